This is an optimization exercise on Yosys and OpenROAD, whose aim is small area and a short achievable clock period, not a production implementation. Where RTL was checked, it was by simulation tests only, not by an equivalence proof against the original. Order is by start time. A run may have started before the one above it ended, and the first run may already hold edits. Some runs may be left out. An edit can pass the tests and still lose a function that they never use. Function not checked in runs 1, 3, 6, 16, 33 to 35, 38 and 41 to 43: the RTL went through the layout flow alone. No driver is modelled on the clock port, so clock power and skew are understated where the tree is cut down; a real chip needs a root buffer or a tree. Power and IR drop assume default switching activity.

**design.v**
```verilog
module deserializer(
    input serial_data,
    input clk,rst,
    input deser_en,
    output reg[9:0] parallel_data,
    output reg data_valid
);
reg [3:0] counter ;
always @(posedge clk,negedge rst) begin
    if (!rst) begin
        parallel_data<=10'b0;
        counter<=4'b0;
        data_valid<=1'b0;
    end
    else if (deser_en) begin
        if(counter!=4'd10)begin
        parallel_data<={serial_data,parallel_data[9:1]};
        counter<=counter+1'b1;
        data_valid<=1'b0;
        end
        else begin
          data_valid<=1'b1;
          counter<=4'b0;
        end
    end
    else
    begin
      data_valid<=1'b0;
    end
end
endmodule
module SERIALIZER(
    input rst,clk,
    input [7:0] data,
    output reg ser_out,
    input data_valid,ss_n
);
reg [7:0] registers;
reg [3:0] counter;  
always @(posedge clk,negedge rst)
begin
  if(!rst)
  begin
    counter<=2'b00;
    registers<=8'b00;
    ser_out<=1'b0;
  end
  else if(data_valid)
  begin
    registers<=data;
    ser_out<=1'b0;
    counter<=4'b0000;
  end
  else if(!ss_n)
  begin
    if (counter!=4'd8) begin
      {registers,ser_out}<={1'b0,registers};
    counter<=counter+1;
    end
    else begin
      counter<=4'd0;
    end
  end
else
counter<=4'b0000;
end
endmodule
module Single_Port_Asyn_RAM #(parameter MEM_DEPTH =256,parameter ADDR_SIZE=8)( 
    input [9:0]din,
    input clk,rst,rx_valid,
    output reg [7:0] dout,
    output reg tx_valid
);
reg [ADDR_SIZE-1:0] MEMORY [0:MEM_DEPTH-1];
reg [ADDR_SIZE-1:0] write_address,read_address;
always @(posedge clk,negedge rst) begin
    if (!rst) begin
        dout<=8'b0;
        tx_valid<=1'b0;
        write_address<='b0;
        read_address<='b0;
    end
    else if(rx_valid)
    begin
      tx_valid<=1'b0;
      case (din[9:8])
        2'b00:begin
          write_address<=din[7:0];
        end 
        2'b01:begin
          MEMORY[write_address]<=din[7:0];
        end
        2'b10:begin
          read_address<=din[7:0];
        end
        2'b11:begin
          dout<=MEMORY[read_address];
          tx_valid<=1'b1;
        end
        default: begin
          dout<=8'b0;
          tx_valid<=1'b0;
          write_address<='b0;
          read_address<='b0;
        end
      endcase
    end
    else
    begin
      tx_valid<=1'b0;
    end
end
endmodule
module SPI_Slave(
    input MOSI,
    input clk,rst,ss_n,
    input tx_valid,
    output wire MISO,
    input [7:0]tx_data,
    output wire [9:0]rx_data,
    output wire rx_valid
);
wire deserializer_en;
localparam IDLE_State     =2'b00;
localparam CHECK_CMD_State=2'b01;
localparam READ_State     =2'b10;
localparam WRITE_State    =3'b11;
reg[1:0] state_next;
reg[1:0] state_reg;
always @(posedge clk,negedge rst) begin
    if (!rst) begin
        state_reg<=3'b00;
    end
    else begin
      state_reg<=state_next;
    end
end
always @(*) begin
    case (state_reg)
        IDLE_State:begin
          if (ss_n) begin
            state_next<=IDLE_State;
          end
          else begin
            state_next<=CHECK_CMD_State;
          end
        end 
        CHECK_CMD_State:begin
          if (ss_n) begin
            state_next<=IDLE_State;
          end
          else begin
            if (MOSI) begin
                state_next<=READ_State;
            end
            else begin
              state_next<=WRITE_State;
            end
          end
        end
        READ_State:begin
          if (ss_n) begin
            state_next<=IDLE_State;
          end
          else begin
            state_next<=READ_State;
          end
        end
        WRITE_State:begin
          if (ss_n) begin
            state_next<=IDLE_State;
          end
          else begin
            state_next<=WRITE_State;
          end
        end
        default: state_next<=IDLE_State;
    endcase
end
assign deserializer_en=(state_reg!=IDLE_State&&state_reg!=CHECK_CMD_State)?1'b1:1'b0;
deserializer  Deserializer_SPI(
    .serial_data(MOSI),
    .clk(clk),
    .rst(rst),
    .deser_en(deserializer_en),
    .parallel_data(rx_data),
    .data_valid(rx_valid)
);
SERIALIZER SERIALIZER_SPI(
   .rst(rst),
   .clk(clk),
   .data(tx_data),
   .ser_out(MISO),
   .data_valid(tx_valid),
   .ss_n(ss_n)
);
endmodule
module SPI_TOP(
    input clk,
	input rst,
	input ss_n,
	input MOSI, 
	output MISO
);
	wire [9:0] SLAVE_RAM;
	wire [7:0] RAM_SLAVE;
	wire tx_valid, rx_valid;
	SPI_Slave SPI_SLAVE 
	(
		.MOSI(MOSI),
		.MISO(MISO),
		.ss_n(ss_n),
		.clk(clk),
		.rst(rst),
		.rx_data(SLAVE_RAM),
		.rx_valid(rx_valid),
		.tx_data(RAM_SLAVE),
		.tx_valid(tx_valid)
	);
	Single_Port_Asyn_RAM RAM
	(
		.clk(clk),
		.rst(rst),
		.din(SLAVE_RAM),
		.rx_valid(rx_valid),
		.dout(RAM_SLAVE),
		.tx_valid(tx_valid)
	);
endmodule
```
**run.sh**
```bash
#!/bin/bash
# synth_recipe.tcl (not shown) runs the flow's synth.tcl, then flattens the netlist and writes it again
# the make line also repeats each setting of config.mk as NAME=value (left out here)
make -C /OpenROAD-flow-scripts/flow DESIGN_CONFIG=/design/flow/config.mk WORK_HOME=/design/flow/orfs CLKGATE_MAP_FILE= SYNTH_SCRIPT=/design/flow/synth_recipe.tcl finish
```
**config.mk**
```make
export PLATFORM = sky130hd
export DESIGN_NAME = SPI_TOP
export DESIGN_NICKNAME = SPI_TOP
export VERILOG_FILES = /design/flow/design.v
export SDC_FILE = /design/flow/constraint.sdc
export NUM_CORES = 8
export LEC_CHECK = 0
export CAP_MARGIN = 30
export CORE_MARGIN = 2
export CORE_UTILIZATION = 35
export SLEW_MARGIN = 40
```
**constraint.sdc**
```tcl
create_clock -name core_clock -period 6.0 [get_ports {clk}]
set_input_delay 1.2000 -clock core_clock [delete_from_list [all_inputs] [get_ports {clk}]]
set_output_delay 1.2000 -clock core_clock [all_outputs]
set_load 0.01 [all_outputs]
```
==> results of run 1 <==
[cell usage in the layout (no fill, tap or decap), drive strengths merged, types with 9 or more instances in the layout]
cell type,synthesis,final
clkbuf,159,302
o22ai,169,169
a32oi,160,160
nand4b,12,12
nand2,109,109
nand3,402,402
or4,34,34
and3,25,25
o2111ai,9,9
a221oi,46,46
or3,12,12
nor4bb,11,11
nor2b,12,12
mux2i,9,9
clkinv,1,106
a222oi,65,65
inv,8,15
dfrtp,55,55
o21ai,49,49
nor3,28,28
or4b,9,9
and4b,9,9
bufinv,0,10
mux2,26,26
a32o,14,14
nor2,383,383
nor4b,10,10
diode,0,95
nand4bb,10,10
buf,233,647
a22oi,428,428
nor4,69,69
a2111oi,9,9
a21oi,47,47
edfxtp,2048,2048
nand4,145,145
a22o,59,59
o211ai,16,16
[metrics by stage]
step | area [sq um] | cells
floorplan | 80570 | 4970
global placement | 88240 | 8197
detailed placement | 89200 | 8241
CTS | 96310 | 8667
global route | 96760 | 8707
finish | 96940 | 8781
[cell families after synthesis]
logic type	after synthesis	synth area share, %
muxes	35	0.4752
DFF	2103	78.03
and+or+nand+nor	1309	8.460
buffers and inverters	401	2.356
xor gates and xnor gates	6	0.06522
adders and majority gates	2	0.03105
AOI/OAI and AO/OA	1114	10.58
[routing by layer]
metal / GRT usage (%) / routed length [microns] / vias up
met5: 2.837 / 709 / -
met4: 39.78 / 62360 / 54
met3: 28.13 / 101800 / 2572
met2: 60.36 / 212000 / 8702
met1: 52.89 / 180200 / 34060
li1: - / - / 21700
[layout make-up]
type	count	share of cell area, %
Sequential cell	2103	64.90
Clock buffer	296	6.285
Timing Repair Buffer	656	6.154
Clock inverter	130	1.047
Tap cell	3026	3.906
Antenna cell	95	0.2452
Multi-Input combinational cell	2466	17.43
Inverter	9	0.03485
[worst max path at each step]
stage / start / to / slack (ns) / depth (start not counted)
after floorplan: SPI_SLAVE.Deserializer_SPI.parallel_data[1] / RAM.MEMORY[0][1] / 1.98 / 0
after global placement: RAM.read_address[2] / RAM.dout[2] / 0.56 / 10
after detailed placement: RAM.read_address[2] / RAM.dout[2] / 1.04 / 10
after CTS: RAM.read_address[2] / RAM.dout[2] / 1.05 / 10
after global routing: RAM.read_address[2] / RAM.dout[2] / 0.76 / 10
final: RAM.read_address[2] / RAM.dout[2] / 0.66 / 10
[power by group]
group	total (mW)	switching (mW)	internal (mW)
clock network	13.9	6.33	7.57
logic	10.6	8.69	1.91
registers	19.0	0.618	18.4
==> impl_summary.txt, run 1 <==
----------------------------------------------------
[Outcome]
  Outcome ... complete, no violations

[STA]
  Final period utilization ... 89.07%
  Peak Freq ... 187.1 MHz
  Worst slew slack as a fraction of its limit ... 28.03%
  Min Hold Slack ... 0.4932 ns
  Unrepaired setup endpoints after global routing ... no
  Post-route setup TNS ... 0 ns
  Final hold viol count ... 0
  Actual slew at the worst max-slew pin ... 1.076 ns
  Clock skew after layout ... 0.06879 ns
  Final setup violating endpoints ... 0
  Final critical delay including setup and external delays ... 5.344 ns
  Slew Limit Fails ... 0
  Crit path setup slack, layout ... 0.6556 ns

[Place]
  Dpl ws ... 1.039 ns
  Routability cong. ... 1.134
  Count of port buffers added during placement ... 4
  Sum of net half-perimeters after detailed placement ... 380,100 microns

[Synthesis]
  Avg Cell Area, Syn ... 16.21 sq um
  Portion of synthesized cell area occupied by the leading cell type ... 76.33%
  Cell type with the highest aggregate area in the netlist ... sky130_fd_sc_hd__edfxtp_1
  Post-synthesis sequential area ratio ... 78.03%
  Net count after synthesis ... 4,976
  Largest cells by area after synthesis ... sky130_fd_sc_hd__edfxtp_1, sky130_fd_sc_hd__a22oi_1, sky130_fd_sc_hd__nand3_1, sky130_fd_sc_hd__nor2_1, sky130_fd_sc_hd__a32oi_1
  Total of flip-flops plus latches after synthesis ... 2,103
  Instance count of the mapped netlist ... 4,970
  Number of enable flip-flop cells after synthesis ... 2,048
  Netlist Area Pre-Place ... 80,570 sq um
  Most instantiated cells after synthesis ... sky130_fd_sc_hd__edfxtp_1, sky130_fd_sc_hd__a22oi_1, sky130_fd_sc_hd__nand3_1
  Cell variety after synth ... 85
  Ys async rst share ... 2.615%
  Most frequent cell after synthesis ... sky130_fd_sc_hd__edfxtp_1
  Synth warnings ... 5
  Post-synth top flop ... sky130_fd_sc_hd__edfxtp_1

[Worst setup path]
  Endpoint of the worst-slack reg-to-reg timing path ... RAM.dout[2]
  Number of cells on the worst reg-to-reg path ... 10
  Kind of end point of the critical path ... flip-flop
  Worst endpoint required time ... 6.81 ns
  Delay-heaviest family, CP ... simple AND/OR/NAND/NOR gates
  Worst reg2reg startpoint ... RAM.read_address[2]
  Dominant cell type by count on the critical path ... sky130_fd_sc_hd__buf_4
  Cell chain of the critical path ... buf_4 > and4bb_4 > buf_4 > a222oi_1 > o22ai_1 > or3_1 > or4_2 > nor4_1 > and3_1 > o21ai_1
  Startpoint-to-endpoint class of the critical path ... flip-flop to flip-flop
  Cell with the largest stage delay on the worst path ... sky130_fd_sc_hd__or4_2
  Worst-case register-to-register setup slack ... 0.66 ns
  Largest stage delay on the critical path ... 1.09 ns
  Biggest fanout along the worst timing path ... 29
  Data arrival at the endpoint of the critical path ... 6.16 ns
  CP Buf/Inv Count ... 2
  Nature of the critical path startpoint ... flip-flop

[Floorplanning]
  Die outline height ... 483.8 microns
  Num rows ... 176
  Starting utilization of the core area ... 35.11%
  Die Outline Area ... 234,100 sq um
  I/O pin total ... 5
  Area inside the core boundary ... 229,500 sq um
  Floorplan die width ... 483.8 microns

[Cells and area]
  Layout overhead on the synthesized area ... 20.31%
  Fraction of layout instances using a drive strength above 1 ... 21.54%
  Reg area ... 62,920 sq um
  Total area of multi-input combinational cells ... 16,890 sq um
  Net count reported at finish ... 5,470
  Register name with the most flops ... RAM.MEMORY
  Final cell utilization of the core ... 42.25%
  Number of filler instances in the final layout ... 20.58k
  Largest registers ... RAM.MEMORY x2048, SPI_SLAVE.Deserializer_SPI.parallel_data x10
  Largest register FFs ... 2,048

[CTS]
  Number of buffers added for setup after CTS ... 0
  Clock tree from TritonCTS ... yes
  CTS resizes ... 0
  Bufs on Longest Clock Path ... 3
  Cell at the root of the clock tree ... sky130_fd_sc_hd__clkbuf_16
  H-Tree Level Count ... 4
  Clock sink count ... 2,103
  Clock buffer count from CTS ... 228
  Post-CTS clock slew at the launch and capture registers of the worst setup and hold paths ... 0.06 ns
  Post-cts hold buffer count ... 0
  Clock network latency to the later pin of the worst-skew pair ... 0.96 ns

[GRT]
  Wire length of the first global-routing pass ... 684,200 microns
  Antenna violations before repair ... 107
  Overall global routing resource usage ... 46.41%
  Largest net degree at the start of global routing ... 143
  Vias in the first global route ... 57.00k
  Remaining global-route overflow ... 0

[Drt]
  Final WL ... 557,100 microns
  Count of nets left with antenna violations after detail routing ... 0
  Via count of the routed design ... 67.09k
  Detailed router's first-iteration violation count ... 16.93k
  Routed vias/inst ... 7.641
  Initial DRT Pass Iterations ... 9
  Remaining DRCs ... 0
  Mean routed wirelength per cell ... 63.44 microns

[Power]
  Peak ir drop on the vdd network ... 0.7245 mV
  Lkg Pwr ... 29.97 nW
  Power density over cell area ... 448.5 nW/um^2
  Overall power after layout ... 43.48 mW

[Flow run]
  Count of maximum capacitance violations ... 0

[Worst hold path]
  Class of the worst hold path ... primary input to asynchronous set/reset pin

----------------------------------------------------
==> inputs of run 2 (changes only) <==
==> design.v (replaced) <==
module deserializer(
    input serial_data,
    input clk,rst,
    input deser_en,
    output reg[9:0] parallel_data,
    output reg data_valid
);
reg [3:0] counter;
wire full = (counter == 4'd10);
always @(posedge clk,negedge rst) begin
    if (!rst) begin
        counter<=4'b0;
        data_valid<=1'b0;
    end
    else begin
        data_valid <= deser_en & full;
        if (deser_en)
            counter <= full ? 4'd0 : counter + 1'b1;
    end
end
always @(posedge clk) begin
    if (deser_en & !full)
        parallel_data<={serial_data,parallel_data[9:1]};
end
endmodule
module SERIALIZER(
    input rst,clk,
    input [7:0] data,
    output reg ser_out,
    input data_valid,ss_n
);
reg [7:0] registers;
reg [3:0] counter;
always @(posedge clk,negedge rst)
begin
  if(!rst)
  begin
    counter<=4'b0000;
    registers<=8'b00;
    ser_out<=1'b0;
  end
  else if(data_valid)
  begin
    registers<=data;
    ser_out<=1'b0;
    counter<=4'b0000;
  end
  else if(!ss_n)
  begin
    if (counter!=4'd8) begin
      {registers,ser_out}<={1'b0,registers};
      counter<=counter+1'b1;
    end
    else begin
      counter<=4'd0;
    end
  end
  else
    counter<=4'b0000;
end
endmodule
module Single_Port_Asyn_RAM #(parameter MEM_DEPTH =256,parameter ADDR_SIZE=8)( 
    input [9:0]din,
    input clk,rst,rx_valid,
    output [7:0] dout,
    output reg tx_valid
);
localparam NG = MEM_DEPTH/8;
reg [ADDR_SIZE-1:0] write_address,read_address;
always @(posedge clk,negedge rst) begin
    if (!rst) begin
        tx_valid<=1'b0;
        write_address<='b0;
        read_address<='b0;
    end
    else begin
        tx_valid <= rx_valid & (din[9:8] == 2'b11);
        if (rx_valid & (din[9:8] == 2'b00))
            write_address <= din[7:0];
        if (rx_valid & (din[9:8] == 2'b10))
            read_address <= din[7:0];
    end
end
reg [ADDR_SIZE-1:0] wa_p;
reg [7:0] wd_p;
reg [2:0] phase;
reg [7:0] rbuf;
always @(posedge clk) begin
    phase <= phase + 1'b1;
    if (rx_valid & (din[9:8] == 2'b01)) begin
        wa_p <= write_address;
        wd_p <= din[7:0];
    end
end
wire wslot = (wa_p[2:0] == phase);
wire [8*NG-1:0] heads;
genvar g;
generate
for (g = 0; g < NG; g = g + 1) begin : grp
    reg [63:0] ring;
    wire [7:0] head = (wslot && wa_p[7:3] == g) ? wd_p : ring[63:56];
    assign heads[8*g +: 8] = head;
    always @(posedge clk)
        ring <= {ring[55:0], head};
end
endgenerate
always @(posedge clk) begin
    if (read_address[2:0] == phase)
        rbuf <= heads[8*read_address[7:3] +: 8];
end
assign dout = rbuf;
endmodule
module SPI_Slave(
    input MOSI,
    input clk,rst,ss_n,
    input tx_valid,
    output wire MISO,
    input [7:0]tx_data,
    output wire [9:0]rx_data,
    output wire rx_valid
);
reg start_q, shift_q;
always @(posedge clk,negedge rst) begin
    if (!rst) begin
        start_q <= 1'b0;
        shift_q <= 1'b0;
    end
    else begin
        start_q <= !ss_n & !start_q & !shift_q;
        shift_q <= !ss_n & (start_q | shift_q);
    end
end
deserializer  Deserializer_SPI(
    .serial_data(MOSI),
    .clk(clk),
    .rst(rst),
    .deser_en(shift_q),
    .parallel_data(rx_data),
    .data_valid(rx_valid)
);
SERIALIZER SERIALIZER_SPI(
   .rst(rst),
   .clk(clk),
   .data(tx_data),
   .ser_out(MISO),
   .data_valid(tx_valid),
   .ss_n(ss_n)
);
endmodule
module SPI_TOP(
    input clk,
	input rst,
	input ss_n,
	input MOSI, 
	output MISO
);
	wire [9:0] SLAVE_RAM;
	wire [7:0] RAM_SLAVE;
	wire tx_valid, rx_valid;
	SPI_Slave SPI_SLAVE 
	(
		.MOSI(MOSI),
		.MISO(MISO),
		.ss_n(ss_n),
		.clk(clk),
		.rst(rst),
		.rx_data(SLAVE_RAM),
		.rx_valid(rx_valid),
		.tx_data(RAM_SLAVE),
		.tx_valid(tx_valid)
	);
	Single_Port_Asyn_RAM RAM
	(
		.clk(clk),
		.rst(rst),
		.din(SLAVE_RAM),
		.rx_valid(rx_valid),
		.dout(RAM_SLAVE),
		.tx_valid(tx_valid)
	);
endmodule
==> run 2 against run 1 <==
  * Setup slack improved by 1.6 ns
  * Critical path depth decreased by 2
  * Global-route usage fell by 32 points
  * Count of clock-buffer cells in the layout fell by 34
  * Sequential share of layout area rose by 7.3 points
  * Area after synthesis decreased by 37%
  * Sequential power fell by 24%
  * Non-clock buffer count down 622
==> impl_summary.txt, run 2 <==
----------------------------------------------------
[Synthesis]
  Portion of synthesized cell area occupied by the leading cell type ... 80.87% (+4.5 points)
  Post-synth top flop ... sky130_fd_sc_hd__dfxtp_1
  Avg Cell Area, Syn ... 15.36 sq um (-5.3%)
  Most instantiated cells after synthesis ... sky130_fd_sc_hd__dfxtp_1, sky130_fd_sc_hd__nand2_1, sky130_fd_sc_hd__mux2_2
  Total of flip-flops plus latches after synthesis ... 2,122 (+0.90%)
  Netlist Area Pre-Place ... 50,770 sq um (-37%)
  Instance count of the mapped netlist ... 3,306 (-33%)
  Net count after synthesis ... 3,313 (-33%)
  Ys async rst share ... 1.744% (-0.87 points)
  Cell type with the highest aggregate area in the netlist ... sky130_fd_sc_hd__dfxtp_1
  Synth warnings ... 4 (-1)
  Cell variety after synth ... 78 (-8.2%)
  Number of enable flip-flop cells after synthesis ... 34 (-98%)

[Flow run]
  Count of maximum capacitance violations ... 0 (unchanged)

[Worst setup path]
  Cell chain of the critical path ... xnor2_2 > and4_2 > buf_4 > nand3_1 > o22ai_1 > o311ai_0 > o21ai_0 > a22oi_1
  Largest stage delay on the critical path ... 0.69 ns (-0.40 ns)
  Delay-heaviest family, CP ... simple AND/OR/NAND/NOR gates
  Nature of the critical path startpoint ... flip-flop
  Cell with the largest stage delay on the worst path ... sky130_fd_sc_hd__and4_2
  Worst endpoint required time ... 6.52 ns (-0.29 ns)
  Number of cells on the worst reg-to-reg path ... 8 (-2)
  Startpoint-to-endpoint class of the critical path ... flip-flop to flip-flop
  Worst-case register-to-register setup slack ... 2.22 ns (+1.56 ns)

[Power]
  Power density over cell area ... 468.1 nW/um^2 (+4.4%)
  Peak ir drop on the vdd network ... 0.2426 mV (-67%)
  Overall power after layout ... 27.89 mW (-36%)

[CTS]
  Number of buffers added for setup after CTS ... 0 (unchanged)
  H-Tree Level Count ... 4 (unchanged)
  Clock network latency to the later pin of the worst-skew pair ... 0.80 ns (-0.16 ns)
  Bufs on Longest Clock Path ... 3 (unchanged)
  Post-cts hold buffer count ... 0 (unchanged)
  Clock sink count ... 2,122 (+0.90%)

[Floorplanning]
  Area inside the core boundary ... 143,800 sq um (-37%)
  I/O pin total ... 5 (unchanged)
  Floorplan die width ... 384.9 microns (-20%)
  Die outline height ... 384.9 microns (-20%)
  Die Outline Area ... 148,100 sq um (-37%)
  Starting utilization of the core area ... 35.30% (+0.19 points)

[Cells and area]
  Register name with the most flops ... RAM.grp.ring
  Largest registers ... RAM.grp.ring x2048, SPI_SLAVE.Deserializer_SPI.parallel_data x10
  Largest register FFs ... 2,048 (unchanged)
  Net count reported at finish ... 3,419 (-37%)
  Fraction of layout instances using a drive strength above 1 ... 16.73% (-4.8 points)
  Final design area excluding fillers ... 59,590 sq um (-39%)
  Number of filler instances in the final layout ... 12.78k (-38%)
  Commonest non-fill, non-tap cells in the layout ... sky130_fd_sc_hd__dfxtp_1, sky130_fd_sc_hd__nand2_1, sky130_fd_sc_hd__mux2_2
  Layout overhead on the synthesized area ... 17.36%

[Drt]
  Via count of the routed design ... 24.49k (-64%)
  Detailed router's first-iteration violation count ... 2,374 (-86%)
  Initial DRT Pass Iterations ... 8 (-1)
  Routed vias/inst ... 4.474 (-41%)
  Remaining DRCs ... 0 (unchanged)
  Final WL ... 106,500 microns (-81%)
  Mean routed wirelength per cell ... 19.46 microns (-69%)
  Count of nets left with antenna violations after detail routing ... 0 (unchanged)

[Place]
  Count of port buffers added during placement ... 4 (unchanged)
  Routability cong. ... 0.9482 (-16%)
  Post-placement cell area ... 52,990 sq um (-41%)

[GRT]
  Vias in the first global route ... 23.54k (-59%)
  Wire length of the first global-routing pass ... 156,200 microns (-77%)
  Antenna violations before repair ... 4 (-96%)
  Remaining global-route overflow ... 0 (unchanged)

[STA]
  Peak Freq ... 264.5 MHz (+41%)
  Clock skew after layout ... 0.05605 ns (-0.01274 ns)
  Unrepaired setup endpoints after global routing ... no
  Post-route setup TNS ... 0 ns (unchanged)
  Final period utilization ... 63.01% (-26 points)
  Final setup violating endpoints ... 0 (unchanged)
  Actual slew at the worst max-slew pin ... 0.9272 ns (-0.1486 ns)

[Worst hold path]
  Class of the worst hold path ... flip-flop to flip-flop

[Outcome]
  Outcome ... complete, no violations

----------------------------------------------------
## run 2: changes by cell type after synthesis, sizes merged, moves of 206 or more
cell    delta
dfxtp   +2051
nand3    -383
edfxtp  -2014
nor2     -289
a22oi    -426
buf      -206
## run 2: final cells by class
cell class | count | area (sq um) | share of cell area (%)
clock buffer | 262 | 5509 | 9.245
antenna | 1 | 2.502 | 0.004199
sequential | 2122 | 43010 | 72.18
multi-input combinational | 1042 | 7261 | 12.18
clock inverter | 83 | 1049 | 1.760
tap | 1903 | 2381 | 3.996
timing repair buffer | 34 | 277.8 | 0.4661
inverter | 26 | 97.59 | 0.1638
## run 2: report_power, final
part | leakage, nW | switching (mW) | internal [mW]
clock network | 3.21 | 5.13 | 7.09
logic | 2.95 | 0.850 | 0.416
registers | 17.4 | 0.141 | 14.3
## run 2: per-layer routing
metal  routed length [microns]  share of wire, %  global-route usage, %
met5                         0                 0                      0
met4                      4596               4.3                  6.590
met3                      7133               6.7                  3.257
met2                     42590                40                  19.78
met1                     52170                49                  21.20
## run 2: worst max path at each step
stage,slack (ns),cells after the start,startpoint,endpoint
after floorplan,3.44,9,RAM.wa_p[2],RAM.rbuf[3]
after global placement,2.08,7,RAM.wa_p[4],RAM.rbuf[1]
after detailed placement,1.88,7,RAM.wa_p[4],RAM.rbuf[1]
after CTS,1.85,7,RAM.wa_p[4],RAM.rbuf[1]
after global routing,2.15,8,RAM.wa_p[2],RAM.rbuf[6]
final,2.22,8,RAM.wa_p[1],RAM.rbuf[6]
## run 2: kinds of logic after synthesis
| kind of cell | count (synthesis) | synth area share, % |
|---|---|---|
| adder cells (fa/ha/maj) | 3 | 0.07393 |
| flip-flops | 2122 | 84.70 |
| AND/OR/NAND/NOR | 459 | 4.147 |
| buffers and inverters | 142 | 1.119 |
| XOR/XNOR | 15 | 0.3031 |
| AO/OA/AOI/OAI | 366 | 5.246 |
| multiplexers | 199 | 4.411 |
## run 2: through the flow
| stage | std cells | hold WS [ns] | setup WS, ns | utilization (%) |
|---|---|---|---|---|
| after floorplan | 3306 | 0.3096 | 3.439 | - |
| after CTS | 5471 | 0.2892 | 1.847 | 41.40 |
| after global placement | 5125 | 0.3096 | 2.085 | 36.81 |
| after detailed placement | 5126 | 0.3121 | 1.883 | 36.84 |
| after global routing | 5472 | 0.3077 | 2.152 | 41.43 |
| final | 5473 | 0.2890 | 2.219 | 41.43 |
==> inputs of run 3 (changes only) <==
--- a/design.v
+++ b/design.v
@@ -95,3 +95,3 @@
 wire wslot = (wa_p[2:0] == phase);
-wire [8*NG-1:0] heads;
+wire [8*NG-1:0] tails;
 genvar g;
@@ -100,11 +100,11 @@
     reg [63:0] ring;
-    wire [7:0] head = (wslot && wa_p[7:3] == g) ? wd_p : ring[63:56];
-    assign heads[8*g +: 8] = head;
+    assign tails[8*g +: 8] = ring[63:56];
     always @(posedge clk)
-        ring <= {ring[55:0], head};
+        ring <= {ring[55:0], (wslot && wa_p[7:3] == g) ? wd_p : ring[63:56]};
 end
 endgenerate
+wire fwd = (wa_p == read_address);
 always @(posedge clk) begin
     if (read_address[2:0] == phase)
-        rbuf <= heads[8*read_address[7:3] +: 8];
+        rbuf <= fwd ? wd_p : tails[8*read_address[7:3] +: 8];
 end
--- a/config.mk
+++ b/config.mk
@@ -10,2 +10,5 @@
 export CORE_UTILIZATION = 35
+export CTS_CLUSTER_DIAMETER = 80
+export CTS_CLUSTER_SIZE = 24
+export SETUP_SLACK_MARGIN = 3.4
 export SLEW_MARGIN = 40
==> run 3 against run 2 <==
  * First-iteration DRC count decreased by 52%
  * Sequential share of layout area grew 7.0 points
  * Worst hold slack better by 0.023 ns
  * Non-clock buffer count decreased by 6
  * Flip-flop and latch count did not move
  * Cell count decreased by 14%
  * Area after synthesis shrank 2.9%
  * Via count down 23%
  * Die area shrank 2.8%
  * Largest power group unchanged
  * Highest routed layer unchanged
==> impl_summary.txt, run 3 <==
----------------------------------------------------
[Power]
  Combinational gate power ... 0.683 mW (-46%)
  Share of total power in sequential cells ... 64.9% (+13 points)
  Overall power after layout ... 22.12 mW (-21%)
  Switching power of the nets ... 4.525 mW (-26%)
  Share of total power consumed by net switching ... 20.45% (-1.5 points)
  Clock share of power ... 32.0% (-12 points)
  Power consumed by sequential cells ... 14.4 mW (about the same)
  Peak ir drop on the vdd network ... 0.3754 mV (+55%)
  Comb pwr share ... 3.1% (-1.4 points)

[Worst setup path]
  Startpoint-to-endpoint class of the critical path ... flip-flop to flip-flop
  Number of cells on the worst reg-to-reg path ... 5 (-3)
  Critical Path Start ... RAM.wa_p[1]
  Cell with the largest stage delay on the worst path ... sky130_fd_sc_hd__nor2_2
  Nature of the critical path startpoint ... flip-flop
  Worst endpoint required time ... 6.56 ns (+0.04 ns)
  Worst-case register-to-register setup slack ... 3.32 ns (+1.10 ns)
  Largest stage delay on the critical path ... 0.83 ns (+0.14 ns)
  Delay-heaviest family, CP ... simple AND/OR/NAND/NOR gates
  Cell chain of the critical path ... xnor2_1 > nand4_1 > nand2b_1 > nor2_2 > mux2_2

[Cells and area]
  Commonest non-fill, non-tap cells in the layout ... sky130_fd_sc_hd__dfxtp_1, sky130_fd_sc_hd__mux2_2, sky130_fd_sc_hd__clkbuf_16
  Register name with the most flops ... RAM.grp.ring
  Net count reported at finish ... 2,832 (-17%)
  Fraction of layout instances using a drive strength above 1 ... 18.21% (+1.5 points)
  Final cell utilization of the core ... 38.90% (-2.5 points)
  Layout overhead on the synthesized area ... 10.17%
  Layout Cells excl Fill ... 4,722 (-14%)
  Largest register FFs ... 2,048 (unchanged)
  Largest registers ... RAM.grp.ring x2048, SPI_SLAVE.Deserializer_SPI.parallel_data x10

[CTS]
  Clock network latency to the later pin of the worst-skew pair ... 0.69 ns (-0.11 ns)
  Bufs on Longest Clock Path ... 3 (unchanged)
  Post-cts hold buffer count ... 0 (unchanged)

[STA]
  Crit path setup slack, layout ... 3.317 ns (+1.098 ns)
  Final period utilization ... 44.71% (-18 points)
  Min Hold Slack ... 0.3116 ns (+0.02253 ns)
  Post-route setup TNS ... 0 ns (unchanged)
  Final setup violating endpoints ... 0 (unchanged)
  Actual slew at the worst max-slew pin ... 0.8694 ns (-0.05778 ns)
  Clock skew after layout ... 0.03778 ns (-0.01827 ns)

[Synthesis]
  Ys async rst share ... 1.744% (unchanged)
  Instance count of the mapped netlist ... 2,756 (-17%)
  Post-synth top flop ... sky130_fd_sc_hd__dfxtp_1
  Portion of synthesized cell area occupied by the leading cell type ... 83.24% (+2.4 points)
  Synth warnings ... 4 (unchanged)
  Avg Cell Area, Syn ... 17.90 sq um (+17%)
  Most instantiated cells after synthesis ... sky130_fd_sc_hd__dfxtp_1, sky130_fd_sc_hd__mux2_2, sky130_fd_sc_hd__mux4_2
  Total of flip-flops plus latches after synthesis ... 2,122 (unchanged)
  Net count after synthesis ... 2,763 (-17%)
  Cell type with the highest aggregate area in the netlist ... sky130_fd_sc_hd__dfxtp_1
  Netlist Area Pre-Place ... 49,320 sq um (-2.9%)

[Place]
  Count of port buffers added during placement ... 4 (unchanged)
  Routability cong. ... 0.7589 (-20%)
  Post-Place Cells ... 4,594 (-10%)
  Dpl ws ... 2.949 ns (+1.066 ns)

[Floorplanning]
  Die outline height ... 379.4 microns (-1.4%)
  I/O pin total ... 5 (unchanged)
  Area inside the core boundary ... 139,700 sq um (-2.9%)
  Starting utilization of the core area ... 35.31% (about the same)
  Die Outline Area ... 143,900 sq um (-2.8%)
  Floorplan die width ... 379.4 microns (-1.4%)

[GRT]
  Vias in the first global route ... 18.09k (-23%)
  Remaining global-route overflow ... 0 (unchanged)
  Wire length of the first global-routing pass ... 115,400 microns (-26%)
  Antenna violations before repair ... 4 (unchanged)

[Drt]
  Final WL ... 77,120 microns (-28%)
  Count of nets left with antenna violations after detail routing ... 0 (unchanged)
  Mean routed wirelength per cell ... 16.33 microns (-16%)
  Remaining DRCs ... 0 (unchanged)
  Via count of the routed design ... 18.75k (-23%)
  Detailed router's first-iteration violation count ... 1,147 (-52%)

[Worst hold path]
  Class of the worst hold path ... flip-flop to flip-flop

[Outcome]
  Outcome ... complete, no violations

----------------------------------------------------
==> run 3: changes by cell type in the layout (fill, tap and decap cells not counted), moves of 14 or more <==
cell / previous run / this run
sky130_fd_sc_hd__nor2_1: 77 / 15
sky130_fd_sc_hd__mux4_2: 0 / 59
sky130_fd_sc_hd__clkinv_2: 35 / 1
sky130_fd_sc_hd__o211ai_1: 17 / 1
sky130_fd_sc_hd__clkbuf_16: 193 / 100
sky130_fd_sc_hd__nand2_1: 230 / 29
sky130_fd_sc_hd__o221ai_1: 57 / 5
sky130_fd_sc_hd__mux2_2: 197 / 284
sky130_fd_sc_hd__o21ai_0: 71 / 7
sky130_fd_sc_hd__nor3_1: 27 / 5
sky130_fd_sc_hd__clkbuf_8: 42 / 1
sky130_fd_sc_hd__a31oi_1: 51 / 3
sky130_fd_sc_hd__clkbuf_1: 27 / 13
==> run 3: final cells by class <==
class / instances / area [sq um] / area share [%]
antenna: 2 / 5.005 / 0.009210
clock buffer: 114 / 2565 / 4.720
clock inverter: 6 / 92.59 / 0.1704
inverter: 14 / 52.55 / 0.09671
multi-input combinational: 560 / 5986 / 11.02
sequential: 2122 / 43020 / 79.16
tap: 1876 / 2347 / 4.319
timing repair buffer: 28 / 277.8 / 0.5112
==> run 3: routing by layer <==
layer,vias up,part of all wire [%],global-route usage (%)
met5,-,0,0
met4,0,2.9,3.616
met3,125,3.5,1.953
met2,256,40,15.40
met1,9230,53,16.46
li1,9135,-,-
==> run 3: logic make-up after synthesis <==
logic type	after synthesis	share of synthesized area, %
buf+inv	74	0.7864
xor+xnor	18	0.3196
flops	2122	87.19
simple gates	136	1.565
compound gates	57	0.8219
mux	346	9.239
fa+ha+maj	3	0.07611
==> run 3: worst max-delay path by stage <==
stage / slack, ns / end / cells past startpoint
2_1_floorplan: 3.97 / SPI_SLAVE.SERIALIZER_SPI.registers[0] / 4
3_3_place_gp: 2.92 / RAM.rbuf[1] / 5
3_5_place_dp: 2.95 / RAM.rbuf[5] / 6
4_1_cts: 3.31 / MISO / 1
5_1_grt: 3.26 / RAM.grp[24].ring[0] / 5
6_report: 3.32 / RAM.grp[27].ring[0] / 5
==> run 3: repair_timing <==
action,CTS,global route
pin swaps,0,1
hold endpoints to repair,0,0
buffers inserted,3,3
resized for setup,8,7
endpoints found under the setup margin,23,110
==> inputs of run 4 (changes only) <==
--- a/design.v
+++ b/design.v
@@ -67,4 +67,12 @@
 );
-localparam NG = MEM_DEPTH/8;
-reg [ADDR_SIZE-1:0] write_address,read_address;
+localparam NG = 24;
+wire hi = din[7] & din[6];
+wire k3 = din[5] & din[4];
+wire [4:0] c_grp  = !hi ? din[7:3] : (!k3 ? {1'b0, din[3:0]} : {2'b10, din[2:0]});
+wire [3:0] c_slot = !hi ? {1'b0, din[2:0]} : (!k3 ? {2'b10, din[5:4]} : {3'b100, din[3]});
+wire cmd_wa = rx_valid & (din[9:8] == 2'b00);
+wire cmd_wr = rx_valid & (din[9:8] == 2'b01);
+wire cmd_ra = rx_valid & (din[9:8] == 2'b10);
+reg [8:0] read_address;
+reg wa_set;    
 always @(posedge clk,negedge rst) begin
@@ -72,4 +80,4 @@
         tx_valid<=1'b0;
-        write_address<='b0;
-        read_address<='b0;
+        read_address<=9'b0;
+        wa_set<=1'b0;
     end
@@ -77,20 +85,35 @@
         tx_valid <= rx_valid & (din[9:8] == 2'b11);
-        if (rx_valid & (din[9:8] == 2'b00))
-            write_address <= din[7:0];
-        if (rx_valid & (din[9:8] == 2'b10))
-            read_address <= din[7:0];
-    end
-end
-reg [ADDR_SIZE-1:0] wa_p;
+        if (cmd_ra)
+            read_address <= {c_grp, c_slot};
+        if (cmd_wa)
+            wa_set <= 1'b1;
+    end
+end
+reg [8:0] write_address;
 reg [7:0] wd_p;
-reg [2:0] phase;
-reg [7:0] rbuf;
-always @(posedge clk) begin
-    phase <= phase + 1'b1;
-    if (rx_valid & (din[9:8] == 2'b01)) begin
-        wa_p <= write_address;
+reg pend;
+wire [8:0] write_address_n = cmd_wa ? {c_grp, c_slot} : (cmd_wr & !wa_set) ? 9'b0 : write_address;
+wire pend_n = cmd_wa ? 1'b0 : cmd_wr ? 1'b1 : pend;
+always @(posedge clk) begin
+    write_address <= write_address_n;
+    pend <= pend_n;
+    if (cmd_wr)
         wd_p <= din[7:0];
-    end
-end
-wire wslot = (wa_p[2:0] == phase);
+end
+reg [3:0] p11, p10;
+wire [3:0] p11_n = (p11 == 4'd10) ? 4'd0 : p11 + 1'b1;
+wire [3:0] p10_n = (p10 == 4'd9)  ? 4'd0 : p10 + 1'b1;
+always @(posedge clk) begin
+    p11 <= p11_n;
+    p10 <= p10_n;
+end
+wire [8:0] read_address_n = cmd_ra ? {c_grp, c_slot} : read_address;
+reg w11, w10, r_hit, fwd;
+always @(posedge clk) begin
+    w11 <= pend_n & (write_address_n[3:0] == p11_n);
+    w10 <= pend_n & (write_address_n[3:0] == p10_n);
+    r_hit <= read_address_n[3:0] == (read_address_n[8] ? p10_n : p11_n);
+    fwd <= pend_n & (write_address_n == read_address_n);
+end
+wire [4:0] w_grp = write_address[8:4];
 wire [8*NG-1:0] tails;
@@ -99,12 +122,15 @@
 for (g = 0; g < NG; g = g + 1) begin : grp
-    reg [63:0] ring;
-    assign tails[8*g +: 8] = ring[63:56];
+    localparam L = (g < 16) ? 11 : 10;
+    reg [8*L-1:0] ring;
+    wire we = ((g < 16) ? w11 : w10) && (w_grp == g);
+    assign tails[8*g +: 8] = ring[8*L-1 -: 8];
     always @(posedge clk)
-        ring <= {ring[55:0], (wslot && wa_p[7:3] == g) ? wd_p : ring[63:56]};
+        ring <= {ring[8*L-9:0], we ? wd_p : ring[8*L-1 -: 8]};
 end
 endgenerate
-wire fwd = (wa_p == read_address);
-always @(posedge clk) begin
-    if (read_address[2:0] == phase)
-        rbuf <= fwd ? wd_p : tails[8*read_address[7:3] +: 8];
+wire [4:0] r_grp = read_address[8:4];
+reg [7:0] rbuf;
+always @(posedge clk) begin
+    if (r_hit)
+        rbuf <= fwd ? wd_p : tails[8*r_grp +: 8];
 end
--- a/config.mk
+++ b/config.mk
@@ -12,3 +12,3 @@
 export CTS_CLUSTER_SIZE = 24
-export SETUP_SLACK_MARGIN = 3.4
+export SETUP_SLACK_MARGIN = 3.6
 export SLEW_MARGIN = 40
==> run 4 against run 3 <==
  * Cell count is 3.1% lower
  * Critical path type unchanged
  * Non-clock buffer count up 3
  * Die area fell by 1.7%
  * Global-route usage down 0.63 points
  * Sequential power hardly changed
  * Area after synthesis fell by 1.7%
  * Clock power rose by 0.6%
  * First-iteration DRC count decreased by 3.7%
==> impl_summary.txt, run 4 <==
----------------------------------------------------
[Outcome]
  Outcome ... complete, no violations

[Synthesis]
  Post-synth top flop ... sky130_fd_sc_hd__dfxtp_1
  Portion of synthesized cell area occupied by the leading cell type ... 85.46% (+2.2 points)
  Synth warnings ... 4 (unchanged)
  Net count after synthesis ... 2,681 (-3.0%)
  Ys async rst share ... 1.457% (-0.29 points)
  Post-synthesis sequential area ratio ... 88.67%
  Total of flip-flops plus latches after synthesis ... 2,127 (+0.24%)
  Netlist Area Pre-Place ... 48,490 sq um (-1.7%)
  Instance count of the mapped netlist ... 2,675 (-2.9%)
  Avg Cell Area, Syn ... 18.13 sq um (+1.3%)
  Most instantiated cells after synthesis ... sky130_fd_sc_hd__dfxtp_1, sky130_fd_sc_hd__mux2_2, sky130_fd_sc_hd__nand2_1
  Cell type with the highest aggregate area in the netlist ... sky130_fd_sc_hd__dfxtp_1

[GRT]
  Global routing usage on met1 ... 15.73% (-0.73 points)
  Met3 Resource Use GR ... 1.844% (-0.11 points)
  Largest net degree at the start of global routing ... 32
  Met2 track utilization from global routing ... 14.52% (-0.88 points)
  Antenna violations before repair ... 8 (+4)
  Wire length of the first global-routing pass ... 107,900 microns (-6.5%)
  Highest-utilization routing layer at the global route stage ... met1
  Vias in the first global route ... 17.23k (-4.7%)
  Remaining global-route overflow ... 0 (unchanged)

[Drt]
  Mean routed wirelength per cell ... 15.80 microns (-3.2%)
  Remaining DRCs ... 0 (unchanged)
  Count of nets left with antenna violations after detail routing ... 0 (unchanged)
  Detailed router's first-iteration violation count ... 1,105 (-3.7%)
  Via count of the routed design ... 17.97k (-4.1%)
  Final WL ... 72,330 microns (-6.2%)
  Initial DRT Pass Iterations ... 5

[Cells and area]
  Commonest non-fill, non-tap cells in the layout ... sky130_fd_sc_hd__dfxtp_1, sky130_fd_sc_hd__mux2_2, sky130_fd_sc_hd__clkbuf_16
  Fraction of layout instances using a drive strength above 1 ... 15.14% (-3.1 points)
  Largest register FFs ... 2,048 (unchanged)
  Final cell utilization of the core ... 38.98% (+0.087 points)
  Largest registers ... RAM.grp.ring x2048, SPI_SLAVE.Deserializer_SPI.parallel_data x10
  Net count reported at finish ... 2,766 (-2.3%)
  Register name with the most flops ... RAM.grp.ring
  Layout overhead on the synthesized area ... 10.54%

[Floorplanning]
  Floorplan die width ... 376.2 microns (-0.84%)
  Area inside the core boundary ... 137,500 sq um (-1.6%)
  I/O pin total ... 5 (unchanged)
  Num rows ... 136
  Die Outline Area ... 141,500 sq um (-1.7%)
  Die outline height ... 376.2 microns (-0.84%)
  Starting utilization of the core area ... 35.27% (-0.038 points)

[STA]
  Final period utilization ... 41.12% (-3.6 points)
  Clock skew after layout ... 0.02844 ns (-0.009336 ns)
  Post-route setup TNS ... 0 ns (unchanged)
  Min Hold Slack ... 0.3139 ns (+0.002302 ns)
  Actual slew at the worst max-slew pin ... 0.8436 ns (-0.02579 ns)
  Final setup violating endpoints ... 0 (unchanged)

[Worst setup path]
  Worst endpoint required time ... 6.46 ns (-0.10 ns)
  Largest stage delay on the critical path ... 0.51 ns (-0.32 ns)
  Number of cells on the worst reg-to-reg path ... 7 (+2)
  Startpoint-to-endpoint class of the critical path ... flip-flop to flip-flop
  Capturing element of the worst setup path ... RAM.rbuf[7]
  CP Depth ... 7 (+2)
  Nature of the critical path startpoint ... flip-flop
  Cell with the largest stage delay on the worst path ... sky130_fd_sc_hd__mux4_2
  Worst-case register-to-register setup slack ... 3.53 ns (+0.22 ns)
  Critical Path Start ... RAM.read_address[4]
  Delay-heaviest family, CP ... multiplexers
  Cell chain of the critical path ... buf_12 > buf_16 > mux4_2 > mux4_2 > inv_2 > o22ai_1 > mux2_2

[CTS]
  Post-cts hold buffer count ... 0 (unchanged)
  Bufs on Longest Clock Path ... 3 (unchanged)
  Clock network latency to the later pin of the worst-skew pair ... 0.70 ns (about the same)

[Worst hold path]
  End point of the most critical hold path ... RAM.grp[14].ring[23]
  Min-delay src ... RAM.grp[14].ring[15]
  Class of the worst hold path ... flip-flop to flip-flop

[Place]
  Routability cong. ... 0.7788 (+2.6%)
  Count of port buffers added during placement ... 4 (unchanged)

[Power]
  Peak ir drop on the vdd network ... 0.2384 mV (-36%)

----------------------------------------------------
-- run 4: changes by cell type in the layout (fill, tap and decap cells not counted), sizes merged, moves of 11 or more --
| cell | previous run | this run |
|---|---|---|
| inv | 17 | 37 |
| xnor2 | 5 | 18 |
| mux2i | 3 | 23 |
| nand3 | 16 | 5 |
| mux2 | 284 | 202 |
| dfxtp | 2051 | 2070 |
-- run 4: routing by layer --
metal,vias up,routed length (microns)
met1,8827,38830
met4,0,1484
met3,101,2740
met5,-,0
met2,259,29270
li1,8786,-
-- run 4: stage by stage --
step | area, sq um | power [mW] | setup WS [ns] | std cells
3_3_place_gp | 50590 | 15.12 | 3.046 | 4440
6_report | 53600 | 22.07 | 3.533 | 4577
2_1_floorplan | 48490 | 15.03 | 3.745 | 2675
5_1_grt | 53590 | 22.87 | 3.476 | 4574
4_1_cts | 53590 | 22.30 | 3.522 | 4574
3_5_place_dp | 50650 | 15.14 | 3.129 | 4442
-- run 4: kinds of logic after synthesis --
| logic type | share of synthesized area (%) |
|---|---|
| compound gates | 0.9057 |
| mux | 7.978 |
| simple gates | 1.143 |
| xor+xnor | 0.3793 |
| buf+inv | 0.8721 |
| fa+ha+maj | 0.05160 |
| flops | 88.67 |
-- run 4: final cells by class --
type	count	area (sq um)	area share [%]
diodes	3	7.507	0.01401
clock buffers	111	2544	4.746
clock inverters	11	187.7	0.3501
inverters	33	123.9	0.2311
multi-input cells	467	5111	9.536
flip-flops and latches	2127	43010	80.23
well taps	1794	2245	4.188
repair buffers	31	376.6	0.7026
-- run 4: worst reg2reg max path, stage by stage (launching register included) --
cell	delay, ns
sky130_fd_sc_hd__dfrtp_4	0.46
sky130_fd_sc_hd__buf_12	0.15
sky130_fd_sc_hd__buf_16	0.16
sky130_fd_sc_hd__mux4_2	0.52
sky130_fd_sc_hd__mux4_2	0.50
sky130_fd_sc_hd__inv_2	0.09
sky130_fd_sc_hd__o22ai_1	0.08
sky130_fd_sc_hd__mux2_2	0.27
-- run 4: where the power goes --
group          switching, mW  internal, mW  leakage [nW]  total (mW)
registers              0.117          14.2          17.3        14.3
logic                  0.299         0.302          2.33       0.601
clock network           4.06          3.07          1.33        7.13
-- run 4: what timing repair did --
| action | CTS | global route |
|---|---|---|
| setup endpoints to repair | 10 | 11 |
| buffers inserted | 7 | 0 |
| pin swaps | 0 | 0 |
| cloned | 3 | 0 |
| gates resized for setup | 42 | 12 |
==> inputs of run 5 (changes only) <==
--- a/config.mk
+++ b/config.mk
@@ -9,6 +9,6 @@
 export CORE_MARGIN = 2
-export CORE_UTILIZATION = 35
+export CORE_UTILIZATION = 50
 export CTS_CLUSTER_DIAMETER = 80
 export CTS_CLUSTER_SIZE = 24
-export SETUP_SLACK_MARGIN = 3.6
+export SETUP_SLACK_MARGIN = 4.0
 export SLEW_MARGIN = 40
==> run 5 against run 4 <==
  * Cell count is 11% lower
  * Flip-flop and latch count unchanged
  * Wire length up 4.9%
  * Via count grew 2.0%
  * Die area decreased by 30%
  * Total power rose by 0.20%
  * Area after synthesis is the same
  * Critical path type unchanged
  * Largest cell class unchanged
==> impl_summary.txt, run 5 <==
----------------------------------------------------
[Synthesis]
  Avg Cell Area, Syn ... 18.13 sq um (unchanged)
  Area fraction in compound gates after synthesis ... 0.9057% (unchanged)
  Portion of synthesized cell area occupied by the leading cell type ... 85.46% (unchanged)
  Instance count of the mapped netlist ... 2,675 (unchanged)
  Ys async rst share ... 1.457% (unchanged)
  Area share of xor/xnor cells in the synthesized design ... 0.3793% (unchanged)
  Most instantiated cells after synthesis ... sky130_fd_sc_hd__dfxtp_1, sky130_fd_sc_hd__mux2_2, sky130_fd_sc_hd__nand2_1
  Post-synth top flop ... sky130_fd_sc_hd__dfxtp_1
  Synth warnings ... 4 (unchanged)
  Post-synthesis sequential area ratio ... 88.67% (unchanged)
  Netlist Area Pre-Place ... 48,490 sq um (unchanged)
  Synthesized-area fraction occupied by adder cells ... 0.05161% (unchanged)
  Cell type with the highest aggregate area in the netlist ... sky130_fd_sc_hd__dfxtp_1

[GRT]
  Remaining global-route overflow ... 0 (unchanged)
  Largest net degree at the start of global routing ... 32 (unchanged)
  Wire length of the first global-routing pass ... 113,200 microns (+4.9%)
  Met2 track utilization from global routing ... 21.89% (+7.4 points)

[Power]
  Power in the clock group ... 7.08 mW (-0.7%)
  Internal portion of total power ... 17.69 mW (+0.55%)
  Top power group ... registers
  Share of total power consumed by net switching ... 19.99% (-0.28 points)
  Combinational gate power ... 0.658 mW (+9.5%)
  Share of total power in sequential cells ... 65.0% (about the same)

[STA]
  Post-route setup TNS ... 0 ns (unchanged)
  Final period utilization ... 41.51% (+0.39 points)
  Clock skew after layout ... 0.03521 ns (+0.006765 ns)
  Actual slew at the worst max-slew pin ... 0.7366 ns (-0.1070 ns)
  Final setup violating endpoints ... 0 (unchanged)

[Cells and area]
  Fraction of layout instances using a drive strength above 1 ... 17.34% (+2.2 points)
  Layout overhead on the synthesized area ... 10.10%
  Buffering overhead ... 1.261% (+0.56 points)
  Layout clock buffers ... 110 (-0.90%)
  Sequential cell area share ... 80.57% (+0.33 points)
  Largest registers ... RAM.grp.ring x2048, SPI_SLAVE.Deserializer_SPI.parallel_data x10
  Total inserted antenna cells ... 1 (-2)
  Fraction of area in multi-input gates ... 9.958% (+0.42 points)
  Total number of sequential cells ... 2,127 (unchanged)
  Register name with the most flops ... RAM.grp.ring
  Signal buffers ... 58 (+87%)
  Area-dominant cell class after layout ... flip-flops and latches
  Largest register FFs ... 2,048 (unchanged)
  Commonest non-fill, non-tap cells in the layout ... sky130_fd_sc_hd__dfxtp_1, sky130_fd_sc_hd__mux2_2, sky130_fd_sc_hd__clkbuf_16
  Total area of multi-input combinational cells ... 5316 sq um (+4.0%)

[Drt]
  Count of nets left with antenna violations after detail routing ... 0 (unchanged)
  Initial DRT Pass Iterations ... 5 (unchanged)
  Top layer used by detailed routing ... met4
  Via count of the routed design ... 18.33k (+2.0%)
  Detailed router's first-iteration violation count ... 1,124 (+1.7%)
  Remaining DRCs ... 0 (unchanged)
  Met1 WL ... 40,030 microns (+3.1%)
  Length of routed met3 wiring ... 3039 microns (+11%)
  Final WL ... 75,840 microns (+4.9%)

[Worst hold path]
  Min-delay src ... RAM.grp[11].ring[5]
  Class of the worst hold path ... flip-flop to flip-flop

[Place]
  Count of port buffers added during placement ... 4 (unchanged)
  Dpl ws ... 3.095 ns (-0.03457 ns)

[Floorplanning]
  Num rows ... 114 (-16%)
  Tap cells ... 1,276 (-29%)
  I/O pin total ... 5 (unchanged)
  Area inside the core boundary ... 96,420 sq um (-30%)
  Die outline height ... 315.4 microns (-16%)
  Starting utilization of the core area ... 50.29% (+15 points)

[CTS]
  Bufs on Longest Clock Path ... 3 (unchanged)
  Clock network latency to the later pin of the worst-skew pair ... 0.70 ns (about the same)
  Post-cts hold buffer count ... 0 (unchanged)

[Worst setup path]
  Nature of the critical path startpoint ... flip-flop
  Worst-case register-to-register setup slack ... 3.51 ns (-0.02 ns)
  Cell chain of the critical path ... buf_12 > buf_16 > mux4_2 > mux4_2 > inv_2 > o22ai_1 > mux2_2
  Largest stage delay on the critical path ... 0.51 ns (about the same)
  Startpoint-to-endpoint class of the critical path ... flip-flop to flip-flop

[Outcome]
  Outcome ... complete, no violations

----------------------------------------------------
run 5: cell types whose count changed in the layout (fill, tap and decap cells not counted), moves of 3 or more:
cell / before / now
sky130_fd_sc_hd__buf_12: 3 / 9
sky130_fd_sc_hd__buf_4: 17 / 37
sky130_fd_sc_hd__clkinv_8: 4 / 1
sky130_fd_sc_hd__dfxtp_1: 2070 / 2067
sky130_fd_sc_hd__dfxtp_2: 0 / 3
sky130_fd_sc_hd__mux4_1: 5 / 2
sky130_fd_sc_hd__mux4_2: 46 / 49
sky130_fd_sc_hd__nand2_1: 35 / 25
sky130_fd_sc_hd__nand2_2: 1 / 9
sky130_fd_sc_hd__nand2b_1: 9 / 5
sky130_fd_sc_hd__nor2_4: 1 / 4
sky130_fd_sc_hd__nor2b_1: 7 / 4
sky130_fd_sc_hd__nor2b_4: 0 / 4
run 5: per-stage QoR:
stage	instances	hold WS (ns)	util (%)	instance area [sq um]	total power, mW
after floorplan	2675	0.3096	-	48420	15.05
after CTS	4060	0.3217	55.04	53070	22.28
final	4080	0.3087	55.37	53390	22.12
after detailed placement	3918	0.3121	51.73	49880	15.15
after global routing	4079	0.3204	55.36	53380	22.87
after global placement	3917	0.3096	51.67	49830	15.11
run 5: how the worst max path moves through the flow:
| stage | to | start | slack, ns | depth (start not counted) |
|---|---|---|---|---|
| after floorplan | RAM.rbuf[5] | RAM.read_address[4] | 3.84 | 7 |
| after global placement | RAM.rbuf[7] | RAM.read_address[4] | 3.04 | 5 |
| after detailed placement | RAM.rbuf[3] | RAM.read_address[4] | 3.09 | 6 |
| after CTS | MISO | SPI_SLAVE.SERIALIZER_SPI.ser_out | 3.52 | 1 |
| after global routing | RAM.rbuf[1] | RAM.read_address[4] | 3.47 | 7 |
| final | RAM.rbuf[3] | RAM.read_address[4] | 3.51 | 7 |
run 5: cells by family (layout without fill, tap and decap cells):
| family | count (synthesis) | after routing |
|---|---|---|
| buffers and inverters | 81 | 208 |
| AO/OA/AOI/OAI | 57 | 57 |
| XOR/XNOR | 21 | 21 |
| flip-flops | 2127 | 2127 |
| multiplexers | 281 | 281 |
| AND/OR/NAND/NOR | 106 | 107 |
| adder cells (fa/ha/maj) | 2 | 2 |
| other | 0 | 1 |
run 5: repair_timing:
item / 4_1_cts / 5_1_grt
setup endpoints to repair: 171 / 137
buffers inserted: 21 / 18
pin swaps: 7 / 10
resized for setup: 63 / 33
gates cloned: 4 / 1
==> inputs of run 6 (changes only) <==
--- a/design.v
+++ b/design.v
@@ -5,3 +5,5 @@
     output reg[9:0] parallel_data,
-    output reg data_valid
+    output reg data_valid,
+    output wire issue,       
+    output wire complete     
 );
@@ -9,2 +11,4 @@
 wire full = (counter == 4'd10);
+assign issue = deser_en & full;
+assign complete = deser_en & (counter == 4'd9);
 always @(posedge clk,negedge rst) begin
@@ -15,3 +19,3 @@
     else begin
-        data_valid <= deser_en & full;
+        data_valid <= issue;
         if (deser_en)
@@ -64,2 +68,4 @@
     input clk,rst,rx_valid,
+    input rx_complete,
+    input MOSI,
     output [7:0] dout,
@@ -68,9 +74,15 @@
 localparam NG = 24;
-wire hi = din[7] & din[6];
-wire k3 = din[5] & din[4];
-wire [4:0] c_grp  = !hi ? din[7:3] : (!k3 ? {1'b0, din[3:0]} : {2'b10, din[2:0]});
-wire [3:0] c_slot = !hi ? {1'b0, din[2:0]} : (!k3 ? {2'b10, din[5:4]} : {3'b100, din[3]});
+function [8:0] conv;
+    input [7:0] a;
+    reg hi, k3;
+    begin
+        hi = a[7] & a[6];
+        k3 = a[5] & a[4];
+        conv[8:4] = !hi ? a[7:3] : (!k3 ? {1'b0, a[3:0]} : {2'b10, a[2:0]});
+        conv[3:0] = !hi ? {1'b0, a[2:0]} : (!k3 ? {2'b10, a[5:4]} : {3'b100, a[3]});
+    end
+endfunction
 wire cmd_wa = rx_valid & (din[9:8] == 2'b00);
 wire cmd_wr = rx_valid & (din[9:8] == 2'b01);
-wire cmd_ra = rx_valid & (din[9:8] == 2'b10);
+wire ld_ra = rx_complete & MOSI & !din[9];
 reg [8:0] read_address;
@@ -85,4 +97,4 @@
         tx_valid <= rx_valid & (din[9:8] == 2'b11);
-        if (cmd_ra)
-            read_address <= {c_grp, c_slot};
+        if (ld_ra)
+            read_address <= conv(din[8:1]);
         if (cmd_wa)
@@ -94,6 +106,7 @@
 reg pend;
-wire [8:0] write_address_n = cmd_wa ? {c_grp, c_slot} : (cmd_wr & !wa_set) ? 9'b0 : write_address;
+wire wa_zero = cmd_wr & !wa_set;
 wire pend_n = cmd_wa ? 1'b0 : cmd_wr ? 1'b1 : pend;
 always @(posedge clk) begin
-    write_address <= write_address_n;
+    if (cmd_wa | wa_zero)
+        write_address <= cmd_wa ? conv(din[7:0]) : 9'b0;
     pend <= pend_n;
@@ -109,11 +122,14 @@
 end
-wire [8:0] read_address_n = cmd_ra ? {c_grp, c_slot} : read_address;
-reg w11, w10, r_hit, fwd;
-always @(posedge clk) begin
-    w11 <= pend_n & (write_address_n[3:0] == p11_n);
-    w10 <= pend_n & (write_address_n[3:0] == p10_n);
-    r_hit <= read_address_n[3:0] == (read_address_n[8] ? p10_n : p11_n);
-    fwd <= pend_n & (write_address_n == read_address_n);
-end
-wire [4:0] w_grp = write_address[8:4];
+wire [3:0] w_slot_n = wa_zero ? 4'd0 : write_address[3:0];
+wire [1:0] w_hi_n = wa_zero ? 2'd0 : write_address[8:7];
+reg [2:0] wsel;
+reg r_hit, fwd;
+always @(posedge clk) begin
+    wsel[0] <= pend_n & (w_hi_n == 2'd0) & (w_slot_n == p11_n);
+    wsel[1] <= pend_n & (w_hi_n == 2'd1) & (w_slot_n == p11_n);
+    wsel[2] <= pend_n & (w_hi_n == 2'd2) & (w_slot_n == p10_n);
+    r_hit <= read_address[3:0] == (read_address[8] ? p10 : p11);
+    fwd <= pend & !wa_zero & (write_address == read_address);
+end
+wire [2:0] w_lo = write_address[6:4];
 wire [8*NG-1:0] tails;
@@ -124,3 +140,3 @@
     reg [8*L-1:0] ring;
-    wire we = ((g < 16) ? w11 : w10) && (w_grp == g);
+    wire we = wsel[g / 8] && (w_lo == g % 8);
     assign tails[8*g +: 8] = ring[8*L-1 -: 8];
@@ -131,6 +147,9 @@
 wire [4:0] r_grp = read_address[8:4];
-reg [7:0] rbuf;
-always @(posedge clk) begin
-    if (r_hit)
-        rbuf <= fwd ? wd_p : tails[8*r_grp +: 8];
+reg [7:0] tsel, rbuf;
+always @(posedge clk) begin
+    tsel <= tails[8*r_grp +: 8];
+    if (fwd)
+        rbuf <= wd_p;
+    else if (r_hit)
+        rbuf <= tsel;
 end
@@ -145,3 +164,5 @@
     output wire [9:0]rx_data,
-    output wire rx_valid
+    output wire rx_valid,
+    output wire rx_issue,
+    output wire rx_complete
 );
@@ -164,3 +185,5 @@
     .parallel_data(rx_data),
-    .data_valid(rx_valid)
+    .data_valid(rx_valid),
+    .issue(rx_issue),
+    .complete(rx_complete)
 );
@@ -184,3 +207,3 @@
 	wire [7:0] RAM_SLAVE;
-	wire tx_valid, rx_valid;
+	wire tx_valid, rx_valid, rx_issue, rx_complete;
 	SPI_Slave SPI_SLAVE 
@@ -194,2 +217,4 @@
 		.rx_valid(rx_valid),
+		.rx_issue(rx_issue),
+		.rx_complete(rx_complete),
 		.tx_data(RAM_SLAVE),
@@ -203,2 +228,4 @@
 		.rx_valid(rx_valid),
+		.rx_complete(rx_complete),
+		.MOSI(MOSI),
 		.dout(RAM_SLAVE),
--- a/config.mk
+++ b/config.mk
@@ -12,3 +12,3 @@
 export CTS_CLUSTER_SIZE = 24
-export SETUP_SLACK_MARGIN = 4.0
+export SETUP_SLACK_MARGIN = 3.6
 export SLEW_MARGIN = 40
==> run 6 against run 5 <==
  * Flip-flop and latch count increased by 9
  * Area after synthesis increased by 1.3%
  * Worst hold slack improved by 0.0050 ns
  * Non-clock buffer count decreased by 29
  * Highest routed layer unchanged
==> impl_summary.txt, run 6 <==
----------------------------------------------------
[CTS]
  Clock network latency to the later pin of the worst-skew pair ... 0.69 ns (about the same)
  Post-cts hold buffer count ... 0 (unchanged)
  Bufs on Longest Clock Path ... 3 (unchanged)
  Clock sink count ... 2,136
  Cell at the root of the clock tree ... sky130_fd_sc_hd__clkbuf_16
  Clock buffer count from CTS ... 99

[Synthesis]
  Area fraction in compound gates after synthesis ... 1.593% (+0.69 points)
  Area share of xor/xnor cells in the synthesized design ... 0.4204% (+0.041 points)
  Synthesized-area fraction occupied by adder cells ... 0.05096% (-0.00064 points)
  Cell type with the highest aggregate area in the netlist ... sky130_fd_sc_hd__dfxtp_1
  Portion of synthesized cell area occupied by the leading cell type ... 84.39% (-1.1 points)
  Number of enable flip-flop cells after synthesis ... 35
  Most instantiated cells after synthesis ... sky130_fd_sc_hd__dfxtp_1, sky130_fd_sc_hd__mux2_2, sky130_fd_sc_hd__mux2_1
  Post-synthesis sequential area ratio ... 88.11% (-0.56 points)
  Netlist Area Pre-Place ... 49,100 sq um (+1.3%)
  Instance count of the mapped netlist ... 2,820 (+5.4%)
  Post-synth top flop ... sky130_fd_sc_hd__dfxtp_1
  Ys async rst share ... 1.451% (-0.0061 points)
  Synth warnings ... 4 (unchanged)
  Avg Cell Area, Syn ... 17.41 sq um (-3.9%)
  Largest family of logic cells by synthesized area ... multiplexers
  Net count after synthesis ... 2,826

[Power]
  Peak ir drop on the vdd network ... 0.2623 mV
  Power density over cell area ... 423.5 nW/um^2

[Worst hold path]
  Class of the worst hold path ... flip-flop to flip-flop

[Place]
  Count of port buffers added during placement ... 4 (unchanged)
  Routability cong. ... 0.8111
  Post-Place Cells ... 4,057 (+3.5%)

[GRT]
  Wire length of the first global-routing pass ... 113,500 microns (+0.32%)
  Largest net degree at the start of global routing ... 33 (+3.1%)
  Vias in the first global route ... 18.93k
  Remaining global-route overflow ... 0 (unchanged)

[STA]
  Final setup violating endpoints ... 0 (unchanged)
  Worst slew slack as a fraction of its limit ... 47.40%
  Actual slew at the worst max-slew pin ... 0.7874 ns (+0.05075 ns)
  Final period utilization ... 39.65% (-1.9 points)
  Peak Freq ... 420.3 MHz
  Clock skew after layout ... 0.03176 ns (-0.003454 ns)
  Post-route setup TNS ... 0 ns (unchanged)

[Drt]
  Count of nets left with antenna violations after detail routing ... 0 (unchanged)
  Mean routed wirelength per cell ... 17.60 microns
  Final WL ... 73,560 microns (-3.0%)
  Remaining DRCs ... 0 (unchanged)
  Initial DRT Pass Iterations ... 7 (+2)
  Via count of the routed design ... 18.87k (+3.0%)
  Detailed router's first-iteration violation count ... 1,388 (+23%)

[Cells and area]
  Total area of multi-input combinational cells ... 5465 sq um (+2.8%)
  Layout Cells excl Fill ... 4,179 (+2.4%)
  Largest register FFs ... 2,048 (unchanged)
  Total inserted antenna cells ... 0 (-1)
  Fraction of layout instances using a drive strength above 1 ... 10.30% (-7.0 points)
  Largest registers ... RAM.grp.ring x2048, SPI_SLAVE.Deserializer_SPI.parallel_data x10
  Reg area ... 43,280 sq um
  Commonest non-fill, non-tap cells in the layout ... sky130_fd_sc_hd__dfxtp_1, sky130_fd_sc_hd__mux2_2, sky130_fd_sc_hd__clkbuf_16
  Layout overhead on the synthesized area ... 8.613%
  Register name with the most flops ... RAM.grp.ring

[Floorplanning]
  Starting utilization of the core area ... 50.63% (+0.34 points)
  Area inside the core boundary ... 96,990 sq um (+0.59%)
  Die outline height ... 317.4 microns (+0.62%)
  I/O pin total ... 5 (unchanged)
  Num rows ... 114 (unchanged)

[Worst setup path]
  Kind of end point of the critical path ... output pin
  Largest stage delay on the critical path ... 0.38 ns (-0.13 ns)
  Startpoint-to-endpoint class of the critical path ... flip-flop to output pin
  Data arrival at the endpoint of the critical path ... 1.18 ns
  CP Buf/Inv Count ... 1
  Cell chain of the critical path ... clkbuf_2
  Nature of the critical path startpoint ... flip-flop
  Biggest fanout along the worst timing path ... 2

[Flow run]
  Count of maximum capacitance violations ... 0

[Outcome]
  Outcome ... complete, no violations

----------------------------------------------------
run 6: metrics by stage:
stage / area (sq um) / utilization (%) / power [mW] / hold slack [ns] / worst slack [ns]
floorplan: 49100 / - / 15.47 / 0.3096 / 3.970
global placement: 50480 / 52.05 / 15.79 / 0.3095 / 2.655
detailed placement: 50600 / 52.17 / 15.83 / 0.3121 / 3.236
CTS: 53320 / 54.97 / 22.82 / 0.3131 / 3.446
global route: 53330 / 54.99 / 23.41 / 0.3243 / 3.554
finish: 53330 / 54.99 / 22.59 / 0.3137 / 3.621
run 6: final timing paths:
path | end | depth (start not counted) | start | slack (ns)
worst min register to register | RAM.grp[4].ring[77] | 0 | RAM.grp[4].ring[69] | 0.31
worst min-delay path | RAM.grp[4].ring[77] | 0 | RAM.grp[4].ring[69] | 0.31
max in group asynchronous | RAM.read_address[5] | 2 | rst | 4.77
worst max-delay path | MISO | 1 | SPI_SLAVE.SERIALIZER_SPI.ser_out | 3.62
min in group asynchronous | RAM.read_address[3] | 2 | rst | 0.90
worst max register to register | RAM.tsel[2] | 6 | RAM.read_address[5] | 3.64
run 6: layout make-up:
cell class              instances  area share (%)
multi-input cells             605           10.25
clock buffers                 109           4.835
well taps                    1276           2.994
clock inverters                 7          0.1619
flip-flops and latches       2136           81.14
repair buffers                 29          0.4997
inverters                      17          0.1196
run 6: report_power, final:
group | switching [mW] | internal (mW) | leakage, nW
Clock | 4.00 | 3.07 | 1.30
Sequential | 0.187 | 14.4 | 17.4
Combinational | 0.569 | 0.362 | 2.48
run 6: kinds of logic after synthesis:
family	Yosys count
flip-flops	2136
multiplexers	288
AND/OR/NAND/NOR	186
AO/OA/AOI/OAI	108
buffers and inverters	79
XOR/XNOR	21
adder cells (fa/ha/maj)	2
run 6: layer usage:
metal / wire, microns / up-vias / track usage, % / share of wire [%]
met5: 0 / - / 0 / 0
met4: 1685 / 0 / 4.599 / 2.3
met3: 2734 / 102 / 2.481 / 3.7
met2: 30280 / 277 / 21.49 / 41
met1: 38850 / 9249 / 23.05 / 53
li1: - / 9245 / - / -
run 6: timing repair:
action	CTS	global route
buffers inserted	5	1
resized for setup	11	2
endpoints found under the setup margin	18	2
==> inputs of run 7 (changes only) <==
--- a/design.v
+++ b/design.v
@@ -6,4 +6,3 @@
     output reg data_valid,
-    output wire issue,       
-    output wire complete     
+    output wire issue        
 );
@@ -12,3 +11,2 @@
 assign issue = deser_en & full;
-assign complete = deser_en & (counter == 4'd9);
 always @(posedge clk,negedge rst) begin
@@ -68,4 +66,3 @@
     input clk,rst,rx_valid,
-    input rx_complete,
-    input MOSI,
+    input rx_issue,
     output [7:0] dout,
@@ -74,15 +71,9 @@
 localparam NG = 24;
-function [8:0] conv;
-    input [7:0] a;
-    reg hi, k3;
-    begin
-        hi = a[7] & a[6];
-        k3 = a[5] & a[4];
-        conv[8:4] = !hi ? a[7:3] : (!k3 ? {1'b0, a[3:0]} : {2'b10, a[2:0]});
-        conv[3:0] = !hi ? {1'b0, a[2:0]} : (!k3 ? {2'b10, a[5:4]} : {3'b100, a[3]});
-    end
-endfunction
+wire hi = din[7] & din[6];
+wire k3 = din[5] & din[4];
+wire [4:0] c_grp  = !hi ? din[7:3] : (!k3 ? {1'b0, din[3:0]} : {2'b10, din[2:0]});
+wire [3:0] c_slot = !hi ? {1'b0, din[2:0]} : (!k3 ? {2'b10, din[5:4]} : {3'b100, din[3]});
 wire cmd_wa = rx_valid & (din[9:8] == 2'b00);
 wire cmd_wr = rx_valid & (din[9:8] == 2'b01);
-wire ld_ra = rx_complete & MOSI & !din[9];
+wire iss_ra = rx_issue & (din[9:8] == 2'b10);
 reg [8:0] read_address;
@@ -97,4 +88,4 @@
         tx_valid <= rx_valid & (din[9:8] == 2'b11);
-        if (ld_ra)
-            read_address <= conv(din[8:1]);
+        if (iss_ra)
+            read_address <= {c_grp, c_slot};
         if (cmd_wa)
@@ -110,3 +101,3 @@
     if (cmd_wa | wa_zero)
-        write_address <= cmd_wa ? conv(din[7:0]) : 9'b0;
+        write_address <= cmd_wa ? {c_grp, c_slot} : 9'b0;
     pend <= pend_n;
@@ -130,4 +121,4 @@
     wsel[2] <= pend_n & (w_hi_n == 2'd2) & (w_slot_n == p10_n);
-    r_hit <= read_address[3:0] == (read_address[8] ? p10 : p11);
-    fwd <= pend & !wa_zero & (write_address == read_address);
+    r_hit <= read_address[3:0] == (read_address[8] ? p10_n : p11_n);
+    fwd <= pend_n & (wa_zero ? (read_address == 9'd0) : (write_address == read_address));
 end
@@ -147,9 +138,6 @@
 wire [4:0] r_grp = read_address[8:4];
-reg [7:0] tsel, rbuf;
-always @(posedge clk) begin
-    tsel <= tails[8*r_grp +: 8];
-    if (fwd)
-        rbuf <= wd_p;
-    else if (r_hit)
-        rbuf <= tsel;
+reg [7:0] rbuf;
+always @(posedge clk) begin
+    if (r_hit)
+        rbuf <= fwd ? wd_p : tails[8*r_grp +: 8];
 end
@@ -165,4 +153,3 @@
     output wire rx_valid,
-    output wire rx_issue,
-    output wire rx_complete
+    output wire rx_issue
 );
@@ -186,4 +173,3 @@
     .data_valid(rx_valid),
-    .issue(rx_issue),
-    .complete(rx_complete)
+    .issue(rx_issue)
 );
@@ -207,3 +193,3 @@
 	wire [7:0] RAM_SLAVE;
-	wire tx_valid, rx_valid, rx_issue, rx_complete;
+	wire tx_valid, rx_valid, rx_issue;
 	SPI_Slave SPI_SLAVE 
@@ -218,3 +204,2 @@
 		.rx_issue(rx_issue),
-		.rx_complete(rx_complete),
 		.tx_data(RAM_SLAVE),
@@ -228,4 +213,3 @@
 		.rx_valid(rx_valid),
-		.rx_complete(rx_complete),
-		.MOSI(MOSI),
+		.rx_issue(rx_issue),
 		.dout(RAM_SLAVE),
==> run 7 against run 6 <==
  * Synthesized cell count grew 0.32%
  * Via count rose by 0.54%
  * Still clean on timing, DRC and antenna
  * Cell area shrank 1.0%
==> impl_summary.txt, run 7 <==
----------------------------------------------------
[STA]
  Peak Freq ... 415.9 MHz (-1.0%)
  Actual slew at the worst max-slew pin ... 0.8610 ns (+0.07367 ns)
  Final period utilization ... 40.07% (+0.42 points)
  Final setup violating endpoints ... 0 (unchanged)
  Clock skew after layout ... 0.03527 ns (+0.003512 ns)
  Min Hold Slack ... 0.3047 ns (-0.008962 ns)
  Crit path setup slack, layout ... 3.596 ns (-0.02495 ns)

[Synthesis]
  Post-synthesis sequential area ratio ... 89.08% (+0.97 points)
  Area fraction in compound gates after synthesis ... 2.144% (+0.55 points)
  Instance count of the mapped netlist ... 2,829 (+0.32%)
  Netlist Area Pre-Place ... 48,390 sq um (-1.5%)
  Synthesized-area fraction occupied by adder cells ... 0.05171% (+0.00075 points)
  Synth warnings ... 4 (unchanged)
  Avg Cell Area, Syn ... 17.11 sq um (-1.8%)
  Cell type with the highest aggregate area in the netlist ... sky130_fd_sc_hd__dfxtp_1
  Post-synth top flop ... sky130_fd_sc_hd__dfxtp_1
  Portion of synthesized cell area occupied by the leading cell type ... 85.31% (+0.91 points)
  Ys async rst share ... 1.457% (+0.0055 points)

[Drt]
  Detailed router's first-iteration violation count ... 1,247 (-10%)
  Remaining DRCs ... 0 (unchanged)
  Count of nets left with antenna violations after detail routing ... 0 (unchanged)
  Via count of the routed design ... 18.98k (+0.54%)
  Initial DRT Pass Iterations ... 6 (-1)
  Final WL ... 77,720 microns (+5.7%)

[Cells and area]
  Layout overhead on the synthesized area ... 9.089%
  Layout Cells excl Fill ... 4,194 (+0.36%)
  Reg area ... 43,120 sq um (-0.37%)
  Total area of multi-input combinational cells ... 4975 sq um (-9.0%)
  Largest registers ... RAM.grp.ring x2048, SPI_SLAVE.Deserializer_SPI.parallel_data x10
  Final cell utilization of the core ... 54.83% (-0.16 points)
  Register name with the most flops ... RAM.grp.ring
  Largest register FFs ... 2,048 (unchanged)
  Fraction of layout instances using a drive strength above 1 ... 10.73% (+0.43 points)
  Final design area excluding fillers ... 52,790 sq um (-1.0%)
  Commonest non-fill, non-tap cells in the layout ... sky130_fd_sc_hd__dfxtp_1, sky130_fd_sc_hd__mux2_2, sky130_fd_sc_hd__clkbuf_16

[Worst setup path]
  Worst-case register-to-register setup slack ... 3.68 ns (+0.04 ns)
  Largest stage delay on the critical path ... 0.40 ns (+0.02 ns)
  Kind of end point of the critical path ... output pin
  Cell chain of the critical path ... buf_6
  Biggest fanout along the worst timing path ... 2 (unchanged)
  Data arrival at the endpoint of the critical path ... 1.20 ns (+0.02 ns)
  Endpoint of the worst-slack reg-to-reg timing path ... RAM.rbuf[4]
  Startpoint-to-endpoint class of the critical path ... flip-flop to output pin
  Critical Path Start ... SPI_SLAVE.SERIALIZER_SPI.ser_out
  CP Buf/Inv Count ... 1 (unchanged)
  Nature of the critical path startpoint ... flip-flop

[Power]
  Internal portion of total power ... 17.75 mW (-0.47%)
  Power density over cell area ... 423.4 nW/um^2 (about the same)
  Switching power of the nets ... 4.597 mW (-3.3%)
  Overall power after layout ... 22.35 mW (-1.1%)
  Comb pwr share ... 2.9% (-1.2 points)
  Peak ir drop on the vdd network ... 0.2678 mV (+2.1%)

[Place]
  Count of port buffers added during placement ... 4 (unchanged)
  Dpl ws ... 3.092 ns (-0.1439 ns)
  Routability cong. ... 0.8469 (+4.4%)
  Post-Place Cells ... 4,062 (+0.12%)

[Worst hold path]
  Cell depth of the worst min-delay path ... 0 (unchanged)
  End point of the most critical hold path ... RAM.grp[18].ring[68]
  Class of the worst hold path ... flip-flop to flip-flop

[Floorplanning]
  Starting utilization of the core area ... 50.26% (-0.37 points)
  Area inside the core boundary ... 96,280 sq um (-0.74%)
  Num rows ... 114 (unchanged)
  I/O pin total ... 5 (unchanged)

[CTS]
  Bufs on Longest Clock Path ... 3 (unchanged)
  Cell at the root of the clock tree ... sky130_fd_sc_hd__clkbuf_16
  Clock network latency to the later pin of the worst-skew pair ... 0.69 ns (about the same)
  Post-cts hold buffer count ... 0 (unchanged)
  Clock buffer count from CTS ... 100 (+1.0%)

[GRT]
  Remaining global-route overflow ... 0 (unchanged)
  Wire length of the first global-routing pass ... 117,500 microns (+3.5%)

[Outcome]
  Outcome ... complete, no violations

----------------------------------------------------
==> run 7: changes by cell type after synthesis, moves of 6 or more <==
| cell | previous run | this run |
|---|---|---|
| sky130_fd_sc_hd__a211oi_1 | 3 | 12 |
| sky130_fd_sc_hd__a22oi_1 | 33 | 11 |
| sky130_fd_sc_hd__buf_2 | 14 | 8 |
| sky130_fd_sc_hd__clkbuf_1 | 33 | 39 |
| sky130_fd_sc_hd__dfxtp_1 | 2070 | 2062 |
| sky130_fd_sc_hd__mux2_1 | 94 | 0 |
| sky130_fd_sc_hd__mux2_2 | 107 | 133 |
| sky130_fd_sc_hd__mux2i_1 | 71 | 42 |
| sky130_fd_sc_hd__mux4_1 | 0 | 7 |
| sky130_fd_sc_hd__nand2_1 | 64 | 95 |
| sky130_fd_sc_hd__nand3_1 | 13 | 20 |
| sky130_fd_sc_hd__o21ai_0 | 20 | 81 |
| sky130_fd_sc_hd__o2bb2ai_1 | 7 | 0 |
==> run 7: final cells by class <==
cell class                 instances  share of cell area (%)
tap                             1276                   3.024
sequential                      2128                   81.68
timing repair buffer              22                  0.4575
multi-input combinational        621                   9.424
antenna                            1                0.004740
inverter                          22                  0.1564
clock buffer                     117                   5.023
clock inverter                     7                  0.2347
==> run 7: power by group through the flow <==
stage	clock, mW	sequential [mW]	combinational, mW
after floorplan	0	14.7	0.444
after global placement	0	14.9	0.481
after detailed placement	0	14.9	0.539
after CTS	7.42	14.5	0.634
after global routing	7.95	14.5	0.693
final	7.20	14.5	0.646
==> run 7: layer usage <==
| layer | up-vias | wire [microns] | GRT usage (%) |
|---|---|---|---|
| met3 | 114 | 2845 | 2.585 |
| met4 | 0 | 1840 | 5.271 |
| met5 | - | 0 | 0 |
| met2 | 265 | 33210 | 23.61 |
| li1 | 9261 | - | - |
| met1 | 9335 | 39830 | 23.83 |
==> run 7: cells by family after synthesis <==
family,after synthesis
multiplexers,203
buffers and inverters,80
AO/OA/AOI/OAI,163
adder cells (fa/ha/maj),2
XOR/XNOR,21
AND/OR/NAND/NOR,232
flip-flops,2128
==> run 7: repair_timing <==
item | 4_1_cts | 5_1_grt
gates resized for setup | 5 | 3
endpoints found under the setup margin | 9 | 4
hold endpoints to repair | 0 | 0
cloned | 0 | 1
setup buffers | 6 | 0
pin swaps | 0 | 0
==> inputs of run 8 (changes only) <==
--- a/config.mk
+++ b/config.mk
@@ -9,5 +9,5 @@
 export CORE_MARGIN = 2
-export CORE_UTILIZATION = 50
+export CORE_UTILIZATION = 60
 export CTS_CLUSTER_DIAMETER = 80
-export CTS_CLUSTER_SIZE = 24
+export CTS_CLUSTER_SIZE = 32
 export SETUP_SLACK_MARGIN = 3.6
==> run 8 against run 7 <==
  * Still clean on timing, DRC and antenna
  * Area after synthesis stayed put
  * Setup slack worse by 0.059 ns
  * Cell count is 5.6% lower
  * Fmax is 2.4% lower
  * Count of clock-buffer cells in the layout is 27 lower
  * Sequential share of layout area is 1.4 points higher
  * Global-route usage is 2.5 points higher
  * Non-clock buffer count is 10 higher
  * Total power is 4.1% lower
  * Via count is 0.42% lower
  * Register-to-register slack hardly changed
  * Combinational power is 3% lower
  * Critical endpoint unchanged
==> impl_summary.txt, run 8 <==
----------------------------------------------------
[Drt]
  Detailed router's first-iteration violation count ... 1,178 (-5.5%)
  Initial DRT Pass Iterations ... 5 (-1)
  Remaining DRCs ... 0 (unchanged)
  Final WL ... 75,000 microns (-3.5%)
  Count of nets left with antenna violations after detail routing ... 0 (unchanged)
  Mean routed wirelength per cell ... 18.93 microns
  Routed vias/inst ... 4.770
  Via count of the routed design ... 18.90k (-0.42%)

[Worst setup path]
  Kind of end point of the critical path ... output pin
  Cell chain of the critical path ... buf_2
  Largest stage delay on the critical path ... 0.45 ns (+0.05 ns)
  Data arrival at the endpoint of the critical path ... 1.26 ns (+0.06 ns)
  Startpoint-to-endpoint class of the critical path ... flip-flop to output pin
  CP Buf/Inv Count ... 1 (unchanged)
  Nature of the critical path startpoint ... flip-flop
  Biggest fanout along the worst timing path ... 2 (unchanged)

[STA]
  Actual slew at the worst max-slew pin ... 0.8637 ns (+0.002672 ns)
  Clock skew after layout ... 0.02038 ns (-0.01489 ns)
  Crit path setup slack, layout ... 3.537 ns (-0.05926 ns)
  Slew Limit Fails ... 0
  Peak Freq ... 405.9 MHz (-2.4%)
  Post-route setup TNS ... 0 ns
  Final setup violating endpoints ... 0 (unchanged)
  Final period utilization ... 41.06% (+0.99 points)
  Min Hold Slack ... 0.3195 ns (+0.01481 ns)

[Floorplanning]
  Num rows ... 104 (-8.8%)
  Area inside the core boundary ... 80,160 sq um (-17%)
  I/O pin total ... 5 (unchanged)
  Starting utilization of the core area ... 60.37% (+10 points)

[Synthesis]
  Ys async rst share ... 1.457% (unchanged)
  Area fraction in compound gates after synthesis ... 2.144% (unchanged)
  Cell type with the highest aggregate area in the netlist ... sky130_fd_sc_hd__dfxtp_1
  Largest cells by area after synthesis ... sky130_fd_sc_hd__dfxtp_1, sky130_fd_sc_hd__mux2_2, sky130_fd_sc_hd__edfxtp_1, sky130_fd_sc_hd__dfrtp_1, sky130_fd_sc_hd__mux4_2
  Netlist Area Pre-Place ... 48,390 sq um (unchanged)
  Synthesized-area fraction occupied by adder cells ... 0.05171% (unchanged)
  Post-synthesis sequential area ratio ... 89.08% (unchanged)
  Instance count of the mapped netlist ... 2,829 (unchanged)
  Largest family of logic cells by synthesized area ... multiplexers
  Fraction of the mapped netlist area in simple logic gates ... 2.304%
  Total of flip-flops plus latches after synthesis ... 2,128
  Post-synth top flop ... sky130_fd_sc_hd__dfxtp_1
  Portion of synthesized cell area occupied by the leading cell type ... 85.31% (unchanged)
  Synth warnings ... 4 (unchanged)
  Area share of xor/xnor cells in the synthesized design ... 0.3801%
  Avg Cell Area, Syn ... 17.11 sq um (unchanged)

[Place]
  Count of port buffers added during placement ... 4 (unchanged)
  Post-Place Cells ... 3,850 (-5.2%)
  Routability cong. ... 0.8755 (+3.4%)
  Dpl ws ... 3.172 ns (+0.07963 ns)

[Cells and area]
  Largest registers ... RAM.grp.ring x2048, SPI_SLAVE.Deserializer_SPI.parallel_data x10
  Commonest non-fill, non-tap cells in the layout ... sky130_fd_sc_hd__dfxtp_1, sky130_fd_sc_hd__mux2_2, sky130_fd_sc_hd__nand2_1
  Fraction of layout instances using a drive strength above 1 ... 10.21% (-0.52 points)
  Layout Cells excl Fill ... 3,961 (-5.6%)
  Largest register FFs ... 2,048 (unchanged)
  Layout overhead on the synthesized area ... 7.250%
  Final design area excluding fillers ... 51,900 sq um (-1.7%)
  Final cell utilization of the core ... 64.75% (+9.9 points)
  Register name with the most flops ... RAM.grp.ring

[Outcome]
  Outcome ... complete, no violations

[GRT]
  Wire length of the first global-routing pass ... 112,500 microns (-4.3%)
  Overall global routing resource usage ... 18.39%
  Remaining global-route overflow ... 0 (unchanged)

[Worst hold path]
  Class of the worst hold path ... flip-flop to flip-flop

[Power]
  Peak ir drop on the vdd network ... 0.2890 mV (+7.9%)
  Power density over cell area ... 412.9 nW/um^2 (-2.5%)
  Overall power after layout ... 21.43 mW (-4.1%)

[CTS]
  Clock network latency to the later pin of the worst-skew pair ... 0.66 ns (-0.03 ns)
  Clock buffer count from CTS ... 76 (-24%)
  Clock sink count ... 2,128
  Cell at the root of the clock tree ... sky130_fd_sc_hd__clkbuf_16
  Bufs on Longest Clock Path ... 3 (unchanged)

----------------------------------------------------
## run 8: kinds of logic (layout without fill, tap and decap cells)
| group | count (synthesis) | after routing |
|---|---|---|
| buf+inv | 80 | 151 |
| xor+xnor | 21 | 21 |
| mux | 203 | 203 |
| flops | 2128 | 2128 |
| simple gates | 232 | 232 |
| other cells | 0 | 1 |
| compound gates | 163 | 163 |
| fa+ha+maj | 2 | 2 |
## run 8: worst paths after layout
kind | cells past startpoint | slack [ns] | start | endpoint
max | 1 | 3.54 | SPI_SLAVE.SERIALIZER_SPI.ser_out | MISO
min reg2reg | 0 | 0.32 | RAM.grp[15].ring[63] | RAM.grp[15].ring[71]
min in group asynchronous | 1 | 0.48 | rst | SPI_SLAVE.Deserializer_SPI.data_valid
max in group asynchronous | 1 | 5.16 | rst | RAM.read_address[4]
max reg2reg | 4 | 3.67 | RAM.read_address[4] | RAM.rbuf[7]
min | 0 | 0.32 | RAM.grp[15].ring[63] | RAM.grp[15].ring[71]
## run 8: timing repair
item / in CTS / in global routing
hold buffers: 0 / 0
gates resized for setup: 7 / 5
buffers inserted: 4 / 9
setup endpoints to repair: 9 / 7
## run 8: report_power, final
part           leakage, nW  internal [mW]  switching, mW
registers             17.3           14.3          0.153
logic                 1.99          0.254          0.372
clock network         1.04           2.48           3.83
total                 20.4           17.1           4.35
## run 8: layout make-up
| type | instances | area, sq um | share of cell area (%) |
|---|---|---|---|
| sequential | 2128 | 43110 | 83.07 |
| multi-input combinational | 621 | 4975 | 9.586 |
| clock buffer | 90 | 2039 | 3.930 |
| tap | 1060 | 1326 | 2.556 |
| timing repair buffer | 32 | 272.8 | 0.5256 |
| clock inverter | 7 | 86.33 | 0.1663 |
| inverter | 22 | 82.58 | 0.1591 |
| antenna | 1 | 2.502 | 0.004822 |
## run 8: worst reg2reg max path, cell delays in order, from the launching register on
cell and delay [ns]:
sky130_fd_sc_hd__dfrtp_4 0.53, sky130_fd_sc_hd__buf_8 0.34, sky130_fd_sc_hd__mux4_2 0.60, sky130_fd_sc_hd__a221oi_1 0.41
sky130_fd_sc_hd__a32oi_1 0.18
## run 8: per-layer routing
layer / vias to the layer above / part of all wire, % / GRT usage, %
met4: 0 / 3.8 / 7.422
met2: 329 / 43 / 27.90
li1: 9235 / - / -
met1: 9188 / 49 / 26.84
met3: 143 / 3.7 / 2.670
met5: - / 0 / 0
==> inputs of run 9 (changes only) <==
--- a/design.v
+++ b/design.v
@@ -126,2 +126,3 @@
 wire [8*NG-1:0] tails;
+wire [7:0] wdn = ~wd_p;
 genvar g;
@@ -133,4 +134,6 @@
     assign tails[8*g +: 8] = ring[8*L-1 -: 8];
+    wire [7:0] head;
+    ring_head hd [7:0] (.wdn(wdn), .wen(!we), .t(ring[8*L-1 -: 8]), .h(head));
     always @(posedge clk)
-        ring <= {ring[8*L-9:0], we ? wd_p : ring[8*L-1 -: 8]};
+        ring <= {ring[8*L-9:0], head};
 end
@@ -144,2 +147,5 @@
 assign dout = rbuf;
+endmodule
+module ring_head(input wdn, input wen, input t, output h);
+assign h = ~((wdn | wen) & ~(t & wen));
 endmodule
--- a/config.mk
+++ b/config.mk
@@ -9,3 +9,3 @@
 export CORE_MARGIN = 2
-export CORE_UTILIZATION = 60
+export CORE_UTILIZATION = 50
 export CTS_CLUSTER_DIAMETER = 80
@@ -14 +14,3 @@
 export SLEW_MARGIN = 40
+export SYNTH_HIERARCHICAL = 1
+export SYNTH_MINIMUM_KEEP_SIZE = 0
==> run 9 against run 8 <==
  * Count of clock-buffer cells in the layout down 2
  * Largest cell class unchanged
  * Critical path type unchanged
  * Wire length down 4.6%
  * Die area up 19%
==> impl_summary.txt, run 9 <==
----------------------------------------------------
[Outcome]
  Outcome ... complete, no violations

[Floorplanning]
  I/O pin total ... 5 (unchanged)
  Starting utilization of the core area ... 50.61% (-9.8 points)
  Area inside the core boundary ... 95,150 sq um (+19%)
  Num rows ... 113 (+8.7%)

[Cells and area]
  Largest register FFs ... 2,048 (unchanged)
  Layout Cells excl Fill ... 4,292 (+8.4%)
  Total inserted antenna cells ... 0 (-1)
  Largest registers ... RAM.grp.ring x2048, SPI_SLAVE.Deserializer_SPI.parallel_data x10
  Register name with the most flops ... RAM.grp.ring
  Fraction of layout instances using a drive strength above 1 ... 4.856% (-5.4 points)
  Layout overhead on the synthesized area ... 7.766%
  Final cell utilization of the core ... 54.54% (-10 points)
  Commonest non-fill, non-tap cells in the layout ... sky130_fd_sc_hd__dfxtp_1, sky130_fd_sc_hd__nand2_1, sky130_fd_sc_hd__o21ai_1
  Final design area excluding fillers ... 51,890 sq um (about the same)

[Drt]
  Via count of the routed design ... 19.41k (+2.7%)
  Count of nets left with antenna violations after detail routing ... 0 (unchanged)
  Final WL ... 71,560 microns (-4.6%)
  Remaining DRCs ... 0 (unchanged)
  Mean routed wirelength per cell ... 16.67 microns (-12%)
  Routed vias/inst ... 4.522 (-5.2%)
  Initial DRT Pass Iterations ... 5 (unchanged)
  Detailed router's first-iteration violation count ... 1,195 (+1.4%)

[STA]
  Final critical delay including setup and external delays ... 2.471 ns
  Final setup violating endpoints ... 0 (unchanged)
  Clock skew after layout ... 0.04142 ns (+0.02104 ns)
  Peak Freq ... 404.7 MHz (-0.31%)
  Slew Limit Fails ... 0 (unchanged)
  Final period utilization ... 41.18% (+0.13 points)
  Actual slew at the worst max-slew pin ... 0.8003 ns (-0.06341 ns)
  Crit path setup slack, layout ... 3.529 ns (-0.007550 ns)
  Min Hold Slack ... 0.3058 ns (-0.01369 ns)

[Place]
  Post-Place Cells ... 4,192 (+8.9%)
  Count of port buffers added during placement ... 4 (unchanged)
  Dpl ws ... 2.949 ns (-0.2231 ns)
  Routability cong. ... 0.8224 (-6.1%)

[CTS]
  Clock network latency to the later pin of the worst-skew pair ... 0.69 ns (+0.03 ns)
  Clock sink count ... 2,128 (unchanged)
  Post-cts hold buffer count ... 0 (unchanged)
  Clock buffer count from CTS ... 77 (+1.3%)
  Bufs on Longest Clock Path ... 3 (unchanged)

[Worst setup path]
  Cell chain of the critical path ... buf_6
  Critical Path Start ... SPI_SLAVE.SERIALIZER_SPI.ser_out
  Endpoint of the worst-slack reg-to-reg timing path ... RAM.grp[12].ring[1]
  CP Depth ... 1 (unchanged)
  Worst reg2reg startpoint ... RAM.write_address[4]
  Capturing element of the worst setup path ... MISO
  Data arrival at the endpoint of the critical path ... 1.27 ns (about the same)
  Biggest fanout along the worst timing path ... 2 (unchanged)
  Largest stage delay on the critical path ... 0.44 ns (about the same)
  CP Buf/Inv Count ... 1 (unchanged)
  Worst-case register-to-register setup slack ... 3.66 ns (about the same)
  Nature of the critical path startpoint ... flip-flop
  Startpoint-to-endpoint class of the critical path ... flip-flop to output pin

[Worst hold path]
  Class of the worst hold path ... flip-flop to flip-flop
  Min-delay src ... RAM.grp[22].ring[5]

[Synthesis]
  Instance count of the mapped netlist ... 2,951 (+4.3%)
  Largest cells by area after synthesis ... sky130_fd_sc_hd__dfxtp_1, sky130_fd_sc_hd__edfxtp_1, sky130_fd_sc_hd__o21ai_1, sky130_fd_sc_hd__nand2_1, sky130_fd_sc_hd__dfrtp_1
  Portion of synthesized cell area occupied by the leading cell type ... 85.72% (+0.42 points)
  Total of flip-flops plus latches after synthesis ... 2,128 (unchanged)
  Avg Cell Area, Syn ... 16.32 sq um (-4.6%)
  Ys async rst share ... 1.457% (unchanged)
  Cell type with the highest aggregate area in the netlist ... sky130_fd_sc_hd__dfxtp_1
  Post-synthesis sequential area ratio ... 89.52% (+0.44 points)
  Netlist Area Pre-Place ... 48,150 sq um (-0.49%)

[GRT]
  Wire length of the first global-routing pass ... 110,900 microns (-1.4%)
  Overall global routing resource usage ... 14.73% (-3.7 points)
  Antenna violations before repair ... 0

[Power]
  Peak ir drop on the vdd network ... 0.2285 mV (-21%)
  Overall power after layout ... 21.25 mW (-0.84%)
  Power density over cell area ... 409.5 nW/um^2 (-0.83%)

----------------------------------------------------
[run 9: modules after synthesis (local to each module, per instance), excerpt]
module / flops+latches / times used / cells inside
SERIALIZER: 13 / 1 / 59
deserializer: 15 / 1 / 33
SPI_Slave: 2 / 1 / 4
ring_head: 0 / 192 / 2
Single_Port_Asyn_RAM: 2098 / 1 / 2471
[run 9: layout make-up]
cell class	instances	area, sq um	area share (%)
flip-flops and latches	2128	43110	83.08
multi-input cells	768	4772	9.196
clock buffers	88	2042	3.935
well taps	1265	1583	3.050
repair buffers	17	202.7	0.3906
clock inverters	6	92.59	0.1784
inverters	20	87.58	0.1688
[run 9: where the power goes]
group	leakage [nW]	total, mW	switching (mW)	internal, mW
Combinational	1.49	0.617	0.372	0.245
Clock	1.04	6.32	3.84	2.48
Sequential	17.3	14.3	0.0875	14.2
[run 9: timing repair]
item                       in CTS  in global routing
buffers inserted                3                  2
gates resized for setup        16                  4
cloned                          1                  0
setup endpoints to repair      17                 37
hold endpoints to repair        0                  0
[run 9: worst min path at each step]
stage / to / cells after the start / slack (ns)
5_1_grt: RAM.grp[18].ring[27] / 0 / 0.30
6_report: RAM.grp[22].ring[13] / 0 / 0.31
2_1_floorplan: RAM.grp[0].ring[10] / 0 / 0.31
3_3_place_gp: RAM.grp[15].ring[34] / 0 / 0.31
3_5_place_dp: RAM.grp[0].ring[82] / 0 / 0.31
4_1_cts: RAM.grp[18].ring[27] / 0 / 0.31
[run 9: metal layers]
layer  vias to the layer above  wire, microns  track usage [%]
met5                         -              0                0
li1                       9698              -                -
met1                      9327          36880            21.95
met3                       112           2559            2.404
met4                         0           2068            5.108
met2                       270          30060            21.87
[run 9: kinds of logic (layout without fill, tap and decap cells)]
logic type / after synthesis / after routing / share of synthesized area, %
muxes: 72 / 72 / 2.359
xor gates and xnor gates: 20 / 20 / 0.3638
adders and majority gates: 2 / 2 / 0.05196
DFF: 2128 / 2128 / 89.52
buffers and inverters: 55 / 131 / 0.6339
and+or+nand+nor: 356 / 356 / 3.308
AOI/OAI and AO/OA: 318 / 318 / 3.765
==> inputs of run 10 (changes only) <==
--- a/config.mk
+++ b/config.mk
@@ -11,3 +11,3 @@
 export CTS_CLUSTER_DIAMETER = 80
-export CTS_CLUSTER_SIZE = 32
+export CTS_CLUSTER_SIZE = 24
 export SETUP_SLACK_MARGIN = 3.6
==> run 10 against run 9 <==
  * Clock skew fell by 0.0046 ns
  * Clock power rose by 11%
  * Count of clock-buffer cells in the layout rose by 22
  * Area after synthesis did not move
  * Wire length rose by 1.2%
  * Register-to-register slack barely moved
  * Critical path depth did not move
  * Largest cell class unchanged
  * Still clean
  * Die area did not move
==> impl_summary.txt, run 10 <==
----------------------------------------------------
[STA]
  Crit path setup slack, layout ... 3.537 ns (+0.007640 ns)
  Final setup violating endpoints ... 0 (unchanged)
  Peak Freq ... 405.9 MHz (+0.31%)
  Slew Limit Fails ... 0 (unchanged)
  Clock skew after layout ... 0.03678 ns (-0.004632 ns)
  Min Hold Slack ... 0.3178 ns (+0.01194 ns)
  Actual slew at the worst max-slew pin ... 0.8038 ns (+0.003459 ns)
  Post-route setup TNS ... 0 ns
  Final critical delay including setup and external delays ... 2.463 ns (-0.007640 ns)
  Final period utilization ... 41.06% (-0.13 points)

[Synthesis]
  Largest cells by area after synthesis ... sky130_fd_sc_hd__dfxtp_1, sky130_fd_sc_hd__edfxtp_1, sky130_fd_sc_hd__o21ai_1, sky130_fd_sc_hd__nand2_1, sky130_fd_sc_hd__dfrtp_1
  Cell type with the highest aggregate area in the netlist ... sky130_fd_sc_hd__dfxtp_1
  Synth warnings ... 10
  Instance count of the mapped netlist ... 2,951 (unchanged)
  Portion of synthesized cell area occupied by the leading cell type ... 85.72% (unchanged)
  Avg Cell Area, Syn ... 16.32 sq um (unchanged)
  Total of flip-flops plus latches after synthesis ... 2,128 (unchanged)
  Ys async rst share ... 1.457% (unchanged)
  Netlist Area Pre-Place ... 48,150 sq um (unchanged)
  Post-synthesis sequential area ratio ... 89.52% (unchanged)

[Place]
  Post-Place Cells ... 4,192 (unchanged)
  Dpl ws ... 2.949 ns (unchanged)
  Count of port buffers added during placement ... 4 (unchanged)

[Cells and area]
  Total area of multi-input combinational cells ... 4762 sq um (-0.21%)
  Final cell utilization of the core ... 55.07% (+0.54 points)
  Largest register FFs ... 2,048 (unchanged)
  Layout overhead on the synthesized area ... 8.829%
  Final design area excluding fillers ... 52,410 sq um (+0.99%)
  Commonest non-fill, non-tap cells in the layout ... sky130_fd_sc_hd__dfxtp_1, sky130_fd_sc_hd__nand2_1, sky130_fd_sc_hd__o21ai_1
  Reg area ... 43,110 sq um (unchanged)
  Largest registers ... RAM.grp.ring x2048, SPI_SLAVE.Deserializer_SPI.parallel_data x10
  Register name with the most flops ... RAM.grp.ring
  Layout Cells excl Fill ... 4,314 (+0.51%)
  Fraction of layout instances using a drive strength above 1 ... 5.381% (+0.52 points)

[GRT]
  Overall global routing resource usage ... 14.87% (+0.14 points)
  Wire length of the first global-routing pass ... 112,000 microns (+1.0%)
  Antenna violations before repair ... 0 (unchanged)
  Vias in the first global route ... 19.22k

[Worst setup path]
  Critical Path Start ... SPI_SLAVE.SERIALIZER_SPI.ser_out
  Nature of the critical path startpoint ... flip-flop
  Data arrival at the endpoint of the critical path ... 1.26 ns (about the same)
  Largest stage delay on the critical path ... 0.44 ns (about the same)
  Startpoint-to-endpoint class of the critical path ... flip-flop to output pin
  Worst-case register-to-register setup slack ... 3.66 ns (about the same)
  CP Buf/Inv Count ... 1 (unchanged)
  Kind of end point of the critical path ... output pin
  Worst reg2reg startpoint ... RAM.write_address[4]
  Biggest fanout along the worst timing path ... 2 (unchanged)

[Drt]
  Initial DRT Pass Iterations ... 6 (+1)
  Routed vias/inst ... 4.515 (-0.16%)
  Count of nets left with antenna violations after detail routing ... 0 (unchanged)
  Remaining DRCs ... 0 (unchanged)
  Mean routed wirelength per cell ... 16.79 microns (+0.68%)
  Detailed router's first-iteration violation count ... 1,220 (+2.1%)
  Via count of the routed design ... 19.48k (+0.36%)
  Final WL ... 72,420 microns (+1.2%)

[CTS]
  Clock buffer count from CTS ... 99 (+29%)
  Bufs on Longest Clock Path ... 3 (unchanged)
  Clock network latency to the later pin of the worst-skew pair ... 0.69 ns (about the same)
  Clock sink count ... 2,128 (unchanged)
  Post-CTS clock slew at the launch and capture registers of the worst setup and hold paths ... 0.09 ns

[Worst hold path]
  Min-delay src ... RAM.grp[10].ring[7]
  Class of the worst hold path ... flip-flop to flip-flop

[Power]
  Peak ir drop on the vdd network ... 0.2274 mV (-0.48%)
  Lkg Pwr ... 20.10 nW
  Power density over cell area ... 419.3 nW/um^2 (+2.4%)
  Overall power after layout ... 21.97 mW (+3.4%)

[Floorplanning]
  Area inside the core boundary ... 95,150 sq um (unchanged)
  Num rows ... 113 (unchanged)
  Starting utilization of the core area ... 50.61% (unchanged)

[Outcome]
  Outcome ... complete, no violations

----------------------------------------------------
==> run 10: kinds of logic (layout without fill, tap and decap cells) <==
| logic type | Yosys count | after routing | share of synthesized area, % |
|---|---|---|---|
| buffers and inverters | 55 | 152 | 0.6339 |
| other | 0 | 1 | 0 |
| adder cells (fa/ha/maj) | 2 | 2 | 0.05196 |
| multiplexers | 72 | 72 | 2.359 |
| AND/OR/NAND/NOR | 356 | 356 | 3.308 |
| flip-flops | 2128 | 2128 | 89.52 |
| XOR/XNOR | 20 | 20 | 0.3638 |
| AO/OA/AOI/OAI | 318 | 318 | 3.765 |
==> run 10: final timing paths <==
check | end | depth (start not counted)
setup / recovery | MISO | 1
hold / removal | RAM.grp[10].ring[15] | 0
setup reg to reg | RAM.grp[14].ring[1] | 4
hold reg to reg | RAM.grp[10].ring[15] | 0
max in group asynchronous | RAM.read_address[5] | 2
min in group asynchronous | RAM.read_address[4] | 2
==> run 10: layout make-up <==
| type | instances | share of cell area, % |
|---|---|---|
| tap | 1265 | 3.020 |
| multi-input combinational | 768 | 9.087 |
| inverter | 20 | 0.1671 |
| clock inverter | 5 | 0.1528 |
| antenna | 1 | 0.004775 |
| sequential | 2128 | 82.27 |
| clock buffer | 110 | 4.887 |
| timing repair buffer | 17 | 0.4107 |
==> run 10: power by group <==
part | total [mW] | switching [mW] | internal, mW
combinational | 0.624 | 0.375 | 0.250
clock | 7.04 | 3.96 | 3.09
sequential | 14.3 | 0.0871 | 14.2
total | 22.0 | 4.42 | 17.6
==> run 10: layer usage <==
layer	share of wire, %	track usage (%)	up-vias
met5	0	0	-
met4	3.1	5.411	0
met2	42	22.10	286
met1	51	22.08	9320
met3	3.4	2.365	136
li1	-	-	9734
==> run 10: Yosys stat by module (local to each module, per instance), a selection <==
module	flops+latches	cells	copies in the design	area (sq um)
Single_Port_Asyn_RAM	2098	2471	1	45240
SERIALIZER	13	59	1	621.8
deserializer	15	33	1	543.0
SPI_Slave	2	4	1	65.06
ring_head	0	2	192	8.758
==> run 10: what timing repair did <==
item | in CTS | in global routing
gates resized for setup | 16 | 2
hold buffers | 0 | 0
buffers inserted | 3 | 2
hold endpoints to repair | 0 | 0
cloned | 1 | 0
endpoints found under the setup margin | 18 | 41
==> inputs of run 11 (changes only) <==
==> flow/run.sh (new file) <==
#!/bin/bash
# Layout flow: the standard ORFS flow (standard.sh), with three changes:
# - the flip-flop driving MISO's output buffer is moved next to that buffer
#   before detailed placement (flow/miso.tcl), so it does not drive a long wire;
# - clock tree synthesis with larger sink clusters and no dummy loads;
# each tool's output goes to a log file of its own here.
set -euo pipefail
export PRE_DETAIL_PLACE_TCL="$PWD/flow/miso.tcl"
export CTS_ARGS="-sink_clustering_enable -repair_clock_nets -sink_clustering_size 32 -sink_clustering_max_diameter 80 -dont_use_dummy_load"
bash standard.sh synth > log_synth.txt 2>&1
bash standard.sh floorplan > log_floorplan.txt 2>&1
bash standard.sh place > log_place.txt 2>&1
bash standard.sh cts > log_cts.txt 2>&1
bash standard.sh route > log_route.txt 2>&1
bash standard.sh finish > log_finish.txt 2>&1
==> flow/miso.tcl (new file) <==
# Place the flip-flop that drives the MISO port's buffer next to that buffer,
# which the flow has placed at the port; detailed placement then legalizes it.
set block [ord::get_db_block]
set bt [$block findBTerm MISO]
set onet [$bt getNet]
set buf ""
foreach it [$onet getITerms] { if {[$it isOutputSignal]} { set buf [$it getInst] } }
if {$buf ne ""} {
  set ff ""
  foreach it [$buf getITerms] {
    if {[$it isInputSignal]} {
      foreach it2 [[$it getNet] getITerms] { if {[$it2 isOutputSignal]} { set ff [$it2 getInst] } }
    }
  }
  if {$ff ne ""} {
    set loc [$buf getLocation]
    set fw [[$ff getMaster] getWidth]
    set x [expr {[lindex $loc 0] - $fw}]
    if {$x < 0} { set x [expr {[lindex $loc 0] + [[$buf getMaster] getWidth]}] }
    puts "miso.tcl: moving [$ff getName] from [$ff getLocation] to $x [lindex $loc 1] (buffer [$buf getName] at $loc)"
    $ff setLocation $x [lindex $loc 1]
    $ff setPlacementStatus PLACED
  }
}
==> standard.sh (new file) <==
#!/bin/bash
# synth_recipe.tcl (not shown) runs the flow's synth.tcl, then flattens the netlist and writes it again
# the make line also repeats each setting of config.mk as NAME=value (left out here)
make -C /OpenROAD-flow-scripts/flow DESIGN_CONFIG=/design/flow/config.mk WORK_HOME=/design/flow/orfs CLKGATE_MAP_FILE= SYNTH_SCRIPT=/design/flow/synth_recipe.tcl "${@:-finish}"
--- a/config.mk
+++ b/config.mk
@@ -10,4 +10,2 @@
 export CORE_UTILIZATION = 50
-export CTS_CLUSTER_DIAMETER = 80
-export CTS_CLUSTER_SIZE = 24
 export SETUP_SLACK_MARGIN = 3.6
removed: run.sh
==> run 11 against run 10 <==
  * Utilization decreased by 0.73 points
  * Sequential share of layout area increased by 1.1 points
  * Combinational power increased by 0.8%
  * Cell count decreased by 0.86%
  * Highest routed layer unchanged
==> impl_summary.txt, run 11 <==
----------------------------------------------------
[Outcome]
  Outcome ... complete, no violations

[Place]
  Post-Place Cells ... 4,192 (unchanged)
  Dpl ws ... 2.951 ns (+0.002150 ns)

[STA]
  Post-route setup TNS ... 0 ns (unchanged)
  Slew Limit Fails ... 0 (unchanged)
  Crit path setup slack, layout ... 3.624 ns (+0.08692 ns)
  Clock skew after layout ... 0.03852 ns (+0.001733 ns)
  Peak Freq ... 420.8 MHz (+3.7%)
  Final critical delay including setup and external delays ... 2.376 ns (-0.08692 ns)
  Final setup violating endpoints ... 0 (unchanged)
  Final period utilization ... 39.61% (-1.4 points)
  Actual slew at the worst max-slew pin ... 0.8393 ns (+0.03551 ns)

[Worst setup path]
  Biggest fanout along the worst timing path ... 2 (unchanged)
  Startpoint-to-endpoint class of the critical path ... flip-flop to output pin
  Kind of end point of the critical path ... output pin
  Worst endpoint required time ... 4.80 ns
  CP Buf/Inv Count ... 1 (unchanged)
  Nature of the critical path startpoint ... flip-flop
  Number of cells on the worst reg-to-reg path ... 4 (unchanged)
  Worst-case register-to-register setup slack ... 3.68 ns (+0.02 ns)
  Endpoint of the worst-slack reg-to-reg timing path ... RAM.grp[10].ring[4]
  Worst reg2reg startpoint ... RAM.write_address[4]
  Data arrival at the endpoint of the critical path ... 1.18 ns (-0.08 ns)

[Synthesis]
  Largest cells by area after synthesis ... sky130_fd_sc_hd__dfxtp_1, sky130_fd_sc_hd__edfxtp_1, sky130_fd_sc_hd__o21ai_1, sky130_fd_sc_hd__nand2_1, sky130_fd_sc_hd__dfrtp_1
  Portion of synthesized cell area occupied by the leading cell type ... 85.72% (unchanged)
  Synth warnings ... 10 (unchanged)
  Total of flip-flops plus latches after synthesis ... 2,128 (unchanged)
  Post-synthesis sequential area ratio ... 89.52% (unchanged)
  Cell type with the highest aggregate area in the netlist ... sky130_fd_sc_hd__dfxtp_1
  Netlist Area Pre-Place ... 48,150 sq um (unchanged)
  Avg Cell Area, Syn ... 16.32 sq um (unchanged)

[Cells and area]
  Commonest non-fill, non-tap cells in the layout ... sky130_fd_sc_hd__dfxtp_1, sky130_fd_sc_hd__nand2_1, sky130_fd_sc_hd__o21ai_1
  Fraction of layout instances using a drive strength above 1 ... 4.714% (-0.67 points)
  Layout overhead on the synthesized area ... 7.382%
  Register name with the most flops ... RAM.grp.ring
  Largest register FFs ... 2,048 (unchanged)
  Final design area excluding fillers ... 51,710 sq um (-1.3%)
  Largest registers ... RAM.grp.ring x2048, SPI_SLAVE.Deserializer_SPI.parallel_data x10
  Total inserted antenna cells ... 0 (-1)
  Final cell utilization of the core ... 54.34% (-0.73 points)

[Drt]
  Remaining DRCs ... 0 (unchanged)
  Routed vias/inst ... 4.522 (+0.17%)
  Via count of the routed design ... 19.34k (-0.69%)
  Initial DRT Pass Iterations ... 5 (-1)
  Mean routed wirelength per cell ... 16.78 microns (about the same)
  Detailed router's first-iteration violation count ... 1,144 (-6.2%)
  Count of nets left with antenna violations after detail routing ... 0 (unchanged)
  Final WL ... 71,770 microns (-0.90%)

[Power]
  Lkg Pwr ... 19.76 nW (-1.7%)
  Overall power after layout ... 20.98 mW (-4.5%)
  Power density over cell area ... 405.8 nW/um^2 (-3.2%)
  Peak ir drop on the vdd network ... 0.2621 mV (+15%)
  Internal portion of total power ... 16.79 mW (-4.4%)
  Comb pwr share ... 3.0% (+0.2 points)
  Share of total power in sequential cells ... 68.2% (+3.1 points)
  Share of total power consumed by net switching ... 20.01% (-0.10 points)

[CTS]
  Post-cts hold buffer count ... 0 (unchanged)
  Bufs on Longest Clock Path ... 3 (unchanged)
  Clock sink count ... 2,128 (unchanged)
  Clock network latency to the later pin of the worst-skew pair ... 0.66 ns (-0.03 ns)
  Post-CTS clock slew at the launch and capture registers of the worst setup and hold paths ... 0.11 ns (+0.02 ns)

[GRT]
  Wire length of the first global-routing pass ... 111,000 microns (-0.91%)
  Overall global routing resource usage ... 14.72% (-0.15 points)
  Vias in the first global route ... 18.97k (-1.3%)
  Antenna violations before repair ... 0 (unchanged)

[Floorplanning]
  Area inside the core boundary ... 95,150 sq um (unchanged)
  Num rows ... 113 (unchanged)
  Starting utilization of the core area ... 50.61% (unchanged)

[Worst hold path]
  Class of the worst hold path ... flip-flop to flip-flop
  Cell depth of the worst min-delay path ... 0 (unchanged)
  Min-delay src ... RAM.grp[21].ring[56]

----------------------------------------------------
==> run 11: cell counts after synthesis <==
No cell type changed its count.
==> run 11: Yosys stat by module, one instance, submodules excluded, excerpt <==
module | cells | times used
ring_head | 2 | 192
SERIALIZER | 59 | 1
Single_Port_Asyn_RAM | 2471 | 1
SPI_Slave | 4 | 1
deserializer | 33 | 1
==> run 11: repair_timing <==
item	4_1_cts	5_1_grt
endpoints found under the setup margin	17	44
setup buffers	4	4
resized for setup	15	6
gates cloned	1	0
==> run 11: cell families (layout without fill, tap and decap cells) <==
logic type      count (synthesis)  after routing  share of synthesized area (%)
flops                        2128           2128                          89.52
mux                            72             72                          2.359
fa+ha+maj                       2              2                        0.05196
buf+inv                        55            116                         0.6339
xor+xnor                       20             20                         0.3638
compound gates                318            318                          3.765
simple gates                  356            356                          3.308
==> run 11: power by group through the flow <==
stage | registers, mW | logic [mW] | clock network [mW]
3_3_place_gp | 14.7 | 0.503 | 0
3_5_place_dp | 14.7 | 0.527 | 0
5_1_grt | 14.3 | 0.668 | 6.73
6_report | 14.3 | 0.629 | 6.04
4_1_cts | 14.3 | 0.604 | 6.26
2_1_floorplan | 14.6 | 0.436 | 0
==> run 11: layout make-up <==
| type | count | area [sq um] |
|---|---|---|
| Multi-Input combinational cell | 768 | 4785 |
| Clock buffer | 76 | 1902 |
| Sequential cell | 2128 | 43110 |
| Inverter | 20 | 87.58 |
| Timing Repair Buffer | 20 | 237.7 |
| Tap cell | 1265 | 1583 |
| Fill cell | 7595 | 43440 |
==> run 11: worst max-delay path by stage <==
stage | slack [ns] | end | start | cells past startpoint
2_1_floorplan | 4.21 | RAM.rbuf[7] | RAM.read_address[4] | 5
3_3_place_gp | 2.98 | RAM.rbuf[7] | RAM.read_address[5] | 6
3_5_place_dp | 2.95 | RAM.rbuf[7] | RAM.read_address[5] | 6
4_1_cts | 3.57 | MISO | SPI_SLAVE.SERIALIZER_SPI.ser_out | 1
5_1_grt | 3.50 | RAM.grp[4].ring[1] | RAM.write_address[4] | 4
6_report | 3.62 | MISO | SPI_SLAVE.SERIALIZER_SPI.ser_out | 1
==> run 11: layer usage <==
layer  track usage, %  wire, microns  part of all wire [%]
met4            5.097           2370                   3.3
met2            21.98          30140                    42
met1            21.81          36860                    51
met5                0              0                     0
met3            2.431           2402                   3.3
==> inputs of run 12 (changes only) <==
--- a/design.v
+++ b/design.v
@@ -126,3 +126,2 @@
 wire [8*NG-1:0] tails;
-wire [7:0] wdn = ~wd_p;
 genvar g;
@@ -134,6 +133,4 @@
     assign tails[8*g +: 8] = ring[8*L-1 -: 8];
-    wire [7:0] head;
-    ring_head hd [7:0] (.wdn(wdn), .wen(!we), .t(ring[8*L-1 -: 8]), .h(head));
     always @(posedge clk)
-        ring <= {ring[8*L-9:0], head};
+        ring <= {ring[8*L-9:0], we ? wd_p : ring[8*L-1 -: 8]};
 end
@@ -147,5 +144,2 @@
 assign dout = rbuf;
-endmodule
-module ring_head(input wdn, input wen, input t, output h);
-assign h = ~((wdn | wen) & ~(t & wen));
 endmodule
--- a/config.mk
+++ b/config.mk
@@ -12,3 +12 @@
 export SLEW_MARGIN = 40
-export SYNTH_HIERARCHICAL = 1
-export SYNTH_MINIMUM_KEEP_SIZE = 0
==> run 12 against run 11 <==
  * Largest power group unchanged
  * Die area up 0.48%
  * Global-route usage is 0.95 points higher
  * Synthesized cell count shrank 4.1%
  * Still clean
==> impl_summary.txt, run 12 <==
----------------------------------------------------
[Cells and area]
  Signal buffers ... 22 (+10%)
  Layout multi-input combinational cell count ... 621 (-19%)
  Layout overhead on the synthesized area ... 7.315% (about the same)
  Largest registers ... RAM.grp.ring x2048, SPI_SLAVE.Deserializer_SPI.parallel_data x10
  Total number of sequential cells ... 2,128 (unchanged)
  Total inserted antenna cells ... 1 (+1)
  Register name with the most flops ... RAM.grp.ring
  Fraction of layout instances using a drive strength above 1 ... 9.721% (+5.0 points)
  Share of final layout cell area taken by clock buffers and inverters ... 3.710% (+0.033 points)
  Sequential cell area share ... 83.02% (-0.36 points)
  Buffering overhead ... 0.4289% (-0.031 points)
  Total area of multi-input combinational cells ... 4985 sq um (+4.2%)
  Final design area excluding fillers ... 51,930 sq um (+0.43%)
  Largest register FFs ... 2,048 (unchanged)
  Area-dominant cell class after layout ... flip-flops and latches
  Commonest non-fill, non-tap cells in the layout ... sky130_fd_sc_hd__dfxtp_1, sky130_fd_sc_hd__mux2_2, sky130_fd_sc_hd__nand2_1
  Number of filler instances in the final layout ... 7,682 (+1.1%)
  Nonclk inv count ... 22 (+10%)
  Reg area ... 43,110 sq um (unchanged)
  Final cell utilization of the core ... 53.94% (-0.41 points)
  Fraction of area in multi-input gates ... 9.599% (+0.35 points)

[CTS]
  Post-CTS clock slew at the launch and capture registers of the worst setup and hold paths ... 0.11 ns (about the same)
  Post-cts hold buffer count ... 0 (unchanged)
  Bufs on Longest Clock Path ... 3 (unchanged)
  Clock buffer count from CTS ... 77
  Clock sink count ... 2,128 (unchanged)

[Synthesis]
  Largest cells by area after synthesis ... sky130_fd_sc_hd__dfxtp_1, sky130_fd_sc_hd__mux2_2, sky130_fd_sc_hd__edfxtp_1, sky130_fd_sc_hd__dfrtp_1, sky130_fd_sc_hd__mux4_2
  Cell type with the highest aggregate area in the netlist ... sky130_fd_sc_hd__dfxtp_1
  Post-synthesis sequential area ratio ... 89.08% (-0.44 points)
  Total of flip-flops plus latches after synthesis ... 2,128 (unchanged)
  Avg Cell Area, Syn ... 17.11 sq um (+4.8%)
  Synth warnings ... 4 (-6)
  Post-synth top flop ... sky130_fd_sc_hd__dfxtp_1
  Portion of synthesized cell area occupied by the leading cell type ... 85.31% (-0.42 points)

[Place]
  Routability cong. ... 0.8469
  Count of port buffers added during placement ... 4
  Dpl ws ... 3.089 ns (+0.1383 ns)
  Post-Place Cells ... 4,062 (-3.1%)

[Drt]
  Initial DRT Pass Iterations ... 6 (+1)
  Routed vias/inst ... 4.535 (+0.28%)
  Remaining DRCs ... 0 (unchanged)
  Via count of the routed design ... 18.81k (-2.8%)
  Count of nets left with antenna violations after detail routing ... 0 (unchanged)
  Mean routed wirelength per cell ... 18.52 microns (+10%)
  Detailed router's first-iteration violation count ... 1,292 (+13%)

[STA]
  Slew Limit Fails ... 0 (unchanged)
  Post-route setup TNS ... 0 ns (unchanged)
  Clock skew after layout ... 0.03627 ns (-0.002242 ns)
  Final setup violating endpoints ... 0 (unchanged)
  Final period utilization ... 39.61% (about the same)
  Unrepaired setup endpoints after global routing ... yes
  Crit path setup slack, layout ... 3.623 ns (-0.0003800 ns)

[GRT]
  Wire length of the first global-routing pass ... 115,800 microns (+4.3%)
  Overall global routing resource usage ... 15.67% (+0.95 points)
  Antenna violations before repair ... 1 (+1)
  Vias in the first global route ... 18.85k (-0.64%)

[Power]
  Lkg Pwr ... 20.23 nW (+2.3%)
  Overall power after layout ... 21.24 mW (+1.2%)
  Peak ir drop on the vdd network ... 0.2790 mV (+6.4%)
  Power density over cell area ... 409.1 nW/um^2 (+0.79%)

[Worst setup path]
  Worst endpoint required time ... 4.80 ns (about the same)
  Startpoint-to-endpoint class of the critical path ... flip-flop to output pin
  CP Buf/Inv Count ... 1 (unchanged)
  Biggest fanout along the worst timing path ... 2 (unchanged)
  Data arrival at the endpoint of the critical path ... 1.18 ns (about the same)
  Kind of end point of the critical path ... output pin

[Floorplanning]
  Num rows ... 114 (+0.88%)
  Starting utilization of the core area ... 50.26% (-0.35 points)
  Area inside the core boundary ... 96,280 sq um (+1.2%)
  Tap cells ... 1,276 (+0.87%)

[Outcome]
  Outcome ... complete, no violations

----------------------------------------------------
==> run 12: cell count changes in the layout (fill, tap and decap cells not counted), moves of 7 or more <==
| cell | change |
|---|---|
| sky130_fd_sc_hd__nand2b_1 | +8 |
| sky130_fd_sc_hd__o21ai_1 | -206 |
| sky130_fd_sc_hd__mux4_1 | -8 |
| sky130_fd_sc_hd__o21ai_0 | +59 |
| sky130_fd_sc_hd__nor2_2 | +10 |
| sky130_fd_sc_hd__mux2_2 | +126 |
| sky130_fd_sc_hd__a222oi_1 | +7 |
| sky130_fd_sc_hd__mux4_2 | +8 |
| sky130_fd_sc_hd__a32oi_1 | -7 |
| sky130_fd_sc_hd__nand2_1 | -141 |
| sky130_fd_sc_hd__a31oi_1 | -11 |
==> run 12: repair_timing <==
item / 4_1_cts / 5_1_grt
gates cloned: 0 / 1
setup endpoints to repair: 9 / 5
gates resized for setup: 5 / 2
setup buffers: 6 / 0
==> run 12: worst paths after layout <==
path / depth (start not counted) / slack (ns) / startpoint / to
worst max-delay path: 1 / 3.62 / SPI_SLAVE.SERIALIZER_SPI.ser_out / MISO
worst min-delay path: 0 / 0.30 / RAM.grp[15].ring[59] / RAM.grp[15].ring[67]
worst max register to register: 4 / 3.63 / RAM.read_address[7] / RAM.rbuf[5]
worst min register to register: 0 / 0.30 / RAM.grp[15].ring[59] / RAM.grp[15].ring[67]
max in group asynchronous: 2 / 4.71 / rst / RAM.read_address[5]
min in group asynchronous: 2 / 0.95 / rst / RAM.read_address[2]
==> run 12: routing by layer <==
| metal | vias to the layer above | global-route usage, % | part of all wire, % |
|---|---|---|---|
| met2 | 280 | 23.07 | 42 |
| met5 | - | 0 | 0 |
| li1 | 9191 | - | - |
| met4 | 0 | 5.379 | 2.8 |
| met1 | 9216 | 23.54 | 51 |
| met3 | 120 | 2.487 | 3.8 |
==> run 12: cell families after synthesis <==
kind of cell | after synthesis | synth area share (%)
xor+xnor | 21 | 0.3801
mux | 203 | 5.321
flops | 2128 | 89.08
compound gates | 163 | 2.143
simple gates | 232 | 2.304
fa+ha+maj | 2 | 0.05170
buf+inv | 80 | 0.7188
==> run 12: where the power goes <==
part           leakage [nW]  switching [mW]  internal (mW)
clock network         0.949            3.77           2.33
logic                  1.94           0.385          0.255
registers              17.3           0.163           14.3
total                  20.2            4.31           16.9
==> inputs of run 13 (changes only) <==
--- a/design.v
+++ b/design.v
@@ -126,2 +126,3 @@
 wire [8*NG-1:0] tails;
+wire [7:0] wdn = ~wd_p;
 genvar g;
@@ -133,4 +134,6 @@
     assign tails[8*g +: 8] = ring[8*L-1 -: 8];
+    wire [7:0] head;
+    ring_head hd [7:0] (.wdn(wdn), .wen(!we), .t(ring[8*L-1 -: 8]), .h(head));
     always @(posedge clk)
-        ring <= {ring[8*L-9:0], we ? wd_p : ring[8*L-1 -: 8]};
+        ring <= {ring[8*L-9:0], head};
 end
@@ -144,2 +147,5 @@
 assign dout = rbuf;
+endmodule
+module ring_head(input wdn, input wen, input t, output h);
+assign h = ~((wdn | wen) & ~(t & wen));
 endmodule
--- a/config.mk
+++ b/config.mk
@@ -10,3 +10,5 @@
 export CORE_UTILIZATION = 50
-export SETUP_SLACK_MARGIN = 3.6
+export SETUP_SLACK_MARGIN = 4.0
 export SLEW_MARGIN = 40
+export SYNTH_HIERARCHICAL = 1
+export SYNTH_MINIMUM_KEEP_SIZE = 0
==> run 13 against run 12 <==
  * Still clean on timing, DRC and antenna
  * Count of clock-buffer cells in the layout is 1 lower
  * Utilization up 1.2 points
  * Cell count is 3.8% higher
  * Global-route usage is 0.65 points lower
  * Worst hold slack improved by 0.0090 ns
  * Wire length is 3.7% lower
  * Flip-flop and latch count unchanged
  * Setup slack lost 0.0013 ns
  * Synthesized cell count up 4.3%
  * Cell area rose by 1.0%
  * Die area shrank 0.48%
  * Non-clock buffer count up 26
  * Largest power group unchanged
  * Highest routed layer unchanged
==> impl_summary.txt, run 13 <==
----------------------------------------------------
[CTS]
  Number of buffers added for setup after CTS ... 16 (+10)
  Clock buffer count from CTS ... 76 (-1.3%)
  Post-cts hold buffer count ... 0 (unchanged)
  Post-CTS clock slew at the launch and capture registers of the worst setup and hold paths ... 0.10 ns (about the same)
  Clock sink count ... 2,128 (unchanged)
  Clock network latency to the later pin of the worst-skew pair ... 0.67 ns
  Bufs on Longest Clock Path ... 3 (unchanged)
  CTS resizes ... 95 (+90)

[Cells and area]
  Total area of multi-input combinational cells ... 5064 sq um (+1.6%)
  Signal buffers ... 48 (+120%)
  Buffering overhead ... 1.322% (+0.89 points)
  Register name with the most flops ... RAM.grp.ring
  Number of filler instances in the final layout ... 7,522 (-2.1%)
  Reg area ... 43,120 sq um (about the same)
  Layout overhead on the synthesized area ... 8.915%
  Nonclk inv count ... 20 (-9.1%)
  Fraction of layout instances using a drive strength above 1 ... 7.928% (-1.8 points)
  Largest register FFs ... 2,048 (unchanged)
  Layout clock buffers ... 76
  Area-dominant cell class after layout ... flip-flops and latches
  Commonest non-fill, non-tap cells in the layout ... sky130_fd_sc_hd__dfxtp_1, sky130_fd_sc_hd__nand2_1, sky130_fd_sc_hd__o21ai_1
  Share of final layout cell area taken by clock buffers and inverters ... 3.626% (-0.084 points)
  Sequential cell area share ... 82.21% (-0.81 points)
  Total inserted antenna cells ... 0 (-1)
  Largest registers ... RAM.grp.ring x2048, SPI_SLAVE.Deserializer_SPI.parallel_data x10
  Layout multi-input combinational cell count ... 768 (+24%)
  Fraction of area in multi-input gates ... 9.655% (+0.056 points)

[Synthesis]
  Synth warnings ... 10 (+6)
  Total of flip-flops plus latches after synthesis ... 2,128 (unchanged)
  Post-synthesis sequential area ratio ... 89.52% (+0.44 points)
  Post-synth top flop ... sky130_fd_sc_hd__dfxtp_1
  Largest cells by area after synthesis ... sky130_fd_sc_hd__dfxtp_1, sky130_fd_sc_hd__edfxtp_1, sky130_fd_sc_hd__o21ai_1, sky130_fd_sc_hd__nand2_1, sky130_fd_sc_hd__dfrtp_1
  Portion of synthesized cell area occupied by the leading cell type ... 85.72% (+0.42 points)
  Ys async rst share ... 1.457%
  Avg Cell Area, Syn ... 16.32 sq um (-4.6%)
  Cell type with the highest aggregate area in the netlist ... sky130_fd_sc_hd__dfxtp_1

[Drt]
  Count of nets left with antenna violations after detail routing ... 0 (unchanged)
  Detailed router's first-iteration violation count ... 1,226 (-5.1%)
  Routed vias/inst ... 4.517 (-0.41%)
  Initial DRT Pass Iterations ... 5 (-1)
  Mean routed wirelength per cell ... 17.18 microns (-7.2%)
  Via count of the routed design ... 19.44k (+3.4%)
  Remaining DRCs ... 0 (unchanged)

[STA]
  Unrepaired setup endpoints after global routing ... yes
  Final setup violating endpoints ... 0 (unchanged)
  Post-route setup TNS ... 0 ns (unchanged)
  Clock skew after layout ... 0.03696 ns (+0.0006895 ns)
  Slew Limit Fails ... 0 (unchanged)
  Crit path setup slack, layout ... 3.622 ns (-0.001330 ns)

[Worst setup path]
  Kind of end point of the critical path ... output pin
  CP Buf/Inv Count ... 1 (unchanged)
  Startpoint-to-endpoint class of the critical path ... flip-flop to output pin
  Biggest fanout along the worst timing path ... 2 (unchanged)
  Worst endpoint required time ... 4.80 ns (about the same)
  Data arrival at the endpoint of the critical path ... 1.18 ns (about the same)

[Floorplanning]
  Starting utilization of the core area ... 50.61% (+0.35 points)
  Area inside the core boundary ... 95,150 sq um (-1.2%)
  Tap cells ... 1,265 (-0.86%)
  Num rows ... 113 (-0.88%)

[Outcome]
  Outcome ... complete, no violations

[GRT]
  Wire length of the first global-routing pass ... 112,900 microns (-2.4%)
  Overall global routing resource usage ... 15.02% (-0.65 points)
  Antenna violations before repair ... 0 (-1)
  Vias in the first global route ... 19.14k (+1.5%)

[Place]
  Dpl ws ... 2.951 ns (-0.1383 ns)
  Count of port buffers added during placement ... 4 (unchanged)
  Routability cong. ... 0.8224 (-2.9%)

[Power]
  Lkg Pwr ... 19.95 nW (-1.4%)
  Power density over cell area ... 405.6 nW/um^2 (-0.84%)
  Peak ir drop on the vdd network ... 0.2621 mV (-6.1%)

[Flow run]
  Count of maximum capacitance violations ... 0

----------------------------------------------------
[run 13: changes by cell type after synthesis, sizes merged, moves of 7 or more]
cell	before	now
nor2b	17	24
nand2	95	239
clkbuf	40	13
o21ai	82	229
nand2b	17	10
mux2	133	7
nor2	39	25
a222oi	7	0
a31oi	5	16
a32oi	5	12
[run 13: path summary, 6_finish.rpt]
path	cells after the start	slack, ns	start	endpoint
worst max-delay path	1	3.62	SPI_SLAVE.SERIALIZER_SPI.ser_out	MISO
worst min-delay path	0	0.31	RAM.grp[18].ring[19]	RAM.grp[18].ring[27]
worst max register to register	7	3.83	RAM.read_address[4]	RAM.rbuf[6]
worst min register to register	0	0.31	RAM.grp[18].ring[19]	RAM.grp[18].ring[27]
max in group asynchronous	2	4.66	rst	RAM.read_address[8]
min in group asynchronous	2	0.97	rst	RAM.read_address[6]
[run 13: kinds of logic after synthesis]
group,share of synthesized area (%)
xor+xnor,0.3638
fa+ha+maj,0.05196
buf+inv,0.6339
compound gates,3.765
mux,2.359
flops,89.52
simple gates,3.308
[run 13: power breakdown]
part | switching [mW] | internal (mW) | total [mW]
registers | 0.0929 | 14.2 | 14.3
logic | 0.472 | 0.435 | 0.907
clock network | 3.74 | 2.30 | 6.04
[run 13: modules after synthesis, one instance, submodules excluded, excerpt]
module / flip-flops and latches / times used / cell area [sq um] / cells
Single_Port_Asyn_RAM: 2098 / 1 / 45240 / 2471
SERIALIZER: 13 / 1 / 621.8 / 59
deserializer: 15 / 1 / 543.0 / 33
SPI_Slave: 2 / 1 / 65.06 / 4
ring_head: 0 / 192 / 8.758 / 2
[run 13: stage by stage]
stage	power [mW]	hold WS [ns]	area, sq um	instances
after global placement	15.16	0.3095	49600	4192
after detailed placement	15.19	0.3121	49610	4192
after CTS	21.38	0.3062	52190	4290
after global routing	22.02	0.3026	52450	4305
final	21.27	0.3059	52450	4305
after floorplan	15.03	0.3096	48150	2951
[run 13: layer usage]
| metal | GRT usage [%] | up-vias | share of wire, % |
|---|---|---|---|
| li1 | - | 9709 | - |
| met1 | 22.23 | 9344 | 51 |
| met2 | 22.57 | 260 | 43 |
| met3 | 2.530 | 131 | 3.2 |
| met4 | 4.892 | 0 | 3.0 |
| met5 | 0 | - | 0 |
==> inputs of run 14 (changes only) <==
--- a/config.mk
+++ b/config.mk
@@ -10,3 +10,3 @@
 export CORE_UTILIZATION = 50
-export SETUP_SLACK_MARGIN = 4.0
+export SETUP_SLACK_MARGIN = 3.8
 export SLEW_MARGIN = 40
==> run 14 against run 13 <==
  * Fmax hardly changed
  * Via count is 0.53% lower
  * Synthesized cell count stayed put
  * Die area stayed put
  * Register-to-register slack hardly changed
  * Total power is 1.1% lower
  * Setup slack worse by 0.0013 ns
  * Sequential share of layout area is 0.90 points higher
  * Area after synthesis stayed put
  * Sequential power hardly changed
  * Count of clock-buffer cells in the layout stayed put
  * Critical path type unchanged
  * Critical endpoint unchanged
  * Highest routed layer unchanged
==> impl_summary.txt, run 14 <==
----------------------------------------------------
[Outcome]
  Outcome ... complete, no violations

[Worst setup path]
  Worst-case register-to-register setup slack ... 3.83 ns (about the same)
  Worst reg2reg startpoint ... RAM.read_address[4]
  Number of cells on the worst reg-to-reg path ... 6 (-1)
  Startpoint-to-endpoint class of the critical path ... flip-flop to output pin
  Biggest fanout along the worst timing path ... 2 (unchanged)
  Kind of end point of the critical path ... output pin
  Worst endpoint required time ... 4.80 ns (about the same)
  CP Depth ... 1 (unchanged)

[Cells and area]
  Fraction of layout instances using a drive strength above 1 ... 5.535% (-2.4 points)
  Layout overhead on the synthesized area ... 7.728%
  Reg area ... 43,120 sq um (about the same)
  Register name with the most flops ... RAM.grp.ring
  Total inserted antenna cells ... 0 (unchanged)
  Largest register FFs ... 2,048 (unchanged)
  Total area of multi-input combinational cells ... 4873 sq um (-3.8%)
  Commonest non-fill, non-tap cells in the layout ... sky130_fd_sc_hd__dfxtp_1, sky130_fd_sc_hd__nand2_1, sky130_fd_sc_hd__o21ai_1
  Number of filler instances in the final layout ... 7,569 (+0.62%)
  Largest registers ... RAM.grp.ring x2048, SPI_SLAVE.Deserializer_SPI.parallel_data x10

[Power]
  Share of total power in sequential cells ... 68.1% (+0.8 points)
  Switching power of the nets ... 4.220 mW (-2.0%)
  Comb pwr share ... 3.2% (-1.1 points)
  Power density over cell area ... 405.4 nW/um^2 (about the same)
  Share of total power consumed by net switching ... 20.07% (-0.18 points)
  Overall power after layout ... 21.03 mW (-1.1%)
  Internal portion of total power ... 16.81 mW (-0.93%)
  Clock share of power ... 28.7% (+0.3 points)
  Peak ir drop on the vdd network ... 0.2620 mV (about the same)
  Lkg Pwr ... 19.81 nW (-0.71%)

[CTS]
  Clock network latency to the later pin of the worst-skew pair ... 0.67 ns (about the same)
  Clock buffer count from CTS ... 76 (unchanged)
  Cell at the root of the clock tree ... sky130_fd_sc_hd__clkbuf_16
  Post-CTS clock slew at the launch and capture registers of the worst setup and hold paths ... 0.10 ns (about the same)
  Bufs on Longest Clock Path ... 3 (unchanged)
  Clock sink count ... 2,128 (unchanged)

[Synthesis]
  Avg Cell Area, Syn ... 16.32 sq um (unchanged)
  Synth warnings ... 10 (unchanged)
  Portion of synthesized cell area occupied by the leading cell type ... 85.72% (unchanged)
  Post-synthesis sequential area ratio ... 89.52% (unchanged)
  Largest cells by area after synthesis ... sky130_fd_sc_hd__dfxtp_1, sky130_fd_sc_hd__edfxtp_1, sky130_fd_sc_hd__o21ai_1, sky130_fd_sc_hd__nand2_1, sky130_fd_sc_hd__dfrtp_1
  Cell type with the highest aggregate area in the netlist ... sky130_fd_sc_hd__dfxtp_1
  Total of flip-flops plus latches after synthesis ... 2,128 (unchanged)
  Post-synth top flop ... sky130_fd_sc_hd__dfxtp_1
  Ys async rst share ... 1.457% (unchanged)

[Floorplanning]
  Num rows ... 113 (unchanged)
  Area inside the core boundary ... 95,150 sq um (unchanged)
  Starting utilization of the core area ... 50.61% (unchanged)
  Die Outline Area ... 98,810 sq um

[STA]
  Unrepaired setup endpoints after global routing ... yes
  Post-route setup TNS ... 0 ns (unchanged)
  Final setup violating endpoints ... 0 (unchanged)
  Clock skew after layout ... 0.03789 ns (+0.0009258 ns)
  Slew Limit Fails ... 0 (unchanged)
  Crit path setup slack, layout ... 3.621 ns (-0.001320 ns)

[Flow run]
  Count of maximum capacitance violations ... 0 (unchanged)

[GRT]
  Antenna violations before repair ... 0 (unchanged)
  Overall global routing resource usage ... 14.74% (-0.28 points)
  Remaining global-route overflow ... 0
  Vias in the first global route ... 18.99k (-0.81%)
  Wire length of the first global-routing pass ... 111,200 microns (-1.6%)

[Drt]
  Initial DRT Pass Iterations ... 5 (unchanged)
  Remaining DRCs ... 0 (unchanged)
  Count of nets left with antenna violations after detail routing ... 0 (unchanged)
  Routed vias/inst ... 4.517 (about the same)
  Via count of the routed design ... 19.34k (-0.53%)

[Worst hold path]
  End point of the most critical hold path ... RAM.grp[18].ring[27]
  Min-delay src ... RAM.grp[18].ring[19]
  Cell depth of the worst min-delay path ... 0 (unchanged)

[Place]
  Routability cong. ... 0.8224 (unchanged)
  Count of port buffers added during placement ... 4 (unchanged)
  Dpl ws ... 2.951 ns (unchanged)

----------------------------------------------------
run 14: cell families (layout without fill, tap and decap cells):
kind of cell             after synthesis  count (layout)  share of synthesized area, %
buffers and inverters                 55             121                        0.6339
AO/OA/AOI/OAI                        318             318                         3.765
XOR/XNOR                              20              20                        0.3638
AND/OR/NAND/NOR                      356             356                         3.308
multiplexers                          72              72                         2.359
adder cells (fa/ha/maj)                2               2                       0.05196
flip-flops                          2128            2128                         89.52
run 14: worst max path at each step:
stage | startpoint | end | slack, ns
2_1_floorplan | RAM.read_address[4] | RAM.rbuf[7] | 4.21
3_3_place_gp | RAM.read_address[5] | RAM.rbuf[7] | 2.98
3_5_place_dp | RAM.read_address[5] | RAM.rbuf[7] | 2.95
4_1_cts | SPI_SLAVE.SERIALIZER_SPI.ser_out | MISO | 3.57
5_1_grt | SPI_SLAVE.SERIALIZER_SPI.ser_out | MISO | 3.55
6_report | SPI_SLAVE.SERIALIZER_SPI.ser_out | MISO | 3.62
run 14: metrics by stage:
step           instances  cell area (sq um)  hold WS, ns
6_report            4282              51870       0.3069
4_1_cts             4275              51710       0.3062
5_1_grt             4282              51870       0.3026
3_5_place_dp        4192              49610       0.3121
3_3_place_gp        4192              49600       0.3095
2_1_floorplan       2951              48150       0.3096
run 14: layout make-up:
| type | count | area share (%) |
|---|---|---|
| Clock buffer | 76 | 3.666 |
| Multi-Input combinational cell | 768 | 9.395 |
| Sequential cell | 2128 | 83.11 |
| Tap cell | 1265 | 3.051 |
| Timing Repair Buffer | 25 | 0.6054 |
| Inverter | 20 | 0.1688 |
run 14: what timing repair did:
action / in CTS / in global routing
gates resized for setup: 29 / 17
setup buffers: 6 / 6
hold buffers: 0 / 0
endpoints found under the setup margin: 97 / 96
gates cloned: 1 / 1
pin swaps: 0 / 7
run 14: power groups by stage:
stage	combinational, mW	clock (mW)	sequential [mW]
after global placement	0.503	0	14.7
final	0.669	6.05	14.3
after global routing	0.710	6.73	14.3
after detailed placement	0.527	0	14.7
after floorplan	0.436	0	14.6
after CTS	0.624	6.26	14.3
run 14: per-layer routing:
layer / wire length (microns) / vias up / track usage [%]
met5: 0 / - / 0
met4: 2405 / 0 / 5.216
met3: 2281 / 131 / 2.431
met2: 30420 / 258 / 21.96
met1: 37200 / 9285 / 21.83
li1: - / 9666 / -
==> inputs of run 15 (changes only) <==
--- a/flow/run.sh
+++ b/flow/run.sh
@@ -1,6 +1,8 @@
 #!/bin/bash
-# Layout flow: the standard ORFS flow (standard.sh), with three changes:
+# Layout flow: the standard ORFS flow (standard.sh), with these changes:
 # - the flip-flop driving MISO's output buffer is moved next to that buffer
 #   before detailed placement (flow/miso.tcl), so it does not drive a long wire;
-# - clock tree synthesis with larger sink clusters and no dummy loads;
+# - clock tree synthesis with larger sink clusters and no dummy loads, after
+#   which the tree's upper levels are replaced by four root buffers, each
+#   driving the leaf buffers of a quarter of the die (flow/quad_ct.tcl);
 # each tool's output goes to a log file of its own here.
@@ -8,2 +10,3 @@
 export PRE_DETAIL_PLACE_TCL="$PWD/flow/miso.tcl"
+export POST_CTS_TCL="$PWD/flow/quad_ct.tcl"
 export CTS_ARGS="-sink_clustering_enable -repair_clock_nets -sink_clustering_size 32 -sink_clustering_max_diameter 80 -dont_use_dummy_load"
==> flow/quad_ct.tcl (new file) <==
# Rebuild the top of the clock tree: the clock port drives NQ root buffers
# (clkbuf_16), each placed at the centroid of, and driving, the leaf clock
# buffers of its part of the die. The tree synthesis's upper levels are removed.
proc quad_ct {nq} {
  set block [ord::get_db_block]
  set bt [$block findBTerm clk]
  set pnet [$bt getNet]
  # the upper-level buffers: clock buffers whose loads are all clock buffers
  set upper {}
  set leaves {}
  foreach inst [$block getInsts] {
    set m [[$inst getMaster] getName]
    if {![string match "sky130_fd_sc_hd__clkbuf_*" $m]} continue
    set out ""
    foreach it [$inst getITerms] { if {[$it isOutputSignal]} { set out $it } }
    set onet [$out getNet]
    set allbuf 1; set n 0
    foreach it [$onet getITerms] {
      if {$it eq $out} continue
      incr n
      if {![string match "sky130_fd_sc_hd__clkbuf_*" [[[$it getInst] getMaster] getName]]} { set allbuf 0 }
    }
    if {$allbuf && $n > 0} { lappend upper $inst } else { lappend leaves $inst }
  }
  # centroid of leaves
  set sx 0; set sy 0
  foreach l $leaves { set loc [$l getLocation]; set sx [expr {$sx + [lindex $loc 0]}]; set sy [expr {$sy + [lindex $loc 1]}] }
  set cx [expr {$sx / [llength $leaves]}]; set cy [expr {$sy / [llength $leaves]}]
  # partition leaves into nq parts by angle around the centroid
  set parts {}
  for {set k 0} {$k < $nq} {incr k} { lappend parts {} }
  foreach l $leaves {
    set loc [$l getLocation]
    set a [expr {atan2([lindex $loc 1] - $cy, [lindex $loc 0] - $cx)}]
    set k [expr {int(floor(($a + 3.14159265358979) / (2*3.14159265358979) * $nq)) % $nq}]
    lset parts $k [concat [lindex $parts $k] [list $l]]
  }
  # remove the upper levels
  foreach u $upper {
    foreach it [$u getITerms] {
      set n [$it getNet]
      if {[$it isOutputSignal] && $n ne "NULL"} { $it disconnect; odb::dbNet_destroy $n } elseif {$n ne "NULL"} { $it disconnect }
    }
    odb::dbInst_destroy $u
  }
  set master [[ord::get_db] findMaster sky130_fd_sc_hd__clkbuf_16]
  for {set k 0} {$k < $nq} {incr k} {
    set ls [lindex $parts $k]
    if {[llength $ls] == 0} continue
    set sx 0; set sy 0
    foreach l $ls { set loc [$l getLocation]; set sx [expr {$sx + [lindex $loc 0]}]; set sy [expr {$sy + [lindex $loc 1]}] }
    set qx [expr {$sx / [llength $ls]}]; set qy [expr {$sy / [llength $ls]}]
    set q [odb::dbInst_create $block $master "clkroot_$k"]
    $q setLocation $qx $qy
    $q setPlacementStatus PLACED
    set qnet [odb::dbNet_create $block "clkroot_net_$k"]
    $qnet setSigType CLOCK
    foreach it [$q getITerms] {
      if {[$it isInputSignal]} { $it connect $pnet }
      if {[$it isOutputSignal]} { $it connect $qnet }
    }
    foreach l $ls {
      foreach it [$l getITerms] { if {[$it isInputSignal]} { $it disconnect; $it connect $qnet } }
    }
    puts "quad_ct: root $k at $qx $qy drives [llength $ls] leaves"
  }
  puts "quad_ct: removed [llength $upper] upper buffers, [llength $leaves] leaves"
}
quad_ct 4
detailed_placement
check_placement -verbose
==> run 15 against run 14 <==
  * Flip-flop and latch count is the same
  * Area after synthesis unchanged
  * Fmax increased by 5.9%
  * Die area unchanged
  * Worst hold slack worse by 0.013 ns
  * Via count fell by 0.21%
  * Combinational power barely moved
  * Critical path depth is the same
  * Critical path type unchanged
  * Critical endpoint unchanged
  * Largest cell class unchanged
  * Largest power group unchanged
  * Highest routed layer unchanged
==> impl_summary.txt, run 15 <==
----------------------------------------------------
[Outcome]
  Outcome ... complete, no violations

[STA]
  Unrepaired setup endpoints after global routing ... yes
  Min Hold Slack ... 0.2943 ns (-0.01263 ns)
  Final setup violating endpoints ... 0 (unchanged)
  Final hold viol count ... 0
  Actual slew at the worst max-slew pin ... 0.8308 ns
  Worst slew slack as a fraction of its limit ... 44.54%
  Post-route setup TNS ... 0 ns (unchanged)
  Clock skew after layout ... 0.06414 ns (+0.02625 ns)

[Power]
  Share of total power in sequential cells ... 68.9% (+0.8 points)
  Power density over cell area ... 401.3 nW/um^2 (-1.0%)
  Peak ir drop on the vdd network ... 0.2766 mV (+5.6%)
  Clock share of power ... 27.8% (-0.9 points)
  Internal portion of total power ... 16.63 mW (-1.1%)
  Share of total power consumed by net switching ... 19.92% (-0.15 points)
  Comb pwr share ... 3.2% (about the same)
  Lkg Pwr ... 19.73 nW (-0.38%)
  Switching power of the nets ... 4.136 mW (-2.0%)
  Overall power after layout ... 20.77 mW (-1.3%)

[Cells and area]
  Largest registers ... RAM.grp.ring x2048, SPI_SLAVE.Deserializer_SPI.parallel_data x10
  Commonest non-fill, non-tap cells in the layout ... sky130_fd_sc_hd__dfxtp_1, sky130_fd_sc_hd__nand2_1, sky130_fd_sc_hd__o21ai_1
  Largest register FFs ... 2,048 (unchanged)
  Total area of multi-input combinational cells ... 4876 sq um (about the same)
  Total inserted antenna cells ... 0 (unchanged)
  Reg area ... 43,120 sq um (unchanged)
  Layout overhead on the synthesized area ... 7.455%
  Number of filler instances in the final layout ... 7,585 (+0.21%)
  Fraction of layout instances using a drive strength above 1 ... 5.447% (-0.089 points)
  Final design area excluding fillers ... 51,740 sq um (-0.25%)
  Register name with the most flops ... RAM.grp.ring

[Synthesis]
  Portion of synthesized cell area occupied by the leading cell type ... 85.72% (unchanged)
  Synth warnings ... 10 (unchanged)
  Post-synth top flop ... sky130_fd_sc_hd__dfxtp_1
  Avg Cell Area, Syn ... 16.32 sq um (unchanged)
  Total of flip-flops plus latches after synthesis ... 2,128 (unchanged)
  Post-synthesis sequential area ratio ... 89.52% (unchanged)
  Ys async rst share ... 1.457% (unchanged)
  Largest cells by area after synthesis ... sky130_fd_sc_hd__dfxtp_1, sky130_fd_sc_hd__edfxtp_1, sky130_fd_sc_hd__o21ai_1, sky130_fd_sc_hd__nand2_1, sky130_fd_sc_hd__dfrtp_1
  Cell type with the highest aggregate area in the netlist ... sky130_fd_sc_hd__dfxtp_1

[GRT]
  Vias in the first global route ... 18.93k (-0.32%)
  Remaining global-route overflow ... 0 (unchanged)
  Antenna violations before repair ... 0 (unchanged)
  Overall global routing resource usage ... 14.60% (-0.14 points)
  Wire length of the first global-routing pass ... 110,800 microns (-0.33%)

[CTS]
  Clock network latency to the later pin of the worst-skew pair ... 0.53 ns (-0.14 ns)
  Post-CTS clock slew at the launch and capture registers of the worst setup and hold paths ... 0.11 ns (about the same)
  Clock sink count ... 2,128 (unchanged)

[Worst setup path]
  Critical Path Start ... SPI_SLAVE.SERIALIZER_SPI.ser_out
  Number of cells on the worst reg-to-reg path ... 6 (unchanged)
  Worst endpoint required time ... 4.80 ns (about the same)
  CP Depth ... 1 (unchanged)
  Kind of end point of the critical path ... output pin
  Worst reg2reg startpoint ... RAM.read_address[6]
  Startpoint-to-endpoint class of the critical path ... flip-flop to output pin
  Biggest fanout along the worst timing path ... 2 (unchanged)

[Floorplanning]
  Die Outline Area ... 98,810 sq um (unchanged)
  Starting utilization of the core area ... 50.61% (unchanged)
  Num rows ... 113 (unchanged)
  Area inside the core boundary ... 95,150 sq um (unchanged)

[Place]
  Routability cong. ... 0.8224 (unchanged)
  Count of port buffers added during placement ... 4 (unchanged)
  Post-placement cell area ... 49,610 sq um (unchanged)

[Drt]
  Final WL ... 71,990 microns
  Count of nets left with antenna violations after detail routing ... 0 (unchanged)
  Routed vias/inst ... 4.514 (about the same)
  Via count of the routed design ... 19.30k (-0.21%)
  Initial DRT Pass Iterations ... 5 (unchanged)
  Remaining DRCs ... 0 (unchanged)

[Worst hold path]
  Cell depth of the worst min-delay path ... 0 (unchanged)
  Min-delay src ... RAM.grp[10].ring[66]

[Flow run]
  Count of maximum capacitance violations ... 0 (unchanged)

----------------------------------------------------
## run 15: cell type report, clock buffers not listed
type | instances | share of cell area [%]
inverter | 20 | 0.1693
multi-input combinational | 768 | 9.423
tap | 1265 | 3.059
timing repair buffer | 24 | 0.5900
sequential | 2128 | 83.32
buffer | 4 | 0.1934
## run 15: kinds of logic after synthesis
family / share of synthesized area [%]
fa+ha+maj: 0.05196
simple gates: 3.308
compound gates: 3.765
flops: 89.52
xor+xnor: 0.3638
mux: 2.359
buf+inv: 0.6339
## run 15: path summary, 6_finish.rpt
path                                                        to  slack, ns
setup reg to reg                                   RAM.rbuf[4]       3.87
hold / removal                            RAM.grp[10].ring[74]       0.29
hold reg to reg                           RAM.grp[10].ring[74]       0.29
min in group asynchronous                  RAM.read_address[6]       1.10
setup / recovery                                          MISO       3.75
max in group asynchronous  SPI_SLAVE.SERIALIZER_SPI.counter[3]       4.52
## run 15: modules after synthesis, one instance, submodules excluded, a selection
| module | cells inside | area [sq um] | copies in the design |
|---|---|---|---|
| Single_Port_Asyn_RAM | 2471 | 45240 | 1 |
| SERIALIZER | 59 | 621.8 | 1 |
| deserializer | 33 | 543.0 | 1 |
| SPI_Slave | 4 | 65.06 | 1 |
| ring_head | 2 | 8.758 | 192 |
## run 15: layer usage
layer	wire, microns	track usage [%]
met1	36780	21.75
met2	30180	21.92
met3	2739	2.404
met4	2282	4.491
met5	0	0
## run 15: power groups by stage
stage / logic (mW) / clock network [mW] / registers (mW)
after floorplan: 0.436 / 0 / 14.6
after global placement: 0.503 / 0 / 14.7
after detailed placement: 0.527 / 0 / 14.7
after global routing: 0.711 / 6.47 / 14.3
final: 0.667 / 5.78 / 14.3
## run 15: stage by stage
step,setup slack (ns),cells
after detailed placement,2.951,4192
after floorplan,4.206,2951
after global placement,2.984,4192
final,3.752,4276
after global routing,3.689,4276
==> inputs of run 16 (changes only) <==
--- a/design.v
+++ b/design.v
@@ -142,5 +142,7 @@
 reg [7:0] rbuf;
+wire [7:0] tsel;
+rmux24 rm (.d(tails), .s(r_grp), .y(tsel));
 always @(posedge clk) begin
     if (r_hit)
-        rbuf <= fwd ? wd_p : tails[8*r_grp +: 8];
+        rbuf <= fwd ? wd_p : tsel;
 end
@@ -150,2 +152,16 @@
 assign h = ~((wdn | wen) & ~(t & wen));
+endmodule
+module rmux24(input [191:0] d, input [4:0] s, output [7:0] y);
+wire [47:0] l1;
+wire [7:0] l2a, l2b;
+genvar i;
+generate for (i = 0; i < 6; i = i + 1) begin : m1
+    mux4x8 m (.d(d[32*i +: 32]), .s(s[1:0]), .y(l1[8*i +: 8]));
+end endgenerate
+mux4x8 m2 (.d(l1[31:0]), .s(s[3:2]), .y(l2a));
+assign l2b = s[2] ? l1[47:40] : l1[39:32];
+assign y = s[4] ? l2b : l2a;
+endmodule
+module mux4x8(input [31:0] d, input [1:0] s, output [7:0] y);
+assign y = d[8*s +: 8];
 endmodule
==> run 16 against run 15 <==
  * Cell area down 0.34%
  * Worst hold slack better by 0.0089 ns
  * Register-to-register slack worse by 0.41 ns
  * Cell count decreased by 1.7%
  * Via count fell by 2.4%
  * Critical path depth increased by 6
  * Sequential share of layout area is 0.29 points higher
  * Critical path type is now flip-flop to flip-flop
==> impl_summary.txt, run 16 <==
----------------------------------------------------
[Cells and area]
  Commonest non-fill, non-tap cells in the layout ... sky130_fd_sc_hd__dfxtp_1, sky130_fd_sc_hd__nand2_1, sky130_fd_sc_hd__o21ai_1
  Layout Cells excl Fill ... 4,205 (-1.7%)
  Largest register FFs ... 2,048 (unchanged)
  Fraction of layout instances using a drive strength above 1 ... 7.313% (+1.9 points)
  Final design area excluding fillers ... 51,570 sq um (-0.34%)
  Register name with the most flops ... RAM.grp.ring
  Total inserted antenna cells ... 0 (unchanged)
  Layout overhead on the synthesized area ... 7.620%
  Largest registers ... RAM.grp.ring x2048, SPI_SLAVE.Deserializer_SPI.parallel_data x10

[Power]
  Peak ir drop on the vdd network ... 0.2395 mV (-13%)
  Share of total power in sequential cells ... 69.5% (+0.6 points)
  Overall power after layout ... 20.66 mW (-0.48%)
  Switching power of the nets ... 4.015 mW (-2.9%)
  Clock share of power ... 28.1% (+0.3 points)
  Combinational gate power ... 0.495 mW (-26%)
  Comb pwr share ... 2.4% (-0.8 points)
  Internal portion of total power ... 16.65 mW (+0.12%)
  Power in the clock group ... 5.81 mW (about the same)
  Power density over cell area ... 400.7 nW/um^2 (-0.14%)
  Lkg Pwr ... 19.68 nW (-0.27%)
  Power consumed by sequential cells ... 14.4 mW (about the same)
  Top power group ... registers

[Floorplanning]
  Num rows ... 113 (unchanged)
  Starting utilization of the core area ... 50.43% (-0.18 points)
  Die Outline Area ... 98,320 sq um (-0.49%)
  I/O pin total ... 5
  Area inside the core boundary ... 95,010 sq um (-0.15%)

[Outcome]
  Outcome ... complete, no violations

[GRT]
  Antenna violations before repair ... 2 (+2)
  Overall global routing resource usage ... 14.83% (+0.24 points)
  Remaining global-route overflow ... 0 (unchanged)
  Wire length of the first global-routing pass ... 110,300 microns (-0.46%)

[CTS]
  Clock sink count ... 2,128 (unchanged)
  Clock network latency to the later pin of the worst-skew pair ... 0.52 ns (about the same)

[STA]
  Final setup violating endpoints ... 0 (unchanged)
  Post-route setup TNS ... 0 ns (unchanged)
  Actual slew at the worst max-slew pin ... 0.7946 ns (-0.03618 ns)
  Clock skew after layout ... 0.03995 ns (-0.02419 ns)
  Crit path setup slack, layout ... 3.461 ns (-0.2917 ns)
  Final hold viol count ... 0 (unchanged)
  Min Hold Slack ... 0.3032 ns (+0.008942 ns)
  Worst slew slack as a fraction of its limit ... 46.88% (+2.3 points)

[Place]
  Post-placement cell area ... 49,460 sq um (-0.32%)
  Count of port buffers added during placement ... 4 (unchanged)
  Routability cong. ... 0.8387 (+2.0%)
  Post-Place Cells ... 4,117 (-1.8%)
  Dpl ws ... 2.729 ns (-0.2218 ns)

[Synthesis]
  Avg Cell Area, Syn ... 16.72 sq um (+2.5%)
  Post-synth top flop ... sky130_fd_sc_hd__dfxtp_1
  Ys async rst share ... 1.457% (unchanged)
  Synth warnings ... 10 (unchanged)
  Total of flip-flops plus latches after synthesis ... 2,128 (unchanged)
  Post-synthesis sequential area ratio ... 89.96% (+0.45 points)
  Cell type with the highest aggregate area in the netlist ... sky130_fd_sc_hd__dfxtp_1
  Number of enable flip-flop cells after synthesis ... 35
  Portion of synthesized cell area occupied by the leading cell type ... 86.15% (+0.43 points)

[Drt]
  Length of routed met3 wiring ... 2857 microns (+4.3%)
  Count of nets left with antenna violations after detail routing ... 0 (unchanged)
  Routed vias/inst ... 4.480 (-0.74%)
  Met1 WL ... 39,070 microns (+6.2%)
  Final WL ... 72,660 microns (+0.93%)
  Via count of the routed design ... 18.84k (-2.4%)
  Met2 wire len ... 28,510 microns (-5.6%)
  Top layer used by detailed routing ... met4
  Initial DRT Pass Iterations ... 6 (+1)

[Worst setup path]
  Kind of end point of the critical path ... flip-flop
  Biggest fanout along the worst timing path ... 7 (+5)
  Startpoint-to-endpoint class of the critical path ... flip-flop to flip-flop
  Worst endpoint required time ... 6.29 ns (+1.49 ns)

[Worst hold path]
  Class of the worst hold path ... flip-flop to flip-flop

[Flow run]
  Count of maximum capacitance violations ... 0 (unchanged)

----------------------------------------------------
==> run 16: changes by cell type in the layout (fill, tap and decap cells not counted), moves of 10 or more <==
cell                       before  now
sky130_fd_sc_hd__a31oi_1       12    0
sky130_fd_sc_hd__a22oi_1       14    1
sky130_fd_sc_hd__nand2_1      232  222
sky130_fd_sc_hd__mux2i_1       36   10
sky130_fd_sc_hd__mux4_2        14   56
sky130_fd_sc_hd__a211oi_1      11    0
sky130_fd_sc_hd__mux4_1        14    0
sky130_fd_sc_hd__nor2b_1       19    9
==> run 16: cells by family (layout without fill, tap and decap cells) <==
logic type               Yosys count  count (layout)  synth area share [%]
flip-flops                      2128            2128                 89.96
AND/OR/NAND/NOR                  318             318                 2.833
AO/OA/AOI/OAI                    266             266                 3.000
multiplexers                      77              77                 3.092
buffers and inverters             51             126                0.6215
XOR/XNOR                          23              23                0.4361
adder cells (fa/ha/maj)            2               2               0.05222
==> run 16: routing by layer <==
layer  track usage (%)  vias up
met4             4.676        0
met3             2.375      110
met2             20.17      280
met1             23.99     9102
met5                 0        -
li1                  -     9347
==> run 16: area by class of cell, clock buffers not listed <==
class / instances / area [sq um]
Sequential cell: 2128 / 43120
Inverter: 23 / 86.33
Timing Repair Buffer: 31 / 364.1
Multi-Input combinational cell: 686 / 4616
Fill cell: 7477 / 43450
Buffer: 4 / 100.1
Tap cell: 1265 / 1583
==> run 16: worst max-delay path, stage by stage, from the launching register on <==
cell	delay, ns
sky130_fd_sc_hd__dfrtp_4	0.53
sky130_fd_sc_hd__buf_12	0.17
sky130_fd_sc_hd__buf_12	0.14
sky130_fd_sc_hd__mux4_2	0.50
sky130_fd_sc_hd__mux4_2	0.50
sky130_fd_sc_hd__nor2_2	0.12
sky130_fd_sc_hd__a21oi_1	0.05
sky130_fd_sc_hd__mux2_2	0.28
==> run 16: worst paths after layout <==
kind                                        end            startpoint  depth (start not counted)  slack [ns]
max                                 RAM.rbuf[2]   RAM.read_address[4]                          7        3.46
min                        RAM.grp[11].ring[46]  RAM.grp[11].ring[38]                          0        0.30
max reg2reg                         RAM.rbuf[2]   RAM.read_address[4]                          7        3.46
min reg2reg                RAM.grp[11].ring[46]  RAM.grp[11].ring[38]                          0        0.30
max in group asynchronous   RAM.read_address[5]                   rst                          2        4.53
min in group asynchronous            RAM.wa_set                   rst                          2        1.10
==> inputs of run 17 (changes only) <==
--- a/design.v
+++ b/design.v
@@ -142,7 +142,5 @@
 reg [7:0] rbuf;
-wire [7:0] tsel;
-rmux24 rm (.d(tails), .s(r_grp), .y(tsel));
 always @(posedge clk) begin
     if (r_hit)
-        rbuf <= fwd ? wd_p : tsel;
+        rbuf <= fwd ? wd_p : tails[8*r_grp +: 8];
 end
@@ -152,16 +150,2 @@
 assign h = ~((wdn | wen) & ~(t & wen));
-endmodule
-module rmux24(input [191:0] d, input [4:0] s, output [7:0] y);
-wire [47:0] l1;
-wire [7:0] l2a, l2b;
-genvar i;
-generate for (i = 0; i < 6; i = i + 1) begin : m1
-    mux4x8 m (.d(d[32*i +: 32]), .s(s[1:0]), .y(l1[8*i +: 8]));
-end endgenerate
-mux4x8 m2 (.d(l1[31:0]), .s(s[3:2]), .y(l2a));
-assign l2b = s[2] ? l1[47:40] : l1[39:32];
-assign y = s[4] ? l2b : l2a;
-endmodule
-module mux4x8(input [31:0] d, input [1:0] s, output [7:0] y);
-assign y = d[8*s +: 8];
 endmodule
--- a/config.mk
+++ b/config.mk
@@ -9,3 +9,3 @@
 export CORE_MARGIN = 2
-export CORE_UTILIZATION = 50
+export CORE_UTILIZATION = 65
 export SETUP_SLACK_MARGIN = 3.8
==> run 17 against run 16 <==
  * Area after synthesis rose by 0.50%
  * Wire length fell by 1.7%
  * Register-to-register slack improved by 0.14 ns
  * Die area fell by 22%
  * First-iteration DRC count fell by 3.7%
  * Critical endpoint is now RAM.grp[18].ring[2]
==> impl_summary.txt, run 17 <==
----------------------------------------------------
[Power]
  Switching power of the nets ... 4.094 mW (+1.9%)
  Share of total power in sequential cells ... 69.0% (-0.5 points)
  Peak ir drop on the vdd network ... 0.2795 mV (+17%)
  Comb pwr share ... 3.2% (+0.8 points)
  Internal portion of total power ... 16.64 mW (about the same)
  Power density over cell area ... 403.8 nW/um^2 (+0.76%)
  Overall power after layout ... 20.73 mW (+0.32%)
  Clock share of power ... 27.8% (-0.3 points)
  Lkg Pwr ... 19.74 nW (+0.33%)

[GRT]
  Remaining global-route overflow ... 0 (unchanged)
  Antenna violations before repair ... 1 (-1)
  Overall global routing resource usage ... 18.76% (+3.9 points)
  Wire length of the first global-routing pass ... 108,900 microns (-1.3%)

[Drt]
  Count of nets left with antenna violations after detail routing ... 0 (unchanged)
  Remaining DRCs ... 0
  Via count of the routed design ... 19.38k (+2.9%)
  Initial DRT Pass Iterations ... 7 (+1)
  Final WL ... 71,450 microns (-1.7%)
  Routed vias/inst ... 4.878 (+8.9%)

[Synthesis]
  Total of flip-flops plus latches after synthesis ... 2,128 (unchanged)
  Post-synthesis sequential area ratio ... 89.52% (-0.45 points)
  Ys async rst share ... 1.457% (unchanged)
  Number of enable flip-flop cells after synthesis ... 35 (unchanged)
  Portion of synthesized cell area occupied by the leading cell type ... 85.72% (-0.43 points)
  Avg Cell Area, Syn ... 16.32 sq um (-2.4%)
  Netlist Area Pre-Place ... 48,150 sq um
  Cell variety after synth ... 63
  Synth warnings ... 10 (unchanged)
  Cell type with the highest aggregate area in the netlist ... sky130_fd_sc_hd__dfxtp_1
  Post-synth top flop ... sky130_fd_sc_hd__dfxtp_1
  Net count after synthesis ... 2,957

[Worst setup path]
  Worst endpoint required time ... 6.38 ns (+0.09 ns)
  Largest stage delay on the critical path ... 0.75 ns (+0.22 ns)
  Cell with the largest stage delay on the worst path ... sky130_fd_sc_hd__edfxtp_1
  Kind of end point of the critical path ... flip-flop
  Biggest fanout along the worst timing path ... 16 (+9)
  Startpoint-to-endpoint class of the critical path ... flip-flop to flip-flop
  Cell chain of the critical path ... nor2b_1 > nand2_1 > o21ai_1

[STA]
  Clock skew after layout ... 0.04074 ns (+0.0007946 ns)
  Post-route setup TNS ... 0 ns (unchanged)
  Worst slew slack as a fraction of its limit ... 37.93% (-9.0 points)
  Final setup violating endpoints ... 0 (unchanged)
  Final hold viol count ... 0 (unchanged)
  Unrepaired setup endpoints after global routing ... yes
  Slew Limit Fails ... 0
  Actual slew at the worst max-slew pin ... 0.9277 ns (+0.1331 ns)
  Min Hold Slack ... 0.2942 ns (-0.009032 ns)
  Peak Freq ... 416.4 MHz

[Cells and area]
  Register name with the most flops ... RAM.grp.ring
  Number of filler instances in the final layout ... 4,841 (-35%)
  Fraction of layout instances using a drive strength above 1 ... 5.176% (-2.1 points)
  Largest registers ... RAM.grp.ring x2048, SPI_SLAVE.Deserializer_SPI.parallel_data x10
  Layout overhead on the synthesized area ... 6.618%
  Final design area excluding fillers ... 51,340 sq um (-0.44%)
  Commonest non-fill, non-tap cells in the layout ... sky130_fd_sc_hd__dfxtp_1, sky130_fd_sc_hd__nand2_1, sky130_fd_sc_hd__o21ai_1
  Largest register FFs ... 2,048 (unchanged)
  Total inserted antenna cells ... 0 (unchanged)

[Floorplanning]
  Die outline height ... 276.2 microns
  Starting utilization of the core area ... 65.78% (+15 points)
  Area inside the core boundary ... 73,210 sq um (-23%)
  Num rows ... 99 (-12%)
  I/O pin total ... 5 (unchanged)
  Die Outline Area ... 76,280 sq um (-22%)

[CTS]
  Clock sink count ... 2,128 (unchanged)
  Clock network latency to the later pin of the worst-skew pair ... 0.52 ns (about the same)

[Outcome]
  Outcome ... complete, no violations

[Place]
  Routability cong. ... 0.8398 (+0.13%)
  Post-placement cell area ... 49,250 sq um (-0.42%)
  Count of port buffers added during placement ... 4 (unchanged)

[Flow run]
  Count of maximum capacitance violations ... 0 (unchanged)

[Worst hold path]
  Class of the worst hold path ... flip-flop to flip-flop

----------------------------------------------------
## run 17: cells by family after synthesis
group	synth area share, %
compound gates	3.765
xor+xnor	0.3638
fa+ha+maj	0.05196
buf+inv	0.6339
flops	89.52
mux	2.359
simple gates	3.308
## run 17: routing by layer
layer,vias up,share of wire (%),global-route usage (%)
li1,9660,-,-
met1,9279,51,28.93
met2,314,42,27.58
met3,127,3.7,2.780
met4,0,3.0,6.011
met5,-,0,0
## run 17: critical path, delay by kind of cell, from the launching register on
family | cells | cell delay [ns]
AOI/OAI and AO/OA | 1 | 0.48
DFF | 1 | 0.75
and+or+nand+nor | 2 | 1.05
## run 17: power by group through the flow
stage	combinational (mW)	sequential (mW)	clock, mW
after floorplan	0.436	14.6	0
after detailed placement	0.490	14.7	0
after global routing	0.704	14.3	6.40
final	0.659	14.3	5.76
after global placement	0.470	14.7	0
## run 17: path summary, 6_finish.rpt
check | startpoint | slack, ns | depth (start not counted) | to
max | RAM.write_address[6] | 3.60 | 3 | RAM.grp[18].ring[2]
min | RAM.grp[12].ring[18] | 0.29 | 0 | RAM.grp[12].ring[26]
max reg2reg | RAM.write_address[6] | 3.60 | 3 | RAM.grp[18].ring[2]
min reg2reg | RAM.grp[12].ring[18] | 0.29 | 0 | RAM.grp[12].ring[26]
max in group asynchronous | rst | 4.51 | 2 | RAM.read_address[4]
min in group asynchronous | rst | 1.11 | 2 | RAM.read_address[0]
## run 17: cell type report, clock buffers not listed
| cell class | count | area [sq um] | area share [%] |
|---|---|---|---|
| flip-flops and latches | 2128 | 43120 | 83.98 |
| multi-input cells | 768 | 4837 | 9.422 |
| repair buffers | 27 | 331.6 | 0.6458 |
| well taps | 959 | 1200 | 2.337 |
| inverters | 20 | 77.57 | 0.1511 |
| plain buffers | 4 | 100.1 | 0.1950 |
## run 17: stage by stage
step,utilization [%],worst slack [ns],cells
global placement,67.26,3.101,3889
finish,70.13,3.599,3973
floorplan,-,4.206,2951
global route,70.13,3.530,3973
detailed placement,67.27,2.991,3889
## run 17: per-module statistics from Yosys (local to each module, per instance), excerpt
module,copies in the design,flops+latches,cells,cell area (sq um)
SPI_Slave,1,2,4,65.06
SERIALIZER,1,13,59,621.8
ring_head,192,0,2,8.758
deserializer,1,15,33,543.0
Single_Port_Asyn_RAM,1,2098,2471,45240
==> inputs of run 18 (changes only) <==
--- a/config.mk
+++ b/config.mk
@@ -9,3 +9,3 @@
 export CORE_MARGIN = 2
-export CORE_UTILIZATION = 65
+export CORE_UTILIZATION = 40
 export SETUP_SLACK_MARGIN = 3.8
==> run 18 against run 17 <==
  * Sequential power is essentially flat
  * Clock power grew 2%
  * Sequential share of layout area shrank 1.3 points
  * Cell area up 1.6%
  * Wire length is 2.1% lower
  * Fmax increased by 3.0%
  * Total power grew 0.45%
  * Flip-flop and latch count did not move
==> impl_summary.txt, run 18 <==
----------------------------------------------------
[STA]
  Slew Limit Fails ... 0 (unchanged)
  Peak Freq ... 428.8 MHz (+3.0%)
  Final hold viol count ... 0 (unchanged)
  Worst slew slack as a fraction of its limit ... 39.53% (+1.6 points)
  Post-route setup TNS ... 0 ns (unchanged)
  Final period utilization ... 38.87%
  Final setup violating endpoints ... 0 (unchanged)
  Clock skew after layout ... 0.05986 ns (+0.01912 ns)
  Unrepaired setup endpoints after global routing ... yes

[Drt]
  Final WL ... 69,960 microns (-2.1%)
  Remaining DRCs ... 0 (unchanged)
  Via count of the routed design ... 19.04k (-1.7%)
  Routed vias/inst ... 4.118 (-16%)
  Count of nets left with antenna violations after detail routing ... 0 (unchanged)
  Initial DRT Pass Iterations ... 5 (-2)

[Place]
  Routability cong. ... 0.7879 (-6.2%)
  Post-placement cell area ... 50,070 sq um (+1.7%)
  Count of port buffers added during placement ... 4 (unchanged)
  Post-Place Cells ... 4,538 (+17%)

[Worst setup path]
  CP Depth ... 3 (unchanged)
  Kind of end point of the critical path ... flip-flop
  Critical Path Start ... RAM.write_address[6]
  Largest stage delay on the critical path ... 0.73 ns (-0.02 ns)
  Number of cells on the worst reg-to-reg path ... 3 (unchanged)
  Cell chain of the critical path ... nor2b_1 > nand2_1 > o21ai_1
  Biggest fanout along the worst timing path ... 16 (unchanged)
  CP Buf/Inv Count ... 0 (unchanged)
  Endpoint of the worst-slack reg-to-reg timing path ... RAM.grp[10].ring[4]
  Delay-heaviest family, CP ... simple AND/OR/NAND/NOR gates
  Worst endpoint required time ... 6.36 ns (-0.02 ns)
  Cell with the largest stage delay on the worst path ... sky130_fd_sc_hd__edfxtp_1
  Worst-case register-to-register setup slack ... 3.67 ns (+0.07 ns)
  Startpoint-to-endpoint class of the critical path ... flip-flop to flip-flop
  Capturing element of the worst setup path ... RAM.grp[10].ring[4]
  Worst reg2reg startpoint ... RAM.write_address[6]

[Outcome]
  Outcome ... complete, no violations

[GRT]
  Antenna violations before repair ... 0 (-1)
  Wire length of the first global-routing pass ... 104,600 microns (-3.9%)
  Remaining global-route overflow ... 0 (unchanged)
  Overall global routing resource usage ... 11.17% (-7.6 points)

[Floorplanning]
  Die Outline Area ... 123,200 sq um (+61%)
  Die outline height ... 351.0 microns (+27%)
  Area inside the core boundary ... 119,700 sq um (+63%)
  Starting utilization of the core area ... 40.24% (-26 points)
  Num rows ... 127 (+28%)

[Worst hold path]
  Class of the worst hold path ... flip-flop to flip-flop

[Cells and area]
  Commonest non-fill, non-tap cells in the layout ... sky130_fd_sc_hd__dfxtp_1, sky130_fd_sc_hd__nand2_1, sky130_fd_sc_hd__o21ai_1
  Final design area excluding fillers ... 52,150 sq um (+1.6%)
  Total inserted antenna cells ... 0 (unchanged)
  Fraction of layout instances using a drive strength above 1 ... 5.144% (-0.031 points)
  Largest register FFs ... 2,048 (unchanged)
  Layout Cells excl Fill ... 4,625 (+16%)
  Largest registers ... RAM.grp.ring x2048, SPI_SLAVE.Deserializer_SPI.parallel_data x10
  Register name with the most flops ... RAM.grp.ring
  Final cell utilization of the core ... 43.58% (-27 points)
  Layout overhead on the synthesized area ... 8.291%

[CTS]
  Clock network latency to the later pin of the worst-skew pair ... 0.50 ns (-0.02 ns)

[Synthesis]
  Post-synthesis sequential area ratio ... 89.52% (unchanged)
  Cell type with the highest aggregate area in the netlist ... sky130_fd_sc_hd__dfxtp_1
  Total of flip-flops plus latches after synthesis ... 2,128 (unchanged)
  Avg Cell Area, Syn ... 16.32 sq um (unchanged)
  Net count after synthesis ... 2,957 (unchanged)
  Netlist Area Pre-Place ... 48,150 sq um (unchanged)
  Synth warnings ... 10 (unchanged)
  Cell variety after synth ... 63 (unchanged)
  Ys async rst share ... 1.457% (unchanged)
  Number of enable flip-flop cells after synthesis ... 35 (unchanged)
  Portion of synthesized cell area occupied by the leading cell type ... 85.72% (unchanged)

[Power]
  Lkg Pwr ... 19.75 nW (about the same)
  Power density over cell area ... 399.3 nW/um^2 (-1.1%)

[Flow run]
  Count of maximum capacitance violations ... 0 (unchanged)

----------------------------------------------------
run 18: Yosys stat by module, one instance, submodules excluded, excerpt:
module	flip-flops and latches	times used	cells inside
ring_head	0	192	2
SERIALIZER	13	1	59
Single_Port_Asyn_RAM	2098	1	2471
deserializer	15	1	33
SPI_Slave	2	1	4
run 18: final cells by class, clock buffers not listed:
cell class,instances,area [sq um]
Buffer,4,100.1
Inverter,20,80.08
Tap cell,1612,2017
Sequential cell,2128,43120
Multi-Input combinational cell,768,4818
Fill cell,10530,67510
Timing Repair Buffer,23,262.8
run 18: how the worst min path moves through the flow:
stage | from | endpoint | slack [ns] | cells after the start
2_1_floorplan | RAM.grp[0].ring[2] | RAM.grp[0].ring[10] | 0.31 | 0
3_3_place_gp | RAM.grp[9].ring[20] | RAM.grp[9].ring[28] | 0.31 | 0
3_5_place_dp | RAM.grp[14].ring[30] | RAM.grp[14].ring[38] | 0.31 | 0
5_1_grt | RAM.grp[15].ring[13] | RAM.grp[15].ring[21] | 0.27 | 0
6_report | RAM.grp[14].ring[14] | RAM.grp[14].ring[22] | 0.28 | 0
run 18: worst reg2reg max path, stage by stage, from the launching register on:
cell and delay [ns]:
sky130_fd_sc_hd__edfxtp_1 0.73, sky130_fd_sc_hd__nor2b_1 0.51, sky130_fd_sc_hd__nand2_1 0.51, sky130_fd_sc_hd__o21ai_1 0.44
run 18: power breakdown:
group	switching [mW]	total (mW)	internal, mW
Combinational	0.346	0.611	0.265
Sequential	0.0930	14.3	14.2
Clock	3.68	5.89	2.21
Total	4.12	20.8	16.7
run 18: logic make-up (layout without fill, tap and decap cells):
family,after synthesis,count (layout),synth area share (%)
AOI/OAI and AO/OA,318,318,3.765
and+or+nand+nor,356,356,3.308
DFF,2128,2128,89.52
muxes,72,72,2.359
adders and majority gates,2,2,0.05196
buffers and inverters,55,117,0.6339
xor gates and xnor gates,20,20,0.3638
run 18: layer usage:
layer / GRT usage, % / vias to the layer above / routed length, microns
li1: - / 9667 / -
met1: 17.24 / 9040 / 37690
met2: 16.18 / 239 / 28120
met3: 1.597 / 98 / 2456
met4: 3.285 / 0 / 1685
met5: 0 / - / 0
run 18: per-stage QoR:
stage / worst slack (ns) / power, mW / hold slack (ns)
after floorplan: 4.206 / 15.03 / 0.3096
after global placement: 3.465 / 15.14 / 0.3095
after detailed placement: 3.401 / 15.18 / 0.3121
after global routing: 3.564 / 21.55 / 0.2714
final: 3.668 / 20.82 / 0.2756
==> inputs of run 19 (changes only) <==
--- a/design.v
+++ b/design.v
@@ -115,3 +115,5 @@
 wire [1:0] w_hi_n = wa_zero ? 2'd0 : write_address[8:7];
+wire [2:0] w_lo_n = wa_zero ? 3'd0 : write_address[6:4];
 reg [2:0] wsel;
+reg [7:0] wlo;
 reg r_hit, fwd;
@@ -121,2 +123,3 @@
     wsel[2] <= pend_n & (w_hi_n == 2'd2) & (w_slot_n == p10_n);
+    wlo <= 8'd1 << w_lo_n;
     r_hit <= read_address[3:0] == (read_address[8] ? p10_n : p11_n);
@@ -124,3 +127,2 @@
 end
-wire [2:0] w_lo = write_address[6:4];
 wire [8*NG-1:0] tails;
@@ -132,3 +134,3 @@
     reg [8*L-1:0] ring;
-    wire we = wsel[g / 8] && (w_lo == g % 8);
+    wire we = wsel[g / 8] && wlo[g % 8];
     assign tails[8*g +: 8] = ring[8*L-1 -: 8];
--- a/config.mk
+++ b/config.mk
@@ -9,3 +9,3 @@
 export CORE_MARGIN = 2
-export CORE_UTILIZATION = 40
+export CORE_UTILIZATION = 50
 export SETUP_SLACK_MARGIN = 3.8
==> run 19 against run 18 <==
  * Still clean
  * Clock power hardly changed
  * Total power up 0.23%
  * Worst hold slack worse by 0.020 ns
  * Synthesized cell count grew 2.0%
  * Cell count is 6.5% lower
  * First-iteration DRC count rose by 26%
  * Cell area decreased by 1.0%
  * Wire length rose by 13%
  * Via count grew 4.1%
  * Setup slack better by 0.11 ns
  * Critical endpoint is now MISO
==> impl_summary.txt, run 19 <==
----------------------------------------------------
[Power]
  Peak ir drop on the vdd network ... 0.2643 mV
  Power density over cell area ... 404.4 nW/um^2 (+1.3%)
  Lkg Pwr ... 19.59 nW (-0.84%)

[Cells and area]
  Largest register FFs ... 2,048 (unchanged)
  Layout overhead on the synthesized area ... 7.071%
  Commonest non-fill, non-tap cells in the layout ... sky130_fd_sc_hd__dfxtp_1, sky130_fd_sc_hd__nand2_1, sky130_fd_sc_hd__o21ai_1
  Largest registers ... RAM.grp.ring x2048, SPI_SLAVE.Deserializer_SPI.parallel_data x10
  Fraction of layout instances using a drive strength above 1 ... 3.727% (-1.4 points)
  Number of filler instances in the final layout ... 7,621 (-28%)
  Final cell utilization of the core ... 54.16% (+11 points)
  Most frequent standard cell in the layout excluding fill and tap cells ... sky130_fd_sc_hd__dfxtp_1
  Register name with the most flops ... RAM.grp.ring
  Total inserted antenna cells ... 0 (unchanged)

[Drt]
  Remaining DRCs ... 0 (unchanged)
  Initial DRT Pass Iterations ... 6 (+1)
  Final WL ... 79,350 microns (+13%)
  Count of nets left with antenna violations after detail routing ... 0 (unchanged)
  Routed vias/inst ... 4.586 (+11%)
  Detailed router's first-iteration violation count ... 1,634
  Mean routed wirelength per cell ... 18.35 microns
  Via count of the routed design ... 19.83k (+4.1%)

[CTS]
  Clock network latency to the later pin of the worst-skew pair ... 0.51 ns (about the same)
  Clock sink count ... 2,136

[Worst hold path]
  Class of the worst hold path ... flip-flop to flip-flop

[STA]
  Peak Freq ... 450.7 MHz (+5.1%)
  Clock skew after layout ... 0.05966 ns (-0.0001935 ns)
  Worst slew slack as a fraction of its limit ... 42.15% (+2.6 points)
  Final period utilization ... 36.98% (-1.9 points)
  Final hold viol count ... 0 (unchanged)
  Final critical delay including setup and external delays ... 2.219 ns
  Final setup violating endpoints ... 0 (unchanged)
  Post-route setup TNS ... 0 ns (unchanged)
  Slew Limit Fails ... 0 (unchanged)
  Unrepaired setup endpoints after global routing ... yes

[Place]
  Sum of net half-perimeters after detailed placement ... 51,880 microns
  Routability cong. ... 0.9163 (+16%)
  Count of port buffers added during placement ... 4 (unchanged)

[Synthesis]
  Cell variety after synth ... 63 (unchanged)
  Most frequent cell after synthesis ... sky130_fd_sc_hd__dfxtp_1
  Number of enable flip-flop cells after synthesis ... 35 (unchanged)
  Avg Cell Area, Syn ... 16.01 sq um (-1.9%)
  Largest cells by area after synthesis ... sky130_fd_sc_hd__dfxtp_1, sky130_fd_sc_hd__edfxtp_1, sky130_fd_sc_hd__o21ai_1, sky130_fd_sc_hd__nand2_1, sky130_fd_sc_hd__mux2i_1
  Netlist Area Pre-Place ... 48,200 sq um (+0.10%)
  Total of flip-flops plus latches after synthesis ... 2,136 (+0.38%)
  Cell type with the highest aggregate area in the netlist ... sky130_fd_sc_hd__dfxtp_1
  Post-synthesis sequential area ratio ... 89.76% (+0.24 points)
  Synth warnings ... 10 (unchanged)
  Ys async rst share ... 1.451% (-0.0055 points)
  Portion of synthesized cell area occupied by the leading cell type ... 85.97% (+0.24 points)
  Net count after synthesis ... 3,017 (+2.0%)

[GRT]
  Antenna violations before repair ... 0 (unchanged)
  Overall global routing resource usage ... 16.02% (+4.8 points)
  Remaining global-route overflow ... 0 (unchanged)
  Wire length of the first global-routing pass ... 118,300 microns (+13%)

[Floorplanning]
  Num rows ... 113 (-11%)
  Starting utilization of the core area ... 50.58% (+10 points)
  Die Outline Area ... 98,910 sq um (-20%)
  Die outline height ... 314.5 microns (-10%)
  Area inside the core boundary ... 95,290 sq um (-20%)

[Worst setup path]
  Cell with the largest stage delay on the worst path ... sky130_fd_sc_hd__dfrtp_1
  Delay-heaviest family, CP ... flip-flops
  CP Buf/Inv Count ... 1 (+1)
  Worst endpoint required time ... 4.80 ns (-1.56 ns)
  Cell chain of the critical path ... buf_2
  Startpoint-to-endpoint class of the critical path ... flip-flop to output pin
  Kind of end point of the critical path ... output pin
  Largest stage delay on the critical path ... 0.38 ns (-0.35 ns)
  Biggest fanout along the worst timing path ... 2 (-14)
  Data arrival at the endpoint of the critical path ... 1.02 ns

[Flow run]
  Count of maximum capacitance violations ... 0 (unchanged)

[Outcome]
  Outcome ... complete, no violations

----------------------------------------------------
==> run 19: cells by family after synthesis <==
family	synth area share [%]
DFF	89.76
and+or+nand+nor	3.291
AOI/OAI and AO/OA	3.982
muxes	1.952
buffers and inverters	0.5684
xor gates and xnor gates	0.3971
adders and majority gates	0.05190
==> run 19: modules after synthesis, one instance, submodules excluded, excerpt <==
module                flip-flops and latches  times used
deserializer                              15           1
ring_head                                  0         192
SPI_Slave                                  2           1
SERIALIZER                                13           1
Single_Port_Asyn_RAM                    2106           1
==> run 19: power breakdown <==
group | total [mW] | internal (mW) | switching [mW]
combinational | 0.596 | 0.255 | 0.341
clock | 5.87 | 2.18 | 3.69
sequential | 14.4 | 14.3 | 0.110
total | 20.9 | 16.7 | 4.14
==> run 19: routing by layer <==
layer  wire length, microns  global-route usage [%]
met5                      0                       0
met4                   2544                   5.032
met3                   3117                   2.655
met2                  33530                   23.90
met1                  40160                   23.91
==> run 19: stage by stage <==
stage / hold slack [ns] / std cells / worst slack (ns) / cell area [sq um] / power [mW]
after floorplan: 0.3096 / 3011 / 4.276 / 48200 / 15.14
after global placement: 0.3095 / 4246 / 3.485 / 49680 / 15.24
after detailed placement: 0.3121 / 4246 / 3.403 / 49700 / 15.29
after global routing: 0.2513 / 4324 / 3.713 / 51610 / 21.58
final: 0.2559 / 4324 / 3.781 / 51610 / 20.87
==> run 19: final timing paths <==
check / depth (start not counted) / to / startpoint / slack (ns)
setup reg to reg: 6 / RAM.rbuf[5] / RAM.read_address[5] / 3.87
setup / recovery: 1 / MISO / SPI_SLAVE.SERIALIZER_SPI.ser_out / 3.78
hold / removal: 0 / RAM.grp[10].ring[43] / RAM.grp[10].ring[35] / 0.26
hold reg to reg: 0 / RAM.grp[10].ring[43] / RAM.grp[10].ring[35] / 0.26
min in group asynchronous: 2 / SPI_SLAVE.Deserializer_SPI.counter[1] / rst / 1.10
max in group asynchronous: 2 / RAM.read_address[1] / rst / 4.54
==> run 19: cell type report, clock buffers not listed <==
| class | instances | area (sq um) | area share (%) |
|---|---|---|---|
| Timing Repair Buffer | 15 | 150.1 | 0.2909 |
| Buffer | 4 | 100.1 | 0.1939 |
| Tap cell | 1265 | 1583 | 3.067 |
| Sequential cell | 2136 | 43270 | 83.84 |
| Inverter | 21 | 95.09 | 0.1842 |
| Multi-Input combinational cell | 814 | 4686 | 9.079 |
==> inputs of run 20 (changes only) <==
--- a/flow/run.sh
+++ b/flow/run.sh
@@ -4,2 +4,3 @@
 #   before detailed placement (flow/miso.tcl), so it does not drive a long wire;
+# - ports get a buf_4 (resized later as needed) rather than the default pick;
 # - clock tree synthesis with larger sink clusters and no dummy loads, after
@@ -11,2 +12,3 @@
 export POST_CTS_TCL="$PWD/flow/quad_ct.tcl"
+export BUFFER_PORTS_ARGS="-buffer_cell sky130_fd_sc_hd__buf_4"
 export CTS_ARGS="-sink_clustering_enable -repair_clock_nets -sink_clustering_size 32 -sink_clustering_max_diameter 80 -dont_use_dummy_load"
==> run 20 against run 19 <==
  * Still clean
  * Combinational power grew 1%
  * Clock skew grew 0.020 ns
  * Total power grew 0.19%
  * Register-to-register slack is essentially flat
  * Critical path depth is the same
  * Fmax shrank 2.9%
  * Global-route usage shrank 0.53 points
  * Flip-flop and latch count is the same
  * Cell area is essentially flat
  * Worst hold slack gained 0.038 ns
  * Critical endpoint unchanged
  * Highest routed layer is now met5
==> impl_summary.txt, run 20 <==
----------------------------------------------------
[Worst setup path]
  Number of cells on the worst reg-to-reg path ... 5 (-1)
  Endpoint of the worst-slack reg-to-reg timing path ... RAM.rbuf[7]
  Delay-heaviest family, CP ... flip-flops
  Data arrival at the endpoint of the critical path ... 1.08 ns (+0.06 ns)
  Worst endpoint required time ... 4.80 ns (about the same)
  Largest stage delay on the critical path ... 0.43 ns (+0.05 ns)
  Kind of end point of the critical path ... output pin
  Cell with the largest stage delay on the worst path ... sky130_fd_sc_hd__dfrtp_2
  Worst reg2reg startpoint ... RAM.read_address[4]
  Critical Path Start ... SPI_SLAVE.SERIALIZER_SPI.ser_out
  CP Buf/Inv Count ... 1 (unchanged)
  Startpoint-to-endpoint class of the critical path ... flip-flop to output pin

[Power]
  Power density over cell area ... 405.5 nW/um^2 (+0.26%)
  Peak ir drop on the vdd network ... 0.3034 mV (+15%)
  Overall power after layout ... 20.91 mW (+0.19%)

[Synthesis]
  Ys async rst share ... 1.451% (unchanged)
  Synth warnings ... 10 (unchanged)
  Portion of synthesized cell area occupied by the leading cell type ... 85.97% (unchanged)
  Cell type with the highest aggregate area in the netlist ... sky130_fd_sc_hd__dfxtp_1
  Cell variety after synth ... 63 (unchanged)
  Netlist Area Pre-Place ... 48,200 sq um (unchanged)
  Most frequent cell after synthesis ... sky130_fd_sc_hd__dfxtp_1
  Avg Cell Area, Syn ... 16.01 sq um (unchanged)
  Post-synthesis sequential area ratio ... 89.76% (unchanged)
  Number of enable flip-flop cells after synthesis ... 35 (unchanged)
  Net count after synthesis ... 3,017 (unchanged)
  Total of flip-flops plus latches after synthesis ... 2,136 (unchanged)
  Largest cells by area after synthesis ... sky130_fd_sc_hd__dfxtp_1, sky130_fd_sc_hd__edfxtp_1, sky130_fd_sc_hd__o21ai_1, sky130_fd_sc_hd__nand2_1, sky130_fd_sc_hd__mux2i_1

[STA]
  Final hold viol count ... 0 (unchanged)
  Final critical delay including setup and external delays ... 2.284 ns (+0.06525 ns)
  Min Hold Slack ... 0.2937 ns (+0.03781 ns)
  Final setup violating endpoints ... 0 (unchanged)
  Post-route setup TNS ... 0 ns (unchanged)
  Slew Limit Fails ... 0 (unchanged)
  Unrepaired setup endpoints after global routing ... yes
  Worst slew slack as a fraction of its limit ... 44.18% (+2.0 points)
  Peak Freq ... 437.8 MHz (-2.9%)

[Outcome]
  Outcome ... complete, no violations

[Cells and area]
  Commonest non-fill, non-tap cells in the layout ... sky130_fd_sc_hd__dfxtp_1, sky130_fd_sc_hd__nand2_1, sky130_fd_sc_hd__o21ai_1
  Total inserted antenna cells ... 0 (unchanged)
  Most frequent standard cell in the layout excluding fill and tap cells ... sky130_fd_sc_hd__dfxtp_1
  Largest registers ... RAM.grp.ring x2048, SPI_SLAVE.Deserializer_SPI.parallel_data x10
  Largest register FFs ... 2,048 (unchanged)
  Fraction of layout instances using a drive strength above 1 ... 3.797% (+0.070 points)
  Register name with the most flops ... RAM.grp.ring
  Layout overhead on the synthesized area ... 6.998% (about the same)

[Floorplanning]
  Area inside the core boundary ... 95,290 sq um (unchanged)
  Die Outline Area ... 98,910 sq um (unchanged)
  Starting utilization of the core area ... 50.58% (unchanged)
  Die outline height ... 314.5 microns (unchanged)

[Flow run]
  Count of maximum capacitance violations ... 0 (unchanged)

[Drt]
  Routed vias/inst ... 4.566 (-0.44%)
  Remaining DRCs ... 0 (unchanged)
  Via count of the routed design ... 19.73k (-0.53%)
  Mean routed wirelength per cell ... 17.73 microns (-3.4%)
  Final WL ... 76,610 microns (-3.4%)
  Initial DRT Pass Iterations ... 5 (-1)
  Count of nets left with antenna violations after detail routing ... 0 (unchanged)
  Detailed router's first-iteration violation count ... 1,420 (-13%)

[GRT]
  Antenna violations before repair ... 2 (+2)
  Overall global routing resource usage ... 15.49% (-0.53 points)
  Remaining global-route overflow ... 0 (unchanged)

[Place]
  Count of port buffers added during placement ... 4 (unchanged)
  Routability cong. ... 0.8444 (-7.8%)
  Sum of net half-perimeters after detailed placement ... 48,580 microns (-6.4%)

[CTS]
  Clock sink count ... 2,136 (unchanged)
  Clock network latency to the later pin of the worst-skew pair ... 0.55 ns (+0.04 ns)

[Worst hold path]
  End point of the most critical hold path ... RAM.grp[21].ring[75]
  Class of the worst hold path ... flip-flop to flip-flop
  Cell depth of the worst min-delay path ... 0 (unchanged)
  Min-delay src ... RAM.grp[21].ring[67]

----------------------------------------------------
run 20: worst max-delay path by stage:
stage / to / slack [ns] / cells after the start
final: MISO / 3.72 / 1
after global routing: MISO / 3.66 / 1
after detailed placement: RAM.rbuf[5] / 3.64 / 5
after global placement: RAM.rbuf[5] / 3.33 / 4
after floorplan: SPI_SLAVE.SERIALIZER_SPI.ser_out / 4.28 / 3
run 20: logic make-up after synthesis:
group | synth area share (%)
buf+inv | 0.5684
mux | 1.952
compound gates | 3.982
simple gates | 3.291
flops | 89.76
fa+ha+maj | 0.05190
xor+xnor | 0.3971
run 20: modules after synthesis (local to each module, per instance), a selection:
module	area, sq um	flops+latches	cells	times used
SERIALIZER	621.8	13	59	1
SPI_Slave	65.06	2	4	1
Single_Port_Asyn_RAM	45290	2106	2531	1
deserializer	543.0	15	33	1
ring_head	8.758	0	2	192
run 20: routing by layer:
| layer | track usage, % | part of all wire (%) | up-vias |
|---|---|---|---|
| li1 | - | - | 9782 |
| met1 | 23.75 | 52 | 9552 |
| met2 | 22.73 | 42 | 275 |
| met3 | 2.273 | 3.8 | 115 |
| met4 | 4.675 | 2.8 | 2 |
| met5 | 0 | 0.017 | - |
run 20: area by class of cell, clock buffers not listed:
type / instances / area (sq um)
Fill cell: 7704 / 43720
Tap cell: 1265 / 1583
Timing Repair Buffer: 11 / 118.9
Sequential cell: 2136 / 43270
Buffer: 4 / 100.1
Multi-Input combinational cell: 814 / 4678
Inverter: 21 / 97.59
run 20: where the power goes:
part | switching [mW] | total [mW] | internal [mW] | leakage (nW)
logic | 0.353 | 0.604 | 0.251 | 1.29
registers | 0.112 | 14.4 | 14.3 | 17.4
clock network | 3.72 | 5.90 | 2.18 | 0.900
run 20: metrics by stage:
step	cells	util [%]	instance area, sq um	setup WS, ns
after floorplan	3011	-	48200	4.276
after global placement	4242	52.09	49640	3.328
final	4320	54.12	51580	3.716
after detailed placement	4243	52.13	49680	3.643
after global routing	4320	54.12	51580	3.663
==> inputs of run 21 (changes only) <==
--- a/config.mk
+++ b/config.mk
@@ -9,3 +9,3 @@
 export CORE_MARGIN = 2
-export CORE_UTILIZATION = 50
+export CORE_UTILIZATION = 65
 export SETUP_SLACK_MARGIN = 3.8
==> run 21 against run 20 <==
  * Cell count decreased by 7.1%
  * Combinational power is 3.5% lower
  * Critical endpoint unchanged
  * Register-to-register slack about the same
  * Highest routed layer unchanged
==> impl_summary.txt, run 21 <==
----------------------------------------------------
[Synthesis]
  Cell type with the highest aggregate area in the netlist ... sky130_fd_sc_hd__dfxtp_1
  Instance count of the mapped netlist ... 3,011
  Cell variety after synth ... 63 (unchanged)
  Netlist Area Pre-Place ... 48,200 sq um (unchanged)
  Ys async rst share ... 1.451% (unchanged)
  Number of enable flip-flop cells after synthesis ... 35 (unchanged)
  Largest cells by area after synthesis ... sky130_fd_sc_hd__dfxtp_1, sky130_fd_sc_hd__edfxtp_1, sky130_fd_sc_hd__o21ai_1, sky130_fd_sc_hd__nand2_1, sky130_fd_sc_hd__mux2i_1
  Total of flip-flops plus latches after synthesis ... 2,136 (unchanged)
  Net count after synthesis ... 3,017 (unchanged)
  Portion of synthesized cell area occupied by the leading cell type ... 85.97% (unchanged)
  Post-synthesis sequential area ratio ... 89.76% (unchanged)
  Avg Cell Area, Syn ... 16.01 sq um (unchanged)
  Most frequent cell after synthesis ... sky130_fd_sc_hd__dfxtp_1

[Worst setup path]
  CP Buf/Inv Count ... 1 (unchanged)
  CP Depth ... 1 (unchanged)
  Capturing element of the worst setup path ... MISO
  Largest stage delay on the critical path ... 0.41 ns (-0.02 ns)
  Critical Path Start ... SPI_SLAVE.SERIALIZER_SPI.ser_out
  Endpoint of the worst-slack reg-to-reg timing path ... RAM.rbuf[3]
  Worst reg2reg startpoint ... RAM.read_address[5]
  Worst endpoint required time ... 4.80 ns (about the same)
  Number of cells on the worst reg-to-reg path ... 5 (unchanged)
  Delay-heaviest family, CP ... flip-flops
  Cell with the largest stage delay on the worst path ... sky130_fd_sc_hd__dfrtp_1

[STA]
  Worst slew slack as a fraction of its limit ... 42.37% (-1.8 points)
  Clock skew after layout ... 0.07892 ns
  Peak Freq ... 448.7 MHz (+2.5%)
  Slew Limit Fails ... 0 (unchanged)
  Final hold viol count ... 0 (unchanged)
  Min Hold Slack ... 0.2571 ns (-0.03658 ns)
  Unrepaired setup endpoints after global routing ... yes
  Crit path setup slack, layout ... 3.772 ns (+0.05576 ns)
  Post-route setup TNS ... 0 ns (unchanged)
  Final setup violating endpoints ... 0 (unchanged)

[Cells and area]
  Fraction of layout instances using a drive strength above 1 ... 3.734% (-0.063 points)
  Commonest non-fill, non-tap cells in the layout ... sky130_fd_sc_hd__dfxtp_1, sky130_fd_sc_hd__nand2_1, sky130_fd_sc_hd__o21ai_1
  Layout Cells excl Fill ... 4,012 (-7.1%)
  Most frequent standard cell in the layout excluding fill and tap cells ... sky130_fd_sc_hd__dfxtp_1
  Layout overhead on the synthesized area ... 6.157%
  Largest registers ... RAM.grp.ring x2048, SPI_SLAVE.Deserializer_SPI.parallel_data x10
  Largest register FFs ... 2,048 (unchanged)
  Final cell utilization of the core ... 69.90% (+16 points)
  Total inserted antenna cells ... 0 (unchanged)

[GRT]
  Largest net degree at the start of global routing ... 33
  Wire length of the first global-routing pass ... 116,200 microns
  Antenna violations before repair ... 2 (unchanged)
  Overall global routing resource usage ... 20.17% (+4.7 points)
  Remaining global-route overflow ... 0 (unchanged)

[Drt]
  Final WL ... 76,060 microns (-0.73%)
  Mean routed wirelength per cell ... 18.96 microns (+6.9%)
  Detailed router's first-iteration violation count ... 1,246 (-12%)
  Count of nets left with antenna violations after detail routing ... 0 (unchanged)
  Routed vias/inst ... 4.873 (+6.7%)
  Initial DRT Pass Iterations ... 5 (unchanged)
  Via count of the routed design ... 19.55k (-0.89%)
  Remaining DRCs ... 0 (unchanged)

[Floorplanning]
  Starting utilization of the core area ... 65.85% (+15 points)
  Die Outline Area ... 76,350 sq um (-23%)
  Area inside the core boundary ... 73,210 sq um (-23%)
  Die outline height ... 276.3 microns (-12%)

[Place]
  Count of port buffers added during placement ... 4 (unchanged)
  Sum of net half-perimeters after detailed placement ... 48,040 microns (-1.1%)
  Post-Place Cells ... 3,937 (-7.2%)
  Dpl ws ... 3.315 ns (-0.3273 ns)
  Routability cong. ... 0.8119 (-3.8%)

[CTS]
  Clock sink count ... 2,136 (unchanged)
  Clock network latency to the later pin of the worst-skew pair ... 0.50 ns (-0.05 ns)

[Worst hold path]
  Class of the worst hold path ... flip-flop to flip-flop

[Power]
  Peak ir drop on the vdd network ... 0.3333 mV (+9.9%)
  Power density over cell area ... 407.4 nW/um^2 (+0.49%)

[Outcome]
  Outcome ... complete, no violations

----------------------------------------------------
run 21: cell count changes in the layout (fill, tap and decap cells not counted), moves of 2 or more:
cell,before,now
sky130_fd_sc_hd__nor2_2,4,1
sky130_fd_sc_hd__inv_4,6,3
sky130_fd_sc_hd__buf_4,8,6
sky130_fd_sc_hd__nor2_4,1,3
sky130_fd_sc_hd__inv_2,2,4
run 21: power breakdown:
part           internal [mW]  total (mW)  switching, mW
combinational          0.253       0.583          0.330
sequential              14.3        14.4          0.141
clock                   2.15        5.83           3.67
run 21: routing by layer:
layer	share of wire [%]	up-vias	global-route usage [%]
met2	41	280	29.35
met3	3.0	121	2.358
met5	0.017	-	0
met4	3.2	2	6.866
li1	-	9794	-
met1	53	9353	31.57
run 21: per-stage QoR:
step | power (mW) | instance area, sq um
after floorplan | 15.14 | 48200
after global placement | 15.27 | 49270
after detailed placement | 15.29 | 49280
after global routing | 21.54 | 51170
final | 20.85 | 51170
run 21: final cells by class, clock buffers not listed:
cell class,instances,area [sq um]
sequential,2136,43280
multi-input combinational,814,4701
fill,4828,22030
buffer,4,100.1
tap,959,1200
inverter,21,86.33
timing repair buffer,10,107.6
run 21: worst min path at each step:
stage / endpoint / slack (ns) / from / cells after the start
5_1_grt: RAM.grp[11].ring[15] / 0.25 / RAM.grp[11].ring[7] / 0
2_1_floorplan: RAM.grp[0].ring[10] / 0.31 / RAM.grp[0].ring[2] / 0
3_3_place_gp: RAM.grp[23].ring[25] / 0.31 / RAM.grp[23].ring[17] / 0
6_report: RAM.grp[11].ring[15] / 0.26 / RAM.grp[11].ring[7] / 0
3_5_place_dp: RAM.grp[0].ring[42] / 0.31 / RAM.grp[0].ring[34] / 0
run 21: cells by family (layout without fill, tap and decap cells):
group	after synthesis	after routing	synth area share, %
AOI/OAI and AO/OA	333	333	3.982
xor gates and xnor gates	21	21	0.3971
adders and majority gates	2	2	0.05190
buffers and inverters	61	103	0.5684
DFF	2136	2136	89.76
muxes	94	94	1.952
and+or+nand+nor	364	364	3.291
run 21: Yosys stat by module, one instance, submodules excluded, a selection:
module / flip-flops and latches / cells / times used
deserializer: 15 / 33 / 1
Single_Port_Asyn_RAM: 2106 / 2531 / 1
SPI_Slave: 2 / 4 / 1
ring_head: 0 / 2 / 192
SERIALIZER: 13 / 59 / 1
==> inputs of run 22 (changes only) <==
--- a/flow/run.sh
+++ b/flow/run.sh
@@ -4,3 +4,2 @@
 #   before detailed placement (flow/miso.tcl), so it does not drive a long wire;
-# - ports get a buf_4 (resized later as needed) rather than the default pick;
 # - clock tree synthesis with larger sink clusters and no dummy loads, after
@@ -12,3 +11,2 @@
 export POST_CTS_TCL="$PWD/flow/quad_ct.tcl"
-export BUFFER_PORTS_ARGS="-buffer_cell sky130_fd_sc_hd__buf_4"
 export CTS_ARGS="-sink_clustering_enable -repair_clock_nets -sink_clustering_size 32 -sink_clustering_max_diameter 80 -dont_use_dummy_load"
==> run 22 against run 21 <==
  * Still clean on timing, DRC and antenna
  * Synthesized cell count did not move
  * Die area is the same
  * Cell area about the same
  * Fmax up 1.2%
  * Register-to-register slack gained 0.04 ns
  * Wire length is 1.3% higher
  * Cell count barely moved
  * Critical path depth is the same
  * Area after synthesis did not move
  * Critical path type unchanged
  * Largest cell class unchanged
==> impl_summary.txt, run 22 <==
----------------------------------------------------
[Place]
  Count of port buffers added during placement ... 4 (unchanged)
  Routability cong. ... 0.8731 (+7.5%)
  Sum of net half-perimeters after detailed placement ... 49,680 microns (+3.4%)

[GRT]
  Antenna violations before repair ... 1 (-1)
  Remaining global-route overflow ... 0 (unchanged)
  Largest net degree at the start of global routing ... 64 (+94%)
  Overall global routing resource usage ... 20.36% (+0.19 points)
  Wire length of the first global-routing pass ... 116,500 microns (+0.26%)

[Power]
  Clock share of power ... 28.0% (about the same)
  Overall power after layout ... 20.82 mW (-0.16%)
  Peak ir drop on the vdd network ... 0.3677 mV (+10%)
  Internal portion of total power ... 16.69 mW (about the same)
  Share of total power in sequential cells ... 69.2% (about the same)
  Switching power of the nets ... 4.124 mW (-0.52%)
  Comb pwr share ... 2.8% (about the same)
  Share of total power consumed by net switching ... 19.81% (-0.071 points)
  Power density over cell area ... 406.8 nW/um^2 (-0.15%)

[STA]
  Unrepaired setup endpoints after global routing ... yes
  Final setup violating endpoints ... 0 (unchanged)
  Peak Freq ... 454.1 MHz (+1.2%)
  Post-route setup TNS ... 0 ns (unchanged)
  Clock skew after layout ... 0.05965 ns (-0.01927 ns)
  Final hold viol count ... 0 (unchanged)
  Slew Limit Fails ... 0 (unchanged)
  Final period utilization ... 36.70%
  Worst slew slack as a fraction of its limit ... 43.37% (+1.0 points)

[Drt]
  Detailed router's first-iteration violation count ... 1,346 (+8.0%)
  Remaining DRCs ... 0 (unchanged)
  Mean routed wirelength per cell ... 19.19 microns (+1.2%)
  Routed vias/inst ... 4.905 (+0.67%)
  Via count of the routed design ... 19.69k (+0.72%)
  Final WL ... 77,010 microns (+1.3%)
  Initial DRT Pass Iterations ... 5 (unchanged)
  Count of nets left with antenna violations after detail routing ... 0 (unchanged)

[Synthesis]
  Portion of synthesized cell area occupied by the leading cell type ... 85.97% (unchanged)
  Ys async rst share ... 1.451% (unchanged)
  Cell variety after synth ... 63 (unchanged)
  Synth warnings ... 10
  Largest cells by area after synthesis ... sky130_fd_sc_hd__dfxtp_1, sky130_fd_sc_hd__edfxtp_1, sky130_fd_sc_hd__o21ai_1, sky130_fd_sc_hd__nand2_1, sky130_fd_sc_hd__mux2i_1
  Avg Cell Area, Syn ... 16.01 sq um (unchanged)
  Most frequent cell after synthesis ... sky130_fd_sc_hd__dfxtp_1
  Instance count of the mapped netlist ... 3,011 (unchanged)
  Total of flip-flops plus latches after synthesis ... 2,136 (unchanged)
  Most instantiated cells after synthesis ... sky130_fd_sc_hd__dfxtp_1, sky130_fd_sc_hd__nand2_1, sky130_fd_sc_hd__o21ai_1
  Number of enable flip-flop cells after synthesis ... 35 (unchanged)
  Cell type with the highest aggregate area in the netlist ... sky130_fd_sc_hd__dfxtp_1
  Post-synthesis sequential area ratio ... 89.76% (unchanged)
  Net count after synthesis ... 3,017 (unchanged)
  Netlist Area Pre-Place ... 48,200 sq um (unchanged)

[Worst setup path]
  CP Buf/Inv Count ... 1 (unchanged)
  Startpoint-to-endpoint class of the critical path ... flip-flop to output pin
  Worst endpoint required time ... 4.80 ns (about the same)
  Delay-heaviest family, CP ... flip-flops
  Largest stage delay on the critical path ... 0.39 ns (-0.02 ns)
  Cell with the largest stage delay on the worst path ... sky130_fd_sc_hd__dfrtp_1

[Cells and area]
  Layout overhead on the synthesized area ... 6.152% (about the same)
  Fraction of layout instances using a drive strength above 1 ... 3.699% (-0.035 points)
  Most frequent standard cell in the layout excluding fill and tap cells ... sky130_fd_sc_hd__dfxtp_1
  Total inserted antenna cells ... 0 (unchanged)
  Largest registers ... RAM.grp.ring x2048, SPI_SLAVE.Deserializer_SPI.parallel_data x10
  Commonest non-fill, non-tap cells in the layout ... sky130_fd_sc_hd__dfxtp_1, sky130_fd_sc_hd__nand2_1, sky130_fd_sc_hd__o21ai_1
  Largest register FFs ... 2,048 (unchanged)

[CTS]
  Clock sink count ... 2,136 (unchanged)
  Clock network latency to the later pin of the worst-skew pair ... 0.52 ns (+0.02 ns)

[Floorplanning]
  Die Outline Area ... 76,350 sq um (unchanged)
  Area inside the core boundary ... 73,210 sq um (unchanged)
  Starting utilization of the core area ... 65.85% (unchanged)
  Die outline height ... 276.3 microns (unchanged)
  Num rows ... 99

[Outcome]
  Outcome ... complete, no violations

[Worst hold path]
  Class of the worst hold path ... flip-flop to flip-flop

----------------------------------------------------
## run 22: cell counts after synthesis
Identical to the previous run, type by type.
## run 22: path summary, 6_finish.rpt
kind	from	to	slack (ns)	cells past startpoint
setup / recovery	SPI_SLAVE.SERIALIZER_SPI.ser_out	MISO	3.80	1
hold / removal	RAM.grp[6].ring[77]	RAM.grp[6].ring[85]	0.29	0
setup reg to reg	RAM.read_address[5]	RAM.rbuf[0]	3.89	6
hold reg to reg	RAM.grp[6].ring[77]	RAM.grp[6].ring[85]	0.29	0
max in group asynchronous	rst	RAM.read_address[5]	4.50	2
min in group asynchronous	rst	SPI_SLAVE.Deserializer_SPI.counter[1]	1.11	2
## run 22: stage by stage
step | instances | setup slack (ns) | util (%) | cell area, sq um | hold WS, ns
final | 4014 | 3.798 | 69.90 | 51170 | 0.2936
after global routing | 4014 | 3.753 | 69.90 | 51170 | 0.3014
after detailed placement | 3941 | 3.435 | 67.38 | 49330 | 0.3121
after global placement | 3941 | 3.460 | 67.35 | 49310 | 0.3095
after floorplan | 3011 | 4.276 | - | 48200 | 0.3096
## run 22: routing by layer
metal  vias up  share of wire, %  track usage (%)
li1       9785                 -                -
met1      9480                52            31.65
met2       313                41            29.44
met3       112               4.2            3.270
met4         0               2.9            6.403
met5         -                 0                0
## run 22: per-module statistics from Yosys (local to each module, per instance), a selection
module | cells inside | area [sq um] | copies in the design | flip-flops and latches
SERIALIZER | 59 | 621.8 | 1 | 13
deserializer | 33 | 543.0 | 1 | 15
Single_Port_Asyn_RAM | 2531 | 45290 | 1 | 2106
SPI_Slave | 4 | 65.06 | 1 | 2
ring_head | 2 | 8.758 | 192 | 0
## run 22: final cells by class, clock buffers not listed
type,count,area [sq um]
tap,959,1200
multi-input combinational,814,4693
inverter,21,91.34
fill,4785,22040
sequential,2136,43270
buffer,4,100.1
timing repair buffer,12,111.4
## run 22: power by group through the flow
stage	clock (mW)	combinational [mW]	sequential [mW]
after global routing	6.44	0.638	14.4
after global placement	0	0.554	14.7
after floorplan	0	0.473	14.7
after detailed placement	0	0.577	14.7
final	5.83	0.589	14.4
## run 22: kinds of logic after synthesis
group | share of synthesized area [%]
buffers and inverters | 0.5684
AND/OR/NAND/NOR | 3.291
adder cells (fa/ha/maj) | 0.05190
flip-flops | 89.76
XOR/XNOR | 0.3971
multiplexers | 1.952
AO/OA/AOI/OAI | 3.982
==> inputs of run 23 (changes only) <==
--- a/config.mk
+++ b/config.mk
@@ -7,3 +7,3 @@
 export LEC_CHECK = 0
-export CAP_MARGIN = 30
+export CAP_MARGIN = 10
 export CORE_MARGIN = 2
@@ -11,3 +11,3 @@
 export SETUP_SLACK_MARGIN = 3.8
-export SLEW_MARGIN = 40
+export SLEW_MARGIN = 10
 export SYNTH_HIERARCHICAL = 1
==> run 23 against run 22 <==
  * Flip-flop and latch count stayed put
  * Sequential power about the same
  * Die area did not move
  * Synthesized cell count is the same
  * Critical path depth unchanged
  * Area after synthesis unchanged
  * Cell count unchanged
  * Global-route usage grew 0.090 points
  * Clock skew is 0.022 ns higher
  * Via count grew 0.39%
  * Total power about the same
  * First-iteration DRC count rose by 3.7%
==> impl_summary.txt, run 23 <==
----------------------------------------------------
[Outcome]
  Outcome ... complete, no violations

[Power]
  Power density over cell area ... 406.8 nW/um^2 (about the same)
  Peak ir drop on the vdd network ... 0.3317 mV (-9.8%)

[Drt]
  Detailed router's first-iteration violation count ... 1,396 (+3.7%)
  Routed vias/inst ... 4.924 (+0.39%)
  Count of nets left with antenna violations after detail routing ... 0 (unchanged)
  Via count of the routed design ... 19.77k (+0.39%)
  Mean routed wirelength per cell ... 19.25 microns (+0.34%)
  Initial DRT Pass Iterations ... 7 (+2)
  Final WL ... 77,280 microns (+0.34%)
  Remaining DRCs ... 0 (unchanged)

[STA]
  Final period utilization ... 36.81% (+0.11 points)
  Slew Limit Fails ... 0 (unchanged)
  Worst slew slack as a fraction of its limit ... 35.55% (-7.8 points)
  Peak Freq ... 452.7 MHz (-0.30%)
  Post-route setup TNS ... 0 ns (unchanged)
  Final hold viol count ... 0 (unchanged)
  Clock skew after layout ... 0.08171 ns (+0.02206 ns)
  Final setup violating endpoints ... 0 (unchanged)
  Unrepaired setup endpoints after global routing ... yes

[Cells and area]
  Total inserted antenna cells ... 0 (unchanged)
  Reg area ... 43,270 sq um (unchanged)
  Layout Cells excl Fill ... 4,014 (unchanged)
  Largest register FFs ... 2,048 (unchanged)
  Total area of multi-input combinational cells ... 4682 sq um (-0.24%)
  Commonest non-fill, non-tap cells in the layout ... sky130_fd_sc_hd__dfxtp_1, sky130_fd_sc_hd__nand2_1, sky130_fd_sc_hd__o21ai_1
  Largest registers ... RAM.grp.ring x2048, SPI_SLAVE.Deserializer_SPI.parallel_data x10
  Number of filler instances in the final layout ... 4,832 (+0.98%)
  Final cell utilization of the core ... 69.87% (about the same)
  Layout overhead on the synthesized area ... 6.110% (about the same)

[Floorplanning]
  Area inside the core boundary ... 73,210 sq um (unchanged)
  Num rows ... 99 (unchanged)
  Die outline height ... 276.3 microns (unchanged)
  Die Outline Area ... 76,350 sq um (unchanged)
  Starting utilization of the core area ... 65.85% (unchanged)

[Worst hold path]
  Min-delay src ... RAM.grp[1].ring[69]
  Cell depth of the worst min-delay path ... 0 (unchanged)
  End point of the most critical hold path ... RAM.grp[1].ring[77]
  Class of the worst hold path ... flip-flop to flip-flop

[Worst setup path]
  Number of cells on the worst reg-to-reg path ... 6 (unchanged)
  Worst endpoint required time ... 4.80 ns (about the same)
  Worst-case register-to-register setup slack ... 3.85 ns (-0.04 ns)
  Endpoint of the worst-slack reg-to-reg timing path ... RAM.rbuf[0]
  CP Buf/Inv Count ... 1 (unchanged)
  Largest stage delay on the critical path ... 0.39 ns (about the same)
  Delay-heaviest family, CP ... flip-flops
  Cell with the largest stage delay on the worst path ... sky130_fd_sc_hd__dfrtp_1

[GRT]
  Largest net degree at the start of global routing ... 64 (unchanged)
  Wire length of the first global-routing pass ... 116,900 microns (+0.37%)
  Overall global routing resource usage ... 20.45% (+0.090 points)
  Remaining global-route overflow ... 0 (unchanged)
  Antenna violations before repair ... 1 (unchanged)

[Place]
  Post-Place Cells ... 3,941 (unchanged)
  Post-placement cell area ... 49,310 sq um (about the same)
  Routability cong. ... 0.8731 (unchanged)
  Sum of net half-perimeters after detailed placement ... 49,720 microns (about the same)
  Count of port buffers added during placement ... 4 (unchanged)

[Synthesis]
  Avg Cell Area, Syn ... 16.01 sq um (unchanged)
  Cell variety after synth ... 63 (unchanged)
  Portion of synthesized cell area occupied by the leading cell type ... 85.97% (unchanged)
  Post-synthesis sequential area ratio ... 89.76% (unchanged)
  Net count after synthesis ... 3,017 (unchanged)
  Number of enable flip-flop cells after synthesis ... 35 (unchanged)
  Netlist Area Pre-Place ... 48,200 sq um (unchanged)
  Most instantiated cells after synthesis ... sky130_fd_sc_hd__dfxtp_1, sky130_fd_sc_hd__nand2_1, sky130_fd_sc_hd__o21ai_1
  Most frequent cell after synthesis ... sky130_fd_sc_hd__dfxtp_1
  Largest cells by area after synthesis ... sky130_fd_sc_hd__dfxtp_1, sky130_fd_sc_hd__edfxtp_1, sky130_fd_sc_hd__o21ai_1, sky130_fd_sc_hd__nand2_1, sky130_fd_sc_hd__mux2i_1
  Total of flip-flops plus latches after synthesis ... 2,136 (unchanged)
  Ys async rst share ... 1.451% (unchanged)
  Instance count of the mapped netlist ... 3,011 (unchanged)

[CTS]
  Clock sink count ... 2,136 (unchanged)

----------------------------------------------------
run 23: cell counts after synthesis:
No cell type changed its count.
run 23: kinds of logic (layout without fill, tap and decap cells):
group,Yosys count,count (layout),share of synthesized area [%]
AOI/OAI and AO/OA,333,333,3.982
xor gates and xnor gates,21,21,0.3971
adders and majority gates,2,2,0.05190
buffers and inverters,61,105,0.5684
DFF,2136,2136,89.76
muxes,94,94,1.952
and+or+nand+nor,364,364,3.291
run 23: through the flow:
stage / hold slack (ns) / worst slack (ns) / power [mW]
2_1_floorplan: 0.3096 / 4.276 / 15.14
3_3_place_gp: 0.3095 / 3.460 / 15.27
3_5_place_dp: 0.3121 / 3.423 / 15.30
5_1_grt: 0.3117 / 3.719 / 21.52
6_report: 0.3122 / 3.791 / 20.81
run 23: cell type report, clock buffers not listed:
cell class / instances / area share (%)
inverters: 21 / 0.1614
repair buffers: 12 / 0.2177
flip-flops and latches: 2136 / 84.60
plain buffers: 4 / 0.1957
well taps: 959 / 2.346
multi-input cells: 814 / 9.154
run 23: worst max-delay path by stage:
| stage | start | end | slack, ns | cells past startpoint |
|---|---|---|---|---|
| finish | SPI_SLAVE.SERIALIZER_SPI.ser_out | MISO | 3.79 | 1 |
| global placement | ss_n | SPI_SLAVE.SERIALIZER_SPI.registers[5] | 3.46 | 4 |
| detailed placement | ss_n | SPI_SLAVE.SERIALIZER_SPI.registers[6] | 3.42 | 4 |
| global route | RAM.read_address[6] | RAM.rbuf[0] | 3.72 | 5 |
| floorplan | ss_n | SPI_SLAVE.SERIALIZER_SPI.ser_out | 4.28 | 3 |
run 23: routing by layer:
metal / up-vias / routed length, microns / GRT usage (%)
met5: - / 8 / 0
met4: 2 / 2136 / 5.773
met3: 124 / 3342 / 3.287
met2: 337 / 31650 / 29.20
met1: 9519 / 40140 / 32.41
li1: 9784 / - / -
run 23: per-module statistics from Yosys, one instance, submodules excluded, excerpt:
module | times used | flip-flops and latches
SERIALIZER | 1 | 13
SPI_Slave | 1 | 2
Single_Port_Asyn_RAM | 1 | 2106
deserializer | 1 | 15
ring_head | 192 | 0
run 23: power breakdown:
group | switching, mW | leakage (nW) | internal [mW]
sequential | 0.105 | 17.4 | 14.3
clock | 3.66 | 0.887 | 2.15
combinational | 0.345 | 1.29 | 0.241
total | 4.11 | 19.6 | 16.7
==> inputs of run 24 (changes only) <==
--- a/flow/quad_ct.tcl
+++ b/flow/quad_ct.tcl
@@ -1,3 +1,3 @@
-# Rebuild the top of the clock tree: the clock port drives NQ root buffers
-# (clkbuf_16), each placed at the centroid of, and driving, the leaf clock
+# Rebuild the top of the clock tree: the clock port drives NQ root buffers,
+# each placed at the centroid of, and driving, the leaf clock
 # buffers of its part of the die. The tree synthesis's upper levels are removed.
@@ -68,3 +68,16 @@
 }
+# Cell choice: buf_16 roots and buf_12 leaves are faster than clkbuf_16 at
+# these loads (and the leaves smaller).
+proc swap_ct {rootm leafm} {
+  set db [ord::get_db]; set block [ord::get_db_block]
+  set rm [$db findMaster $rootm]; set lm [$db findMaster $leafm]
+  set nr 0; set nl 0
+  foreach inst [$block getInsts] {
+    set n [$inst getName]
+    if {[string match "clkroot_*" $n]} { $inst swapMaster $rm; incr nr } elseif {[[$inst getMaster] getName] eq "sky130_fd_sc_hd__clkbuf_16"} { $inst swapMaster $lm; incr nl }
+  }
+  puts "swap_ct: $nr roots to $rootm, $nl leaves to $leafm"
+}
 quad_ct 4
+swap_ct sky130_fd_sc_hd__buf_16 sky130_fd_sc_hd__buf_12
 detailed_placement
--- a/config.mk
+++ b/config.mk
@@ -7,3 +7,3 @@
 export LEC_CHECK = 0
-export CAP_MARGIN = 10
+export CAP_MARGIN = 30
 export CORE_MARGIN = 2
@@ -11,3 +11,3 @@
 export SETUP_SLACK_MARGIN = 3.8
-export SLEW_MARGIN = 10
+export SLEW_MARGIN = 40
 export SYNTH_HIERARCHICAL = 1
==> run 24 against run 23 <==
  * Synthesized cell count unchanged
  * Combinational power about the same
  * Critical path depth unchanged
  * Total power decreased by 0.93%
  * Critical endpoint unchanged
  * Setup slack improved by 0.051 ns
  * Flip-flop and latch count unchanged
==> impl_summary.txt, run 24 <==
----------------------------------------------------
[Outcome]
  Outcome ... complete, no violations

[STA]
  Unrepaired setup endpoints after global routing ... yes
  Peak Freq ... 463.4 MHz (+2.4%)
  Actual slew at the worst max-slew pin ... 0.8483 ns
  Clock skew after layout ... 0.06835 ns (-0.01336 ns)
  Final setup violating endpoints ... 0 (unchanged)
  Final hold viol count ... 0 (unchanged)
  Post-route setup TNS ... 0 ns (unchanged)
  Slew Limit Fails ... 0 (unchanged)
  Final critical delay including setup and external delays ... 2.158 ns
  Final period utilization ... 35.96% (-0.85 points)
  Worst slew slack as a fraction of its limit ... 43.36% (+7.8 points)

[Cells and area]
  Reg area ... 43,270 sq um (unchanged)
  Total area of multi-input combinational cells ... 4693 sq um (+0.24%)
  Layout overhead on the synthesized area ... 5.472%
  Total inserted antenna cells ... 0 (unchanged)
  Largest registers ... RAM.grp.ring x2048, SPI_SLAVE.Deserializer_SPI.parallel_data x10
  Final cell utilization of the core ... 69.45% (-0.42 points)
  Layout Cells excl Fill ... 4,014 (unchanged)
  Net count reported at finish ... 3,063
  Commonest non-fill, non-tap cells in the layout ... sky130_fd_sc_hd__dfxtp_1, sky130_fd_sc_hd__nand2_1, sky130_fd_sc_hd__o21ai_1

[Synthesis]
  Instance count of the mapped netlist ... 3,011 (unchanged)
  Net count after synthesis ... 3,017 (unchanged)
  Ys async rst share ... 1.451% (unchanged)
  Most instantiated cells after synthesis ... sky130_fd_sc_hd__dfxtp_1, sky130_fd_sc_hd__nand2_1, sky130_fd_sc_hd__o21ai_1
  Avg Cell Area, Syn ... 16.01 sq um (unchanged)
  Cell variety after synth ... 63 (unchanged)
  Netlist Area Pre-Place ... 48,200 sq um (unchanged)
  Most frequent cell after synthesis ... sky130_fd_sc_hd__dfxtp_1
  Number of enable flip-flop cells after synthesis ... 35 (unchanged)
  Post-synthesis sequential area ratio ... 89.76% (unchanged)
  Portion of synthesized cell area occupied by the leading cell type ... 85.97% (unchanged)
  Largest cells by area after synthesis ... sky130_fd_sc_hd__dfxtp_1, sky130_fd_sc_hd__edfxtp_1, sky130_fd_sc_hd__o21ai_1, sky130_fd_sc_hd__nand2_1, sky130_fd_sc_hd__mux2i_1
  Total of flip-flops plus latches after synthesis ... 2,136 (unchanged)

[Worst setup path]
  CP Buf/Inv Count ... 1 (unchanged)
  Largest stage delay on the critical path ... 0.39 ns (about the same)
  Delay-heaviest family, CP ... flip-flops
  CP Depth ... 1 (unchanged)
  Cell with the largest stage delay on the worst path ... sky130_fd_sc_hd__dfrtp_1
  Number of cells on the worst reg-to-reg path ... 5 (-1)
  Worst endpoint required time ... 4.80 ns (about the same)
  Endpoint of the worst-slack reg-to-reg timing path ... RAM.rbuf[0]
  Critical Path Start ... SPI_SLAVE.SERIALIZER_SPI.ser_out
  Worst-case register-to-register setup slack ... 3.91 ns (+0.06 ns)

[Drt]
  Routed vias/inst ... 4.896 (-0.57%)
  Via count of the routed design ... 19.65k (-0.57%)
  Count of nets left with antenna violations after detail routing ... 0 (unchanged)
  Final WL ... 77,050 microns (-0.30%)
  Mean routed wirelength per cell ... 19.19 microns (-0.30%)
  Remaining DRCs ... 0 (unchanged)
  Detailed router's first-iteration violation count ... 1,424 (+2.0%)

[GRT]
  Remaining global-route overflow ... 0 (unchanged)
  Antenna violations before repair ... 1 (unchanged)
  Wire length of the first global-routing pass ... 116,500 microns (-0.40%)
  Largest net degree at the start of global routing ... 64 (unchanged)
  Overall global routing resource usage ... 20.36% (-0.088 points)

[Power]
  Peak ir drop on the vdd network ... 0.3754 mV (+13%)
  Overall power after layout ... 20.61 mW (-0.93%)
  Power density over cell area ... 405.4 nW/um^2 (-0.33%)

[CTS]
  Clock sink count ... 2,136 (unchanged)

[Floorplanning]
  Num rows ... 99 (unchanged)
  Die outline height ... 276.3 microns (unchanged)
  Area inside the core boundary ... 73,210 sq um (unchanged)
  Starting utilization of the core area ... 65.85% (unchanged)
  Die Outline Area ... 76,350 sq um (unchanged)

[Place]
  Post-Place Cells ... 3,941 (unchanged)
  Count of port buffers added during placement ... 4 (unchanged)
  Post-placement cell area ... 49,330 sq um (about the same)
  Routability cong. ... 0.8731 (unchanged)
  Sum of net half-perimeters after detailed placement ... 49,680 microns (about the same)

[Worst hold path]
  Class of the worst hold path ... flip-flop to flip-flop

----------------------------------------------------
## run 24: routing by layer
layer	vias up	part of all wire (%)	global-route usage, %
met5	-	0	0
met4	0	2.7	6.319
met3	111	4.3	3.296
met2	323	41	29.41
met1	9428	52	31.70
li1	9791	-	-
## run 24: logic make-up after synthesis
group | share of synthesized area [%]
AO/OA/AOI/OAI | 3.982
XOR/XNOR | 0.3971
adder cells (fa/ha/maj) | 0.05190
buffers and inverters | 0.5684
flip-flops | 89.76
multiplexers | 1.952
AND/OR/NAND/NOR | 3.291
## run 24: final cells by class, clock buffers not listed
class	instances	share of cell area [%]
timing repair buffer	12	0.2239
inverter	21	0.1797
sequential	2136	85.11
buffer	4	0.2166
multi-input combinational	814	9.231
tap	959	2.360
## run 24: worst min-delay path by stage
stage | from | to | slack, ns | cells past startpoint
2_1_floorplan | RAM.grp[0].ring[2] | RAM.grp[0].ring[10] | 0.31 | 0
3_3_place_gp | RAM.grp[23].ring[38] | RAM.grp[23].ring[46] | 0.31 | 0
3_5_place_dp | RAM.grp[13].ring[7] | RAM.grp[13].ring[15] | 0.31 | 0
5_1_grt | RAM.grp[1].ring[21] | RAM.grp[1].ring[29] | 0.31 | 0
6_report | RAM.grp[6].ring[77] | RAM.grp[6].ring[85] | 0.29 | 0
## run 24: where the power goes
| group | switching (mW) | internal [mW] | total (mW) |
|---|---|---|---|
| sequential | 0.105 | 14.3 | 14.4 |
| combinational | 0.346 | 0.242 | 0.588 |
| clock | 3.72 | 1.91 | 5.63 |
| total | 4.17 | 16.4 | 20.6 |
## run 24: modules after synthesis (local to each module, per instance), excerpt
module                area, sq um  cells inside
SERIALIZER                  621.8            59
SPI_Slave                   65.06             4
Single_Port_Asyn_RAM        45290          2531
deserializer                543.0            33
ring_head                   8.758             2
## run 24: worst reg2reg max path: stages, from the launching register on
cell and delay, ns:
sky130_fd_sc_hd__dfrtp_1 0.62, sky130_fd_sc_hd__nor2b_2 0.54, sky130_fd_sc_hd__buf_4 0.25, sky130_fd_sc_hd__a22oi_1 0.08, sky130_fd_sc_hd__nand3_1 0.19, sky130_fd_sc_hd__a32oi_1 0.11
## run 24: per-stage QoR
step / hold WS, ns / setup slack [ns]
floorplan: 0.3096 / 4.276
detailed placement: 0.3121 / 3.435
finish: 0.2936 / 3.842
global route: 0.3070 / 3.794
global placement: 0.3095 / 3.460
==> inputs of run 25 (changes only) <==
--- a/flow/run.sh
+++ b/flow/run.sh
@@ -11,3 +11,3 @@
 export POST_CTS_TCL="$PWD/flow/quad_ct.tcl"
-export CTS_ARGS="-sink_clustering_enable -repair_clock_nets -sink_clustering_size 32 -sink_clustering_max_diameter 80 -dont_use_dummy_load"
+export CTS_ARGS="-sink_clustering_enable -repair_clock_nets -sink_clustering_size 28 -sink_clustering_max_diameter 70 -dont_use_dummy_load"
 bash standard.sh synth > log_synth.txt 2>&1
==> run 25 against run 24 <==
  * Still clean on timing, DRC and antenna
  * Cell area grew 0.40%
  * Die area unchanged
  * Fmax fell by 0.58%
  * Synthesized cell count did not move
  * Wire length increased by 0.49%
  * Total power rose by 1.5%
  * Worst hold slack got worse by 0.0058 ns
  * Critical endpoint unchanged
  * Largest cell class unchanged
  * Largest power group unchanged
==> impl_summary.txt, run 25 <==
----------------------------------------------------
[GRT]
  Antenna violations before repair ... 0 (-1)
  Overall global routing resource usage ... 20.54% (+0.18 points)
  Remaining global-route overflow ... 0 (unchanged)
  Wire length of the first global-routing pass ... 118,300 microns (+1.6%)

[Worst setup path]
  Nature of the critical path startpoint ... flip-flop
  Cell with the largest stage delay on the worst path ... sky130_fd_sc_hd__dfrtp_1
  Number of cells on the worst reg-to-reg path ... 6 (+1)
  Largest stage delay on the critical path ... 0.38 ns (about the same)
  CP Buf/Inv Count ... 1 (unchanged)
  Worst endpoint required time ... 4.80 ns (about the same)
  CP Depth ... 1 (unchanged)

[STA]
  Final period utilization ... 36.17% (+0.21 points)
  Worst slew slack as a fraction of its limit ... 44.22% (+0.86 points)
  Final critical delay including setup and external delays ... 2.170 ns (+0.01262 ns)
  Min Hold Slack ... 0.2878 ns (-0.005839 ns)
  Slew Limit Fails ... 0 (unchanged)
  Clock skew after layout ... 0.05740 ns (-0.01095 ns)
  Post-route setup TNS ... 0 ns (unchanged)
  Final hold viol count ... 0 (unchanged)
  Unrepaired setup endpoints after global routing ... yes
  Peak Freq ... 460.7 MHz (-0.58%)
  Final setup violating endpoints ... 0 (unchanged)
  Actual slew at the worst max-slew pin ... 0.8355 ns (-0.01285 ns)
  Crit path setup slack, layout ... 3.830 ns (-0.01262 ns)

[Synthesis]
  Largest cells by area after synthesis ... sky130_fd_sc_hd__dfxtp_1, sky130_fd_sc_hd__edfxtp_1, sky130_fd_sc_hd__o21ai_1, sky130_fd_sc_hd__nand2_1, sky130_fd_sc_hd__mux2i_1
  Most instantiated cells after synthesis ... sky130_fd_sc_hd__dfxtp_1, sky130_fd_sc_hd__nand2_1, sky130_fd_sc_hd__o21ai_1
  Total of flip-flops plus latches after synthesis ... 2,136 (unchanged)
  Avg Cell Area, Syn ... 16.01 sq um (unchanged)
  Ys async rst share ... 1.451% (unchanged)
  Most frequent cell after synthesis ... sky130_fd_sc_hd__dfxtp_1
  Post-synthesis sequential area ratio ... 89.76% (unchanged)
  Net count after synthesis ... 3,017 (unchanged)
  Synth warnings ... 10
  Netlist Area Pre-Place ... 48,200 sq um (unchanged)
  Number of enable flip-flop cells after synthesis ... 35 (unchanged)
  Portion of synthesized cell area occupied by the leading cell type ... 85.97% (unchanged)
  Instance count of the mapped netlist ... 3,011 (unchanged)
  Cell variety after synth ... 63 (unchanged)

[Floorplanning]
  Num rows ... 99 (unchanged)
  Area inside the core boundary ... 73,210 sq um (unchanged)
  Starting utilization of the core area ... 65.85% (unchanged)
  Die Outline Area ... 76,350 sq um (unchanged)

[Power]
  Overall power after layout ... 20.92 mW (+1.5%)
  Peak ir drop on the vdd network ... 0.3533 mV (-5.9%)
  Power density over cell area ... 409.9 nW/um^2 (+1.1%)
  Internal portion of total power ... 16.69 mW (+1.5%)
  Switching power of the nets ... 4.231 mW (+1.4%)
  Share of total power consumed by net switching ... 20.22% (-0.024 points)
  Share of total power in sequential cells ... 68.8% (-1.0 points)
  Comb pwr share ... 2.8% (about the same)

[Cells and area]
  Net count reported at finish ... 3,073 (+0.33%)
  Total inserted antenna cells ... 0 (unchanged)
  Reg area ... 43,270 sq um (unchanged)
  Layout overhead on the synthesized area ... 5.890%
  Register name with the most flops ... RAM.grp.ring
  Largest registers ... RAM.grp.ring x2048, SPI_SLAVE.Deserializer_SPI.parallel_data x10
  Commonest non-fill, non-tap cells in the layout ... sky130_fd_sc_hd__dfxtp_1, sky130_fd_sc_hd__nand2_1, sky130_fd_sc_hd__o21ai_1
  Total area of multi-input combinational cells ... 4695 sq um (about the same)

[Drt]
  Routed vias/inst ... 4.923 (+0.54%)
  Remaining DRCs ... 0 (unchanged)
  Mean routed wirelength per cell ... 19.24 microns (+0.24%)
  Via count of the routed design ... 19.81k (+0.79%)
  Count of nets left with antenna violations after detail routing ... 0 (unchanged)

[Worst hold path]
  Class of the worst hold path ... flip-flop to flip-flop
  Cell depth of the worst min-delay path ... 0 (unchanged)

[CTS]
  Clock sink count ... 2,136 (unchanged)

[Outcome]
  Outcome ... complete, no violations

[Place]
  Count of port buffers added during placement ... 4 (unchanged)
  Post-placement cell area ... 49,330 sq um (unchanged)
  Dpl ws ... 3.435 ns (unchanged)
  Routability cong. ... 0.8731 (unchanged)

----------------------------------------------------
[run 25: cell types whose count changed in the layout (fill, tap and decap cells not counted), sizes merged]
cell,before,now
buf,81,91
[run 25: final timing paths]
check | start | endpoint | slack (ns)
worst max-delay path | SPI_SLAVE.SERIALIZER_SPI.ser_out | MISO | 3.83
worst min-delay path | RAM.grp[1].ring[77] | RAM.grp[1].ring[85] | 0.29
worst max register to register | RAM.read_address[5] | RAM.rbuf[0] | 3.89
worst min register to register | RAM.grp[1].ring[77] | RAM.grp[1].ring[85] | 0.29
max in group asynchronous | rst | RAM.read_address[5] | 4.46
min in group asynchronous | rst | SPI_SLAVE.Deserializer_SPI.counter[3] | 1.13
[run 25: per-module statistics from Yosys, one instance, submodules excluded, excerpt]
module,flops+latches,times used,cell area [sq um]
ring_head,0,192,8.758
SERIALIZER,13,1,621.8
SPI_Slave,2,1,65.06
Single_Port_Asyn_RAM,2106,1,45290
deserializer,15,1,543.0
[run 25: cell type report, clock buffers not listed]
| class | instances | area share [%] |
|---|---|---|
| Buffer | 4 | 0.2157 |
| Inverter | 21 | 0.1789 |
| Multi-Input combinational cell | 814 | 9.197 |
| Sequential cell | 2136 | 84.78 |
| Tap cell | 959 | 2.351 |
| Timing Repair Buffer | 12 | 0.2231 |
[run 25: through the flow]
step | util [%] | std cells
after global routing | 69.72 | 4024
after detailed placement | 67.38 | 3941
after global placement | 67.35 | 3941
final | 69.72 | 4024
after floorplan | - | 3011
[run 25: kinds of logic (layout without fill, tap and decap cells)]
logic type,count (synthesis),count (layout),synth area share [%]
AOI/OAI and AO/OA,333,333,3.982
xor gates and xnor gates,21,21,0.3971
adders and majority gates,2,2,0.05190
buffers and inverters,61,115,0.5684
DFF,2136,2136,89.76
muxes,94,94,1.952
and+or+nand+nor,364,364,3.291
[run 25: per-layer routing]
layer | up-vias | wire (microns) | global-route usage (%)
met1 | 9601 | 40770 | 32.36
li1 | 9817 | - | -
met4 | 0 | 2186 | 6.095
met2 | 269 | 31940 | 29.90
met3 | 122 | 2518 | 2.628
met5 | - | 0 | 0
[run 25: power groups by stage]
stage / combinational [mW] / clock, mW / sequential (mW)
floorplan: 0.473 / 0 / 14.7
global placement: 0.554 / 0 / 14.7
detailed placement: 0.577 / 0 / 14.7
global route: 0.639 / 6.57 / 14.4
finish: 0.590 / 5.93 / 14.4
==> inputs of run 26 (changes only) <==
--- a/flow/run.sh
+++ b/flow/run.sh
@@ -6,3 +6,4 @@
 #   which the tree's upper levels are replaced by four root buffers, each
-#   driving the leaf buffers of a quarter of the die (flow/quad_ct.tcl);
+#   driving the leaf buffers of a quarter of the die, with buf_16 roots and
+#   buf_12 leaves (flow/quad_ct.tcl);
 # each tool's output goes to a log file of its own here.
@@ -11,3 +12,3 @@
 export POST_CTS_TCL="$PWD/flow/quad_ct.tcl"
-export CTS_ARGS="-sink_clustering_enable -repair_clock_nets -sink_clustering_size 28 -sink_clustering_max_diameter 70 -dont_use_dummy_load"
+export CTS_ARGS="-sink_clustering_enable -repair_clock_nets -sink_clustering_size 32 -sink_clustering_max_diameter 80 -dont_use_dummy_load"
 bash standard.sh synth > log_synth.txt 2>&1
==> run 26 against run 25 <==
  * Still clean
  * Highest routed layer unchanged
  * Combinational power is essentially flat
  * Fmax grew 0.58%
  * Largest power group unchanged
  * Critical path type unchanged
  * Area after synthesis is the same
  * Synthesized cell count is the same
  * Flip-flop and latch count is the same
==> impl_summary.txt, run 26 <==
----------------------------------------------------
[Worst setup path]
  CP Buf/Inv Count ... 1 (unchanged)
  Cell with the largest stage delay on the worst path ... sky130_fd_sc_hd__dfrtp_1
  Largest stage delay on the critical path ... 0.39 ns (about the same)
  Worst endpoint required time ... 4.80 ns (about the same)
  Nature of the critical path startpoint ... flip-flop
  Data arrival at the endpoint of the critical path ... 0.96 ns

[Drt]
  Remaining DRCs ... 0 (unchanged)
  Mean routed wirelength per cell ... 19.19 microns (-0.24%)
  Final WL ... 77,050 microns
  Via count of the routed design ... 19.65k (-0.79%)
  Count of nets left with antenna violations after detail routing ... 0 (unchanged)
  Routed vias/inst ... 4.896 (-0.54%)

[Place]
  Dpl ws ... 3.435 ns (unchanged)
  Routability cong. ... 0.8731 (unchanged)
  Post-Place Cells ... 3,941 (unchanged)
  Post-placement cell area ... 49,330 sq um (unchanged)
  Count of port buffers added during placement ... 4 (unchanged)

[Cells and area]
  Layout Cells excl Fill ... 4,014 (-0.25%)
  Fraction of layout instances using a drive strength above 1 ... 3.699%
  Largest register FFs ... 2,048
  Layout overhead on the synthesized area ... 5.472%
  Final design area excluding fillers ... 50,840 sq um
  Commonest non-fill, non-tap cells in the layout ... sky130_fd_sc_hd__dfxtp_1, sky130_fd_sc_hd__nand2_1, sky130_fd_sc_hd__o21ai_1
  Total inserted antenna cells ... 0 (unchanged)
  Largest registers ... RAM.grp.ring x2048, SPI_SLAVE.Deserializer_SPI.parallel_data x10
  Net count reported at finish ... 3,063 (-0.33%)
  Register name with the most flops ... RAM.grp.ring

[STA]
  Crit path setup slack, layout ... 3.842 ns (+0.01262 ns)
  Unrepaired setup endpoints after global routing ... yes
  Post-route setup TNS ... 0 ns (unchanged)
  Final period utilization ... 35.96% (-0.21 points)
  Worst slew slack as a fraction of its limit ... 43.36% (-0.86 points)
  Peak Freq ... 463.4 MHz (+0.58%)
  Clock skew after layout ... 0.06835 ns (+0.01095 ns)
  Final critical delay including setup and external delays ... 2.158 ns (-0.01262 ns)
  Slew Limit Fails ... 0 (unchanged)
  Final hold viol count ... 0 (unchanged)
  Final setup violating endpoints ... 0 (unchanged)
  Actual slew at the worst max-slew pin ... 0.8483 ns (+0.01285 ns)

[Synthesis]
  Netlist Area Pre-Place ... 48,200 sq um (unchanged)
  Most frequent cell after synthesis ... sky130_fd_sc_hd__dfxtp_1
  Number of enable flip-flop cells after synthesis ... 35 (unchanged)
  Ys async rst share ... 1.451% (unchanged)
  Most instantiated cells after synthesis ... sky130_fd_sc_hd__dfxtp_1, sky130_fd_sc_hd__nand2_1, sky130_fd_sc_hd__o21ai_1
  Portion of synthesized cell area occupied by the leading cell type ... 85.97% (unchanged)
  Area fraction in compound gates after synthesis ... 3.982% (unchanged)
  Synth warnings ... 10 (unchanged)
  Multiplexer share of the synthesized area ... 1.952% (unchanged)
  Synthesized-area fraction occupied by adder cells ... 0.05191% (unchanged)
  Largest family of logic cells by synthesized area ... compound AO/OA/AOI/OAI gates
  Fraction of the mapped netlist area in simple logic gates ... 3.291% (unchanged)
  Net count after synthesis ... 3,017 (unchanged)
  Total of flip-flops plus latches after synthesis ... 2,136 (unchanged)
  Avg Cell Area, Syn ... 16.01 sq um (unchanged)
  Post-synthesis sequential area ratio ... 89.76% (unchanged)
  Area share of xor/xnor cells in the synthesized design ... 0.3971% (unchanged)
  Largest cells by area after synthesis ... sky130_fd_sc_hd__dfxtp_1, sky130_fd_sc_hd__edfxtp_1, sky130_fd_sc_hd__o21ai_1, sky130_fd_sc_hd__nand2_1, sky130_fd_sc_hd__mux2i_1
  Instance count of the mapped netlist ... 3,011 (unchanged)
  Cell variety after synth ... 63 (unchanged)

[Floorplanning]
  Die Outline Area ... 76,350 sq um (unchanged)
  Num rows ... 99 (unchanged)
  Area inside the core boundary ... 73,210 sq um (unchanged)
  Starting utilization of the core area ... 65.85% (unchanged)

[Outcome]
  Outcome ... complete, no violations

[GRT]
  Antenna violations before repair ... 1 (+1)
  Overall global routing resource usage ... 20.36% (-0.18 points)
  Wire length of the first global-routing pass ... 116,500 microns (-1.6%)
  Remaining global-route overflow ... 0 (unchanged)

[CTS]
  Clock sink count ... 2,136 (unchanged)

[Power]
  Peak ir drop on the vdd network ... 0.3754 mV (+6.3%)

[Worst hold path]
  Class of the worst hold path ... flip-flop to flip-flop

----------------------------------------------------
run 26: per-layer routing:
metal / part of all wire [%] / vias up / GRT usage, % / wire, microns
li1: - / 9791 / - / -
met1: 52 / 9428 / 31.70 / 39900
met2: 41 / 323 / 29.41 / 31790
met3: 4.3 / 111 / 3.296 / 3276
met4: 2.7 / 0 / 6.319 / 2073
met5: 0 / - / 0 / 0
run 26: cell families (layout without fill, tap and decap cells):
| family | count (synthesis) | in the layout |
|---|---|---|
| AOI/OAI and AO/OA | 333 | 333 |
| xor gates and xnor gates | 21 | 21 |
| adders and majority gates | 2 | 2 |
| buffers and inverters | 61 | 105 |
| DFF | 2136 | 2136 |
| muxes | 94 | 94 |
| and+or+nand+nor | 364 | 364 |
run 26: final timing paths:
check | startpoint | to | slack (ns) | depth (start not counted)
worst min-delay path | RAM.grp[6].ring[77] | RAM.grp[6].ring[85] | 0.29 | 0
min in group asynchronous | rst | RAM.tx_valid | 1.16 | 2
worst min register to register | RAM.grp[6].ring[77] | RAM.grp[6].ring[85] | 0.29 | 0
worst max register to register | RAM.read_address[6] | RAM.rbuf[0] | 3.91 | 5
worst max-delay path | SPI_SLAVE.SERIALIZER_SPI.ser_out | MISO | 3.84 | 1
max in group asynchronous | rst | RAM.read_address[5] | 4.44 | 2
run 26: modules after synthesis, one instance, submodules excluded, excerpt:
module,flip-flops and latches,times used,cells
SERIALIZER,13,1,59
Single_Port_Asyn_RAM,2106,1,2531
deserializer,15,1,33
SPI_Slave,2,1,4
ring_head,0,192,2
run 26: per-stage QoR:
| stage | power (mW) | utilization, % | hold slack, ns |
|---|---|---|---|
| 2_1_floorplan | 15.14 | - | 0.3096 |
| 3_3_place_gp | 15.27 | 67.35 | 0.3095 |
| 3_5_place_dp | 15.30 | 67.38 | 0.3121 |
| 5_1_grt | 21.30 | 69.45 | 0.3070 |
| 6_report | 20.61 | 69.45 | 0.2936 |
run 26: final cells by class, clock buffers not listed:
cell class	count	area, sq um	share of cell area (%)
Timing Repair Buffer	12	113.9	0.2239
Sequential cell	2136	43270	85.11
Buffer	4	110.1	0.2166
Tap cell	959	1200	2.360
Inverter	21	91.34	0.1797
Multi-Input combinational cell	814	4693	9.231
run 26: power by group:
part	leakage, nW	internal [mW]	switching (mW)	total, mW
clock network	0.690	1.91	3.72	5.63
logic	1.30	0.242	0.346	0.588
registers	17.4	14.3	0.105	14.4
==> inputs of run 27 (changes only) <==
==> flow/miso.tcl (replaced) <==
# Place the flip-flop that drives the MISO port's buffer next to that buffer,
# which the flow has placed at the port, together with the gates of its hold
# loop (the other loads of its output and the gate driving its input), so its
# output drives only short wires; detailed placement then legalizes them.
set block [ord::get_db_block]
set bt [$block findBTerm MISO]
set onet [$bt getNet]
set buf ""
foreach it [$onet getITerms] { if {[$it isOutputSignal]} { set buf [$it getInst] } }
proc place_near {inst x y} {
  puts "miso.tcl: moving [$inst getName] ([[$inst getMaster] getName]) from [$inst getLocation] to $x $y"
  $inst setLocation $x $y
  $inst setPlacementStatus PLACED
}
if {$buf ne ""} {
  set ff ""; set qnet ""
  foreach it [$buf getITerms] {
    if {[$it isInputSignal]} {
      set qnet [$it getNet]
      foreach it2 [$qnet getITerms] { if {[$it2 isOutputSignal]} { set ff [$it2 getInst] } }
    }
  }
  if {$ff ne ""} {
    set loc [$buf getLocation]
    set bx [lindex $loc 0]; set by [lindex $loc 1]
    set fw [[$ff getMaster] getWidth]
    set x [expr {$bx - $fw}]
    set dir -1
    if {$x < 0} { set x [expr {$bx + [[$buf getMaster] getWidth]}]; set dir 1 }
    place_near $ff $x $by
    # the hold loop's gates, placed beside the flip-flop
    set near {}
    foreach it [$qnet getITerms] {
      set i [$it getInst]
      if {$i ne $ff && $i ne $buf && ![$it isOutputSignal]} { lappend near $i }
    }
    foreach it [$ff getITerms] {
      if {[[$it getMTerm] getName] eq "D" && [$it getNet] ne "NULL"} {
        foreach it2 [[$it getNet] getITerms] { if {[$it2 isOutputSignal]} { lappend near [$it2 getInst] } }
      }
    }
    set cx $x
    foreach i [lsort -unique $near] {
      if {$dir < 0} { set cx [expr {$cx - [[$i getMaster] getWidth]}]; place_near $i $cx $by } else { place_near $i [expr {$cx + $fw}] $by; set cx [expr {$cx + [[$i getMaster] getWidth]}] }
    }
  }
}
==> run 27 against run 26 <==
  * Die area did not move
  * Clock skew grew 0.011 ns
  * Area after synthesis stayed put
  * Wire length grew 0.54%
  * Setup slack about the same
  * Sequential power barely moved
  * Largest power group unchanged
  * Worst hold slack improved by 0.012 ns
  * Synthesized cell count stayed put
  * Highest routed layer unchanged
  * Sequential share of layout area barely moved
  * Flip-flop and latch count unchanged
  * Fmax about the same
==> impl_summary.txt, run 27 <==
----------------------------------------------------
[STA]
  Unrepaired setup endpoints after global routing ... yes
  Clock skew after layout ... 0.07978 ns (+0.01143 ns)
  Final period utilization ... 35.97% (about the same)
  Post-route setup TNS ... 0 ns (unchanged)
  Slew Limit Fails ... 0 (unchanged)
  Peak Freq ... 463.4 MHz (about the same)
  Final hold viol count ... 0 (unchanged)
  Crit path setup slack, layout ... 3.842 ns (-0.0002800 ns)
  Actual slew at the worst max-slew pin ... 0.8528 ns (+0.004485 ns)
  Min Hold Slack ... 0.3059 ns (+0.01227 ns)

[Cells and area]
  Register name with the most flops ... RAM.grp.ring
  Net count reported at finish ... 3,063 (unchanged)
  Final design area excluding fillers ... 50,840 sq um (about the same)
  Layout Cells excl Fill ... 4,014 (unchanged)
  Largest registers ... RAM.grp.ring x2048, SPI_SLAVE.Deserializer_SPI.parallel_data x10
  Total inserted antenna cells ... 0 (unchanged)
  Layout overhead on the synthesized area ... 5.477% (about the same)
  Reg area ... 43,270 sq um (unchanged)
  Largest register FFs ... 2,048 (unchanged)

[Power]
  Peak ir drop on the vdd network ... 0.3431 mV (-8.6%)
  Overall power after layout ... 20.61 mW (about the same)
  Combinational gate power ... 0.595 mW (+1%)
  Power in the clock group ... 5.62 mW (about the same)
  Share of total power consumed by net switching ... 20.24% (about the same)
  Power consumed by sequential cells ... 14.4 mW (about the same)
  Internal portion of total power ... 16.44 mW (about the same)
  Comb pwr share ... 2.9% (about the same)
  Top power group ... registers
  Clock share of power ... 27.3% (about the same)

[Outcome]
  Outcome ... complete, no violations

[Worst setup path]
  Nature of the critical path startpoint ... flip-flop
  Data arrival at the endpoint of the critical path ... 0.96 ns (about the same)
  Cell with the largest stage delay on the worst path ... sky130_fd_sc_hd__dfrtp_1
  CP Buf/Inv Count ... 1 (unchanged)
  Worst reg2reg startpoint ... RAM.read_address[5]
  Worst-case register-to-register setup slack ... 3.90 ns (about the same)
  Number of cells on the worst reg-to-reg path ... 6 (+1)

[Drt]
  Count of nets left with antenna violations after detail routing ... 0 (unchanged)
  Routed vias/inst ... 4.901 (+0.11%)
  Final WL ... 77,460 microns (+0.54%)
  Mean routed wirelength per cell ... 19.30 microns (+0.54%)
  Via count of the routed design ... 19.67k (+0.11%)
  Remaining DRCs ... 0 (unchanged)

[Synthesis]
  Fraction of the mapped netlist area in simple logic gates ... 3.291% (unchanged)
  Netlist Area Pre-Place ... 48,200 sq um (unchanged)
  Instance count of the mapped netlist ... 3,011 (unchanged)
  Synth warnings ... 10 (unchanged)
  Synthesized-area fraction occupied by adder cells ... 0.05191% (unchanged)
  Ys async rst share ... 1.451% (unchanged)
  Area fraction in compound gates after synthesis ... 3.982% (unchanged)
  Largest cells by area after synthesis ... sky130_fd_sc_hd__dfxtp_1, sky130_fd_sc_hd__edfxtp_1, sky130_fd_sc_hd__o21ai_1, sky130_fd_sc_hd__nand2_1, sky130_fd_sc_hd__mux2i_1
  Avg Cell Area, Syn ... 16.01 sq um (unchanged)
  Multiplexer share of the synthesized area ... 1.952% (unchanged)
  Largest family of logic cells by synthesized area ... compound AO/OA/AOI/OAI gates
  Number of enable flip-flop cells after synthesis ... 35 (unchanged)
  Portion of synthesized cell area occupied by the leading cell type ... 85.97% (unchanged)
  Area share of xor/xnor cells in the synthesized design ... 0.3971% (unchanged)
  Most frequent cell after synthesis ... sky130_fd_sc_hd__dfxtp_1
  Cell variety after synth ... 63 (unchanged)

[Place]
  Count of port buffers added during placement ... 4 (unchanged)
  Routability cong. ... 0.8731 (unchanged)

[Worst hold path]
  Min-delay src ... RAM.grp[22].ring[53]
  Cell depth of the worst min-delay path ... 0 (unchanged)
  End point of the most critical hold path ... RAM.grp[22].ring[61]

[Floorplanning]
  Die Outline Area ... 76,350 sq um (unchanged)
  Starting utilization of the core area ... 65.85% (unchanged)
  Num rows ... 99 (unchanged)

[GRT]
  Remaining global-route overflow ... 0 (unchanged)
  Wire length of the first global-routing pass ... 116,900 microns (+0.38%)
  Overall global routing resource usage ... 20.39% (+0.022 points)

[CTS]
  Clock sink count ... 2,136 (unchanged)

----------------------------------------------------
run 27: changes by cell type in the layout (fill, tap and decap cells not counted):
| cell | previous run | this run |
|---|---|---|
| sky130_fd_sc_hd__nor2b_2 | 4 | 3 |
| sky130_fd_sc_hd__nor2_2 | 3 | 2 |
| sky130_fd_sc_hd__clkinvlp_4 | 0 | 1 |
| sky130_fd_sc_hd__inv_2 | 2 | 1 |
| sky130_fd_sc_hd__a31oi_1 | 8 | 10 |
| sky130_fd_sc_hd__buf_8 | 0 | 1 |
| sky130_fd_sc_hd__a31oi_2 | 2 | 0 |
| sky130_fd_sc_hd__and2_2 | 0 | 1 |
| sky130_fd_sc_hd__nor2b_4 | 0 | 1 |
| sky130_fd_sc_hd__and2_1 | 3 | 2 |
| sky130_fd_sc_hd__nand2b_2 | 2 | 1 |
| sky130_fd_sc_hd__buf_12 | 69 | 68 |
| sky130_fd_sc_hd__nor2_4 | 1 | 2 |
| sky130_fd_sc_hd__nand2b_4 | 1 | 2 |
run 27: worst max path at each step:
stage / startpoint / cells past startpoint / endpoint / slack (ns)
after floorplan: ss_n / 3 / SPI_SLAVE.SERIALIZER_SPI.ser_out / 4.28
after global placement: ss_n / 4 / SPI_SLAVE.SERIALIZER_SPI.registers[5] / 3.46
after detailed placement: ss_n / 4 / SPI_SLAVE.SERIALIZER_SPI.registers[0] / 3.40
after global routing: SPI_SLAVE.SERIALIZER_SPI.ser_out / 1 / MISO / 3.79
final: SPI_SLAVE.SERIALIZER_SPI.ser_out / 1 / MISO / 3.84
run 27: final cells by class, clock buffers not listed:
class,count,share of cell area [%]
Timing Repair Buffer,12,0.2141
Buffer,4,0.2166
Multi-Input combinational cell,814,9.238
Sequential cell,2136,85.11
Tap cell,959,2.360
Inverter,21,0.1870
run 27: cell families (layout without fill, tap and decap cells):
family / after synthesis / count (layout)
compound gates: 333 / 333
xor+xnor: 21 / 21
fa+ha+maj: 2 / 2
buf+inv: 61 / 105
flops: 2136 / 2136
mux: 94 / 94
simple gates: 364 / 364
run 27: routing by layer:
metal  part of all wire (%)  vias to the layer above  GRT usage (%)
met5                      0                        -              0
met3                    3.5                      105          3.194
met1                     52                     9507          32.14
li1                       -                     9797              -
met4                    2.2                        0          4.820
met2                     42                      265          29.76
==> inputs of run 28 (changes only) <==
--- a/flow/run.sh
+++ b/flow/run.sh
@@ -12,2 +12,3 @@
 export POST_CTS_TCL="$PWD/flow/quad_ct.tcl"
+export BUFFER_PORTS_ARGS="-buffer_cell sky130_fd_sc_hd__buf_4"
 export CTS_ARGS="-sink_clustering_enable -repair_clock_nets -sink_clustering_size 32 -sink_clustering_max_diameter 80 -dont_use_dummy_load"
==> flow/miso.tcl (replaced) <==
# Place the flip-flop that drives the MISO port's buffer next to that buffer,
# which the flow has placed at the port; detailed placement then legalizes it.
set block [ord::get_db_block]
set bt [$block findBTerm MISO]
set onet [$bt getNet]
set buf ""
foreach it [$onet getITerms] { if {[$it isOutputSignal]} { set buf [$it getInst] } }
if {$buf ne ""} {
  set ff ""
  foreach it [$buf getITerms] {
    if {[$it isInputSignal]} {
      foreach it2 [[$it getNet] getITerms] { if {[$it2 isOutputSignal]} { set ff [$it2 getInst] } }
    }
  }
  if {$ff ne ""} {
    set loc [$buf getLocation]
    set fw [[$ff getMaster] getWidth]
    set x [expr {[lindex $loc 0] - $fw}]
    if {$x < 0} { set x [expr {[lindex $loc 0] + [[$buf getMaster] getWidth]}] }
    puts "miso.tcl: moving [$ff getName] from [$ff getLocation] to $x [lindex $loc 1] (buffer [$buf getName] at $loc)"
    $ff setLocation $x [lindex $loc 1]
    $ff setPlacementStatus PLACED
  }
}
==> run 28 against run 27 <==
  * Still clean
  * Synthesized cell count unchanged
  * Flip-flop and latch count unchanged
  * Wire length shrank 1.8%
  * Register-to-register slack lost 0.05 ns
  * Area after synthesis unchanged
  * Total power grew 0.23%
  * Sequential share of layout area barely moved
  * Die area stayed put
  * Combinational power shrank 2%
  * Critical path depth unchanged
  * Critical path type unchanged
  * Largest cell class unchanged
  * Highest routed layer is now met5
==> impl_summary.txt, run 28 <==
----------------------------------------------------
[Power]
  Power density over cell area ... 406.4 nW/um^2
  Peak ir drop on the vdd network ... 0.3256 mV (-5.1%)
  Overall power after layout ... 20.66 mW (+0.23%)
  Lkg Pwr ... 19.36 nW

[STA]
  Worst slew slack as a fraction of its limit ... 40.41%
  Post-route setup TNS ... 0 ns (unchanged)
  Clock skew after layout ... 0.08155 ns (+0.001764 ns)
  Final critical delay including setup and external delays ... 2.191 ns
  Slew Limit Fails ... 0 (unchanged)
  Final period utilization ... 36.52% (+0.55 points)
  Unrepaired setup endpoints after global routing ... yes
  Actual slew at the worst max-slew pin ... 0.8938 ns (+0.04098 ns)
  Final hold viol count ... 0 (unchanged)
  Peak Freq ... 456.4 MHz (-1.5%)

[Cells and area]
  Layout overhead on the synthesized area ... 5.472% (about the same)
  Commonest non-fill, non-tap cells in the layout ... sky130_fd_sc_hd__dfxtp_1, sky130_fd_sc_hd__nand2_1, sky130_fd_sc_hd__o21ai_1
  Layout Cells excl Fill ... 4,012 (-0.050%)
  Final design area excluding fillers ... 50,840 sq um (about the same)
  Largest registers ... RAM.grp.ring x2048, SPI_SLAVE.Deserializer_SPI.parallel_data x10
  Net count reported at finish ... 3,061 (-0.065%)
  Register name with the most flops ... RAM.grp.ring
  Total inserted antenna cells ... 0 (unchanged)
  Largest register FFs ... 2,048 (unchanged)

[Synthesis]
  Cell variety after synth ... 63 (unchanged)
  Most frequent cell after synthesis ... sky130_fd_sc_hd__dfxtp_1
  Avg Cell Area, Syn ... 16.01 sq um (unchanged)
  Net count after synthesis ... 3,017
  Ys async rst share ... 1.451% (unchanged)
  Instance count of the mapped netlist ... 3,011 (unchanged)
  Portion of synthesized cell area occupied by the leading cell type ... 85.97% (unchanged)
  Largest cells by area after synthesis ... sky130_fd_sc_hd__dfxtp_1, sky130_fd_sc_hd__edfxtp_1, sky130_fd_sc_hd__o21ai_1, sky130_fd_sc_hd__nand2_1, sky130_fd_sc_hd__mux2i_1
  Netlist Area Pre-Place ... 48,200 sq um (unchanged)
  Synth warnings ... 10 (unchanged)
  Number of enable flip-flop cells after synthesis ... 35 (unchanged)

[CTS]
  Clock sink count ... 2,136 (unchanged)
  Clock network latency to the later pin of the worst-skew pair ... 0.46 ns
  Post-CTS clock slew at the launch and capture registers of the worst setup and hold paths ... 0.11 ns

[Worst setup path]
  Worst endpoint required time ... 4.80 ns
  Nature of the critical path startpoint ... flip-flop
  Kind of end point of the critical path ... output pin
  Delay-heaviest family, CP ... flip-flops
  Cell with the largest stage delay on the worst path ... sky130_fd_sc_hd__dfrtp_1
  CP Buf/Inv Count ... 1 (unchanged)
  Data arrival at the endpoint of the critical path ... 0.99 ns (+0.03 ns)
  Biggest fanout along the worst timing path ... 2
  Number of cells on the worst reg-to-reg path ... 5 (-1)
  CP Depth ... 1 (unchanged)

[Worst hold path]
  Cell depth of the worst min-delay path ... 0 (unchanged)

[Drt]
  Initial DRT Pass Iterations ... 5
  Mean routed wirelength per cell ... 18.96 microns (-1.8%)
  Remaining DRCs ... 0 (unchanged)
  Final WL ... 76,070 microns (-1.8%)
  Detailed router's first-iteration violation count ... 1,292
  Count of nets left with antenna violations after detail routing ... 0 (unchanged)
  Routed vias/inst ... 4.884 (-0.35%)
  Via count of the routed design ... 19.60k (-0.40%)

[Floorplanning]
  I/O pin total ... 5
  Die outline height ... 276.3 microns
  Die Outline Area ... 76,350 sq um (unchanged)
  Starting utilization of the core area ... 65.85% (unchanged)
  Num rows ... 99 (unchanged)
  Floorplan die width ... 276.3 microns

[GRT]
  Overall global routing resource usage ... 20.17% (-0.22 points)
  Largest net degree at the start of global routing ... 33
  Remaining global-route overflow ... 0 (unchanged)
  Wire length of the first global-routing pass ... 116,300 microns (-0.54%)
  Antenna violations before repair ... 2
  Vias in the first global route ... 19.28k

[Place]
  Routability cong. ... 0.8119 (-7.0%)
  Count of port buffers added during placement ... 4 (unchanged)

[Outcome]
  Outcome ... complete, no violations

----------------------------------------------------
==> run 28: changes by cell type in the layout (fill, tap and decap cells not counted), sizes merged <==
cell	before	now
clkdlybuf4s50	2	0
buf	81	82
clkinvlp	1	0
dlymetal6s2s	1	0
inv	19	20
==> run 28: routing by layer <==
metal	routed length [microns]	GRT usage, %	share of wire, %
met5	13	0	0.017
met4	2558	6.978	3.4
met3	2386	2.298	3.1
met2	31200	29.32	41
met1	39910	31.56	52
==> run 28: through the flow <==
stage,hold WS (ns),util (%),worst slack [ns]
5_1_grt,0.2481,69.45,3.751
3_3_place_gp,0.3095,67.30,3.282
2_1_floorplan,0.3096,-,4.276
6_report,0.2509,69.45,3.809
3_5_place_dp,0.3121,67.31,3.315
==> run 28: path summary, 6_finish.rpt <==
check / endpoint / startpoint / slack [ns]
max reg2reg: RAM.rbuf[3] / RAM.read_address[5] / 3.85
min: RAM.grp[11].ring[15] / RAM.grp[11].ring[7] / 0.25
min reg2reg: RAM.grp[11].ring[15] / RAM.grp[11].ring[7] / 0.25
min in group asynchronous: RAM.read_address[2] / rst / 0.66
max: MISO / SPI_SLAVE.SERIALIZER_SPI.ser_out / 3.81
max in group asynchronous: RAM.read_address[5] / rst / 4.94
==> run 28: cell type report, clock buffers not listed <==
type / count / area [sq um]
flip-flops and latches: 2136 / 43280
fillers: 4871 / 22370
multi-input cells: 814 / 4701
well taps: 959 / 1200
plain buffers: 4 / 110.1
repair buffers: 10 / 107.6
inverters: 21 / 86.33
==> run 28: per-module statistics from Yosys, one instance, submodules excluded, excerpt <==
module / flops+latches / copies in the design
ring_head: 0 / 192
SERIALIZER: 13 / 1
Single_Port_Asyn_RAM: 2106 / 1
deserializer: 15 / 1
SPI_Slave: 2 / 1
==> run 28: logic make-up (layout without fill, tap and decap cells) <==
logic type	count (synthesis)	after routing	share of synthesized area [%]
AND/OR/NAND/NOR	364	364	3.291
AO/OA/AOI/OAI	333	333	3.982
buffers and inverters	61	103	0.5684
adder cells (fa/ha/maj)	2	2	0.05190
XOR/XNOR	21	21	0.3971
multiplexers	94	94	1.952
flip-flops	2136	2136	89.76
==> run 28: where the power goes <==
group          internal [mW]  leakage [nW]  switching [mW]  total, mW
logic                  0.253          1.30           0.331      0.584
registers               14.3          17.4           0.140       14.4
clock network           1.91         0.690            3.74       5.65
total                   16.5          19.4            4.21       20.7
==> inputs of run 29 (changes only) <==
--- a/flow/run.sh
+++ b/flow/run.sh
@@ -12,3 +12,2 @@
 export POST_CTS_TCL="$PWD/flow/quad_ct.tcl"
-export BUFFER_PORTS_ARGS="-buffer_cell sky130_fd_sc_hd__buf_4"
 export CTS_ARGS="-sink_clustering_enable -repair_clock_nets -sink_clustering_size 32 -sink_clustering_max_diameter 80 -dont_use_dummy_load"
--- a/flow/quad_ct.tcl
+++ b/flow/quad_ct.tcl
@@ -80,2 +80,26 @@
 }
+proc fix_leaf_slew {limit} {
+  set db [ord::get_db]; set block [ord::get_db_block]
+  set bm [$db findMaster sky130_fd_sc_hd__buf_16]
+  set_propagated_clock [all_clocks]
+  estimate_parasitics -placement
+  set up 0
+  foreach inst [$block getInsts] {
+    if {[[$inst getMaster] getName] ne "sky130_fd_sc_hd__buf_12"} continue
+    set out ""
+    foreach it [$inst getITerms] { if {[$it isOutputSignal]} { set out [$it getNet] } }
+    if {$out eq "" || $out eq "NULL"} continue
+    set worst 0
+    foreach it [$out getITerms] {
+      if {[$it isOutputSignal]} continue
+      set pin [get_pins [[$it getInst] getName]/[[$it getMTerm] getName]]
+      foreach edge {rise fall} {
+        set s [sta::time_ui_sta [get_property $pin slew_max_$edge]]
+        if {$s > $worst} { set worst $s }
+      }
+    }
+    if {$worst * 1e12 > $limit} { $inst swapMaster $bm; incr up }
+  }
+  puts "fix_leaf_slew: $up leaves to buf_16"
+}
 quad_ct 4
@@ -83,2 +107,4 @@
 detailed_placement
+fix_leaf_slew 108
+detailed_placement
 check_placement -verbose
--- a/config.mk
+++ b/config.mk
@@ -9,3 +9,3 @@
 export CORE_MARGIN = 2
-export CORE_UTILIZATION = 65
+export CORE_UTILIZATION = 70
 export SETUP_SLACK_MARGIN = 3.8
==> run 29 against run 28 <==
  * Utilization grew 5.5 points
  * Fmax shrank 1.8%
  * Cell area grew 0.73%
  * Global-route usage grew 3.0 points
  * Setup slack lost 0.041 ns
  * Critical path type unchanged
  * Highest routed layer is now met4
==> impl_summary.txt, run 29 <==
----------------------------------------------------
[Outcome]
  Outcome ... complete, no violations

[Cells and area]
  Largest register FFs ... 2,048 (unchanged)
  Largest registers ... RAM.grp.ring x2048, SPI_SLAVE.Deserializer_SPI.parallel_data x10
  Register name with the most flops ... RAM.grp.ring
  Total inserted antenna cells ... 0 (unchanged)
  Final cell utilization of the core ... 74.93% (+5.5 points)
  Final design area excluding fillers ... 51,210 sq um (+0.73%)
  Net count reported at finish ... 3,062 (+0.033%)
  Commonest non-fill, non-tap cells in the layout ... sky130_fd_sc_hd__dfxtp_1, sky130_fd_sc_hd__nand2_1, sky130_fd_sc_hd__o21ai_1
  Number of filler instances in the final layout ... 4,038 (-17%)
  Layout overhead on the synthesized area ... 6.237%

[Power]
  Power density over cell area ... 419.8 nW/um^2 (+3.3%)
  Peak ir drop on the vdd network ... 0.4016 mV (+23%)
  Lkg Pwr ... 19.57 nW (+1.1%)

[Worst setup path]
  Worst endpoint required time ... 4.80 ns (about the same)
  CP Buf/Inv Count ... 1 (unchanged)
  Biggest fanout along the worst timing path ... 2 (unchanged)
  Cell with the largest stage delay on the worst path ... sky130_fd_sc_hd__dfrtp_1
  Kind of end point of the critical path ... output pin
  Startpoint-to-endpoint class of the critical path ... flip-flop to output pin
  Data arrival at the endpoint of the critical path ... 1.03 ns (+0.04 ns)
  Delay-heaviest family, CP ... flip-flops
  Nature of the critical path startpoint ... flip-flop

[Drt]
  Final WL ... 81,150 microns (+6.7%)
  Count of nets left with antenna violations after detail routing ... 0 (unchanged)
  Remaining DRCs ... 0 (unchanged)
  Via count of the routed design ... 20.08k (+2.4%)
  Detailed router's first-iteration violation count ... 1,375 (+6.4%)
  Initial DRT Pass Iterations ... 5 (unchanged)
  Mean routed wirelength per cell ... 20.62 microns (+8.7%)
  Routed vias/inst ... 5.100 (+4.4%)

[Synthesis]
  Fraction of the mapped netlist area in simple logic gates ... 3.291% (unchanged)
  Number of enable flip-flop cells after synthesis ... 35 (unchanged)
  Largest cells by area after synthesis ... sky130_fd_sc_hd__dfxtp_1, sky130_fd_sc_hd__edfxtp_1, sky130_fd_sc_hd__o21ai_1, sky130_fd_sc_hd__nand2_1, sky130_fd_sc_hd__mux2i_1
  Ys async rst share ... 1.451% (unchanged)
  Net count after synthesis ... 3,017 (unchanged)
  Largest family of logic cells by synthesized area ... compound AO/OA/AOI/OAI gates
  Instance count of the mapped netlist ... 3,011 (unchanged)
  Portion of synthesized cell area occupied by the leading cell type ... 85.97% (unchanged)
  Avg Cell Area, Syn ... 16.01 sq um (unchanged)
  Area share of xor/xnor cells in the synthesized design ... 0.3971% (unchanged)
  Multiplexer share of the synthesized area ... 1.952% (unchanged)
  Synthesized-area fraction occupied by adder cells ... 0.05191% (unchanged)
  Synth warnings ... 10 (unchanged)
  Most frequent cell after synthesis ... sky130_fd_sc_hd__dfxtp_1
  Cell variety after synth ... 63 (unchanged)

[CTS]
  Clock sink count ... 2,136 (unchanged)
  Post-CTS clock slew at the launch and capture registers of the worst setup and hold paths ... 0.11 ns (about the same)
  Clock network latency to the later pin of the worst-skew pair ... 0.54 ns (+0.08 ns)

[Place]
  Dpl ws ... 3.412 ns (+0.09663 ns)
  Count of port buffers added during placement ... 4 (unchanged)
  Sum of net half-perimeters after detailed placement ... 50,010 microns
  Routability cong. ... 0.8993 (+11%)

[STA]
  Unrepaired setup endpoints after global routing ... yes
  Peak Freq ... 448.1 MHz (-1.8%)
  Worst slew slack as a fraction of its limit ... 42.77% (+2.4 points)
  Crit path setup slack, layout ... 3.768 ns (-0.04080 ns)
  Final period utilization ... 37.20% (+0.68 points)
  Actual slew at the worst max-slew pin ... 0.8563 ns (-0.03745 ns)
  Slew Limit Fails ... 0 (unchanged)
  Post-route setup TNS ... 0 ns (unchanged)

[Floorplanning]
  Num rows ... 96 (-3.0%)
  Die Outline Area ... 70,980 sq um (-7.0%)
  I/O pin total ... 5 (unchanged)
  Floorplan die width ... 266.4 microns (-3.6%)
  Die outline height ... 266.4 microns (-3.6%)
  Starting utilization of the core area ... 70.53% (+4.7 points)

[GRT]
  Remaining global-route overflow ... 0 (unchanged)
  Vias in the first global route ... 19.95k (+3.5%)
  Wire length of the first global-routing pass ... 122,000 microns (+4.9%)
  Overall global routing resource usage ... 23.20% (+3.0 points)

----------------------------------------------------
==> run 29: cell counts after synthesis <==
Identical to the previous run, type by type.
==> run 29: worst paths after layout <==
check                                            startpoint              endpoint  slack [ns]  cells after the start
max reg2reg                             RAM.read_address[5]           RAM.rbuf[3]        3.79                      5
max in group asynchronous                               rst   RAM.read_address[4]        4.53                      2
max                        SPI_SLAVE.SERIALIZER_SPI.ser_out                  MISO        3.77                      1
min reg2reg                            RAM.grp[10].ring[50]  RAM.grp[10].ring[58]        0.30                      0
min                                    RAM.grp[10].ring[50]  RAM.grp[10].ring[58]        0.30                      0
min in group asynchronous                               rst   RAM.read_address[5]        1.08                      2
==> run 29: cell type report, clock buffers not listed <==
class                      instances  area, sq um  share of cell area [%]
timing repair buffer              11        103.9                  0.2028
sequential                      2136        43270                   84.50
buffer                             4        110.1                  0.2150
multi-input combinational        814         4688                   9.155
tap                              882         1104                   2.155
inverter                          21        90.09                  0.1759
==> run 29: logic make-up (layout without fill, tap and decap cells) <==
family	after synthesis	in the layout
flops	2136	2136
simple gates	364	364
compound gates	333	333
mux	94	94
buf+inv	61	104
xor+xnor	21	21
fa+ha+maj	2	2
==> run 29: stage by stage <==
stage | hold WS (ns) | total power [mW] | std cells
6_report | 0.2982 | 21.50 | 3936
5_1_grt | 0.3008 | 22.16 | 3936
3_5_place_dp | 0.3121 | 15.29 | 3863
3_3_place_gp | 0.3095 | 15.26 | 3863
2_1_floorplan | 0.3096 | 15.14 | 3011
==> run 29: metal layers <==
metal	GRT usage, %	routed length [microns]	vias up
met5	0	0	-
met4	5.481	1926	0
met3	3.266	2775	104
met2	35.07	35500	300
met1	35.88	40950	9862
li1	-	-	9809
==> run 29: power by group <==
group / switching (mW) / internal [mW]
clock: 3.94 / 2.57
sequential: 0.102 / 14.3
combinational: 0.344 / 0.243
==> run 29: per-module statistics from Yosys (local to each module, per instance), a selection <==
module,flops+latches,copies in the design,cells inside
SERIALIZER,13,1,59
Single_Port_Asyn_RAM,2106,1,2531
deserializer,15,1,33
SPI_Slave,2,1,4
ring_head,0,192,2
==> inputs of run 30 (changes only) <==
--- a/flow/quad_ct.tcl
+++ b/flow/quad_ct.tcl
@@ -107,3 +107,3 @@
 detailed_placement
-fix_leaf_slew 108
+fix_leaf_slew 116
 detailed_placement
==> run 30 against run 29 <==
  * Fmax up 1.4%
  * Combinational power about the same
  * Utilization fell by 0.56 points
  * Total power decreased by 3.1%
  * Cell area decreased by 0.75%
==> impl_summary.txt, run 30 <==
----------------------------------------------------
[STA]
  Actual slew at the worst max-slew pin ... 0.8547 ns (-0.001649 ns)
  Final period utilization ... 36.67% (-0.53 points)
  Post-route setup TNS ... 0 ns (unchanged)

[Worst setup path]
  Nature of the critical path startpoint ... flip-flop
  Worst reg2reg startpoint ... RAM.read_address[5]
  Biggest fanout along the worst timing path ... 2 (unchanged)
  Worst endpoint required time ... 4.80 ns (about the same)
  Data arrival at the endpoint of the critical path ... 1.00 ns (-0.03 ns)
  Cell with the largest stage delay on the worst path ... sky130_fd_sc_hd__dfrtp_1
  Number of cells on the worst reg-to-reg path ... 5 (unchanged)
  CP Buf/Inv Count ... 1 (unchanged)
  Worst-case register-to-register setup slack ... 3.82 ns (+0.03 ns)
  Kind of end point of the critical path ... output pin
  Startpoint-to-endpoint class of the critical path ... flip-flop to output pin
  Endpoint of the worst-slack reg-to-reg timing path ... RAM.rbuf[0]

[Power]
  Clock share of power ... 28.1% (-2.2 points)
  Lkg Pwr ... 19.40 nW (-0.85%)
  Switching power of the nets ... 4.261 mW (-2.9%)
  Internal portion of total power ... 16.58 mW (-3.1%)
  Share of total power consumed by net switching ... 20.45% (+0.040 points)
  Share of total power in sequential cells ... 69.1% (+2.1 points)
  Comb pwr share ... 2.8% (about the same)
  Peak ir drop on the vdd network ... 0.3475 mV (-13%)
  Power density over cell area ... 410.0 nW/um^2 (-2.3%)

[Cells and area]
  Largest registers ... RAM.grp.ring x2048, SPI_SLAVE.Deserializer_SPI.parallel_data x10
  Commonest non-fill, non-tap cells in the layout ... sky130_fd_sc_hd__dfxtp_1, sky130_fd_sc_hd__nand2_1, sky130_fd_sc_hd__o21ai_1
  Largest register FFs ... 2,048 (unchanged)
  Fraction of area in multi-input gates ... 9.224% (+0.069 points)
  Layout overhead on the synthesized area ... 5.443%
  Total number of sequential cells ... 2,136 (unchanged)
  Nonclk inv count ... 21 (unchanged)
  Total area of multi-input combinational cells ... 4688 sq um (unchanged)
  Reg area ... 43,270 sq um (unchanged)
  Layout multi-input combinational cell count ... 814 (unchanged)
  Total inserted antenna cells ... 0 (unchanged)
  Area-dominant cell class after layout ... flip-flops and latches
  Register name with the most flops ... RAM.grp.ring
  Net count reported at finish ... 3,062 (unchanged)
  Number of filler instances in the final layout ... 4,095 (+1.4%)
  Layout Cells excl Fill ... 3,936 (unchanged)

[CTS]
  Post-CTS clock slew at the launch and capture registers of the worst setup and hold paths ... 0.11 ns (about the same)
  Clock network latency to the later pin of the worst-skew pair ... 0.49 ns (-0.05 ns)
  Clock sink count ... 2,136 (unchanged)

[Drt]
  Mean routed wirelength per cell ... 20.62 microns (about the same)
  Remaining DRCs ... 0 (unchanged)
  Final WL ... 81,140 microns (about the same)
  Detailed router's first-iteration violation count ... 1,488 (+8.2%)
  Via count of the routed design ... 20.12k (+0.21%)
  Routed vias/inst ... 5.111 (+0.21%)

[GRT]
  Overall global routing resource usage ... 23.18% (about the same)
  Wire length of the first global-routing pass ... 121,900 microns (about the same)
  Vias in the first global route ... 19.95k (+0.0050%)
  Remaining global-route overflow ... 0 (unchanged)

[Synthesis]
  Cell variety after synth ... 63 (unchanged)
  Most frequent cell after synthesis ... sky130_fd_sc_hd__dfxtp_1
  Instance count of the mapped netlist ... 3,011 (unchanged)
  Number of enable flip-flop cells after synthesis ... 35 (unchanged)
  Avg Cell Area, Syn ... 16.01 sq um (unchanged)
  Net count after synthesis ... 3,017 (unchanged)
  Largest cells by area after synthesis ... sky130_fd_sc_hd__dfxtp_1, sky130_fd_sc_hd__edfxtp_1, sky130_fd_sc_hd__o21ai_1, sky130_fd_sc_hd__nand2_1, sky130_fd_sc_hd__mux2i_1
  Ys async rst share ... 1.451% (unchanged)

[Outcome]
  Outcome ... complete, no violations

[Floorplanning]
  Num rows ... 96 (unchanged)
  Starting utilization of the core area ... 70.53% (unchanged)
  Tap cells ... 882 (unchanged)
  I/O pin total ... 5 (unchanged)
  Die outline height ... 266.4 microns (unchanged)

[Worst hold path]
  Min-delay src ... RAM.grp[10].ring[79]
  End point of the most critical hold path ... RAM.grp[10].ring[87]

[Place]
  Count of port buffers added during placement ... 4 (unchanged)
  Sum of net half-perimeters after detailed placement ... 50,010 microns (unchanged)

----------------------------------------------------
-- run 30: power groups by stage --
stage          logic, mW  clock network [mW]  registers [mW]
2_1_floorplan      0.473                   0            14.7
6_report           0.586                5.86            14.4
3_5_place_dp       0.570                   0            14.7
3_3_place_gp       0.547                   0            14.7
5_1_grt            0.629                6.44            14.4
-- run 30: how the worst max path moves through the flow --
stage | startpoint | end | slack (ns) | depth (start not counted)
final | SPI_SLAVE.SERIALIZER_SPI.ser_out | MISO | 3.80 | 1
after global routing | RAM.read_address[5] | RAM.rbuf[3] | 3.75 | 5
after detailed placement | ss_n | SPI_SLAVE.SERIALIZER_SPI.registers[6] | 3.41 | 4
after floorplan | ss_n | SPI_SLAVE.SERIALIZER_SPI.ser_out | 4.28 | 3
after global placement | ss_n | SPI_SLAVE.SERIALIZER_SPI.registers[6] | 3.47 | 4
-- run 30: per-module statistics from Yosys, one instance, submodules excluded, a selection --
module | times used | area (sq um) | flops+latches | cells
ring_head | 192 | 8.758 | 0 | 2
deserializer | 1 | 543.0 | 15 | 33
SERIALIZER | 1 | 621.8 | 13 | 59
Single_Port_Asyn_RAM | 1 | 45290 | 2106 | 2531
SPI_Slave | 1 | 65.06 | 2 | 4
-- run 30: cell families after synthesis --
| family | Yosys count | synth area share, % |
|---|---|---|
| DFF | 2136 | 89.76 |
| and+or+nand+nor | 364 | 3.291 |
| AOI/OAI and AO/OA | 333 | 3.982 |
| muxes | 94 | 1.952 |
| buffers and inverters | 61 | 0.5684 |
| xor gates and xnor gates | 21 | 0.3971 |
| adders and majority gates | 2 | 0.05190 |
-- run 30: routing by layer --
| layer | share of wire [%] | GRT usage, % | vias to the layer above |
|---|---|---|---|
| li1 | - | - | 9795 |
| met1 | 50 | 35.84 | 9891 |
| met2 | 44 | 35.05 | 330 |
| met3 | 3.8 | 3.266 | 102 |
| met4 | 2.2 | 5.451 | 0 |
| met5 | 0 | 0 | - |
-- run 30: through the flow --
stage,instance area [sq um],power [mW],hold WS (ns),setup WS (ns)
final,50830,20.84,0.2949,3.800
after global routing,50830,21.48,0.2965,3.753
after detailed placement,49210,15.29,0.3121,3.412
after global placement,49200,15.26,0.3095,3.468
after floorplan,48200,15.14,0.3096,4.276
==> inputs of run 31 (changes only) <==
--- a/config.mk
+++ b/config.mk
@@ -9,3 +9,3 @@
 export CORE_MARGIN = 2
-export CORE_UTILIZATION = 70
+export CORE_UTILIZATION = 65
 export SETUP_SLACK_MARGIN = 3.8
==> run 31 against run 30 <==
  * Register-to-register slack better by 0.06 ns
  * Sequential share of layout area is 0.16 points lower
  * Critical path depth stayed put
  * Cell area is 0.18% higher
  * Utilization is 4.8 points lower
  * Critical endpoint unchanged
  * Highest routed layer unchanged
==> impl_summary.txt, run 31 <==
----------------------------------------------------
[Cells and area]
  Final design area excluding fillers ... 50,920 sq um (+0.18%)
  Register name with the most flops ... RAM.grp.ring
  Total inserted antenna cells ... 0 (unchanged)
  Net count reported at finish ... 3,063 (+0.033%)
  Fraction of layout instances using a drive strength above 1 ... 3.699%
  Largest registers ... RAM.grp.ring x2048, SPI_SLAVE.Deserializer_SPI.parallel_data x10
  Layout overhead on the synthesized area ... 5.632%
  Largest register FFs ... 2,048 (unchanged)
  Commonest non-fill, non-tap cells in the layout ... sky130_fd_sc_hd__dfxtp_1, sky130_fd_sc_hd__nand2_1, sky130_fd_sc_hd__o21ai_1

[Floorplanning]
  I/O pin total ... 5 (unchanged)
  Num rows ... 99 (+3.1%)
  Area inside the core boundary ... 73,210 sq um
  Die outline height ... 276.3 microns (+3.7%)
  Starting utilization of the core area ... 65.85% (-4.7 points)

[Synthesis]
  Cell variety after synth ... 63 (unchanged)
  Instance count of the mapped netlist ... 3,011 (unchanged)
  Avg Cell Area, Syn ... 16.01 sq um (unchanged)
  Net count after synthesis ... 3,017 (unchanged)
  Most frequent cell after synthesis ... sky130_fd_sc_hd__dfxtp_1
  Number of enable flip-flop cells after synthesis ... 35 (unchanged)
  Synth warnings ... 10
  Largest cells by area after synthesis ... sky130_fd_sc_hd__dfxtp_1, sky130_fd_sc_hd__edfxtp_1, sky130_fd_sc_hd__o21ai_1, sky130_fd_sc_hd__nand2_1, sky130_fd_sc_hd__mux2i_1
  Most instantiated cells after synthesis ... sky130_fd_sc_hd__dfxtp_1, sky130_fd_sc_hd__nand2_1, sky130_fd_sc_hd__o21ai_1
  Ys async rst share ... 1.451% (unchanged)

[STA]
  Post-route setup TNS ... 0 ns (unchanged)
  Final setup violating endpoints ... 0
  Final period utilization ... 36.04% (-0.63 points)
  Final critical delay including setup and external delays ... 2.162 ns
  Actual slew at the worst max-slew pin ... 0.8393 ns (-0.01539 ns)
  Worst slew slack as a fraction of its limit ... 43.97%
  Slew Limit Fails ... 0
  Unrepaired setup endpoints after global routing ... yes

[Worst setup path]
  Kind of end point of the critical path ... output pin
  Worst endpoint required time ... 4.80 ns (about the same)
  Data arrival at the endpoint of the critical path ... 0.96 ns (-0.04 ns)
  Nature of the critical path startpoint ... flip-flop
  Startpoint-to-endpoint class of the critical path ... flip-flop to output pin
  Cell with the largest stage delay on the worst path ... sky130_fd_sc_hd__dfrtp_1
  CP Buf/Inv Count ... 1 (unchanged)
  Delay-heaviest family, CP ... flip-flops
  Biggest fanout along the worst timing path ... 2 (unchanged)

[Power]
  Power density over cell area ... 407.1 nW/um^2 (-0.71%)
  Lkg Pwr ... 19.41 nW (about the same)
  Peak ir drop on the vdd network ... 0.3775 mV (+8.6%)

[Drt]
  Remaining DRCs ... 0 (unchanged)
  Mean routed wirelength per cell ... 19.17 microns (-7.0%)
  Detailed router's first-iteration violation count ... 1,371 (-7.9%)
  Initial DRT Pass Iterations ... 5
  Routed vias/inst ... 4.906 (-4.0%)
  Final WL ... 76,950 microns (-5.2%)
  Via count of the routed design ... 19.69k (-2.1%)

[Worst hold path]
  Class of the worst hold path ... flip-flop to flip-flop

[Place]
  Count of port buffers added during placement ... 4 (unchanged)
  Sum of net half-perimeters after detailed placement ... 49,680 microns (-0.67%)
  Routability cong. ... 0.8731
  Post-placement cell area ... 49,330 sq um (+0.23%)

[GRT]
  Highest-utilization routing layer at the global route stage ... met1
  Remaining global-route overflow ... 0 (unchanged)
  Vias in the first global route ... 19.09k (-4.3%)
  Overall global routing resource usage ... 20.36% (-2.8 points)
  Largest net degree at the start of global routing ... 64
  Met3 Resource Use GR ... 3.296% (+0.030 points)
  Antenna violations before repair ... 1
  Wire length of the first global-routing pass ... 116,500 microns (-4.4%)
  Global routing usage on met1 ... 31.70% (-4.1 points)
  Met2 track utilization from global routing ... 29.41% (-5.6 points)

[Outcome]
  Outcome ... complete, no violations

[CTS]
  Post-CTS clock slew at the launch and capture registers of the worst setup and hold paths ... 0.11 ns (about the same)
  Clock network latency to the later pin of the worst-skew pair ... 0.49 ns (about the same)
  Clock sink count ... 2,136 (unchanged)

[Flow run]
  Count of maximum capacitance violations ... 0

----------------------------------------------------
[run 31: layout make-up, clock buffers not listed]
cell class	instances	area, sq um
plain buffers	4	110.1
fillers	4817	22290
inverters	21	91.34
multi-input cells	814	4703
flip-flops and latches	2136	43270
well taps	959	1200
repair buffers	12	121.4
[run 31: power breakdown]
group / total (mW) / internal [mW] / switching (mW) / leakage (nW)
clock network: 5.73 / 1.99 / 3.74 / 0.716
logic: 0.596 / 0.249 / 0.346 / 1.31
registers: 14.4 / 14.3 / 0.107 / 17.4
[run 31: per-stage QoR]
stage / total power [mW] / setup WS, ns / std cells / utilization [%] / hold slack [ns]
floorplan: 15.14 / 4.276 / 3011 / - / 0.3096
global placement: 15.27 / 3.460 / 3941 / 67.35 / 0.3095
detailed placement: 15.30 / 3.435 / 3941 / 67.38 / 0.3121
global route: 21.41 / 3.790 / 4014 / 69.56 / 0.2997
finish: 20.73 / 3.838 / 4014 / 69.56 / 0.2883
[run 31: cell families after synthesis]
family,synth area share [%]
AOI/OAI and AO/OA,3.982
xor gates and xnor gates,0.3971
adders and majority gates,0.05190
buffers and inverters,0.5684
DFF,89.76
muxes,1.952
and+or+nand+nor,3.291
[run 31: metal layers]
metal  vias up  wire length, microns
met5         -                     0
met4         0                  2094
met3       108                  3368
met2       325                 31670
met1      9455                 39810
li1       9804                     -
[run 31: per-module statistics from Yosys, one instance, submodules excluded, excerpt]
module / cell area (sq um) / flops+latches / cells inside
deserializer: 543.0 / 15 / 33
Single_Port_Asyn_RAM: 45290 / 2106 / 2531
SERIALIZER: 621.8 / 13 / 59
SPI_Slave: 65.06 / 2 / 4
ring_head: 8.758 / 0 / 2
[run 31: final timing paths]
| kind | startpoint | endpoint | slack (ns) | cells past startpoint |
|---|---|---|---|---|
| worst max-delay path | SPI_SLAVE.SERIALIZER_SPI.ser_out | MISO | 3.84 | 1 |
| worst min-delay path | RAM.grp[6].ring[77] | RAM.grp[6].ring[85] | 0.29 | 0 |
| worst max register to register | RAM.read_address[5] | RAM.rbuf[5] | 3.88 | 6 |
| worst min register to register | RAM.grp[6].ring[77] | RAM.grp[6].ring[85] | 0.29 | 0 |
| max in group asynchronous | rst | RAM.read_address[5] | 4.45 | 2 |
| min in group asynchronous | rst | SPI_SLAVE.SERIALIZER_SPI.counter[3] | 1.16 | 2 |
==> inputs of run 32 (changes only) <==
--- a/flow/run.sh
+++ b/flow/run.sh
@@ -4,7 +4,2 @@
 #   before detailed placement (flow/miso.tcl), so it does not drive a long wire;
-# - clock tree synthesis with larger sink clusters and no dummy loads, after
-#   which the tree's upper levels are replaced by four root buffers, each
-#   driving the leaf buffers of a quarter of the die, with buf_16 roots and
-#   buf_12 leaves (flow/quad_ct.tcl);
-# each tool's output goes to a log file of its own here.
 set -euo pipefail
==> run 32 against run 31 <==
  * Worst hold slack stayed put
  * Total power unchanged
  * Wire length unchanged
  * Die area stayed put
  * Sequential power barely moved
  * Global-route usage unchanged
  * Fmax did not move
  * Sequential share of layout area unchanged
  * Combinational power hardly changed
  * Setup slack is the same
  * Area after synthesis unchanged
  * Largest cell class unchanged
==> impl_summary.txt, run 32 <==
----------------------------------------------------
[Power]
  Internal portion of total power ... 16.53 mW (unchanged)
  Peak ir drop on the vdd network ... 0.3775 mV (unchanged)
  Overall power after layout ... 20.73 mW (unchanged)
  Share of total power consumed by net switching ... 20.25% (unchanged)
  Comb pwr share ... 2.9% (about the same)
  Clock share of power ... 27.7% (about the same)
  Switching power of the nets ... 4.198 mW (unchanged)

[Worst setup path]
  Cell with the largest stage delay on the worst path ... sky130_fd_sc_hd__dfrtp_1
  CP Depth ... 1 (unchanged)
  Number of cells on the worst reg-to-reg path ... 6 (unchanged)
  Data arrival at the endpoint of the critical path ... 0.96 ns (about the same)
  Worst reg2reg startpoint ... RAM.read_address[5]
  Endpoint of the worst-slack reg-to-reg timing path ... RAM.rbuf[5]
  Kind of end point of the critical path ... output pin
  CP Buf/Inv Count ... 1 (unchanged)
  Nature of the critical path startpoint ... flip-flop
  Worst endpoint required time ... 4.80 ns (about the same)
  Worst-case register-to-register setup slack ... 3.88 ns (about the same)
  Startpoint-to-endpoint class of the critical path ... flip-flop to output pin
  Delay-heaviest family, CP ... flip-flops

[STA]
  Final critical delay including setup and external delays ... 2.162 ns (unchanged)
  Min Hold Slack ... 0.2883 ns (unchanged)
  Slew Limit Fails ... 0 (unchanged)
  Post-route setup TNS ... 0 ns (unchanged)
  Actual slew at the worst max-slew pin ... 0.8393 ns (unchanged)
  Crit path setup slack, layout ... 3.838 ns (unchanged)
  Worst slew slack as a fraction of its limit ... 43.97% (unchanged)
  Final setup violating endpoints ... 0 (unchanged)
  Final period utilization ... 36.04% (unchanged)

[Synthesis]
  Cell variety after synth ... 63 (unchanged)
  Instance count of the mapped netlist ... 3,011 (unchanged)
  Synth warnings ... 10 (unchanged)
  Avg Cell Area, Syn ... 16.01 sq um (unchanged)
  Largest cells by area after synthesis ... sky130_fd_sc_hd__dfxtp_1, sky130_fd_sc_hd__edfxtp_1, sky130_fd_sc_hd__o21ai_1, sky130_fd_sc_hd__nand2_1, sky130_fd_sc_hd__mux2i_1
  Most frequent cell after synthesis ... sky130_fd_sc_hd__dfxtp_1
  Net count after synthesis ... 3,017 (unchanged)

[Drt]
  Final WL ... 76,950 microns (unchanged)
  Mean routed wirelength per cell ... 19.17 microns (unchanged)
  Routed vias/inst ... 4.906 (unchanged)
  Detailed router's first-iteration violation count ... 1,371 (unchanged)
  Remaining DRCs ... 0 (unchanged)
  Via count of the routed design ... 19.69k (unchanged)
  Initial DRT Pass Iterations ... 5 (unchanged)

[Floorplanning]
  I/O pin total ... 5 (unchanged)
  Area inside the core boundary ... 73,210 sq um (unchanged)
  Die outline height ... 276.3 microns (unchanged)
  Starting utilization of the core area ... 65.85% (unchanged)
  Num rows ... 99 (unchanged)

[CTS]
  Post-CTS clock slew at the launch and capture registers of the worst setup and hold paths ... 0.11 ns (about the same)
  Clock sink count ... 2,136 (unchanged)
  Clock network latency to the later pin of the worst-skew pair ... 0.49 ns (about the same)

[Cells and area]
  Total inserted antenna cells ... 0 (unchanged)
  Final cell utilization of the core ... 69.56% (unchanged)
  Largest registers ... RAM.grp.ring x2048, SPI_SLAVE.Deserializer_SPI.parallel_data x10
  Net count reported at finish ... 3,063 (unchanged)
  Largest register FFs ... 2,048 (unchanged)
  Layout overhead on the synthesized area ... 5.632% (unchanged)
  Register name with the most flops ... RAM.grp.ring

[Outcome]
  Outcome ... complete, no violations

[Place]
  Dpl ws ... 3.435 ns (unchanged)
  Count of port buffers added during placement ... 4 (unchanged)
  Routability cong. ... 0.8731 (unchanged)
  Sum of net half-perimeters after detailed placement ... 49,680 microns (unchanged)

[GRT]
  Wire length of the first global-routing pass ... 116,500 microns (unchanged)
  Largest net degree at the start of global routing ... 64 (unchanged)
  Overall global routing resource usage ... 20.36% (unchanged)
  Antenna violations before repair ... 1 (unchanged)
  Remaining global-route overflow ... 0 (unchanged)
  Vias in the first global route ... 19.09k (unchanged)

[Worst hold path]
  Class of the worst hold path ... flip-flop to flip-flop

[Flow run]
  Count of maximum capacitance violations ... 0 (unchanged)

----------------------------------------------------
==> run 32: cell counts after synthesis <==
Identical to the previous run, type by type.
==> run 32: logic make-up after synthesis <==
kind of cell,share of synthesized area (%)
compound gates,3.982
simple gates,3.291
buf+inv,0.5684
mux,1.952
fa+ha+maj,0.05190
xor+xnor,0.3971
flops,89.76
==> run 32: how the worst min path moves through the flow <==
stage / start / end / depth (start not counted)
floorplan: RAM.grp[0].ring[2] / RAM.grp[0].ring[10] / 0
global placement: RAM.grp[23].ring[38] / RAM.grp[23].ring[46] / 0
detailed placement: RAM.grp[13].ring[7] / RAM.grp[13].ring[15] / 0
global route: RAM.grp[1].ring[21] / RAM.grp[1].ring[29] / 0
finish: RAM.grp[6].ring[77] / RAM.grp[6].ring[85] / 0
==> run 32: cell type report, clock buffers not listed <==
| cell class | instances | area (sq um) |
|---|---|---|
| flip-flops and latches | 2136 | 43270 |
| repair buffers | 12 | 121.4 |
| multi-input cells | 814 | 4703 |
| plain buffers | 4 | 110.1 |
| inverters | 21 | 91.34 |
| fillers | 4817 | 22290 |
| well taps | 959 | 1200 |
==> run 32: power groups by stage <==
stage	sequential, mW	combinational [mW]	clock (mW)
2_1_floorplan	14.7	0.473	0
3_3_place_gp	14.7	0.554	0
3_5_place_dp	14.7	0.577	0
5_1_grt	14.4	0.644	6.35
6_report	14.4	0.596	5.73
==> run 32: per-layer routing <==
metal | global-route usage, % | part of all wire (%) | up-vias
met5 | 0 | 0 | -
met3 | 3.296 | 4.4 | 108
li1 | - | - | 9804
met4 | 6.319 | 2.7 | 0
met1 | 31.70 | 52 | 9455
met2 | 29.41 | 41 | 325
==> run 32: stage by stage <==
step                instances  instance area, sq um
floorplan                3011                 48200
global placement         3941                 49310
finish                   4014                 50920
global route             4014                 50920
detailed placement       3941                 49330
==> run 32: per-module statistics from Yosys (local to each module, per instance), a selection <==
| module | cells inside | copies in the design | area [sq um] |
|---|---|---|---|
| Single_Port_Asyn_RAM | 2531 | 1 | 45290 |
| SERIALIZER | 59 | 1 | 621.8 |
| deserializer | 33 | 1 | 543.0 |
| SPI_Slave | 4 | 1 | 65.06 |
| ring_head | 2 | 192 | 8.758 |
==> inputs of run 33 (changes only) <==
--- a/design.v
+++ b/design.v
@@ -142,3 +142,14 @@
 endgenerate
-wire [4:0] r_grp = read_address[8:4];
+reg [7:0] rlo;
+always @(posedge clk)
+    rlo <= 8'd1 << read_address[6:4];
+wire [1:0] r_hi = read_address[8:7];
+wire [23:0] tsel_b;
+genvar h;
+generate
+for (h = 0; h < 3; h = h + 1) begin : rb
+    sel8 s (.d(tails[64*h +: 64]), .oh(rlo), .y(tsel_b[8*h +: 8]));
+end
+endgenerate
+wire [7:0] tsel = (r_hi == 2'd0) ? tsel_b[7:0] : (r_hi == 2'd1) ? tsel_b[15:8] : tsel_b[23:16];
 reg [7:0] rbuf;
@@ -146,3 +157,3 @@
     if (r_hit)
-        rbuf <= fwd ? wd_p : tails[8*r_grp +: 8];
+        rbuf <= fwd ? wd_p : tsel;
 end
@@ -152,2 +163,12 @@
 assign h = ~((wdn | wen) & ~(t & wen));
+endmodule
+module sel8(input [63:0] d, input [7:0] oh, output [7:0] y);
+reg [7:0] acc;
+integer k;
+always @(*) begin
+    acc = 8'd0;
+    for (k = 0; k < 8; k = k + 1)
+        acc = acc | (d[8*k +: 8] & {8{oh[k]}});
+end
+assign y = acc;
 endmodule
==> run 33 against run 32 <==
  * Still clean
  * Total power decreased by 1.1%
  * Cell count fell by 0.95%
  * Clock skew decreased by 0.019 ns
  * Synthesized cell count fell by 0.96%
  * Area after synthesis decreased by 0.75%
  * Register-to-register slack lost 0.08 ns
  * Cell area shrank 0.76%
  * Die area decreased by 0.74%
  * Worst hold slack worse by 0.032 ns
  * Utilization down 0.29 points
  * Highest routed layer unchanged
==> impl_summary.txt, run 33 <==
----------------------------------------------------
[Outcome]
  Outcome ... complete, no violations

[Cells and area]
  Largest register FFs ... 2,048 (unchanged)
  Layout overhead on the synthesized area ... 5.626% (about the same)
  Final cell utilization of the core ... 69.26% (-0.29 points)
  Largest registers ... RAM.grp.ring x2048, SPI_SLAVE.Deserializer_SPI.parallel_data x10
  Register name with the most flops ... RAM.grp.ring
  Total inserted antenna cells ... 0 (unchanged)
  Final design area excluding fillers ... 50,530 sq um (-0.76%)
  Number of filler instances in the final layout ... 4,892 (+1.6%)
  Net count reported at finish ... 3,025 (-1.2%)

[Worst setup path]
  Worst endpoint required time ... 6.20 ns (+1.40 ns)
  Number of cells on the worst reg-to-reg path ... 6 (unchanged)
  Worst-case register-to-register setup slack ... 3.80 ns (-0.08 ns)
  Startpoint-to-endpoint class of the critical path ... flip-flop to flip-flop
  Worst reg2reg startpoint ... RAM.rlo[6]
  Data arrival at the endpoint of the critical path ... 2.40 ns (+1.44 ns)
  Endpoint of the worst-slack reg-to-reg timing path ... RAM.rbuf[7]
  Kind of end point of the critical path ... flip-flop
  Nature of the critical path startpoint ... flip-flop

[Place]
  Routability cong. ... 0.8374 (-4.1%)
  Post-placement cell area ... 48,930 sq um (-0.81%)
  Sum of net half-perimeters after detailed placement ... 46,750 microns (-5.9%)
  Count of port buffers added during placement ... 4 (unchanged)

[GRT]
  Vias in the first global route ... 19.18k (+0.44%)
  Overall global routing resource usage ... 20.16% (-0.20 points)
  Largest net degree at the start of global routing ... 33 (-48%)
  Antenna violations before repair ... 0 (-1)
  Wire length of the first global-routing pass ... 113,800 microns (-2.3%)
  Remaining global-route overflow ... 0 (unchanged)

[CTS]
  Clock sink count ... 2,144 (+0.37%)
  Clock network latency to the later pin of the worst-skew pair ... 0.46 ns (-0.03 ns)
  Post-CTS clock slew at the launch and capture registers of the worst setup and hold paths ... 0.11 ns (about the same)

[Worst hold path]
  Min-delay src ... RAM.grp[22].ring[57]
  End point of the most critical hold path ... RAM.grp[22].ring[65]
  Class of the worst hold path ... flip-flop to flip-flop
  Cell depth of the worst min-delay path ... 0 (unchanged)

[Drt]
  Initial DRT Pass Iterations ... 5 (unchanged)
  Detailed router's first-iteration violation count ... 1,382 (+0.80%)
  Mean routed wirelength per cell ... 18.91 microns (-1.3%)
  Via count of the routed design ... 19.43k (-1.3%)
  Routed vias/inst ... 4.887 (-0.39%)
  Remaining DRCs ... 0 (unchanged)
  Final WL ... 75,200 microns (-2.3%)

[STA]
  Worst slew slack as a fraction of its limit ... 45.90% (+1.9 points)
  Min Hold Slack ... 0.2563 ns (-0.03204 ns)
  Slew Limit Fails ... 0 (unchanged)
  Actual slew at the worst max-slew pin ... 0.8103 ns (-0.02901 ns)
  Post-route setup TNS ... 0 ns (unchanged)
  Final critical delay including setup and external delays ... 2.202 ns (+0.04005 ns)
  Final period utilization ... 36.71% (+0.67 points)
  Final setup violating endpoints ... 0 (unchanged)

[Synthesis]
  Largest cells by area after synthesis ... sky130_fd_sc_hd__dfxtp_1, sky130_fd_sc_hd__edfxtp_1, sky130_fd_sc_hd__o21ai_1, sky130_fd_sc_hd__nand2_1, sky130_fd_sc_hd__dfrtp_1
  Most frequent cell after synthesis ... sky130_fd_sc_hd__dfxtp_1
  Cell type with the highest aggregate area in the netlist ... sky130_fd_sc_hd__dfxtp_1
  Avg Cell Area, Syn ... 16.04 sq um (+0.22%)
  Net count after synthesis ... 2,988 (-0.96%)
  Synth warnings ... 11 (+1)
  Instance count of the mapped netlist ... 2,982 (-0.96%)
  Portion of synthesized cell area occupied by the leading cell type ... 86.95%

[Floorplanning]
  I/O pin total ... 5 (unchanged)
  Starting utilization of the core area ... 65.57% (-0.27 points)
  Num rows ... 99 (unchanged)
  Die outline height ... 275.3 microns (-0.37%)
  Area inside the core boundary ... 72,960 sq um (-0.34%)

[Power]
  Clock share of power ... 28.0% (+0.3 points)
  Peak ir drop on the vdd network ... 0.3474 mV (-8.0%)
  Comb pwr share ... 1.0% (-1.9 points)
  Share of total power consumed by net switching ... 19.91% (-0.34 points)
  Internal portion of total power ... 16.42 mW (-0.65%)
  Switching power of the nets ... 4.083 mW (-2.7%)

[Flow run]
  Count of maximum capacitance violations ... 0 (unchanged)

----------------------------------------------------
[run 33: area by class of cell, clock buffers not listed]
type	count	area, sq um	share of cell area [%]
Sequential cell	2144	43440	85.96
Multi-Input combinational cell	772	4219	8.349
Tap cell	959	1200	2.374
Buffer	4	110.1	0.2179
Inverter	23	101.3	0.2006
Timing Repair Buffer	6	50.05	0.09904
[run 33: worst max-delay path, stage by stage (launching register included)]
cell and delay, ns:
sky130_fd_sc_hd__dfxtp_2 0.57, sky130_fd_sc_hd__a22oi_1 0.51, sky130_fd_sc_hd__nand4_1 0.16, sky130_fd_sc_hd__mux2i_1 0.35
sky130_fd_sc_hd__nor2_1 0.10, sky130_fd_sc_hd__a21oi_1 0.15, sky130_fd_sc_hd__o21ai_0 0.09
[run 33: kinds of logic after synthesis]
logic type               count (synthesis)  share of synthesized area (%)
flip-flops                            2144                          90.77
AO/OA/AOI/OAI                          371                          4.600
AND/OR/NAND/NOR                        363                          3.316
multiplexers                            13                         0.2720
XOR/XNOR                                23                         0.4211
buffers and inverters                   66                         0.5675
adder cells (fa/ha/maj)                  2                        0.05230
[run 33: metal layers]
metal	share of wire, %	vias up	global-route usage (%)
met1	48	9350	28.93
met2	45	267	31.82
met5	0	-	0
li1	-	9678	-
met4	4.2	0	7.397
met3	2.9	134	2.645
[run 33: per-stage QoR]
| step | power, mW | setup WS [ns] | cells |
|---|---|---|---|
| final | 20.51 | 3.798 | 3976 |
| after global routing | 21.17 | 3.782 | 3976 |
| after detailed placement | 15.08 | 3.458 | 3903 |
| after global placement | 15.06 | 3.354 | 3903 |
| after floorplan | 14.95 | 4.276 | 2982 |
[run 33: power groups by stage]
stage               clock network (mW)  registers (mW)  logic (mW)
detailed placement                   0            14.9       0.203
finish                            5.75            14.6       0.205
global placement                     0            14.9       0.194
floorplan                            0            14.7       0.217
global route                      6.37            14.6       0.227
[run 33: modules after synthesis, one instance, submodules excluded, a selection]
module                cell area (sq um)  times used  cells
Single_Port_Asyn_RAM              43970           1   2358
SERIALIZER                        621.8           1     59
deserializer                      543.0           1     33
sel8                              320.3           3     48
SPI_Slave                         65.06           1      4
ring_head                         8.758         192      2
==> inputs of run 34 (changes only) <==
--- a/config.mk
+++ b/config.mk
@@ -10,3 +10,3 @@
 export CORE_UTILIZATION = 65
-export SETUP_SLACK_MARGIN = 3.8
+export SETUP_SLACK_MARGIN = 3.9
 export SLEW_MARGIN = 40
==> run 34 against run 33 <==
  * Die area is the same
  * Cell count about the same
  * Fmax grew 1.4%
  * Cell area up 0.13%
  * Wire length about the same
  * Critical endpoint is now MISO
  * Largest cell class unchanged
  * Largest power group unchanged
==> impl_summary.txt, run 34 <==
----------------------------------------------------
[Outcome]
  Outcome ... complete, no violations

[Cells and area]
  Number of filler instances in the final layout ... 4,885 (-0.14%)
  Total inserted antenna cells ... 0 (unchanged)
  Final design area excluding fillers ... 50,600 sq um (+0.13%)
  Layout Cells excl Fill ... 3,977 (+0.025%)
  Layout overhead on the synthesized area ... 5.761%
  Fraction of layout instances using a drive strength above 1 ... 4.374%
  Reg area ... 43,450 sq um (about the same)
  Largest registers ... RAM.grp.ring x2048, SPI_SLAVE.Deserializer_SPI.parallel_data x10
  Register name with the most flops ... RAM.grp.ring
  Total area of multi-input combinational cells ... 4260 sq um (+0.98%)
  Largest register FFs ... 2,048 (unchanged)
  Net count reported at finish ... 3,026 (+0.033%)

[GRT]
  Remaining global-route overflow ... 0 (unchanged)
  Largest net degree at the start of global routing ... 33 (unchanged)
  Wire length of the first global-routing pass ... 114,000 microns (+0.19%)
  Antenna violations before repair ... 0 (unchanged)
  Vias in the first global route ... 19.20k (+0.13%)
  Overall global routing resource usage ... 20.20% (+0.036 points)

[STA]
  Final critical delay including setup and external delays ... 2.172 ns (-0.03049 ns)
  Post-route setup TNS ... 0 ns (unchanged)
  Slew Limit Fails ... 0 (unchanged)
  Final setup violating endpoints ... 0 (unchanged)
  Actual slew at the worst max-slew pin ... 0.8240 ns (+0.01377 ns)

[Place]
  Post-placement cell area ... 48,930 sq um (unchanged)
  Post-Place Cells ... 3,903 (unchanged)
  Count of port buffers added during placement ... 4 (unchanged)
  Sum of net half-perimeters after detailed placement ... 46,750 microns (unchanged)
  Routability cong. ... 0.8374 (unchanged)

[Worst setup path]
  Delay-heaviest family, CP ... flip-flops
  CP Buf/Inv Count ... 1 (+1)
  Data arrival at the endpoint of the critical path ... 0.97 ns (-1.43 ns)
  Cell with the largest stage delay on the worst path ... sky130_fd_sc_hd__dfrtp_1
  Largest stage delay on the critical path ... 0.39 ns (-0.18 ns)
  Worst endpoint required time ... 4.80 ns (-1.40 ns)
  Startpoint-to-endpoint class of the critical path ... flip-flop to output pin
  Kind of end point of the critical path ... output pin
  Nature of the critical path startpoint ... flip-flop

[Floorplanning]
  Die outline height ... 275.3 microns (unchanged)
  Starting utilization of the core area ... 65.57% (unchanged)
  Area inside the core boundary ... 72,960 sq um (unchanged)
  Die Outline Area ... 75,790 sq um
  Num rows ... 99 (unchanged)
  I/O pin total ... 5 (unchanged)

[CTS]
  Clock network latency to the later pin of the worst-skew pair ... 0.46 ns (about the same)
  Clock sink count ... 2,144 (unchanged)
  Post-CTS clock slew at the launch and capture registers of the worst setup and hold paths ... 0.11 ns (about the same)

[Synthesis]
  Most frequent cell after synthesis ... sky130_fd_sc_hd__dfxtp_1
  Avg Cell Area, Syn ... 16.04 sq um (unchanged)
  Multiplexer share of the synthesized area ... 0.2720% (unchanged)
  Area share of xor/xnor cells in the synthesized design ... 0.4211% (unchanged)
  Largest cells by area after synthesis ... sky130_fd_sc_hd__dfxtp_1, sky130_fd_sc_hd__edfxtp_1, sky130_fd_sc_hd__o21ai_1, sky130_fd_sc_hd__nand2_1, sky130_fd_sc_hd__dfrtp_1
  Net count after synthesis ... 2,988 (unchanged)
  Cell type with the highest aggregate area in the netlist ... sky130_fd_sc_hd__dfxtp_1
  Cell variety after synth ... 56
  Synth warnings ... 11 (unchanged)
  Area fraction in compound gates after synthesis ... 4.600% (unchanged)
  Portion of synthesized cell area occupied by the leading cell type ... 86.95% (unchanged)
  Synthesized-area fraction occupied by adder cells ... 0.05231% (unchanged)
  Instance count of the mapped netlist ... 2,982 (unchanged)

[Drt]
  Via count of the routed design ... 19.53k (+0.53%)
  Mean routed wirelength per cell ... 18.93 microns (about the same)
  Detailed router's first-iteration violation count ... 1,353 (-2.1%)
  Final WL ... 75,270 microns (about the same)
  Remaining DRCs ... 0 (unchanged)
  Initial DRT Pass Iterations ... 8 (+3)
  Routed vias/inst ... 4.911 (+0.50%)

[Worst hold path]
  Class of the worst hold path ... flip-flop to flip-flop

[Power]
  Overall power after layout ... 20.50 mW (about the same)
  Peak ir drop on the vdd network ... 0.3480 mV (+0.19%)

[Flow run]
  Count of maximum capacitance violations ... 0 (unchanged)

----------------------------------------------------
-- run 34: cell counts after synthesis --
No cell type changed its count.
-- run 34: area by class of cell, clock buffers not listed --
| type | count | area share (%) |
|---|---|---|
| multi-input cells | 772 | 8.420 |
| flip-flops and latches | 2144 | 85.88 |
| well taps | 959 | 2.371 |
| plain buffers | 4 | 0.2176 |
| inverters | 23 | 0.2003 |
| repair buffers | 7 | 0.1187 |
-- run 34: logic make-up after synthesis --
family | Yosys count
fa+ha+maj | 2
compound gates | 371
xor+xnor | 23
flops | 2144
mux | 13
buf+inv | 66
simple gates | 363
-- run 34: metal layers --
layer / vias to the layer above / GRT usage [%] / share of wire, %
met5: - / 0 / 0
met4: 0 / 7.781 / 4.2
met3: 126 / 2.671 / 3.1
met2: 287 / 31.73 / 45
met1: 9435 / 28.94 / 48
li1: 9684 / - / -
-- run 34: where the power goes --
group / leakage, nW / switching, mW / total, mW / internal (mW)
Sequential: 17.4 / 0.194 / 14.6 / 14.4
Clock: 0.713 / 3.77 / 5.75 / 1.98
Combinational: 1.22 / 0.119 / 0.206 / 0.0868
Total: 19.4 / 4.08 / 20.5 / 16.4
-- run 34: path summary, 6_finish.rpt --
check                                                 startpoint                                    end  slack [ns]  depth (start not counted)
worst max-delay path            SPI_SLAVE.SERIALIZER_SPI.ser_out                                   MISO        3.83                          1
worst min-delay path                        RAM.grp[22].ring[57]                   RAM.grp[22].ring[65]        0.26                          0
worst max register to register                        RAM.rlo[6]                            RAM.rbuf[5]        3.97                          6
worst min register to register              RAM.grp[22].ring[57]                   RAM.grp[22].ring[65]        0.26                          0
max in group asynchronous                                    rst                    RAM.read_address[8]        4.52                          2
min in group asynchronous                                    rst  SPI_SLAVE.SERIALIZER_SPI.registers[0]        1.11                          2
-- run 34: worst reg2reg max path, stage by stage (launching register included) --
cell and delay, ns:
sky130_fd_sc_hd__dfxtp_4 0.50, sky130_fd_sc_hd__a22oi_1 0.41, sky130_fd_sc_hd__nand4_1 0.15, sky130_fd_sc_hd__mux2i_1 0.38, sky130_fd_sc_hd__nor2_1 0.09, sky130_fd_sc_hd__a21oi_1 0.15, sky130_fd_sc_hd__o21ai_0 0.08
-- run 34: metrics by stage --
stage / worst slack [ns] / utilization (%)
floorplan: 4.276 / -
finish: 3.828 / 69.35
detailed placement: 3.458 / 67.06
global route: 3.788 / 69.35
global placement: 3.354 / 67.03
==> inputs of run 35 (changes only) <==
--- a/config.mk
+++ b/config.mk
@@ -9,4 +9,4 @@
 export CORE_MARGIN = 2
-export CORE_UTILIZATION = 65
-export SETUP_SLACK_MARGIN = 3.9
+export CORE_UTILIZATION = 60
+export SETUP_SLACK_MARGIN = 3.8
 export SLEW_MARGIN = 40
==> run 35 against run 34 <==
  * Wire length shrank 1.6%
  * Via count is 0.47% lower
  * Still clean
  * First-iteration DRC count decreased by 10%
  * Setup slack got worse by 0.016 ns
  * Worst hold slack better by 0.040 ns
  * Total power is essentially flat
  * Critical endpoint unchanged
  * Critical path depth stayed put
  * Largest cell class unchanged
  * Cell count grew 2.3%
  * Fmax is 0.75% lower
==> impl_summary.txt, run 35 <==
----------------------------------------------------
[Worst hold path]
  Class of the worst hold path ... flip-flop to flip-flop

[Floorplanning]
  Die outline height ... 286.4 microns (+4.0%)
  Starting utilization of the core area ... 60.56% (-5.0 points)
  Area inside the core boundary ... 79,000 sq um (+8.3%)
  I/O pin total ... 5 (unchanged)
  Die Outline Area ... 82,010 sq um (+8.2%)
  Num rows ... 103 (+4.0%)

[Worst setup path]
  Worst endpoint required time ... 4.80 ns (about the same)
  Largest stage delay on the critical path ... 0.41 ns (+0.02 ns)
  CP Buf/Inv Count ... 1 (unchanged)
  Biggest fanout along the worst timing path ... 2
  Data arrival at the endpoint of the critical path ... 0.99 ns (+0.02 ns)
  Nature of the critical path startpoint ... flip-flop
  Kind of end point of the critical path ... output pin
  Startpoint-to-endpoint class of the critical path ... flip-flop to output pin
  Delay-heaviest family, CP ... flip-flops
  Cell with the largest stage delay on the worst path ... sky130_fd_sc_hd__dfrtp_1

[Place]
  Dpl ws ... 3.429 ns (-0.02927 ns)
  Sum of net half-perimeters after detailed placement ... 47,560 microns (+1.7%)
  Routability cong. ... 0.7944 (-5.1%)
  Count of port buffers added during placement ... 4 (unchanged)

[Drt]
  Remaining DRCs ... 0 (unchanged)
  Met1 WL ... 40,180 microns (+11%)
  Detailed router's first-iteration violation count ... 1,216 (-10%)
  Met2 wire len ... 29,360 microns (-13%)
  Length of routed met3 wiring ... 2754 microns (+19%)
  Mean routed wirelength per cell ... 18.21 microns (-3.8%)
  Initial DRT Pass Iterations ... 5 (-3)
  Via count of the routed design ... 19.44k (-0.47%)
  Top layer used by detailed routing ... met4
  Routed vias/inst ... 4.779 (-2.7%)
  Final WL ... 74,060 microns (-1.6%)

[Synthesis]
  Instance count of the mapped netlist ... 2,982 (unchanged)
  Most frequent cell after synthesis ... sky130_fd_sc_hd__dfxtp_1
  Largest cells by area after synthesis ... sky130_fd_sc_hd__dfxtp_1, sky130_fd_sc_hd__edfxtp_1, sky130_fd_sc_hd__o21ai_1, sky130_fd_sc_hd__nand2_1, sky130_fd_sc_hd__dfrtp_1
  Portion of synthesized cell area occupied by the leading cell type ... 86.95% (unchanged)
  Cell variety after synth ... 56 (unchanged)
  Net count after synthesis ... 2,988 (unchanged)
  Cell type with the highest aggregate area in the netlist ... sky130_fd_sc_hd__dfxtp_1
  Avg Cell Area, Syn ... 16.04 sq um (unchanged)
  Synth warnings ... 11 (unchanged)

[Cells and area]
  Largest registers ... RAM.grp.ring x2048, SPI_SLAVE.Deserializer_SPI.parallel_data x10
  Fraction of layout instances using a drive strength above 1 ... 3.545% (-0.83 points)
  Number of filler instances in the final layout ... 5,714 (+17%)
  Largest register FFs ... 2,048 (unchanged)
  Net count reported at finish ... 3,026 (unchanged)
  Layout overhead on the synthesized area ... 5.780% (about the same)
  Total inserted antenna cells ... 0 (unchanged)
  Reg area ... 43,440 sq um (about the same)
  Final cell utilization of the core ... 64.06% (-5.3 points)
  Register name with the most flops ... RAM.grp.ring
  Total area of multi-input combinational cells ... 4144 sq um (-2.7%)

[STA]
  Peak Freq ... 457.0 MHz
  Final critical delay including setup and external delays ... 2.188 ns (+0.01644 ns)
  Post-route setup TNS ... 0 ns (unchanged)
  Actual slew at the worst max-slew pin ... 0.8154 ns (-0.008631 ns)
  Slew Limit Fails ... 0 (unchanged)
  Final setup violating endpoints ... 0 (unchanged)
  Crit path setup slack, layout ... 3.812 ns (-0.01644 ns)

[GRT]
  Largest net degree at the start of global routing ... 33 (unchanged)
  Wire length of the first global-routing pass ... 111,200 microns (-2.4%)
  Overall global routing resource usage ... 18.12% (-2.1 points)
  Remaining global-route overflow ... 0 (unchanged)
  Antenna violations before repair ... 0 (unchanged)
  Vias in the first global route ... 18.47k (-3.8%)

[Flow run]
  Count of maximum capacitance violations ... 0 (unchanged)

[CTS]
  Clock network latency to the later pin of the worst-skew pair ... 0.49 ns (+0.03 ns)
  Clock sink count ... 2,144 (unchanged)
  Post-CTS clock slew at the launch and capture registers of the worst setup and hold paths ... 0.12 ns (about the same)

[Outcome]
  Outcome ... complete, no violations

[Power]
  Peak ir drop on the vdd network ... 0.3097 mV (-11%)

----------------------------------------------------
## run 35: cell counts after synthesis
Identical to the previous run, type by type.
## run 35: final cells by class, clock buffers not listed
cell class | count | share of cell area, %
Sequential cell | 2144 | 85.83
Multi-Input combinational cell | 772 | 8.188
Tap cell | 1050 | 2.596
Buffer | 4 | 0.2176
Inverter | 23 | 0.2003
Timing Repair Buffer | 7 | 0.1261
## run 35: cells by family after synthesis
| logic type | Yosys count | synth area share (%) |
|---|---|---|
| AOI/OAI and AO/OA | 371 | 4.600 |
| adders and majority gates | 2 | 0.05230 |
| xor gates and xnor gates | 23 | 0.4211 |
| buffers and inverters | 66 | 0.5675 |
| DFF | 2144 | 90.77 |
| muxes | 13 | 0.2720 |
| and+or+nand+nor | 363 | 3.316 |
## run 35: Yosys stat by module, one instance, submodules excluded, a selection
module / copies in the design / cells
ring_head: 192 / 2
SPI_Slave: 1 / 4
Single_Port_Asyn_RAM: 1 / 2358
sel8: 3 / 48
SERIALIZER: 1 / 59
deserializer: 1 / 33
## run 35: stage by stage
stage | area [sq um] | hold slack (ns) | std cells | total power, mW
global route | 50610 | 0.2952 | 4068 | 21.20
finish | 50610 | 0.2964 | 4068 | 20.51
global placement | 49030 | 0.3095 | 3995 | 15.04
detailed placement | 49050 | 0.3121 | 3995 | 15.06
floorplan | 47840 | 0.3096 | 2982 | 14.95
## run 35: path summary, 6_finish.rpt
check,startpoint,to,slack (ns),depth (start not counted)
min,RAM.grp[16].ring[1],RAM.grp[16].ring[9],0.30,0
min in group asynchronous,rst,RAM.read_address[7],1.17,2
max reg2reg,SPI_SLAVE.Deserializer_SPI.parallel_data[9],RAM.wsel[0],3.97,4
max,SPI_SLAVE.SERIALIZER_SPI.ser_out,MISO,3.81,1
min reg2reg,RAM.grp[16].ring[1],RAM.grp[16].ring[9],0.30,0
max in group asynchronous,rst,RAM.read_address[8],4.46,2
## run 35: per-layer routing
layer	vias up	global-route usage, %
met5	-	0
met4	0	4.895
met3	104	2.671
li1	9685	-
met1	9399	29.72
met2	252	24.95
## run 35: power by group
part	switching (mW)	internal, mW
Sequential	0.171	14.4
Clock	3.77	2.01
Combinational	0.118	0.0871
==> inputs of run 36 (changes only) <==
--- a/design.v
+++ b/design.v
@@ -6,3 +6,3 @@
     output reg data_valid,
-    output wire issue        
+    output wire complete     
 );
@@ -10,3 +10,3 @@
 wire full = (counter == 4'd10);
-assign issue = deser_en & full;
+assign complete = deser_en & (counter == 4'd9);
 always @(posedge clk,negedge rst) begin
@@ -17,3 +17,3 @@
     else begin
-        data_valid <= issue;
+        data_valid <= deser_en & full;
         if (deser_en)
@@ -66,3 +66,4 @@
     input clk,rst,rx_valid,
-    input rx_issue,
+    input rx_complete,
+    input MOSI,
     output [7:0] dout,
@@ -71,9 +72,15 @@
 localparam NG = 24;
-wire hi = din[7] & din[6];
-wire k3 = din[5] & din[4];
-wire [4:0] c_grp  = !hi ? din[7:3] : (!k3 ? {1'b0, din[3:0]} : {2'b10, din[2:0]});
-wire [3:0] c_slot = !hi ? {1'b0, din[2:0]} : (!k3 ? {2'b10, din[5:4]} : {3'b100, din[3]});
+function [8:0] conv;
+    input [7:0] a;
+    reg hi, k3;
+    begin
+        hi = a[7] & a[6];
+        k3 = a[5] & a[4];
+        conv[8:4] = !hi ? a[7:3] : (!k3 ? {1'b0, a[3:0]} : {2'b10, a[2:0]});
+        conv[3:0] = !hi ? {1'b0, a[2:0]} : (!k3 ? {2'b10, a[5:4]} : {3'b100, a[3]});
+    end
+endfunction
 wire cmd_wa = rx_valid & (din[9:8] == 2'b00);
 wire cmd_wr = rx_valid & (din[9:8] == 2'b01);
-wire iss_ra = rx_issue & (din[9:8] == 2'b10);
+wire ld_ra = rx_complete & MOSI & !din[9];
 reg [8:0] read_address;
@@ -88,4 +95,4 @@
         tx_valid <= rx_valid & (din[9:8] == 2'b11);
-        if (iss_ra)
-            read_address <= {c_grp, c_slot};
+        if (ld_ra)
+            read_address <= conv(din[8:1]);
         if (cmd_wa)
@@ -101,3 +108,3 @@
     if (cmd_wa | wa_zero)
-        write_address <= cmd_wa ? {c_grp, c_slot} : 9'b0;
+        write_address <= cmd_wa ? conv(din[7:0]) : 9'b0;
     pend <= pend_n;
@@ -124,4 +131,4 @@
     wlo <= 8'd1 << w_lo_n;
-    r_hit <= read_address[3:0] == (read_address[8] ? p10_n : p11_n);
-    fwd <= pend_n & (wa_zero ? (read_address == 9'd0) : (write_address == read_address));
+    r_hit <= read_address[3:0] == (read_address[8] ? p10 : p11);
+    fwd <= pend & !wa_zero & (write_address == read_address);
 end
@@ -153,7 +160,9 @@
 endgenerate
-wire [7:0] tsel = (r_hi == 2'd0) ? tsel_b[7:0] : (r_hi == 2'd1) ? tsel_b[15:8] : tsel_b[23:16];
-reg [7:0] rbuf;
-always @(posedge clk) begin
-    if (r_hit)
-        rbuf <= fwd ? wd_p : tsel;
+reg [7:0] tsel, rbuf;
+always @(posedge clk) begin
+    tsel <= (r_hi == 2'd0) ? tsel_b[7:0] : (r_hi == 2'd1) ? tsel_b[15:8] : tsel_b[23:16];
+    if (fwd)
+        rbuf <= wd_p;
+    else if (r_hit)
+        rbuf <= tsel;
 end
@@ -182,3 +191,3 @@
     output wire rx_valid,
-    output wire rx_issue
+    output wire rx_complete
 );
@@ -202,3 +211,3 @@
     .data_valid(rx_valid),
-    .issue(rx_issue)
+    .complete(rx_complete)
 );
@@ -222,3 +231,3 @@
 	wire [7:0] RAM_SLAVE;
-	wire tx_valid, rx_valid, rx_issue;
+	wire tx_valid, rx_valid, rx_complete;
 	SPI_Slave SPI_SLAVE 
@@ -232,3 +241,3 @@
 		.rx_valid(rx_valid),
-		.rx_issue(rx_issue),
+		.rx_complete(rx_complete),
 		.tx_data(RAM_SLAVE),
@@ -242,3 +251,4 @@
 		.rx_valid(rx_valid),
-		.rx_issue(rx_issue),
+		.rx_complete(rx_complete),
+		.MOSI(MOSI),
 		.dout(RAM_SLAVE),
--- a/config.mk
+++ b/config.mk
@@ -9,4 +9,4 @@
 export CORE_MARGIN = 2
-export CORE_UTILIZATION = 60
-export SETUP_SLACK_MARGIN = 3.8
+export CORE_UTILIZATION = 65
+export SETUP_SLACK_MARGIN = 3.9
 export SLEW_MARGIN = 40
==> run 36 against run 35 <==
  * Still clean
  * Die area down 7.1%
  * Sequential share of layout area about the same
  * Utilization is 5.4 points higher
  * Clock skew shrank 0.018 ns
  * Worst hold slack improved by 0.011 ns
  * Synthesized cell count up 0.37%
  * Clock power decreased by 0.7%
  * Global-route usage up 1.9 points
  * Critical path depth did not move
  * Cell area up 0.32%
==> impl_summary.txt, run 36 <==
----------------------------------------------------
[Worst hold path]
  Cell depth of the worst min-delay path ... 0 (unchanged)
  Class of the worst hold path ... flip-flop to flip-flop
  Min-delay src ... RAM.grp[0].ring[39]

[STA]
  Slew Limit Fails ... 0 (unchanged)
  Actual slew at the worst max-slew pin ... 0.8700 ns (+0.05463 ns)
  Crit path setup slack, layout ... 3.865 ns (+0.05380 ns)
  Peak Freq ... 468.5 MHz (+2.5%)
  Final critical delay including setup and external delays ... 2.135 ns (-0.05380 ns)
  Post-route setup TNS ... 0 ns (unchanged)
  Final setup violating endpoints ... 0 (unchanged)

[GRT]
  Overall global routing resource usage ... 19.99% (+1.9 points)
  Vias in the first global route ... 19.05k (+3.2%)
  Largest net degree at the start of global routing ... 33 (unchanged)
  Antenna violations before repair ... 0 (unchanged)
  Wire length of the first global-routing pass ... 115,000 microns (+3.4%)
  Remaining global-route overflow ... 0 (unchanged)

[Drt]
  Detailed router's first-iteration violation count ... 1,210 (-0.49%)
  Remaining DRCs ... 0 (unchanged)
  Initial DRT Pass Iterations ... 16 (+11)
  Routed vias/inst ... 4.885 (+2.2%)
  Mean routed wirelength per cell ... 19.10 microns (+4.9%)
  Final WL ... 76,270 microns (+3.0%)
  Via count of the routed design ... 19.51k (+0.33%)

[CTS]
  Clock network latency to the later pin of the worst-skew pair ... 0.47 ns (-0.02 ns)
  Post-CTS clock slew at the launch and capture registers of the worst setup and hold paths ... 0.11 ns (about the same)
  Clock sink count ... 2,152 (+0.37%)

[Place]
  Routability cong. ... 0.8329 (+4.8%)
  Post-placement cell area ... 49,220 sq um (+0.35%)
  Count of port buffers added during placement ... 4 (unchanged)
  Sum of net half-perimeters after detailed placement ... 47,970 microns (+0.86%)

[Synthesis]
  Avg Cell Area, Syn ... 16.07 sq um (+0.16%)
  Largest cells by area after synthesis ... sky130_fd_sc_hd__dfxtp_1, sky130_fd_sc_hd__edfxtp_1, sky130_fd_sc_hd__o21ai_1, sky130_fd_sc_hd__nand2_1, sky130_fd_sc_hd__dfrtp_1
  Synth warnings ... 11 (unchanged)
  Instance count of the mapped netlist ... 2,993 (+0.37%)
  Portion of synthesized cell area occupied by the leading cell type ... 86.82% (-0.13 points)
  Netlist Area Pre-Place ... 48,100 sq um
  Net count after synthesis ... 2,999 (+0.37%)
  Cell type with the highest aggregate area in the netlist ... sky130_fd_sc_hd__dfxtp_1
  Most frequent cell after synthesis ... sky130_fd_sc_hd__dfxtp_1
  Cell variety after synth ... 55 (-1.8%)

[Cells and area]
  Largest register FFs ... 2,048 (unchanged)
  Register name with the most flops ... RAM.grp.ring
  Final design area excluding fillers ... 50,770 sq um (+0.32%)
  Layout overhead on the synthesized area ... 5.556%
  Net count reported at finish ... 3,041 (+0.50%)
  Final cell utilization of the core ... 69.47% (+5.4 points)
  Fraction of layout instances using a drive strength above 1 ... 3.891% (+0.35 points)
  Number of filler instances in the final layout ... 4,903 (-14%)
  Largest registers ... RAM.grp.ring x2048, SPI_SLAVE.Deserializer_SPI.parallel_data x10

[Floorplanning]
  Starting utilization of the core area ... 65.81% (+5.3 points)
  Die Outline Area ... 76,190 sq um (-7.1%)
  Num rows ... 99 (-3.9%)
  Area inside the core boundary ... 73,080 sq um (-7.5%)
  Die outline height ... 276.0 microns (-3.6%)
  I/O pin total ... 5 (unchanged)

[Worst setup path]
  Data arrival at the endpoint of the critical path ... 0.93 ns (-0.06 ns)
  Cell with the largest stage delay on the worst path ... sky130_fd_sc_hd__dfrtp_1
  CP Depth ... 1 (unchanged)
  Critical Path Start ... SPI_SLAVE.SERIALIZER_SPI.ser_out
  Nature of the critical path startpoint ... flip-flop
  Worst endpoint required time ... 4.80 ns (about the same)
  Startpoint-to-endpoint class of the critical path ... flip-flop to output pin
  Kind of end point of the critical path ... output pin
  CP Buf/Inv Count ... 1 (unchanged)
  Biggest fanout along the worst timing path ... 2 (unchanged)
  Number of cells on the worst reg-to-reg path ... 5 (+1)
  Largest stage delay on the critical path ... 0.38 ns (-0.03 ns)

[Power]
  Lkg Pwr ... 19.54 nW
  Peak ir drop on the vdd network ... 0.3255 mV (+5.1%)

[Outcome]
  Outcome ... complete, no violations

[Flow run]
  Count of maximum capacitance violations ... 0 (unchanged)

----------------------------------------------------
run 36: changes by cell type after synthesis, moves of 6 or more:
cell,previous run,this run
sky130_fd_sc_hd__mux2_2,0,8
sky130_fd_sc_hd__nor2_1,28,16
sky130_fd_sc_hd__clkbuf_1,22,28
sky130_fd_sc_hd__dfxtp_1,2078,2086
sky130_fd_sc_hd__nand2_1,257,265
run 36: kinds of logic (layout without fill, tap and decap cells):
logic type / Yosys count / after routing / share of synthesized area [%]
AOI/OAI and AO/OA: 359 / 359 / 4.412
and+or+nand+nor: 364 / 364 / 3.338
buffers and inverters: 67 / 107 / 0.5827
muxes: 25 / 25 / 0.5411
xor gates and xnor gates: 24 / 24 / 0.4526
DFF: 2152 / 2152 / 90.62
adders and majority gates: 2 / 2 / 0.05202
other: 0 / 1 / 0
run 36: final timing paths:
kind	end	slack, ns
setup / recovery	MISO	3.87
hold / removal	RAM.grp[0].ring[47]	0.31
setup reg to reg	RAM.wsel[1]	4.08
hold reg to reg	RAM.grp[0].ring[47]	0.31
max in group asynchronous	SPI_SLAVE.SERIALIZER_SPI.counter[0]	4.56
min in group asynchronous	SPI_SLAVE.SERIALIZER_SPI.registers[7]	1.11
run 36: stage by stage:
step | power (mW) | hold slack, ns | instances
global placement | 15.26 | 0.3095 | 3918
finish | 20.69 | 0.3071 | 3993
global route | 21.38 | 0.3095 | 3992
detailed placement | 15.28 | 0.3121 | 3918
floorplan | 15.13 | 0.3096 | 2993
run 36: per-layer routing:
metal  up-vias  routed length (microns)  track usage (%)
met1      9282                    37530            29.73
met4         0                     2800            6.655
li1       9734                        -                -
met2       340                    32750            30.52
met3       149                     3188            2.890
met5         -                        0                0
run 36: final cells by class, clock buffers not listed:
| cell class | count | area, sq um | share of cell area [%] |
|---|---|---|---|
| tap | 959 | 1200 | 2.363 |
| sequential | 2152 | 43600 | 85.87 |
| timing repair buffer | 14 | 116.4 | 0.2292 |
| buffer | 4 | 110.1 | 0.2169 |
| inverter | 21 | 83.83 | 0.1651 |
| multi-input combinational | 774 | 4245 | 8.362 |
| antenna | 1 | 2.502 | 0.004929 |
run 36: power breakdown:
part	internal [mW]	switching [mW]	leakage [nW]	total, mW
Sequential	14.5	0.196	17.5	14.7
Combinational	0.0926	0.130	1.29	0.222
Clock	1.98	3.76	0.713	5.74
Total	16.6	4.09	19.5	20.7
==> inputs of run 37 (changes only) <==
--- a/config.mk
+++ b/config.mk
@@ -10,3 +10,3 @@
 export CORE_UTILIZATION = 65
-export SETUP_SLACK_MARGIN = 3.9
+export SETUP_SLACK_MARGIN = 3.8
 export SLEW_MARGIN = 40
==> run 37 against run 36 <==
  * Register-to-register slack about the same
  * Synthesized cell count unchanged
  * Sequential share of layout area unchanged
  * Total power unchanged
  * Largest cell class unchanged
  * Worst hold slack unchanged
  * Die area unchanged
  * Wire length unchanged
  * Still clean on timing, DRC and antenna
  * Flip-flop and latch count unchanged
  * Highest routed layer unchanged
  * Utilization unchanged
  * Critical path depth unchanged
  * Clock power about the same
  * Fmax unchanged
==> impl_summary.txt, run 37 <==
----------------------------------------------------
[Synthesis]
  Cell type with the highest aggregate area in the netlist ... sky130_fd_sc_hd__dfxtp_1
  Largest cells by area after synthesis ... sky130_fd_sc_hd__dfxtp_1, sky130_fd_sc_hd__edfxtp_1, sky130_fd_sc_hd__o21ai_1, sky130_fd_sc_hd__nand2_1, sky130_fd_sc_hd__dfrtp_1
  Portion of synthesized cell area occupied by the leading cell type ... 86.82% (unchanged)
  Instance count of the mapped netlist ... 2,993 (unchanged)
  Netlist Area Pre-Place ... 48,100 sq um (unchanged)
  Avg Cell Area, Syn ... 16.07 sq um (unchanged)
  Synth warnings ... 11 (unchanged)
  Most frequent cell after synthesis ... sky130_fd_sc_hd__dfxtp_1
  Net count after synthesis ... 2,999 (unchanged)

[Worst setup path]
  Biggest fanout along the worst timing path ... 2 (unchanged)
  Data arrival at the endpoint of the critical path ... 0.93 ns (about the same)
  Nature of the critical path startpoint ... flip-flop
  Largest stage delay on the critical path ... 0.38 ns (about the same)
  CP Buf/Inv Count ... 1 (unchanged)
  Number of cells on the worst reg-to-reg path ... 5 (unchanged)
  Worst endpoint required time ... 4.80 ns (about the same)
  Kind of end point of the critical path ... output pin
  Startpoint-to-endpoint class of the critical path ... flip-flop to output pin
  Cell with the largest stage delay on the worst path ... sky130_fd_sc_hd__dfrtp_1
  CP Depth ... 1 (unchanged)
  Worst-case register-to-register setup slack ... 4.08 ns (about the same)
  Endpoint of the worst-slack reg-to-reg timing path ... RAM.wsel[1]

[Cells and area]
  Layout overhead on the synthesized area ... 5.556% (unchanged)
  Net count reported at finish ... 3,041 (unchanged)
  Reg area ... 43,600 sq um (unchanged)
  Largest registers ... RAM.grp.ring x2048, SPI_SLAVE.Deserializer_SPI.parallel_data x10
  Fraction of layout instances using a drive strength above 1 ... 3.891% (unchanged)
  Total area of multi-input combinational cells ... 4245 sq um (unchanged)
  Largest register FFs ... 2,048 (unchanged)
  Number of filler instances in the final layout ... 4,903 (unchanged)
  Register name with the most flops ... RAM.grp.ring

[STA]
  Post-route setup TNS ... 0 ns (unchanged)
  Peak Freq ... 468.5 MHz (unchanged)
  Slew Limit Fails ... 0 (unchanged)
  Clock skew after layout ... 0.04951 ns
  Final setup violating endpoints ... 0 (unchanged)
  Actual slew at the worst max-slew pin ... 0.8700 ns (unchanged)

[GRT]
  Vias in the first global route ... 19.05k (unchanged)
  Largest net degree at the start of global routing ... 33 (unchanged)
  Antenna violations before repair ... 0 (unchanged)
  Remaining global-route overflow ... 0 (unchanged)

[Floorplanning]
  Starting utilization of the core area ... 65.81% (unchanged)
  Num rows ... 99 (unchanged)
  Die outline height ... 276.0 microns (unchanged)
  I/O pin total ... 5 (unchanged)
  Die Outline Area ... 76,190 sq um (unchanged)
  Area inside the core boundary ... 73,080 sq um (unchanged)

[Flow run]
  Count of maximum capacitance violations ... 0 (unchanged)

[Drt]
  Final WL ... 76,270 microns (unchanged)
  Detailed router's first-iteration violation count ... 1,210 (unchanged)
  Met2 wire len ... 32,750 microns (unchanged)
  Initial DRT Pass Iterations ... 16 (unchanged)
  Length of routed met3 wiring ... 3188 microns (unchanged)
  Via count of the routed design ... 19.51k (unchanged)
  Top layer used by detailed routing ... met4
  Mean routed wirelength per cell ... 19.10 microns (unchanged)
  Remaining DRCs ... 0 (unchanged)
  Routed vias/inst ... 4.885 (unchanged)

[Worst hold path]
  End point of the most critical hold path ... RAM.grp[0].ring[47]
  Min-delay src ... RAM.grp[0].ring[39]
  Class of the worst hold path ... flip-flop to flip-flop
  Cell depth of the worst min-delay path ... 0 (unchanged)

[Power]
  Peak ir drop on the vdd network ... 0.3255 mV (unchanged)
  Lkg Pwr ... 19.54 nW (unchanged)

[CTS]
  Clock sink count ... 2,152 (unchanged)
  Post-CTS clock slew at the launch and capture registers of the worst setup and hold paths ... 0.11 ns (about the same)
  Clock network latency to the later pin of the worst-skew pair ... 0.47 ns (about the same)

[Place]
  Routability cong. ... 0.8329 (unchanged)
  Sum of net half-perimeters after detailed placement ... 47,970 microns (unchanged)
  Count of port buffers added during placement ... 4 (unchanged)

[Outcome]
  Outcome ... complete, no violations

----------------------------------------------------
==> run 37: cell counts after synthesis <==
No cell type changed its count.
==> run 37: layer usage <==
metal | up-vias | GRT usage (%)
met4 | 0 | 6.655
met3 | 149 | 2.890
met5 | - | 0
li1 | 9734 | -
met2 | 340 | 30.52
met1 | 9282 | 29.73
==> run 37: metrics by stage <==
stage | setup WS (ns) | instance area [sq um] | util, % | instances | power [mW]
final | 3.865 | 50770 | 69.47 | 3993 | 20.69
after global routing | 3.813 | 50770 | 69.47 | 3992 | 21.38
after detailed placement | 3.438 | 49220 | 67.35 | 3918 | 15.28
after global placement | 3.435 | 49210 | 67.33 | 3918 | 15.26
after floorplan | 4.101 | 48100 | - | 2993 | 15.13
==> run 37: per-module statistics from Yosys, one instance, submodules excluded, a selection <==
module,flops+latches,cells inside,area (sq um)
Single_Port_Asyn_RAM,2122,2366,44220
deserializer,15,36,545.5
ring_head,0,2,8.758
SERIALIZER,13,59,621.8
sel8,0,48,320.3
SPI_Slave,2,4,65.06
==> run 37: report_power, final <==
group	switching, mW	internal (mW)	leakage [nW]
registers	0.196	14.5	17.5
clock network	3.76	1.98	0.713
logic	0.130	0.0926	1.29
==> run 37: final cells by class, clock buffers not listed <==
| type | count | area share [%] |
|---|---|---|
| Sequential cell | 2152 | 85.87 |
| Multi-Input combinational cell | 774 | 8.362 |
| Tap cell | 959 | 2.363 |
| Timing Repair Buffer | 14 | 0.2292 |
| Buffer | 4 | 0.2169 |
| Inverter | 21 | 0.1651 |
| Antenna cell | 1 | 0.004929 |
==> run 37: logic make-up after synthesis <==
logic type / synth area share, %
buffers and inverters: 0.5827
muxes: 0.5411
and+or+nand+nor: 3.338
AOI/OAI and AO/OA: 4.412
xor gates and xnor gates: 0.4526
DFF: 90.62
adders and majority gates: 0.05202
==> run 37: worst max-delay path by stage <==
stage,startpoint,endpoint,slack [ns]
2_1_floorplan,MOSI,RAM.read_address[7],4.10
3_3_place_gp,ss_n,SPI_SLAVE.SERIALIZER_SPI.registers[0],3.44
3_5_place_dp,ss_n,SPI_SLAVE.SERIALIZER_SPI.registers[5],3.44
5_1_grt,SPI_SLAVE.SERIALIZER_SPI.ser_out,MISO,3.81
6_report,SPI_SLAVE.SERIALIZER_SPI.ser_out,MISO,3.87
==> inputs of run 38 (changes only) <==
--- a/design.v
+++ b/design.v
@@ -149,5 +149,3 @@
 endgenerate
-reg [7:0] rlo;
-always @(posedge clk)
-    rlo <= 8'd1 << read_address[6:4];
+wire [7:0] rlo = 8'd1 << read_address[6:4];
 wire [1:0] r_hi = read_address[8:7];
==> run 38 against run 37 <==
  * Via count rose by 1.3%
  * Cell count down 0.23%
  * Sequential power about the same
  * Register-to-register slack got worse by 0.27 ns
  * Critical path depth is 5 higher
  * Critical endpoint is now RAM.tsel[4]
  * Die area is 0.33% lower
==> impl_summary.txt, run 38 <==
----------------------------------------------------
[Cells and area]
  Layout multi-input combinational cell count ... 775 (+0.13%)
  Most frequent standard cell in the layout excluding fill and tap cells ... sky130_fd_sc_hd__dfxtp_1
  Fraction of area in multi-input gates ... 8.484% (+0.12 points)
  Area-dominant cell class after layout ... flip-flops and latches
  Total inserted antenna cells ... 0 (-1)
  Total number of sequential cells ... 2,144 (-0.37%)
  Largest register FFs ... 2,048 (unchanged)
  Sequential cell area share ... 85.77% (-0.10 points)
  Fraction of layout instances using a drive strength above 1 ... 3.835% (-0.056 points)
  Total area of multi-input combinational cells ... 4295 sq um (+1.2%)
  Number of filler instances in the final layout ... 4,937 (+0.69%)
  Register name with the most flops ... RAM.grp.ring
  Largest registers ... RAM.grp.ring x2048, SPI_SLAVE.Deserializer_SPI.parallel_data x10
  Reg area ... 43,430 sq um (-0.39%)
  Net count reported at finish ... 3,033 (-0.26%)
  Layout overhead on the synthesized area ... 5.620% (about the same)
  Nonclk inv count ... 21 (unchanged)

[Worst setup path]
  Data arrival at the endpoint of the critical path ... 2.57 ns (+1.64 ns)
  Worst endpoint required time ... 6.38 ns (+1.58 ns)
  Nature of the critical path startpoint ... flip-flop
  CP Buf/Inv Count ... 1 (unchanged)
  Kind of end point of the critical path ... flip-flop
  Startpoint-to-endpoint class of the critical path ... flip-flop to flip-flop
  Biggest fanout along the worst timing path ... 16 (+14)
  Cell with the largest stage delay on the worst path ... sky130_fd_sc_hd__dfrtp_1
  Largest stage delay on the critical path ... 0.76 ns (+0.38 ns)

[Synthesis]
  Largest cells by area after synthesis ... sky130_fd_sc_hd__dfxtp_1, sky130_fd_sc_hd__edfxtp_1, sky130_fd_sc_hd__o21ai_1, sky130_fd_sc_hd__nand2_1, sky130_fd_sc_hd__dfrtp_1
  Avg Cell Area, Syn ... 16.06 sq um (about the same)
  Portion of synthesized cell area occupied by the leading cell type ... 86.78% (about the same)
  Instance count of the mapped netlist ... 2,985 (-0.27%)
  Netlist Area Pre-Place ... 47,940 sq um (-0.33%)
  Synth warnings ... 11 (unchanged)
  Net count after synthesis ... 2,991 (-0.27%)
  Most frequent cell after synthesis ... sky130_fd_sc_hd__dfxtp_1
  Cell type with the highest aggregate area in the netlist ... sky130_fd_sc_hd__dfxtp_1

[Floorplanning]
  Die Outline Area ... 75,940 sq um (-0.33%)
  I/O pin total ... 5 (unchanged)
  Num rows ... 99 (unchanged)
  Tap cells ... 959 (unchanged)
  Die outline height ... 275.6 microns (-0.16%)
  Area inside the core boundary ... 72,960 sq um (-0.17%)

[Drt]
  Final WL ... 81,250 microns (+6.5%)
  Remaining DRCs ... 0 (unchanged)
  Via count of the routed design ... 19.77k (+1.3%)
  Detailed router's first-iteration violation count ... 1,623 (+34%)
  Mean routed wirelength per cell ... 20.39 microns (+6.8%)
  Initial DRT Pass Iterations ... 6 (-10)
  Routed vias/inst ... 4.961 (+1.6%)

[GRT]
  Vias in the first global route ... 18.88k (-0.89%)
  Overall global routing resource usage ... 21.55%
  Antenna violations before repair ... 2 (+2)
  Remaining global-route overflow ... 0 (unchanged)
  Largest net degree at the start of global routing ... 33 (unchanged)

[Place]
  Routability cong. ... 0.8596 (+3.2%)
  Count of port buffers added during placement ... 4 (unchanged)
  Dpl ws ... 3.403 ns (-0.03547 ns)
  Sum of net half-perimeters after detailed placement ... 53,550 microns (+12%)

[STA]
  Worst slew slack as a fraction of its limit ... 40.70%
  Post-route setup TNS ... 0 ns (unchanged)
  Actual slew at the worst max-slew pin ... 0.8882 ns (+0.01816 ns)
  Clock skew after layout ... 0.05135 ns (+0.001848 ns)
  Crit path setup slack, layout ... 3.810 ns (-0.05584 ns)
  Peak Freq ... 456.5 MHz (-2.5%)

[Power]
  Peak ir drop on the vdd network ... 0.3698 mV (+14%)
  Lkg Pwr ... 19.46 nW (-0.42%)

[CTS]
  Clock sink count ... 2,144 (-0.37%)
  Post-CTS clock slew at the launch and capture registers of the worst setup and hold paths ... 0.12 ns (about the same)
  Clock network latency to the later pin of the worst-skew pair ... 0.47 ns (about the same)

[Outcome]
  Outcome ... complete, no violations

[Flow run]
  Count of maximum capacitance violations ... 0 (unchanged)

[Worst hold path]
  Class of the worst hold path ... flip-flop to flip-flop

----------------------------------------------------
[run 38: cell types whose count changed in the layout (fill, tap and decap cells not counted), sizes merged]
cell / delta
dfxtp: -8
buf: -1
clkdlybuf4s50: +1
clkinv: -1
diode: -1
dlymetal6s2s: -1
inv: +1
nor2: +1
[run 38: cell families (layout without fill, tap and decap cells)]
group / Yosys count / in the layout / share of synthesized area [%]
compound gates: 359 / 359 / 4.427
xor+xnor: 24 / 24 / 0.4542
fa+ha+maj: 2 / 2 / 0.05219
buf+inv: 67 / 106 / 0.5846
flops: 2144 / 2144 / 90.59
mux: 25 / 25 / 0.5429
simple gates: 364 / 365 / 3.349
[run 38: per-stage QoR]
stage / hold WS, ns / cells / instance area [sq um] / utilization [%] / total power, mW
global route: 0.3311 / 3984 / 50630 / 69.40 / 21.30
finish: 0.3223 / 3984 / 50630 / 69.40 / 20.65
global placement: 0.3095 / 3908 / 49040 / 67.22 / 15.21
floorplan: 0.3096 / 2985 / 47940 / - / 15.09
detailed placement: 0.3121 / 3908 / 49060 / 67.24 / 15.24
[run 38: power by group]
group	switching, mW	internal (mW)	total, mW
registers	0.162	14.5	14.6
clock network	3.75	1.96	5.71
logic	0.187	0.115	0.301
[run 38: Yosys stat by module, one instance, submodules excluded, a selection]
module | cells inside | flops+latches
Single_Port_Asyn_RAM | 2358 | 2114
SERIALIZER | 59 | 13
deserializer | 36 | 15
sel8 | 48 | 0
SPI_Slave | 4 | 2
ring_head | 2 | 0
[run 38: path summary, 6_finish.rpt]
path | from | end | slack [ns] | cells after the start
max | RAM.read_address[4] | RAM.tsel[4] | 3.81 | 6
min | RAM.grp[0].ring[73] | RAM.grp[0].ring[81] | 0.32 | 0
max reg2reg | RAM.read_address[4] | RAM.tsel[4] | 3.81 | 6
min reg2reg | RAM.grp[0].ring[73] | RAM.grp[0].ring[81] | 0.32 | 0
max in group asynchronous | rst | SPI_SLAVE.Deserializer_SPI.counter[2] | 4.46 | 2
min in group asynchronous | rst | SPI_SLAVE.SERIALIZER_SPI.ser_out | 1.16 | 2
[run 38: per-layer routing]
layer  global-route usage, %  vias up  share of wire (%)
met3                   3.341      147                4.5
met5                       0        -              0.016
li1                        -     9704                  -
met2                   33.60      431                 44
met1                   31.18     9481                 48
met4                   7.226        2                3.5
==> inputs of run 39 (changes only) <==
--- a/design.v
+++ b/design.v
@@ -149,3 +149,5 @@
 endgenerate
-wire [7:0] rlo = 8'd1 << read_address[6:4];
+reg [7:0] rlo;
+always @(posedge clk)
+    rlo <= 8'd1 << read_address[6:4];
 wire [1:0] r_hi = read_address[8:7];
==> flow/miso.tcl (replaced) <==
# Place the flip-flop that drives the MISO port's buffer next to that buffer,
# which the flow has placed at the port, together with the gates of its hold
# loop (the other loads of its output and the gate driving its input), so its
# output drives only short wires; detailed placement then legalizes them.
set block [ord::get_db_block]
set bt [$block findBTerm MISO]
set onet [$bt getNet]
set buf ""
foreach it [$onet getITerms] { if {[$it isOutputSignal]} { set buf [$it getInst] } }
proc place_near {inst x y} {
  puts "miso.tcl: moving [$inst getName] ([[$inst getMaster] getName]) from [$inst getLocation] to $x $y"
  $inst setLocation $x $y
  $inst setPlacementStatus PLACED
}
if {$buf ne ""} {
  set ff ""; set qnet ""
  foreach it [$buf getITerms] {
    if {[$it isInputSignal]} {
      set qnet [$it getNet]
      foreach it2 [$qnet getITerms] { if {[$it2 isOutputSignal]} { set ff [$it2 getInst] } }
    }
  }
  if {$ff ne ""} {
    set loc [$buf getLocation]
    set bx [lindex $loc 0]; set by [lindex $loc 1]
    set fw [[$ff getMaster] getWidth]
    set x [expr {$bx - $fw}]
    set dir -1
    if {$x < 0} { set x [expr {$bx + [[$buf getMaster] getWidth]}]; set dir 1 }
    place_near $ff $x $by
    # the hold loop's gates, placed beside the flip-flop
    set near {}
    foreach it [$qnet getITerms] {
      set i [$it getInst]
      if {$i ne $ff && $i ne $buf && ![$it isOutputSignal]} { lappend near $i }
    }
    foreach it [$ff getITerms] {
      if {[[$it getMTerm] getName] eq "D" && [$it getNet] ne "NULL"} {
        foreach it2 [[$it getNet] getITerms] { if {[$it2 isOutputSignal]} { lappend near [$it2 getInst] } }
      }
    }
    set cx $x
    foreach i [lsort -unique $near] {
      if {$dir < 0} { set cx [expr {$cx - [[$i getMaster] getWidth]}]; place_near $i $cx $by } else { place_near $i [expr {$cx + $fw}] $by; set cx [expr {$cx + [[$i getMaster] getWidth]}] }
    }
  }
}
==> run 39 against run 38 <==
  * Register-to-register slack improved by 0.27 ns
  * Combinational power down 29%
  * Critical endpoint is now MISO
  * Largest cell class unchanged
  * First-iteration DRC count fell by 23%
  * Global-route usage fell by 1.4 points
  * Clock power is essentially flat
  * Still clean on timing, DRC and antenna
==> impl_summary.txt, run 39 <==
----------------------------------------------------
[Cells and area]
  Total inserted antenna cells ... 0 (unchanged)
  Final cell utilization of the core ... 69.45% (about the same)
  Net count reported at finish ... 3,040 (+0.23%)
  Number of filler instances in the final layout ... 4,978 (+0.83%)
  Register name with the most flops ... RAM.grp.ring
  Final design area excluding fillers ... 50,760 sq um (+0.25%)
  Largest register FFs ... 2,048 (unchanged)

[Place]
  Count of port buffers added during placement ... 4 (unchanged)
  Routability cong. ... 0.8329 (-3.1%)
  Post-placement cell area ... 49,220 sq um (+0.34%)
  Sum of net half-perimeters after detailed placement ... 48,080 microns (-10%)
  Dpl ws ... 3.439 ns (+0.03642 ns)

[Flow run]
  Count of maximum capacitance violations ... 0 (unchanged)

[Floorplanning]
  I/O pin total ... 5 (unchanged)
  Die outline height ... 276.0 microns (+0.16%)
  Num rows ... 99 (unchanged)
  Area inside the core boundary ... 73,080 sq um (+0.17%)

[Power]
  Clock share of power ... 27.8% (about the same)
  Internal portion of total power ... 16.60 mW (+0.34%)
  Comb pwr share ... 1.0% (-0.5 points)
  Switching power of the nets ... 4.091 mW (-0.19%)
  Share of total power consumed by net switching ... 19.77% (-0.084 points)
  Lkg Pwr ... 19.53 nW (+0.33%)
  Share of total power in sequential cells ... 71.2% (+0.3 points)

[STA]
  Actual slew at the worst max-slew pin ... 0.8466 ns (-0.04157 ns)
  Post-route setup TNS ... 0 ns (unchanged)
  Crit path setup slack, layout ... 3.814 ns (+0.004400 ns)
  Clock skew after layout ... 0.05656 ns (+0.005202 ns)
  Peak Freq ... 457.5 MHz (+0.20%)

[CTS]
  Post-CTS clock slew at the launch and capture registers of the worst setup and hold paths ... 0.11 ns (about the same)
  Clock sink count ... 2,152 (+0.37%)
  Clock network latency to the later pin of the worst-skew pair ... 0.49 ns (+0.02 ns)

[Worst hold path]
  Class of the worst hold path ... flip-flop to flip-flop
  End point of the most critical hold path ... RAM.grp[0].ring[39]
  Cell depth of the worst min-delay path ... 0 (unchanged)

[Worst setup path]
  Nature of the critical path startpoint ... flip-flop
  Endpoint of the worst-slack reg-to-reg timing path ... RAM.wsel[2]
  Cell with the largest stage delay on the worst path ... sky130_fd_sc_hd__dfrtp_1
  Worst reg2reg startpoint ... SPI_SLAVE.Deserializer_SPI.parallel_data[9]
  Number of cells on the worst reg-to-reg path ... 5 (-1)
  CP Buf/Inv Count ... 1 (unchanged)
  Kind of end point of the critical path ... output pin
  Worst-case register-to-register setup slack ... 4.08 ns (+0.27 ns)
  Data arrival at the endpoint of the critical path ... 0.99 ns (-1.58 ns)
  Worst endpoint required time ... 4.80 ns (-1.58 ns)
  Biggest fanout along the worst timing path ... 2 (-14)
  Largest stage delay on the critical path ... 0.39 ns (-0.37 ns)
  Startpoint-to-endpoint class of the critical path ... flip-flop to output pin

[Synthesis]
  Synth warnings ... 11 (unchanged)
  Most frequent cell after synthesis ... sky130_fd_sc_hd__dfxtp_1
  Instance count of the mapped netlist ... 2,993 (+0.27%)
  Fraction of the mapped netlist area in simple logic gates ... 3.338% (-0.011 points)
  Total of flip-flops plus latches after synthesis ... 2,152
  Synthesized-area fraction occupied by adder cells ... 0.05203% (-0.00017 points)
  Area share of xor/xnor cells in the synthesized design ... 0.4526% (-0.0015 points)
  Multiplexer share of the synthesized area ... 0.5411% (-0.0018 points)
  Net count after synthesis ... 2,999 (+0.27%)
  Largest cells by area after synthesis ... sky130_fd_sc_hd__dfxtp_1, sky130_fd_sc_hd__edfxtp_1, sky130_fd_sc_hd__o21ai_1, sky130_fd_sc_hd__nand2_1, sky130_fd_sc_hd__dfrtp_1
  Area fraction in compound gates after synthesis ... 4.412% (-0.015 points)
  Netlist Area Pre-Place ... 48,100 sq um (+0.33%)
  Cell type with the highest aggregate area in the netlist ... sky130_fd_sc_hd__dfxtp_1
  Largest family of logic cells by synthesized area ... compound AO/OA/AOI/OAI gates

[Drt]
  Remaining DRCs ... 0 (unchanged)
  Final WL ... 76,410 microns (-6.0%)
  Mean routed wirelength per cell ... 19.14 microns (-6.1%)
  Detailed router's first-iteration violation count ... 1,253 (-23%)

[GRT]
  Vias in the first global route ... 18.96k (+0.41%)
  Antenna violations before repair ... 0 (-2)
  Overall global routing resource usage ... 20.12% (-1.4 points)
  Remaining global-route overflow ... 0 (unchanged)

[Outcome]
  Outcome ... complete, no violations

----------------------------------------------------
==> run 39: cell count changes after synthesis <==
cell and change:
sky130_fd_sc_hd__dfxtp_1 +8
==> run 39: cells by family after synthesis <==
kind of cell / after synthesis
DFF: 2152
and+or+nand+nor: 364
AOI/OAI and AO/OA: 359
buffers and inverters: 67
muxes: 25
xor gates and xnor gates: 24
adders and majority gates: 2
==> run 39: area by class of cell, clock buffers not listed <==
class | instances | area, sq um | area share [%]
inverters | 21 | 85.08 | 0.1676
repair buffers | 13 | 102.6 | 0.2021
plain buffers | 4 | 110.1 | 0.2169
flip-flops and latches | 2152 | 43600 | 85.90
well taps | 959 | 1200 | 2.364
multi-input cells | 774 | 4245 | 8.364
==> run 39: worst max path at each step <==
stage / end / slack [ns]
finish: MISO / 3.81
global placement: SPI_SLAVE.SERIALIZER_SPI.registers[0] / 3.44
floorplan: RAM.read_address[7] / 4.10
detailed placement: SPI_SLAVE.SERIALIZER_SPI.registers[5] / 3.44
global route: MISO / 3.76
==> run 39: through the flow <==
stage                     hold slack, ns  total power [mW]  std cells
after global routing              0.2788             21.38       3991
after detailed placement          0.3121             15.28       3918
final                             0.2789             20.70       3991
after floorplan                   0.3096             15.13       2993
after global placement            0.3095             15.26       3918
==> run 39: per-layer routing <==
metal | wire, microns | GRT usage, %
met1 | 37840 | 29.98
met2 | 32740 | 30.48
met3 | 2935 | 2.814
met4 | 2883 | 7.258
met5 | 0 | 0
==> run 39: modules after synthesis (local to each module, per instance), a selection <==
module                flops+latches  cells inside  times used  area, sq um
Single_Port_Asyn_RAM           2122          2366           1        44220
SERIALIZER                       13            59           1        621.8
deserializer                     15            36           1        545.5
sel8                              0            48           3        320.3
SPI_Slave                         2             4           1        65.06
ring_head                         0             2         192        8.758
==> run 39: power by group through the flow <==
stage               Sequential [mW]  Combinational (mW)  Clock [mW]
detailed placement             15.1               0.214           0
global route                   14.8               0.241        6.37
floorplan                      14.9               0.203           0
global placement               15.1               0.207           0
finish                         14.7               0.214        5.74
==> inputs of run 40 (changes only) <==
--- a/flow/run.sh
+++ b/flow/run.sh
@@ -7,2 +7,3 @@
 export POST_CTS_TCL="$PWD/flow/quad_ct.tcl"
+export BUFFER_PORTS_ARGS="-buffer_cell sky130_fd_sc_hd__buf_4"
 export CTS_ARGS="-sink_clustering_enable -repair_clock_nets -sink_clustering_size 32 -sink_clustering_max_diameter 80 -dont_use_dummy_load"
==> flow/miso.tcl (replaced) <==
# Place the flip-flop that drives the MISO port's buffer next to that buffer,
# which the flow has placed at the port; detailed placement then legalizes it.
set block [ord::get_db_block]
set bt [$block findBTerm MISO]
set onet [$bt getNet]
set buf ""
foreach it [$onet getITerms] { if {[$it isOutputSignal]} { set buf [$it getInst] } }
if {$buf ne ""} {
  set ff ""
  foreach it [$buf getITerms] {
    if {[$it isInputSignal]} {
      foreach it2 [[$it getNet] getITerms] { if {[$it2 isOutputSignal]} { set ff [$it2 getInst] } }
    }
  }
  if {$ff ne ""} {
    set loc [$buf getLocation]
    set fw [[$ff getMaster] getWidth]
    set x [expr {[lindex $loc 0] - $fw}]
    if {$x < 0} { set x [expr {[lindex $loc 0] + [[$buf getMaster] getWidth]}] }
    puts "miso.tcl: moving [$ff getName] from [$ff getLocation] to $x [lindex $loc 1] (buffer [$buf getName] at $loc)"
    $ff setLocation $x [lindex $loc 1]
    $ff setPlacementStatus PLACED
  }
}
==> run 40 against run 39 <==
  * Critical path depth stayed put
  * Sequential share of layout area is 0.053 points lower
  * Register-to-register slack worse by 0.05 ns
  * Cell area about the same
  * Largest power group unchanged
  * Utilization barely moved
==> impl_summary.txt, run 40 <==
----------------------------------------------------
[Outcome]
  Outcome ... complete, no violations

[Worst setup path]
  CP Buf/Inv Count ... 1 (unchanged)
  Cell with the largest stage delay on the worst path ... sky130_fd_sc_hd__dfrtp_1
  Biggest fanout along the worst timing path ... 2 (unchanged)
  Startpoint-to-endpoint class of the critical path ... flip-flop to output pin
  Capturing element of the worst setup path ... MISO
  Nature of the critical path startpoint ... flip-flop
  Cell chain of the critical path ... buf_6
  Number of cells on the worst reg-to-reg path ... 5 (unchanged)
  Kind of end point of the critical path ... output pin
  Largest stage delay on the critical path ... 0.39 ns (about the same)
  Worst endpoint required time ... 4.80 ns (about the same)
  Worst reg2reg startpoint ... SPI_SLAVE.Deserializer_SPI.parallel_data[9]
  Worst-case register-to-register setup slack ... 4.03 ns (-0.05 ns)
  Data arrival at the endpoint of the critical path ... 0.94 ns (-0.05 ns)
  Endpoint of the worst-slack reg-to-reg timing path ... RAM.wsel[1]

[Place]
  Post-Place Cells ... 3,921 (+0.077%)
  Sum of net half-perimeters after detailed placement ... 46,830 microns (-2.6%)
  Dpl ws ... 3.865 ns (+0.4257 ns)
  Post-placement cell area ... 49,220 sq um (about the same)
  Count of port buffers added during placement ... 4 (unchanged)
  Routability cong. ... 0.7691 (-7.7%)

[STA]
  Peak Freq ... 467.8 MHz (+2.3%)
  Clock skew after layout ... 0.07847 ns (+0.02191 ns)
  Crit path setup slack, layout ... 3.862 ns (+0.04840 ns)
  Min Hold Slack ... 0.2686 ns (-0.01037 ns)
  Final hold viol count ... 0
  Post-route setup TNS ... 0 ns (unchanged)
  Final period utilization ... 35.63%
  Actual slew at the worst max-slew pin ... 0.9369 ns (+0.09027 ns)

[Synthesis]
  Total of flip-flops plus latches after synthesis ... 2,152 (unchanged)
  Post-synthesis sequential area ratio ... 90.62%
  Post-synth top flop ... sky130_fd_sc_hd__dfxtp_1
  Synth warnings ... 11 (unchanged)
  Instance count of the mapped netlist ... 2,993 (unchanged)
  Net count after synthesis ... 2,999 (unchanged)
  Netlist Area Pre-Place ... 48,100 sq um (unchanged)
  Largest cells by area after synthesis ... sky130_fd_sc_hd__dfxtp_1, sky130_fd_sc_hd__edfxtp_1, sky130_fd_sc_hd__o21ai_1, sky130_fd_sc_hd__nand2_1, sky130_fd_sc_hd__dfrtp_1
  Cell type with the highest aggregate area in the netlist ... sky130_fd_sc_hd__dfxtp_1
  Avg Cell Area, Syn ... 16.07 sq um
  Most frequent cell after synthesis ... sky130_fd_sc_hd__dfxtp_1

[Floorplanning]
  Area inside the core boundary ... 73,080 sq um (unchanged)
  Num rows ... 99 (unchanged)
  I/O pin total ... 5 (unchanged)
  Die outline height ... 276.0 microns (unchanged)
  Die Outline Area ... 76,190 sq um

[Cells and area]
  Register name with the most flops ... RAM.grp.ring
  Final design area excluding fillers ... 50,780 sq um (about the same)
  Layout Cells excl Fill ... 3,994 (+0.075%)
  Number of filler instances in the final layout ... 5,023 (+0.90%)
  Final cell utilization of the core ... 69.48% (about the same)
  Net count reported at finish ... 3,043 (+0.099%)
  Total inserted antenna cells ... 0 (unchanged)
  Largest register FFs ... 2,048 (unchanged)
  Layout overhead on the synthesized area ... 5.572%

[CTS]
  Clock sink count ... 2,152 (unchanged)
  Post-CTS clock slew at the launch and capture registers of the worst setup and hold paths ... 0.11 ns (about the same)
  Clock network latency to the later pin of the worst-skew pair ... 0.49 ns (about the same)

[Worst hold path]
  Class of the worst hold path ... flip-flop to flip-flop
  Cell depth of the worst min-delay path ... 0 (unchanged)
  Min-delay src ... RAM.grp[1].ring[54]

[GRT]
  Antenna violations before repair ... 0 (unchanged)
  Overall global routing resource usage ... 20.17% (+0.053 points)
  Remaining global-route overflow ... 0 (unchanged)
  Vias in the first global route ... 19.23k (+1.4%)

[Power]
  Overall power after layout ... 20.79 mW (+0.48%)
  Lkg Pwr ... 19.55 nW (+0.11%)

[Drt]
  Detailed router's first-iteration violation count ... 1,299 (+3.7%)
  Final WL ... 76,480 microns (+0.10%)
  Mean routed wirelength per cell ... 19.15 microns (about the same)

[Flow run]
  Count of maximum capacitance violations ... 0 (unchanged)

----------------------------------------------------
-- run 40: cell counts after synthesis --
Identical to the previous run, type by type.
-- run 40: layer usage --
layer / global-route usage (%) / part of all wire [%] / up-vias
li1: - / - / 9742
met1: 30.77 / 51 / 9334
met2: 30.57 / 42 / 309
met3: 2.113 / 3.0 / 134
met4: 6.697 / 3.3 / 0
met5: 0 / 0 / -
-- run 40: how the worst min path moves through the flow --
| stage | end |
|---|---|
| floorplan | RAM.grp[0].ring[10] |
| global placement | RAM.grp[11].ring[52] |
| detailed placement | RAM.grp[0].ring[25] |
| global route | RAM.grp[3].ring[30] |
| finish | RAM.grp[1].ring[62] |
-- run 40: Yosys stat by module (local to each module, per instance), a selection --
module,cells,copies in the design
Single_Port_Asyn_RAM,2366,1
sel8,48,3
deserializer,36,1
SERIALIZER,59,1
SPI_Slave,4,1
ring_head,2,192
-- run 40: logic make-up (layout without fill, tap and decap cells) --
logic type | after synthesis | in the layout | synth area share (%)
AOI/OAI and AO/OA | 359 | 359 | 4.412
xor gates and xnor gates | 24 | 24 | 0.4526
adders and majority gates | 2 | 2 | 0.05202
buffers and inverters | 67 | 109 | 0.5827
DFF | 2152 | 2152 | 90.62
muxes | 25 | 25 | 0.5411
and+or+nand+nor | 364 | 364 | 3.338
-- run 40: area by class of cell, clock buffers not listed --
class	instances	area (sq um)	area share, %
buffer	4	110.1	0.2168
inverter	21	81.33	0.1602
multi-input combinational	774	4238	8.346
sequential	2152	43590	85.85
tap	959	1200	2.363
timing repair buffer	15	116.4	0.2292
-- run 40: where the power goes --
part           switching [mW]  internal, mW  total, mW
sequential              0.157          14.5       14.7
clock                    3.81          2.01       5.83
combinational           0.181        0.0954      0.276
total                    4.15          16.6       20.8
==> inputs of run 41 (changes only) <==
--- a/design.v
+++ b/design.v
@@ -124,3 +124,3 @@
 reg [2:0] wsel;
-reg [7:0] wlo;
+reg [2:0] wlo;
 reg r_hit, fwd;
@@ -130,3 +130,3 @@
     wsel[2] <= pend_n & (w_hi_n == 2'd2) & (w_slot_n == p10_n);
-    wlo <= 8'd1 << w_lo_n;
+    wlo <= w_lo_n;
     r_hit <= read_address[3:0] == (read_address[8] ? p10 : p11);
@@ -141,3 +141,3 @@
     reg [8*L-1:0] ring;
-    wire we = wsel[g / 8] && wlo[g % 8];
+    wire we = wsel[g / 8] && (wlo == g % 8);
     assign tails[8*g +: 8] = ring[8*L-1 -: 8];
@@ -149,5 +149,6 @@
 endgenerate
-reg [7:0] rlo;
+reg [2:0] rlo;
 always @(posedge clk)
-    rlo <= 8'd1 << read_address[6:4];
+    rlo <= read_address[6:4];
+wire [7:0] rlo_oh = 8'd1 << rlo;
 wire [1:0] r_hi = read_address[8:7];
@@ -157,3 +158,3 @@
 for (h = 0; h < 3; h = h + 1) begin : rb
-    sel8 s (.d(tails[64*h +: 64]), .oh(rlo), .y(tsel_b[8*h +: 8]));
+    sel8 s (.d(tails[64*h +: 64]), .oh(rlo_oh), .y(tsel_b[8*h +: 8]));
 end
--- a/flow/run.sh
+++ b/flow/run.sh
@@ -7,3 +7,2 @@
 export POST_CTS_TCL="$PWD/flow/quad_ct.tcl"
-export BUFFER_PORTS_ARGS="-buffer_cell sky130_fd_sc_hd__buf_4"
 export CTS_ARGS="-sink_clustering_enable -repair_clock_nets -sink_clustering_size 32 -sink_clustering_max_diameter 80 -dont_use_dummy_load"
==> run 41 against run 40 <==
  * Cell count down 0.25%
  * Worst hold slack worse by 0.032 ns
  * Area after synthesis down 0.47%
  * Critical endpoint unchanged
  * Cell area is 0.31% lower
  * Critical path type unchanged
==> impl_summary.txt, run 41 <==
----------------------------------------------------
[Worst setup path]
  Startpoint-to-endpoint class of the critical path ... flip-flop to output pin
  Worst endpoint required time ... 4.80 ns (about the same)
  Nature of the critical path startpoint ... flip-flop
  Data arrival at the endpoint of the critical path ... 0.95 ns (about the same)
  Cell with the largest stage delay on the worst path ... sky130_fd_sc_hd__dfrtp_1
  Kind of end point of the critical path ... output pin
  Cell chain of the critical path ... buf_2
  Largest stage delay on the critical path ... 0.39 ns (about the same)
  Biggest fanout along the worst timing path ... 2 (unchanged)
  Worst-case register-to-register setup slack ... 3.89 ns (-0.14 ns)

[Floorplanning]
  Die outline height ... 275.4 microns (-0.23%)
  Die Outline Area ... 75,840 sq um (-0.46%)
  Area inside the core boundary ... 72,960 sq um (-0.17%)
  Num rows ... 99 (unchanged)
  I/O pin total ... 5 (unchanged)

[Drt]
  Detailed router's first-iteration violation count ... 1,350 (+3.9%)
  Remaining DRCs ... 0
  Met2 wire len ... 32,010 microns (-1.5%)
  Top layer used by detailed routing ... met4
  Mean routed wirelength per cell ... 18.74 microns (-2.1%)
  Final WL ... 74,650 microns (-2.4%)
  Met1 WL ... 38,050 microns (-3.0%)

[Synthesis]
  Largest cells by area after synthesis ... sky130_fd_sc_hd__dfxtp_1, sky130_fd_sc_hd__edfxtp_1, sky130_fd_sc_hd__o21ai_1, sky130_fd_sc_hd__nand2_1, sky130_fd_sc_hd__dfrtp_1
  Synth warnings ... 11 (unchanged)
  Fraction of the mapped netlist area in simple logic gates ... 3.416% (+0.078 points)
  Largest family of logic cells by synthesized area ... compound AO/OA/AOI/OAI gates
  Most frequent cell after synthesis ... sky130_fd_sc_hd__dfxtp_1
  Instance count of the mapped netlist ... 2,977 (-0.53%)
  Post-synth top flop ... sky130_fd_sc_hd__dfxtp_1
  Post-synthesis sequential area ratio ... 90.63% (about the same)
  Netlist Area Pre-Place ... 47,870 sq um (-0.47%)
  Net count after synthesis ... 2,983 (-0.53%)
  Cell type with the highest aggregate area in the netlist ... sky130_fd_sc_hd__dfxtp_1
  Area fraction in compound gates after synthesis ... 4.391% (-0.021 points)
  Multiplexer share of the synthesized area ... 0.5541% (+0.013 points)
  Total of flip-flops plus latches after synthesis ... 2,142 (-0.46%)
  Avg Cell Area, Syn ... 16.08 sq um (about the same)
  Area share of xor/xnor cells in the synthesized design ... 0.4391% (-0.014 points)
  Synthesized-area fraction occupied by adder cells ... 0.05227% (+0.00024 points)

[Place]
  Sum of net half-perimeters after detailed placement ... 45,850 microns (-2.1%)
  Routability cong. ... 0.7993 (+3.9%)
  Count of port buffers added during placement ... 4 (unchanged)

[CTS]
  Clock sink count ... 2,142 (-0.46%)
  Post-CTS clock slew at the launch and capture registers of the worst setup and hold paths ... 0.11 ns (about the same)
  Clock network latency to the later pin of the worst-skew pair ... 0.48 ns (about the same)

[GRT]
  Overall global routing resource usage ... 19.98% (-0.19 points)
  Antenna violations before repair ... 0 (unchanged)
  Global routing usage on met1 ... 30.50% (-0.27 points)
  Remaining global-route overflow ... 0 (unchanged)
  Highest-utilization routing layer at the global route stage ... met1
  Met2 track utilization from global routing ... 30.02% (-0.55 points)
  Vias in the first global route ... 19.20k (-0.17%)

[Cells and area]
  Largest register FFs ... 2,048 (unchanged)
  Register name with the most flops ... RAM.grp.ring
  Total area of multi-input combinational cells ... 4307 sq um (+1.6%)
  Net count reported at finish ... 3,033 (-0.33%)
  Layout overhead on the synthesized area ... 5.742%
  Total inserted antenna cells ... 0 (unchanged)
  Reg area ... 43,390 sq um (-0.46%)
  Number of filler instances in the final layout ... 4,976 (-0.94%)

[Flow run]
  Count of maximum capacitance violations ... 0 (unchanged)

[Worst hold path]
  Class of the worst hold path ... flip-flop to flip-flop

[STA]
  Clock skew after layout ... 0.07272 ns (-0.005744 ns)
  Final hold viol count ... 0 (unchanged)
  Post-route setup TNS ... 0 ns (unchanged)
  Actual slew at the worst max-slew pin ... 0.8606 ns (-0.07630 ns)
  Min Hold Slack ... 0.2368 ns (-0.03175 ns)
  Peak Freq ... 464.5 MHz (-0.72%)
  Final period utilization ... 35.88% (+0.26 points)

[Outcome]
  Outcome ... complete, no violations

[Power]
  Lkg Pwr ... 19.46 nW (-0.45%)

----------------------------------------------------
[run 41: per-stage QoR]
| stage | setup slack [ns] | power [mW] | util (%) | cell area [sq um] | std cells |
|---|---|---|---|---|---|
| 3_3_place_gp | 3.450 | 15.24 | 67.22 | 49040 | 3909 |
| 5_1_grt | 3.721 | 21.32 | 69.38 | 50620 | 3984 |
| 6_report | 3.847 | 20.65 | 69.38 | 50620 | 3984 |
| 3_5_place_dp | 3.412 | 15.27 | 67.25 | 49060 | 3910 |
| 2_1_floorplan | 4.121 | 15.07 | - | 47870 | 2977 |
[run 41: path summary, 6_finish.rpt]
check                                                       to  cells after the start                             start
setup / recovery                                          MISO                      1  SPI_SLAVE.SERIALIZER_SPI.ser_out
hold / removal                            RAM.grp[16].ring[24]                      0              RAM.grp[16].ring[16]
setup reg to reg                           RAM.grp[13].ring[2]                      4                        RAM.wlo[0]
hold reg to reg                           RAM.grp[16].ring[24]                      0              RAM.grp[16].ring[16]
max in group asynchronous                  RAM.read_address[7]                      2                               rst
min in group asynchronous  SPI_SLAVE.SERIALIZER_SPI.counter[0]                      2                               rst
[run 41: power breakdown]
part / total [mW] / internal [mW] / switching [mW] / leakage [nW]
clock network: 5.70 / 1.95 / 3.76 / 0.703
registers: 14.6 / 14.5 / 0.140 / 17.5
logic: 0.336 / 0.106 / 0.229 / 1.30
[run 41: cells by family after synthesis]
| family | Yosys count |
|---|---|
| and+or+nand+nor | 364 |
| muxes | 25 |
| AOI/OAI and AO/OA | 358 |
| adders and majority gates | 2 |
| DFF | 2142 |
| buffers and inverters | 62 |
| xor gates and xnor gates | 24 |
[run 41: area by class of cell, clock buffers not listed]
type	count	share of cell area, %
flip-flops and latches	2142	85.72
multi-input cells	773	8.508
plain buffers	4	0.2175
well taps	959	2.370
inverters	20	0.1607
repair buffers	18	0.2768
[run 41: modules after synthesis, one instance, submodules excluded, excerpt]
| module | cell area (sq um) | times used | cells inside | flip-flops and latches |
|---|---|---|---|---|
| Single_Port_Asyn_RAM | 44000 | 1 | 2350 | 2112 |
| SERIALIZER | 621.8 | 1 | 59 | 13 |
| deserializer | 545.5 | 1 | 36 | 15 |
| sel8 | 320.3 | 3 | 48 | 0 |
| SPI_Slave | 65.06 | 1 | 4 | 2 |
| ring_head | 8.758 | 192 | 2 | 0 |
==> inputs of run 42 (changes only) <==
--- a/design.v
+++ b/design.v
@@ -124,3 +124,3 @@
 reg [2:0] wsel;
-reg [2:0] wlo;
+reg [7:0] wlo;
 reg r_hit, fwd;
@@ -130,3 +130,3 @@
     wsel[2] <= pend_n & (w_hi_n == 2'd2) & (w_slot_n == p10_n);
-    wlo <= w_lo_n;
+    wlo <= 8'd1 << w_lo_n;
     r_hit <= read_address[3:0] == (read_address[8] ? p10 : p11);
@@ -141,3 +141,3 @@
     reg [8*L-1:0] ring;
-    wire we = wsel[g / 8] && (wlo == g % 8);
+    wire we = wsel[g / 8] && wlo[g % 8];
     assign tails[8*g +: 8] = ring[8*L-1 -: 8];
==> run 42 against run 41 <==
  * Still clean on timing, DRC and antenna
  * Combinational power down 12%
  * Utilization down 0.087 points
  * Cell area about the same
  * Synthesized cell count up 0.27%
  * Register-to-register slack better by 0.02 ns
  * Die area up 0.23%
  * Flip-flop and latch count up 5
  * Critical path type unchanged
  * Largest power group unchanged
  * Highest routed layer unchanged
==> impl_summary.txt, run 42 <==
----------------------------------------------------
[Place]
  Sum of net half-perimeters after detailed placement ... 51,930 microns (+13%)
  Count of port buffers added during placement ... 4 (unchanged)
  Routability cong. ... 0.8719 (+9.1%)

[Synthesis]
  Most frequent cell after synthesis ... sky130_fd_sc_hd__dfxtp_1
  Cell type with the highest aggregate area in the netlist ... sky130_fd_sc_hd__dfxtp_1
  Synth warnings ... 11 (unchanged)
  Net count after synthesis ... 2,991 (+0.27%)
  Total of flip-flops plus latches after synthesis ... 2,147 (+0.23%)
  Largest cells by area after synthesis ... sky130_fd_sc_hd__dfxtp_1, sky130_fd_sc_hd__edfxtp_1, sky130_fd_sc_hd__o21ai_1, sky130_fd_sc_hd__nand2_1, sky130_fd_sc_hd__dfrtp_1
  Avg Cell Area, Syn ... 16.08 sq um (about the same)
  Number of enable flip-flop cells after synthesis ... 35
  Instance count of the mapped netlist ... 2,985 (+0.27%)
  Portion of synthesized cell area occupied by the leading cell type ... 86.82%
  Netlist Area Pre-Place ... 47,980 sq um (+0.24%)
  Post-synthesis sequential area ratio ... 90.63% (about the same)
  Post-synth top flop ... sky130_fd_sc_hd__dfxtp_1

[Power]
  Share of total power in sequential cells ... 71.0% (+0.3 points)
  Share of total power consumed by net switching ... 19.80% (-0.18 points)
  Clock share of power ... 27.6% (about the same)
  Lkg Pwr ... 19.49 nW (+0.13%)
  Internal portion of total power ... 16.56 mW (+0.25%)
  Switching power of the nets ... 4.089 mW (-0.90%)
  Overall power after layout ... 20.65 mW (about the same)

[Cells and area]
  Number of filler instances in the final layout ... 4,967 (-0.18%)
  Register name with the most flops ... RAM.grp.ring
  Largest register FFs ... 2,048 (unchanged)
  Net count reported at finish ... 3,034 (+0.033%)
  Final cell utilization of the core ... 69.30% (-0.087 points)
  Total inserted antenna cells ... 0 (unchanged)
  Layout overhead on the synthesized area ... 5.541%

[Floorplanning]
  Num rows ... 99 (unchanged)
  Die Outline Area ... 76,010 sq um (+0.23%)
  Die outline height ... 275.7 microns (+0.12%)
  I/O pin total ... 5 (unchanged)
  Area inside the core boundary ... 73,080 sq um (+0.17%)

[STA]
  Unrepaired setup endpoints after global routing ... yes
  Clock skew after layout ... 0.04788 ns (-0.02484 ns)
  Final period utilization ... 36.40% (+0.51 points)
  Slew Limit Fails ... 0
  Post-route setup TNS ... 0 ns (unchanged)
  Peak Freq ... 457.9 MHz (-1.4%)
  Min Hold Slack ... 0.3110 ns (+0.07418 ns)
  Final hold viol count ... 0 (unchanged)
  Actual slew at the worst max-slew pin ... 0.8249 ns (-0.03566 ns)

[Worst setup path]
  Cell chain of the critical path ... buf_2
  Worst-case register-to-register setup slack ... 3.91 ns (+0.02 ns)
  Startpoint-to-endpoint class of the critical path ... flip-flop to output pin
  Worst endpoint required time ... 4.80 ns (about the same)
  Kind of end point of the critical path ... output pin
  Critical Path Start ... SPI_SLAVE.SERIALIZER_SPI.ser_out
  Largest stage delay on the critical path ... 0.40 ns (about the same)
  Biggest fanout along the worst timing path ... 2 (unchanged)
  Cell with the largest stage delay on the worst path ... sky130_fd_sc_hd__dfrtp_1
  Worst reg2reg startpoint ... RAM.rlo[1]
  Data arrival at the endpoint of the critical path ... 0.98 ns (+0.03 ns)
  Nature of the critical path startpoint ... flip-flop

[Drt]
  Remaining DRCs ... 0 (unchanged)
  Mean routed wirelength per cell ... 19.92 microns (+6.3%)
  Detailed router's first-iteration violation count ... 1,561 (+16%)
  Final WL ... 79,380 microns (+6.3%)

[Outcome]
  Outcome ... complete, no violations

[CTS]
  Post-CTS clock slew at the launch and capture registers of the worst setup and hold paths ... 0.11 ns (about the same)
  Clock sink count ... 2,147 (+0.23%)
  Clock network latency to the later pin of the worst-skew pair ... 0.48 ns (about the same)

[Worst hold path]
  Class of the worst hold path ... flip-flop to flip-flop
  Min-delay src ... RAM.grp[11].ring[14]

[Flow run]
  Count of maximum capacitance violations ... 0 (unchanged)

[GRT]
  Remaining global-route overflow ... 0 (unchanged)
  Vias in the first global route ... 18.73k (-2.4%)
  Antenna violations before repair ... 0 (unchanged)
  Overall global routing resource usage ... 21.09% (+1.1 points)

----------------------------------------------------
-- run 42: metal layers --
| layer | routed length (microns) | GRT usage (%) | part of all wire [%] | up-vias |
|---|---|---|---|---|
| li1 | - | - | - | 9725 |
| met1 | 40790 | 33.00 | 51 | 9551 |
| met2 | 33140 | 30.71 | 42 | 392 |
| met3 | 3356 | 3.158 | 4.2 | 127 |
| met4 | 2095 | 5.999 | 2.6 | 0 |
| met5 | 0 | 0 | 0 | - |
-- run 42: cell type report, clock buffers not listed --
cell class              instances  area (sq um)  area share, %
well taps                     959          1200          2.369
plain buffers                   4         110.1         0.2174
multi-input cells             774          4264          8.420
flip-flops and latches       2147         43490          85.87
inverters                      21         91.34         0.1804
repair buffers                 12         92.59         0.1828
-- run 42: path summary, 6_finish.rpt --
kind,endpoint,depth (start not counted)
min in group asynchronous,SPI_SLAVE.Deserializer_SPI.counter[3],1
min reg2reg,RAM.grp[11].ring[22],0
max in group asynchronous,SPI_SLAVE.start_q,1
max,MISO,1
min,RAM.grp[11].ring[22],0
max reg2reg,RAM.tsel[3],5
-- run 42: stage by stage --
stage / cell area (sq um) / setup WS, ns / instances
floorplan: 47980 / 4.101 / 2985
finish: 50640 / 3.816 / 3985
global placement: 49100 / 3.341 / 3911
detailed placement: 49120 / 3.314 / 3911
global route: 50640 / 3.757 / 3985
-- run 42: kinds of logic after synthesis --
family / synth area share [%]
DFF: 90.63
xor gates and xnor gates: 0.4537
AOI/OAI and AO/OA: 4.422
muxes: 0.5424
buffers and inverters: 0.5580
and+or+nand+nor: 3.345
adders and majority gates: 0.05214
-- run 42: per-module statistics from Yosys, one instance, submodules excluded, excerpt --
module | flip-flops and latches | cells | area (sq um)
deserializer | 15 | 36 | 545.5
ring_head | 0 | 2 | 8.758
Single_Port_Asyn_RAM | 2117 | 2358 | 44110
sel8 | 0 | 48 | 320.3
SERIALIZER | 13 | 59 | 621.8
SPI_Slave | 2 | 4 | 65.06
-- run 42: power by group through the flow --
| stage | registers, mW | clock network, mW | logic (mW) |
|---|---|---|---|
| finish | 14.7 | 5.70 | 0.296 |
| global route | 14.7 | 6.33 | 0.317 |
| detailed placement | 15.0 | 0 | 0.287 |
| global placement | 15.0 | 0 | 0.272 |
| floorplan | 14.9 | 0 | 0.213 |
==> inputs of run 43 (changes only) <==
--- a/design.v
+++ b/design.v
@@ -113,5 +113,21 @@
 end
+function [3:0] next_phase;
+    input [3:0] p;
+    input [3:0] last;
+    begin
+        case (p)
+            4'd0: next_phase = 4'd1;   4'd1: next_phase = 4'd2;
+            4'd2: next_phase = 4'd3;   4'd3: next_phase = 4'd4;
+            4'd4: next_phase = 4'd5;   4'd5: next_phase = 4'd6;
+            4'd6: next_phase = 4'd7;   4'd7: next_phase = 4'd8;
+            4'd8: next_phase = 4'd9;   4'd9: next_phase = 4'd10;
+            default: next_phase = 4'd0;
+        endcase
+        if (p == last)
+            next_phase = 4'd0;
+    end
+endfunction
 reg [3:0] p11, p10;
-wire [3:0] p11_n = (p11 == 4'd10) ? 4'd0 : p11 + 1'b1;
-wire [3:0] p10_n = (p10 == 4'd9)  ? 4'd0 : p10 + 1'b1;
+wire [3:0] p11_n = next_phase(p11, 4'd10);
+wire [3:0] p10_n = next_phase(p10, 4'd9);
 always @(posedge clk) begin
@@ -149,6 +165,5 @@
 endgenerate
-reg [2:0] rlo;
+reg [7:0] rlo;
 always @(posedge clk)
-    rlo <= read_address[6:4];
-wire [7:0] rlo_oh = 8'd1 << rlo;
+    rlo <= 8'd1 << read_address[6:4];
 wire [1:0] r_hi = read_address[8:7];
@@ -158,3 +173,3 @@
 for (h = 0; h < 3; h = h + 1) begin : rb
-    sel8 s (.d(tails[64*h +: 64]), .oh(rlo_oh), .y(tsel_b[8*h +: 8]));
+    sel8 s (.d(tails[64*h +: 64]), .oh(rlo), .y(tsel_b[8*h +: 8]));
 end
==> run 43 against run 42 <==
  * Cell area increased by 1.1%
  * Critical path depth did not move
  * Area after synthesis rose by 1.0%
  * Global-route usage fell by 1.5 points
  * Synthesized cell count grew 1.6%
  * Clock power rose by 2%
  * Combinational power down 27%
  * Cell count up 1.4%
  * Sequential power is essentially flat
  * Wire length down 6.0%
  * Setup slack lost 0.018 ns
  * Via count hardly changed
  * Largest cell class unchanged
  * Largest power group unchanged
==> impl_summary.txt, run 43 <==
----------------------------------------------------
[Outcome]
  Outcome ... complete, no violations

[Power]
  Lkg Pwr ... 19.67 nW (+0.97%)
  Combinational gate power ... 0.217 mW (-27%)
  Share of total power in sequential cells ... 70.7% (-0.3 points)
  Overall power after layout ... 20.54 mW (-0.55%)
  Power in the clock group ... 5.79 mW (+2%)
  Share of total power consumed by net switching ... 19.60% (-0.20 points)
  Clock share of power ... 28.2% (+0.6 points)
  Power consumed by sequential cells ... 14.5 mW (about the same)
  Internal portion of total power ... 16.51 mW (-0.29%)
  Switching power of the nets ... 4.024 mW (-1.6%)

[GRT]
  Global routing usage on met1 ... 31.03% (-2.0 points)
  Met2 track utilization from global routing ... 28.11% (-2.6 points)
  Met3 Resource Use GR ... 2.396% (-0.76 points)
  Overall global routing resource usage ... 19.57% (-1.5 points)
  Vias in the first global route ... 19.31k (+3.1%)
  Remaining global-route overflow ... 0 (unchanged)
  Largest net degree at the start of global routing ... 33
  Highest-utilization routing layer at the global route stage ... met1
  Antenna violations before repair ... 2 (+2)

[Cells and area]
  Fraction of layout instances using a drive strength above 1 ... 3.646%
  Net count reported at finish ... 3,088 (+1.8%)
  Register name with the most flops ... RAM.grp.ring
  Layout Cells excl Fill ... 4,042 (+1.4%)
  Layout overhead on the synthesized area ... 5.578% (about the same)
  Largest register FFs ... 2,048 (unchanged)

[Synthesis]
  Number of enable flip-flop cells after synthesis ... 35 (unchanged)
  Post-synthesis sequential area ratio ... 90.25% (-0.38 points)
  Post-synth top flop ... sky130_fd_sc_hd__dfxtp_1
  Largest cells by area after synthesis ... sky130_fd_sc_hd__dfxtp_1, sky130_fd_sc_hd__edfxtp_1, sky130_fd_sc_hd__o21ai_1, sky130_fd_sc_hd__nand2_1, sky130_fd_sc_hd__dfrtp_1
  Most frequent cell after synthesis ... sky130_fd_sc_hd__dfxtp_1
  Net count after synthesis ... 3,046 (+1.8%)
  Netlist Area Pre-Place ... 48,470 sq um (+1.0%)
  Synth warnings ... 11 (unchanged)
  Avg Cell Area, Syn ... 15.99 sq um (-0.55%)
  Portion of synthesized cell area occupied by the leading cell type ... 86.48% (-0.34 points)
  Total of flip-flops plus latches after synthesis ... 2,160 (+0.61%)
  Cell type with the highest aggregate area in the netlist ... sky130_fd_sc_hd__dfxtp_1
  Instance count of the mapped netlist ... 3,032 (+1.6%)

[Worst setup path]
  Cell chain of the critical path ... buf_2
  Worst endpoint required time ... 4.80 ns (about the same)
  Nature of the critical path startpoint ... flip-flop
  Biggest fanout along the worst timing path ... 2 (unchanged)
  Cell with the largest stage delay on the worst path ... sky130_fd_sc_hd__dfrtp_1
  Data arrival at the endpoint of the critical path ... 1.00 ns (+0.02 ns)
  Largest stage delay on the critical path ... 0.39 ns (about the same)

[Place]
  Dpl ws ... 3.386 ns (+0.07247 ns)
  Routability cong. ... 0.8173 (-6.3%)
  Count of port buffers added during placement ... 4 (unchanged)
  Post-Place Cells ... 3,967 (+1.4%)
  Sum of net half-perimeters after detailed placement ... 45,600 microns (-12%)

[Drt]
  Mean routed wirelength per cell ... 18.47 microns (-7.3%)
  Final WL ... 74,640 microns (-6.0%)
  Remaining DRCs ... 0 (unchanged)
  Detailed router's first-iteration violation count ... 1,237 (-21%)

[Flow run]
  Count of maximum capacitance violations ... 0 (unchanged)

[Floorplanning]
  Die outline height ... 277.1 microns (+0.50%)
  Num rows ... 100 (+1.0%)
  I/O pin total ... 5 (unchanged)
  Die Outline Area ... 76,780 sq um (+1.0%)
  Area inside the core boundary ... 74,200 sq um (+1.5%)

[CTS]
  Clock sink count ... 2,160 (+0.61%)
  Post-CTS clock slew at the launch and capture registers of the worst setup and hold paths ... 0.11 ns (about the same)
  Clock network latency to the later pin of the worst-skew pair ... 0.48 ns (about the same)

[Worst hold path]
  Class of the worst hold path ... flip-flop to flip-flop

[STA]
  Slew Limit Fails ... 0 (unchanged)
  Unrepaired setup endpoints after global routing ... yes
  Peak Freq ... 454.3 MHz (-0.80%)
  Clock skew after layout ... 0.05701 ns (+0.009133 ns)
  Actual slew at the worst max-slew pin ... 0.8418 ns (+0.01690 ns)
  Post-route setup TNS ... 0 ns (unchanged)

----------------------------------------------------
run 43: changes by cell type after synthesis, sizes merged, moves of 4 or more:
cell / previous run / this run
nor2: 17 / 24
dfxtp: 2081 / 2094
nor4bb: 0 / 4
xor2: 6 / 1
a31oi: 2 / 6
ha: 2 / 10
run 43: final timing paths:
check                           cells after the start  slack [ns]                                         from                             endpoint
worst max-delay path                                1        3.80             SPI_SLAVE.SERIALIZER_SPI.ser_out                                 MISO
worst min-delay path                                0        0.28                          RAM.grp[5].ring[36]                  RAM.grp[5].ring[44]
worst max register to register                      3        3.98  SPI_SLAVE.Deserializer_SPI.parallel_data[9]                 RAM.write_address[2]
worst min register to register                      0        0.28                          RAM.grp[5].ring[36]                  RAM.grp[5].ring[44]
max in group asynchronous                           2        4.56                                          rst                  RAM.read_address[8]
min in group asynchronous                           2        1.10                                          rst  SPI_SLAVE.SERIALIZER_SPI.counter[3]
run 43: cells by family (layout without fill, tap and decap cells):
group | after synthesis | in the layout | synth area share, %
flip-flops | 2160 | 2160 | 90.25
AND/OR/NAND/NOR | 375 | 375 | 3.505
AO/OA/AOI/OAI | 371 | 371 | 4.496
buffers and inverters | 71 | 111 | 0.5937
multiplexers | 24 | 24 | 0.5188
XOR/XNOR | 21 | 21 | 0.3794
adder cells (fa/ha/maj) | 10 | 10 | 0.2581
other | 0 | 1 | 0
run 43: stage by stage:
step | instance area, sq um | hold WS, ns | utilization, %
2_1_floorplan | 48470 | 0.3096 | -
3_3_place_gp | 49600 | 0.3096 | 66.84
3_5_place_dp | 49620 | 0.3121 | 66.88
5_1_grt | 51180 | 0.2811 | 68.97
6_report | 51180 | 0.2793 | 68.98
run 43: Yosys stat by module (local to each module, per instance), a selection:
module	cell area (sq um)	flip-flops and latches	times used
Single_Port_Asyn_RAM	44600	2130	1
SERIALIZER	621.8	13	1
deserializer	545.5	15	1
sel8	320.3	0	3
SPI_Slave	65.06	2	1
ring_head	8.758	0	192
run 43: per-layer routing:
layer | vias up | routed length (microns)
li1 | 9884 | -
met1 | 9468 | 38970
met2 | 301 | 30700
met3 | 123 | 2706
met4 | 2 | 2259
met5 | - | 9
run 43: layout make-up, clock buffers not listed:
type                            instances  area (sq um)
Antenna cell                            1         2.502
Buffer                                  4         110.1
Fill cell                            5147         23020
Inverter                               24         106.4
Multi-Input combinational cell        801          4454
Sequential cell                      2160         43750
Tap cell                              969          1212
Timing Repair Buffer                   14         110.1
==> inputs of run 44 (changes only) <==
--- a/design.v
+++ b/design.v
@@ -113,24 +113,14 @@
 end
-function [3:0] next_phase;
-    input [3:0] p;
-    input [3:0] last;
-    begin
-        case (p)
-            4'd0: next_phase = 4'd1;   4'd1: next_phase = 4'd2;
-            4'd2: next_phase = 4'd3;   4'd3: next_phase = 4'd4;
-            4'd4: next_phase = 4'd5;   4'd5: next_phase = 4'd6;
-            4'd6: next_phase = 4'd7;   4'd7: next_phase = 4'd8;
-            4'd8: next_phase = 4'd9;   4'd9: next_phase = 4'd10;
-            default: next_phase = 4'd0;
-        endcase
-        if (p == last)
-            next_phase = 4'd0;
-    end
-endfunction
 reg [3:0] p11, p10;
-wire [3:0] p11_n = next_phase(p11, 4'd10);
-wire [3:0] p10_n = next_phase(p10, 4'd9);
-always @(posedge clk) begin
-    p11 <= p11_n;
-    p10 <= p10_n;
+wire [3:0] p11_n = (p11 == 4'd10) ? 4'd0 : p11 + 1'b1;
+wire [3:0] p10_n = (p10 == 4'd9)  ? 4'd0 : p10 + 1'b1;
+always @(posedge clk) begin
+    if (p11 != 4'd10)
+        p11 <= p11 + 1'b1;
+    else
+        p11 <= 4'd0;
+    if (p10 != 4'd9)
+        p10 <= p10 + 1'b1;
+    else
+        p10 <= 4'd0;
 end
==> run 44 against run 43 <==
  * Still clean on timing, DRC and antenna
  * Area after synthesis fell by 0.73%
  * Worst hold slack improved by 0.032 ns
  * Sequential share of layout area rose by 0.39 points
  * Wire length fell by 4.0%
  * Utilization rose by 0.48 points
  * Cell count fell by 1.2%
  * Register-to-register slack improved by 0.03 ns
  * Fmax rose by 1.1%
  * Highest routed layer is now met4
==> impl_summary.txt, run 44 <==
----------------------------------------------------
[Outcome]
  Outcome ... complete, no violations

[Cells and area]
  Largest register FFs ... 2,048 (unchanged)
  Register name with the most flops ... RAM.grp.ring
  Final cell utilization of the core ... 69.46% (+0.48 points)
  Fraction of layout instances using a drive strength above 1 ... 3.656% (+0.010 points)
  Commonest non-fill, non-tap cells in the layout ... sky130_fd_sc_hd__dfxtp_1, sky130_fd_sc_hd__nand2_1, sky130_fd_sc_hd__o21ai_1
  Total inserted antenna cells ... 0 (-1)
  Net count reported at finish ... 3,048 (-1.3%)
  Layout Cells excl Fill ... 3,995 (-1.2%)
  Layout overhead on the synthesized area ... 5.491% (about the same)
  Final design area excluding fillers ... 50,760 sq um (-0.81%)

[STA]
  Slew Limit Fails ... 0 (unchanged)
  Unrepaired setup endpoints after global routing ... yes
  Actual slew at the worst max-slew pin ... 0.8681 ns (+0.02629 ns)
  Post-route setup TNS ... 0 ns (unchanged)
  Min Hold Slack ... 0.3109 ns (+0.03159 ns)
  Clock skew after layout ... 0.04362 ns (-0.01339 ns)

[Place]
  Dpl ws ... 3.392 ns (+0.005120 ns)
  Post-placement cell area ... 49,230 sq um (-0.79%)
  Routability cong. ... 0.8232 (+0.72%)
  Post-Place Cells ... 3,921 (-1.2%)

[Worst setup path]
  Cell chain of the critical path ... buf_6
  Number of cells on the worst reg-to-reg path ... 5 (+2)
  Worst-case register-to-register setup slack ... 4.01 ns (+0.03 ns)
  Worst endpoint required time ... 4.80 ns (about the same)
  Endpoint of the worst-slack reg-to-reg timing path ... RAM.tsel[5]
  Biggest fanout along the worst timing path ... 2 (unchanged)
  Nature of the critical path startpoint ... flip-flop
  Data arrival at the endpoint of the critical path ... 0.98 ns (-0.02 ns)
  Largest stage delay on the critical path ... 0.41 ns (+0.02 ns)
  CP Depth ... 1 (unchanged)
  Cell with the largest stage delay on the worst path ... sky130_fd_sc_hd__dfrtp_1

[Floorplanning]
  Num rows ... 99 (-1.0%)
  Die Outline Area ... 76,220 sq um (-0.72%)
  I/O pin total ... 5 (unchanged)
  Area inside the core boundary ... 73,080 sq um (-1.5%)
  Die outline height ... 276.1 microns (-0.36%)

[Power]
  Lkg Pwr ... 19.59 nW (-0.45%)
  Overall power after layout ... 20.67 mW (+0.66%)
  Share of total power consumed by net switching ... 19.65% (+0.050 points)
  Clock share of power ... 27.6% (-0.6 points)
  Internal portion of total power ... 16.61 mW (+0.60%)
  Switching power of the nets ... 4.061 mW (+0.92%)
  Share of total power in sequential cells ... 71.2% (+0.5 points)

[Synthesis]
  Post-synthesis sequential area ratio ... 90.58% (+0.33 points)
  Net count after synthesis ... 3,007 (-1.3%)
  Instance count of the mapped netlist ... 2,997 (-1.2%)
  Number of enable flip-flop cells after synthesis ... 35 (unchanged)
  Netlist Area Pre-Place ... 48,120 sq um (-0.73%)
  Cell type with the highest aggregate area in the netlist ... sky130_fd_sc_hd__dfxtp_1
  Most frequent cell after synthesis ... sky130_fd_sc_hd__dfxtp_1
  Synth warnings ... 11 (unchanged)
  Total of flip-flops plus latches after synthesis ... 2,152 (-0.37%)
  Post-synth top flop ... sky130_fd_sc_hd__dfxtp_1

[Flow run]
  Count of maximum capacitance violations ... 0 (unchanged)

[CTS]
  Clock sink count ... 2,152 (-0.37%)
  Clock network latency to the later pin of the worst-skew pair ... 0.47 ns (about the same)
  Post-CTS clock slew at the launch and capture registers of the worst setup and hold paths ... 0.11 ns (about the same)

[Drt]
  Mean routed wirelength per cell ... 17.94 microns (-2.8%)
  Remaining DRCs ... 0 (unchanged)
  Detailed router's first-iteration violation count ... 1,441 (+16%)
  Final WL ... 71,680 microns (-4.0%)

[GRT]
  Remaining global-route overflow ... 0 (unchanged)
  Antenna violations before repair ... 0 (-2)
  Largest net degree at the start of global routing ... 33 (unchanged)
  Overall global routing resource usage ... 18.87% (-0.70 points)
  Vias in the first global route ... 18.93k (-2.0%)

[Worst hold path]
  Min-delay src ... RAM.grp[15].ring[44]
  Cell depth of the worst min-delay path ... 0 (unchanged)
  End point of the most critical hold path ... RAM.grp[15].ring[52]
  Class of the worst hold path ... flip-flop to flip-flop

----------------------------------------------------
[run 44: changes by cell type after synthesis, sizes merged, moves of 3 or more]
cell / previous run / this run
nor2: 24 / 20
mux2i: 15 / 18
o21ai: 234 / 230
ha: 10 / 6
a31oi: 6 / 1
nand2: 262 / 270
nor4bb: 4 / 0
inv: 24 / 19
dfxtp: 2094 / 2086
[run 44: worst max-delay path by stage]
stage	end	slack (ns)	from
floorplan	RAM.read_address[7]	4.10	MOSI
global placement	SPI_SLAVE.SERIALIZER_SPI.registers[0]	3.49	ss_n
detailed placement	RAM.read_address[1]	3.39	MOSI
global route	MISO	3.77	SPI_SLAVE.SERIALIZER_SPI.ser_out
finish	MISO	3.82	SPI_SLAVE.SERIALIZER_SPI.ser_out
[run 44: logic make-up after synthesis]
family | Yosys count | share of synthesized area, %
AOI/OAI and AO/OA | 356 | 4.345
xor gates and xnor gates | 23 | 0.4186
adders and majority gates | 6 | 0.1560
buffers and inverters | 64 | 0.5434
DFF | 2152 | 90.58
muxes | 26 | 0.5694
and+or+nand+nor | 370 | 3.388
[run 44: area by class of cell, clock buffers not listed]
class / count / area, sq um
plain buffers: 4 / 110.1
fillers: 4983 / 22320
inverters: 19 / 81.33
multi-input cells: 781 / 4272
flip-flops and latches: 2152 / 43590
well taps: 959 / 1200
repair buffers: 12 / 101.3
[run 44: metal layers]
metal,track usage (%),share of wire (%),vias to the layer above
met5,0,0,-
met4,4.344,2.1,0
met3,3.617,4.7,97
met2,26.04,39,303
met1,30.73,54,9241
li1,-,-,9759
[run 44: power by group through the flow]
| stage | sequential [mW] | combinational (mW) | clock (mW) |
|---|---|---|---|
| 2_1_floorplan | 14.9 | 0.203 | 0 |
| 3_3_place_gp | 15.0 | 0.227 | 0 |
| 3_5_place_dp | 15.0 | 0.241 | 0 |
| 5_1_grt | 14.8 | 0.265 | 6.38 |
| 6_report | 14.7 | 0.243 | 5.71 |
[run 44: Yosys stat by module, one instance, submodules excluded, a selection]
module	flops+latches	cell area (sq um)	copies in the design	cells inside
deserializer	15	545.5	1	36
SERIALIZER	13	621.8	1	59
Single_Port_Asyn_RAM	2122	44240	1	2370
ring_head	0	8.758	192	2
SPI_Slave	2	65.06	1	4
sel8	0	320.3	3	48
==> inputs of run 45 (changes only) <==
--- a/flow/run.sh
+++ b/flow/run.sh
@@ -7,2 +7,3 @@
 export POST_CTS_TCL="$PWD/flow/quad_ct.tcl"
+export BUFFER_PORTS_ARGS="-buffer_cell sky130_fd_sc_hd__buf_4"
 export CTS_ARGS="-sink_clustering_enable -repair_clock_nets -sink_clustering_size 32 -sink_clustering_max_diameter 80 -dont_use_dummy_load"
==> flow/miso.tcl (replaced) <==
# Place the flip-flop that drives the MISO port's buffer next to that buffer,
# which the flow has placed at the port, together with the gates of its hold
# loop (the other loads of its output and the gate driving its input), so its
# output drives only short wires; detailed placement then legalizes them.
set block [ord::get_db_block]
set bt [$block findBTerm MISO]
set onet [$bt getNet]
set buf ""
foreach it [$onet getITerms] { if {[$it isOutputSignal]} { set buf [$it getInst] } }
proc place_near {inst x y} {
  puts "miso.tcl: moving [$inst getName] ([[$inst getMaster] getName]) from [$inst getLocation] to $x $y"
  $inst setLocation $x $y
  $inst setPlacementStatus PLACED
}
if {$buf ne ""} {
  set ff ""; set qnet ""
  foreach it [$buf getITerms] {
    if {[$it isInputSignal]} {
      set qnet [$it getNet]
      foreach it2 [$qnet getITerms] { if {[$it2 isOutputSignal]} { set ff [$it2 getInst] } }
    }
  }
  if {$ff ne ""} {
    set loc [$buf getLocation]
    set bx [lindex $loc 0]; set by [lindex $loc 1]
    set fw [[$ff getMaster] getWidth]
    set x [expr {$bx - $fw}]
    set dir -1
    if {$x < 0} { set x [expr {$bx + [[$buf getMaster] getWidth]}]; set dir 1 }
    place_near $ff $x $by
    # the hold loop's gates, placed beside the flip-flop
    set near {}
    foreach it [$qnet getITerms] {
      set i [$it getInst]
      if {$i ne $ff && $i ne $buf && ![$it isOutputSignal]} { lappend near $i }
    }
    foreach it [$ff getITerms] {
      if {[[$it getMTerm] getName] eq "D" && [$it getNet] ne "NULL"} {
        foreach it2 [[$it getNet] getITerms] { if {[$it2 isOutputSignal]} { lappend near [$it2 getInst] } }
      }
    }
    set cx $x
    foreach i [lsort -unique $near] {
      if {$dir < 0} { set cx [expr {$cx - [[$i getMaster] getWidth]}]; place_near $i $cx $by } else { place_near $i [expr {$cx + $fw}] $by; set cx [expr {$cx + [[$i getMaster] getWidth]}] }
    }
  }
}
==> run 45 against run 44 <==
  * Still clean on timing, DRC and antenna
  * Fmax fell by 0.90%
  * Utilization about the same
  * Register-to-register slack better by 0.06 ns
  * Wire length increased by 8.3%
  * Critical path depth unchanged
  * Synthesized cell count unchanged
  * Clock skew up 0.0092 ns
  * Die area stayed put
  * Via count increased by 1.4%
  * Worst hold slack better by 0.013 ns
  * Sequential power hardly changed
  * Critical endpoint unchanged
  * Largest cell class unchanged
  * Largest power group unchanged
==> impl_summary.txt, run 45 <==
----------------------------------------------------
[Cells and area]
  Final design area excluding fillers ... 50,770 sq um (about the same)
  Layout overhead on the synthesized area ... 5.507% (about the same)
  Layout Cells excl Fill ... 3,994 (-0.025%)
  Final cell utilization of the core ... 69.47% (about the same)
  Number of filler instances in the final layout ... 4,927 (-1.1%)
  Commonest non-fill, non-tap cells in the layout ... sky130_fd_sc_hd__dfxtp_1, sky130_fd_sc_hd__nand2_1, sky130_fd_sc_hd__o21ai_1
  Fraction of layout instances using a drive strength above 1 ... 3.759% (+0.10 points)
  Net count reported at finish ... 3,045 (-0.098%)

[STA]
  Slew Limit Fails ... 0 (unchanged)
  Final hold viol count ... 0
  Min Hold Slack ... 0.3237 ns (+0.01287 ns)
  Final period utilization ... 36.63%
  Clock skew after layout ... 0.05282 ns (+0.009203 ns)
  Actual slew at the worst max-slew pin ... 0.7124 ns (-0.1557 ns)
  Unrepaired setup endpoints after global routing ... yes
  Post-route setup TNS ... 0 ns (unchanged)

[Worst hold path]
  End point of the most critical hold path ... RAM.grp[15].ring[23]
  Class of the worst hold path ... flip-flop to flip-flop
  Min-delay src ... RAM.grp[15].ring[15]
  Cell depth of the worst min-delay path ... 0 (unchanged)

[Flow run]
  Count of maximum capacitance violations ... 0 (unchanged)

[GRT]
  Largest net degree at the start of global routing ... 33 (unchanged)
  Overall global routing resource usage ... 20.48% (+1.6 points)
  Vias in the first global route ... 18.93k (unchanged)
  Antenna violations before repair ... 2 (+2)
  Remaining global-route overflow ... 0 (unchanged)

[Worst setup path]
  Cell chain of the critical path ... buf_6
  Biggest fanout along the worst timing path ... 2 (unchanged)
  Endpoint of the worst-slack reg-to-reg timing path ... RAM.wsel[1]
  Number of cells on the worst reg-to-reg path ... 5 (unchanged)
  Worst endpoint required time ... 4.80 ns (about the same)
  Nature of the critical path startpoint ... flip-flop
  Cell with the largest stage delay on the worst path ... sky130_fd_sc_hd__dfrtp_1
  Data arrival at the endpoint of the critical path ... 1.00 ns (+0.02 ns)
  Largest stage delay on the critical path ... 0.41 ns (about the same)

[Synthesis]
  Cell type with the highest aggregate area in the netlist ... sky130_fd_sc_hd__dfxtp_1
  Post-synthesis sequential area ratio ... 90.58% (unchanged)
  Post-synth top flop ... sky130_fd_sc_hd__dfxtp_1
  Instance count of the mapped netlist ... 2,997 (unchanged)
  Ys async rst share ... 1.441%
  Most frequent cell after synthesis ... sky130_fd_sc_hd__dfxtp_1
  Synth warnings ... 11 (unchanged)
  Net count after synthesis ... 3,007 (unchanged)
  Netlist Area Pre-Place ... 48,120 sq um (unchanged)

[Floorplanning]
  Num rows ... 99 (unchanged)
  Area inside the core boundary ... 73,080 sq um (unchanged)
  I/O pin total ... 5 (unchanged)
  Die Outline Area ... 76,220 sq um (unchanged)
  Die outline height ... 276.1 microns (unchanged)

[CTS]
  Clock network latency to the later pin of the worst-skew pair ... 0.48 ns (about the same)
  Clock sink count ... 2,152 (unchanged)
  Post-CTS clock slew at the launch and capture registers of the worst setup and hold paths ... 0.12 ns (about the same)

[Drt]
  Remaining DRCs ... 0 (unchanged)
  Detailed router's first-iteration violation count ... 1,362 (-5.5%)
  Final WL ... 77,620 microns (+8.3%)
  Count of nets left with antenna violations after detail routing ... 0
  Mean routed wirelength per cell ... 19.43 microns (+8.3%)

[Power]
  Lkg Pwr ... 19.58 nW (about the same)
  Internal portion of total power ... 16.64 mW (+0.17%)
  Overall power after layout ... 20.73 mW (+0.28%)
  Peak ir drop on the vdd network ... 0.3234 mV
  Share of total power consumed by net switching ... 19.73% (+0.085 points)
  Clock share of power ... 27.9% (+0.3 points)
  Comb pwr share ... 1.0%
  Switching power of the nets ... 4.090 mW (+0.71%)
  Share of total power in sequential cells ... 71.1% (about the same)

[Place]
  Post-placement cell area ... 49,200 sq um (about the same)
  Post-Place Cells ... 3,918 (-0.077%)
  Routability cong. ... 0.8490 (+3.1%)
  Dpl ws ... 3.910 ns (+0.5188 ns)

[Outcome]
  Outcome ... complete, no violations

----------------------------------------------------
[run 45: cell types whose count changed in the layout (fill, tap and decap cells not counted), moves of 2 or more]
cell and change:
sky130_fd_sc_hd__buf_12 -3, sky130_fd_sc_hd__buf_16 +3, sky130_fd_sc_hd__clkdlybuf4s50_1 -3, sky130_fd_sc_hd__clkinv_2 -2, sky130_fd_sc_hd__dfxtp_1 -3, sky130_fd_sc_hd__dfxtp_2 +3, sky130_fd_sc_hd__diode_2 +2, sky130_fd_sc_hd__inv_2 -2
sky130_fd_sc_hd__inv_4 +3
[run 45: power by group through the flow]
stage	clock (mW)	sequential, mW	combinational, mW
3_5_place_dp	0	15.1	0.207
3_3_place_gp	0	15.0	0.198
6_report	5.78	14.7	0.211
2_1_floorplan	0	14.9	0.203
5_1_grt	6.42	14.8	0.230
[run 45: worst max path at each step]
stage / from / end / slack (ns) / depth (start not counted)
global route: SPI_SLAVE.SERIALIZER_SPI.ser_out / MISO / 3.75 / 1
detailed placement: MOSI / RAM.read_address[8] / 3.91 / 4
floorplan: MOSI / RAM.read_address[7] / 4.10 / 3
global placement: MOSI / RAM.read_address[7] / 3.94 / 4
finish: SPI_SLAVE.SERIALIZER_SPI.ser_out / MISO / 3.80 / 1
[run 45: cell type report, clock buffers not listed]
type                    instances  area (sq um)  area share, %
diodes                          2         5.005       0.009858
repair buffers                  9         71.32         0.1405
inverters                      19         86.33         0.1700
plain buffers                   4         110.1         0.2169
multi-input cells             781          4272          8.414
well taps                     959          1200          2.363
flip-flops and latches       2152         43600          85.87
[run 45: logic make-up (layout without fill, tap and decap cells)]
family	count (synthesis)	count (layout)	share of synthesized area (%)
simple gates	370	370	3.388
fa+ha+maj	6	6	0.1560
flops	2152	2152	90.58
buf+inv	64	100	0.5434
mux	26	26	0.5694
other cells	0	2	0
compound gates	356	356	4.345
xor+xnor	23	23	0.4186
[run 45: metal layers]
metal	vias up	share of wire, %	GRT usage, %
met5	-	0	0
met4	0	2.1	5.114
met3	100	3.8	2.467
met2	291	41	29.09
met1	9539	53	33.46
li1	9742	-	-
[run 45: per-module statistics from Yosys (local to each module, per instance), a selection]
module                cells inside  flops+latches  times used  area (sq um)
SERIALIZER                      59             13           1         621.8
SPI_Slave                        4              2           1         65.06
Single_Port_Asyn_RAM          2370           2122           1         44240
deserializer                    36             15           1         545.5
ring_head                        2              0         192         8.758
sel8                            48              0           3         320.3
==> inputs of run 46 (changes only) <==
==> flow/miso.tcl (replaced) <==
# Place the flip-flop that drives the MISO port's buffer next to that buffer,
# which the flow has placed at the port; detailed placement then legalizes it.
set block [ord::get_db_block]
set bt [$block findBTerm MISO]
set onet [$bt getNet]
set buf ""
foreach it [$onet getITerms] { if {[$it isOutputSignal]} { set buf [$it getInst] } }
if {$buf ne ""} {
  set ff ""
  foreach it [$buf getITerms] {
    if {[$it isInputSignal]} {
      foreach it2 [[$it getNet] getITerms] { if {[$it2 isOutputSignal]} { set ff [$it2 getInst] } }
    }
  }
  if {$ff ne ""} {
    set loc [$buf getLocation]
    set fw [[$ff getMaster] getWidth]
    set x [expr {[lindex $loc 0] - $fw}]
    if {$x < 0} { set x [expr {[lindex $loc 0] + [[$buf getMaster] getWidth]}] }
    puts "miso.tcl: moving [$ff getName] from [$ff getLocation] to $x [lindex $loc 1] (buffer [$buf getName] at $loc)"
    $ff setLocation $x [lindex $loc 1]
    $ff setPlacementStatus PLACED
  }
}
==> run 46 against run 45 <==
  * Still clean
  * Sequential share of layout area barely moved
  * Wire length is 0.21% lower
  * Setup slack lost 0.0050 ns
  * Sequential power about the same
  * Critical path type unchanged
  * Register-to-register slack barely moved
  * Critical path depth is the same
==> impl_summary.txt, run 46 <==
----------------------------------------------------
[Synthesis]
  Ys async rst share ... 1.441% (unchanged)
  Post-synth top flop ... sky130_fd_sc_hd__dfxtp_1
  Post-synthesis sequential area ratio ... 90.58% (unchanged)
  Most frequent cell after synthesis ... sky130_fd_sc_hd__dfxtp_1
  Cell type with the highest aggregate area in the netlist ... sky130_fd_sc_hd__dfxtp_1
  Total of flip-flops plus latches after synthesis ... 2,152
  Synth warnings ... 11 (unchanged)
  Avg Cell Area, Syn ... 16.06 sq um
  Net count after synthesis ... 3,007 (unchanged)
  Netlist Area Pre-Place ... 48,120 sq um (unchanged)
  Instance count of the mapped netlist ... 2,997 (unchanged)

[CTS]
  Clock network latency to the later pin of the worst-skew pair ... 0.48 ns (about the same)
  Post-CTS clock slew at the launch and capture registers of the worst setup and hold paths ... 0.11 ns (about the same)

[GRT]
  Remaining global-route overflow ... 0 (unchanged)
  Vias in the first global route ... 18.95k (+0.12%)
  Overall global routing resource usage ... 20.49% (about the same)
  Largest net degree at the start of global routing ... 33 (unchanged)
  Antenna violations before repair ... 1 (-1)

[Flow run]
  Count of maximum capacitance violations ... 0 (unchanged)

[Worst setup path]
  Worst endpoint required time ... 4.80 ns (about the same)
  Biggest fanout along the worst timing path ... 2 (unchanged)
  Number of cells on the worst reg-to-reg path ... 5 (unchanged)
  Data arrival at the endpoint of the critical path ... 1.00 ns (about the same)
  Cell with the largest stage delay on the worst path ... sky130_fd_sc_hd__dfrtp_2
  Largest stage delay on the critical path ... 0.43 ns (+0.02 ns)
  Endpoint of the worst-slack reg-to-reg timing path ... RAM.wsel[1]
  Delay-heaviest family, CP ... flip-flops
  Nature of the critical path startpoint ... flip-flop

[Cells and area]
  Fraction of layout instances using a drive strength above 1 ... 3.760% (about the same)
  Total inserted antenna cells ... 0 (-2)
  Final design area excluding fillers ... 50,760 sq um (about the same)
  Commonest non-fill, non-tap cells in the layout ... sky130_fd_sc_hd__dfxtp_1, sky130_fd_sc_hd__nand2_1, sky130_fd_sc_hd__o21ai_1
  Number of filler instances in the final layout ... 4,936 (+0.18%)
  Final cell utilization of the core ... 69.45% (about the same)
  Layout Cells excl Fill ... 3,991 (-0.075%)
  Net count reported at finish ... 3,044 (-0.033%)

[STA]
  Post-route setup TNS ... 0 ns (unchanged)
  Final period utilization ... 36.71% (+0.083 points)
  Min Hold Slack ... 0.2925 ns (-0.03125 ns)
  Slew Limit Fails ... 0 (unchanged)
  Clock skew after layout ... 0.03288 ns (-0.01994 ns)
  Actual slew at the worst max-slew pin ... 0.6805 ns (-0.03189 ns)
  Unrepaired setup endpoints after global routing ... yes
  Final hold viol count ... 0 (unchanged)

[Place]
  Post-Place Cells ... 3,918 (unchanged)
  Routability cong. ... 0.8490 (unchanged)
  Post-placement cell area ... 49,200 sq um (unchanged)

[Worst hold path]
  Cell depth of the worst min-delay path ... 0 (unchanged)
  Class of the worst hold path ... flip-flop to flip-flop
  Min-delay src ... RAM.grp[5].ring[47]
  End point of the most critical hold path ... RAM.grp[5].ring[55]

[Power]
  Lkg Pwr ... 19.57 nW (about the same)
  Clock share of power ... 27.9% (about the same)
  Peak ir drop on the vdd network ... 0.3313 mV (+2.4%)
  Share of total power in sequential cells ... 71.1% (about the same)
  Switching power of the nets ... 4.088 mW (about the same)
  Comb pwr share ... 1.0% (about the same)
  Share of total power consumed by net switching ... 19.72% (about the same)
  Internal portion of total power ... 16.64 mW (unchanged)

[Drt]
  Routed vias/inst ... 4.952
  Detailed router's first-iteration violation count ... 1,460 (+7.2%)
  Count of nets left with antenna violations after detail routing ... 0 (unchanged)
  Remaining DRCs ... 0 (unchanged)
  Final WL ... 77,450 microns (-0.21%)
  Mean routed wirelength per cell ... 19.41 microns (-0.13%)

[Floorplanning]
  I/O pin total ... 5 (unchanged)
  Area inside the core boundary ... 73,080 sq um (unchanged)
  Die Outline Area ... 76,220 sq um (unchanged)
  Die outline height ... 276.1 microns (unchanged)
  Num rows ... 99 (unchanged)

[Outcome]
  Outcome ... complete, no violations

----------------------------------------------------
==> run 46: cell counts after synthesis <==
Identical to the previous run, type by type.
==> run 46: per-module statistics from Yosys (local to each module, per instance), a selection <==
module	copies in the design	flip-flops and latches
deserializer	1	15
SPI_Slave	1	2
ring_head	192	0
sel8	3	0
Single_Port_Asyn_RAM	1	2122
SERIALIZER	1	13
==> run 46: cell families after synthesis <==
group	count (synthesis)	share of synthesized area (%)
simple gates	370	3.388
buf+inv	64	0.5434
xor+xnor	23	0.4186
flops	2152	90.58
compound gates	356	4.345
mux	26	0.5694
fa+ha+maj	6	0.1560
==> run 46: layer usage <==
metal	track usage, %	routed length (microns)	vias to the layer above
li1	-	-	9748
met3	3.524	3489	120
met4	5.142	1934	0
met5	0	0	-
met2	28.83	31320	317
met1	32.98	40710	9577
==> run 46: area by class of cell, clock buffers not listed <==
cell class	count	area, sq um	share of cell area [%]
plain buffers	4	110.1	0.2169
inverters	19	86.33	0.1701
flip-flops and latches	2152	43600	85.89
multi-input cells	781	4272	8.416
well taps	959	1200	2.364
repair buffers	8	63.81	0.1257
==> run 46: through the flow <==
step / worst slack, ns / total power, mW
2_1_floorplan: 4.101 / 15.15
3_3_place_gp: 3.938 / 15.25
3_5_place_dp: 3.914 / 15.27
5_1_grt: 3.751 / 21.41
6_report: 3.797 / 20.73
==> run 46: worst max path at each step <==
stage | slack, ns | depth (start not counted) | end | startpoint
after floorplan | 4.10 | 3 | RAM.read_address[7] | MOSI
after global placement | 3.94 | 4 | RAM.read_address[7] | MOSI
after detailed placement | 3.91 | 4 | RAM.read_address[0] | MOSI
after global routing | 3.75 | 1 | MISO | SPI_SLAVE.SERIALIZER_SPI.ser_out
final | 3.80 | 1 | MISO | SPI_SLAVE.SERIALIZER_SPI.ser_out
==> run 46: power groups by stage <==
stage | clock, mW | combinational [mW] | sequential [mW]
after floorplan | 0 | 0.203 | 14.9
final | 5.78 | 0.211 | 14.7
after global routing | 6.40 | 0.234 | 14.8
after detailed placement | 0 | 0.207 | 15.1
after global placement | 0 | 0.198 | 15.0
==> inputs of run 47 (changes only) <==
==> flow/miso.tcl (replaced) <==
# Place the flip-flop that drives the MISO port's buffer next to that buffer,
# which the flow has placed at the port, together with the gates of its hold
# loop (the other loads of its output and the gate driving its input), so its
# output drives only short wires; detailed placement then legalizes them.
set block [ord::get_db_block]
set bt [$block findBTerm MISO]
set onet [$bt getNet]
set buf ""
foreach it [$onet getITerms] { if {[$it isOutputSignal]} { set buf [$it getInst] } }
proc place_near {inst x y} {
  puts "miso.tcl: moving [$inst getName] ([[$inst getMaster] getName]) from [$inst getLocation] to $x $y"
  $inst setLocation $x $y
  $inst setPlacementStatus PLACED
}
if {$buf ne ""} {
  set ff ""; set qnet ""
  foreach it [$buf getITerms] {
    if {[$it isInputSignal]} {
      set qnet [$it getNet]
      foreach it2 [$qnet getITerms] { if {[$it2 isOutputSignal]} { set ff [$it2 getInst] } }
    }
  }
  if {$ff ne ""} {
    set loc [$buf getLocation]
    set bx [lindex $loc 0]; set by [lindex $loc 1]
    set fw [[$ff getMaster] getWidth]
    set x [expr {$bx - $fw}]
    set dir -1
    if {$x < 0} { set x [expr {$bx + [[$buf getMaster] getWidth]}]; set dir 1 }
    place_near $ff $x $by
    # keep it the smallest drive, which is the fastest at this light load
    $ff swapMaster [[ord::get_db] findMaster sky130_fd_sc_hd__dfrtp_1]
    $ff setDoNotTouch 1
    # the hold loop's gates, placed beside the flip-flop
    set near {}
    foreach it [$qnet getITerms] {
      set i [$it getInst]
      if {$i ne $ff && $i ne $buf && ![$it isOutputSignal]} { lappend near $i }
    }
    foreach it [$ff getITerms] {
      if {[[$it getMTerm] getName] eq "D" && [$it getNet] ne "NULL"} {
        foreach it2 [[$it getNet] getITerms] { if {[$it2 isOutputSignal]} { lappend near [$it2 getInst] } }
      }
    }
    set cx $x
    foreach i [lsort -unique $near] {
      if {$dir < 0} { set cx [expr {$cx - [[$i getMaster] getWidth]}]; place_near $i $cx $by } else { place_near $i [expr {$cx + $fw}] $by; set cx [expr {$cx + [[$i getMaster] getWidth]}] }
    }
  }
}
==> run 47 against run 46 <==
  * The flow now stops in clock tree synthesis (4_1_cts)
  * Area after synthesis unchanged
  * Synthesized cell count unchanged
==> impl_summary.txt, run 47 <==
----------------------------------------------------
[Floorplanning]
  Floorplan die width ... 276.1 microns
  Num rows ... 99 (unchanged)
  Die outline height ... 276.1 microns (unchanged)
  I/O pin total ... 5 (unchanged)
  Starting utilization of the core area ... 65.84%

[Place]
  Sum of net half-perimeters after detailed placement ... 50,860 microns
  Routability cong. ... 0.8490 (unchanged)
  Post-Place Cells ... 3,918 (unchanged)
  Post-placement cell area ... 49,200 sq um (unchanged)
  Count of port buffers added during placement ... 4

[Synthesis]
  Ys async rst share ... 1.441% (unchanged)
  Netlist Area Pre-Place ... 48,120 sq um (unchanged)
  Post-synthesis sequential area ratio ... 90.58% (unchanged)
  Number of enable flip-flop cells after synthesis ... 35
  Largest cells by area after synthesis ... sky130_fd_sc_hd__dfxtp_1, sky130_fd_sc_hd__edfxtp_1, sky130_fd_sc_hd__nand2_1, sky130_fd_sc_hd__o21ai_1, sky130_fd_sc_hd__dfrtp_1
  Cell type with the highest aggregate area in the netlist ... sky130_fd_sc_hd__dfxtp_1
  Synth warnings ... 11 (unchanged)
  Most instantiated cells after synthesis ... sky130_fd_sc_hd__dfxtp_1, sky130_fd_sc_hd__nand2_1, sky130_fd_sc_hd__o21ai_1
  Instance count of the mapped netlist ... 2,997 (unchanged)
  Most frequent cell after synthesis ... sky130_fd_sc_hd__dfxtp_1
  Portion of synthesized cell area occupied by the leading cell type ... 86.78%
  Total of flip-flops plus latches after synthesis ... 2,152 (unchanged)
  Avg Cell Area, Syn ... 16.06 sq um (unchanged)
  Net count after synthesis ... 3,007 (unchanged)
  Post-synth top flop ... sky130_fd_sc_hd__dfxtp_1
  Cell variety after synth ... 55

[CTS]
  Clock sink count ... 2,152

[Outcome]
  Error that halted the flow ... [ERROR ODB-0370] Attempt to disconnect term CLK of dont_touch instance SPI_SLAVE.SERIALIZER_SPI.ser_out$_DFFE_PN0P_
  Stop stage ... clock tree synthesis (4_1_cts)
  Outcome ... did not finish

----------------------------------------------------
## run 47: cell counts after synthesis
Identical to the previous run, type by type.
## run 47: worst max path at each step
stage	from	to	slack (ns)	depth (start not counted)
2_1_floorplan	MOSI	RAM.read_address[7]	4.10	3
3_3_place_gp	MOSI	RAM.read_address[7]	3.94	4
3_5_place_dp	MOSI	RAM.read_address[8]	3.91	4
## run 47: power groups by stage
stage | logic, mW | clock network, mW | registers, mW
2_1_floorplan | 0.203 | 0 | 14.9
3_3_place_gp | 0.198 | 0 | 15.0
3_5_place_dp | 0.207 | 0 | 15.1
## run 47: Yosys stat by module (local to each module, per instance), a selection
module / cells inside / area (sq um) / times used
ring_head: 2 / 8.758 / 192
SPI_Slave: 4 / 65.06 / 1
sel8: 48 / 320.3 / 3
deserializer: 36 / 545.5 / 1
SERIALIZER: 59 / 621.8 / 1
Single_Port_Asyn_RAM: 2370 / 44240 / 1
## run 47: cell families after synthesis
family,share of synthesized area [%]
DFF,90.58
and+or+nand+nor,3.388
AOI/OAI and AO/OA,4.345
buffers and inverters,0.5434
muxes,0.5694
xor gates and xnor gates,0.4186
adders and majority gates,0.1560
## run 47: stage by stage
stage | hold slack [ns] | setup WS, ns | utilization (%)
3_5_place_dp | 0.3121 | 3.910 | 67.32
3_3_place_gp | 0.3095 | 3.938 | 67.30
2_1_floorplan | 0.3096 | 4.101 | -
==> inputs of run 48 (changes only) <==
--- a/flow/miso.tcl
+++ b/flow/miso.tcl
@@ -30,5 +30,2 @@
     place_near $ff $x $by
-    # keep it the smallest drive, which is the fastest at this light load
-    $ff swapMaster [[ord::get_db] findMaster sky130_fd_sc_hd__dfrtp_1]
-    $ff setDoNotTouch 1
     # the hold loop's gates, placed beside the flip-flop
--- a/flow/quad_ct.tcl
+++ b/flow/quad_ct.tcl
@@ -110 +110,25 @@
 check_placement -verbose
+# The flip-flop driving MISO's output buffer keeps the smallest drive, the
+# fastest at its light load: the later timing repair is not to resize it.
+proc keep_miso_ff {} {
+  set block [ord::get_db_block]
+  set onet [[$block findBTerm MISO] getNet]
+  foreach it [$onet getITerms] {
+    if {![$it isOutputSignal]} continue
+    set buf [$it getInst]
+    foreach bi [$buf getITerms] {
+      if {![$bi isInputSignal]} continue
+      foreach it2 [[$bi getNet] getITerms] {
+        if {[$it2 isOutputSignal]} {
+          set ff [$it2 getInst]
+          if {[string match "sky130_fd_sc_hd__dfrtp_*" [[$ff getMaster] getName]]} {
+            $ff swapMaster [[ord::get_db] findMaster sky130_fd_sc_hd__dfrtp_1]
+            $ff setDoNotTouch 1
+            puts "keep_miso_ff: [$ff getName] is dfrtp_1, not to be resized"
+          }
+        }
+      }
+    }
+  }
+}
+keep_miso_ff
==> run 48 against run 47 <==
  * The run now finishes clean
  * Area after synthesis is the same
  * Synthesized cell count did not move
==> impl_summary.txt, run 48 <==
----------------------------------------------------
[Outcome]
  Outcome ... complete, no violations

[Power]
  Top power group ... registers
  Power in the clock group ... 5.80 mW
  Clock share of power ... 28.0%
  Overall power after layout ... 20.75 mW
  Share of total power consumed by net switching ... 19.75%
  Internal portion of total power ... 16.65 mW
  Power density over cell area ... 408.8 nW/um^2

[Place]
  Post-Place Cells ... 3,918 (unchanged)
  Count of port buffers added during placement ... 4 (unchanged)
  Routability cong. ... 0.8490 (unchanged)
  Post-placement cell area ... 49,200 sq um (unchanged)
  Sum of net half-perimeters after detailed placement ... 50,840 microns (about the same)

[Worst setup path]
  CP Depth ... 1
  Delay-heaviest family, CP ... flip-flops
  Cell chain of the critical path ... buf_6
  Worst-case register-to-register setup slack ... 4.09 ns
  Worst reg2reg startpoint ... SPI_SLAVE.Deserializer_SPI.parallel_data[9]
  Data arrival at the endpoint of the critical path ... 0.98 ns
  CP Buf/Inv Count ... 1
  Kind of end point of the critical path ... output pin
  Largest stage delay on the critical path ... 0.41 ns

[Drt]
  Routed vias/inst ... 4.919
  Initial DRT Pass Iterations ... 16
  Final WL ... 77,410 microns
  Count of nets left with antenna violations after detail routing ... 0
  Via count of the routed design ... 19.63k
  Remaining DRCs ... 0

[Synthesis]
  Avg Cell Area, Syn ... 16.06 sq um (unchanged)
  Post-synthesis sequential area ratio ... 90.58% (unchanged)
  Instance count of the mapped netlist ... 2,997 (unchanged)
  Netlist Area Pre-Place ... 48,120 sq um (unchanged)
  Most instantiated cells after synthesis ... sky130_fd_sc_hd__dfxtp_1, sky130_fd_sc_hd__nand2_1, sky130_fd_sc_hd__o21ai_1
  Total of flip-flops plus latches after synthesis ... 2,152 (unchanged)
  Largest cells by area after synthesis ... sky130_fd_sc_hd__dfxtp_1, sky130_fd_sc_hd__edfxtp_1, sky130_fd_sc_hd__nand2_1, sky130_fd_sc_hd__o21ai_1, sky130_fd_sc_hd__dfrtp_1
  Most frequent cell after synthesis ... sky130_fd_sc_hd__dfxtp_1
  Synth warnings ... 11 (unchanged)
  Post-synth top flop ... sky130_fd_sc_hd__dfxtp_1
  Cell type with the highest aggregate area in the netlist ... sky130_fd_sc_hd__dfxtp_1
  Net count after synthesis ... 3,007 (unchanged)
  Ys async rst share ... 1.441% (unchanged)
  Cell variety after synth ... 55 (unchanged)
  Number of enable flip-flop cells after synthesis ... 35 (unchanged)
  Portion of synthesized cell area occupied by the leading cell type ... 86.78% (unchanged)

[CTS]
  Clock sink count ... 2,152 (unchanged)
  Post-CTS clock slew at the launch and capture registers of the worst setup and hold paths ... 0.11 ns
  Clock network latency to the later pin of the worst-skew pair ... 0.48 ns

[STA]
  Actual slew at the worst max-slew pin ... 0.7329 ns
  Peak Freq ... 457.7 MHz
  Slew Limit Fails ... 0
  Final setup violating endpoints ... 0
  Unrepaired setup endpoints after global routing ... yes
  Final hold viol count ... 0
  Final critical delay including setup and external delays ... 2.185 ns

[Worst hold path]
  Class of the worst hold path ... flip-flop to flip-flop

[GRT]
  Largest net degree at the start of global routing ... 33
  Wire length of the first global-routing pass ... 116,900 microns
  Overall global routing resource usage ... 20.44%
  Remaining global-route overflow ... 0

[Cells and area]
  Register name with the most flops ... RAM.grp.ring
  Largest registers ... RAM.grp.ring x2048, SPI_SLAVE.Deserializer_SPI.parallel_data x10
  Net count reported at finish ... 3,043
  Fraction of layout instances using a drive strength above 1 ... 3.695%
  Final design area excluding fillers ... 50,760 sq um
  Layout overhead on the synthesized area ... 5.486%

[Floorplanning]
  Num rows ... 99 (unchanged)
  I/O pin total ... 5 (unchanged)
  Floorplan die width ... 276.1 microns (unchanged)
  Die Outline Area ... 76,220 sq um
  Starting utilization of the core area ... 65.84% (unchanged)
  Die outline height ... 276.1 microns (unchanged)

----------------------------------------------------
## run 48: cell counts after synthesis
Identical to the previous run, type by type.
## run 48: cell type report, clock buffers not listed
type | instances | area, sq um
Sequential cell | 2152 | 43600
Tap cell | 959 | 1200
Inverter | 19 | 86.33
Buffer | 4 | 110.1
Antenna cell | 1 | 2.502
Timing Repair Buffer | 7 | 56.30
Multi-Input combinational cell | 781 | 4272
Fill cell | 4942 | 22320
## run 48: per-layer routing
layer	vias up	GRT usage, %	wire (microns)
met5	-	0	0
met4	0	5.661	1987
met3	122	2.510	2400
met2	258	28.94	31130
met1	9516	33.22	41890
li1	9736	-	-
## run 48: worst min path at each step
stage / from / end / slack (ns) / cells past startpoint
final: RAM.grp[4].ring[58] / RAM.grp[4].ring[66] / 0.29 / 0
after global routing: RAM.grp[5].ring[23] / RAM.grp[5].ring[31] / 0.30 / 0
after detailed placement: RAM.grp[22].ring[65] / RAM.grp[22].ring[73] / 0.31 / 0
after global placement: RAM.grp[3].ring[17] / RAM.grp[3].ring[25] / 0.31 / 0
after floorplan: RAM.grp[0].ring[2] / RAM.grp[0].ring[10] / 0.31 / 0
## run 48: metrics by stage
stage,utilization (%),hold WS [ns],worst slack (ns)
2_1_floorplan,-,0.3096,4.101
3_3_place_gp,67.30,0.3095,3.938
3_5_place_dp,67.32,0.3121,3.900
5_1_grt,69.45,0.2958,3.767
6_report,69.46,0.2945,3.815
## run 48: cell families (layout without fill, tap and decap cells)
| group | after synthesis | after routing | share of synthesized area (%) |
|---|---|---|---|
| compound gates | 356 | 356 | 4.345 |
| xor+xnor | 23 | 23 | 0.4186 |
| fa+ha+maj | 6 | 6 | 0.1560 |
| buf+inv | 64 | 98 | 0.5434 |
| flops | 2152 | 2152 | 90.58 |
| mux | 26 | 26 | 0.5694 |
| other cells | 0 | 1 | 0 |
| simple gates | 370 | 370 | 3.388 |
## run 48: per-module statistics from Yosys (local to each module, per instance), a selection
module / flops+latches / cells / copies in the design
sel8: 0 / 48 / 3
ring_head: 0 / 2 / 192
SERIALIZER: 13 / 59 / 1
deserializer: 15 / 36 / 1
SPI_Slave: 2 / 4 / 1
Single_Port_Asyn_RAM: 2122 / 2370 / 1
==> inputs of run 49 (changes only) <==
--- a/flow/run.sh
+++ b/flow/run.sh
@@ -4,2 +4,3 @@
 #   before detailed placement (flow/miso.tcl), so it does not drive a long wire;
+# - ports get a buf_4 (resized later as needed) rather than the default pick;
 set -euo pipefail
==> flow/miso.tcl (replaced) <==
# Place the flip-flop that drives the MISO port's buffer next to that buffer,
# which the flow has placed at the port; detailed placement then legalizes it.
set block [ord::get_db_block]
set bt [$block findBTerm MISO]
set onet [$bt getNet]
set buf ""
foreach it [$onet getITerms] { if {[$it isOutputSignal]} { set buf [$it getInst] } }
if {$buf ne ""} {
  set ff ""
  foreach it [$buf getITerms] {
    if {[$it isInputSignal]} {
      foreach it2 [[$it getNet] getITerms] { if {[$it2 isOutputSignal]} { set ff [$it2 getInst] } }
    }
  }
  if {$ff ne ""} {
    set loc [$buf getLocation]
    set fw [[$ff getMaster] getWidth]
    set x [expr {[lindex $loc 0] - $fw}]
    if {$x < 0} { set x [expr {[lindex $loc 0] + [[$buf getMaster] getWidth]}] }
    puts "miso.tcl: moving [$ff getName] from [$ff getLocation] to $x [lindex $loc 1] (buffer [$buf getName] at $loc)"
    $ff setLocation $x [lindex $loc 1]
    $ff setPlacementStatus PLACED
  }
}
--- a/flow/quad_ct.tcl
+++ b/flow/quad_ct.tcl
@@ -110,25 +110 @@
 check_placement -verbose
-# The flip-flop driving MISO's output buffer keeps the smallest drive, the
-# fastest at its light load: the later timing repair is not to resize it.
-proc keep_miso_ff {} {
-  set block [ord::get_db_block]
-  set onet [[$block findBTerm MISO] getNet]
-  foreach it [$onet getITerms] {
-    if {![$it isOutputSignal]} continue
-    set buf [$it getInst]
-    foreach bi [$buf getITerms] {
-      if {![$bi isInputSignal]} continue
-      foreach it2 [[$bi getNet] getITerms] {
-        if {[$it2 isOutputSignal]} {
-          set ff [$it2 getInst]
-          if {[string match "sky130_fd_sc_hd__dfrtp_*" [[$ff getMaster] getName]]} {
-            $ff swapMaster [[ord::get_db] findMaster sky130_fd_sc_hd__dfrtp_1]
-            $ff setDoNotTouch 1
-            puts "keep_miso_ff: [$ff getName] is dfrtp_1, not to be resized"
-          }
-        }
-      }
-    }
-  }
-}
-keep_miso_ff
==> run 49 against run 48 <==
  * Highest routed layer unchanged
  * Setup slack worse by 0.018 ns
  * Largest cell class unchanged
  * Critical path depth is the same
  * Clock power about the same
  * Sequential share of layout area is essentially flat
==> impl_summary.txt, run 49 <==
----------------------------------------------------
[CTS]
  Clock network latency to the later pin of the worst-skew pair ... 0.48 ns (about the same)
  Post-CTS clock slew at the launch and capture registers of the worst setup and hold paths ... 0.11 ns (about the same)
  Clock sink count ... 2,152 (unchanged)

[Worst setup path]
  Endpoint of the worst-slack reg-to-reg timing path ... RAM.wsel[1]
  Delay-heaviest family, CP ... flip-flops
  Worst reg2reg startpoint ... SPI_SLAVE.Deserializer_SPI.parallel_data[9]
  CP Buf/Inv Count ... 1 (unchanged)
  CP Depth ... 1 (unchanged)
  Largest stage delay on the critical path ... 0.43 ns (+0.02 ns)
  Worst-case register-to-register setup slack ... 4.07 ns (-0.02 ns)
  Cell chain of the critical path ... buf_6
  Kind of end point of the critical path ... output pin
  Data arrival at the endpoint of the critical path ... 1.00 ns (+0.02 ns)

[STA]
  Final period utilization ... 36.71%
  Final critical delay including setup and external delays ... 2.203 ns (+0.01812 ns)
  Final setup violating endpoints ... 0 (unchanged)
  Crit path setup slack, layout ... 3.797 ns (-0.01812 ns)
  Peak Freq ... 454.0 MHz (-0.82%)
  Min Hold Slack ... 0.2925 ns (-0.002056 ns)
  Unrepaired setup endpoints after global routing ... yes
  Slew Limit Fails ... 0 (unchanged)
  Final hold viol count ... 0 (unchanged)
  Actual slew at the worst max-slew pin ... 0.6805 ns (-0.05238 ns)

[Power]
  Lkg Pwr ... 19.57 nW
  Power density over cell area ... 408.4 nW/um^2 (about the same)

[Synthesis]
  Instance count of the mapped netlist ... 2,997 (unchanged)
  Most frequent cell after synthesis ... sky130_fd_sc_hd__dfxtp_1
  Post-synth top flop ... sky130_fd_sc_hd__dfxtp_1
  Number of enable flip-flop cells after synthesis ... 35 (unchanged)
  Net count after synthesis ... 3,007 (unchanged)
  Portion of synthesized cell area occupied by the leading cell type ... 86.78% (unchanged)
  Synth warnings ... 11 (unchanged)
  Cell variety after synth ... 55 (unchanged)
  Netlist Area Pre-Place ... 48,120 sq um (unchanged)
  Ys async rst share ... 1.441% (unchanged)
  Avg Cell Area, Syn ... 16.06 sq um (unchanged)
  Largest cells by area after synthesis ... sky130_fd_sc_hd__dfxtp_1, sky130_fd_sc_hd__edfxtp_1, sky130_fd_sc_hd__nand2_1, sky130_fd_sc_hd__o21ai_1, sky130_fd_sc_hd__dfrtp_1
  Total of flip-flops plus latches after synthesis ... 2,152 (unchanged)
  Post-synthesis sequential area ratio ... 90.58% (unchanged)
  Cell type with the highest aggregate area in the netlist ... sky130_fd_sc_hd__dfxtp_1

[Place]
  Routability cong. ... 0.8490 (unchanged)
  Dpl ws ... 3.914 ns (+0.01428 ns)
  Count of port buffers added during placement ... 4 (unchanged)
  Sum of net half-perimeters after detailed placement ... 50,440 microns (-0.77%)

[GRT]
  Wire length of the first global-routing pass ... 117,000 microns (+0.11%)
  Remaining global-route overflow ... 0 (unchanged)
  Overall global routing resource usage ... 20.49% (+0.045 points)

[Drt]
  Count of nets left with antenna violations after detail routing ... 0 (unchanged)
  Remaining DRCs ... 0 (unchanged)
  Initial DRT Pass Iterations ... 17 (+1)
  Routed vias/inst ... 4.952 (+0.66%)
  Via count of the routed design ... 19.76k (+0.66%)
  Final WL ... 77,450 microns (about the same)

[Cells and area]
  Final cell utilization of the core ... 69.45% (about the same)
  Register name with the most flops ... RAM.grp.ring
  Layout overhead on the synthesized area ... 5.484% (about the same)
  Total inserted antenna cells ... 0 (-1)
  Net count reported at finish ... 3,044 (+0.033%)
  Fraction of layout instances using a drive strength above 1 ... 3.760% (+0.065 points)
  Largest registers ... RAM.grp.ring x2048, SPI_SLAVE.Deserializer_SPI.parallel_data x10

[Floorplanning]
  I/O pin total ... 5 (unchanged)
  Die outline height ... 276.1 microns (unchanged)
  Num rows ... 99 (unchanged)
  Die Outline Area ... 76,220 sq um (unchanged)
  Starting utilization of the core area ... 65.84% (unchanged)
  Floorplan die width ... 276.1 microns (unchanged)

[Worst hold path]
  End point of the most critical hold path ... RAM.grp[5].ring[55]
  Class of the worst hold path ... flip-flop to flip-flop
  Cell depth of the worst min-delay path ... 0 (unchanged)
  Min-delay src ... RAM.grp[5].ring[47]

[Outcome]
  Outcome ... complete, no violations

----------------------------------------------------
-- run 49: how the worst max path moves through the flow --
stage	to
floorplan	RAM.read_address[7]
global route	MISO
global placement	RAM.read_address[7]
finish	MISO
detailed placement	RAM.read_address[0]
-- run 49: cells by family after synthesis --
kind of cell / count (synthesis) / synth area share [%]
buffers and inverters: 64 / 0.5434
XOR/XNOR: 23 / 0.4186
AO/OA/AOI/OAI: 356 / 4.345
AND/OR/NAND/NOR: 370 / 3.388
multiplexers: 26 / 0.5694
flip-flops: 2152 / 90.58
adder cells (fa/ha/maj): 6 / 0.1560
-- run 49: layer usage --
layer	track usage (%)	share of wire, %	up-vias
li1	-	-	9748
met1	32.98	53	9577
met2	28.83	40	317
met3	3.524	4.5	120
met4	5.142	2.5	0
met5	0	0	-
-- run 49: cell type report, clock buffers not listed --
type	count	area, sq um
sequential	2152	43600
fill	4936	22320
multi-input combinational	781	4272
tap	959	1200
buffer	4	110.1
inverter	19	86.33
timing repair buffer	8	63.81
-- run 49: Yosys stat by module, one instance, submodules excluded, excerpt --
module / cells / times used / flops+latches
SERIALIZER: 59 / 1 / 13
SPI_Slave: 4 / 1 / 2
Single_Port_Asyn_RAM: 2370 / 1 / 2122
deserializer: 36 / 1 / 15
ring_head: 2 / 192 / 0
sel8: 48 / 3 / 0
-- run 49: power breakdown --
group,total [mW],switching (mW),internal (mW)
registers,14.7,0.188,14.6
logic,0.211,0.122,0.0897
clock network,5.78,3.78,2.00
-- run 49: per-stage QoR --
stage | cells | total power, mW | area (sq um)
after floorplan | 2997 | 15.15 | 48120
after global placement | 3918 | 15.25 | 49180
after detailed placement | 3918 | 15.27 | 49200
after global routing | 3991 | 21.41 | 50760
final | 3991 | 20.73 | 50760
==> inputs of run 50 (changes only) <==
--- a/config.mk
+++ b/config.mk
@@ -9,3 +9,3 @@
 export CORE_MARGIN = 2
-export CORE_UTILIZATION = 65
+export CORE_UTILIZATION = 60
 export SETUP_SLACK_MARGIN = 3.8
==> run 50 against run 49 <==
  * Via count is 1.6% lower
  * Flip-flop and latch count stayed put
  * Sequential power hardly changed
  * Highest routed layer unchanged
  * Utilization is 5.1 points lower
==> impl_summary.txt, run 50 <==
----------------------------------------------------
[Cells and area]
  Register name with the most flops ... RAM.grp.ring
  Number of filler instances in the final layout ... 5,803 (+18%)
  Fraction of layout instances using a drive strength above 1 ... 3.757% (about the same)
  Total inserted antenna cells ... 0 (unchanged)
  Layout Cells excl Fill ... 4,084 (+2.3%)
  Reg area ... 43,590 sq um (about the same)
  Total area of multi-input combinational cells ... 4272 sq um (unchanged)
  Net count reported at finish ... 3,046 (+0.066%)

[Synthesis]
  Cell variety after synth ... 55 (unchanged)
  Portion of synthesized cell area occupied by the leading cell type ... 86.78% (unchanged)
  Net count after synthesis ... 3,007 (unchanged)
  Post-synth top flop ... sky130_fd_sc_hd__dfxtp_1
  Instance count of the mapped netlist ... 2,997 (unchanged)
  Number of enable flip-flop cells after synthesis ... 35 (unchanged)
  Total of flip-flops plus latches after synthesis ... 2,152 (unchanged)
  Synth warnings ... 11 (unchanged)
  Ys async rst share ... 1.441% (unchanged)
  Post-synthesis sequential area ratio ... 90.58% (unchanged)
  Avg Cell Area, Syn ... 16.06 sq um (unchanged)
  Netlist Area Pre-Place ... 48,120 sq um (unchanged)

[STA]
  Final period utilization ... 37.12% (+0.40 points)
  Min Hold Slack ... 0.2718 ns (-0.02063 ns)
  Unrepaired setup endpoints after global routing ... yes
  Final critical delay including setup and external delays ... 2.227 ns (+0.02419 ns)
  Peak Freq ... 449.0 MHz (-1.1%)
  Final hold viol count ... 0 (unchanged)
  Final setup violating endpoints ... 0 (unchanged)
  Crit path setup slack, layout ... 3.773 ns (-0.02419 ns)

[Worst hold path]
  Min-delay src ... RAM.grp[11].ring[18]
  Class of the worst hold path ... flip-flop to flip-flop
  Cell depth of the worst min-delay path ... 0 (unchanged)
  End point of the most critical hold path ... RAM.grp[11].ring[26]

[Power]
  Lkg Pwr ... 19.61 nW (+0.16%)
  Share of total power in sequential cells ... 70.9% (-0.2 points)
  Share of total power consumed by net switching ... 19.88% (+0.15 points)
  Clock share of power ... 28.0% (about the same)
  Overall power after layout ... 20.80 mW (+0.32%)
  Power density over cell area ... 408.4 nW/um^2 (about the same)

[Floorplanning]
  Floorplan die width ... 287.2 microns (+4.0%)
  I/O pin total ... 5 (unchanged)
  Die Outline Area ... 82,480 sq um (+8.2%)
  Die outline height ... 287.2 microns (+4.0%)
  Starting utilization of the core area ... 60.81% (-5.0 points)

[GRT]
  Highest-utilization routing layer at the global route stage ... met2
  Wire length of the first global-routing pass ... 115,100 microns (-1.6%)
  Remaining global-route overflow ... 0 (unchanged)
  Met2 track utilization from global routing ... 29.96% (+1.1 points)
  Overall global routing resource usage ... 18.67% (-1.8 points)

[Worst setup path]
  Cell chain of the critical path ... buf_6
  Kind of end point of the critical path ... output pin
  Worst-case register-to-register setup slack ... 3.97 ns (-0.10 ns)
  Capturing element of the worst setup path ... MISO
  CP Buf/Inv Count ... 1 (unchanged)
  CP Depth ... 1 (unchanged)
  Endpoint of the worst-slack reg-to-reg timing path ... RAM.tsel[5]
  Delay-heaviest family, CP ... flip-flops
  Largest stage delay on the critical path ... 0.41 ns (-0.02 ns)
  Data arrival at the endpoint of the critical path ... 1.03 ns (+0.03 ns)

[CTS]
  Post-CTS clock slew at the launch and capture registers of the worst setup and hold paths ... 0.11 ns (about the same)
  Clock sink count ... 2,152 (unchanged)
  Clock network latency to the later pin of the worst-skew pair ... 0.49 ns (about the same)

[Drt]
  Count of nets left with antenna violations after detail routing ... 0 (unchanged)
  Initial DRT Pass Iterations ... 5 (-12)
  Remaining DRCs ... 0 (unchanged)
  Routed vias/inst ... 4.762 (-3.8%)
  Final WL ... 75,800 microns (-2.1%)

[Outcome]
  Outcome ... complete, no violations

[Place]
  Dpl ws ... 3.825 ns (-0.08908 ns)
  Sum of net half-perimeters after detailed placement ... 47,090 microns (-6.7%)
  Count of port buffers added during placement ... 4 (unchanged)
  Post-Place Cells ... 4,010 (+2.3%)

----------------------------------------------------
==> run 50: cell count changes in the layout (fill, tap and decap cells not counted) <==
cell and change:
sky130_fd_sc_hd__dfrtp_1 +2, sky130_fd_sc_hd__inv_4 +1, sky130_fd_sc_hd__dfxtp_2 -1, sky130_fd_sc_hd__buf_16 +3, sky130_fd_sc_hd__buf_12 -2, sky130_fd_sc_hd__dfxtp_1 +1, sky130_fd_sc_hd__inv_1 +1, sky130_fd_sc_hd__dfrtp_2 -2
sky130_fd_sc_hd__buf_4 +1, sky130_fd_sc_hd__clkinv_1 -2
==> run 50: cell type report, clock buffers not listed <==
cell class	instances	share of cell area, %
repair buffers	10	0.1941
flip-flops and latches	2152	85.61
well taps	1050	2.580
inverters	19	0.1745
plain buffers	4	0.2162
multi-input cells	781	8.389
==> run 50: worst register-to-register path: stages (launching register included) <==
cell                      delay, ns
sky130_fd_sc_hd__dfxtp_2       0.57
sky130_fd_sc_hd__a22oi_1       0.58
sky130_fd_sc_hd__nand4_1       0.21
sky130_fd_sc_hd__mux2i_1       0.34
sky130_fd_sc_hd__o21ai_0       0.13
==> run 50: logic make-up after synthesis <==
family / count (synthesis) / share of synthesized area [%]
DFF: 2152 / 90.58
adders and majority gates: 6 / 0.1560
and+or+nand+nor: 370 / 3.388
AOI/OAI and AO/OA: 356 / 4.345
buffers and inverters: 64 / 0.5434
muxes: 26 / 0.5694
xor gates and xnor gates: 23 / 0.4186
==> run 50: metal layers <==
| metal | up-vias | part of all wire [%] |
|---|---|---|
| met5 | - | 0 |
| met4 | 0 | 2.9 |
| met3 | 119 | 2.7 |
| met2 | 224 | 46 |
| met1 | 9358 | 49 |
| li1 | 9747 | - |
==> run 50: modules after synthesis, one instance, submodules excluded, excerpt <==
module	cells	area [sq um]	times used
Single_Port_Asyn_RAM	2370	44240	1
SERIALIZER	59	621.8	1
SPI_Slave	4	65.06	1
ring_head	2	8.758	192
deserializer	36	545.5	1
sel8	48	320.3	3
==> run 50: power by group through the flow <==
| stage | clock (mW) | sequential, mW | combinational (mW) |
|---|---|---|---|
| after floorplan | 0 | 14.9 | 0.203 |
| after global routing | 6.49 | 14.8 | 0.259 |
| after detailed placement | 0 | 15.1 | 0.232 |
| final | 5.82 | 14.7 | 0.232 |
| after global placement | 0 | 15.1 | 0.217 |
==> inputs of run 51 (changes only) <==
--- a/config.mk
+++ b/config.mk
@@ -9,3 +9,3 @@
 export CORE_MARGIN = 2
-export CORE_UTILIZATION = 60
+export CORE_UTILIZATION = 70
 export SETUP_SLACK_MARGIN = 3.8
==> run 51 against run 50 <==
  * Cell area fell by 0.50%
  * Sequential power barely moved
  * Combinational power rose by 5%
  * Synthesized cell count did not move
  * Area after synthesis did not move
  * Via count rose by 1.2%
  * Total power fell by 0.28%
  * Largest power group unchanged
==> impl_summary.txt, run 51 <==
----------------------------------------------------
[Floorplanning]
  Floorplan die width ... 266.2 microns (-7.3%)
  I/O pin total ... 5 (unchanged)
  Starting utilization of the core area ... 70.41% (+9.6 points)
  Die Outline Area ... 70,860 sq um (-14%)
  Die outline height ... 266.2 microns (-7.3%)

[Worst setup path]
  Cell chain of the critical path ... buf_6
  CP Buf/Inv Count ... 1 (unchanged)
  Data arrival at the endpoint of the critical path ... 0.98 ns (-0.05 ns)
  Largest stage delay on the critical path ... 0.42 ns (about the same)
  Kind of end point of the critical path ... output pin
  Delay-heaviest family, CP ... flip-flops
  Worst endpoint required time ... 4.80 ns
  Endpoint of the worst-slack reg-to-reg timing path ... RAM.wsel[0]
  Cell with the largest stage delay on the worst path ... sky130_fd_sc_hd__dfrtp_2
  Worst-case register-to-register setup slack ... 4.07 ns (+0.10 ns)

[Synthesis]
  Instance count of the mapped netlist ... 2,997 (unchanged)
  Avg Cell Area, Syn ... 16.06 sq um (unchanged)
  Synthesized-area fraction occupied by adder cells ... 0.1560% (unchanged)
  Post-synth top flop ... sky130_fd_sc_hd__dfxtp_1
  Fraction of the mapped netlist area in simple logic gates ... 3.388% (unchanged)
  Largest cells by area after synthesis ... sky130_fd_sc_hd__dfxtp_1, sky130_fd_sc_hd__edfxtp_1, sky130_fd_sc_hd__nand2_1, sky130_fd_sc_hd__o21ai_1, sky130_fd_sc_hd__dfrtp_1
  Post-synthesis sequential area ratio ... 90.58% (unchanged)
  Total of flip-flops plus latches after synthesis ... 2,152 (unchanged)
  Netlist Area Pre-Place ... 48,120 sq um (unchanged)
  Area fraction in compound gates after synthesis ... 4.345% (unchanged)
  Largest family of logic cells by synthesized area ... compound AO/OA/AOI/OAI gates
  Most instantiated cells after synthesis ... sky130_fd_sc_hd__dfxtp_1, sky130_fd_sc_hd__nand2_1, sky130_fd_sc_hd__o21ai_1
  Net count after synthesis ... 3,007 (unchanged)
  Synth warnings ... 11 (unchanged)
  Number of enable flip-flop cells after synthesis ... 35 (unchanged)
  Cell variety after synth ... 55 (unchanged)
  Portion of synthesized cell area occupied by the leading cell type ... 86.78% (unchanged)
  Ys async rst share ... 1.441% (unchanged)
  Multiplexer share of the synthesized area ... 0.5694% (unchanged)

[Drt]
  Routed vias/inst ... 5.021 (+5.4%)
  Count of nets left with antenna violations after detail routing ... 0 (unchanged)
  Initial DRT Pass Iterations ... 5 (unchanged)
  Final WL ... 75,600 microns (-0.27%)
  Remaining DRCs ... 0 (unchanged)

[STA]
  Final setup violating endpoints ... 0 (unchanged)
  Peak Freq ... 459.5 MHz (+2.3%)
  Final critical delay including setup and external delays ... 2.176 ns (-0.05088 ns)
  Crit path setup slack, layout ... 3.824 ns (+0.05088 ns)
  Final period utilization ... 36.27% (-0.85 points)
  Final hold viol count ... 0 (unchanged)
  Unrepaired setup endpoints after global routing ... yes

[Cells and area]
  Net count reported at finish ... 3,049 (+0.098%)
  Fraction of layout instances using a drive strength above 1 ... 3.754% (about the same)
  Total inserted antenna cells ... 0 (unchanged)
  Final design area excluding fillers ... 50,670 sq um
  Register name with the most flops ... RAM.grp.ring
  Largest registers ... RAM.grp.ring x2048, SPI_SLAVE.Deserializer_SPI.parallel_data x10
  Number of filler instances in the final layout ... 4,189 (-28%)

[CTS]
  Clock network latency to the later pin of the worst-skew pair ... 0.49 ns (about the same)
  Post-CTS clock slew at the launch and capture registers of the worst setup and hold paths ... 0.11 ns (about the same)
  Clock sink count ... 2,152 (unchanged)

[Outcome]
  Outcome ... complete, no violations

[Flow run]
  Count of maximum capacitance violations ... 0

[GRT]
  Highest-utilization routing layer at the global route stage ... met1
  Met2 track utilization from global routing ... 31.13% (+1.2 points)
  Remaining global-route overflow ... 0 (unchanged)
  Wire length of the first global-routing pass ... 114,300 microns (-0.71%)

[Worst hold path]
  End point of the most critical hold path ... RAM.grp[10].ring[16]
  Min-delay src ... RAM.grp[10].ring[8]
  Class of the worst hold path ... flip-flop to flip-flop
  Cell depth of the worst min-delay path ... 0 (unchanged)

[Place]
  Count of port buffers added during placement ... 4 (unchanged)
  Sum of net half-perimeters after detailed placement ... 47,410 microns (+0.69%)
  Dpl ws ... 3.838 ns (+0.01273 ns)

[Power]
  Lkg Pwr ... 19.59 nW (about the same)
  Power density over cell area ... 409.3 nW/um^2 (+0.22%)

----------------------------------------------------
-- run 51: cell types whose count changed in the layout (fill, tap and decap cells not counted), sizes merged --
cell	previous run	this run
buf	82	85
clkinv	0	3
inv	19	16
-- run 51: cell type report, clock buffers not listed --
class                      instances  area (sq um)  share of cell area, %
sequential                      2152         43590                  86.04
multi-input combinational        781          4272                  8.430
tap                              882          1104                  2.178
buffer                             4         110.1                 0.2173
timing repair buffer              13         101.3                 0.2000
inverter                          19         73.82                 0.1457
-- run 51: logic make-up after synthesis --
logic type	Yosys count
compound gates	356
xor+xnor	23
fa+ha+maj	6
buf+inv	64
flops	2152
mux	26
simple gates	370
-- run 51: how the worst max path moves through the flow --
| stage | cells after the start | end | slack, ns |
|---|---|---|---|
| 5_1_grt | 1 | MISO | 3.79 |
| 3_3_place_gp | 4 | RAM.read_address[7] | 3.90 |
| 2_1_floorplan | 3 | RAM.read_address[7] | 4.10 |
| 6_report | 1 | MISO | 3.82 |
| 3_5_place_dp | 3 | SPI_SLAVE.SERIALIZER_SPI.ser_out | 3.84 |
-- run 51: through the flow --
stage	utilization, %	power, mW	std cells
after floorplan	-	15.15	2997
after global placement	71.88	15.26	3846
after detailed placement	71.88	15.29	3846
after global routing	74.14	21.38	3919
final	74.14	20.74	3919
-- run 51: where the power goes --
part	switching [mW]	total (mW)	internal, mW
combinational	0.151	0.244	0.0936
sequential	0.168	14.7	14.5
clock	3.80	5.78	1.98
total	4.11	20.7	16.6
-- run 51: routing by layer --
metal	wire length, microns	vias up
li1	-	9747
met1	39400	9509
met2	31110	322
met3	3350	97
met4	1730	2
met5	12	-
-- run 51: per-module statistics from Yosys, one instance, submodules excluded, excerpt --
module / copies in the design / flip-flops and latches / cells
deserializer: 1 / 15 / 36
SPI_Slave: 1 / 2 / 4
sel8: 3 / 0 / 48
SERIALIZER: 1 / 13 / 59
ring_head: 192 / 0 / 2
Single_Port_Asyn_RAM: 1 / 2122 / 2370
==> inputs of run 52 (changes only) <==
--- a/flow/miso.tcl
+++ b/flow/miso.tcl
@@ -1,3 +1,5 @@
 # Place the flip-flop that drives the MISO port's buffer next to that buffer,
-# which the flow has placed at the port; detailed placement then legalizes it.
+# which the flow has placed at the port. The flip-flop's other loads (its own
+# hold loop) are moved onto the buffer's output, the same signal, so the
+# flip-flop drives the buffer alone; detailed placement then legalizes.
 set block [ord::get_db_block]
@@ -8,6 +10,7 @@
 if {$buf ne ""} {
-  set ff ""
+  set ff ""; set qnet ""
   foreach it [$buf getITerms] {
     if {[$it isInputSignal]} {
-      foreach it2 [[$it getNet] getITerms] { if {[$it2 isOutputSignal]} { set ff [$it2 getInst] } }
+      set qnet [$it getNet]
+      foreach it2 [$qnet getITerms] { if {[$it2 isOutputSignal]} { set ff [$it2 getInst] } }
     }
@@ -22,2 +25,11 @@
     $ff setPlacementStatus PLACED
+    set moved 0
+    foreach it [$qnet getITerms] {
+      set i [$it getInst]
+      if {$i eq $ff || $i eq $buf || [$it isOutputSignal]} continue
+      $it disconnect
+      $it connect $onet
+      incr moved
+      puts "miso.tcl: [$i getName]/[[$it getMTerm] getName] now reads the buffer's output"
+    }
   }
==> run 52 against run 51 <==
  * Critical path depth stayed put
  * Synthesized cell count stayed put
  * Via count rose by 0.37%
  * Utilization about the same
  * Sequential share of layout area hardly changed
  * Critical path type unchanged
==> impl_summary.txt, run 52 <==
----------------------------------------------------
[Synthesis]
  Synth warnings ... 11 (unchanged)
  Portion of synthesized cell area occupied by the leading cell type ... 86.78% (unchanged)
  Largest cells by area after synthesis ... sky130_fd_sc_hd__dfxtp_1, sky130_fd_sc_hd__edfxtp_1, sky130_fd_sc_hd__nand2_1, sky130_fd_sc_hd__o21ai_1, sky130_fd_sc_hd__dfrtp_1
  Netlist Area Pre-Place ... 48,120 sq um (unchanged)
  Avg Cell Area, Syn ... 16.06 sq um (unchanged)
  Number of enable flip-flop cells after synthesis ... 35 (unchanged)
  Cell variety after synth ... 55 (unchanged)
  Total of flip-flops plus latches after synthesis ... 2,152 (unchanged)
  Post-synth top flop ... sky130_fd_sc_hd__dfxtp_1
  Ys async rst share ... 1.441% (unchanged)
  Post-synthesis sequential area ratio ... 90.58% (unchanged)
  Most instantiated cells after synthesis ... sky130_fd_sc_hd__dfxtp_1, sky130_fd_sc_hd__nand2_1, sky130_fd_sc_hd__o21ai_1
  Instance count of the mapped netlist ... 2,997 (unchanged)
  Net count after synthesis ... 3,007 (unchanged)

[STA]
  Final setup violating endpoints ... 0 (unchanged)
  Peak Freq ... 463.1 MHz (+0.78%)
  Final critical delay including setup and external delays ... 2.159 ns (-0.01675 ns)
  Final period utilization ... 35.99% (-0.28 points)
  Unrepaired setup endpoints after global routing ... no
  Post-route setup TNS ... 0 ns
  Final hold viol count ... 0 (unchanged)

[Flow run]
  Count of maximum capacitance violations ... 0 (unchanged)

[Worst setup path]
  Cell chain of the critical path ... buf_6
  CP Depth ... 1 (unchanged)
  Largest stage delay on the critical path ... 0.39 ns (-0.03 ns)
  Endpoint of the worst-slack reg-to-reg timing path ... RAM.wsel[0]
  Data arrival at the endpoint of the critical path ... 0.96 ns (-0.02 ns)
  Delay-heaviest family, CP ... flip-flops
  Nature of the critical path startpoint ... flip-flop
  Worst endpoint required time ... 4.80 ns (about the same)
  Worst-case register-to-register setup slack ... 4.09 ns (+0.02 ns)
  Cell with the largest stage delay on the worst path ... sky130_fd_sc_hd__dfrtp_1
  CP Buf/Inv Count ... 1 (unchanged)

[Worst hold path]
  End point of the most critical hold path ... RAM.grp[10].ring[16]
  Class of the worst hold path ... flip-flop to flip-flop
  Cell depth of the worst min-delay path ... 0 (unchanged)
  Min-delay src ... RAM.grp[10].ring[8]

[CTS]
  Clock sink count ... 2,152 (unchanged)
  Clock network latency to the later pin of the worst-skew pair ... 0.48 ns (about the same)
  Post-CTS clock slew at the launch and capture registers of the worst setup and hold paths ... 0.11 ns (about the same)

[Cells and area]
  Register name with the most flops ... RAM.grp.ring
  Final cell utilization of the core ... 74.12% (about the same)
  Final design area excluding fillers ... 50,660 sq um (about the same)
  Layout Cells excl Fill ... 3,918 (-0.026%)
  Number of filler instances in the final layout ... 4,190 (+0.024%)
  Fraction of layout instances using a drive strength above 1 ... 3.689% (-0.065 points)
  Total area of multi-input combinational cells ... 4272 sq um (unchanged)
  Total inserted antenna cells ... 0 (unchanged)
  Reg area ... 43,590 sq um (about the same)
  Largest registers ... RAM.grp.ring x2048, SPI_SLAVE.Deserializer_SPI.parallel_data x10
  Net count reported at finish ... 3,048 (-0.033%)

[Floorplanning]
  Die Outline Area ... 70,860 sq um (unchanged)
  Starting utilization of the core area ... 70.41% (unchanged)
  Floorplan die width ... 266.2 microns (unchanged)
  Die outline height ... 266.2 microns (unchanged)
  I/O pin total ... 5 (unchanged)

[Outcome]
  Outcome ... complete, no violations

[Drt]
  Initial DRT Pass Iterations ... 5 (unchanged)
  Count of nets left with antenna violations after detail routing ... 0 (unchanged)
  Remaining DRCs ... 0 (unchanged)
  Final WL ... 75,620 microns (about the same)
  Routed vias/inst ... 5.041 (+0.40%)

[GRT]
  Wire length of the first global-routing pass ... 114,300 microns (unchanged)
  Vias in the first global route ... 19.21k
  Remaining global-route overflow ... 0 (unchanged)
  Antenna violations before repair ... 0

[Power]
  Power density over cell area ... 409.2 nW/um^2 (about the same)
  Lkg Pwr ... 19.59 nW (about the same)

[Place]
  Count of port buffers added during placement ... 4 (unchanged)
  Post-Place Cells ... 3,846 (unchanged)
  Sum of net half-perimeters after detailed placement ... 47,410 microns (about the same)

----------------------------------------------------
==> run 52: metrics by stage <==
stage | setup slack, ns | total power, mW
final | 3.841 | 20.73
after global routing | 3.805 | 21.38
after global placement | 3.897 | 15.26
after detailed placement | 3.838 | 15.29
after floorplan | 4.101 | 15.15
==> run 52: worst max path at each step <==
stage                                          start                          endpoint  slack [ns]
floorplan                                       MOSI               RAM.read_address[7]        4.10
global placement                                MOSI               RAM.read_address[7]        3.90
detailed placement                              ss_n  SPI_SLAVE.SERIALIZER_SPI.ser_out        3.84
global route        SPI_SLAVE.SERIALIZER_SPI.ser_out                              MISO        3.80
finish              SPI_SLAVE.SERIALIZER_SPI.ser_out                              MISO        3.84
==> run 52: per-layer routing <==
layer  global-route usage, %  routed length (microns)  vias up
met1                   34.39                    39340     9614
met5                       0                        0        -
li1                        -                        -     9747
met2                   31.21                    31320      300
met4                   4.874                     1606        0
met3                   3.863                     3360       89
==> run 52: cell type report, clock buffers not listed <==
class,instances,area share [%]
timing repair buffer,12,0.1852
sequential,2152,86.05
multi-input combinational,781,8.432
tap,882,2.178
inverter,19,0.1457
buffer,4,0.2173
==> run 52: where the power goes <==
group | internal [mW] | switching [mW] | total [mW]
Clock | 1.98 | 3.79 | 5.77
Combinational | 0.0932 | 0.151 | 0.244
Sequential | 14.5 | 0.168 | 14.7
Total | 16.6 | 4.11 | 20.7
==> run 52: cells by family after synthesis <==
kind of cell | after synthesis | share of synthesized area (%)
xor+xnor | 23 | 0.4186
mux | 26 | 0.5694
simple gates | 370 | 3.388
flops | 2152 | 90.58
compound gates | 356 | 4.345
fa+ha+maj | 6 | 0.1560
buf+inv | 64 | 0.5434
==> run 52: modules after synthesis (local to each module, per instance), excerpt <==
module | copies in the design | cells
Single_Port_Asyn_RAM | 1 | 2370
deserializer | 1 | 36
SPI_Slave | 1 | 4
sel8 | 3 | 48
ring_head | 192 | 2
SERIALIZER | 1 | 59
==> inputs of run 53 (changes only) <==
--- a/flow/miso.tcl
+++ b/flow/miso.tcl
@@ -2,4 +2,5 @@
 # which the flow has placed at the port. The flip-flop's other loads (its own
-# hold loop) are moved onto the buffer's output, the same signal, so the
-# flip-flop drives the buffer alone; detailed placement then legalizes.
+# hold loop) are moved onto the buffer's output, the same signal, and placed
+# beside it, so the flip-flop drives the buffer alone; detailed placement then
+# legalizes.
 set block [ord::get_db_block]
@@ -25,3 +26,3 @@
     $ff setPlacementStatus PLACED
-    set moved 0
+    set cx $x
     foreach it [$qnet getITerms] {
@@ -31,4 +32,7 @@
       $it connect $onet
-      incr moved
-      puts "miso.tcl: [$i getName]/[[$it getMTerm] getName] now reads the buffer's output"
+      set cx [expr {$cx - [[$i getMaster] getWidth]}]
+      if {$cx < 0} { set cx [expr {[lindex $loc 0] + [[$buf getMaster] getWidth]}] }
+      $i setLocation $cx [lindex $loc 1]
+      $i setPlacementStatus PLACED
+      puts "miso.tcl: [$i getName]/[[$it getMTerm] getName] now reads the buffer's output, placed beside it"
     }
==> run 53 against run 52 <==
  * Register-to-register slack got worse by 0.10 ns
  * Clock power barely moved
  * Synthesized cell count did not move
==> impl_summary.txt, run 53 <==
----------------------------------------------------
[Worst setup path]
  Nature of the critical path startpoint ... flip-flop
  Cell chain of the critical path ... buf_6
  Worst endpoint required time ... 4.80 ns (about the same)
  Cell with the largest stage delay on the worst path ... sky130_fd_sc_hd__dfrtp_1
  Delay-heaviest family, CP ... flip-flops
  CP Buf/Inv Count ... 1 (unchanged)
  Largest stage delay on the critical path ... 0.39 ns (about the same)
  Data arrival at the endpoint of the critical path ... 0.94 ns (-0.02 ns)

[STA]
  Final hold viol count ... 0 (unchanged)
  Crit path setup slack, layout ... 3.861 ns (+0.02020 ns)
  Final setup violating endpoints ... 0 (unchanged)
  Final period utilization ... 35.65% (-0.34 points)
  Final critical delay including setup and external delays ... 2.139 ns (-0.02020 ns)
  Post-route setup TNS ... 0 ns (unchanged)
  Unrepaired setup endpoints after global routing ... no
  Peak Freq ... 467.5 MHz (+0.94%)

[Worst hold path]
  Class of the worst hold path ... flip-flop to flip-flop

[Power]
  Internal portion of total power ... 16.63 mW (about the same)
  Switching power of the nets ... 4.090 mW (-0.46%)
  Share of total power in sequential cells ... 71.0% (about the same)
  Comb pwr share ... 1.2% (about the same)
  Power density over cell area ... 409.0 nW/um^2 (about the same)
  Lkg Pwr ... 19.59 nW (about the same)
  Share of total power consumed by net switching ... 19.74% (-0.083 points)

[Cells and area]
  Largest registers ... RAM.grp.ring x2048, SPI_SLAVE.Deserializer_SPI.parallel_data x10
  Net count reported at finish ... 3,048 (unchanged)
  Final cell utilization of the core ... 74.14% (about the same)
  Register name with the most flops ... RAM.grp.ring
  Final design area excluding fillers ... 50,670 sq um (about the same)
  Fraction of layout instances using a drive strength above 1 ... 3.689% (unchanged)

[Drt]
  Count of nets left with antenna violations after detail routing ... 0 (unchanged)
  Initial DRT Pass Iterations ... 5 (unchanged)
  Routed vias/inst ... 5.036 (-0.10%)
  Final WL ... 75,530 microns (-0.12%)
  Remaining DRCs ... 0 (unchanged)

[Synthesis]
  Most instantiated cells after synthesis ... sky130_fd_sc_hd__dfxtp_1, sky130_fd_sc_hd__nand2_1, sky130_fd_sc_hd__o21ai_1
  Avg Cell Area, Syn ... 16.06 sq um (unchanged)
  Post-synth top flop ... sky130_fd_sc_hd__dfxtp_1
  Synthesized-area fraction occupied by adder cells ... 0.1560% (unchanged)
  Instance count of the mapped netlist ... 2,997 (unchanged)
  Netlist Area Pre-Place ... 48,120 sq um (unchanged)
  Area fraction in compound gates after synthesis ... 4.345% (unchanged)
  Cell variety after synth ... 55 (unchanged)
  Multiplexer share of the synthesized area ... 0.5694% (unchanged)
  Post-synthesis sequential area ratio ... 90.58% (unchanged)
  Largest cells by area after synthesis ... sky130_fd_sc_hd__dfxtp_1, sky130_fd_sc_hd__edfxtp_1, sky130_fd_sc_hd__nand2_1, sky130_fd_sc_hd__o21ai_1, sky130_fd_sc_hd__dfrtp_1
  Area share of xor/xnor cells in the synthesized design ... 0.4186% (unchanged)
  Largest family of logic cells by synthesized area ... compound AO/OA/AOI/OAI gates
  Synth warnings ... 11 (unchanged)
  Number of enable flip-flop cells after synthesis ... 35 (unchanged)
  Portion of synthesized cell area occupied by the leading cell type ... 86.78% (unchanged)
  Ys async rst share ... 1.441% (unchanged)
  Net count after synthesis ... 3,007 (unchanged)
  Fraction of the mapped netlist area in simple logic gates ... 3.388% (unchanged)
  Total of flip-flops plus latches after synthesis ... 2,152 (unchanged)

[CTS]
  Post-CTS clock slew at the launch and capture registers of the worst setup and hold paths ... 0.11 ns (about the same)
  Clock network latency to the later pin of the worst-skew pair ... 0.48 ns (about the same)
  Clock sink count ... 2,152 (unchanged)

[Floorplanning]
  I/O pin total ... 5 (unchanged)
  Die Outline Area ... 70,860 sq um (unchanged)
  Floorplan die width ... 266.2 microns (unchanged)
  Die outline height ... 266.2 microns (unchanged)
  Starting utilization of the core area ... 70.41% (unchanged)

[GRT]
  Antenna violations before repair ... 2 (+2)
  Remaining global-route overflow ... 0 (unchanged)
  Wire length of the first global-routing pass ... 114,400 microns (+0.11%)
  Vias in the first global route ... 19.25k (+0.25%)

[Place]
  Sum of net half-perimeters after detailed placement ... 47,670 microns (+0.55%)
  Count of port buffers added during placement ... 4 (unchanged)

[Outcome]
  Outcome ... complete, no violations

[Flow run]
  Count of maximum capacitance violations ... 0 (unchanged)

----------------------------------------------------
-- run 53: cell counts after synthesis --
No cell type changed its count.
-- run 53: logic make-up after synthesis --
kind of cell	Yosys count
AND/OR/NAND/NOR	370
buffers and inverters	64
AO/OA/AOI/OAI	356
multiplexers	26
flip-flops	2152
adder cells (fa/ha/maj)	6
XOR/XNOR	23
-- run 53: routing by layer --
layer | track usage [%] | routed length [microns]
met5 | 0 | 26
met2 | 30.81 | 31350
met4 | 5.147 | 1769
met1 | 34.78 | 39530
met3 | 3.216 | 2859
-- run 53: final timing paths --
path	from	endpoint	slack (ns)	cells after the start
worst max register to register	SPI_SLAVE.SERIALIZER_SPI.counter[1]	SPI_SLAVE.SERIALIZER_SPI.ser_out	3.99	5
worst min-delay path	RAM.grp[14].ring[21]	RAM.grp[14].ring[29]	0.29	0
min in group asynchronous	rst	SPI_SLAVE.shift_q	0.70	1
worst max-delay path	SPI_SLAVE.SERIALIZER_SPI.ser_out	MISO	3.86	1
worst min register to register	RAM.grp[14].ring[21]	RAM.grp[14].ring[29]	0.29	0
max in group asynchronous	rst	RAM.read_address[8]	4.96	1
-- run 53: area by class of cell, clock buffers not listed --
| cell class | count | area, sq um | share of cell area [%] |
|---|---|---|---|
| inverters | 19 | 75.07 | 0.1482 |
| multi-input cells | 781 | 4272 | 8.430 |
| plain buffers | 4 | 110.1 | 0.2173 |
| repair buffers | 12 | 93.84 | 0.1852 |
| flip-flops and latches | 2152 | 43590 | 86.03 |
| well taps | 882 | 1104 | 2.178 |
| diodes | 1 | 2.502 | 0.004939 |
-- run 53: power by group through the flow --
stage	Clock [mW]	Sequential, mW	Combinational (mW)
floorplan	0	14.9	0.203
global placement	0	15.0	0.226
detailed placement	0	15.0	0.239
global route	6.37	14.7	0.267
finish	5.77	14.7	0.241
-- run 53: modules after synthesis, one instance, submodules excluded, excerpt --
| module | flops+latches | cells inside |
|---|---|---|
| SERIALIZER | 13 | 59 |
| SPI_Slave | 2 | 4 |
| Single_Port_Asyn_RAM | 2122 | 2370 |
| deserializer | 15 | 36 |
| ring_head | 0 | 2 |
| sel8 | 0 | 48 |
-- run 53: stage by stage --
step	hold WS (ns)	std cells	power, mW
floorplan	0.3096	2997	15.15
global placement	0.3096	3846	15.26
detailed placement	0.3121	3846	15.29
global route	0.2954	3918	21.38
finish	0.2941	3919	20.72
==> inputs of run 54 (changes only) <==
--- a/flow/run.sh
+++ b/flow/run.sh
@@ -3,3 +3,4 @@
 # - the flip-flop driving MISO's output buffer is moved next to that buffer
-#   before detailed placement (flow/miso.tcl), so it does not drive a long wire;
+#   before detailed placement, and its hold loop reads the buffer's output (the
+#   same signal), so the flip-flop drives the buffer alone (flow/miso.tcl);
 # - ports get a buf_4 (resized later as needed) rather than the default pick;
==> run 54 against run 53 <==
  * Area after synthesis is the same
  * Synthesized cell count is the same
  * Global-route usage is the same
  * Still clean
  * Wire length is the same
  * Clock skew is the same
  * Via count is the same
  * Critical path depth is the same
  * Setup slack is the same
  * Register-to-register slack is essentially flat
  * Cell area is the same
==> impl_summary.txt, run 54 <==
----------------------------------------------------
[Synthesis]
  Cell variety after synth ... 55 (unchanged)
  Instance count of the mapped netlist ... 2,997 (unchanged)
  Avg Cell Area, Syn ... 16.06 sq um (unchanged)
  Largest cells by area after synthesis ... sky130_fd_sc_hd__dfxtp_1, sky130_fd_sc_hd__edfxtp_1, sky130_fd_sc_hd__nand2_1, sky130_fd_sc_hd__o21ai_1, sky130_fd_sc_hd__dfrtp_1
  Portion of synthesized cell area occupied by the leading cell type ... 86.78% (unchanged)
  Ys async rst share ... 1.441% (unchanged)
  Post-synth top flop ... sky130_fd_sc_hd__dfxtp_1
  Synthesized-area fraction occupied by adder cells ... 0.1560% (unchanged)
  Net count after synthesis ... 3,007 (unchanged)
  Fraction of the mapped netlist area in simple logic gates ... 3.388% (unchanged)
  Area fraction in compound gates after synthesis ... 4.345% (unchanged)
  Netlist Area Pre-Place ... 48,120 sq um (unchanged)
  Number of enable flip-flop cells after synthesis ... 35 (unchanged)
  Total of flip-flops plus latches after synthesis ... 2,152 (unchanged)
  Largest family of logic cells by synthesized area ... compound AO/OA/AOI/OAI gates
  Synth warnings ... 11 (unchanged)
  Most instantiated cells after synthesis ... sky130_fd_sc_hd__dfxtp_1, sky130_fd_sc_hd__nand2_1, sky130_fd_sc_hd__o21ai_1
  Multiplexer share of the synthesized area ... 0.5694% (unchanged)

[Cells and area]
  Net count reported at finish ... 3,048 (unchanged)
  Register name with the most flops ... RAM.grp.ring
  Final cell utilization of the core ... 74.14% (unchanged)
  Final design area excluding fillers ... 50,670 sq um (unchanged)
  Layout Cells excl Fill ... 3,919 (unchanged)
  Largest registers ... RAM.grp.ring x2048, SPI_SLAVE.Deserializer_SPI.parallel_data x10
  Fraction of layout instances using a drive strength above 1 ... 3.689% (unchanged)

[Outcome]
  Outcome ... complete, no violations

[Worst setup path]
  Nature of the critical path startpoint ... flip-flop
  Data arrival at the endpoint of the critical path ... 0.94 ns (about the same)
  Delay-heaviest family, CP ... flip-flops
  Worst endpoint required time ... 4.80 ns (about the same)
  Largest stage delay on the critical path ... 0.39 ns (about the same)
  CP Buf/Inv Count ... 1 (unchanged)
  Cell with the largest stage delay on the worst path ... sky130_fd_sc_hd__dfrtp_1

[GRT]
  Highest-utilization routing layer at the global route stage ... met1
  Wire length of the first global-routing pass ... 114,400 microns (unchanged)
  Vias in the first global route ... 19.25k (unchanged)
  Met3 Resource Use GR ... 3.216% (unchanged)
  Met2 track utilization from global routing ... 30.81% (unchanged)
  Remaining global-route overflow ... 0 (unchanged)
  Global routing usage on met1 ... 34.78% (unchanged)

[STA]
  Final period utilization ... 35.65% (unchanged)
  Min Hold Slack ... 0.2941 ns (unchanged)
  Final hold viol count ... 0 (unchanged)
  Crit path setup slack, layout ... 3.861 ns (unchanged)
  Post-route setup TNS ... 0 ns (unchanged)
  Final critical delay including setup and external delays ... 2.139 ns (unchanged)
  Peak Freq ... 467.5 MHz (unchanged)
  Unrepaired setup endpoints after global routing ... no
  Final setup violating endpoints ... 0 (unchanged)

[Drt]
  Top layer used by detailed routing ... met5
  Remaining DRCs ... 0 (unchanged)
  Met2 wire len ... 31,350 microns (unchanged)
  Met1 WL ... 39,530 microns (unchanged)
  Routed vias/inst ... 5.036 (unchanged)
  Length of routed met3 wiring ... 2859 microns (unchanged)
  Initial DRT Pass Iterations ... 5 (unchanged)
  Final WL ... 75,530 microns (unchanged)

[Place]
  Count of port buffers added during placement ... 4 (unchanged)
  Post-Place Cells ... 3,846 (unchanged)
  Sum of net half-perimeters after detailed placement ... 47,670 microns (unchanged)

[CTS]
  Clock sink count ... 2,152 (unchanged)
  Clock network latency to the later pin of the worst-skew pair ... 0.48 ns (about the same)
  Post-CTS clock slew at the launch and capture registers of the worst setup and hold paths ... 0.11 ns (about the same)

[Floorplanning]
  Floorplan die width ... 266.2 microns (unchanged)
  Die outline height ... 266.2 microns (unchanged)
  I/O pin total ... 5 (unchanged)
  Starting utilization of the core area ... 70.41% (unchanged)
  Die Outline Area ... 70,860 sq um (unchanged)

[Worst hold path]
  Class of the worst hold path ... flip-flop to flip-flop

[Power]
  Overall power after layout ... 20.72 mW (unchanged)

[Flow run]
  Count of maximum capacitance violations ... 0 (unchanged)

----------------------------------------------------
[run 54: cell counts in the layout (fill, tap and decap cells not counted)]
No cell type changed its count.
[run 54: kinds of logic (layout without fill, tap and decap cells)]
| kind of cell | Yosys count | after routing |
|---|---|---|
| and+or+nand+nor | 370 | 370 |
| AOI/OAI and AO/OA | 356 | 356 |
| buffers and inverters | 64 | 103 |
| adders and majority gates | 6 | 6 |
| DFF | 2152 | 2152 |
| muxes | 26 | 26 |
| xor gates and xnor gates | 23 | 23 |
| other | 0 | 1 |
[run 54: modules after synthesis (local to each module, per instance), excerpt]
module | flops+latches | area, sq um | times used | cells
Single_Port_Asyn_RAM | 2122 | 44240 | 1 | 2370
deserializer | 15 | 545.5 | 1 | 36
SERIALIZER | 13 | 621.8 | 1 | 59
sel8 | 0 | 320.3 | 3 | 48
SPI_Slave | 2 | 65.06 | 1 | 4
ring_head | 0 | 8.758 | 192 | 2
[run 54: worst reg2reg max path: cells and delay by family (launching register included)]
family / cells / cell delay, ns
fa+ha+maj: 1 / 0.19
compound gates: 2 / 0.72
flops: 1 / 0.41
buf+inv: 1 / 0.06
simple gates: 1 / 0.48
[run 54: final cells by class, clock buffers not listed]
type / instances / area, sq um / share of cell area, %
Tap cell: 882 / 1104 / 2.178
Buffer: 4 / 110.1 / 0.2173
Sequential cell: 2152 / 43590 / 86.03
Multi-Input combinational cell: 781 / 4272 / 8.430
Antenna cell: 1 / 2.502 / 0.004939
Timing Repair Buffer: 12 / 93.84 / 0.1852
Inverter: 19 / 75.07 / 0.1482
[run 54: report_power, final]
group          internal (mW)  switching, mW  total, mW
Clock                   1.99           3.78       5.77
Sequential              14.5          0.166       14.7
Combinational         0.0932          0.148      0.241
Total                   16.6           4.09       20.7
[run 54: path summary, 6_finish.rpt]
check,from,to,slack [ns],cells after the start
max,SPI_SLAVE.SERIALIZER_SPI.ser_out,MISO,3.86,1
min,RAM.grp[14].ring[21],RAM.grp[14].ring[29],0.29,0
max reg2reg,SPI_SLAVE.SERIALIZER_SPI.counter[1],SPI_SLAVE.SERIALIZER_SPI.ser_out,3.99,5
min reg2reg,RAM.grp[14].ring[21],RAM.grp[14].ring[29],0.29,0
max in group asynchronous,rst,RAM.read_address[8],4.96,1
min in group asynchronous,rst,SPI_SLAVE.shift_q,0.70,1

## static timing again, ports no longer ideal
The results above use ideal ports. As a check the final layouts listed here were re-extracted and re-timed, cells and wires unchanged. Step 1 (the two cells are an assumption about what drives the block):
set clk [get_ports {clk}]
set_driving_cell -lib_cell sky130_fd_sc_hd__clkbuf_16 $clk
set_driving_cell -lib_cell sky130_fd_sc_hd__buf_2 [delete_from_list [all_inputs] $clk]
Step 2 also shifts input and output timing later by t, the mid clock arrival at the registers, as if the neighbouring blocks saw the same clock. Three values: no drivers, after step 1, after step 2; two values: the first two.
| run | shift t [ns] | setup WS [ns] | worst data-port slew with drivers (ns) |
|---|---|---|---|
| run 1 | 1.018 | 0.656 / 0.656 / 0.656 | 0.05 |
| run 2 | 0.846 | 2.219 / 2.219 / 2.219 | 0.04 |
| run 3 | 0.752 | 3.317 / 3.317 / 3.192 | 0.03 |
| run 4 | 0.758 | 3.533 / 3.522 / 3.312 | 0.04 |
| run 5 | 0.744 | 3.509 / 3.503 / 3.390 | 0.04 |
| run 6 | 0.744 | 3.621 / 3.555 / 3.245 | 0.03 |
| run 7 | 0.740 | 3.596 / 3.528 / 3.362 | 0.03 |
| run 8 | 0.720 | 3.537 / 3.470 / 3.069 | 0.04 |
| run 9 | 0.734 | 3.529 / 3.460 / 3.370 | 0.07 |
| run 10 | 0.736 | 3.537 / 3.469 / 3.358 | 0.07 |
| run 11 | 0.714 | 3.624 / 3.555 / 3.345 | 0.07 |
| run 12 | 0.722 | 3.623 / 3.555 / 3.312 | 0.03 |
| run 13 | 0.716 | 3.622 / 3.554 / 3.356 | 0.07 |
| run 14 | 0.714 | 3.621 / 3.554 / 3.347 | 0.07 |
| run 15 | 0.633 | 3.752 / 3.611 / 3.339 | 0.07 |
| run 16 | 0.631 | 3.461 / 3.461 / 3.377 | 0.05 |
| run 17 | 0.629 | 3.599 / 3.599 / 3.259 | 0.07 |
| run 18 | 0.613 | 3.668 / 3.613 / 3.375 | 0.13 |
| run 19 | 0.620 | 3.781 / 3.643 / 3.404 | 0.04 |
| run 20 | 0.641 | 3.716 / 3.577 / 3.856 | 0.09 |
| run 21 | 0.605 | 3.772 / 3.636 / 3.845 | 0.10 |
| run 22 | 0.629 | 3.798 / 3.660 / 3.362 | 0.05 |
| run 23 | 0.619 | 3.791 / 3.652 / 3.395 | 0.05 |
| run 24 | 0.606 | 3.842 / 3.685 / 3.772 | 0.05 |
| run 25 | 0.611 | 3.830 / 3.677 / 3.768 | 0.05 |
| run 26 | 0.606 | 3.842 / 3.685 / 3.772 | 0.05 |
| run 27 | 0.590 | 3.842 / 3.687 / 3.764 | 0.05 |
| run 28 | 0.579 | 3.809 / 3.660 / 3.850 | 0.11 |
| run 29 | 0.663 | 3.768 / 3.615 / 3.334 | 0.05 |
| run 30 | 0.621 | 3.800 / 3.645 / 3.368 | 0.05 |
| run 31 | 0.613 | 3.838 / 3.681 / 3.769 | 0.05 |
| run 32 | 0.613 | 3.838 / 3.681 / 3.769 | 0.05 |
| run 33 | 0.605 | 3.798 / 3.673 / 3.419 | 0.03 |
| run 34 | 0.602 | 3.828 / 3.676 / 3.805 | 0.03 |
| run 35 | 0.606 | 3.812 / 3.659 / 3.410 | 0.04 |
| run 36 | 0.597 | 3.865 / 3.715 / 3.698 | 0.03 |
| run 37 | 0.597 | 3.865 / 3.715 / 3.698 | 0.03 |
| run 38 | 0.603 | 3.810 / 3.663 / 3.456 | 0.11 |
| run 39 | 0.611 | 3.814 / 3.659 / 3.388 | 0.04 |
| run 40 | 0.603 | 3.862 / 3.713 / 3.835 | 0.04 |
| run 41 | 0.596 | 3.847 / 3.697 / 3.433 | 0.05 |
| run 42 | 0.605 | 3.816 / 3.665 / 3.334 | 0.12 |
| run 43 | 0.610 | 3.799 / 3.643 / 3.455 | 0.03 |
| run 44 | 0.605 | 3.822 / 3.668 / 3.385 | 0.04 |
| run 45 | 0.609 | 3.802 / 3.649 / 3.817 | 0.06 |
| run 46 | 0.613 | 3.797 / 3.643 / 3.842 | 0.07 |
| run 48 | 0.611 | 3.815 / 3.664 / 3.835 | 0.06 |
| run 49 | 0.613 | 3.797 / 3.643 / 3.842 | 0.07 |
| run 50 | 0.607 | 3.773 / 3.624 / 3.975 | 0.09 |
| run 51 | 0.606 | 3.824 / 3.669 / 3.778 | 0.07 |
| run 52 | 0.607 | 3.841 / 3.684 / 3.797 | 0.07 |
| run 53 | 0.602 | 3.861 / 3.709 / 3.724 | 0.06 |
| run 54 | 0.602 | 3.861 / 3.709 / 3.724 | 0.06 |
After both steps setup and hold are still met in every run listed. The setup slack of run 42, which loses most, moves by -0.151 ns with the drivers and by -0.482 ns with both steps.
